Background: an optimization exercise with open tools, aiming at small area, a short achievable clock period and few clock cycles. Do not read the settings as production practice. In this exercise RTL edits were held to simulation tests only and were not proved equivalent to the original. The runs stand in the order in which they began. Some may have run side by side, so a run need not build on the results above it, and the first need not be the original design. The series may have gaps, and a smaller design here may also do less where the tests do not look. Power figures rest on the tool's default switching activity, not on a simulated workload.

==> flow/design.v <==
module JAM (
input CLK,
input RST,
output reg [2:0] W,
output reg [2:0] J,
input [6:0] Cost,
output [3:0] MatchCount,
output [9:0] MinCost,
output reg Valid );
reg [6:0] k;       
reg [6:0] c;       
wire act = ~k[6];
wire [2:0] col = k[5:3];
wire [2:0] s = k[2:0];
always @(posedge CLK) begin
    c <= Cost;
    if (RST) begin
        {J, W} <= 6'd0;
        k <= 7'h7E;
        Valid <= 1'b0;
    end else begin
        {J, W} <= {J, W} + 6'd1;
        if (k != 7'd64) k <= k + 7'd1;
        if (k == 7'd63) Valid <= 1'b1;
    end
end
wire [7:0] en;
genvar g;
generate for (g = 0; g < 8; g = g + 1) begin : gen_en
    assign en[g] = act & (col == g);
end endgenerate
wire [7:0] fs;
generate for (g = 0; g < 8; g = g + 1) begin : gen_fs
    assign fs[g] = (s <= 7 - g);
end endgenerate
reg [9:0] v0;
reg [3:0] n0;
reg [9:0] v1;
reg [3:0] n1;
reg [9:0] v2;
reg [3:0] n2;
reg [9:0] v3;
reg [3:0] n3;
reg [9:0] v4;
reg [3:0] n4;
reg [9:0] v5;
reg [3:0] n5;
reg [9:0] v6;
reg [3:0] n6;
reg [9:0] v7;
reg [3:0] n7;
reg [9:0] v8;
reg [3:0] n8;
reg [9:0] v9;
reg [3:0] n9;
reg [9:0] v10;
reg [3:0] n10;
reg [9:0] v11;
reg [3:0] n11;
reg [9:0] v12;
reg [3:0] n12;
reg [9:0] v13;
reg [3:0] n13;
reg [9:0] v14;
reg [3:0] n14;
reg [8:0] v15;
reg [3:0] n15;
reg [9:0] v16;
reg [3:0] n16;
reg [9:0] v17;
reg [3:0] n17;
reg [9:0] v18;
reg [3:0] n18;
reg [9:0] v19;
reg [3:0] n19;
reg [9:0] v20;
reg [3:0] n20;
reg [9:0] v21;
reg [3:0] n21;
reg [9:0] v22;
reg [3:0] n22;
reg [8:0] v23;
reg [3:0] n23;
reg [9:0] v24;
reg [3:0] n24;
reg [9:0] v25;
reg [3:0] n25;
reg [9:0] v26;
reg [3:0] n26;
reg [8:0] v27;
reg [3:0] n27;
reg [9:0] v28;
reg [3:0] n28;
reg [8:0] v29;
reg [3:0] n29;
reg [8:0] v30;
reg [3:0] n30;
reg [9:0] v32;
reg [3:0] n32;
reg [9:0] v33;
reg [3:0] n33;
reg [9:0] v34;
reg [3:0] n34;
reg [9:0] v35;
reg [3:0] n35;
reg [9:0] v36;
reg [3:0] n36;
reg [9:0] v37;
reg [3:0] n37;
reg [9:0] v38;
reg [3:0] n38;
reg [8:0] v39;
reg [3:0] n39;
reg [9:0] v40;
reg [3:0] n40;
reg [9:0] v41;
reg [3:0] n41;
reg [9:0] v42;
reg [3:0] n42;
reg [8:0] v43;
reg [3:0] n43;
reg [9:0] v44;
reg [3:0] n44;
reg [8:0] v45;
reg [3:0] n45;
reg [8:0] v46;
reg [3:0] n46;
reg [9:0] v48;
reg [3:0] n48;
reg [9:0] v49;
reg [3:0] n49;
reg [9:0] v50;
reg [3:0] n50;
reg [8:0] v51;
reg [3:0] n51;
reg [9:0] v52;
reg [3:0] n52;
reg [8:0] v53;
reg [3:0] n53;
reg [8:0] v54;
reg [3:0] n54;
reg [9:0] v56;
reg [3:0] n56;
reg [8:0] v57;
reg [3:0] n57;
reg [8:0] v58;
reg [3:0] n58;
reg [8:0] v60;
reg [3:0] n60;
reg [9:0] v64;
reg [3:0] n64;
reg [9:0] v65;
reg [3:0] n65;
reg [9:0] v66;
reg [3:0] n66;
reg [9:0] v67;
reg [3:0] n67;
reg [9:0] v68;
reg [3:0] n68;
reg [9:0] v69;
reg [3:0] n69;
reg [9:0] v70;
reg [3:0] n70;
reg [8:0] v71;
reg [3:0] n71;
reg [9:0] v72;
reg [3:0] n72;
reg [9:0] v73;
reg [3:0] n73;
reg [9:0] v74;
reg [3:0] n74;
reg [8:0] v75;
reg [3:0] n75;
reg [9:0] v76;
reg [3:0] n76;
reg [8:0] v77;
reg [3:0] n77;
reg [8:0] v78;
reg [3:0] n78;
reg [9:0] v80;
reg [3:0] n80;
reg [9:0] v81;
reg [3:0] n81;
reg [9:0] v82;
reg [3:0] n82;
reg [8:0] v83;
reg [3:0] n83;
reg [9:0] v84;
reg [3:0] n84;
reg [8:0] v85;
reg [3:0] n85;
reg [8:0] v86;
reg [3:0] n86;
reg [9:0] v88;
reg [3:0] n88;
reg [8:0] v89;
reg [3:0] n89;
reg [8:0] v90;
reg [3:0] n90;
reg [8:0] v92;
reg [3:0] n92;
reg [9:0] v96;
reg [3:0] n96;
reg [9:0] v97;
reg [3:0] n97;
reg [9:0] v98;
reg [3:0] n98;
reg [8:0] v99;
reg [3:0] n99;
reg [9:0] v100;
reg [3:0] n100;
reg [8:0] v101;
reg [3:0] n101;
reg [8:0] v102;
reg [3:0] n102;
reg [9:0] v104;
reg [3:0] n104;
reg [8:0] v105;
reg [3:0] n105;
reg [8:0] v106;
reg [3:0] n106;
reg [8:0] v108;
reg [3:0] n108;
reg [9:0] v112;
reg [3:0] n112;
reg [8:0] v113;
reg [3:0] n113;
reg [8:0] v114;
reg [3:0] n114;
reg [8:0] v116;
reg [3:0] n116;
reg [8:0] v120;
reg [3:0] n120;
reg [9:0] v128;
reg [3:0] n128;
reg [9:0] v129;
reg [3:0] n129;
reg [9:0] v130;
reg [3:0] n130;
reg [9:0] v131;
reg [3:0] n131;
reg [9:0] v132;
reg [3:0] n132;
reg [9:0] v133;
reg [3:0] n133;
reg [9:0] v134;
reg [3:0] n134;
reg [8:0] v135;
reg [3:0] n135;
reg [9:0] v136;
reg [3:0] n136;
reg [9:0] v137;
reg [3:0] n137;
reg [9:0] v138;
reg [3:0] n138;
reg [8:0] v139;
reg [3:0] n139;
reg [9:0] v140;
reg [3:0] n140;
reg [8:0] v141;
reg [3:0] n141;
reg [8:0] v142;
reg [3:0] n142;
reg [9:0] v144;
reg [3:0] n144;
reg [9:0] v145;
reg [3:0] n145;
reg [9:0] v146;
reg [3:0] n146;
reg [8:0] v147;
reg [3:0] n147;
reg [9:0] v148;
reg [3:0] n148;
reg [8:0] v149;
reg [3:0] n149;
reg [8:0] v150;
reg [3:0] n150;
reg [9:0] v152;
reg [3:0] n152;
reg [8:0] v153;
reg [3:0] n153;
reg [8:0] v154;
reg [3:0] n154;
reg [8:0] v156;
reg [3:0] n156;
reg [9:0] v160;
reg [3:0] n160;
reg [9:0] v161;
reg [3:0] n161;
reg [9:0] v162;
reg [3:0] n162;
reg [8:0] v163;
reg [3:0] n163;
reg [9:0] v164;
reg [3:0] n164;
reg [8:0] v165;
reg [3:0] n165;
reg [8:0] v166;
reg [3:0] n166;
reg [9:0] v168;
reg [3:0] n168;
reg [8:0] v169;
reg [3:0] n169;
reg [8:0] v170;
reg [3:0] n170;
reg [8:0] v172;
reg [3:0] n172;
reg [9:0] v176;
reg [3:0] n176;
reg [8:0] v177;
reg [3:0] n177;
reg [8:0] v178;
reg [3:0] n178;
reg [8:0] v180;
reg [3:0] n180;
reg [8:0] v184;
reg [3:0] n184;
reg [9:0] v192;
reg [3:0] n192;
reg [9:0] v193;
reg [3:0] n193;
reg [9:0] v194;
reg [3:0] n194;
reg [8:0] v195;
reg [3:0] n195;
reg [9:0] v196;
reg [3:0] n196;
reg [8:0] v197;
reg [3:0] n197;
reg [8:0] v198;
reg [3:0] n198;
reg [9:0] v200;
reg [3:0] n200;
reg [8:0] v201;
reg [3:0] n201;
reg [8:0] v202;
reg [3:0] n202;
reg [8:0] v204;
reg [3:0] n204;
reg [9:0] v208;
reg [3:0] n208;
reg [8:0] v209;
reg [3:0] n209;
reg [8:0] v210;
reg [3:0] n210;
reg [8:0] v212;
reg [3:0] n212;
reg [8:0] v216;
reg [3:0] n216;
reg [9:0] v224;
reg [3:0] n224;
reg [8:0] v225;
reg [3:0] n225;
reg [8:0] v226;
reg [3:0] n226;
reg [8:0] v228;
reg [3:0] n228;
reg [8:0] v232;
reg [3:0] n232;
reg [8:0] v240;
reg [3:0] n240;
wire [9:0] sv0 = v1 + c;
wire take0 = fs[7] | (sv0 < v0);
wire eq0 = (sv0 == v0);
always @(posedge CLK) begin
    if (en[7] & take0) begin v0 <= sv0; n0 <= n1; end
    else if (en[7] & eq0) begin v0 <= v0; n0 <= n0 + n1; end
    else begin v0 <= v0; n0 <= n0; end
end
always @(posedge CLK) begin
    if (en[0]) begin v128 <= {3'd0, c}; n128 <= 4'd1; end
    else begin v128 <= v1; n128 <= n1; end
end
wire [9:0] sv2 = v3 + c;
wire take2 = fs[7] | (sv2 < v2);
wire eq2 = (sv2 == v2);
always @(posedge CLK) begin
    if (en[6] & take2) begin v1 <= sv2; n1 <= n3; end
    else if (en[6] & eq2) begin v1 <= v2; n1 <= n2 + n3; end
    else begin v1 <= v2; n1 <= n2; end
end
wire [9:0] sv3 = v2 + c;
wire take3 = fs[1] | (sv3 < v3);
wire eq3 = (sv3 == v3);
always @(posedge CLK) begin
    if (en[1] & take3) begin v129 <= sv3; n129 <= n2; end
    else if (en[1] & eq3) begin v129 <= v3; n129 <= n3 + n2; end
    else begin v129 <= v3; n129 <= n3; end
end
wire [9:0] sv4 = v5 + c;
wire take4 = fs[7] | (sv4 < v4);
wire eq4 = (sv4 == v4);
always @(posedge CLK) begin
    if (en[6] & take4) begin v2 <= sv4; n2 <= n5; end
    else if (en[6] & eq4) begin v2 <= v4; n2 <= n4 + n5; end
    else begin v2 <= v4; n2 <= n4; end
end
wire [9:0] sv5 = v4 + c;
wire take5 = fs[2] | (sv5 < v5);
wire eq5 = (sv5 == v5);
always @(posedge CLK) begin
    if (en[1] & take5) begin v130 <= sv5; n130 <= n4; end
    else if (en[1] & eq5) begin v130 <= v5; n130 <= n5 + n4; end
    else begin v130 <= v5; n130 <= n5; end
end
wire [9:0] sv6 = v7 + c;
wire take6 = fs[7] | (sv6 < v6);
wire eq6 = (sv6 == v6);
always @(posedge CLK) begin
    if (en[5] & take6) begin v3 <= sv6; n3 <= n7; end
    else if (en[5] & eq6) begin v3 <= v6; n3 <= n6 + n7; end
    else begin v3 <= v6; n3 <= n6; end
end
wire [9:0] sv7 = v6 + c;
wire take7 = fs[2] | (sv7 < v7);
wire eq7 = (sv7 == v7);
always @(posedge CLK) begin
    if (en[2] & take7) begin v131 <= sv7; n131 <= n6; end
    else if (en[2] & eq7) begin v131 <= v7; n131 <= n7 + n6; end
    else begin v131 <= v7; n131 <= n7; end
end
wire [9:0] sv8 = v9 + c;
wire take8 = fs[7] | (sv8 < v8);
wire eq8 = (sv8 == v8);
always @(posedge CLK) begin
    if (en[6] & take8) begin v4 <= sv8; n4 <= n9; end
    else if (en[6] & eq8) begin v4 <= v8; n4 <= n8 + n9; end
    else begin v4 <= v8; n4 <= n8; end
end
wire [9:0] sv9 = v8 + c;
wire take9 = fs[3] | (sv9 < v9);
wire eq9 = (sv9 == v9);
always @(posedge CLK) begin
    if (en[1] & take9) begin v132 <= sv9; n132 <= n8; end
    else if (en[1] & eq9) begin v132 <= v9; n132 <= n9 + n8; end
    else begin v132 <= v9; n132 <= n9; end
end
wire [9:0] sv10 = v11 + c;
wire take10 = fs[7] | (sv10 < v10);
wire eq10 = (sv10 == v10);
always @(posedge CLK) begin
    if (en[5] & take10) begin v5 <= sv10; n5 <= n11; end
    else if (en[5] & eq10) begin v5 <= v10; n5 <= n10 + n11; end
    else begin v5 <= v10; n5 <= n10; end
end
wire [9:0] sv11 = v10 + c;
wire take11 = fs[3] | (sv11 < v11);
wire eq11 = (sv11 == v11);
always @(posedge CLK) begin
    if (en[2] & take11) begin v133 <= sv11; n133 <= n10; end
    else if (en[2] & eq11) begin v133 <= v11; n133 <= n11 + n10; end
    else begin v133 <= v11; n133 <= n11; end
end
wire [9:0] sv12 = v13 + c;
wire take12 = fs[7] | (sv12 < v12);
wire eq12 = (sv12 == v12);
always @(posedge CLK) begin
    if (en[5] & take12) begin v6 <= sv12; n6 <= n13; end
    else if (en[5] & eq12) begin v6 <= v12; n6 <= n12 + n13; end
    else begin v6 <= v12; n6 <= n12; end
end
wire [9:0] sv13 = v12 + c;
wire take13 = fs[3] | (sv13 < v13);
wire eq13 = (sv13 == v13);
always @(posedge CLK) begin
    if (en[2] & take13) begin v134 <= sv13; n134 <= n12; end
    else if (en[2] & eq13) begin v134 <= v13; n134 <= n13 + n12; end
    else begin v134 <= v13; n134 <= n13; end
end
wire [9:0] sv14 = v240 + c;
wire take14 = fs[7] | (sv14 < v14);
wire eq14 = (sv14 == v14);
always @(posedge CLK) begin
    if (en[4] & take14) begin v7 <= sv14; n7 <= n240; end
    else if (en[4] & eq14) begin v7 <= v14; n7 <= n14 + n240; end
    else begin v7 <= v14; n7 <= n14; end
end
wire [8:0] sv15 = v14 + c;
wire take15 = fs[3] | (sv15 < v15);
wire eq15 = (sv15 == v15);
always @(posedge CLK) begin
    if (en[3] & take15) begin v135 <= sv15; n135 <= n14; end
    else if (en[3] & eq15) begin v135 <= v15; n135 <= n15 + n14; end
    else begin v135 <= v15; n135 <= n15; end
end
wire [9:0] sv16 = v17 + c;
wire take16 = fs[7] | (sv16 < v16);
wire eq16 = (sv16 == v16);
always @(posedge CLK) begin
    if (en[6] & take16) begin v8 <= sv16; n8 <= n17; end
    else if (en[6] & eq16) begin v8 <= v16; n8 <= n16 + n17; end
    else begin v8 <= v16; n8 <= n16; end
end
wire [9:0] sv17 = v16 + c;
wire take17 = fs[4] | (sv17 < v17);
wire eq17 = (sv17 == v17);
always @(posedge CLK) begin
    if (en[1] & take17) begin v136 <= sv17; n136 <= n16; end
    else if (en[1] & eq17) begin v136 <= v17; n136 <= n17 + n16; end
    else begin v136 <= v17; n136 <= n17; end
end
wire [9:0] sv18 = v19 + c;
wire take18 = fs[7] | (sv18 < v18);
wire eq18 = (sv18 == v18);
always @(posedge CLK) begin
    if (en[5] & take18) begin v9 <= sv18; n9 <= n19; end
    else if (en[5] & eq18) begin v9 <= v18; n9 <= n18 + n19; end
    else begin v9 <= v18; n9 <= n18; end
end
wire [9:0] sv19 = v18 + c;
wire take19 = fs[4] | (sv19 < v19);
wire eq19 = (sv19 == v19);
always @(posedge CLK) begin
    if (en[2] & take19) begin v137 <= sv19; n137 <= n18; end
    else if (en[2] & eq19) begin v137 <= v19; n137 <= n19 + n18; end
    else begin v137 <= v19; n137 <= n19; end
end
wire [9:0] sv20 = v21 + c;
wire take20 = fs[7] | (sv20 < v20);
wire eq20 = (sv20 == v20);
always @(posedge CLK) begin
    if (en[5] & take20) begin v10 <= sv20; n10 <= n21; end
    else if (en[5] & eq20) begin v10 <= v20; n10 <= n20 + n21; end
    else begin v10 <= v20; n10 <= n20; end
end
wire [9:0] sv21 = v20 + c;
wire take21 = fs[4] | (sv21 < v21);
wire eq21 = (sv21 == v21);
always @(posedge CLK) begin
    if (en[2] & take21) begin v138 <= sv21; n138 <= n20; end
    else if (en[2] & eq21) begin v138 <= v21; n138 <= n21 + n20; end
    else begin v138 <= v21; n138 <= n21; end
end
wire [9:0] sv22 = v232 + c;
wire take22 = fs[7] | (sv22 < v22);
wire eq22 = (sv22 == v22);
always @(posedge CLK) begin
    if (en[4] & take22) begin v11 <= sv22; n11 <= n232; end
    else if (en[4] & eq22) begin v11 <= v22; n11 <= n22 + n232; end
    else begin v11 <= v22; n11 <= n22; end
end
wire [8:0] sv23 = v22 + c;
wire take23 = fs[4] | (sv23 < v23);
wire eq23 = (sv23 == v23);
always @(posedge CLK) begin
    if (en[3] & take23) begin v139 <= sv23; n139 <= n22; end
    else if (en[3] & eq23) begin v139 <= v23; n139 <= n23 + n22; end
    else begin v139 <= v23; n139 <= n23; end
end
wire [9:0] sv24 = v25 + c;
wire take24 = fs[7] | (sv24 < v24);
wire eq24 = (sv24 == v24);
always @(posedge CLK) begin
    if (en[5] & take24) begin v12 <= sv24; n12 <= n25; end
    else if (en[5] & eq24) begin v12 <= v24; n12 <= n24 + n25; end
    else begin v12 <= v24; n12 <= n24; end
end
wire [9:0] sv25 = v24 + c;
wire take25 = fs[4] | (sv25 < v25);
wire eq25 = (sv25 == v25);
always @(posedge CLK) begin
    if (en[2] & take25) begin v140 <= sv25; n140 <= n24; end
    else if (en[2] & eq25) begin v140 <= v25; n140 <= n25 + n24; end
    else begin v140 <= v25; n140 <= n25; end
end
wire [9:0] sv26 = v228 + c;
wire take26 = fs[7] | (sv26 < v26);
wire eq26 = (sv26 == v26);
always @(posedge CLK) begin
    if (en[4] & take26) begin v13 <= sv26; n13 <= n228; end
    else if (en[4] & eq26) begin v13 <= v26; n13 <= n26 + n228; end
    else begin v13 <= v26; n13 <= n26; end
end
wire [8:0] sv27 = v26 + c;
wire take27 = fs[4] | (sv27 < v27);
wire eq27 = (sv27 == v27);
always @(posedge CLK) begin
    if (en[3] & take27) begin v141 <= sv27; n141 <= n26; end
    else if (en[3] & eq27) begin v141 <= v27; n141 <= n27 + n26; end
    else begin v141 <= v27; n141 <= n27; end
end
wire [9:0] sv28 = v226 + c;
wire take28 = fs[7] | (sv28 < v28);
wire eq28 = (sv28 == v28);
always @(posedge CLK) begin
    if (en[4] & take28) begin v14 <= sv28; n14 <= n226; end
    else if (en[4] & eq28) begin v14 <= v28; n14 <= n28 + n226; end
    else begin v14 <= v28; n14 <= n28; end
end
wire [8:0] sv29 = v28 + c;
wire take29 = fs[4] | (sv29 < v29);
wire eq29 = (sv29 == v29);
always @(posedge CLK) begin
    if (en[3] & take29) begin v142 <= sv29; n142 <= n28; end
    else if (en[3] & eq29) begin v142 <= v29; n142 <= n29 + n28; end
    else begin v142 <= v29; n142 <= n29; end
end
always @(posedge CLK) begin v15 <= v30; n15 <= n30; end
wire [9:0] sv32 = v33 + c;
wire take32 = fs[7] | (sv32 < v32);
wire eq32 = (sv32 == v32);
always @(posedge CLK) begin
    if (en[6] & take32) begin v16 <= sv32; n16 <= n33; end
    else if (en[6] & eq32) begin v16 <= v32; n16 <= n32 + n33; end
    else begin v16 <= v32; n16 <= n32; end
end
wire [9:0] sv33 = v32 + c;
wire take33 = fs[5] | (sv33 < v33);
wire eq33 = (sv33 == v33);
always @(posedge CLK) begin
    if (en[1] & take33) begin v144 <= sv33; n144 <= n32; end
    else if (en[1] & eq33) begin v144 <= v33; n144 <= n33 + n32; end
    else begin v144 <= v33; n144 <= n33; end
end
wire [9:0] sv34 = v35 + c;
wire take34 = fs[7] | (sv34 < v34);
wire eq34 = (sv34 == v34);
always @(posedge CLK) begin
    if (en[5] & take34) begin v17 <= sv34; n17 <= n35; end
    else if (en[5] & eq34) begin v17 <= v34; n17 <= n34 + n35; end
    else begin v17 <= v34; n17 <= n34; end
end
wire [9:0] sv35 = v34 + c;
wire take35 = fs[5] | (sv35 < v35);
wire eq35 = (sv35 == v35);
always @(posedge CLK) begin
    if (en[2] & take35) begin v145 <= sv35; n145 <= n34; end
    else if (en[2] & eq35) begin v145 <= v35; n145 <= n35 + n34; end
    else begin v145 <= v35; n145 <= n35; end
end
wire [9:0] sv36 = v37 + c;
wire take36 = fs[7] | (sv36 < v36);
wire eq36 = (sv36 == v36);
always @(posedge CLK) begin
    if (en[5] & take36) begin v18 <= sv36; n18 <= n37; end
    else if (en[5] & eq36) begin v18 <= v36; n18 <= n36 + n37; end
    else begin v18 <= v36; n18 <= n36; end
end
wire [9:0] sv37 = v36 + c;
wire take37 = fs[5] | (sv37 < v37);
wire eq37 = (sv37 == v37);
always @(posedge CLK) begin
    if (en[2] & take37) begin v146 <= sv37; n146 <= n36; end
    else if (en[2] & eq37) begin v146 <= v37; n146 <= n37 + n36; end
    else begin v146 <= v37; n146 <= n37; end
end
wire [9:0] sv38 = v216 + c;
wire take38 = fs[7] | (sv38 < v38);
wire eq38 = (sv38 == v38);
always @(posedge CLK) begin
    if (en[4] & take38) begin v19 <= sv38; n19 <= n216; end
    else if (en[4] & eq38) begin v19 <= v38; n19 <= n38 + n216; end
    else begin v19 <= v38; n19 <= n38; end
end
wire [8:0] sv39 = v38 + c;
wire take39 = fs[5] | (sv39 < v39);
wire eq39 = (sv39 == v39);
always @(posedge CLK) begin
    if (en[3] & take39) begin v147 <= sv39; n147 <= n38; end
    else if (en[3] & eq39) begin v147 <= v39; n147 <= n39 + n38; end
    else begin v147 <= v39; n147 <= n39; end
end
wire [9:0] sv40 = v41 + c;
wire take40 = fs[7] | (sv40 < v40);
wire eq40 = (sv40 == v40);
always @(posedge CLK) begin
    if (en[5] & take40) begin v20 <= sv40; n20 <= n41; end
    else if (en[5] & eq40) begin v20 <= v40; n20 <= n40 + n41; end
    else begin v20 <= v40; n20 <= n40; end
end
wire [9:0] sv41 = v40 + c;
wire take41 = fs[5] | (sv41 < v41);
wire eq41 = (sv41 == v41);
always @(posedge CLK) begin
    if (en[2] & take41) begin v148 <= sv41; n148 <= n40; end
    else if (en[2] & eq41) begin v148 <= v41; n148 <= n41 + n40; end
    else begin v148 <= v41; n148 <= n41; end
end
wire [9:0] sv42 = v212 + c;
wire take42 = fs[7] | (sv42 < v42);
wire eq42 = (sv42 == v42);
always @(posedge CLK) begin
    if (en[4] & take42) begin v21 <= sv42; n21 <= n212; end
    else if (en[4] & eq42) begin v21 <= v42; n21 <= n42 + n212; end
    else begin v21 <= v42; n21 <= n42; end
end
wire [8:0] sv43 = v42 + c;
wire take43 = fs[5] | (sv43 < v43);
wire eq43 = (sv43 == v43);
always @(posedge CLK) begin
    if (en[3] & take43) begin v149 <= sv43; n149 <= n42; end
    else if (en[3] & eq43) begin v149 <= v43; n149 <= n43 + n42; end
    else begin v149 <= v43; n149 <= n43; end
end
wire [9:0] sv44 = v210 + c;
wire take44 = fs[7] | (sv44 < v44);
wire eq44 = (sv44 == v44);
always @(posedge CLK) begin
    if (en[4] & take44) begin v22 <= sv44; n22 <= n210; end
    else if (en[4] & eq44) begin v22 <= v44; n22 <= n44 + n210; end
    else begin v22 <= v44; n22 <= n44; end
end
wire [8:0] sv45 = v44 + c;
wire take45 = fs[5] | (sv45 < v45);
wire eq45 = (sv45 == v45);
always @(posedge CLK) begin
    if (en[3] & take45) begin v150 <= sv45; n150 <= n44; end
    else if (en[3] & eq45) begin v150 <= v45; n150 <= n45 + n44; end
    else begin v150 <= v45; n150 <= n45; end
end
always @(posedge CLK) begin v23 <= v46; n23 <= n46; end
wire [9:0] sv48 = v49 + c;
wire take48 = fs[7] | (sv48 < v48);
wire eq48 = (sv48 == v48);
always @(posedge CLK) begin
    if (en[5] & take48) begin v24 <= sv48; n24 <= n49; end
    else if (en[5] & eq48) begin v24 <= v48; n24 <= n48 + n49; end
    else begin v24 <= v48; n24 <= n48; end
end
wire [9:0] sv49 = v48 + c;
wire take49 = fs[5] | (sv49 < v49);
wire eq49 = (sv49 == v49);
always @(posedge CLK) begin
    if (en[2] & take49) begin v152 <= sv49; n152 <= n48; end
    else if (en[2] & eq49) begin v152 <= v49; n152 <= n49 + n48; end
    else begin v152 <= v49; n152 <= n49; end
end
wire [9:0] sv50 = v204 + c;
wire take50 = fs[7] | (sv50 < v50);
wire eq50 = (sv50 == v50);
always @(posedge CLK) begin
    if (en[4] & take50) begin v25 <= sv50; n25 <= n204; end
    else if (en[4] & eq50) begin v25 <= v50; n25 <= n50 + n204; end
    else begin v25 <= v50; n25 <= n50; end
end
wire [8:0] sv51 = v50 + c;
wire take51 = fs[5] | (sv51 < v51);
wire eq51 = (sv51 == v51);
always @(posedge CLK) begin
    if (en[3] & take51) begin v153 <= sv51; n153 <= n50; end
    else if (en[3] & eq51) begin v153 <= v51; n153 <= n51 + n50; end
    else begin v153 <= v51; n153 <= n51; end
end
wire [9:0] sv52 = v202 + c;
wire take52 = fs[7] | (sv52 < v52);
wire eq52 = (sv52 == v52);
always @(posedge CLK) begin
    if (en[4] & take52) begin v26 <= sv52; n26 <= n202; end
    else if (en[4] & eq52) begin v26 <= v52; n26 <= n52 + n202; end
    else begin v26 <= v52; n26 <= n52; end
end
wire [8:0] sv53 = v52 + c;
wire take53 = fs[5] | (sv53 < v53);
wire eq53 = (sv53 == v53);
always @(posedge CLK) begin
    if (en[3] & take53) begin v154 <= sv53; n154 <= n52; end
    else if (en[3] & eq53) begin v154 <= v53; n154 <= n53 + n52; end
    else begin v154 <= v53; n154 <= n53; end
end
always @(posedge CLK) begin v27 <= v54; n27 <= n54; end
wire [9:0] sv56 = v198 + c;
wire take56 = fs[7] | (sv56 < v56);
wire eq56 = (sv56 == v56);
always @(posedge CLK) begin
    if (en[4] & take56) begin v28 <= sv56; n28 <= n198; end
    else if (en[4] & eq56) begin v28 <= v56; n28 <= n56 + n198; end
    else begin v28 <= v56; n28 <= n56; end
end
wire [8:0] sv57 = v56 + c;
wire take57 = fs[5] | (sv57 < v57);
wire eq57 = (sv57 == v57);
always @(posedge CLK) begin
    if (en[3] & take57) begin v156 <= sv57; n156 <= n56; end
    else if (en[3] & eq57) begin v156 <= v57; n156 <= n57 + n56; end
    else begin v156 <= v57; n156 <= n57; end
end
always @(posedge CLK) begin v29 <= v58; n29 <= n58; end
always @(posedge CLK) begin v30 <= v60; n30 <= n60; end
wire [9:0] sv64 = v65 + c;
wire take64 = fs[7] | (sv64 < v64);
wire eq64 = (sv64 == v64);
always @(posedge CLK) begin
    if (en[6] & take64) begin v32 <= sv64; n32 <= n65; end
    else if (en[6] & eq64) begin v32 <= v64; n32 <= n64 + n65; end
    else begin v32 <= v64; n32 <= n64; end
end
wire [9:0] sv65 = v64 + c;
wire take65 = fs[6] | (sv65 < v65);
wire eq65 = (sv65 == v65);
always @(posedge CLK) begin
    if (en[1] & take65) begin v160 <= sv65; n160 <= n64; end
    else if (en[1] & eq65) begin v160 <= v65; n160 <= n65 + n64; end
    else begin v160 <= v65; n160 <= n65; end
end
wire [9:0] sv66 = v67 + c;
wire take66 = fs[7] | (sv66 < v66);
wire eq66 = (sv66 == v66);
always @(posedge CLK) begin
    if (en[5] & take66) begin v33 <= sv66; n33 <= n67; end
    else if (en[5] & eq66) begin v33 <= v66; n33 <= n66 + n67; end
    else begin v33 <= v66; n33 <= n66; end
end
wire [9:0] sv67 = v66 + c;
wire take67 = fs[6] | (sv67 < v67);
wire eq67 = (sv67 == v67);
always @(posedge CLK) begin
    if (en[2] & take67) begin v161 <= sv67; n161 <= n66; end
    else if (en[2] & eq67) begin v161 <= v67; n161 <= n67 + n66; end
    else begin v161 <= v67; n161 <= n67; end
end
wire [9:0] sv68 = v69 + c;
wire take68 = fs[7] | (sv68 < v68);
wire eq68 = (sv68 == v68);
always @(posedge CLK) begin
    if (en[5] & take68) begin v34 <= sv68; n34 <= n69; end
    else if (en[5] & eq68) begin v34 <= v68; n34 <= n68 + n69; end
    else begin v34 <= v68; n34 <= n68; end
end
wire [9:0] sv69 = v68 + c;
wire take69 = fs[6] | (sv69 < v69);
wire eq69 = (sv69 == v69);
always @(posedge CLK) begin
    if (en[2] & take69) begin v162 <= sv69; n162 <= n68; end
    else if (en[2] & eq69) begin v162 <= v69; n162 <= n69 + n68; end
    else begin v162 <= v69; n162 <= n69; end
end
wire [9:0] sv70 = v184 + c;
wire take70 = fs[7] | (sv70 < v70);
wire eq70 = (sv70 == v70);
always @(posedge CLK) begin
    if (en[4] & take70) begin v35 <= sv70; n35 <= n184; end
    else if (en[4] & eq70) begin v35 <= v70; n35 <= n70 + n184; end
    else begin v35 <= v70; n35 <= n70; end
end
wire [8:0] sv71 = v70 + c;
wire take71 = fs[6] | (sv71 < v71);
wire eq71 = (sv71 == v71);
always @(posedge CLK) begin
    if (en[3] & take71) begin v163 <= sv71; n163 <= n70; end
    else if (en[3] & eq71) begin v163 <= v71; n163 <= n71 + n70; end
    else begin v163 <= v71; n163 <= n71; end
end
wire [9:0] sv72 = v73 + c;
wire take72 = fs[7] | (sv72 < v72);
wire eq72 = (sv72 == v72);
always @(posedge CLK) begin
    if (en[5] & take72) begin v36 <= sv72; n36 <= n73; end
    else if (en[5] & eq72) begin v36 <= v72; n36 <= n72 + n73; end
    else begin v36 <= v72; n36 <= n72; end
end
wire [9:0] sv73 = v72 + c;
wire take73 = fs[6] | (sv73 < v73);
wire eq73 = (sv73 == v73);
always @(posedge CLK) begin
    if (en[2] & take73) begin v164 <= sv73; n164 <= n72; end
    else if (en[2] & eq73) begin v164 <= v73; n164 <= n73 + n72; end
    else begin v164 <= v73; n164 <= n73; end
end
wire [9:0] sv74 = v180 + c;
wire take74 = fs[7] | (sv74 < v74);
wire eq74 = (sv74 == v74);
always @(posedge CLK) begin
    if (en[4] & take74) begin v37 <= sv74; n37 <= n180; end
    else if (en[4] & eq74) begin v37 <= v74; n37 <= n74 + n180; end
    else begin v37 <= v74; n37 <= n74; end
end
wire [8:0] sv75 = v74 + c;
wire take75 = fs[6] | (sv75 < v75);
wire eq75 = (sv75 == v75);
always @(posedge CLK) begin
    if (en[3] & take75) begin v165 <= sv75; n165 <= n74; end
    else if (en[3] & eq75) begin v165 <= v75; n165 <= n75 + n74; end
    else begin v165 <= v75; n165 <= n75; end
end
wire [9:0] sv76 = v178 + c;
wire take76 = fs[7] | (sv76 < v76);
wire eq76 = (sv76 == v76);
always @(posedge CLK) begin
    if (en[4] & take76) begin v38 <= sv76; n38 <= n178; end
    else if (en[4] & eq76) begin v38 <= v76; n38 <= n76 + n178; end
    else begin v38 <= v76; n38 <= n76; end
end
wire [8:0] sv77 = v76 + c;
wire take77 = fs[6] | (sv77 < v77);
wire eq77 = (sv77 == v77);
always @(posedge CLK) begin
    if (en[3] & take77) begin v166 <= sv77; n166 <= n76; end
    else if (en[3] & eq77) begin v166 <= v77; n166 <= n77 + n76; end
    else begin v166 <= v77; n166 <= n77; end
end
always @(posedge CLK) begin v39 <= v78; n39 <= n78; end
wire [9:0] sv80 = v81 + c;
wire take80 = fs[7] | (sv80 < v80);
wire eq80 = (sv80 == v80);
always @(posedge CLK) begin
    if (en[5] & take80) begin v40 <= sv80; n40 <= n81; end
    else if (en[5] & eq80) begin v40 <= v80; n40 <= n80 + n81; end
    else begin v40 <= v80; n40 <= n80; end
end
wire [9:0] sv81 = v80 + c;
wire take81 = fs[6] | (sv81 < v81);
wire eq81 = (sv81 == v81);
always @(posedge CLK) begin
    if (en[2] & take81) begin v168 <= sv81; n168 <= n80; end
    else if (en[2] & eq81) begin v168 <= v81; n168 <= n81 + n80; end
    else begin v168 <= v81; n168 <= n81; end
end
wire [9:0] sv82 = v172 + c;
wire take82 = fs[7] | (sv82 < v82);
wire eq82 = (sv82 == v82);
always @(posedge CLK) begin
    if (en[4] & take82) begin v41 <= sv82; n41 <= n172; end
    else if (en[4] & eq82) begin v41 <= v82; n41 <= n82 + n172; end
    else begin v41 <= v82; n41 <= n82; end
end
wire [8:0] sv83 = v82 + c;
wire take83 = fs[6] | (sv83 < v83);
wire eq83 = (sv83 == v83);
always @(posedge CLK) begin
    if (en[3] & take83) begin v169 <= sv83; n169 <= n82; end
    else if (en[3] & eq83) begin v169 <= v83; n169 <= n83 + n82; end
    else begin v169 <= v83; n169 <= n83; end
end
wire [9:0] sv84 = v170 + c;
wire take84 = fs[7] | (sv84 < v84);
wire eq84 = (sv84 == v84);
always @(posedge CLK) begin
    if (en[4] & take84) begin v42 <= sv84; n42 <= n170; end
    else if (en[4] & eq84) begin v42 <= v84; n42 <= n84 + n170; end
    else begin v42 <= v84; n42 <= n84; end
end
wire [8:0] sv85 = v84 + c;
wire take85 = fs[6] | (sv85 < v85);
wire eq85 = (sv85 == v85);
always @(posedge CLK) begin
    if (en[3] & take85) begin v170 <= sv85; n170 <= n84; end
    else if (en[3] & eq85) begin v170 <= v85; n170 <= n85 + n84; end
    else begin v170 <= v85; n170 <= n85; end
end
always @(posedge CLK) begin v43 <= v86; n43 <= n86; end
wire [9:0] sv88 = v166 + c;
wire take88 = fs[7] | (sv88 < v88);
wire eq88 = (sv88 == v88);
always @(posedge CLK) begin
    if (en[4] & take88) begin v44 <= sv88; n44 <= n166; end
    else if (en[4] & eq88) begin v44 <= v88; n44 <= n88 + n166; end
    else begin v44 <= v88; n44 <= n88; end
end
wire [8:0] sv89 = v88 + c;
wire take89 = fs[6] | (sv89 < v89);
wire eq89 = (sv89 == v89);
always @(posedge CLK) begin
    if (en[3] & take89) begin v172 <= sv89; n172 <= n88; end
    else if (en[3] & eq89) begin v172 <= v89; n172 <= n89 + n88; end
    else begin v172 <= v89; n172 <= n89; end
end
always @(posedge CLK) begin v45 <= v90; n45 <= n90; end
always @(posedge CLK) begin v46 <= v92; n46 <= n92; end
wire [9:0] sv96 = v97 + c;
wire take96 = fs[7] | (sv96 < v96);
wire eq96 = (sv96 == v96);
always @(posedge CLK) begin
    if (en[5] & take96) begin v48 <= sv96; n48 <= n97; end
    else if (en[5] & eq96) begin v48 <= v96; n48 <= n96 + n97; end
    else begin v48 <= v96; n48 <= n96; end
end
wire [9:0] sv97 = v96 + c;
wire take97 = fs[6] | (sv97 < v97);
wire eq97 = (sv97 == v97);
always @(posedge CLK) begin
    if (en[2] & take97) begin v176 <= sv97; n176 <= n96; end
    else if (en[2] & eq97) begin v176 <= v97; n176 <= n97 + n96; end
    else begin v176 <= v97; n176 <= n97; end
end
wire [9:0] sv98 = v156 + c;
wire take98 = fs[7] | (sv98 < v98);
wire eq98 = (sv98 == v98);
always @(posedge CLK) begin
    if (en[4] & take98) begin v49 <= sv98; n49 <= n156; end
    else if (en[4] & eq98) begin v49 <= v98; n49 <= n98 + n156; end
    else begin v49 <= v98; n49 <= n98; end
end
wire [8:0] sv99 = v98 + c;
wire take99 = fs[6] | (sv99 < v99);
wire eq99 = (sv99 == v99);
always @(posedge CLK) begin
    if (en[3] & take99) begin v177 <= sv99; n177 <= n98; end
    else if (en[3] & eq99) begin v177 <= v99; n177 <= n99 + n98; end
    else begin v177 <= v99; n177 <= n99; end
end
wire [9:0] sv100 = v154 + c;
wire take100 = fs[7] | (sv100 < v100);
wire eq100 = (sv100 == v100);
always @(posedge CLK) begin
    if (en[4] & take100) begin v50 <= sv100; n50 <= n154; end
    else if (en[4] & eq100) begin v50 <= v100; n50 <= n100 + n154; end
    else begin v50 <= v100; n50 <= n100; end
end
wire [8:0] sv101 = v100 + c;
wire take101 = fs[6] | (sv101 < v101);
wire eq101 = (sv101 == v101);
always @(posedge CLK) begin
    if (en[3] & take101) begin v178 <= sv101; n178 <= n100; end
    else if (en[3] & eq101) begin v178 <= v101; n178 <= n101 + n100; end
    else begin v178 <= v101; n178 <= n101; end
end
always @(posedge CLK) begin v51 <= v102; n51 <= n102; end
wire [9:0] sv104 = v150 + c;
wire take104 = fs[7] | (sv104 < v104);
wire eq104 = (sv104 == v104);
always @(posedge CLK) begin
    if (en[4] & take104) begin v52 <= sv104; n52 <= n150; end
    else if (en[4] & eq104) begin v52 <= v104; n52 <= n104 + n150; end
    else begin v52 <= v104; n52 <= n104; end
end
wire [8:0] sv105 = v104 + c;
wire take105 = fs[6] | (sv105 < v105);
wire eq105 = (sv105 == v105);
always @(posedge CLK) begin
    if (en[3] & take105) begin v180 <= sv105; n180 <= n104; end
    else if (en[3] & eq105) begin v180 <= v105; n180 <= n105 + n104; end
    else begin v180 <= v105; n180 <= n105; end
end
always @(posedge CLK) begin v53 <= v106; n53 <= n106; end
always @(posedge CLK) begin v54 <= v108; n54 <= n108; end
wire [9:0] sv112 = v142 + c;
wire take112 = fs[7] | (sv112 < v112);
wire eq112 = (sv112 == v112);
always @(posedge CLK) begin
    if (en[4] & take112) begin v56 <= sv112; n56 <= n142; end
    else if (en[4] & eq112) begin v56 <= v112; n56 <= n112 + n142; end
    else begin v56 <= v112; n56 <= n112; end
end
wire [8:0] sv113 = v112 + c;
wire take113 = fs[6] | (sv113 < v113);
wire eq113 = (sv113 == v113);
always @(posedge CLK) begin
    if (en[3] & take113) begin v184 <= sv113; n184 <= n112; end
    else if (en[3] & eq113) begin v184 <= v113; n184 <= n113 + n112; end
    else begin v184 <= v113; n184 <= n113; end
end
always @(posedge CLK) begin v57 <= v114; n57 <= n114; end
always @(posedge CLK) begin v58 <= v116; n58 <= n116; end
always @(posedge CLK) begin v60 <= v120; n60 <= n120; end
wire [9:0] sv128 = v129 + c;
wire take128 = fs[6] | (sv128 < v128);
wire eq128 = (sv128 == v128);
always @(posedge CLK) begin
    if (en[6] & take128) begin v64 <= sv128; n64 <= n129; end
    else if (en[6] & eq128) begin v64 <= v128; n64 <= n128 + n129; end
    else begin v64 <= v128; n64 <= n128; end
end
wire [9:0] sv129 = v128 + c;
wire take129 = fs[7] | (sv129 < v129);
wire eq129 = (sv129 == v129);
always @(posedge CLK) begin
    if (en[1] & take129) begin v192 <= sv129; n192 <= n128; end
    else if (en[1] & eq129) begin v192 <= v129; n192 <= n129 + n128; end
    else begin v192 <= v129; n192 <= n129; end
end
wire [9:0] sv130 = v131 + c;
wire take130 = fs[6] | (sv130 < v130);
wire eq130 = (sv130 == v130);
always @(posedge CLK) begin
    if (en[5] & take130) begin v65 <= sv130; n65 <= n131; end
    else if (en[5] & eq130) begin v65 <= v130; n65 <= n130 + n131; end
    else begin v65 <= v130; n65 <= n130; end
end
wire [9:0] sv131 = v130 + c;
wire take131 = fs[7] | (sv131 < v131);
wire eq131 = (sv131 == v131);
always @(posedge CLK) begin
    if (en[2] & take131) begin v193 <= sv131; n193 <= n130; end
    else if (en[2] & eq131) begin v193 <= v131; n193 <= n131 + n130; end
    else begin v193 <= v131; n193 <= n131; end
end
wire [9:0] sv132 = v133 + c;
wire take132 = fs[6] | (sv132 < v132);
wire eq132 = (sv132 == v132);
always @(posedge CLK) begin
    if (en[5] & take132) begin v66 <= sv132; n66 <= n133; end
    else if (en[5] & eq132) begin v66 <= v132; n66 <= n132 + n133; end
    else begin v66 <= v132; n66 <= n132; end
end
wire [9:0] sv133 = v132 + c;
wire take133 = fs[7] | (sv133 < v133);
wire eq133 = (sv133 == v133);
always @(posedge CLK) begin
    if (en[2] & take133) begin v194 <= sv133; n194 <= n132; end
    else if (en[2] & eq133) begin v194 <= v133; n194 <= n133 + n132; end
    else begin v194 <= v133; n194 <= n133; end
end
wire [9:0] sv134 = v120 + c;
wire take134 = fs[6] | (sv134 < v134);
wire eq134 = (sv134 == v134);
always @(posedge CLK) begin
    if (en[4] & take134) begin v67 <= sv134; n67 <= n120; end
    else if (en[4] & eq134) begin v67 <= v134; n67 <= n134 + n120; end
    else begin v67 <= v134; n67 <= n134; end
end
wire [8:0] sv135 = v134 + c;
wire take135 = fs[7] | (sv135 < v135);
wire eq135 = (sv135 == v135);
always @(posedge CLK) begin
    if (en[3] & take135) begin v195 <= sv135; n195 <= n134; end
    else if (en[3] & eq135) begin v195 <= v135; n195 <= n135 + n134; end
    else begin v195 <= v135; n195 <= n135; end
end
wire [9:0] sv136 = v137 + c;
wire take136 = fs[6] | (sv136 < v136);
wire eq136 = (sv136 == v136);
always @(posedge CLK) begin
    if (en[5] & take136) begin v68 <= sv136; n68 <= n137; end
    else if (en[5] & eq136) begin v68 <= v136; n68 <= n136 + n137; end
    else begin v68 <= v136; n68 <= n136; end
end
wire [9:0] sv137 = v136 + c;
wire take137 = fs[7] | (sv137 < v137);
wire eq137 = (sv137 == v137);
always @(posedge CLK) begin
    if (en[2] & take137) begin v196 <= sv137; n196 <= n136; end
    else if (en[2] & eq137) begin v196 <= v137; n196 <= n137 + n136; end
    else begin v196 <= v137; n196 <= n137; end
end
wire [9:0] sv138 = v116 + c;
wire take138 = fs[6] | (sv138 < v138);
wire eq138 = (sv138 == v138);
always @(posedge CLK) begin
    if (en[4] & take138) begin v69 <= sv138; n69 <= n116; end
    else if (en[4] & eq138) begin v69 <= v138; n69 <= n138 + n116; end
    else begin v69 <= v138; n69 <= n138; end
end
wire [8:0] sv139 = v138 + c;
wire take139 = fs[7] | (sv139 < v139);
wire eq139 = (sv139 == v139);
always @(posedge CLK) begin
    if (en[3] & take139) begin v197 <= sv139; n197 <= n138; end
    else if (en[3] & eq139) begin v197 <= v139; n197 <= n139 + n138; end
    else begin v197 <= v139; n197 <= n139; end
end
wire [9:0] sv140 = v114 + c;
wire take140 = fs[6] | (sv140 < v140);
wire eq140 = (sv140 == v140);
always @(posedge CLK) begin
    if (en[4] & take140) begin v70 <= sv140; n70 <= n114; end
    else if (en[4] & eq140) begin v70 <= v140; n70 <= n140 + n114; end
    else begin v70 <= v140; n70 <= n140; end
end
wire [8:0] sv141 = v140 + c;
wire take141 = fs[7] | (sv141 < v141);
wire eq141 = (sv141 == v141);
always @(posedge CLK) begin
    if (en[3] & take141) begin v198 <= sv141; n198 <= n140; end
    else if (en[3] & eq141) begin v198 <= v141; n198 <= n141 + n140; end
    else begin v198 <= v141; n198 <= n141; end
end
always @(posedge CLK) begin v71 <= v142; n71 <= n142; end
wire [9:0] sv144 = v145 + c;
wire take144 = fs[6] | (sv144 < v144);
wire eq144 = (sv144 == v144);
always @(posedge CLK) begin
    if (en[5] & take144) begin v72 <= sv144; n72 <= n145; end
    else if (en[5] & eq144) begin v72 <= v144; n72 <= n144 + n145; end
    else begin v72 <= v144; n72 <= n144; end
end
wire [9:0] sv145 = v144 + c;
wire take145 = fs[7] | (sv145 < v145);
wire eq145 = (sv145 == v145);
always @(posedge CLK) begin
    if (en[2] & take145) begin v200 <= sv145; n200 <= n144; end
    else if (en[2] & eq145) begin v200 <= v145; n200 <= n145 + n144; end
    else begin v200 <= v145; n200 <= n145; end
end
wire [9:0] sv146 = v108 + c;
wire take146 = fs[6] | (sv146 < v146);
wire eq146 = (sv146 == v146);
always @(posedge CLK) begin
    if (en[4] & take146) begin v73 <= sv146; n73 <= n108; end
    else if (en[4] & eq146) begin v73 <= v146; n73 <= n146 + n108; end
    else begin v73 <= v146; n73 <= n146; end
end
wire [8:0] sv147 = v146 + c;
wire take147 = fs[7] | (sv147 < v147);
wire eq147 = (sv147 == v147);
always @(posedge CLK) begin
    if (en[3] & take147) begin v201 <= sv147; n201 <= n146; end
    else if (en[3] & eq147) begin v201 <= v147; n201 <= n147 + n146; end
    else begin v201 <= v147; n201 <= n147; end
end
wire [9:0] sv148 = v106 + c;
wire take148 = fs[6] | (sv148 < v148);
wire eq148 = (sv148 == v148);
always @(posedge CLK) begin
    if (en[4] & take148) begin v74 <= sv148; n74 <= n106; end
    else if (en[4] & eq148) begin v74 <= v148; n74 <= n148 + n106; end
    else begin v74 <= v148; n74 <= n148; end
end
wire [8:0] sv149 = v148 + c;
wire take149 = fs[7] | (sv149 < v149);
wire eq149 = (sv149 == v149);
always @(posedge CLK) begin
    if (en[3] & take149) begin v202 <= sv149; n202 <= n148; end
    else if (en[3] & eq149) begin v202 <= v149; n202 <= n149 + n148; end
    else begin v202 <= v149; n202 <= n149; end
end
always @(posedge CLK) begin v75 <= v150; n75 <= n150; end
wire [9:0] sv152 = v102 + c;
wire take152 = fs[6] | (sv152 < v152);
wire eq152 = (sv152 == v152);
always @(posedge CLK) begin
    if (en[4] & take152) begin v76 <= sv152; n76 <= n102; end
    else if (en[4] & eq152) begin v76 <= v152; n76 <= n152 + n102; end
    else begin v76 <= v152; n76 <= n152; end
end
wire [8:0] sv153 = v152 + c;
wire take153 = fs[7] | (sv153 < v153);
wire eq153 = (sv153 == v153);
always @(posedge CLK) begin
    if (en[3] & take153) begin v204 <= sv153; n204 <= n152; end
    else if (en[3] & eq153) begin v204 <= v153; n204 <= n153 + n152; end
    else begin v204 <= v153; n204 <= n153; end
end
always @(posedge CLK) begin v77 <= v154; n77 <= n154; end
always @(posedge CLK) begin v78 <= v156; n78 <= n156; end
wire [9:0] sv160 = v161 + c;
wire take160 = fs[6] | (sv160 < v160);
wire eq160 = (sv160 == v160);
always @(posedge CLK) begin
    if (en[5] & take160) begin v80 <= sv160; n80 <= n161; end
    else if (en[5] & eq160) begin v80 <= v160; n80 <= n160 + n161; end
    else begin v80 <= v160; n80 <= n160; end
end
wire [9:0] sv161 = v160 + c;
wire take161 = fs[7] | (sv161 < v161);
wire eq161 = (sv161 == v161);
always @(posedge CLK) begin
    if (en[2] & take161) begin v208 <= sv161; n208 <= n160; end
    else if (en[2] & eq161) begin v208 <= v161; n208 <= n161 + n160; end
    else begin v208 <= v161; n208 <= n161; end
end
wire [9:0] sv162 = v92 + c;
wire take162 = fs[6] | (sv162 < v162);
wire eq162 = (sv162 == v162);
always @(posedge CLK) begin
    if (en[4] & take162) begin v81 <= sv162; n81 <= n92; end
    else if (en[4] & eq162) begin v81 <= v162; n81 <= n162 + n92; end
    else begin v81 <= v162; n81 <= n162; end
end
wire [8:0] sv163 = v162 + c;
wire take163 = fs[7] | (sv163 < v163);
wire eq163 = (sv163 == v163);
always @(posedge CLK) begin
    if (en[3] & take163) begin v209 <= sv163; n209 <= n162; end
    else if (en[3] & eq163) begin v209 <= v163; n209 <= n163 + n162; end
    else begin v209 <= v163; n209 <= n163; end
end
wire [9:0] sv164 = v90 + c;
wire take164 = fs[6] | (sv164 < v164);
wire eq164 = (sv164 == v164);
always @(posedge CLK) begin
    if (en[4] & take164) begin v82 <= sv164; n82 <= n90; end
    else if (en[4] & eq164) begin v82 <= v164; n82 <= n164 + n90; end
    else begin v82 <= v164; n82 <= n164; end
end
wire [8:0] sv165 = v164 + c;
wire take165 = fs[7] | (sv165 < v165);
wire eq165 = (sv165 == v165);
always @(posedge CLK) begin
    if (en[3] & take165) begin v210 <= sv165; n210 <= n164; end
    else if (en[3] & eq165) begin v210 <= v165; n210 <= n165 + n164; end
    else begin v210 <= v165; n210 <= n165; end
end
always @(posedge CLK) begin v83 <= v166; n83 <= n166; end
wire [9:0] sv168 = v86 + c;
wire take168 = fs[6] | (sv168 < v168);
wire eq168 = (sv168 == v168);
always @(posedge CLK) begin
    if (en[4] & take168) begin v84 <= sv168; n84 <= n86; end
    else if (en[4] & eq168) begin v84 <= v168; n84 <= n168 + n86; end
    else begin v84 <= v168; n84 <= n168; end
end
wire [8:0] sv169 = v168 + c;
wire take169 = fs[7] | (sv169 < v169);
wire eq169 = (sv169 == v169);
always @(posedge CLK) begin
    if (en[3] & take169) begin v212 <= sv169; n212 <= n168; end
    else if (en[3] & eq169) begin v212 <= v169; n212 <= n169 + n168; end
    else begin v212 <= v169; n212 <= n169; end
end
always @(posedge CLK) begin v85 <= v170; n85 <= n170; end
always @(posedge CLK) begin v86 <= v172; n86 <= n172; end
wire [9:0] sv176 = v78 + c;
wire take176 = fs[6] | (sv176 < v176);
wire eq176 = (sv176 == v176);
always @(posedge CLK) begin
    if (en[4] & take176) begin v88 <= sv176; n88 <= n78; end
    else if (en[4] & eq176) begin v88 <= v176; n88 <= n176 + n78; end
    else begin v88 <= v176; n88 <= n176; end
end
wire [8:0] sv177 = v176 + c;
wire take177 = fs[7] | (sv177 < v177);
wire eq177 = (sv177 == v177);
always @(posedge CLK) begin
    if (en[3] & take177) begin v216 <= sv177; n216 <= n176; end
    else if (en[3] & eq177) begin v216 <= v177; n216 <= n177 + n176; end
    else begin v216 <= v177; n216 <= n177; end
end
always @(posedge CLK) begin v89 <= v178; n89 <= n178; end
always @(posedge CLK) begin v90 <= v180; n90 <= n180; end
always @(posedge CLK) begin v92 <= v184; n92 <= n184; end
wire [9:0] sv192 = v193 + c;
wire take192 = fs[5] | (sv192 < v192);
wire eq192 = (sv192 == v192);
always @(posedge CLK) begin
    if (en[5] & take192) begin v96 <= sv192; n96 <= n193; end
    else if (en[5] & eq192) begin v96 <= v192; n96 <= n192 + n193; end
    else begin v96 <= v192; n96 <= n192; end
end
wire [9:0] sv193 = v192 + c;
wire take193 = fs[7] | (sv193 < v193);
wire eq193 = (sv193 == v193);
always @(posedge CLK) begin
    if (en[2] & take193) begin v224 <= sv193; n224 <= n192; end
    else if (en[2] & eq193) begin v224 <= v193; n224 <= n193 + n192; end
    else begin v224 <= v193; n224 <= n193; end
end
wire [9:0] sv194 = v60 + c;
wire take194 = fs[5] | (sv194 < v194);
wire eq194 = (sv194 == v194);
always @(posedge CLK) begin
    if (en[4] & take194) begin v97 <= sv194; n97 <= n60; end
    else if (en[4] & eq194) begin v97 <= v194; n97 <= n194 + n60; end
    else begin v97 <= v194; n97 <= n194; end
end
wire [8:0] sv195 = v194 + c;
wire take195 = fs[7] | (sv195 < v195);
wire eq195 = (sv195 == v195);
always @(posedge CLK) begin
    if (en[3] & take195) begin v225 <= sv195; n225 <= n194; end
    else if (en[3] & eq195) begin v225 <= v195; n225 <= n195 + n194; end
    else begin v225 <= v195; n225 <= n195; end
end
wire [9:0] sv196 = v58 + c;
wire take196 = fs[5] | (sv196 < v196);
wire eq196 = (sv196 == v196);
always @(posedge CLK) begin
    if (en[4] & take196) begin v98 <= sv196; n98 <= n58; end
    else if (en[4] & eq196) begin v98 <= v196; n98 <= n196 + n58; end
    else begin v98 <= v196; n98 <= n196; end
end
wire [8:0] sv197 = v196 + c;
wire take197 = fs[7] | (sv197 < v197);
wire eq197 = (sv197 == v197);
always @(posedge CLK) begin
    if (en[3] & take197) begin v226 <= sv197; n226 <= n196; end
    else if (en[3] & eq197) begin v226 <= v197; n226 <= n197 + n196; end
    else begin v226 <= v197; n226 <= n197; end
end
always @(posedge CLK) begin v99 <= v198; n99 <= n198; end
wire [9:0] sv200 = v54 + c;
wire take200 = fs[5] | (sv200 < v200);
wire eq200 = (sv200 == v200);
always @(posedge CLK) begin
    if (en[4] & take200) begin v100 <= sv200; n100 <= n54; end
    else if (en[4] & eq200) begin v100 <= v200; n100 <= n200 + n54; end
    else begin v100 <= v200; n100 <= n200; end
end
wire [8:0] sv201 = v200 + c;
wire take201 = fs[7] | (sv201 < v201);
wire eq201 = (sv201 == v201);
always @(posedge CLK) begin
    if (en[3] & take201) begin v228 <= sv201; n228 <= n200; end
    else if (en[3] & eq201) begin v228 <= v201; n228 <= n201 + n200; end
    else begin v228 <= v201; n228 <= n201; end
end
always @(posedge CLK) begin v101 <= v202; n101 <= n202; end
always @(posedge CLK) begin v102 <= v204; n102 <= n204; end
wire [9:0] sv208 = v46 + c;
wire take208 = fs[5] | (sv208 < v208);
wire eq208 = (sv208 == v208);
always @(posedge CLK) begin
    if (en[4] & take208) begin v104 <= sv208; n104 <= n46; end
    else if (en[4] & eq208) begin v104 <= v208; n104 <= n208 + n46; end
    else begin v104 <= v208; n104 <= n208; end
end
wire [8:0] sv209 = v208 + c;
wire take209 = fs[7] | (sv209 < v209);
wire eq209 = (sv209 == v209);
always @(posedge CLK) begin
    if (en[3] & take209) begin v232 <= sv209; n232 <= n208; end
    else if (en[3] & eq209) begin v232 <= v209; n232 <= n209 + n208; end
    else begin v232 <= v209; n232 <= n209; end
end
always @(posedge CLK) begin v105 <= v210; n105 <= n210; end
always @(posedge CLK) begin v106 <= v212; n106 <= n212; end
always @(posedge CLK) begin v108 <= v216; n108 <= n216; end
wire [9:0] sv224 = v30 + c;
wire take224 = fs[4] | (sv224 < v224);
wire eq224 = (sv224 == v224);
always @(posedge CLK) begin
    if (en[4] & take224) begin v112 <= sv224; n112 <= n30; end
    else if (en[4] & eq224) begin v112 <= v224; n112 <= n224 + n30; end
    else begin v112 <= v224; n112 <= n224; end
end
wire [8:0] sv225 = v224 + c;
wire take225 = fs[7] | (sv225 < v225);
wire eq225 = (sv225 == v225);
always @(posedge CLK) begin
    if (en[3] & take225) begin v240 <= sv225; n240 <= n224; end
    else if (en[3] & eq225) begin v240 <= v225; n240 <= n225 + n224; end
    else begin v240 <= v225; n240 <= n225; end
end
always @(posedge CLK) begin v113 <= v226; n113 <= n226; end
always @(posedge CLK) begin v114 <= v228; n114 <= n228; end
always @(posedge CLK) begin v116 <= v232; n116 <= n232; end
always @(posedge CLK) begin v120 <= v240; n120 <= n240; end
assign MinCost = v0;
assign MatchCount = n0;
endmodule
==> flow/run.sh <==
#!/bin/bash
# synth_recipe.tcl (not shown) runs the flow's synth.tcl, then flattens the netlist and writes it again
# the make line also repeats each setting of config.mk as NAME=value (left out here)
make -C /OpenROAD-flow-scripts/flow DESIGN_CONFIG=/design/flow/config.mk WORK_HOME=/design/flow/orfs CLKGATE_MAP_FILE= SYNTH_SCRIPT=/design/flow/synth_recipe.tcl finish
==> flow/config.mk <==
export PLATFORM = sky130hd
export DESIGN_NAME = JAM
export DESIGN_NICKNAME = JAM
export VERILOG_FILES = /design/flow/design.v
export SDC_FILE = /design/flow/constraint.sdc
export NUM_CORES = 4
export LEC_CHECK = 0
export CAP_MARGIN = 20
export CORE_MARGIN = 2
export CORE_UTILIZATION = 40
export SLEW_MARGIN = 20
==> flow/constraint.sdc <==
create_clock -name core_clock -period 6.0 [get_ports {CLK}]
set_input_delay 1.2000 -clock core_clock [delete_from_list [all_inputs] [get_ports {CLK}]]
set_output_delay 1.2000 -clock core_clock [all_outputs]
set_load 0.01 [all_outputs]
==> results of run 1 <==
power breakdown:
part / leakage [nW] / switching, mW / internal, mW
sequential: 18.3 / 4.11 / 17.5
combinational: 51.4 / 15.2 / 11.4
clock: 4.47 / 6.98 / 10.2
final timing paths:
| kind | cells after the start | endpoint | slack (ns) |
|---|---|---|---|
| setup reg to reg | 15 | n133[3] | 0.81 |
| hold / removal | 0 | v27[0] | 0.36 |
| setup / recovery | 15 | n133[3] | 0.81 |
| hold reg to reg | 0 | v27[0] | 0.36 |
area by class of cell:
class	instances	share of cell area, %
sequential	2233	26.3
clock inverter	123	0.933
tap	5038	3.69
multi-input combinational	12800	59.0
timing repair buffer	269	1.51
antenna	42	0.0616
clock buffer	347	4.43
inverter	1853	4.08
cells in the final DEF, fill, tap and decap left out, drive strengths merged, types with 226 or more instances in the layout:
cell	instances
fa	226
nor3	374
inv	1873
dfxtp	2219
a21o	266
nand4	289
nand3	455
o21ai	892
clkbuf	347
ha	2427
mux2i	259
o211ai	256
buf	240
nand2	912
nor2	1356
xnor2	705
mux2	897
a211oi	237
a21oi	1363
stage by stage:
step / setup TNS [ns] / area (µm²) / worst slack [ns] / hold WS, ns / power (mW)
after global placement: 0 / 161000 / 0.910 / 0.342 / 47.4
after detailed placement: 0 / 161000 / 0.873 / 0.344 / 47.7
final: 0 / 171000 / 0.806 / 0.356 / 65.3
after floorplan: -0.0553 / 153000 / -0.0553 / 0.334 / 38.9
after CTS: 0 / 171000 / 0.811 / 0.356 / 65.1
after global routing: 0 / 171000 / 0.308 / 0.364 / 69.6
cells by family after synthesis:
kind of cell / after synthesis
AO/OA/AOI/OAI: 3905
XOR/XNOR: 927
flip-flops: 2233
adder cells (fa/ha/maj): 2653
multiplexers: 1156
AND/OR/NAND/NOR: 4149
buffers and inverters: 2145
per-layer routing:
metal | global-route usage [%] | vias up | part of all wire, %
li1 | - | 61900 | -
met1 | 37.0 | 60700 | 44
met2 | 42.5 | 4245 | 43
met3 | 3.86 | 983 | 7.1
met4 | 14.3 | 16 | 5.9
met5 | 0 | - | 0.018
worst max-delay path, stage by stage (launching register included):
cell       delay (ns)
dfxtp_4          0.78
buf_12           0.33
ha_1             0.29
a21oi_1          0.18
o211ai_1         0.18
o41ai_1          0.60
nor3_1           0.12
xnor2_1          0.21
ha_1             0.28
nand4_1          0.16
a211oi_1         0.07
a2111oi_0        0.69
o21ai_1          0.35
buf_4            0.28
a22o_1           0.20
a221o_1          0.33
==> reports/results.ini, run 1 <==
[status]
status=complete, no violations

[clocking]
tritoncts=built
cts_hold_buf=0
cts_made_buffers=266
clk_pin_slew_ns=0.07
cts.sink_count=2233
insertion_delay_ns=0.93
post_cts_buffers=0
cts_max_level=5
cts_buffer_depth=4
clk_root_buffer_cell=clkbuf_16
cts-resized-gates=0

[critical_path]
crit_path_start=c[1]
required_ns=6.81
cp_max_fo=29
critPathArrivalTime_ns=6.00
rr_startpoint=c[1]
setup.worst_path.end_class=register
crit_path_start_kind=register
critPathKind=reg2reg

[floorplan]
ios=30
row_count=227
die_w_um=623
die_h_um=623
core_area_um2=382000
start_util_pct=40.1
dieArea_um2=388000

[global_routing]
grt.total_usage_pct=27.5
grt_max_degree=50
overflow=0
first_global_vias=120000
antenna_found_initial=45
grt_pass1_wl_um=795000

[power_and_ir_drop]
power.density_nw_per_um2=383
peakVddDrop_mv=0.347
power_leakage_nw=74.2

[synthesis]
postSynthAreaPerCell_um2=8.93
yosysWarnings=1
synth_top_area_cell=dfxtp_1
synth-async-reset-ratio_pct=0
synth-compound-area-share_pct=16.0
yosys-mux-area-fraction_pct=8.28
synth_edf_count=14
syn-num-nets=19800
ys_seq_area_share_pct=29.2
synth-xor-area-share_pct=5.30
synth.distinct_cells=79
yosysMostFrequentCell=ha_1
yosys-top-cells-area=dfxtp_1 (29%), ha_1 (20%), mux2_2 (6.6%)
synth_top_area_share_pct=29.0
ys_ff_latch=2233
synth_simple_gate_area_share_pct=13.1
synth_common_cells=ha_1 (2427), dfxtp_1 (2219), inv_1 (1852), a21oi_1 (1363), nor2_1 (1356)
synth_top_family_by_area=adder cells
syn_area_um2=153000
ys.flop_type=dfxtp_1
yosys.area_share.adder_pct=22.8
syn-instance-count=17200

[sta]
period_share_pct=86.6
layout_min_cycle_time_ns=5.19
drv_slew=0
hold_viol=0
skew_ns=0.0664
max_freq_mhz=193
max-slew-margin-rel_pct=19.9
rsz0062_at_grt=false
finalSetupViolCount=0
tightest_slew_ns=1.20

[hold_path]
hold_class=reg2reg
min_from=v54[0]

[route]
finalWirelength_um=551000
wl_per_cell_um=24.3
vias_per_cell=5.63
drt_iter0_drc=11000
drt-pass1-iter-count=6
remaining_drc_errors=0
ant_nets=0
vias=128000

[place]
gp_congestion=0.990
dp_hpwl_um=444000
placed_cells=22200
numPortBuffers=29

[layout]
instances_no_fill=22700
multiInputGateArea_um2=101000
syn_to_final_growth_pct=11.3
post-route-util_pct=44.7
num-fill-cells=36700
regArea_um2=44900
layout-drive-gt1-share_pct=9.84
finalNetCount=20100

[job]
maxCapViolations=0

Testbench counts, summed over its fixed seeds: cycles 1,206.
==> run 2: changes to the inputs <==
==> flow/design.v (replaced) <==
module JAM (
input CLK,
input RST,
output reg [2:0] W,
output reg [2:0] J,
input [6:0] Cost,
output [3:0] MatchCount,
output [9:0] MinCost,
output reg Valid );
reg [5:0] ta;      
reg [6:0] ka;      
reg [6:0] kb;      
reg [6:0] c;       
always @(posedge CLK) begin
    c <= Cost;
    if (RST) begin
        ta <= 6'd0; W <= 3'd0; J <= 3'd0;
        ka <= 7'h7E; kb <= 7'h7D;
        Valid <= 1'b0;
    end else begin
        ta <= ta + 6'd1;
        if (ta[2:0] == 3'd7) J <= J + 3'd1; else W <= W + 3'd1;
        if (ka != 7'd64) ka <= ka + 7'd1;
        if (kb != 7'd64) kb <= kb + 7'd1;
        if (kb == 7'd63) Valid <= 1'b1;
    end
end
wire loa = ~ka[5];            
wire lob = ~kb[5];            
reg [7:0] en;      
reg [7:0] sd;      
always @(posedge CLK) begin
    en <= ka[6] ? 8'd0 : (8'd1 << ka[5:3]);
    sd <= 8'd1 << ka[2:0];
end
reg [9:0] v0;
reg [3:0] n0;
reg [9:0] v1;
reg [3:0] n1;
reg [9:0] v2;
reg [3:0] n2;
reg [9:0] v3;
reg [3:0] n3;
reg [9:0] v4;
reg [3:0] n4;
reg [9:0] v5;
reg [3:0] n5;
reg [9:0] v6;
reg [3:0] n6;
reg [9:0] v7;
reg [3:0] n7;
reg [9:0] v8;
reg [3:0] n8;
reg [9:0] v9;
reg [3:0] n9;
reg [9:0] v10;
reg [3:0] n10;
reg [9:0] v11;
reg [3:0] n11;
reg [9:0] v12;
reg [3:0] n12;
reg [9:0] v13;
reg [3:0] n13;
reg [9:0] v14;
reg [3:0] n14;
reg [8:0] v15;
reg [3:0] n15;
reg [9:0] v16;
reg [3:0] n16;
reg [9:0] v17;
reg [3:0] n17;
reg [9:0] v18;
reg [3:0] n18;
reg [9:0] v19;
reg [3:0] n19;
reg [9:0] v20;
reg [3:0] n20;
reg [9:0] v21;
reg [3:0] n21;
reg [9:0] v22;
reg [3:0] n22;
reg [8:0] v23;
reg [3:0] n23;
reg [9:0] v24;
reg [3:0] n24;
reg [9:0] v25;
reg [3:0] n25;
reg [9:0] v26;
reg [3:0] n26;
reg [8:0] v27;
reg [3:0] n27;
reg [9:0] v28;
reg [3:0] n28;
reg [8:0] v29;
reg [3:0] n29;
reg [8:0] v30;
reg [3:0] n30;
reg [9:0] v32;
reg [3:0] n32;
reg [9:0] v33;
reg [3:0] n33;
reg [9:0] v34;
reg [3:0] n34;
reg [9:0] v35;
reg [3:0] n35;
reg [9:0] v36;
reg [3:0] n36;
reg [9:0] v37;
reg [3:0] n37;
reg [9:0] v38;
reg [3:0] n38;
reg [8:0] v39;
reg [3:0] n39;
reg [9:0] v40;
reg [3:0] n40;
reg [9:0] v41;
reg [3:0] n41;
reg [9:0] v42;
reg [3:0] n42;
reg [8:0] v43;
reg [3:0] n43;
reg [9:0] v44;
reg [3:0] n44;
reg [8:0] v45;
reg [3:0] n45;
reg [8:0] v46;
reg [3:0] n46;
reg [9:0] v48;
reg [3:0] n48;
reg [9:0] v49;
reg [3:0] n49;
reg [9:0] v50;
reg [3:0] n50;
reg [8:0] v51;
reg [3:0] n51;
reg [9:0] v52;
reg [3:0] n52;
reg [8:0] v53;
reg [3:0] n53;
reg [8:0] v54;
reg [3:0] n54;
reg [9:0] v56;
reg [3:0] n56;
reg [8:0] v57;
reg [3:0] n57;
reg [8:0] v58;
reg [3:0] n58;
reg [8:0] v60;
reg [3:0] n60;
reg [9:0] v64;
reg [3:0] n64;
reg [9:0] v65;
reg [3:0] n65;
reg [9:0] v66;
reg [3:0] n66;
reg [9:0] v67;
reg [3:0] n67;
reg [9:0] v68;
reg [3:0] n68;
reg [9:0] v69;
reg [3:0] n69;
reg [9:0] v70;
reg [3:0] n70;
reg [8:0] v71;
reg [3:0] n71;
reg [9:0] v72;
reg [3:0] n72;
reg [9:0] v73;
reg [3:0] n73;
reg [9:0] v74;
reg [3:0] n74;
reg [8:0] v75;
reg [3:0] n75;
reg [9:0] v76;
reg [3:0] n76;
reg [8:0] v77;
reg [3:0] n77;
reg [8:0] v78;
reg [3:0] n78;
reg [9:0] v80;
reg [3:0] n80;
reg [9:0] v81;
reg [3:0] n81;
reg [9:0] v82;
reg [3:0] n82;
reg [8:0] v83;
reg [3:0] n83;
reg [9:0] v84;
reg [3:0] n84;
reg [8:0] v85;
reg [3:0] n85;
reg [8:0] v86;
reg [3:0] n86;
reg [9:0] v88;
reg [3:0] n88;
reg [8:0] v89;
reg [3:0] n89;
reg [8:0] v90;
reg [3:0] n90;
reg [8:0] v92;
reg [3:0] n92;
reg [9:0] v96;
reg [3:0] n96;
reg [9:0] v97;
reg [3:0] n97;
reg [9:0] v98;
reg [3:0] n98;
reg [8:0] v99;
reg [3:0] n99;
reg [9:0] v100;
reg [3:0] n100;
reg [8:0] v101;
reg [3:0] n101;
reg [8:0] v102;
reg [3:0] n102;
reg [9:0] v104;
reg [3:0] n104;
reg [8:0] v105;
reg [3:0] n105;
reg [8:0] v106;
reg [3:0] n106;
reg [8:0] v108;
reg [3:0] n108;
reg [9:0] v112;
reg [3:0] n112;
reg [8:0] v113;
reg [3:0] n113;
reg [8:0] v114;
reg [3:0] n114;
reg [8:0] v116;
reg [3:0] n116;
reg [8:0] v120;
reg [3:0] n120;
reg [9:0] v128;
reg [3:0] n128;
reg [9:0] v129;
reg [3:0] n129;
reg [9:0] v130;
reg [3:0] n130;
reg [9:0] v131;
reg [3:0] n131;
reg [9:0] v132;
reg [3:0] n132;
reg [9:0] v133;
reg [3:0] n133;
reg [9:0] v134;
reg [3:0] n134;
reg [8:0] v135;
reg [3:0] n135;
reg [9:0] v136;
reg [3:0] n136;
reg [9:0] v137;
reg [3:0] n137;
reg [9:0] v138;
reg [3:0] n138;
reg [8:0] v139;
reg [3:0] n139;
reg [9:0] v140;
reg [3:0] n140;
reg [8:0] v141;
reg [3:0] n141;
reg [8:0] v142;
reg [3:0] n142;
reg [9:0] v144;
reg [3:0] n144;
reg [9:0] v145;
reg [3:0] n145;
reg [9:0] v146;
reg [3:0] n146;
reg [8:0] v147;
reg [3:0] n147;
reg [9:0] v148;
reg [3:0] n148;
reg [8:0] v149;
reg [3:0] n149;
reg [8:0] v150;
reg [3:0] n150;
reg [9:0] v152;
reg [3:0] n152;
reg [8:0] v153;
reg [3:0] n153;
reg [8:0] v154;
reg [3:0] n154;
reg [8:0] v156;
reg [3:0] n156;
reg [9:0] v160;
reg [3:0] n160;
reg [9:0] v161;
reg [3:0] n161;
reg [9:0] v162;
reg [3:0] n162;
reg [8:0] v163;
reg [3:0] n163;
reg [9:0] v164;
reg [3:0] n164;
reg [8:0] v165;
reg [3:0] n165;
reg [8:0] v166;
reg [3:0] n166;
reg [9:0] v168;
reg [3:0] n168;
reg [8:0] v169;
reg [3:0] n169;
reg [8:0] v170;
reg [3:0] n170;
reg [8:0] v172;
reg [3:0] n172;
reg [9:0] v176;
reg [3:0] n176;
reg [8:0] v177;
reg [3:0] n177;
reg [8:0] v178;
reg [3:0] n178;
reg [8:0] v180;
reg [3:0] n180;
reg [8:0] v184;
reg [3:0] n184;
reg [9:0] v192;
reg [3:0] n192;
reg [9:0] v193;
reg [3:0] n193;
reg [9:0] v194;
reg [3:0] n194;
reg [8:0] v195;
reg [3:0] n195;
reg [9:0] v196;
reg [3:0] n196;
reg [8:0] v197;
reg [3:0] n197;
reg [8:0] v198;
reg [3:0] n198;
reg [9:0] v200;
reg [3:0] n200;
reg [8:0] v201;
reg [3:0] n201;
reg [8:0] v202;
reg [3:0] n202;
reg [8:0] v204;
reg [3:0] n204;
reg [9:0] v208;
reg [3:0] n208;
reg [8:0] v209;
reg [3:0] n209;
reg [8:0] v210;
reg [3:0] n210;
reg [8:0] v212;
reg [3:0] n212;
reg [8:0] v216;
reg [3:0] n216;
reg [9:0] v224;
reg [3:0] n224;
reg [8:0] v225;
reg [3:0] n225;
reg [8:0] v226;
reg [3:0] n226;
reg [8:0] v228;
reg [3:0] n228;
reg [8:0] v232;
reg [3:0] n232;
reg [8:0] v240;
reg [3:0] n240;
reg [9:0] sv0;
always @(posedge CLK) sv0 <= v4 + c;
wire [3:0] ns0 = n2;
wire en0 = en[7];
wire tk0 = |(sd & 8'd1) | (sv0 < v0);
wire eq0 = (sv0 == v0);
always @(posedge CLK) begin
    if (en0 & tk0) begin v0 <= sv0; n0 <= ns0; end
    else if (en0 & eq0) begin v0 <= v0; n0 <= n0 + ns0; end
    else begin v0 <= v0; n0 <= n0; end
end
reg [9:0] sv1;
always @(posedge CLK) sv1 <= (loa ? 10'd0 : v10) + c;
wire [3:0] ns1 = (lob ? 4'd1 : n5);
wire en1 = (en[0] | en[6]);
wire tk1 = (lob ? |(sd & 8'd255) : |(sd & 8'd1)) | (sv1 < v1);
wire eq1 = (sv1 == v1);
always @(posedge CLK) begin
    if (en1 & tk1) begin v128 <= sv1; n128 <= ns1; end
    else if (en1 & eq1) begin v128 <= v1; n128 <= n1 + ns1; end
    else begin v128 <= v1; n128 <= n1; end
end
reg [9:0] sv2;
always @(posedge CLK) sv2 <= v12 + c;
wire [3:0] ns2 = n6;
wire en2 = en[6];
wire tk2 = |(sd & 8'd3) | (sv2 < v2);
wire eq2 = (sv2 == v2);
always @(posedge CLK) begin
    if (en2 & tk2) begin v1 <= sv2; n1 <= ns2; end
    else if (en2 & eq2) begin v1 <= v2; n1 <= n2 + ns2; end
    else begin v1 <= v2; n1 <= n2; end
end
reg [9:0] sv3;
always @(posedge CLK) sv3 <= v22 + c;
wire [3:0] ns3 = n11;
wire en3 = en[5];
wire tk3 = |(sd & 8'd1) | (sv3 < v3);
wire eq3 = (sv3 == v3);
always @(posedge CLK) begin
    if (en3 & tk3) begin v129 <= sv3; n129 <= ns3; end
    else if (en3 & eq3) begin v129 <= v3; n129 <= n3 + ns3; end
    else begin v129 <= v3; n129 <= n3; end
end
always @(posedge CLK) begin v2 <= v4; n2 <= n4; end
reg [9:0] sv5;
always @(posedge CLK) sv5 <= v26 + c;
wire [3:0] ns5 = n13;
wire en5 = en[5];
wire tk5 = |(sd & 8'd3) | (sv5 < v5);
wire eq5 = (sv5 == v5);
always @(posedge CLK) begin
    if (en5 & tk5) begin v130 <= sv5; n130 <= ns5; end
    else if (en5 & eq5) begin v130 <= v5; n130 <= n5 + ns5; end
    else begin v130 <= v5; n130 <= n5; end
end
reg [9:0] sv6;
always @(posedge CLK) sv6 <= v28 + c;
wire [3:0] ns6 = n14;
wire en6 = en[5];
wire tk6 = |(sd & 8'd7) | (sv6 < v6);
wire eq6 = (sv6 == v6);
always @(posedge CLK) begin
    if (en6 & tk6) begin v3 <= sv6; n3 <= ns6; end
    else if (en6 & eq6) begin v3 <= v6; n3 <= n6 + ns6; end
    else begin v3 <= v6; n3 <= n6; end
end
reg [9:0] sv7;
always @(posedge CLK) sv7 <= {1'd0, v209} + c;
wire [3:0] ns7 = n232;
wire en7 = en[4];
wire tk7 = |(sd & 8'd1) | (sv7 < v7);
wire eq7 = (sv7 == v7);
always @(posedge CLK) begin
    if (en7 & tk7) begin v131 <= sv7; n131 <= ns7; end
    else if (en7 & eq7) begin v131 <= v7; n131 <= n7 + ns7; end
    else begin v131 <= v7; n131 <= n7; end
end
reg [9:0] sv8;
always @(posedge CLK) sv8 <= v24 + c;
wire [3:0] ns8 = n12;
wire en8 = en[6];
wire tk8 = |(sd & 8'd1) | (sv8 < v8);
wire eq8 = (sv8 == v8);
always @(posedge CLK) begin
    if (en8 & tk8) begin v4 <= sv8; n4 <= ns8; end
    else if (en8 & eq8) begin v4 <= v8; n4 <= n8 + ns8; end
    else begin v4 <= v8; n4 <= n8; end
end
always @(posedge CLK) begin v132 <= v9; n132 <= n9; end
always @(posedge CLK) begin v5 <= v10; n5 <= n10; end
reg [9:0] sv11;
always @(posedge CLK) sv11 <= {1'd0, v201} + c;
wire [3:0] ns11 = n228;
wire en11 = en[4];
wire tk11 = |(sd & 8'd3) | (sv11 < v11);
wire eq11 = (sv11 == v11);
always @(posedge CLK) begin
    if (en11 & tk11) begin v133 <= sv11; n133 <= ns11; end
    else if (en11 & eq11) begin v133 <= v11; n133 <= n11 + ns11; end
    else begin v133 <= v11; n133 <= n11; end
end
always @(posedge CLK) begin v6 <= v12; n6 <= n12; end
reg [9:0] sv13;
always @(posedge CLK) sv13 <= {1'd0, v197} + c;
wire [3:0] ns13 = n226;
wire en13 = en[4];
wire tk13 = |(sd & 8'd7) | (sv13 < v13);
wire eq13 = (sv13 == v13);
always @(posedge CLK) begin
    if (en13 & tk13) begin v134 <= sv13; n134 <= ns13; end
    else if (en13 & eq13) begin v134 <= v13; n134 <= n13 + ns13; end
    else begin v134 <= v13; n134 <= n13; end
end
reg [9:0] sv14;
always @(posedge CLK) sv14 <= {1'd0, v195} + c;
wire [3:0] ns14 = n225;
wire en14 = en[4];
wire tk14 = |(sd & 8'd15) | (sv14 < v14);
wire eq14 = (sv14 == v14);
always @(posedge CLK) begin
    if (en14 & tk14) begin v7 <= sv14; n7 <= ns14; end
    else if (en14 & eq14) begin v7 <= v14; n7 <= n14 + ns14; end
    else begin v7 <= v14; n7 <= n14; end
end
always @(posedge CLK) begin v135 <= v15; n135 <= n15; end
reg [9:0] sv16;
always @(posedge CLK) sv16 <= v40 + c;
wire [3:0] ns16 = n20;
wire en16 = en[6];
wire tk16 = |(sd & 8'd1) | (sv16 < v16);
wire eq16 = (sv16 == v16);
always @(posedge CLK) begin
    if (en16 & tk16) begin v8 <= sv16; n8 <= ns16; end
    else if (en16 & eq16) begin v8 <= v16; n8 <= n16 + ns16; end
    else begin v8 <= v16; n8 <= n16; end
end
reg [9:0] sv17;
always @(posedge CLK) sv17 <= v50 + c;
wire [3:0] ns17 = n25;
wire en17 = en[5];
wire tk17 = |(sd & 8'd1) | (sv17 < v17);
wire eq17 = (sv17 == v17);
always @(posedge CLK) begin
    if (en17 & tk17) begin v136 <= sv17; n136 <= ns17; end
    else if (en17 & eq17) begin v136 <= v17; n136 <= n17 + ns17; end
    else begin v136 <= v17; n136 <= n17; end
end
reg [9:0] sv18;
always @(posedge CLK) sv18 <= v52 + c;
wire [3:0] ns18 = n26;
wire en18 = en[5];
wire tk18 = |(sd & 8'd1) | (sv18 < v18);
wire eq18 = (sv18 == v18);
always @(posedge CLK) begin
    if (en18 & tk18) begin v9 <= sv18; n9 <= ns18; end
    else if (en18 & eq18) begin v9 <= v18; n9 <= n18 + ns18; end
    else begin v9 <= v18; n9 <= n18; end
end
always @(posedge CLK) begin v137 <= v19; n137 <= n19; end
reg [9:0] sv20;
always @(posedge CLK) sv20 <= v56 + c;
wire [3:0] ns20 = n28;
wire en20 = en[5];
wire tk20 = |(sd & 8'd3) | (sv20 < v20);
wire eq20 = (sv20 == v20);
always @(posedge CLK) begin
    if (en20 & tk20) begin v10 <= sv20; n10 <= ns20; end
    else if (en20 & eq20) begin v10 <= v20; n10 <= n20 + ns20; end
    else begin v10 <= v20; n10 <= n20; end
end
always @(posedge CLK) begin v138 <= v21; n138 <= n21; end
always @(posedge CLK) begin v11 <= v22; n11 <= n22; end
always @(posedge CLK) begin v139 <= v23; n139 <= n23; end
always @(posedge CLK) begin v12 <= v24; n12 <= n24; end
always @(posedge CLK) begin v140 <= v25; n140 <= n25; end
always @(posedge CLK) begin v13 <= v26; n13 <= n26; end
always @(posedge CLK) begin v141 <= v27; n141 <= n27; end
always @(posedge CLK) begin v14 <= v28; n14 <= n28; end
always @(posedge CLK) begin v142 <= v29; n142 <= n29; end
always @(posedge CLK) begin v15 <= v30; n15 <= n30; end
reg [9:0] sv32;
always @(posedge CLK) sv32 <= v72 + c;
wire [3:0] ns32 = n36;
wire en32 = en[6];
wire tk32 = |(sd & 8'd1) | (sv32 < v32);
wire eq32 = (sv32 == v32);
always @(posedge CLK) begin
    if (en32 & tk32) begin v16 <= sv32; n16 <= ns32; end
    else if (en32 & eq32) begin v16 <= v32; n16 <= n32 + ns32; end
    else begin v16 <= v32; n16 <= n32; end
end
reg [9:0] sv33;
always @(posedge CLK) sv33 <= v82 + c;
wire [3:0] ns33 = n41;
wire en33 = en[5];
wire tk33 = |(sd & 8'd1) | (sv33 < v33);
wire eq33 = (sv33 == v33);
always @(posedge CLK) begin
    if (en33 & tk33) begin v144 <= sv33; n144 <= ns33; end
    else if (en33 & eq33) begin v144 <= v33; n144 <= n33 + ns33; end
    else begin v144 <= v33; n144 <= n33; end
end
reg [9:0] sv34;
always @(posedge CLK) sv34 <= v84 + c;
wire [3:0] ns34 = n42;
wire en34 = en[5];
wire tk34 = |(sd & 8'd1) | (sv34 < v34);
wire eq34 = (sv34 == v34);
always @(posedge CLK) begin
    if (en34 & tk34) begin v17 <= sv34; n17 <= ns34; end
    else if (en34 & eq34) begin v17 <= v34; n17 <= n34 + ns34; end
    else begin v17 <= v34; n17 <= n34; end
end
reg [9:0] sv35;
always @(posedge CLK) sv35 <= {1'd0, v153} + c;
wire [3:0] ns35 = n204;
wire en35 = en[4];
wire tk35 = |(sd & 8'd1) | (sv35 < v35);
wire eq35 = (sv35 == v35);
always @(posedge CLK) begin
    if (en35 & tk35) begin v145 <= sv35; n145 <= ns35; end
    else if (en35 & eq35) begin v145 <= v35; n145 <= n35 + ns35; end
    else begin v145 <= v35; n145 <= n35; end
end
reg [9:0] sv36;
always @(posedge CLK) sv36 <= v88 + c;
wire [3:0] ns36 = n44;
wire en36 = en[5];
wire tk36 = |(sd & 8'd3) | (sv36 < v36);
wire eq36 = (sv36 == v36);
always @(posedge CLK) begin
    if (en36 & tk36) begin v18 <= sv36; n18 <= ns36; end
    else if (en36 & eq36) begin v18 <= v36; n18 <= n36 + ns36; end
    else begin v18 <= v36; n18 <= n36; end
end
reg [9:0] sv37;
always @(posedge CLK) sv37 <= {1'd0, v149} + c;
wire [3:0] ns37 = n202;
wire en37 = en[4];
wire tk37 = |(sd & 8'd1) | (sv37 < v37);
wire eq37 = (sv37 == v37);
always @(posedge CLK) begin
    if (en37 & tk37) begin v146 <= sv37; n146 <= ns37; end
    else if (en37 & eq37) begin v146 <= v37; n146 <= n37 + ns37; end
    else begin v146 <= v37; n146 <= n37; end
end
reg [9:0] sv38;
always @(posedge CLK) sv38 <= {1'd0, v147} + c;
wire [3:0] ns38 = n201;
wire en38 = en[4];
wire tk38 = |(sd & 8'd1) | (sv38 < v38);
wire eq38 = (sv38 == v38);
always @(posedge CLK) begin
    if (en38 & tk38) begin v19 <= sv38; n19 <= ns38; end
    else if (en38 & eq38) begin v19 <= v38; n19 <= n38 + ns38; end
    else begin v19 <= v38; n19 <= n38; end
end
reg [8:0] sv39;
always @(posedge CLK) sv39 <= v14[8:0] + c;
wire [3:0] ns39 = n7;
wire en39 = en[3];
wire tk39 = |(sd & 8'd7) | (sv39 < v39);
wire eq39 = (sv39 == v39);
always @(posedge CLK) begin
    if (en39 & tk39) begin v147 <= sv39; n147 <= ns39; end
    else if (en39 & eq39) begin v147 <= v39; n147 <= n39 + ns39; end
    else begin v147 <= v39; n147 <= n39; end
end
always @(posedge CLK) begin v20 <= v40; n20 <= n40; end
reg [9:0] sv41;
always @(posedge CLK) sv41 <= {1'd0, v141} + c;
wire [3:0] ns41 = n198;
wire en41 = en[4];
wire tk41 = |(sd & 8'd3) | (sv41 < v41);
wire eq41 = (sv41 == v41);
always @(posedge CLK) begin
    if (en41 & tk41) begin v148 <= sv41; n148 <= ns41; end
    else if (en41 & eq41) begin v148 <= v41; n148 <= n41 + ns41; end
    else begin v148 <= v41; n148 <= n41; end
end
reg [9:0] sv42;
always @(posedge CLK) sv42 <= {1'd0, v139} + c;
wire [3:0] ns42 = n197;
wire en42 = en[4];
wire tk42 = |(sd & 8'd3) | (sv42 < v42);
wire eq42 = (sv42 == v42);
always @(posedge CLK) begin
    if (en42 & tk42) begin v21 <= sv42; n21 <= ns42; end
    else if (en42 & eq42) begin v21 <= v42; n21 <= n42 + ns42; end
    else begin v21 <= v42; n21 <= n42; end
end
reg [8:0] sv43;
always @(posedge CLK) sv43 <= v22[8:0] + c;
wire [3:0] ns43 = n11;
wire en43 = en[3];
wire tk43 = |(sd & 8'd3) | (sv43 < v43);
wire eq43 = (sv43 == v43);
always @(posedge CLK) begin
    if (en43 & tk43) begin v149 <= sv43; n149 <= ns43; end
    else if (en43 & eq43) begin v149 <= v43; n149 <= n43 + ns43; end
    else begin v149 <= v43; n149 <= n43; end
end
reg [9:0] sv44;
always @(posedge CLK) sv44 <= {1'd0, v135} + c;
wire [3:0] ns44 = n195;
wire en44 = en[4];
wire tk44 = |(sd & 8'd7) | (sv44 < v44);
wire eq44 = (sv44 == v44);
always @(posedge CLK) begin
    if (en44 & tk44) begin v22 <= sv44; n22 <= ns44; end
    else if (en44 & eq44) begin v22 <= v44; n22 <= n44 + ns44; end
    else begin v22 <= v44; n22 <= n44; end
end
reg [8:0] sv45;
always @(posedge CLK) sv45 <= v26[8:0] + c;
wire [3:0] ns45 = n13;
wire en45 = en[3];
wire tk45 = |(sd & 8'd3) | (sv45 < v45);
wire eq45 = (sv45 == v45);
always @(posedge CLK) begin
    if (en45 & tk45) begin v150 <= sv45; n150 <= ns45; end
    else if (en45 & eq45) begin v150 <= v45; n150 <= n45 + ns45; end
    else begin v150 <= v45; n150 <= n45; end
end
reg [8:0] sv46;
always @(posedge CLK) sv46 <= v28[8:0] + c;
wire [3:0] ns46 = n14;
wire en46 = en[3];
wire tk46 = |(sd & 8'd3) | (sv46 < v46);
wire eq46 = (sv46 == v46);
always @(posedge CLK) begin
    if (en46 & tk46) begin v23 <= sv46; n23 <= ns46; end
    else if (en46 & eq46) begin v23 <= v46; n23 <= n46 + ns46; end
    else begin v23 <= v46; n23 <= n46; end
end
reg [9:0] sv48;
always @(posedge CLK) sv48 <= v112 + c;
wire [3:0] ns48 = n56;
wire en48 = en[5];
wire tk48 = |(sd & 8'd1) | (sv48 < v48);
wire eq48 = (sv48 == v48);
always @(posedge CLK) begin
    if (en48 & tk48) begin v24 <= sv48; n24 <= ns48; end
    else if (en48 & eq48) begin v24 <= v48; n24 <= n48 + ns48; end
    else begin v24 <= v48; n24 <= n48; end
end
always @(posedge CLK) begin v152 <= v49; n152 <= n49; end
always @(posedge CLK) begin v25 <= v50; n25 <= n50; end
reg [8:0] sv51;
always @(posedge CLK) sv51 <= v38[8:0] + c;
wire [3:0] ns51 = n19;
wire en51 = en[3];
wire tk51 = |(sd & 8'd1) | (sv51 < v51);
wire eq51 = (sv51 == v51);
always @(posedge CLK) begin
    if (en51 & tk51) begin v153 <= sv51; n153 <= ns51; end
    else if (en51 & eq51) begin v153 <= v51; n153 <= n51 + ns51; end
    else begin v153 <= v51; n153 <= n51; end
end
always @(posedge CLK) begin v26 <= v52; n26 <= n52; end
reg [8:0] sv53;
always @(posedge CLK) sv53 <= v42[8:0] + c;
wire [3:0] ns53 = n21;
wire en53 = en[3];
wire tk53 = |(sd & 8'd1) | (sv53 < v53);
wire eq53 = (sv53 == v53);
always @(posedge CLK) begin
    if (en53 & tk53) begin v154 <= sv53; n154 <= ns53; end
    else if (en53 & eq53) begin v154 <= v53; n154 <= n53 + ns53; end
    else begin v154 <= v53; n154 <= n53; end
end
reg [8:0] sv54;
always @(posedge CLK) sv54 <= v44[8:0] + c;
wire [3:0] ns54 = n22;
wire en54 = en[3];
wire tk54 = |(sd & 8'd1) | (sv54 < v54);
wire eq54 = (sv54 == v54);
always @(posedge CLK) begin
    if (en54 & tk54) begin v27 <= sv54; n27 <= ns54; end
    else if (en54 & eq54) begin v27 <= v54; n27 <= n54 + ns54; end
    else begin v27 <= v54; n27 <= n54; end
end
always @(posedge CLK) begin v28 <= v56; n28 <= n56; end
reg [8:0] sv57;
always @(posedge CLK) sv57 <= v50[8:0] + c;
wire [3:0] ns57 = n25;
wire en57 = en[3];
wire tk57 = |(sd & 8'd1) | (sv57 < v57);
wire eq57 = (sv57 == v57);
always @(posedge CLK) begin
    if (en57 & tk57) begin v156 <= sv57; n156 <= ns57; end
    else if (en57 & eq57) begin v156 <= v57; n156 <= n57 + ns57; end
    else begin v156 <= v57; n156 <= n57; end
end
reg [8:0] sv58;
always @(posedge CLK) sv58 <= v52[8:0] + c;
wire [3:0] ns58 = n26;
wire en58 = en[3];
wire tk58 = |(sd & 8'd1) | (sv58 < v58);
wire eq58 = (sv58 == v58);
always @(posedge CLK) begin
    if (en58 & tk58) begin v29 <= sv58; n29 <= ns58; end
    else if (en58 & eq58) begin v29 <= v58; n29 <= n58 + ns58; end
    else begin v29 <= v58; n29 <= n58; end
end
reg [8:0] sv60;
always @(posedge CLK) sv60 <= v56[8:0] + c;
wire [3:0] ns60 = n28;
wire en60 = en[3];
wire tk60 = |(sd & 8'd1) | (sv60 < v60);
wire eq60 = (sv60 == v60);
always @(posedge CLK) begin
    if (en60 & tk60) begin v30 <= sv60; n30 <= ns60; end
    else if (en60 & eq60) begin v30 <= v60; n30 <= n60 + ns60; end
    else begin v30 <= v60; n30 <= n60; end
end
reg [9:0] sv64;
always @(posedge CLK) sv64 <= v136 + c;
wire [3:0] ns64 = n68;
wire en64 = en[6];
wire tk64 = |(sd & 8'd1) | (sv64 < v64);
wire eq64 = (sv64 == v64);
always @(posedge CLK) begin
    if (en64 & tk64) begin v32 <= sv64; n32 <= ns64; end
    else if (en64 & eq64) begin v32 <= v64; n32 <= n64 + ns64; end
    else begin v32 <= v64; n32 <= n64; end
end
reg [9:0] sv65;
always @(posedge CLK) sv65 <= v146 + c;
wire [3:0] ns65 = n73;
wire en65 = en[5];
wire tk65 = |(sd & 8'd1) | (sv65 < v65);
wire eq65 = (sv65 == v65);
always @(posedge CLK) begin
    if (en65 & tk65) begin v160 <= sv65; n160 <= ns65; end
    else if (en65 & eq65) begin v160 <= v65; n160 <= n65 + ns65; end
    else begin v160 <= v65; n160 <= n65; end
end
reg [9:0] sv66;
always @(posedge CLK) sv66 <= v148 + c;
wire [3:0] ns66 = n74;
wire en66 = en[5];
wire tk66 = |(sd & 8'd1) | (sv66 < v66);
wire eq66 = (sv66 == v66);
always @(posedge CLK) begin
    if (en66 & tk66) begin v33 <= sv66; n33 <= ns66; end
    else if (en66 & eq66) begin v33 <= v66; n33 <= n66 + ns66; end
    else begin v33 <= v66; n33 <= n66; end
end
reg [9:0] sv67;
always @(posedge CLK) sv67 <= (loa ? v6 : {1'd0, v89}) + c;
wire [3:0] ns67 = (lob ? n3 : n172);
wire en67 = (en[2] | en[4]);
wire tk67 = (lob ? |(sd & 8'd31) : |(sd & 8'd1)) | (sv67 < v67);
wire eq67 = (sv67 == v67);
always @(posedge CLK) begin
    if (en67 & tk67) begin v161 <= sv67; n161 <= ns67; end
    else if (en67 & eq67) begin v161 <= v67; n161 <= n67 + ns67; end
    else begin v161 <= v67; n161 <= n67; end
end
reg [9:0] sv68;
always @(posedge CLK) sv68 <= v152 + c;
wire [3:0] ns68 = n76;
wire en68 = en[5];
wire tk68 = |(sd & 8'd3) | (sv68 < v68);
wire eq68 = (sv68 == v68);
always @(posedge CLK) begin
    if (en68 & tk68) begin v34 <= sv68; n34 <= ns68; end
    else if (en68 & eq68) begin v34 <= v68; n34 <= n68 + ns68; end
    else begin v34 <= v68; n34 <= n68; end
end
reg [9:0] sv69;
always @(posedge CLK) sv69 <= (loa ? v10 : {1'd0, v85}) + c;
wire [3:0] ns69 = (lob ? n5 : n170);
wire en69 = (en[2] | en[4]);
wire tk69 = (lob ? |(sd & 8'd15) : |(sd & 8'd1)) | (sv69 < v69);
wire eq69 = (sv69 == v69);
always @(posedge CLK) begin
    if (en69 & tk69) begin v162 <= sv69; n162 <= ns69; end
    else if (en69 & eq69) begin v162 <= v69; n162 <= n69 + ns69; end
    else begin v162 <= v69; n162 <= n69; end
end
reg [9:0] sv70;
always @(posedge CLK) sv70 <= (loa ? v12 : {1'd0, v83}) + c;
wire [3:0] ns70 = (lob ? n6 : n169);
wire en70 = (en[2] | en[4]);
wire tk70 = (lob ? |(sd & 8'd15) : |(sd & 8'd1)) | (sv70 < v70);
wire eq70 = (sv70 == v70);
always @(posedge CLK) begin
    if (en70 & tk70) begin v35 <= sv70; n35 <= ns70; end
    else if (en70 & eq70) begin v35 <= v70; n35 <= n70 + ns70; end
    else begin v35 <= v70; n35 <= n70; end
end
always @(posedge CLK) begin v163 <= v71; n163 <= n71; end
always @(posedge CLK) begin v36 <= v72; n36 <= n72; end
reg [9:0] sv73;
always @(posedge CLK) sv73 <= (loa ? v18 : {1'd0, v77}) + c;
wire [3:0] ns73 = (lob ? n9 : n166);
wire en73 = (en[2] | en[4]);
wire tk73 = (lob ? |(sd & 8'd7) : |(sd & 8'd3)) | (sv73 < v73);
wire eq73 = (sv73 == v73);
always @(posedge CLK) begin
    if (en73 & tk73) begin v164 <= sv73; n164 <= ns73; end
    else if (en73 & eq73) begin v164 <= v73; n164 <= n73 + ns73; end
    else begin v164 <= v73; n164 <= n73; end
end
reg [9:0] sv74;
always @(posedge CLK) sv74 <= (loa ? v20 : {1'd0, v75}) + c;
wire [3:0] ns74 = (lob ? n10 : n165);
wire en74 = (en[2] | en[4]);
wire tk74 = (lob ? |(sd & 8'd7) : |(sd & 8'd3)) | (sv74 < v74);
wire eq74 = (sv74 == v74);
always @(posedge CLK) begin
    if (en74 & tk74) begin v37 <= sv74; n37 <= ns74; end
    else if (en74 & eq74) begin v37 <= v74; n37 <= n74 + ns74; end
    else begin v37 <= v74; n37 <= n74; end
end
always @(posedge CLK) begin v165 <= v75; n165 <= n75; end
reg [9:0] sv76;
always @(posedge CLK) sv76 <= (loa ? v24 : {1'd0, v71}) + c;
wire [3:0] ns76 = (lob ? n12 : n163);
wire en76 = (en[2] | en[4]);
wire tk76 = (lob ? |(sd & 8'd7) : |(sd & 8'd7)) | (sv76 < v76);
wire eq76 = (sv76 == v76);
always @(posedge CLK) begin
    if (en76 & tk76) begin v38 <= sv76; n38 <= ns76; end
    else if (en76 & eq76) begin v38 <= v76; n38 <= n76 + ns76; end
    else begin v38 <= v76; n38 <= n76; end
end
always @(posedge CLK) begin v166 <= v77; n166 <= n77; end
always @(posedge CLK) begin v39 <= v78; n39 <= n78; end
reg [9:0] sv80;
always @(posedge CLK) sv80 <= v176 + c;
wire [3:0] ns80 = n88;
wire en80 = en[5];
wire tk80 = |(sd & 8'd1) | (sv80 < v80);
wire eq80 = (sv80 == v80);
always @(posedge CLK) begin
    if (en80 & tk80) begin v40 <= sv80; n40 <= ns80; end
    else if (en80 & eq80) begin v40 <= v80; n40 <= n80 + ns80; end
    else begin v40 <= v80; n40 <= n80; end
end
reg [9:0] sv81;
always @(posedge CLK) sv81 <= v34 + c;
wire [3:0] ns81 = n17;
wire en81 = en[2];
wire tk81 = |(sd & 8'd3) | (sv81 < v81);
wire eq81 = (sv81 == v81);
always @(posedge CLK) begin
    if (en81 & tk81) begin v168 <= sv81; n168 <= ns81; end
    else if (en81 & eq81) begin v168 <= v81; n168 <= n81 + ns81; end
    else begin v168 <= v81; n168 <= n81; end
end
reg [9:0] sv82;
always @(posedge CLK) sv82 <= v36 + c;
wire [3:0] ns82 = n18;
wire en82 = en[2];
wire tk82 = |(sd & 8'd3) | (sv82 < v82);
wire eq82 = (sv82 == v82);
always @(posedge CLK) begin
    if (en82 & tk82) begin v41 <= sv82; n41 <= ns82; end
    else if (en82 & eq82) begin v41 <= v82; n41 <= n82 + ns82; end
    else begin v41 <= v82; n41 <= n82; end
end
always @(posedge CLK) begin v169 <= v83; n169 <= n83; end
reg [9:0] sv84;
always @(posedge CLK) sv84 <= v40 + c;
wire [3:0] ns84 = n20;
wire en84 = en[2];
wire tk84 = |(sd & 8'd3) | (sv84 < v84);
wire eq84 = (sv84 == v84);
always @(posedge CLK) begin
    if (en84 & tk84) begin v42 <= sv84; n42 <= ns84; end
    else if (en84 & eq84) begin v42 <= v84; n42 <= n84 + ns84; end
    else begin v42 <= v84; n42 <= n84; end
end
always @(posedge CLK) begin v170 <= v85; n170 <= n85; end
always @(posedge CLK) begin v43 <= v86; n43 <= n86; end
reg [9:0] sv88;
always @(posedge CLK) sv88 <= v48 + c;
wire [3:0] ns88 = n24;
wire en88 = en[2];
wire tk88 = |(sd & 8'd3) | (sv88 < v88);
wire eq88 = (sv88 == v88);
always @(posedge CLK) begin
    if (en88 & tk88) begin v44 <= sv88; n44 <= ns88; end
    else if (en88 & eq88) begin v44 <= v88; n44 <= n88 + ns88; end
    else begin v44 <= v88; n44 <= n88; end
end
always @(posedge CLK) begin v172 <= v89; n172 <= n89; end
always @(posedge CLK) begin v45 <= v90; n45 <= n90; end
always @(posedge CLK) begin v46 <= v92; n46 <= n92; end
reg [9:0] sv96;
always @(posedge CLK) sv96 <= v208 + c;
wire [3:0] ns96 = n104;
wire en96 = en[5];
wire tk96 = |(sd & 8'd1) | (sv96 < v96);
wire eq96 = (sv96 == v96);
always @(posedge CLK) begin
    if (en96 & tk96) begin v48 <= sv96; n48 <= ns96; end
    else if (en96 & eq96) begin v48 <= v96; n48 <= n96 + ns96; end
    else begin v48 <= v96; n48 <= n96; end
end
reg [9:0] sv97;
always @(posedge CLK) sv97 <= (loa ? v66 : {1'd0, v29}) + c;
wire [3:0] ns97 = (lob ? n33 : n142);
wire en97 = (en[2] | en[4]);
wire tk97 = (lob ? |(sd & 8'd1) : |(sd & 8'd1)) | (sv97 < v97);
wire eq97 = (sv97 == v97);
always @(posedge CLK) begin
    if (en97 & tk97) begin v176 <= sv97; n176 <= ns97; end
    else if (en97 & eq97) begin v176 <= v97; n176 <= n97 + ns97; end
    else begin v176 <= v97; n176 <= n97; end
end
reg [9:0] sv98;
always @(posedge CLK) sv98 <= (loa ? v68 : {1'd0, v27}) + c;
wire [3:0] ns98 = (lob ? n34 : n141);
wire en98 = (en[2] | en[4]);
wire tk98 = (lob ? |(sd & 8'd1) : |(sd & 8'd1)) | (sv98 < v98);
wire eq98 = (sv98 == v98);
always @(posedge CLK) begin
    if (en98 & tk98) begin v49 <= sv98; n49 <= ns98; end
    else if (en98 & eq98) begin v49 <= v98; n49 <= n98 + ns98; end
    else begin v49 <= v98; n49 <= n98; end
end
reg [8:0] sv99;
always @(posedge CLK) sv99 <= v134[8:0] + c;
wire [3:0] ns99 = n67;
wire en99 = en[3];
wire tk99 = |(sd & 8'd15) | (sv99 < v99);
wire eq99 = (sv99 == v99);
always @(posedge CLK) begin
    if (en99 & tk99) begin v177 <= sv99; n177 <= ns99; end
    else if (en99 & eq99) begin v177 <= v99; n177 <= n99 + ns99; end
    else begin v177 <= v99; n177 <= n99; end
end
reg [9:0] sv100;
always @(posedge CLK) sv100 <= (loa ? v72 : {1'd0, v23}) + c;
wire [3:0] ns100 = (lob ? n36 : n139);
wire en100 = (en[2] | en[4]);
wire tk100 = (lob ? |(sd & 8'd1) : |(sd & 8'd1)) | (sv100 < v100);
wire eq100 = (sv100 == v100);
always @(posedge CLK) begin
    if (en100 & tk100) begin v50 <= sv100; n50 <= ns100; end
    else if (en100 & eq100) begin v50 <= v100; n50 <= n100 + ns100; end
    else begin v50 <= v100; n50 <= n100; end
end
reg [8:0] sv101;
always @(posedge CLK) sv101 <= v138[8:0] + c;
wire [3:0] ns101 = n69;
wire en101 = en[3];
wire tk101 = |(sd & 8'd7) | (sv101 < v101);
wire eq101 = (sv101 == v101);
always @(posedge CLK) begin
    if (en101 & tk101) begin v178 <= sv101; n178 <= ns101; end
    else if (en101 & eq101) begin v178 <= v101; n178 <= n101 + ns101; end
    else begin v178 <= v101; n178 <= n101; end
end
reg [8:0] sv102;
always @(posedge CLK) sv102 <= v140[8:0] + c;
wire [3:0] ns102 = n70;
wire en102 = en[3];
wire tk102 = |(sd & 8'd7) | (sv102 < v102);
wire eq102 = (sv102 == v102);
always @(posedge CLK) begin
    if (en102 & tk102) begin v51 <= sv102; n51 <= ns102; end
    else if (en102 & eq102) begin v51 <= v102; n51 <= n102 + ns102; end
    else begin v51 <= v102; n51 <= n102; end
end
reg [9:0] sv104;
always @(posedge CLK) sv104 <= (loa ? v80 : {1'd0, v15}) + c;
wire [3:0] ns104 = (lob ? n40 : n135);
wire en104 = (en[2] | en[4]);
wire tk104 = (lob ? |(sd & 8'd1) : |(sd & 8'd3)) | (sv104 < v104);
wire eq104 = (sv104 == v104);
always @(posedge CLK) begin
    if (en104 & tk104) begin v52 <= sv104; n52 <= ns104; end
    else if (en104 & eq104) begin v52 <= v104; n52 <= n104 + ns104; end
    else begin v52 <= v104; n52 <= n104; end
end
reg [8:0] sv105;
always @(posedge CLK) sv105 <= v146[8:0] + c;
wire [3:0] ns105 = n73;
wire en105 = en[3];
wire tk105 = |(sd & 8'd3) | (sv105 < v105);
wire eq105 = (sv105 == v105);
always @(posedge CLK) begin
    if (en105 & tk105) begin v180 <= sv105; n180 <= ns105; end
    else if (en105 & eq105) begin v180 <= v105; n180 <= n105 + ns105; end
    else begin v180 <= v105; n180 <= n105; end
end
reg [8:0] sv106;
always @(posedge CLK) sv106 <= v148[8:0] + c;
wire [3:0] ns106 = n74;
wire en106 = en[3];
wire tk106 = |(sd & 8'd3) | (sv106 < v106);
wire eq106 = (sv106 == v106);
always @(posedge CLK) begin
    if (en106 & tk106) begin v53 <= sv106; n53 <= ns106; end
    else if (en106 & eq106) begin v53 <= v106; n53 <= n106 + ns106; end
    else begin v53 <= v106; n53 <= n106; end
end
reg [8:0] sv108;
always @(posedge CLK) sv108 <= v152[8:0] + c;
wire [3:0] ns108 = n76;
wire en108 = en[3];
wire tk108 = |(sd & 8'd3) | (sv108 < v108);
wire eq108 = (sv108 == v108);
always @(posedge CLK) begin
    if (en108 & tk108) begin v54 <= sv108; n54 <= ns108; end
    else if (en108 & eq108) begin v54 <= v108; n54 <= n108 + ns108; end
    else begin v54 <= v108; n54 <= n108; end
end
reg [9:0] sv112;
always @(posedge CLK) sv112 <= v96 + c;
wire [3:0] ns112 = n48;
wire en112 = en[2];
wire tk112 = |(sd & 8'd1) | (sv112 < v112);
wire eq112 = (sv112 == v112);
always @(posedge CLK) begin
    if (en112 & tk112) begin v56 <= sv112; n56 <= ns112; end
    else if (en112 & eq112) begin v56 <= v112; n56 <= n112 + ns112; end
    else begin v56 <= v112; n56 <= n112; end
end
reg [8:0] sv113;
always @(posedge CLK) sv113 <= v162[8:0] + c;
wire [3:0] ns113 = n81;
wire en113 = en[3];
wire tk113 = |(sd & 8'd1) | (sv113 < v113);
wire eq113 = (sv113 == v113);
always @(posedge CLK) begin
    if (en113 & tk113) begin v184 <= sv113; n184 <= ns113; end
    else if (en113 & eq113) begin v184 <= v113; n184 <= n113 + ns113; end
    else begin v184 <= v113; n184 <= n113; end
end
reg [8:0] sv114;
always @(posedge CLK) sv114 <= v164[8:0] + c;
wire [3:0] ns114 = n82;
wire en114 = en[3];
wire tk114 = |(sd & 8'd1) | (sv114 < v114);
wire eq114 = (sv114 == v114);
always @(posedge CLK) begin
    if (en114 & tk114) begin v57 <= sv114; n57 <= ns114; end
    else if (en114 & eq114) begin v57 <= v114; n57 <= n114 + ns114; end
    else begin v57 <= v114; n57 <= n114; end
end
reg [8:0] sv116;
always @(posedge CLK) sv116 <= v168[8:0] + c;
wire [3:0] ns116 = n84;
wire en116 = en[3];
wire tk116 = |(sd & 8'd1) | (sv116 < v116);
wire eq116 = (sv116 == v116);
always @(posedge CLK) begin
    if (en116 & tk116) begin v58 <= sv116; n58 <= ns116; end
    else if (en116 & eq116) begin v58 <= v116; n58 <= n116 + ns116; end
    else begin v58 <= v116; n58 <= n116; end
end
reg [8:0] sv120;
always @(posedge CLK) sv120 <= v176[8:0] + c;
wire [3:0] ns120 = n88;
wire en120 = en[3];
wire tk120 = |(sd & 8'd1) | (sv120 < v120);
wire eq120 = (sv120 == v120);
always @(posedge CLK) begin
    if (en120 & tk120) begin v60 <= sv120; n60 <= ns120; end
    else if (en120 & eq120) begin v60 <= v120; n60 <= n120 + ns120; end
    else begin v60 <= v120; n60 <= n120; end
end
reg [9:0] sv128;
always @(posedge CLK) sv128 <= v9 + c;
wire [3:0] ns128 = n132;
wire en128 = en[6];
wire tk128 = |(sd & 8'd1) | (sv128 < v128);
wire eq128 = (sv128 == v128);
always @(posedge CLK) begin
    if (en128 & tk128) begin v64 <= sv128; n64 <= ns128; end
    else if (en128 & eq128) begin v64 <= v128; n64 <= n128 + ns128; end
    else begin v64 <= v128; n64 <= n128; end
end
reg [9:0] sv129;
always @(posedge CLK) sv129 <= (loa ? v2 : v19) + c;
wire [3:0] ns129 = (lob ? n1 : n137);
wire en129 = (en[1] | en[5]);
wire tk129 = (lob ? |(sd & 8'd127) : |(sd & 8'd1)) | (sv129 < v129);
wire eq129 = (sv129 == v129);
always @(posedge CLK) begin
    if (en129 & tk129) begin v192 <= sv129; n192 <= ns129; end
    else if (en129 & eq129) begin v192 <= v129; n192 <= n129 + ns129; end
    else begin v192 <= v129; n192 <= n129; end
end
reg [9:0] sv130;
always @(posedge CLK) sv130 <= (loa ? v4 : v21) + c;
wire [3:0] ns130 = (lob ? n2 : n138);
wire en130 = (en[1] | en[5]);
wire tk130 = (lob ? |(sd & 8'd63) : |(sd & 8'd1)) | (sv130 < v130);
wire eq130 = (sv130 == v130);
always @(posedge CLK) begin
    if (en130 & tk130) begin v65 <= sv130; n65 <= ns130; end
    else if (en130 & eq130) begin v65 <= v130; n65 <= n130 + ns130; end
    else begin v65 <= v130; n65 <= n130; end
end
reg [9:0] sv131;
always @(posedge CLK) sv131 <= {1'd0, v216} + c;
wire [3:0] ns131 = n108;
wire en131 = en[4];
wire tk131 = |(sd & 8'd1) | (sv131 < v131);
wire eq131 = (sv131 == v131);
always @(posedge CLK) begin
    if (en131 & tk131) begin v193 <= sv131; n193 <= ns131; end
    else if (en131 & eq131) begin v193 <= v131; n193 <= n131 + ns131; end
    else begin v193 <= v131; n193 <= n131; end
end
reg [9:0] sv132;
always @(posedge CLK) sv132 <= (loa ? v8 : v25) + c;
wire [3:0] ns132 = (lob ? n4 : n140);
wire en132 = (en[1] | en[5]);
wire tk132 = (lob ? |(sd & 8'd31) : |(sd & 8'd3)) | (sv132 < v132);
wire eq132 = (sv132 == v132);
always @(posedge CLK) begin
    if (en132 & tk132) begin v66 <= sv132; n66 <= ns132; end
    else if (en132 & eq132) begin v66 <= v132; n66 <= n132 + ns132; end
    else begin v66 <= v132; n66 <= n132; end
end
reg [9:0] sv133;
always @(posedge CLK) sv133 <= {1'd0, v212} + c;
wire [3:0] ns133 = n106;
wire en133 = en[4];
wire tk133 = |(sd & 8'd1) | (sv133 < v133);
wire eq133 = (sv133 == v133);
always @(posedge CLK) begin
    if (en133 & tk133) begin v194 <= sv133; n194 <= ns133; end
    else if (en133 & eq133) begin v194 <= v133; n194 <= n133 + ns133; end
    else begin v194 <= v133; n194 <= n133; end
end
reg [9:0] sv134;
always @(posedge CLK) sv134 <= {1'd0, v210} + c;
wire [3:0] ns134 = n105;
wire en134 = en[4];
wire tk134 = |(sd & 8'd1) | (sv134 < v134);
wire eq134 = (sv134 == v134);
always @(posedge CLK) begin
    if (en134 & tk134) begin v67 <= sv134; n67 <= ns134; end
    else if (en134 & eq134) begin v67 <= v134; n67 <= n134 + ns134; end
    else begin v67 <= v134; n67 <= n134; end
end
always @(posedge CLK) begin v195 <= v135; n195 <= n135; end
reg [9:0] sv136;
always @(posedge CLK) sv136 <= v16 + c;
wire [3:0] ns136 = n8;
wire en136 = en[1];
wire tk136 = |(sd & 8'd15) | (sv136 < v136);
wire eq136 = (sv136 == v136);
always @(posedge CLK) begin
    if (en136 & tk136) begin v68 <= sv136; n68 <= ns136; end
    else if (en136 & eq136) begin v68 <= v136; n68 <= n136 + ns136; end
    else begin v68 <= v136; n68 <= n136; end
end
reg [9:0] sv137;
always @(posedge CLK) sv137 <= {1'd0, v204} + c;
wire [3:0] ns137 = n102;
wire en137 = en[4];
wire tk137 = |(sd & 8'd3) | (sv137 < v137);
wire eq137 = (sv137 == v137);
always @(posedge CLK) begin
    if (en137 & tk137) begin v196 <= sv137; n196 <= ns137; end
    else if (en137 & eq137) begin v196 <= v137; n196 <= n137 + ns137; end
    else begin v196 <= v137; n196 <= n137; end
end
reg [9:0] sv138;
always @(posedge CLK) sv138 <= {1'd0, v202} + c;
wire [3:0] ns138 = n101;
wire en138 = en[4];
wire tk138 = |(sd & 8'd3) | (sv138 < v138);
wire eq138 = (sv138 == v138);
always @(posedge CLK) begin
    if (en138 & tk138) begin v69 <= sv138; n69 <= ns138; end
    else if (en138 & eq138) begin v69 <= v138; n69 <= n138 + ns138; end
    else begin v69 <= v138; n69 <= n138; end
end
always @(posedge CLK) begin v197 <= v139; n197 <= n139; end
reg [9:0] sv140;
always @(posedge CLK) sv140 <= {1'd0, v198} + c;
wire [3:0] ns140 = n99;
wire en140 = en[4];
wire tk140 = |(sd & 8'd7) | (sv140 < v140);
wire eq140 = (sv140 == v140);
always @(posedge CLK) begin
    if (en140 & tk140) begin v70 <= sv140; n70 <= ns140; end
    else if (en140 & eq140) begin v70 <= v140; n70 <= n140 + ns140; end
    else begin v70 <= v140; n70 <= n140; end
end
always @(posedge CLK) begin v198 <= v141; n198 <= n141; end
always @(posedge CLK) begin v71 <= v142; n71 <= n142; end
reg [9:0] sv144;
always @(posedge CLK) sv144 <= (loa ? v32 : v49) + c;
wire [3:0] ns144 = (lob ? n16 : n152);
wire en144 = (en[1] | en[5]);
wire tk144 = (lob ? |(sd & 8'd7) : |(sd & 8'd1)) | (sv144 < v144);
wire eq144 = (sv144 == v144);
always @(posedge CLK) begin
    if (en144 & tk144) begin v72 <= sv144; n72 <= ns144; end
    else if (en144 & eq144) begin v72 <= v144; n72 <= n144 + ns144; end
    else begin v72 <= v144; n72 <= n144; end
end
always @(posedge CLK) begin v200 <= v145; n200 <= n145; end
always @(posedge CLK) begin v73 <= v146; n73 <= n146; end
always @(posedge CLK) begin v201 <= v147; n201 <= n147; end
always @(posedge CLK) begin v74 <= v148; n74 <= n148; end
always @(posedge CLK) begin v202 <= v149; n202 <= n149; end
always @(posedge CLK) begin v75 <= v150; n75 <= n150; end
always @(posedge CLK) begin v76 <= v152; n76 <= n152; end
always @(posedge CLK) begin v204 <= v153; n204 <= n153; end
always @(posedge CLK) begin v77 <= v154; n77 <= n154; end
always @(posedge CLK) begin v78 <= v156; n78 <= n156; end
reg [9:0] sv160;
always @(posedge CLK) sv160 <= (loa ? v64 : v81) + c;
wire [3:0] ns160 = (lob ? n32 : n168);
wire en160 = (en[1] | en[5]);
wire tk160 = (lob ? |(sd & 8'd3) : |(sd & 8'd1)) | (sv160 < v160);
wire eq160 = (sv160 == v160);
always @(posedge CLK) begin
    if (en160 & tk160) begin v80 <= sv160; n80 <= ns160; end
    else if (en160 & eq160) begin v80 <= v160; n80 <= n160 + ns160; end
    else begin v80 <= v160; n80 <= n160; end
end
reg [9:0] sv161;
always @(posedge CLK) sv161 <= {1'd0, v156} + c;
wire [3:0] ns161 = n78;
wire en161 = en[4];
wire tk161 = |(sd & 8'd1) | (sv161 < v161);
wire eq161 = (sv161 == v161);
always @(posedge CLK) begin
    if (en161 & tk161) begin v208 <= sv161; n208 <= ns161; end
    else if (en161 & eq161) begin v208 <= v161; n208 <= n161 + ns161; end
    else begin v208 <= v161; n208 <= n161; end
end
reg [9:0] sv162;
always @(posedge CLK) sv162 <= {1'd0, v154} + c;
wire [3:0] ns162 = n77;
wire en162 = en[4];
wire tk162 = |(sd & 8'd1) | (sv162 < v162);
wire eq162 = (sv162 == v162);
always @(posedge CLK) begin
    if (en162 & tk162) begin v81 <= sv162; n81 <= ns162; end
    else if (en162 & eq162) begin v81 <= v162; n81 <= n162 + ns162; end
    else begin v81 <= v162; n81 <= n162; end
end
reg [8:0] sv163;
always @(posedge CLK) sv163 <= v7[8:0] + c;
wire [3:0] ns163 = n131;
wire en163 = en[3];
wire tk163 = |(sd & 8'd15) | (sv163 < v163);
wire eq163 = (sv163 == v163);
always @(posedge CLK) begin
    if (en163 & tk163) begin v209 <= sv163; n209 <= ns163; end
    else if (en163 & eq163) begin v209 <= v163; n209 <= n163 + ns163; end
    else begin v209 <= v163; n209 <= n163; end
end
reg [9:0] sv164;
always @(posedge CLK) sv164 <= {1'd0, v150} + c;
wire [3:0] ns164 = n75;
wire en164 = en[4];
wire tk164 = |(sd & 8'd1) | (sv164 < v164);
wire eq164 = (sv164 == v164);
always @(posedge CLK) begin
    if (en164 & tk164) begin v82 <= sv164; n82 <= ns164; end
    else if (en164 & eq164) begin v82 <= v164; n82 <= n164 + ns164; end
    else begin v82 <= v164; n82 <= n164; end
end
reg [8:0] sv165;
always @(posedge CLK) sv165 <= v11[8:0] + c;
wire [3:0] ns165 = n133;
wire en165 = en[3];
wire tk165 = |(sd & 8'd7) | (sv165 < v165);
wire eq165 = (sv165 == v165);
always @(posedge CLK) begin
    if (en165 & tk165) begin v210 <= sv165; n210 <= ns165; end
    else if (en165 & eq165) begin v210 <= v165; n210 <= n165 + ns165; end
    else begin v210 <= v165; n210 <= n165; end
end
reg [8:0] sv166;
always @(posedge CLK) sv166 <= v13[8:0] + c;
wire [3:0] ns166 = n134;
wire en166 = en[3];
wire tk166 = |(sd & 8'd7) | (sv166 < v166);
wire eq166 = (sv166 == v166);
always @(posedge CLK) begin
    if (en166 & tk166) begin v83 <= sv166; n83 <= ns166; end
    else if (en166 & eq166) begin v83 <= v166; n83 <= n166 + ns166; end
    else begin v83 <= v166; n83 <= n166; end
end
reg [9:0] sv168;
always @(posedge CLK) sv168 <= {1'd0, v142} + c;
wire [3:0] ns168 = n71;
wire en168 = en[4];
wire tk168 = |(sd & 8'd3) | (sv168 < v168);
wire eq168 = (sv168 == v168);
always @(posedge CLK) begin
    if (en168 & tk168) begin v84 <= sv168; n84 <= ns168; end
    else if (en168 & eq168) begin v84 <= v168; n84 <= n168 + ns168; end
    else begin v84 <= v168; n84 <= n168; end
end
reg [8:0] sv169;
always @(posedge CLK) sv169 <= v19[8:0] + c;
wire [3:0] ns169 = n137;
wire en169 = en[3];
wire tk169 = |(sd & 8'd3) | (sv169 < v169);
wire eq169 = (sv169 == v169);
always @(posedge CLK) begin
    if (en169 & tk169) begin v212 <= sv169; n212 <= ns169; end
    else if (en169 & eq169) begin v212 <= v169; n212 <= n169 + ns169; end
    else begin v212 <= v169; n212 <= n169; end
end
reg [8:0] sv170;
always @(posedge CLK) sv170 <= v21[8:0] + c;
wire [3:0] ns170 = n138;
wire en170 = en[3];
wire tk170 = |(sd & 8'd3) | (sv170 < v170);
wire eq170 = (sv170 == v170);
always @(posedge CLK) begin
    if (en170 & tk170) begin v85 <= sv170; n85 <= ns170; end
    else if (en170 & eq170) begin v85 <= v170; n85 <= n170 + ns170; end
    else begin v85 <= v170; n85 <= n170; end
end
reg [8:0] sv172;
always @(posedge CLK) sv172 <= v25[8:0] + c;
wire [3:0] ns172 = n140;
wire en172 = en[3];
wire tk172 = |(sd & 8'd3) | (sv172 < v172);
wire eq172 = (sv172 == v172);
always @(posedge CLK) begin
    if (en172 & tk172) begin v86 <= sv172; n86 <= ns172; end
    else if (en172 & eq172) begin v86 <= v172; n86 <= n172 + ns172; end
    else begin v86 <= v172; n86 <= n172; end
end
always @(posedge CLK) begin v88 <= v176; n88 <= n176; end
reg [8:0] sv177;
always @(posedge CLK) sv177 <= v35[8:0] + c;
wire [3:0] ns177 = n145;
wire en177 = en[3];
wire tk177 = |(sd & 8'd1) | (sv177 < v177);
wire eq177 = (sv177 == v177);
always @(posedge CLK) begin
    if (en177 & tk177) begin v216 <= sv177; n216 <= ns177; end
    else if (en177 & eq177) begin v216 <= v177; n216 <= n177 + ns177; end
    else begin v216 <= v177; n216 <= n177; end
end
reg [8:0] sv178;
always @(posedge CLK) sv178 <= v37[8:0] + c;
wire [3:0] ns178 = n146;
wire en178 = en[3];
wire tk178 = |(sd & 8'd1) | (sv178 < v178);
wire eq178 = (sv178 == v178);
always @(posedge CLK) begin
    if (en178 & tk178) begin v89 <= sv178; n89 <= ns178; end
    else if (en178 & eq178) begin v89 <= v178; n89 <= n178 + ns178; end
    else begin v89 <= v178; n89 <= n178; end
end
reg [8:0] sv180;
always @(posedge CLK) sv180 <= v41[8:0] + c;
wire [3:0] ns180 = n148;
wire en180 = en[3];
wire tk180 = |(sd & 8'd1) | (sv180 < v180);
wire eq180 = (sv180 == v180);
always @(posedge CLK) begin
    if (en180 & tk180) begin v90 <= sv180; n90 <= ns180; end
    else if (en180 & eq180) begin v90 <= v180; n90 <= n180 + ns180; end
    else begin v90 <= v180; n90 <= n180; end
end
reg [8:0] sv184;
always @(posedge CLK) sv184 <= v49[8:0] + c;
wire [3:0] ns184 = n152;
wire en184 = en[3];
wire tk184 = |(sd & 8'd1) | (sv184 < v184);
wire eq184 = (sv184 == v184);
always @(posedge CLK) begin
    if (en184 & tk184) begin v92 <= sv184; n92 <= ns184; end
    else if (en184 & eq184) begin v92 <= v184; n92 <= n184 + ns184; end
    else begin v92 <= v184; n92 <= n184; end
end
reg [9:0] sv192;
always @(posedge CLK) sv192 <= (loa ? v128 : v145) + c;
wire [3:0] ns192 = (lob ? n64 : n200);
wire en192 = (en[1] | en[5]);
wire tk192 = (lob ? |(sd & 8'd1) : |(sd & 8'd1)) | (sv192 < v192);
wire eq192 = (sv192 == v192);
always @(posedge CLK) begin
    if (en192 & tk192) begin v96 <= sv192; n96 <= ns192; end
    else if (en192 & eq192) begin v96 <= v192; n96 <= n192 + ns192; end
    else begin v96 <= v192; n96 <= n192; end
end
reg [9:0] sv193;
always @(posedge CLK) sv193 <= (loa ? v3 : {1'd0, v92}) + c;
wire [3:0] ns193 = (lob ? n129 : n46);
wire en193 = (en[2] | en[4]);
wire tk193 = (lob ? |(sd & 8'd63) : |(sd & 8'd1)) | (sv193 < v193);
wire eq193 = (sv193 == v193);
always @(posedge CLK) begin
    if (en193 & tk193) begin v224 <= sv193; n224 <= ns193; end
    else if (en193 & eq193) begin v224 <= v193; n224 <= n193 + ns193; end
    else begin v224 <= v193; n224 <= n193; end
end
reg [9:0] sv194;
always @(posedge CLK) sv194 <= (loa ? v5 : {1'd0, v90}) + c;
wire [3:0] ns194 = (lob ? n130 : n45);
wire en194 = (en[2] | en[4]);
wire tk194 = (lob ? |(sd & 8'd31) : |(sd & 8'd1)) | (sv194 < v194);
wire eq194 = (sv194 == v194);
always @(posedge CLK) begin
    if (en194 & tk194) begin v97 <= sv194; n97 <= ns194; end
    else if (en194 & eq194) begin v97 <= v194; n97 <= n194 + ns194; end
    else begin v97 <= v194; n97 <= n194; end
end
always @(posedge CLK) begin v225 <= v195; n225 <= n195; end
reg [9:0] sv196;
always @(posedge CLK) sv196 <= (loa ? v9 : {1'd0, v86}) + c;
wire [3:0] ns196 = (lob ? n132 : n43);
wire en196 = (en[2] | en[4]);
wire tk196 = (lob ? |(sd & 8'd15) : |(sd & 8'd1)) | (sv196 < v196);
wire eq196 = (sv196 == v196);
always @(posedge CLK) begin
    if (en196 & tk196) begin v98 <= sv196; n98 <= ns196; end
    else if (en196 & eq196) begin v98 <= v196; n98 <= n196 + ns196; end
    else begin v98 <= v196; n98 <= n196; end
end
always @(posedge CLK) begin v226 <= v197; n226 <= n197; end
always @(posedge CLK) begin v99 <= v198; n99 <= n198; end
reg [9:0] sv200;
always @(posedge CLK) sv200 <= (loa ? v17 : {1'd0, v78}) + c;
wire [3:0] ns200 = (lob ? n136 : n39);
wire en200 = (en[2] | en[4]);
wire tk200 = (lob ? |(sd & 8'd7) : |(sd & 8'd3)) | (sv200 < v200);
wire eq200 = (sv200 == v200);
always @(posedge CLK) begin
    if (en200 & tk200) begin v100 <= sv200; n100 <= ns200; end
    else if (en200 & eq200) begin v100 <= v200; n100 <= n200 + ns200; end
    else begin v100 <= v200; n100 <= n200; end
end
always @(posedge CLK) begin v228 <= v201; n228 <= n201; end
always @(posedge CLK) begin v101 <= v202; n101 <= n202; end
always @(posedge CLK) begin v102 <= v204; n102 <= n204; end
reg [9:0] sv208;
always @(posedge CLK) sv208 <= v33 + c;
wire [3:0] ns208 = n144;
wire en208 = en[2];
wire tk208 = |(sd & 8'd3) | (sv208 < v208);
wire eq208 = (sv208 == v208);
always @(posedge CLK) begin
    if (en208 & tk208) begin v104 <= sv208; n104 <= ns208; end
    else if (en208 & eq208) begin v104 <= v208; n104 <= n208 + ns208; end
    else begin v104 <= v208; n104 <= n208; end
end
always @(posedge CLK) begin v232 <= v209; n232 <= n209; end
always @(posedge CLK) begin v105 <= v210; n105 <= n210; end
always @(posedge CLK) begin v106 <= v212; n106 <= n212; end
always @(posedge CLK) begin v108 <= v216; n108 <= n216; end
reg [9:0] sv224;
always @(posedge CLK) sv224 <= (loa ? v65 : {1'd0, v30}) + c;
wire [3:0] ns224 = (lob ? n160 : n15);
wire en224 = (en[2] | en[4]);
wire tk224 = (lob ? |(sd & 8'd1) : |(sd & 8'd1)) | (sv224 < v224);
wire eq224 = (sv224 == v224);
always @(posedge CLK) begin
    if (en224 & tk224) begin v112 <= sv224; n112 <= ns224; end
    else if (en224 & eq224) begin v112 <= v224; n112 <= n224 + ns224; end
    else begin v112 <= v224; n112 <= n224; end
end
reg [8:0] sv225;
always @(posedge CLK) sv225 <= v131[8:0] + c;
wire [3:0] ns225 = n193;
wire en225 = en[3];
wire tk225 = |(sd & 8'd31) | (sv225 < v225);
wire eq225 = (sv225 == v225);
always @(posedge CLK) begin
    if (en225 & tk225) begin v240 <= sv225; n240 <= ns225; end
    else if (en225 & eq225) begin v240 <= v225; n240 <= n225 + ns225; end
    else begin v240 <= v225; n240 <= n225; end
end
reg [8:0] sv226;
always @(posedge CLK) sv226 <= v133[8:0] + c;
wire [3:0] ns226 = n194;
wire en226 = en[3];
wire tk226 = |(sd & 8'd15) | (sv226 < v226);
wire eq226 = (sv226 == v226);
always @(posedge CLK) begin
    if (en226 & tk226) begin v113 <= sv226; n113 <= ns226; end
    else if (en226 & eq226) begin v113 <= v226; n113 <= n226 + ns226; end
    else begin v113 <= v226; n113 <= n226; end
end
reg [8:0] sv228;
always @(posedge CLK) sv228 <= v137[8:0] + c;
wire [3:0] ns228 = n196;
wire en228 = en[3];
wire tk228 = |(sd & 8'd7) | (sv228 < v228);
wire eq228 = (sv228 == v228);
always @(posedge CLK) begin
    if (en228 & tk228) begin v114 <= sv228; n114 <= ns228; end
    else if (en228 & eq228) begin v114 <= v228; n114 <= n228 + ns228; end
    else begin v114 <= v228; n114 <= n228; end
end
reg [8:0] sv232;
always @(posedge CLK) sv232 <= v145[8:0] + c;
wire [3:0] ns232 = n200;
wire en232 = en[3];
wire tk232 = |(sd & 8'd3) | (sv232 < v232);
wire eq232 = (sv232 == v232);
always @(posedge CLK) begin
    if (en232 & tk232) begin v116 <= sv232; n116 <= ns232; end
    else if (en232 & eq232) begin v116 <= v232; n116 <= n232 + ns232; end
    else begin v116 <= v232; n116 <= n232; end
end
reg [8:0] sv240;
always @(posedge CLK) sv240 <= v161[8:0] + c;
wire [3:0] ns240 = n208;
wire en240 = en[3];
wire tk240 = |(sd & 8'd1) | (sv240 < v240);
wire eq240 = (sv240 == v240);
always @(posedge CLK) begin
    if (en240 & tk240) begin v120 <= sv240; n120 <= ns240; end
    else if (en240 & eq240) begin v120 <= v240; n120 <= n240 + ns240; end
    else begin v120 <= v240; n120 <= n240; end
end
assign MinCost = v0;
assign MatchCount = n0;
endmodule
--- a/flow/config.mk
+++ b/flow/config.mk
@@ -8,4 +8,5 @@
 export CAP_MARGIN = 20
 export CORE_MARGIN = 2
 export CORE_UTILIZATION = 40
+export SETUP_SLACK_MARGIN = 3.5
 export SLEW_MARGIN = 20
==> run 2 against run 1 <==
Sequential share of layout area grew 6.6 points. Total power grew 41%. Still clean. First-iteration DRC count grew 33%.
==> reports/results.ini, run 2 <==
[status]
status=complete, no violations  ; unchanged

[layout]
layout_common_cells=dfxtp_1 (3046), ha_1 (1862), inv_1 (1523)  ; was ha_1 (2427), dfxtp_1 (2212), inv_1 (1852)
final_common_cell=dfxtp_1  ; was ha_1
layout-drive-gt1-share_pct=22.2  ; was 9.84%
finalNetCount=19500  ; was 20.1k
syn_to_final_growth_pct=25.2  ; was 11.3%

[power_and_ir_drop]
power.density_nw_per_um2=472  ; was 383 nW/µm²
p_seq_share_pct=40.2  ; was 33.0%
switching_share_pct=39.9  ; was 40.2%
p_comb_share_pct=34.4  ; was 40.7%
p_switching_mw=36.6  ; was 26.3 mW
peakVddDrop_mv=0.376  ; was 0.347 mV
clkPwrFrac_pct=25.4  ; was 26.3%
power_leakage_nw=87.0  ; was 74.2 nW
internal_power_mw=55.3  ; was 39.0 mW

[floorplan]
core_area_um2=388000  ; was 382000 µm²
die_h_um=628  ; was 623 µm
die_w_um=628  ; was 623 µm
start_util_pct=40.1  ; about the same
row_count=229  ; was 227
ios=30  ; unchanged
dieArea_um2=394000  ; was 388000 µm²

[critical_path]
reg2reg_slack_ns=3.09  ; was 0.81 ns
rr_startpoint=c[0]  ; was c[1]
crit_cells=18  ; was 15
critPathArrivalTime_ns=3.83  ; was 6.00 ns
setup.worst_path.end_class=register  ; unchanged
path_delay_family=buffers and inverters  ; was compound AO/OA/AOI/OAI gates
worstReg2RegEnd=sv134[4]  ; was n133[3]
critPathKind=reg2reg  ; unchanged
cp_max_fo=5  ; was 29
critPathSlowestCell=fa_2  ; was dfxtp_4
worst-path-buf-inv=13  ; was 2
path_common_cell=buf_6  ; was ha_1
crit_path_start_kind=register  ; unchanged
required_ns=6.91  ; was 6.81 ns
r2r_cells=18  ; was 15
cp_cell_sequence=buf_12 > buf_12 > buf_16 > buf_12 > ha_4 > fa_2 > a21o_1 > a21oi_2 > buf_4 > buf_6 > buf_6 > buf_6 > buf_6 > buf_6 > buf_6 > buf_6 > buf_6 > xnor2_2  ; was buf_12 > ha_1 > a21oi_1 > o211ai_1 > o41ai_1 > nor3_1 > xnor2_1 > ha_1 > nand4_1 > a211oi_1 > a2111oi_0 > o21ai_1 > buf_4 > a22o_1 > a221o_1
max_stage_delay_ns=0.38  ; was 0.78 ns

[job]
maxCapViolations=0  ; unchanged

[sta]
drv_slew=0  ; unchanged
max_freq_mhz=343  ; was 193 MHz
worst_slack_ns=3.09  ; was 0.806 ns
fin_tns_setup_ns=0  ; unchanged
max-slew-margin-rel_pct=22.4  ; was 19.9%
tightest_slew_ns=1.15  ; was 1.20 ns
layout_min_cycle_time_ns=2.91  ; was 5.19 ns
skew_ns=0.0559  ; was 0.0664 ns
period_share_pct=48.6  ; was 86.6%
hold_viol=0  ; unchanged
rsz0062_at_grt=true  ; was false
finalSetupViolCount=0  ; unchanged

[clocking]
cts_max_level=5  ; unchanged
insertion_delay_ns=1.01  ; was 0.93 ns
clk_pin_slew_ns=0.06  ; was 0.07 ns
cts_buffer_depth=4  ; unchanged
cts.sink_count=3184  ; was 2233
cts_made_buffers=355  ; was 266
clk_root_buffer_cell=clkbuf_16  ; unchanged
tritoncts=built  ; unchanged

[route]
wl_per_cell_um=30.0  ; was 24.3 µm
ant_nets=0  ; unchanged
drt_iter0_drc=14600  ; was 11.0k
drt-pass1-iter-count=6  ; unchanged
finalWirelength_um=690000  ; was 551000 µm
remaining_drc_errors=0  ; unchanged
vias_per_cell=5.65  ; was 5.63
vias=130000  ; was 128k

[global_routing]
grt.total_usage_pct=33.4  ; was 27.5%
first_global_vias=117000  ; was 120k
grt_pass1_wl_um=912000  ; was 795000 µm
grt_max_degree=44  ; was 50
antenna_found_initial=128  ; was 45
overflow=0  ; unchanged

[synthesis]
synth_common_cells=dfxtp_1 (3170), ha_1 (2018), inv_1 (1568), nand2_1 (1264), o21ai_0 (1083)  ; was ha_1 (2427), dfxtp_1 (2219), inv_1 (1852), a21oi_1 (1363), nor2_1 (1356)
postSynthAreaPerCell_um2=9.73  ; was 8.93 µm²
syn_area_um2=156000  ; was 153000 µm²
synth_edf_count=14  ; unchanged
synth-async-reset-ratio_pct=0  ; unchanged
ys.flop_type=dfxtp_1  ; unchanged
synth_top_area_share_pct=40.8  ; was 29.0%
synth_top_area_cell=dfxtp_1  ; unchanged
ys_seq_area_share_pct=41.1  ; was 29.2%
yosys-top-cells-area=dfxtp_1 (41%), ha_1 (16%), mux2_2 (5.6%)  ; was dfxtp_1 (29%), ha_1 (20%), mux2_2 (6.6%)
syn-instance-count=16000  ; was 17.2k
synth.distinct_cells=91  ; was 79
yosysWarnings=1  ; unchanged
ys_ff_latch=3184  ; was 2233
yosysMostFrequentCell=dfxtp_1  ; was ha_1
syn-num-nets=18200  ; was 19.8k

[hold_path]
min_from=n86[3]  ; was v54[0]
min_path_cells=0  ; unchanged
whs_endpoint=n43[3]  ; was v27[0]
hold_class=reg2reg  ; unchanged

[place]
gp_congestion=1.05  ; was 0.990
dp_hpwl_um=515000  ; was 444000 µm
numPortBuffers=29  ; unchanged
dp_slack_ns=2.11  ; was 0.873 ns

-- run 2: cell families after synthesis --
logic type	after synthesis	share of synthesized area, %
xor gates and xnor gates	709	3.99
buffers and inverters	1884	4.61
AOI/OAI and AO/OA	3257	13.2
DFF	3184	41.1
adders and majority gates	2219	18.8
and+or+nand+nor	3717	11.2
muxes	1019	7.18
-- run 2: per-stage QoR --
step	hold WS (ns)	instance area, µm²	power (mW)	std cells	util, %
2_1_floorplan	0.310	156000	49.0	16000	-
3_3_place_gp	0.310	163000	61.7	21100	42.0
3_5_place_dp	0.312	163000	62.0	21100	42.1
4_1_cts	0.287	187000	88.2	22400	48.2
5_1_grt	0.297	195000	95.5	22900	50.1
6_report	0.296	195000	91.9	23000	50.2
-- run 2: metal layers --
layer	vias up	track usage, %	part of all wire [%]
met3	1888	7.64	11
met5	-	0	0.021
met4	24	28.1	11
li1	58700	-	-
met1	62200	43.1	39
met2	6806	47.0	39
-- run 2: final cells by class --
class / instances / area [µm²]
repair buffers: 1276 / 13600
well taps: 5197 / 6500
diodes: 163 / 408
multi-input cells: 10900 / 91800
clock buffers: 481 / 10200
flip-flops and latches: 3184 / 64100
inverters: 1568 / 5930
fillers: 34900 / 193000
clock inverters: 171 / 2300
-- run 2: worst max path at each step --
| stage | start | endpoint |
|---|---|---|
| 2_1_floorplan | c[1] | sv100[6] |
| 3_3_place_gp | sd[0] | v100[0] |
| 3_5_place_dp | sd[0] | v162[0] |
| 4_1_cts | n0[3] | MatchCount[3] |
| 5_1_grt | c[0] | sv134[4] |
| 6_report | c[0] | sv134[4] |
-- run 2: timing repair --
item / 4_1_cts / 5_1_grt
hold buffers: 0 / 0
pin swaps: 467 / 702
endpoints found under the setup margin: 1912 / 1073
resized for setup: 1094 / 912
buffers inserted: 695 / 349
gates cloned: 36 / 17
hold endpoints to repair: 0 / 0
-- run 2: power by group through the flow --
stage	combinational (mW)	clock (mW)	sequential, mW
2_1_floorplan	18.5	0	30.6
3_3_place_gp	25.1	0	36.6
3_5_place_dp	25.5	0	36.5
4_1_cts	28.5	23.5	36.2
5_1_grt	34.5	24.3	36.7
6_report	31.6	23.4	37.0
Testbench counts for the RTL of run 2, summed over its fixed seeds: cycles 1,224.
==> run 3: changes to the inputs <==
==> flow/design.v (replaced) <==
module JAM (
input CLK,
input RST,
output reg [2:0] W,
output reg [2:0] J,
input [6:0] Cost,
output [3:0] MatchCount,
output [9:0] MinCost,
output reg Valid );
reg [5:0] ta;      
reg [6:0] ka;      
reg [6:0] kb;      
reg [6:0] kn;      
reg [6:0] c;       
always @(posedge CLK) begin
    c <= Cost;
    if (RST) begin
        ta <= 6'd0; W <= 3'd0; J <= 3'd0;
        kn <= 7'h7F; ka <= 7'h7E; kb <= 7'h7D;
        Valid <= 1'b0;
    end else begin
        ta <= ta + 6'd1;
        if (ta[2:0] == 3'd7) J <= J + 3'd1; else W <= W + 3'd1;
        if (kn != 7'd64) kn <= kn + 7'd1;
        if (ka != 7'd64) ka <= ka + 7'd1;
        if (kb != 7'd64) kb <= kb + 7'd1;
        if (kb == 7'd63) Valid <= 1'b1;
    end
end
wire lob = ~kb[5];            
reg [7:0] ca;
reg [7:0] en;
reg [7:0] sd;
always @(posedge CLK) begin
    ca <= kn[6] ? 8'd0 : (8'd1 << kn[5:3]);
    en <= ka[6] ? 8'd0 : (8'd1 << ka[5:3]);
    sd <= 8'd1 << ka[2:0];
end
reg [9:0] v0;
reg [3:0] n0;
reg [9:0] v1;
reg [3:0] n1;
reg [9:0] v2;
reg [3:0] n2;
reg [9:0] v3;
reg [3:0] n3;
reg [9:0] v4;
reg [3:0] n4;
reg [9:0] v5;
reg [3:0] n5;
reg [9:0] v6;
reg [3:0] n6;
reg [9:0] v7;
reg [3:0] n7;
reg [9:0] v8;
reg [3:0] n8;
reg [9:0] v9;
reg [3:0] n9;
reg [9:0] v10;
reg [3:0] n10;
reg [9:0] v11;
reg [3:0] n11;
reg [9:0] v12;
reg [3:0] n12;
reg [9:0] v13;
reg [3:0] n13;
reg [9:0] v14;
reg [3:0] n14;
reg [8:0] v15;
reg [3:0] n15;
reg [9:0] v16;
reg [3:0] n16;
reg [9:0] v17;
reg [3:0] n17;
reg [9:0] v18;
reg [3:0] n18;
reg [9:0] v19;
reg [3:0] n19;
reg [9:0] v20;
reg [3:0] n20;
reg [9:0] v21;
reg [3:0] n21;
reg [9:0] v22;
reg [3:0] n22;
reg [8:0] v23;
reg [3:0] n23;
reg [9:0] v24;
reg [3:0] n24;
reg [9:0] v25;
reg [3:0] n25;
reg [9:0] v26;
reg [3:0] n26;
reg [8:0] v27;
reg [3:0] n27;
reg [9:0] v28;
reg [3:0] n28;
reg [8:0] v29;
reg [3:0] n29;
reg [8:0] v30;
reg [3:0] n30;
reg [9:0] v32;
reg [3:0] n32;
reg [9:0] v33;
reg [3:0] n33;
reg [9:0] v34;
reg [3:0] n34;
reg [9:0] v35;
reg [3:0] n35;
reg [9:0] v36;
reg [3:0] n36;
reg [9:0] v37;
reg [3:0] n37;
reg [9:0] v38;
reg [3:0] n38;
reg [8:0] v39;
reg [3:0] n39;
reg [9:0] v40;
reg [3:0] n40;
reg [9:0] v41;
reg [3:0] n41;
reg [9:0] v42;
reg [3:0] n42;
reg [8:0] v43;
reg [3:0] n43;
reg [9:0] v44;
reg [3:0] n44;
reg [8:0] v45;
reg [3:0] n45;
reg [8:0] v46;
reg [3:0] n46;
reg [9:0] v48;
reg [3:0] n48;
reg [9:0] v49;
reg [3:0] n49;
reg [9:0] v50;
reg [3:0] n50;
reg [8:0] v51;
reg [3:0] n51;
reg [9:0] v52;
reg [3:0] n52;
reg [8:0] v53;
reg [3:0] n53;
reg [8:0] v54;
reg [3:0] n54;
reg [9:0] v56;
reg [3:0] n56;
reg [8:0] v57;
reg [3:0] n57;
reg [8:0] v58;
reg [3:0] n58;
reg [8:0] v60;
reg [3:0] n60;
reg [9:0] v64;
reg [3:0] n64;
reg [9:0] v65;
reg [3:0] n65;
reg [9:0] v66;
reg [3:0] n66;
reg [9:0] v67;
reg [3:0] n67;
reg [9:0] v68;
reg [3:0] n68;
reg [9:0] v69;
reg [3:0] n69;
reg [9:0] v70;
reg [3:0] n70;
reg [8:0] v71;
reg [3:0] n71;
reg [9:0] v72;
reg [3:0] n72;
reg [9:0] v73;
reg [3:0] n73;
reg [9:0] v74;
reg [3:0] n74;
reg [8:0] v75;
reg [3:0] n75;
reg [9:0] v76;
reg [3:0] n76;
reg [8:0] v77;
reg [3:0] n77;
reg [8:0] v78;
reg [3:0] n78;
reg [9:0] v80;
reg [3:0] n80;
reg [9:0] v81;
reg [3:0] n81;
reg [9:0] v82;
reg [3:0] n82;
reg [8:0] v83;
reg [3:0] n83;
reg [9:0] v84;
reg [3:0] n84;
reg [8:0] v85;
reg [3:0] n85;
reg [8:0] v86;
reg [3:0] n86;
reg [9:0] v88;
reg [3:0] n88;
reg [8:0] v89;
reg [3:0] n89;
reg [8:0] v90;
reg [3:0] n90;
reg [8:0] v92;
reg [3:0] n92;
reg [9:0] v96;
reg [3:0] n96;
reg [9:0] v97;
reg [3:0] n97;
reg [9:0] v98;
reg [3:0] n98;
reg [8:0] v99;
reg [3:0] n99;
reg [9:0] v100;
reg [3:0] n100;
reg [8:0] v101;
reg [3:0] n101;
reg [8:0] v102;
reg [3:0] n102;
reg [9:0] v104;
reg [3:0] n104;
reg [8:0] v105;
reg [3:0] n105;
reg [8:0] v106;
reg [3:0] n106;
reg [8:0] v108;
reg [3:0] n108;
reg [9:0] v112;
reg [3:0] n112;
reg [8:0] v113;
reg [3:0] n113;
reg [8:0] v114;
reg [3:0] n114;
reg [8:0] v116;
reg [3:0] n116;
reg [8:0] v120;
reg [3:0] n120;
reg [9:0] v128;
reg [3:0] n128;
reg [9:0] v129;
reg [3:0] n129;
reg [9:0] v130;
reg [3:0] n130;
reg [9:0] v131;
reg [3:0] n131;
reg [9:0] v132;
reg [3:0] n132;
reg [9:0] v133;
reg [3:0] n133;
reg [9:0] v134;
reg [3:0] n134;
reg [8:0] v135;
reg [3:0] n135;
reg [9:0] v136;
reg [3:0] n136;
reg [9:0] v137;
reg [3:0] n137;
reg [9:0] v138;
reg [3:0] n138;
reg [8:0] v139;
reg [3:0] n139;
reg [9:0] v140;
reg [3:0] n140;
reg [8:0] v141;
reg [3:0] n141;
reg [8:0] v142;
reg [3:0] n142;
reg [9:0] v144;
reg [3:0] n144;
reg [9:0] v145;
reg [3:0] n145;
reg [9:0] v146;
reg [3:0] n146;
reg [8:0] v147;
reg [3:0] n147;
reg [9:0] v148;
reg [3:0] n148;
reg [8:0] v149;
reg [3:0] n149;
reg [8:0] v150;
reg [3:0] n150;
reg [9:0] v152;
reg [3:0] n152;
reg [8:0] v153;
reg [3:0] n153;
reg [8:0] v154;
reg [3:0] n154;
reg [8:0] v156;
reg [3:0] n156;
reg [9:0] v160;
reg [3:0] n160;
reg [9:0] v161;
reg [3:0] n161;
reg [9:0] v162;
reg [3:0] n162;
reg [8:0] v163;
reg [3:0] n163;
reg [9:0] v164;
reg [3:0] n164;
reg [8:0] v165;
reg [3:0] n165;
reg [8:0] v166;
reg [3:0] n166;
reg [9:0] v168;
reg [3:0] n168;
reg [8:0] v169;
reg [3:0] n169;
reg [8:0] v170;
reg [3:0] n170;
reg [8:0] v172;
reg [3:0] n172;
reg [9:0] v176;
reg [3:0] n176;
reg [8:0] v177;
reg [3:0] n177;
reg [8:0] v178;
reg [3:0] n178;
reg [8:0] v180;
reg [3:0] n180;
reg [8:0] v184;
reg [3:0] n184;
reg [9:0] v192;
reg [3:0] n192;
reg [9:0] v193;
reg [3:0] n193;
reg [9:0] v194;
reg [3:0] n194;
reg [8:0] v195;
reg [3:0] n195;
reg [9:0] v196;
reg [3:0] n196;
reg [8:0] v197;
reg [3:0] n197;
reg [8:0] v198;
reg [3:0] n198;
reg [9:0] v200;
reg [3:0] n200;
reg [8:0] v201;
reg [3:0] n201;
reg [8:0] v202;
reg [3:0] n202;
reg [8:0] v204;
reg [3:0] n204;
reg [9:0] v208;
reg [3:0] n208;
reg [8:0] v209;
reg [3:0] n209;
reg [8:0] v210;
reg [3:0] n210;
reg [8:0] v212;
reg [3:0] n212;
reg [8:0] v216;
reg [3:0] n216;
reg [9:0] v224;
reg [3:0] n224;
reg [8:0] v225;
reg [3:0] n225;
reg [8:0] v226;
reg [3:0] n226;
reg [8:0] v228;
reg [3:0] n228;
reg [8:0] v232;
reg [3:0] n232;
reg [8:0] v240;
reg [3:0] n240;
reg [9:0] su0;
always @(posedge CLK) su0 <= (({10{ca[6]}} & v10) | ({10{ca[4]}} & {1'd0, v135}) | ({10{ca[3]}} & v164)) + c;
reg [9:0] su1;
always @(posedge CLK) su1 <= (({10{ca[2]}} & v6) | ({10{ca[4]}} & {1'd0, v89}) | ({10{ca[5]}} & v148) | ({10{ca[3]}} & v168)) + c;
reg [9:0] su2;
always @(posedge CLK) su2 <= (({10{ca[2]}} & v10) | ({10{ca[4]}} & {1'd0, v85}) | ({10{ca[5]}} & v152) | ({10{ca[3]}} & v176)) + c;
reg [9:0] su3;
always @(posedge CLK) su3 <= (({10{ca[2]}} & v12) | ({10{ca[4]}} & {1'd0, v83}) | ({10{ca[5]}} & v176) | ({10{ca[3]}} & v7)) + c;
reg [9:0] su4;
always @(posedge CLK) su4 <= (({10{ca[2]}} & v18) | ({10{ca[4]}} & {1'd0, v77}) | ({10{ca[5]}} & v208) | ({10{ca[3]}} & v11)) + c;
reg [9:0] su5;
always @(posedge CLK) su5 <= (({10{ca[2]}} & v20) | ({10{ca[4]}} & {1'd0, v75}) | ({10{ca[6]}} & v9) | ({10{ca[3]}} & v13)) + c;
reg [9:0] su6;
always @(posedge CLK) su6 <= (({10{ca[2]}} & v24) | ({10{ca[4]}} & {1'd0, v71}) | ({10{ca[1]}} & v16) | ({10{ca[3]}} & v19)) + c;
reg [9:0] su7;
always @(posedge CLK) su7 <= (({10{ca[2]}} & v66) | ({10{ca[4]}} & {1'd0, v29}) | ({10{ca[3]}} & v14)) + c;
reg [9:0] su8;
always @(posedge CLK) su8 <= (({10{ca[2]}} & v68) | ({10{ca[4]}} & {1'd0, v27}) | ({10{ca[3]}} & v22)) + c;
reg [9:0] su9;
always @(posedge CLK) su9 <= (({10{ca[2]}} & v72) | ({10{ca[4]}} & {1'd0, v23}) | ({10{ca[3]}} & v26)) + c;
reg [9:0] su10;
always @(posedge CLK) su10 <= (({10{ca[2]}} & v80) | ({10{ca[4]}} & {1'd0, v15}) | ({10{ca[3]}} & v28)) + c;
reg [9:0] su11;
always @(posedge CLK) su11 <= (({10{ca[1]}} & v2) | ({10{ca[5]}} & v19) | ({10{ca[2]}} & v34) | ({10{ca[4]}} & {1'd0, v198}) | ({10{ca[3]}} & v131)) + c;
reg [9:0] su12;
always @(posedge CLK) su12 <= (({10{ca[1]}} & v4) | ({10{ca[5]}} & v21) | ({10{ca[2]}} & v36) | ({10{ca[4]}} & {1'd0, v156}) | ({10{ca[3]}} & v133)) + c;
reg [9:0] su13;
always @(posedge CLK) su13 <= (({10{ca[1]}} & v8) | ({10{ca[5]}} & v25) | ({10{ca[2]}} & v40) | ({10{ca[4]}} & {1'd0, v154}) | ({10{ca[3]}} & v137)) + c;
reg [9:0] su14;
always @(posedge CLK) su14 <= (({10{ca[1]}} & v32) | ({10{ca[5]}} & v49) | ({10{ca[2]}} & v48) | ({10{ca[4]}} & {1'd0, v150}) | ({10{ca[3]}} & v145)) + c;
reg [9:0] su15;
always @(posedge CLK) su15 <= (({10{ca[1]}} & v64) | ({10{ca[5]}} & v81) | ({10{ca[2]}} & v96) | ({10{ca[4]}} & {1'd0, v142}) | ({10{ca[3]}} & v161)) + c;
reg [9:0] su16;
always @(posedge CLK) su16 <= (({10{ca[1]}} & v128) | ({10{ca[5]}} & v145) | ({10{ca[4]}} & {1'd0, v216}) | ({10{ca[3]}} & v21)) + c;
reg [9:0] su17;
always @(posedge CLK) su17 <= (({10{ca[2]}} & v3) | ({10{ca[4]}} & {1'd0, v92}) | ({10{ca[3]}} & v38)) + c;
reg [9:0] su18;
always @(posedge CLK) su18 <= (({10{ca[2]}} & v5) | ({10{ca[4]}} & {1'd0, v90}) | ({10{ca[3]}} & v42)) + c;
reg [9:0] su19;
always @(posedge CLK) su19 <= (({10{ca[2]}} & v9) | ({10{ca[4]}} & {1'd0, v86}) | ({10{ca[3]}} & v44)) + c;
reg [9:0] su20;
always @(posedge CLK) su20 <= (({10{ca[2]}} & v17) | ({10{ca[4]}} & {1'd0, v78}) | ({10{ca[3]}} & v50)) + c;
reg [9:0] su21;
always @(posedge CLK) su21 <= (({10{ca[2]}} & v65) | ({10{ca[4]}} & {1'd0, v30}) | ({10{ca[3]}} & v52)) + c;
reg [9:0] su22;
always @(posedge CLK) su22 <= (({10{ca[7]}} & v4) | ({10{ca[5]}} & v56) | ({10{ca[4]}} & {1'd0, v212}) | ({10{ca[3]}} & v25)) + c;
reg [9:0] su23;
always @(posedge CLK) su23 <= (({10{ca[6]}} & v12) | ({10{ca[5]}} & v82) | ({10{ca[4]}} & {1'd0, v210}) | ({10{ca[3]}} & v35)) + c;
reg [9:0] su24;
always @(posedge CLK) su24 <= (({10{ca[5]}} & v22) | ({10{ca[6]}} & v72) | ({10{ca[4]}} & {1'd0, v204}) | ({10{ca[3]}} & v37)) + c;
reg [9:0] su25;
always @(posedge CLK) su25 <= (({10{ca[5]}} & v26) | ({10{ca[4]}} & {1'd0, v153}) | ({10{ca[2]}} & v33) | ({10{ca[3]}} & v41)) + c;
reg [9:0] su26;
always @(posedge CLK) su26 <= (({10{ca[5]}} & v28) | ({10{ca[4]}} & {1'd0, v149}) | ({10{ca[3]}} & v56)) + c;
reg [9:0] su27;
always @(posedge CLK) su27 <= (({10{ca[4]}} & {1'd0, v209}) | ({10{ca[5]}} & v84) | ({10{ca[3]}} & v134)) + c;
reg [9:0] su28;
always @(posedge CLK) su28 <= (({10{ca[6]}} & v24) | ({10{ca[5]}} & v88) | ({10{ca[4]}} & {1'd0, v202}) | ({10{ca[3]}} & v49)) + c;
reg [9:0] su29;
always @(posedge CLK) su29 <= (({10{ca[4]}} & {1'd0, v201}) | ({10{ca[5]}} & v112) | ({10{ca[3]}} & v138)) + c;
reg [9:0] su30;
always @(posedge CLK) su30 <= (({10{ca[4]}} & {1'd0, v197}) | ({10{ca[6]}} & v136) | ({10{ca[3]}} & v140)) + c;
reg [9:0] su31;
always @(posedge CLK) su31 <= (({10{ca[4]}} & {1'd0, v195}) | ({10{ca[5]}} & v146) | ({10{ca[3]}} & v146)) + c;
reg [9:0] su32;
always @(posedge CLK) su32 <= (({10{ca[6]}} & v40) | ({10{ca[4]}} & {1'd0, v147}) | ({10{ca[3]}} & v148)) + c;
reg [9:0] su33;
always @(posedge CLK) su33 <= (({10{ca[5]}} & v50) | ({10{ca[4]}} & {1'd0, v141}) | ({10{ca[3]}} & v152)) + c;
reg [9:0] su34;
always @(posedge CLK) su34 <= (({10{ca[5]}} & v52) | ({10{ca[4]}} & {1'd0, v139}) | ({10{ca[3]}} & v162)) + c;
wire [3:0] ns0 = n2;
wire en0 = en[7];
wire lt0 = (su22 < v0);
wire eq0 = (su22 == v0);
wire tk0 = en0 & (|(sd & 8'd1) | lt0);
always @(posedge CLK) begin
    if (RST) begin v0 <= 10'd0; n0 <= 4'd0; end else
    if (tk0) begin v0 <= su22; n0 <= ns0; end
    else if (en0 & eq0) begin v0 <= v0; n0 <= n0 + ns0; end
    else begin v0 <= v0; n0 <= n0; end
end
wire [3:0] ns1 = (lob ? 4'd1 : n5);
wire en1 = (en[0] | en[6]);
wire lt1 = (su0 < v1);
wire eq1 = (su0 == v1);
wire tk1 = en1 & ((lob ? |(sd & 8'd255) : |(sd & 8'd1)) | lt1);
always @(posedge CLK) begin
    if (tk1) begin v128 <= su0; n128 <= ns1; end
    else if (en1 & eq1) begin v128 <= v1; n128 <= n1 + ns1; end
    else begin v128 <= v1; n128 <= n1; end
end
wire [3:0] ns2 = n6;
wire en2 = en[6];
wire lt2 = (su23 < v2);
wire eq2 = (su23 == v2);
wire tk2 = en2 & (|(sd & 8'd3) | lt2);
always @(posedge CLK) begin
    if (tk2) begin v1 <= su23; n1 <= ns2; end
    else if (en2 & eq2) begin v1 <= v2; n1 <= n2 + ns2; end
    else begin v1 <= v2; n1 <= n2; end
end
wire [3:0] ns3 = n11;
wire en3 = en[5];
wire lt3 = (su24 < v3);
wire eq3 = (su24 == v3);
wire tk3 = en3 & (|(sd & 8'd1) | lt3);
always @(posedge CLK) begin
    if (tk3) begin v129 <= su24; n129 <= ns3; end
    else if (en3 & eq3) begin v129 <= v3; n129 <= n3 + ns3; end
    else begin v129 <= v3; n129 <= n3; end
end
always @(posedge CLK) begin v2 <= v4; n2 <= n4; end
wire [3:0] ns5 = n13;
wire en5 = en[5];
wire lt5 = (su25 < v5);
wire eq5 = (su25 == v5);
wire tk5 = en5 & (|(sd & 8'd3) | lt5);
always @(posedge CLK) begin
    if (tk5) begin v130 <= su25; n130 <= ns5; end
    else if (en5 & eq5) begin v130 <= v5; n130 <= n5 + ns5; end
    else begin v130 <= v5; n130 <= n5; end
end
wire [3:0] ns6 = n14;
wire en6 = en[5];
wire lt6 = (su26 < v6);
wire eq6 = (su26 == v6);
wire tk6 = en6 & (|(sd & 8'd7) | lt6);
always @(posedge CLK) begin
    if (tk6) begin v3 <= su26; n3 <= ns6; end
    else if (en6 & eq6) begin v3 <= v6; n3 <= n6 + ns6; end
    else begin v3 <= v6; n3 <= n6; end
end
wire [3:0] ns7 = n232;
wire en7 = en[4];
wire lt7 = (su27 < v7);
wire eq7 = (su27 == v7);
wire tk7 = en7 & (|(sd & 8'd1) | lt7);
always @(posedge CLK) begin
    if (tk7) begin v131 <= su27; n131 <= ns7; end
    else if (en7 & eq7) begin v131 <= v7; n131 <= n7 + ns7; end
    else begin v131 <= v7; n131 <= n7; end
end
wire [3:0] ns8 = n12;
wire en8 = en[6];
wire lt8 = (su28 < v8);
wire eq8 = (su28 == v8);
wire tk8 = en8 & (|(sd & 8'd1) | lt8);
always @(posedge CLK) begin
    if (tk8) begin v4 <= su28; n4 <= ns8; end
    else if (en8 & eq8) begin v4 <= v8; n4 <= n8 + ns8; end
    else begin v4 <= v8; n4 <= n8; end
end
always @(posedge CLK) begin v132 <= v9; n132 <= n9; end
always @(posedge CLK) begin v5 <= v10; n5 <= n10; end
wire [3:0] ns11 = n228;
wire en11 = en[4];
wire lt11 = (su29 < v11);
wire eq11 = (su29 == v11);
wire tk11 = en11 & (|(sd & 8'd3) | lt11);
always @(posedge CLK) begin
    if (tk11) begin v133 <= su29; n133 <= ns11; end
    else if (en11 & eq11) begin v133 <= v11; n133 <= n11 + ns11; end
    else begin v133 <= v11; n133 <= n11; end
end
always @(posedge CLK) begin v6 <= v12; n6 <= n12; end
wire [3:0] ns13 = n226;
wire en13 = en[4];
wire lt13 = (su30 < v13);
wire eq13 = (su30 == v13);
wire tk13 = en13 & (|(sd & 8'd7) | lt13);
always @(posedge CLK) begin
    if (tk13) begin v134 <= su30; n134 <= ns13; end
    else if (en13 & eq13) begin v134 <= v13; n134 <= n13 + ns13; end
    else begin v134 <= v13; n134 <= n13; end
end
wire [3:0] ns14 = n225;
wire en14 = en[4];
wire lt14 = (su31 < v14);
wire eq14 = (su31 == v14);
wire tk14 = en14 & (|(sd & 8'd15) | lt14);
always @(posedge CLK) begin
    if (tk14) begin v7 <= su31; n7 <= ns14; end
    else if (en14 & eq14) begin v7 <= v14; n7 <= n14 + ns14; end
    else begin v7 <= v14; n7 <= n14; end
end
always @(posedge CLK) begin v135 <= v15; n135 <= n15; end
wire [3:0] ns16 = n20;
wire en16 = en[6];
wire lt16 = (su32 < v16);
wire eq16 = (su32 == v16);
wire tk16 = en16 & (|(sd & 8'd1) | lt16);
always @(posedge CLK) begin
    if (tk16) begin v8 <= su32; n8 <= ns16; end
    else if (en16 & eq16) begin v8 <= v16; n8 <= n16 + ns16; end
    else begin v8 <= v16; n8 <= n16; end
end
wire [3:0] ns17 = n25;
wire en17 = en[5];
wire lt17 = (su33 < v17);
wire eq17 = (su33 == v17);
wire tk17 = en17 & (|(sd & 8'd1) | lt17);
always @(posedge CLK) begin
    if (tk17) begin v136 <= su33; n136 <= ns17; end
    else if (en17 & eq17) begin v136 <= v17; n136 <= n17 + ns17; end
    else begin v136 <= v17; n136 <= n17; end
end
wire [3:0] ns18 = n26;
wire en18 = en[5];
wire lt18 = (su34 < v18);
wire eq18 = (su34 == v18);
wire tk18 = en18 & (|(sd & 8'd1) | lt18);
always @(posedge CLK) begin
    if (tk18) begin v9 <= su34; n9 <= ns18; end
    else if (en18 & eq18) begin v9 <= v18; n9 <= n18 + ns18; end
    else begin v9 <= v18; n9 <= n18; end
end
always @(posedge CLK) begin v137 <= v19; n137 <= n19; end
wire [3:0] ns20 = n28;
wire en20 = en[5];
wire lt20 = (su22 < v20);
wire eq20 = (su22 == v20);
wire tk20 = en20 & (|(sd & 8'd3) | lt20);
always @(posedge CLK) begin
    if (tk20) begin v10 <= su22; n10 <= ns20; end
    else if (en20 & eq20) begin v10 <= v20; n10 <= n20 + ns20; end
    else begin v10 <= v20; n10 <= n20; end
end
always @(posedge CLK) begin v138 <= v21; n138 <= n21; end
always @(posedge CLK) begin v11 <= v22; n11 <= n22; end
always @(posedge CLK) begin v139 <= v23; n139 <= n23; end
always @(posedge CLK) begin v12 <= v24; n12 <= n24; end
always @(posedge CLK) begin v140 <= v25; n140 <= n25; end
always @(posedge CLK) begin v13 <= v26; n13 <= n26; end
always @(posedge CLK) begin v141 <= v27; n141 <= n27; end
always @(posedge CLK) begin v14 <= v28; n14 <= n28; end
always @(posedge CLK) begin v142 <= v29; n142 <= n29; end
always @(posedge CLK) begin v15 <= v30; n15 <= n30; end
wire [3:0] ns32 = n36;
wire en32 = en[6];
wire lt32 = (su24 < v32);
wire eq32 = (su24 == v32);
wire tk32 = en32 & (|(sd & 8'd1) | lt32);
always @(posedge CLK) begin
    if (tk32) begin v16 <= su24; n16 <= ns32; end
    else if (en32 & eq32) begin v16 <= v32; n16 <= n32 + ns32; end
    else begin v16 <= v32; n16 <= n32; end
end
wire [3:0] ns33 = n41;
wire en33 = en[5];
wire lt33 = (su23 < v33);
wire eq33 = (su23 == v33);
wire tk33 = en33 & (|(sd & 8'd1) | lt33);
always @(posedge CLK) begin
    if (tk33) begin v144 <= su23; n144 <= ns33; end
    else if (en33 & eq33) begin v144 <= v33; n144 <= n33 + ns33; end
    else begin v144 <= v33; n144 <= n33; end
end
wire [3:0] ns34 = n42;
wire en34 = en[5];
wire lt34 = (su27 < v34);
wire eq34 = (su27 == v34);
wire tk34 = en34 & (|(sd & 8'd1) | lt34);
always @(posedge CLK) begin
    if (tk34) begin v17 <= su27; n17 <= ns34; end
    else if (en34 & eq34) begin v17 <= v34; n17 <= n34 + ns34; end
    else begin v17 <= v34; n17 <= n34; end
end
wire [3:0] ns35 = n204;
wire en35 = en[4];
wire lt35 = (su25 < v35);
wire eq35 = (su25 == v35);
wire tk35 = en35 & (|(sd & 8'd1) | lt35);
always @(posedge CLK) begin
    if (tk35) begin v145 <= su25; n145 <= ns35; end
    else if (en35 & eq35) begin v145 <= v35; n145 <= n35 + ns35; end
    else begin v145 <= v35; n145 <= n35; end
end
wire [3:0] ns36 = n44;
wire en36 = en[5];
wire lt36 = (su28 < v36);
wire eq36 = (su28 == v36);
wire tk36 = en36 & (|(sd & 8'd3) | lt36);
always @(posedge CLK) begin
    if (tk36) begin v18 <= su28; n18 <= ns36; end
    else if (en36 & eq36) begin v18 <= v36; n18 <= n36 + ns36; end
    else begin v18 <= v36; n18 <= n36; end
end
wire [3:0] ns37 = n202;
wire en37 = en[4];
wire lt37 = (su26 < v37);
wire eq37 = (su26 == v37);
wire tk37 = en37 & (|(sd & 8'd1) | lt37);
always @(posedge CLK) begin
    if (tk37) begin v146 <= su26; n146 <= ns37; end
    else if (en37 & eq37) begin v146 <= v37; n146 <= n37 + ns37; end
    else begin v146 <= v37; n146 <= n37; end
end
wire [3:0] ns38 = n201;
wire en38 = en[4];
wire lt38 = (su32 < v38);
wire eq38 = (su32 == v38);
wire tk38 = en38 & (|(sd & 8'd1) | lt38);
always @(posedge CLK) begin
    if (tk38) begin v19 <= su32; n19 <= ns38; end
    else if (en38 & eq38) begin v19 <= v38; n19 <= n38 + ns38; end
    else begin v19 <= v38; n19 <= n38; end
end
wire [3:0] ns39 = n7;
wire en39 = en[3];
wire lt39 = (su7[8:0] < v39);
wire eq39 = (su7[8:0] == v39);
wire tk39 = en39 & (|(sd & 8'd7) | lt39);
always @(posedge CLK) begin
    if (tk39) begin v147 <= su7[8:0]; n147 <= ns39; end
    else if (en39 & eq39) begin v147 <= v39; n147 <= n39 + ns39; end
    else begin v147 <= v39; n147 <= n39; end
end
always @(posedge CLK) begin v20 <= v40; n20 <= n40; end
wire [3:0] ns41 = n198;
wire en41 = en[4];
wire lt41 = (su33 < v41);
wire eq41 = (su33 == v41);
wire tk41 = en41 & (|(sd & 8'd3) | lt41);
always @(posedge CLK) begin
    if (tk41) begin v148 <= su33; n148 <= ns41; end
    else if (en41 & eq41) begin v148 <= v41; n148 <= n41 + ns41; end
    else begin v148 <= v41; n148 <= n41; end
end
wire [3:0] ns42 = n197;
wire en42 = en[4];
wire lt42 = (su34 < v42);
wire eq42 = (su34 == v42);
wire tk42 = en42 & (|(sd & 8'd3) | lt42);
always @(posedge CLK) begin
    if (tk42) begin v21 <= su34; n21 <= ns42; end
    else if (en42 & eq42) begin v21 <= v42; n21 <= n42 + ns42; end
    else begin v21 <= v42; n21 <= n42; end
end
wire [3:0] ns43 = n11;
wire en43 = en[3];
wire lt43 = (su8[8:0] < v43);
wire eq43 = (su8[8:0] == v43);
wire tk43 = en43 & (|(sd & 8'd3) | lt43);
always @(posedge CLK) begin
    if (tk43) begin v149 <= su8[8:0]; n149 <= ns43; end
    else if (en43 & eq43) begin v149 <= v43; n149 <= n43 + ns43; end
    else begin v149 <= v43; n149 <= n43; end
end
wire [3:0] ns44 = n195;
wire en44 = en[4];
wire lt44 = (su0 < v44);
wire eq44 = (su0 == v44);
wire tk44 = en44 & (|(sd & 8'd7) | lt44);
always @(posedge CLK) begin
    if (tk44) begin v22 <= su0; n22 <= ns44; end
    else if (en44 & eq44) begin v22 <= v44; n22 <= n44 + ns44; end
    else begin v22 <= v44; n22 <= n44; end
end
wire [3:0] ns45 = n13;
wire en45 = en[3];
wire lt45 = (su9[8:0] < v45);
wire eq45 = (su9[8:0] == v45);
wire tk45 = en45 & (|(sd & 8'd3) | lt45);
always @(posedge CLK) begin
    if (tk45) begin v150 <= su9[8:0]; n150 <= ns45; end
    else if (en45 & eq45) begin v150 <= v45; n150 <= n45 + ns45; end
    else begin v150 <= v45; n150 <= n45; end
end
wire [3:0] ns46 = n14;
wire en46 = en[3];
wire lt46 = (su10[8:0] < v46);
wire eq46 = (su10[8:0] == v46);
wire tk46 = en46 & (|(sd & 8'd3) | lt46);
always @(posedge CLK) begin
    if (tk46) begin v23 <= su10[8:0]; n23 <= ns46; end
    else if (en46 & eq46) begin v23 <= v46; n23 <= n46 + ns46; end
    else begin v23 <= v46; n23 <= n46; end
end
wire [3:0] ns48 = n56;
wire en48 = en[5];
wire lt48 = (su29 < v48);
wire eq48 = (su29 == v48);
wire tk48 = en48 & (|(sd & 8'd1) | lt48);
always @(posedge CLK) begin
    if (tk48) begin v24 <= su29; n24 <= ns48; end
    else if (en48 & eq48) begin v24 <= v48; n24 <= n48 + ns48; end
    else begin v24 <= v48; n24 <= n48; end
end
always @(posedge CLK) begin v152 <= v49; n152 <= n49; end
always @(posedge CLK) begin v25 <= v50; n25 <= n50; end
wire [3:0] ns51 = n19;
wire en51 = en[3];
wire lt51 = (su17[8:0] < v51);
wire eq51 = (su17[8:0] == v51);
wire tk51 = en51 & (|(sd & 8'd1) | lt51);
always @(posedge CLK) begin
    if (tk51) begin v153 <= su17[8:0]; n153 <= ns51; end
    else if (en51 & eq51) begin v153 <= v51; n153 <= n51 + ns51; end
    else begin v153 <= v51; n153 <= n51; end
end
always @(posedge CLK) begin v26 <= v52; n26 <= n52; end
wire [3:0] ns53 = n21;
wire en53 = en[3];
wire lt53 = (su18[8:0] < v53);
wire eq53 = (su18[8:0] == v53);
wire tk53 = en53 & (|(sd & 8'd1) | lt53);
always @(posedge CLK) begin
    if (tk53) begin v154 <= su18[8:0]; n154 <= ns53; end
    else if (en53 & eq53) begin v154 <= v53; n154 <= n53 + ns53; end
    else begin v154 <= v53; n154 <= n53; end
end
wire [3:0] ns54 = n22;
wire en54 = en[3];
wire lt54 = (su19[8:0] < v54);
wire eq54 = (su19[8:0] == v54);
wire tk54 = en54 & (|(sd & 8'd1) | lt54);
always @(posedge CLK) begin
    if (tk54) begin v27 <= su19[8:0]; n27 <= ns54; end
    else if (en54 & eq54) begin v27 <= v54; n27 <= n54 + ns54; end
    else begin v27 <= v54; n27 <= n54; end
end
always @(posedge CLK) begin v28 <= v56; n28 <= n56; end
wire [3:0] ns57 = n25;
wire en57 = en[3];
wire lt57 = (su20[8:0] < v57);
wire eq57 = (su20[8:0] == v57);
wire tk57 = en57 & (|(sd & 8'd1) | lt57);
always @(posedge CLK) begin
    if (tk57) begin v156 <= su20[8:0]; n156 <= ns57; end
    else if (en57 & eq57) begin v156 <= v57; n156 <= n57 + ns57; end
    else begin v156 <= v57; n156 <= n57; end
end
wire [3:0] ns58 = n26;
wire en58 = en[3];
wire lt58 = (su21[8:0] < v58);
wire eq58 = (su21[8:0] == v58);
wire tk58 = en58 & (|(sd & 8'd1) | lt58);
always @(posedge CLK) begin
    if (tk58) begin v29 <= su21[8:0]; n29 <= ns58; end
    else if (en58 & eq58) begin v29 <= v58; n29 <= n58 + ns58; end
    else begin v29 <= v58; n29 <= n58; end
end
wire [3:0] ns60 = n28;
wire en60 = en[3];
wire lt60 = (su26[8:0] < v60);
wire eq60 = (su26[8:0] == v60);
wire tk60 = en60 & (|(sd & 8'd1) | lt60);
always @(posedge CLK) begin
    if (tk60) begin v30 <= su26[8:0]; n30 <= ns60; end
    else if (en60 & eq60) begin v30 <= v60; n30 <= n60 + ns60; end
    else begin v30 <= v60; n30 <= n60; end
end
wire [3:0] ns64 = n68;
wire en64 = en[6];
wire lt64 = (su30 < v64);
wire eq64 = (su30 == v64);
wire tk64 = en64 & (|(sd & 8'd1) | lt64);
always @(posedge CLK) begin
    if (tk64) begin v32 <= su30; n32 <= ns64; end
    else if (en64 & eq64) begin v32 <= v64; n32 <= n64 + ns64; end
    else begin v32 <= v64; n32 <= n64; end
end
wire [3:0] ns65 = n73;
wire en65 = en[5];
wire lt65 = (su31 < v65);
wire eq65 = (su31 == v65);
wire tk65 = en65 & (|(sd & 8'd1) | lt65);
always @(posedge CLK) begin
    if (tk65) begin v160 <= su31; n160 <= ns65; end
    else if (en65 & eq65) begin v160 <= v65; n160 <= n65 + ns65; end
    else begin v160 <= v65; n160 <= n65; end
end
wire [3:0] ns66 = n74;
wire en66 = en[5];
wire lt66 = (su1 < v66);
wire eq66 = (su1 == v66);
wire tk66 = en66 & (|(sd & 8'd1) | lt66);
always @(posedge CLK) begin
    if (tk66) begin v33 <= su1; n33 <= ns66; end
    else if (en66 & eq66) begin v33 <= v66; n33 <= n66 + ns66; end
    else begin v33 <= v66; n33 <= n66; end
end
wire [3:0] ns67 = (lob ? n3 : n172);
wire en67 = (en[2] | en[4]);
wire lt67 = (su1 < v67);
wire eq67 = (su1 == v67);
wire tk67 = en67 & ((lob ? |(sd & 8'd31) : |(sd & 8'd1)) | lt67);
always @(posedge CLK) begin
    if (tk67) begin v161 <= su1; n161 <= ns67; end
    else if (en67 & eq67) begin v161 <= v67; n161 <= n67 + ns67; end
    else begin v161 <= v67; n161 <= n67; end
end
wire [3:0] ns68 = n76;
wire en68 = en[5];
wire lt68 = (su2 < v68);
wire eq68 = (su2 == v68);
wire tk68 = en68 & (|(sd & 8'd3) | lt68);
always @(posedge CLK) begin
    if (tk68) begin v34 <= su2; n34 <= ns68; end
    else if (en68 & eq68) begin v34 <= v68; n34 <= n68 + ns68; end
    else begin v34 <= v68; n34 <= n68; end
end
wire [3:0] ns69 = (lob ? n5 : n170);
wire en69 = (en[2] | en[4]);
wire lt69 = (su2 < v69);
wire eq69 = (su2 == v69);
wire tk69 = en69 & ((lob ? |(sd & 8'd15) : |(sd & 8'd1)) | lt69);
always @(posedge CLK) begin
    if (tk69) begin v162 <= su2; n162 <= ns69; end
    else if (en69 & eq69) begin v162 <= v69; n162 <= n69 + ns69; end
    else begin v162 <= v69; n162 <= n69; end
end
wire [3:0] ns70 = (lob ? n6 : n169);
wire en70 = (en[2] | en[4]);
wire lt70 = (su3 < v70);
wire eq70 = (su3 == v70);
wire tk70 = en70 & ((lob ? |(sd & 8'd15) : |(sd & 8'd1)) | lt70);
always @(posedge CLK) begin
    if (tk70) begin v35 <= su3; n35 <= ns70; end
    else if (en70 & eq70) begin v35 <= v70; n35 <= n70 + ns70; end
    else begin v35 <= v70; n35 <= n70; end
end
always @(posedge CLK) begin v163 <= v71; n163 <= n71; end
always @(posedge CLK) begin v36 <= v72; n36 <= n72; end
wire [3:0] ns73 = (lob ? n9 : n166);
wire en73 = (en[2] | en[4]);
wire lt73 = (su4 < v73);
wire eq73 = (su4 == v73);
wire tk73 = en73 & ((lob ? |(sd & 8'd7) : |(sd & 8'd3)) | lt73);
always @(posedge CLK) begin
    if (tk73) begin v164 <= su4; n164 <= ns73; end
    else if (en73 & eq73) begin v164 <= v73; n164 <= n73 + ns73; end
    else begin v164 <= v73; n164 <= n73; end
end
wire [3:0] ns74 = (lob ? n10 : n165);
wire en74 = (en[2] | en[4]);
wire lt74 = (su5 < v74);
wire eq74 = (su5 == v74);
wire tk74 = en74 & ((lob ? |(sd & 8'd7) : |(sd & 8'd3)) | lt74);
always @(posedge CLK) begin
    if (tk74) begin v37 <= su5; n37 <= ns74; end
    else if (en74 & eq74) begin v37 <= v74; n37 <= n74 + ns74; end
    else begin v37 <= v74; n37 <= n74; end
end
always @(posedge CLK) begin v165 <= v75; n165 <= n75; end
wire [3:0] ns76 = (lob ? n12 : n163);
wire en76 = (en[2] | en[4]);
wire lt76 = (su6 < v76);
wire eq76 = (su6 == v76);
wire tk76 = en76 & ((lob ? |(sd & 8'd7) : |(sd & 8'd7)) | lt76);
always @(posedge CLK) begin
    if (tk76) begin v38 <= su6; n38 <= ns76; end
    else if (en76 & eq76) begin v38 <= v76; n38 <= n76 + ns76; end
    else begin v38 <= v76; n38 <= n76; end
end
always @(posedge CLK) begin v166 <= v77; n166 <= n77; end
always @(posedge CLK) begin v39 <= v78; n39 <= n78; end
wire [3:0] ns80 = n88;
wire en80 = en[5];
wire lt80 = (su3 < v80);
wire eq80 = (su3 == v80);
wire tk80 = en80 & (|(sd & 8'd1) | lt80);
always @(posedge CLK) begin
    if (tk80) begin v40 <= su3; n40 <= ns80; end
    else if (en80 & eq80) begin v40 <= v80; n40 <= n80 + ns80; end
    else begin v40 <= v80; n40 <= n80; end
end
wire [3:0] ns81 = n17;
wire en81 = en[2];
wire lt81 = (su11 < v81);
wire eq81 = (su11 == v81);
wire tk81 = en81 & (|(sd & 8'd3) | lt81);
always @(posedge CLK) begin
    if (tk81) begin v168 <= su11; n168 <= ns81; end
    else if (en81 & eq81) begin v168 <= v81; n168 <= n81 + ns81; end
    else begin v168 <= v81; n168 <= n81; end
end
wire [3:0] ns82 = n18;
wire en82 = en[2];
wire lt82 = (su12 < v82);
wire eq82 = (su12 == v82);
wire tk82 = en82 & (|(sd & 8'd3) | lt82);
always @(posedge CLK) begin
    if (tk82) begin v41 <= su12; n41 <= ns82; end
    else if (en82 & eq82) begin v41 <= v82; n41 <= n82 + ns82; end
    else begin v41 <= v82; n41 <= n82; end
end
always @(posedge CLK) begin v169 <= v83; n169 <= n83; end
wire [3:0] ns84 = n20;
wire en84 = en[2];
wire lt84 = (su13 < v84);
wire eq84 = (su13 == v84);
wire tk84 = en84 & (|(sd & 8'd3) | lt84);
always @(posedge CLK) begin
    if (tk84) begin v42 <= su13; n42 <= ns84; end
    else if (en84 & eq84) begin v42 <= v84; n42 <= n84 + ns84; end
    else begin v42 <= v84; n42 <= n84; end
end
always @(posedge CLK) begin v170 <= v85; n170 <= n85; end
always @(posedge CLK) begin v43 <= v86; n43 <= n86; end
wire [3:0] ns88 = n24;
wire en88 = en[2];
wire lt88 = (su14 < v88);
wire eq88 = (su14 == v88);
wire tk88 = en88 & (|(sd & 8'd3) | lt88);
always @(posedge CLK) begin
    if (tk88) begin v44 <= su14; n44 <= ns88; end
    else if (en88 & eq88) begin v44 <= v88; n44 <= n88 + ns88; end
    else begin v44 <= v88; n44 <= n88; end
end
always @(posedge CLK) begin v172 <= v89; n172 <= n89; end
always @(posedge CLK) begin v45 <= v90; n45 <= n90; end
always @(posedge CLK) begin v46 <= v92; n46 <= n92; end
wire [3:0] ns96 = n104;
wire en96 = en[5];
wire lt96 = (su4 < v96);
wire eq96 = (su4 == v96);
wire tk96 = en96 & (|(sd & 8'd1) | lt96);
always @(posedge CLK) begin
    if (tk96) begin v48 <= su4; n48 <= ns96; end
    else if (en96 & eq96) begin v48 <= v96; n48 <= n96 + ns96; end
    else begin v48 <= v96; n48 <= n96; end
end
wire [3:0] ns97 = (lob ? n33 : n142);
wire en97 = (en[2] | en[4]);
wire lt97 = (su7 < v97);
wire eq97 = (su7 == v97);
wire tk97 = en97 & ((lob ? |(sd & 8'd1) : |(sd & 8'd1)) | lt97);
always @(posedge CLK) begin
    if (tk97) begin v176 <= su7; n176 <= ns97; end
    else if (en97 & eq97) begin v176 <= v97; n176 <= n97 + ns97; end
    else begin v176 <= v97; n176 <= n97; end
end
wire [3:0] ns98 = (lob ? n34 : n141);
wire en98 = (en[2] | en[4]);
wire lt98 = (su8 < v98);
wire eq98 = (su8 == v98);
wire tk98 = en98 & ((lob ? |(sd & 8'd1) : |(sd & 8'd1)) | lt98);
always @(posedge CLK) begin
    if (tk98) begin v49 <= su8; n49 <= ns98; end
    else if (en98 & eq98) begin v49 <= v98; n49 <= n98 + ns98; end
    else begin v49 <= v98; n49 <= n98; end
end
wire [3:0] ns99 = n67;
wire en99 = en[3];
wire lt99 = (su27[8:0] < v99);
wire eq99 = (su27[8:0] == v99);
wire tk99 = en99 & (|(sd & 8'd15) | lt99);
always @(posedge CLK) begin
    if (tk99) begin v177 <= su27[8:0]; n177 <= ns99; end
    else if (en99 & eq99) begin v177 <= v99; n177 <= n99 + ns99; end
    else begin v177 <= v99; n177 <= n99; end
end
wire [3:0] ns100 = (lob ? n36 : n139);
wire en100 = (en[2] | en[4]);
wire lt100 = (su9 < v100);
wire eq100 = (su9 == v100);
wire tk100 = en100 & ((lob ? |(sd & 8'd1) : |(sd & 8'd1)) | lt100);
always @(posedge CLK) begin
    if (tk100) begin v50 <= su9; n50 <= ns100; end
    else if (en100 & eq100) begin v50 <= v100; n50 <= n100 + ns100; end
    else begin v50 <= v100; n50 <= n100; end
end
wire [3:0] ns101 = n69;
wire en101 = en[3];
wire lt101 = (su29[8:0] < v101);
wire eq101 = (su29[8:0] == v101);
wire tk101 = en101 & (|(sd & 8'd7) | lt101);
always @(posedge CLK) begin
    if (tk101) begin v178 <= su29[8:0]; n178 <= ns101; end
    else if (en101 & eq101) begin v178 <= v101; n178 <= n101 + ns101; end
    else begin v178 <= v101; n178 <= n101; end
end
wire [3:0] ns102 = n70;
wire en102 = en[3];
wire lt102 = (su30[8:0] < v102);
wire eq102 = (su30[8:0] == v102);
wire tk102 = en102 & (|(sd & 8'd7) | lt102);
always @(posedge CLK) begin
    if (tk102) begin v51 <= su30[8:0]; n51 <= ns102; end
    else if (en102 & eq102) begin v51 <= v102; n51 <= n102 + ns102; end
    else begin v51 <= v102; n51 <= n102; end
end
wire [3:0] ns104 = (lob ? n40 : n135);
wire en104 = (en[2] | en[4]);
wire lt104 = (su10 < v104);
wire eq104 = (su10 == v104);
wire tk104 = en104 & ((lob ? |(sd & 8'd1) : |(sd & 8'd3)) | lt104);
always @(posedge CLK) begin
    if (tk104) begin v52 <= su10; n52 <= ns104; end
    else if (en104 & eq104) begin v52 <= v104; n52 <= n104 + ns104; end
    else begin v52 <= v104; n52 <= n104; end
end
wire [3:0] ns105 = n73;
wire en105 = en[3];
wire lt105 = (su31[8:0] < v105);
wire eq105 = (su31[8:0] == v105);
wire tk105 = en105 & (|(sd & 8'd3) | lt105);
always @(posedge CLK) begin
    if (tk105) begin v180 <= su31[8:0]; n180 <= ns105; end
    else if (en105 & eq105) begin v180 <= v105; n180 <= n105 + ns105; end
    else begin v180 <= v105; n180 <= n105; end
end
wire [3:0] ns106 = n74;
wire en106 = en[3];
wire lt106 = (su32[8:0] < v106);
wire eq106 = (su32[8:0] == v106);
wire tk106 = en106 & (|(sd & 8'd3) | lt106);
always @(posedge CLK) begin
    if (tk106) begin v53 <= su32[8:0]; n53 <= ns106; end
    else if (en106 & eq106) begin v53 <= v106; n53 <= n106 + ns106; end
    else begin v53 <= v106; n53 <= n106; end
end
wire [3:0] ns108 = n76;
wire en108 = en[3];
wire lt108 = (su33[8:0] < v108);
wire eq108 = (su33[8:0] == v108);
wire tk108 = en108 & (|(sd & 8'd3) | lt108);
always @(posedge CLK) begin
    if (tk108) begin v54 <= su33[8:0]; n54 <= ns108; end
    else if (en108 & eq108) begin v54 <= v108; n54 <= n108 + ns108; end
    else begin v54 <= v108; n54 <= n108; end
end
wire [3:0] ns112 = n48;
wire en112 = en[2];
wire lt112 = (su15 < v112);
wire eq112 = (su15 == v112);
wire tk112 = en112 & (|(sd & 8'd1) | lt112);
always @(posedge CLK) begin
    if (tk112) begin v56 <= su15; n56 <= ns112; end
    else if (en112 & eq112) begin v56 <= v112; n56 <= n112 + ns112; end
    else begin v56 <= v112; n56 <= n112; end
end
wire [3:0] ns113 = n81;
wire en113 = en[3];
wire lt113 = (su34[8:0] < v113);
wire eq113 = (su34[8:0] == v113);
wire tk113 = en113 & (|(sd & 8'd1) | lt113);
always @(posedge CLK) begin
    if (tk113) begin v184 <= su34[8:0]; n184 <= ns113; end
    else if (en113 & eq113) begin v184 <= v113; n184 <= n113 + ns113; end
    else begin v184 <= v113; n184 <= n113; end
end
wire [3:0] ns114 = n82;
wire en114 = en[3];
wire lt114 = (su0[8:0] < v114);
wire eq114 = (su0[8:0] == v114);
wire tk114 = en114 & (|(sd & 8'd1) | lt114);
always @(posedge CLK) begin
    if (tk114) begin v57 <= su0[8:0]; n57 <= ns114; end
    else if (en114 & eq114) begin v57 <= v114; n57 <= n114 + ns114; end
    else begin v57 <= v114; n57 <= n114; end
end
wire [3:0] ns116 = n84;
wire en116 = en[3];
wire lt116 = (su1[8:0] < v116);
wire eq116 = (su1[8:0] == v116);
wire tk116 = en116 & (|(sd & 8'd1) | lt116);
always @(posedge CLK) begin
    if (tk116) begin v58 <= su1[8:0]; n58 <= ns116; end
    else if (en116 & eq116) begin v58 <= v116; n58 <= n116 + ns116; end
    else begin v58 <= v116; n58 <= n116; end
end
wire [3:0] ns120 = n88;
wire en120 = en[3];
wire lt120 = (su2[8:0] < v120);
wire eq120 = (su2[8:0] == v120);
wire tk120 = en120 & (|(sd & 8'd1) | lt120);
always @(posedge CLK) begin
    if (tk120) begin v60 <= su2[8:0]; n60 <= ns120; end
    else if (en120 & eq120) begin v60 <= v120; n60 <= n120 + ns120; end
    else begin v60 <= v120; n60 <= n120; end
end
wire [3:0] ns128 = n132;
wire en128 = en[6];
wire lt128 = (su5 < v128);
wire eq128 = (su5 == v128);
wire tk128 = en128 & (|(sd & 8'd1) | lt128);
always @(posedge CLK) begin
    if (tk128) begin v64 <= su5; n64 <= ns128; end
    else if (en128 & eq128) begin v64 <= v128; n64 <= n128 + ns128; end
    else begin v64 <= v128; n64 <= n128; end
end
wire [3:0] ns129 = (lob ? n1 : n137);
wire en129 = (en[1] | en[5]);
wire lt129 = (su11 < v129);
wire eq129 = (su11 == v129);
wire tk129 = en129 & ((lob ? |(sd & 8'd127) : |(sd & 8'd1)) | lt129);
always @(posedge CLK) begin
    if (tk129) begin v192 <= su11; n192 <= ns129; end
    else if (en129 & eq129) begin v192 <= v129; n192 <= n129 + ns129; end
    else begin v192 <= v129; n192 <= n129; end
end
wire [3:0] ns130 = (lob ? n2 : n138);
wire en130 = (en[1] | en[5]);
wire lt130 = (su12 < v130);
wire eq130 = (su12 == v130);
wire tk130 = en130 & ((lob ? |(sd & 8'd63) : |(sd & 8'd1)) | lt130);
always @(posedge CLK) begin
    if (tk130) begin v65 <= su12; n65 <= ns130; end
    else if (en130 & eq130) begin v65 <= v130; n65 <= n130 + ns130; end
    else begin v65 <= v130; n65 <= n130; end
end
wire [3:0] ns131 = n108;
wire en131 = en[4];
wire lt131 = (su16 < v131);
wire eq131 = (su16 == v131);
wire tk131 = en131 & (|(sd & 8'd1) | lt131);
always @(posedge CLK) begin
    if (tk131) begin v193 <= su16; n193 <= ns131; end
    else if (en131 & eq131) begin v193 <= v131; n193 <= n131 + ns131; end
    else begin v193 <= v131; n193 <= n131; end
end
wire [3:0] ns132 = (lob ? n4 : n140);
wire en132 = (en[1] | en[5]);
wire lt132 = (su13 < v132);
wire eq132 = (su13 == v132);
wire tk132 = en132 & ((lob ? |(sd & 8'd31) : |(sd & 8'd3)) | lt132);
always @(posedge CLK) begin
    if (tk132) begin v66 <= su13; n66 <= ns132; end
    else if (en132 & eq132) begin v66 <= v132; n66 <= n132 + ns132; end
    else begin v66 <= v132; n66 <= n132; end
end
wire [3:0] ns133 = n106;
wire en133 = en[4];
wire lt133 = (su22 < v133);
wire eq133 = (su22 == v133);
wire tk133 = en133 & (|(sd & 8'd1) | lt133);
always @(posedge CLK) begin
    if (tk133) begin v194 <= su22; n194 <= ns133; end
    else if (en133 & eq133) begin v194 <= v133; n194 <= n133 + ns133; end
    else begin v194 <= v133; n194 <= n133; end
end
wire [3:0] ns134 = n105;
wire en134 = en[4];
wire lt134 = (su23 < v134);
wire eq134 = (su23 == v134);
wire tk134 = en134 & (|(sd & 8'd1) | lt134);
always @(posedge CLK) begin
    if (tk134) begin v67 <= su23; n67 <= ns134; end
    else if (en134 & eq134) begin v67 <= v134; n67 <= n134 + ns134; end
    else begin v67 <= v134; n67 <= n134; end
end
always @(posedge CLK) begin v195 <= v135; n195 <= n135; end
wire [3:0] ns136 = n8;
wire en136 = en[1];
wire lt136 = (su6 < v136);
wire eq136 = (su6 == v136);
wire tk136 = en136 & (|(sd & 8'd15) | lt136);
always @(posedge CLK) begin
    if (tk136) begin v68 <= su6; n68 <= ns136; end
    else if (en136 & eq136) begin v68 <= v136; n68 <= n136 + ns136; end
    else begin v68 <= v136; n68 <= n136; end
end
wire [3:0] ns137 = n102;
wire en137 = en[4];
wire lt137 = (su24 < v137);
wire eq137 = (su24 == v137);
wire tk137 = en137 & (|(sd & 8'd3) | lt137);
always @(posedge CLK) begin
    if (tk137) begin v196 <= su24; n196 <= ns137; end
    else if (en137 & eq137) begin v196 <= v137; n196 <= n137 + ns137; end
    else begin v196 <= v137; n196 <= n137; end
end
wire [3:0] ns138 = n101;
wire en138 = en[4];
wire lt138 = (su28 < v138);
wire eq138 = (su28 == v138);
wire tk138 = en138 & (|(sd & 8'd3) | lt138);
always @(posedge CLK) begin
    if (tk138) begin v69 <= su28; n69 <= ns138; end
    else if (en138 & eq138) begin v69 <= v138; n69 <= n138 + ns138; end
    else begin v69 <= v138; n69 <= n138; end
end
always @(posedge CLK) begin v197 <= v139; n197 <= n139; end
wire [3:0] ns140 = n99;
wire en140 = en[4];
wire lt140 = (su11 < v140);
wire eq140 = (su11 == v140);
wire tk140 = en140 & (|(sd & 8'd7) | lt140);
always @(posedge CLK) begin
    if (tk140) begin v70 <= su11; n70 <= ns140; end
    else if (en140 & eq140) begin v70 <= v140; n70 <= n140 + ns140; end
    else begin v70 <= v140; n70 <= n140; end
end
always @(posedge CLK) begin v198 <= v141; n198 <= n141; end
always @(posedge CLK) begin v71 <= v142; n71 <= n142; end
wire [3:0] ns144 = (lob ? n16 : n152);
wire en144 = (en[1] | en[5]);
wire lt144 = (su14 < v144);
wire eq144 = (su14 == v144);
wire tk144 = en144 & ((lob ? |(sd & 8'd7) : |(sd & 8'd1)) | lt144);
always @(posedge CLK) begin
    if (tk144) begin v72 <= su14; n72 <= ns144; end
    else if (en144 & eq144) begin v72 <= v144; n72 <= n144 + ns144; end
    else begin v72 <= v144; n72 <= n144; end
end
always @(posedge CLK) begin v200 <= v145; n200 <= n145; end
always @(posedge CLK) begin v73 <= v146; n73 <= n146; end
always @(posedge CLK) begin v201 <= v147; n201 <= n147; end
always @(posedge CLK) begin v74 <= v148; n74 <= n148; end
always @(posedge CLK) begin v202 <= v149; n202 <= n149; end
always @(posedge CLK) begin v75 <= v150; n75 <= n150; end
always @(posedge CLK) begin v76 <= v152; n76 <= n152; end
always @(posedge CLK) begin v204 <= v153; n204 <= n153; end
always @(posedge CLK) begin v77 <= v154; n77 <= n154; end
always @(posedge CLK) begin v78 <= v156; n78 <= n156; end
wire [3:0] ns160 = (lob ? n32 : n168);
wire en160 = (en[1] | en[5]);
wire lt160 = (su15 < v160);
wire eq160 = (su15 == v160);
wire tk160 = en160 & ((lob ? |(sd & 8'd3) : |(sd & 8'd1)) | lt160);
always @(posedge CLK) begin
    if (tk160) begin v80 <= su15; n80 <= ns160; end
    else if (en160 & eq160) begin v80 <= v160; n80 <= n160 + ns160; end
    else begin v80 <= v160; n80 <= n160; end
end
wire [3:0] ns161 = n78;
wire en161 = en[4];
wire lt161 = (su12 < v161);
wire eq161 = (su12 == v161);
wire tk161 = en161 & (|(sd & 8'd1) | lt161);
always @(posedge CLK) begin
    if (tk161) begin v208 <= su12; n208 <= ns161; end
    else if (en161 & eq161) begin v208 <= v161; n208 <= n161 + ns161; end
    else begin v208 <= v161; n208 <= n161; end
end
wire [3:0] ns162 = n77;
wire en162 = en[4];
wire lt162 = (su13 < v162);
wire eq162 = (su13 == v162);
wire tk162 = en162 & (|(sd & 8'd1) | lt162);
always @(posedge CLK) begin
    if (tk162) begin v81 <= su13; n81 <= ns162; end
    else if (en162 & eq162) begin v81 <= v162; n81 <= n162 + ns162; end
    else begin v81 <= v162; n81 <= n162; end
end
wire [3:0] ns163 = n131;
wire en163 = en[3];
wire lt163 = (su3[8:0] < v163);
wire eq163 = (su3[8:0] == v163);
wire tk163 = en163 & (|(sd & 8'd15) | lt163);
always @(posedge CLK) begin
    if (tk163) begin v209 <= su3[8:0]; n209 <= ns163; end
    else if (en163 & eq163) begin v209 <= v163; n209 <= n163 + ns163; end
    else begin v209 <= v163; n209 <= n163; end
end
wire [3:0] ns164 = n75;
wire en164 = en[4];
wire lt164 = (su14 < v164);
wire eq164 = (su14 == v164);
wire tk164 = en164 & (|(sd & 8'd1) | lt164);
always @(posedge CLK) begin
    if (tk164) begin v82 <= su14; n82 <= ns164; end
    else if (en164 & eq164) begin v82 <= v164; n82 <= n164 + ns164; end
    else begin v82 <= v164; n82 <= n164; end
end
wire [3:0] ns165 = n133;
wire en165 = en[3];
wire lt165 = (su4[8:0] < v165);
wire eq165 = (su4[8:0] == v165);
wire tk165 = en165 & (|(sd & 8'd7) | lt165);
always @(posedge CLK) begin
    if (tk165) begin v210 <= su4[8:0]; n210 <= ns165; end
    else if (en165 & eq165) begin v210 <= v165; n210 <= n165 + ns165; end
    else begin v210 <= v165; n210 <= n165; end
end
wire [3:0] ns166 = n134;
wire en166 = en[3];
wire lt166 = (su5[8:0] < v166);
wire eq166 = (su5[8:0] == v166);
wire tk166 = en166 & (|(sd & 8'd7) | lt166);
always @(posedge CLK) begin
    if (tk166) begin v83 <= su5[8:0]; n83 <= ns166; end
    else if (en166 & eq166) begin v83 <= v166; n83 <= n166 + ns166; end
    else begin v83 <= v166; n83 <= n166; end
end
wire [3:0] ns168 = n71;
wire en168 = en[4];
wire lt168 = (su15 < v168);
wire eq168 = (su15 == v168);
wire tk168 = en168 & (|(sd & 8'd3) | lt168);
always @(posedge CLK) begin
    if (tk168) begin v84 <= su15; n84 <= ns168; end
    else if (en168 & eq168) begin v84 <= v168; n84 <= n168 + ns168; end
    else begin v84 <= v168; n84 <= n168; end
end
wire [3:0] ns169 = n137;
wire en169 = en[3];
wire lt169 = (su6[8:0] < v169);
wire eq169 = (su6[8:0] == v169);
wire tk169 = en169 & (|(sd & 8'd3) | lt169);
always @(posedge CLK) begin
    if (tk169) begin v212 <= su6[8:0]; n212 <= ns169; end
    else if (en169 & eq169) begin v212 <= v169; n212 <= n169 + ns169; end
    else begin v212 <= v169; n212 <= n169; end
end
wire [3:0] ns170 = n138;
wire en170 = en[3];
wire lt170 = (su16[8:0] < v170);
wire eq170 = (su16[8:0] == v170);
wire tk170 = en170 & (|(sd & 8'd3) | lt170);
always @(posedge CLK) begin
    if (tk170) begin v85 <= su16[8:0]; n85 <= ns170; end
    else if (en170 & eq170) begin v85 <= v170; n85 <= n170 + ns170; end
    else begin v85 <= v170; n85 <= n170; end
end
wire [3:0] ns172 = n140;
wire en172 = en[3];
wire lt172 = (su22[8:0] < v172);
wire eq172 = (su22[8:0] == v172);
wire tk172 = en172 & (|(sd & 8'd3) | lt172);
always @(posedge CLK) begin
    if (tk172) begin v86 <= su22[8:0]; n86 <= ns172; end
    else if (en172 & eq172) begin v86 <= v172; n86 <= n172 + ns172; end
    else begin v86 <= v172; n86 <= n172; end
end
always @(posedge CLK) begin v88 <= v176; n88 <= n176; end
wire [3:0] ns177 = n145;
wire en177 = en[3];
wire lt177 = (su23[8:0] < v177);
wire eq177 = (su23[8:0] == v177);
wire tk177 = en177 & (|(sd & 8'd1) | lt177);
always @(posedge CLK) begin
    if (tk177) begin v216 <= su23[8:0]; n216 <= ns177; end
    else if (en177 & eq177) begin v216 <= v177; n216 <= n177 + ns177; end
    else begin v216 <= v177; n216 <= n177; end
end
wire [3:0] ns178 = n146;
wire en178 = en[3];
wire lt178 = (su24[8:0] < v178);
wire eq178 = (su24[8:0] == v178);
wire tk178 = en178 & (|(sd & 8'd1) | lt178);
always @(posedge CLK) begin
    if (tk178) begin v89 <= su24[8:0]; n89 <= ns178; end
    else if (en178 & eq178) begin v89 <= v178; n89 <= n178 + ns178; end
    else begin v89 <= v178; n89 <= n178; end
end
wire [3:0] ns180 = n148;
wire en180 = en[3];
wire lt180 = (su25[8:0] < v180);
wire eq180 = (su25[8:0] == v180);
wire tk180 = en180 & (|(sd & 8'd1) | lt180);
always @(posedge CLK) begin
    if (tk180) begin v90 <= su25[8:0]; n90 <= ns180; end
    else if (en180 & eq180) begin v90 <= v180; n90 <= n180 + ns180; end
    else begin v90 <= v180; n90 <= n180; end
end
wire [3:0] ns184 = n152;
wire en184 = en[3];
wire lt184 = (su28[8:0] < v184);
wire eq184 = (su28[8:0] == v184);
wire tk184 = en184 & (|(sd & 8'd1) | lt184);
always @(posedge CLK) begin
    if (tk184) begin v92 <= su28[8:0]; n92 <= ns184; end
    else if (en184 & eq184) begin v92 <= v184; n92 <= n184 + ns184; end
    else begin v92 <= v184; n92 <= n184; end
end
wire [3:0] ns192 = (lob ? n64 : n200);
wire en192 = (en[1] | en[5]);
wire lt192 = (su16 < v192);
wire eq192 = (su16 == v192);
wire tk192 = en192 & ((lob ? |(sd & 8'd1) : |(sd & 8'd1)) | lt192);
always @(posedge CLK) begin
    if (tk192) begin v96 <= su16; n96 <= ns192; end
    else if (en192 & eq192) begin v96 <= v192; n96 <= n192 + ns192; end
    else begin v96 <= v192; n96 <= n192; end
end
wire [3:0] ns193 = (lob ? n129 : n46);
wire en193 = (en[2] | en[4]);
wire lt193 = (su17 < v193);
wire eq193 = (su17 == v193);
wire tk193 = en193 & ((lob ? |(sd & 8'd63) : |(sd & 8'd1)) | lt193);
always @(posedge CLK) begin
    if (tk193) begin v224 <= su17; n224 <= ns193; end
    else if (en193 & eq193) begin v224 <= v193; n224 <= n193 + ns193; end
    else begin v224 <= v193; n224 <= n193; end
end
wire [3:0] ns194 = (lob ? n130 : n45);
wire en194 = (en[2] | en[4]);
wire lt194 = (su18 < v194);
wire eq194 = (su18 == v194);
wire tk194 = en194 & ((lob ? |(sd & 8'd31) : |(sd & 8'd1)) | lt194);
always @(posedge CLK) begin
    if (tk194) begin v97 <= su18; n97 <= ns194; end
    else if (en194 & eq194) begin v97 <= v194; n97 <= n194 + ns194; end
    else begin v97 <= v194; n97 <= n194; end
end
always @(posedge CLK) begin v225 <= v195; n225 <= n195; end
wire [3:0] ns196 = (lob ? n132 : n43);
wire en196 = (en[2] | en[4]);
wire lt196 = (su19 < v196);
wire eq196 = (su19 == v196);
wire tk196 = en196 & ((lob ? |(sd & 8'd15) : |(sd & 8'd1)) | lt196);
always @(posedge CLK) begin
    if (tk196) begin v98 <= su19; n98 <= ns196; end
    else if (en196 & eq196) begin v98 <= v196; n98 <= n196 + ns196; end
    else begin v98 <= v196; n98 <= n196; end
end
always @(posedge CLK) begin v226 <= v197; n226 <= n197; end
always @(posedge CLK) begin v99 <= v198; n99 <= n198; end
wire [3:0] ns200 = (lob ? n136 : n39);
wire en200 = (en[2] | en[4]);
wire lt200 = (su20 < v200);
wire eq200 = (su20 == v200);
wire tk200 = en200 & ((lob ? |(sd & 8'd7) : |(sd & 8'd3)) | lt200);
always @(posedge CLK) begin
    if (tk200) begin v100 <= su20; n100 <= ns200; end
    else if (en200 & eq200) begin v100 <= v200; n100 <= n200 + ns200; end
    else begin v100 <= v200; n100 <= n200; end
end
always @(posedge CLK) begin v228 <= v201; n228 <= n201; end
always @(posedge CLK) begin v101 <= v202; n101 <= n202; end
always @(posedge CLK) begin v102 <= v204; n102 <= n204; end
wire [3:0] ns208 = n144;
wire en208 = en[2];
wire lt208 = (su25 < v208);
wire eq208 = (su25 == v208);
wire tk208 = en208 & (|(sd & 8'd3) | lt208);
always @(posedge CLK) begin
    if (tk208) begin v104 <= su25; n104 <= ns208; end
    else if (en208 & eq208) begin v104 <= v208; n104 <= n208 + ns208; end
    else begin v104 <= v208; n104 <= n208; end
end
always @(posedge CLK) begin v232 <= v209; n232 <= n209; end
always @(posedge CLK) begin v105 <= v210; n105 <= n210; end
always @(posedge CLK) begin v106 <= v212; n106 <= n212; end
always @(posedge CLK) begin v108 <= v216; n108 <= n216; end
wire [3:0] ns224 = (lob ? n160 : n15);
wire en224 = (en[2] | en[4]);
wire lt224 = (su21 < v224);
wire eq224 = (su21 == v224);
wire tk224 = en224 & ((lob ? |(sd & 8'd1) : |(sd & 8'd1)) | lt224);
always @(posedge CLK) begin
    if (tk224) begin v112 <= su21; n112 <= ns224; end
    else if (en224 & eq224) begin v112 <= v224; n112 <= n224 + ns224; end
    else begin v112 <= v224; n112 <= n224; end
end
wire [3:0] ns225 = n193;
wire en225 = en[3];
wire lt225 = (su11[8:0] < v225);
wire eq225 = (su11[8:0] == v225);
wire tk225 = en225 & (|(sd & 8'd31) | lt225);
always @(posedge CLK) begin
    if (tk225) begin v240 <= su11[8:0]; n240 <= ns225; end
    else if (en225 & eq225) begin v240 <= v225; n240 <= n225 + ns225; end
    else begin v240 <= v225; n240 <= n225; end
end
wire [3:0] ns226 = n194;
wire en226 = en[3];
wire lt226 = (su12[8:0] < v226);
wire eq226 = (su12[8:0] == v226);
wire tk226 = en226 & (|(sd & 8'd15) | lt226);
always @(posedge CLK) begin
    if (tk226) begin v113 <= su12[8:0]; n113 <= ns226; end
    else if (en226 & eq226) begin v113 <= v226; n113 <= n226 + ns226; end
    else begin v113 <= v226; n113 <= n226; end
end
wire [3:0] ns228 = n196;
wire en228 = en[3];
wire lt228 = (su13[8:0] < v228);
wire eq228 = (su13[8:0] == v228);
wire tk228 = en228 & (|(sd & 8'd7) | lt228);
always @(posedge CLK) begin
    if (tk228) begin v114 <= su13[8:0]; n114 <= ns228; end
    else if (en228 & eq228) begin v114 <= v228; n114 <= n228 + ns228; end
    else begin v114 <= v228; n114 <= n228; end
end
wire [3:0] ns232 = n200;
wire en232 = en[3];
wire lt232 = (su14[8:0] < v232);
wire eq232 = (su14[8:0] == v232);
wire tk232 = en232 & (|(sd & 8'd3) | lt232);
always @(posedge CLK) begin
    if (tk232) begin v116 <= su14[8:0]; n116 <= ns232; end
    else if (en232 & eq232) begin v116 <= v232; n116 <= n232 + ns232; end
    else begin v116 <= v232; n116 <= n232; end
end
wire [3:0] ns240 = n208;
wire en240 = en[3];
wire lt240 = (su15[8:0] < v240);
wire eq240 = (su15[8:0] == v240);
wire tk240 = en240 & (|(sd & 8'd1) | lt240);
always @(posedge CLK) begin
    if (tk240) begin v120 <= su15[8:0]; n120 <= ns240; end
    else if (en240 & eq240) begin v120 <= v240; n120 <= n240 + ns240; end
    else begin v120 <= v240; n120 <= n240; end
end
assign MinCost = v0;
assign MatchCount = n0;
endmodule
--- a/flow/config.mk
+++ b/flow/config.mk
@@ -7,6 +7,8 @@
 export LEC_CHECK = 0
 export CAP_MARGIN = 20
 export CORE_MARGIN = 2
-export CORE_UTILIZATION = 40
+export CORE_UTILIZATION = 60
+export CTS_CLUSTER_DIAMETER = 80
+export CTS_CLUSTER_SIZE = 30
 export SETUP_SLACK_MARGIN = 3.5
 export SLEW_MARGIN = 20
==> run 3 against run 2 <==
The flow now stops in 5_1_grt. Synthesized cell count is 16% lower. Area after synthesis is 15% lower.
==> reports/results.ini, run 3 <==
[status]
status=did not finish  ; was complete, no violations
lastStage=5_1_grt
error=[ERROR GRT-0116] Global routing finished with congestion. Check the congestion regions in the DRC Viewer.

[synthesis]
synth_edf_count=0  ; was 14
postSynthAreaPerCell_um2=9.75  ; was 9.73 µm²
synth.distinct_cells=94  ; was 91
ys_ff_latch=2623  ; was 3184
synth_top_area_cell=dfxtp_1  ; unchanged
yosys-top-cells-area=dfxtp_1 (40%), ha_1 (15%), mux2_2 (8.3%)  ; was dfxtp_1 (41%), ha_1 (16%), mux2_2 (5.6%)
syn_area_um2=132000  ; was 156000 µm²
yosysMostFrequentCell=dfxtp_1  ; unchanged
synth_common_cells=dfxtp_1 (2623), inv_1 (1607), ha_1 (1600), mux2_2 (970), o21ai_0 (805)  ; was dfxtp_1 (3170), ha_1 (2018), inv_1 (1568), nand2_1 (1264), o21ai_0 (1083)
yosysWarnings=1  ; unchanged
ys.flop_type=dfxtp_1  ; unchanged
syn-num-nets=15300  ; was 18.2k
ys_seq_area_share_pct=39.8  ; was 41.1%
synth_top_area_share_pct=39.8  ; was 40.8%
syn-instance-count=13500  ; was 16.0k
synth-async-reset-ratio_pct=0  ; unchanged

[clocking]
cts_made_buffers=141  ; was 355
cts_buffer_depth=3  ; was 4
cts.sink_count=2623  ; was 3184
clk_root_buffer_cell=clkbuf_16  ; unchanged
cts_max_level=4  ; was 5

[floorplan]
die_w_um=473  ; was 628 µm
ios=30  ; unchanged
row_count=172  ; was 229
die_h_um=473  ; was 628 µm
start_util_pct=60.2  ; was 40.1%

[global_routing]
overflow=366
grt_pass1_wl_um=1190000
grt_max_degree=68
first_global_vias=132000
grt.total_usage_pct=75.7

[place]
numPortBuffers=29  ; unchanged
placed_cell_area_um2=137000  ; was 163000 µm²
dp_hpwl_um=595000  ; was 515000 µm
gp_congestion=1.28  ; was 1.05

run 3: cell types whose count changed after synthesis, sizes merged, moves of 94 or more:
cell	before	now
a211oi	175	81
nand3	176	295
a21oi	849	703
nand2	1264	803
mux2	779	975
a22oi	1	302
dfxtp	3170	2623
ha	2018	1600
nor3	250	67
xnor2	519	167
o21ai	1095	824
o211ai	148	42
a222oi	0	210
nor2	1022	468
run 3: timing repair:
action                                  in CTS
pin swaps                                  524
hold buffers                                 0
endpoints found under the setup margin    1772
resized for setup                         1614
setup buffers                              586
cloned                                      61
run 3: power groups by stage:
stage | sequential (mW) | clock [mW] | combinational, mW
2_1_floorplan | 22.3 | 0 | 7.78
3_3_place_gp | 26.2 | 0 | 11.5
3_5_place_dp | 26.2 | 0 | 12.2
4_1_cts | 25.9 | 12.3 | 14.2
run 3: per-stage QoR:
step / setup slack (ns) / util (%) / std cells / hold WS, ns
after floorplan: 3.11 / - / 13500 / 0.310
after global placement: 1.44 / 62.6 / 16200 / 0.310
after detailed placement: 1.37 / 62.6 / 16200 / 0.312
after CTS: 2.79 / 71.0 / 17100 / 0.325
run 3: kinds of logic after synthesis:
group                      synth area share, %
AOI/OAI and AO/OA                         16.0
DFF                                       39.8
and+or+nand+nor                           8.77
buffers and inverters                     6.04
adders and majority gates                 17.3
muxes                                     9.79
xor gates and xnor gates                  2.18
run 3: worst max-delay path by stage:
stage               start  cells after the start  slack, ns      end
floorplan            c[1]                      8       3.11  su31[8]
detailed placement  kb[5]                      5       1.37  n192[3]
global placement    kb[5]                      6       1.44   v97[7]
CTS                 ca[3]                      9       2.79  su12[9]
run 3: per-layer routing:
metal  overflow  GRT usage, %
met5          0          33.3
met4        168          68.5
met3          6          63.1
met2        189          88.5
met1          3          79.4
Testbench counts for the RTL of run 3, summed over its fixed seeds: cycles 1,224.
==> run 4: changes to the inputs <==
==> flow/design.v (replaced) <==
module JAM (
input CLK,
input RST,
output reg [2:0] W,
output reg [2:0] J,
input [6:0] Cost,
output [3:0] MatchCount,
output [9:0] MinCost,
output reg Valid );
reg [5:0] ta;      
reg [6:0] ka;      
reg [6:0] kb;      
reg [6:0] kn;      
always @(posedge CLK) begin
    if (RST) begin
        ta <= 6'd0; W <= 3'd0; J <= 3'd0;
        kn <= 7'h00; ka <= 7'h7F; kb <= 7'h7E;
        Valid <= 1'b0;
    end else begin
        ta <= ta + 6'd1;
        if (ta[2:0] == 3'd7) J <= J + 3'd1; else W <= W + 3'd1;
        if (kn != 7'd64) kn <= kn + 7'd1;
        if (ka != 7'd64) ka <= ka + 7'd1;
        if (kb != 7'd64) kb <= kb + 7'd1;
        if (kb == 7'd63) Valid <= 1'b1;
    end
end
wire lob = ~kb[5];            
reg [7:0] ca;
reg [7:0] en;
reg [7:0] sd;
always @(posedge CLK) begin
    ca <= kn[6] ? 8'd0 : (8'd1 << kn[5:3]);
    en <= ka[6] ? 8'd0 : (8'd1 << ka[5:3]);
    sd <= 8'd1 << ka[2:0];
end
reg [9:0] v0;
reg [3:0] n0;
reg [9:0] v1;
reg [3:0] n1;
reg [9:0] v2;
reg [3:0] n2;
reg [9:0] v3;
reg [3:0] n3;
reg [9:0] v4;
reg [3:0] n4;
reg [9:0] v5;
reg [3:0] n5;
reg [9:0] v6;
reg [3:0] n6;
reg [9:0] v7;
reg [3:0] n7;
reg [9:0] v8;
reg [3:0] n8;
reg [9:0] v9;
reg [3:0] n9;
reg [9:0] v10;
reg [3:0] n10;
reg [9:0] v11;
reg [3:0] n11;
reg [9:0] v12;
reg [3:0] n12;
reg [9:0] v13;
reg [3:0] n13;
reg [9:0] v14;
reg [3:0] n14;
reg [8:0] v15;
reg [3:0] n15;
reg [9:0] v16;
reg [3:0] n16;
reg [9:0] v17;
reg [3:0] n17;
reg [9:0] v18;
reg [3:0] n18;
reg [9:0] v19;
reg [3:0] n19;
reg [9:0] v20;
reg [3:0] n20;
reg [9:0] v21;
reg [3:0] n21;
reg [9:0] v22;
reg [3:0] n22;
reg [8:0] v23;
reg [3:0] n23;
reg [9:0] v24;
reg [3:0] n24;
reg [9:0] v25;
reg [3:0] n25;
reg [9:0] v26;
reg [3:0] n26;
reg [8:0] v27;
reg [3:0] n27;
reg [9:0] v28;
reg [3:0] n28;
reg [8:0] v29;
reg [3:0] n29;
reg [8:0] v30;
reg [3:0] n30;
reg [9:0] v32;
reg [3:0] n32;
reg [9:0] v33;
reg [3:0] n33;
reg [9:0] v34;
reg [3:0] n34;
reg [9:0] v35;
reg [3:0] n35;
reg [9:0] v36;
reg [3:0] n36;
reg [9:0] v37;
reg [3:0] n37;
reg [9:0] v38;
reg [3:0] n38;
reg [8:0] v39;
reg [3:0] n39;
reg [9:0] v40;
reg [3:0] n40;
reg [9:0] v41;
reg [3:0] n41;
reg [9:0] v42;
reg [3:0] n42;
reg [8:0] v43;
reg [3:0] n43;
reg [9:0] v44;
reg [3:0] n44;
reg [8:0] v45;
reg [3:0] n45;
reg [8:0] v46;
reg [3:0] n46;
reg [9:0] v48;
reg [3:0] n48;
reg [9:0] v49;
reg [3:0] n49;
reg [9:0] v50;
reg [3:0] n50;
reg [8:0] v51;
reg [3:0] n51;
reg [9:0] v52;
reg [3:0] n52;
reg [8:0] v53;
reg [3:0] n53;
reg [8:0] v54;
reg [3:0] n54;
reg [9:0] v56;
reg [3:0] n56;
reg [8:0] v57;
reg [3:0] n57;
reg [8:0] v58;
reg [3:0] n58;
reg [8:0] v60;
reg [3:0] n60;
reg [9:0] v64;
reg [3:0] n64;
reg [9:0] v65;
reg [3:0] n65;
reg [9:0] v66;
reg [3:0] n66;
reg [9:0] v67;
reg [3:0] n67;
reg [9:0] v68;
reg [3:0] n68;
reg [9:0] v69;
reg [3:0] n69;
reg [9:0] v70;
reg [3:0] n70;
reg [8:0] v71;
reg [3:0] n71;
reg [9:0] v72;
reg [3:0] n72;
reg [9:0] v73;
reg [3:0] n73;
reg [9:0] v74;
reg [3:0] n74;
reg [8:0] v75;
reg [3:0] n75;
reg [9:0] v76;
reg [3:0] n76;
reg [8:0] v77;
reg [3:0] n77;
reg [8:0] v78;
reg [3:0] n78;
reg [9:0] v80;
reg [3:0] n80;
reg [9:0] v81;
reg [3:0] n81;
reg [9:0] v82;
reg [3:0] n82;
reg [8:0] v83;
reg [3:0] n83;
reg [9:0] v84;
reg [3:0] n84;
reg [8:0] v85;
reg [3:0] n85;
reg [8:0] v86;
reg [3:0] n86;
reg [9:0] v88;
reg [3:0] n88;
reg [8:0] v89;
reg [3:0] n89;
reg [8:0] v90;
reg [3:0] n90;
reg [8:0] v92;
reg [3:0] n92;
reg [9:0] v96;
reg [3:0] n96;
reg [9:0] v97;
reg [3:0] n97;
reg [9:0] v98;
reg [3:0] n98;
reg [8:0] v99;
reg [3:0] n99;
reg [9:0] v100;
reg [3:0] n100;
reg [8:0] v101;
reg [3:0] n101;
reg [8:0] v102;
reg [3:0] n102;
reg [9:0] v104;
reg [3:0] n104;
reg [8:0] v105;
reg [3:0] n105;
reg [8:0] v106;
reg [3:0] n106;
reg [8:0] v108;
reg [3:0] n108;
reg [9:0] v112;
reg [3:0] n112;
reg [8:0] v113;
reg [3:0] n113;
reg [8:0] v114;
reg [3:0] n114;
reg [8:0] v116;
reg [3:0] n116;
reg [8:0] v120;
reg [3:0] n120;
reg [9:0] v128;
reg [3:0] n128;
reg [9:0] v129;
reg [3:0] n129;
reg [9:0] v130;
reg [3:0] n130;
reg [9:0] v131;
reg [3:0] n131;
reg [9:0] v132;
reg [3:0] n132;
reg [9:0] v133;
reg [3:0] n133;
reg [9:0] v134;
reg [3:0] n134;
reg [8:0] v135;
reg [3:0] n135;
reg [9:0] v136;
reg [3:0] n136;
reg [9:0] v137;
reg [3:0] n137;
reg [9:0] v138;
reg [3:0] n138;
reg [8:0] v139;
reg [3:0] n139;
reg [9:0] v140;
reg [3:0] n140;
reg [8:0] v141;
reg [3:0] n141;
reg [8:0] v142;
reg [3:0] n142;
reg [9:0] v144;
reg [3:0] n144;
reg [9:0] v145;
reg [3:0] n145;
reg [9:0] v146;
reg [3:0] n146;
reg [8:0] v147;
reg [3:0] n147;
reg [9:0] v148;
reg [3:0] n148;
reg [8:0] v149;
reg [3:0] n149;
reg [8:0] v150;
reg [3:0] n150;
reg [9:0] v152;
reg [3:0] n152;
reg [8:0] v153;
reg [3:0] n153;
reg [8:0] v154;
reg [3:0] n154;
reg [8:0] v156;
reg [3:0] n156;
reg [9:0] v160;
reg [3:0] n160;
reg [9:0] v161;
reg [3:0] n161;
reg [9:0] v162;
reg [3:0] n162;
reg [8:0] v163;
reg [3:0] n163;
reg [9:0] v164;
reg [3:0] n164;
reg [8:0] v165;
reg [3:0] n165;
reg [8:0] v166;
reg [3:0] n166;
reg [9:0] v168;
reg [3:0] n168;
reg [8:0] v169;
reg [3:0] n169;
reg [8:0] v170;
reg [3:0] n170;
reg [8:0] v172;
reg [3:0] n172;
reg [9:0] v176;
reg [3:0] n176;
reg [8:0] v177;
reg [3:0] n177;
reg [8:0] v178;
reg [3:0] n178;
reg [8:0] v180;
reg [3:0] n180;
reg [8:0] v184;
reg [3:0] n184;
reg [9:0] v192;
reg [3:0] n192;
reg [9:0] v193;
reg [3:0] n193;
reg [9:0] v194;
reg [3:0] n194;
reg [8:0] v195;
reg [3:0] n195;
reg [9:0] v196;
reg [3:0] n196;
reg [8:0] v197;
reg [3:0] n197;
reg [8:0] v198;
reg [3:0] n198;
reg [9:0] v200;
reg [3:0] n200;
reg [8:0] v201;
reg [3:0] n201;
reg [8:0] v202;
reg [3:0] n202;
reg [8:0] v204;
reg [3:0] n204;
reg [9:0] v208;
reg [3:0] n208;
reg [8:0] v209;
reg [3:0] n209;
reg [8:0] v210;
reg [3:0] n210;
reg [8:0] v212;
reg [3:0] n212;
reg [8:0] v216;
reg [3:0] n216;
reg [9:0] v224;
reg [3:0] n224;
reg [8:0] v225;
reg [3:0] n225;
reg [8:0] v226;
reg [3:0] n226;
reg [8:0] v228;
reg [3:0] n228;
reg [8:0] v232;
reg [3:0] n232;
reg [8:0] v240;
reg [3:0] n240;
reg [9:0] su0;
always @(posedge CLK) su0 <= (({10{ca[2]}} & v6) | ({10{ca[4]}} & {1'd0, v89}) | ({10{ca[3]}} & v134)) + Cost;
reg [9:0] su1;
always @(posedge CLK) su1 <= (({10{ca[2]}} & v10) | ({10{ca[4]}} & {1'd0, v85}) | ({10{ca[3]}} & v138)) + Cost;
reg [9:0] su2;
always @(posedge CLK) su2 <= (({10{ca[2]}} & v12) | ({10{ca[4]}} & {1'd0, v83}) | ({10{ca[3]}} & v140)) + Cost;
reg [9:0] su3;
always @(posedge CLK) su3 <= (({10{ca[2]}} & v18) | ({10{ca[4]}} & {1'd0, v77}) | ({10{ca[3]}} & v146) | ({10{ca[5]}} & v52)) + Cost;
reg [9:0] su4;
always @(posedge CLK) su4 <= (({10{ca[2]}} & v20) | ({10{ca[4]}} & {1'd0, v75}) | ({10{ca[3]}} & v148) | ({10{ca[5]}} & v56) | ({10{ca[6]}} & v40)) + Cost;
reg [9:0] su5;
always @(posedge CLK) su5 <= (({10{ca[2]}} & v24) | ({10{ca[4]}} & {1'd0, v71}) | ({10{ca[3]}} & v152) | ({10{ca[5]}} & v152) | ({10{ca[6]}} & v136) | ({10{ca[1]}} & v16)) + Cost;
reg [9:0] su6;
always @(posedge CLK) su6 <= (({10{ca[2]}} & v66) | ({10{ca[4]}} & {1'd0, v29}) | ({10{ca[3]}} & v35) | ({10{ca[5]}} & v148)) + Cost;
reg [9:0] su7;
always @(posedge CLK) su7 <= (({10{ca[2]}} & v68) | ({10{ca[4]}} & {1'd0, v27}) | ({10{ca[3]}} & v37)) + Cost;
reg [9:0] su8;
always @(posedge CLK) su8 <= (({10{ca[2]}} & v72) | ({10{ca[4]}} & {1'd0, v23}) | ({10{ca[3]}} & v41)) + Cost;
reg [9:0] su9;
always @(posedge CLK) su9 <= (({10{ca[2]}} & v80) | ({10{ca[4]}} & {1'd0, v15}) | ({10{ca[3]}} & v49) | ({10{ca[5]}} & v176)) + Cost;
reg [9:0] su10;
always @(posedge CLK) su10 <= (({10{ca[2]}} & v3) | ({10{ca[4]}} & {1'd0, v92}) | ({10{ca[3]}} & v131)) + Cost;
reg [9:0] su11;
always @(posedge CLK) su11 <= (({10{ca[2]}} & v5) | ({10{ca[4]}} & {1'd0, v90}) | ({10{ca[3]}} & v133)) + Cost;
reg [9:0] su12;
always @(posedge CLK) su12 <= (({10{ca[2]}} & v9) | ({10{ca[4]}} & {1'd0, v86}) | ({10{ca[3]}} & v137)) + Cost;
reg [9:0] su13;
always @(posedge CLK) su13 <= (({10{ca[2]}} & v17) | ({10{ca[4]}} & {1'd0, v78}) | ({10{ca[3]}} & v145) | ({10{ca[1]}} & v128) | ({10{ca[5]}} & v145) | ({10{ca[6]}} & v9)) + Cost;
reg [9:0] su14;
always @(posedge CLK) su14 <= (({10{ca[2]}} & v65) | ({10{ca[4]}} & {1'd0, v30}) | ({10{ca[3]}} & v161) | ({10{ca[5]}} & v146)) + Cost;
reg [9:0] su15;
always @(posedge CLK) su15 <= (({10{ca[4]}} & {1'd0, v209}) | ({10{ca[3]}} & v14) | ({10{ca[1]}} & v32) | ({10{ca[5]}} & v49) | ({10{ca[6]}} & v72)) + Cost;
reg [9:0] su16;
always @(posedge CLK) su16 <= (({10{ca[4]}} & {1'd0, v201}) | ({10{ca[3]}} & v22) | ({10{ca[5]}} & v22)) + Cost;
reg [9:0] su17;
always @(posedge CLK) su17 <= (({10{ca[4]}} & {1'd0, v197}) | ({10{ca[3]}} & v26) | ({10{ca[5]}} & v26) | ({10{ca[6]}} & v10)) + Cost;
reg [9:0] su18;
always @(posedge CLK) su18 <= (({10{ca[4]}} & {1'd0, v195}) | ({10{ca[3]}} & v28) | ({10{ca[5]}} & v28) | ({10{ca[6]}} & v12) | ({10{ca[7]}} & v4)) + Cost;
reg [9:0] su19;
always @(posedge CLK) su19 <= (({10{ca[4]}} & {1'd0, v153}) | ({10{ca[3]}} & v19) | ({10{ca[5]}} & v50)) + Cost;
reg [9:0] su20;
always @(posedge CLK) su20 <= (({10{ca[4]}} & {1'd0, v149}) | ({10{ca[3]}} & v21) | ({10{ca[5]}} & v112) | ({10{ca[2]}} & v96)) + Cost;
reg [9:0] su21;
always @(posedge CLK) su21 <= (({10{ca[4]}} & {1'd0, v147}) | ({10{ca[3]}} & v38) | ({10{ca[5]}} & v208) | ({10{ca[2]}} & v33)) + Cost;
reg [9:0] su22;
always @(posedge CLK) su22 <= (({10{ca[4]}} & {1'd0, v141}) | ({10{ca[3]}} & v25) | ({10{ca[5]}} & v82) | ({10{ca[2]}} & v36)) + Cost;
reg [9:0] su23;
always @(posedge CLK) su23 <= (({10{ca[4]}} & {1'd0, v139}) | ({10{ca[3]}} & v42) | ({10{ca[5]}} & v84) | ({10{ca[2]}} & v40)) + Cost;
reg [9:0] su24;
always @(posedge CLK) su24 <= (({10{ca[4]}} & {1'd0, v135}) | ({10{ca[3]}} & v44) | ({10{ca[5]}} & v88) | ({10{ca[2]}} & v48)) + Cost;
reg [9:0] su25;
always @(posedge CLK) su25 <= (({10{ca[3]}} & v50) | ({10{ca[4]}} & {1'd0, v204}) | ({10{ca[1]}} & v2) | ({10{ca[5]}} & v19)) + Cost;
reg [9:0] su26;
always @(posedge CLK) su26 <= (({10{ca[3]}} & v52) | ({10{ca[4]}} & {1'd0, v202}) | ({10{ca[1]}} & v4) | ({10{ca[5]}} & v21)) + Cost;
reg [9:0] su27;
always @(posedge CLK) su27 <= (({10{ca[3]}} & v56) | ({10{ca[4]}} & {1'd0, v198}) | ({10{ca[1]}} & v8) | ({10{ca[5]}} & v25) | ({10{ca[6]}} & v24)) + Cost;
reg [9:0] su28;
always @(posedge CLK) su28 <= (({10{ca[3]}} & v162) | ({10{ca[4]}} & {1'd0, v156})) + Cost;
reg [9:0] su29;
always @(posedge CLK) su29 <= (({10{ca[3]}} & v164) | ({10{ca[4]}} & {1'd0, v154})) + Cost;
reg [9:0] su30;
always @(posedge CLK) su30 <= (({10{ca[3]}} & v168) | ({10{ca[4]}} & {1'd0, v150})) + Cost;
reg [9:0] su31;
always @(posedge CLK) su31 <= (({10{ca[3]}} & v176) | ({10{ca[4]}} & {1'd0, v142}) | ({10{ca[1]}} & v64) | ({10{ca[5]}} & v81) | ({10{ca[2]}} & v34)) + Cost;
reg [9:0] su32;
always @(posedge CLK) su32 <= (({10{ca[4]}} & {1'd0, v216}) | ({10{ca[3]}} & v7)) + Cost;
reg [9:0] su33;
always @(posedge CLK) su33 <= (({10{ca[4]}} & {1'd0, v212}) | ({10{ca[3]}} & v11)) + Cost;
reg [9:0] su34;
always @(posedge CLK) su34 <= (({10{ca[4]}} & {1'd0, v210}) | ({10{ca[3]}} & v13)) + Cost;
wire [3:0] ns0 = n2;
wire en0 = en[7];
wire lt0 = (su18 < v0);
wire eq0 = (su18 == v0);
wire tk0 = en0 & (|(sd & 8'd1) | lt0);
always @(posedge CLK) begin
    if (RST) begin v0 <= 10'd0; n0 <= 4'd0; end else
    if (tk0) begin v0 <= su18; n0 <= ns0; end
    else if (en0 & eq0) begin v0 <= v0; n0 <= n0 + ns0; end
    else begin v0 <= v0; n0 <= n0; end
end
wire [3:0] ns1 = (lob ? 4'd1 : n5);
wire en1 = (en[0] | en[6]);
wire lt1 = (su17 < v1);
wire eq1 = (su17 == v1);
wire tk1 = en1 & ((lob ? |(sd & 8'd255) : |(sd & 8'd1)) | lt1);
always @(posedge CLK) begin
    if (tk1) begin v128 <= su17; n128 <= ns1; end
    else if (en1 & eq1) begin v128 <= v1; n128 <= n1 + ns1; end
    else begin v128 <= v1; n128 <= n1; end
end
wire [3:0] ns2 = n6;
wire en2 = en[6];
wire lt2 = (su18 < v2);
wire eq2 = (su18 == v2);
wire tk2 = en2 & (|(sd & 8'd3) | lt2);
always @(posedge CLK) begin
    if (tk2) begin v1 <= su18; n1 <= ns2; end
    else if (en2 & eq2) begin v1 <= v2; n1 <= n2 + ns2; end
    else begin v1 <= v2; n1 <= n2; end
end
wire [3:0] ns3 = n11;
wire en3 = en[5];
wire lt3 = (su16 < v3);
wire eq3 = (su16 == v3);
wire tk3 = en3 & (|(sd & 8'd1) | lt3);
always @(posedge CLK) begin
    if (tk3) begin v129 <= su16; n129 <= ns3; end
    else if (en3 & eq3) begin v129 <= v3; n129 <= n3 + ns3; end
    else begin v129 <= v3; n129 <= n3; end
end
always @(posedge CLK) begin v2 <= v4; n2 <= n4; end
wire [3:0] ns5 = n13;
wire en5 = en[5];
wire lt5 = (su17 < v5);
wire eq5 = (su17 == v5);
wire tk5 = en5 & (|(sd & 8'd3) | lt5);
always @(posedge CLK) begin
    if (tk5) begin v130 <= su17; n130 <= ns5; end
    else if (en5 & eq5) begin v130 <= v5; n130 <= n5 + ns5; end
    else begin v130 <= v5; n130 <= n5; end
end
wire [3:0] ns6 = n14;
wire en6 = en[5];
wire lt6 = (su18 < v6);
wire eq6 = (su18 == v6);
wire tk6 = en6 & (|(sd & 8'd7) | lt6);
always @(posedge CLK) begin
    if (tk6) begin v3 <= su18; n3 <= ns6; end
    else if (en6 & eq6) begin v3 <= v6; n3 <= n6 + ns6; end
    else begin v3 <= v6; n3 <= n6; end
end
wire [3:0] ns7 = n232;
wire en7 = en[4];
wire lt7 = (su15 < v7);
wire eq7 = (su15 == v7);
wire tk7 = en7 & (|(sd & 8'd1) | lt7);
always @(posedge CLK) begin
    if (tk7) begin v131 <= su15; n131 <= ns7; end
    else if (en7 & eq7) begin v131 <= v7; n131 <= n7 + ns7; end
    else begin v131 <= v7; n131 <= n7; end
end
wire [3:0] ns8 = n12;
wire en8 = en[6];
wire lt8 = (su27 < v8);
wire eq8 = (su27 == v8);
wire tk8 = en8 & (|(sd & 8'd1) | lt8);
always @(posedge CLK) begin
    if (tk8) begin v4 <= su27; n4 <= ns8; end
    else if (en8 & eq8) begin v4 <= v8; n4 <= n8 + ns8; end
    else begin v4 <= v8; n4 <= n8; end
end
always @(posedge CLK) begin v132 <= v9; n132 <= n9; end
always @(posedge CLK) begin v5 <= v10; n5 <= n10; end
wire [3:0] ns11 = n228;
wire en11 = en[4];
wire lt11 = (su16 < v11);
wire eq11 = (su16 == v11);
wire tk11 = en11 & (|(sd & 8'd3) | lt11);
always @(posedge CLK) begin
    if (tk11) begin v133 <= su16; n133 <= ns11; end
    else if (en11 & eq11) begin v133 <= v11; n133 <= n11 + ns11; end
    else begin v133 <= v11; n133 <= n11; end
end
always @(posedge CLK) begin v6 <= v12; n6 <= n12; end
wire [3:0] ns13 = n226;
wire en13 = en[4];
wire lt13 = (su17 < v13);
wire eq13 = (su17 == v13);
wire tk13 = en13 & (|(sd & 8'd7) | lt13);
always @(posedge CLK) begin
    if (tk13) begin v134 <= su17; n134 <= ns13; end
    else if (en13 & eq13) begin v134 <= v13; n134 <= n13 + ns13; end
    else begin v134 <= v13; n134 <= n13; end
end
wire [3:0] ns14 = n225;
wire en14 = en[4];
wire lt14 = (su18 < v14);
wire eq14 = (su18 == v14);
wire tk14 = en14 & (|(sd & 8'd15) | lt14);
always @(posedge CLK) begin
    if (tk14) begin v7 <= su18; n7 <= ns14; end
    else if (en14 & eq14) begin v7 <= v14; n7 <= n14 + ns14; end
    else begin v7 <= v14; n7 <= n14; end
end
always @(posedge CLK) begin v135 <= v15; n135 <= n15; end
wire [3:0] ns16 = n20;
wire en16 = en[6];
wire lt16 = (su4 < v16);
wire eq16 = (su4 == v16);
wire tk16 = en16 & (|(sd & 8'd1) | lt16);
always @(posedge CLK) begin
    if (tk16) begin v8 <= su4; n8 <= ns16; end
    else if (en16 & eq16) begin v8 <= v16; n8 <= n16 + ns16; end
    else begin v8 <= v16; n8 <= n16; end
end
wire [3:0] ns17 = n25;
wire en17 = en[5];
wire lt17 = (su19 < v17);
wire eq17 = (su19 == v17);
wire tk17 = en17 & (|(sd & 8'd1) | lt17);
always @(posedge CLK) begin
    if (tk17) begin v136 <= su19; n136 <= ns17; end
    else if (en17 & eq17) begin v136 <= v17; n136 <= n17 + ns17; end
    else begin v136 <= v17; n136 <= n17; end
end
wire [3:0] ns18 = n26;
wire en18 = en[5];
wire lt18 = (su3 < v18);
wire eq18 = (su3 == v18);
wire tk18 = en18 & (|(sd & 8'd1) | lt18);
always @(posedge CLK) begin
    if (tk18) begin v9 <= su3; n9 <= ns18; end
    else if (en18 & eq18) begin v9 <= v18; n9 <= n18 + ns18; end
    else begin v9 <= v18; n9 <= n18; end
end
always @(posedge CLK) begin v137 <= v19; n137 <= n19; end
wire [3:0] ns20 = n28;
wire en20 = en[5];
wire lt20 = (su4 < v20);
wire eq20 = (su4 == v20);
wire tk20 = en20 & (|(sd & 8'd3) | lt20);
always @(posedge CLK) begin
    if (tk20) begin v10 <= su4; n10 <= ns20; end
    else if (en20 & eq20) begin v10 <= v20; n10 <= n20 + ns20; end
    else begin v10 <= v20; n10 <= n20; end
end
always @(posedge CLK) begin v138 <= v21; n138 <= n21; end
always @(posedge CLK) begin v11 <= v22; n11 <= n22; end
always @(posedge CLK) begin v139 <= v23; n139 <= n23; end
always @(posedge CLK) begin v12 <= v24; n12 <= n24; end
always @(posedge CLK) begin v140 <= v25; n140 <= n25; end
always @(posedge CLK) begin v13 <= v26; n13 <= n26; end
always @(posedge CLK) begin v141 <= v27; n141 <= n27; end
always @(posedge CLK) begin v14 <= v28; n14 <= n28; end
always @(posedge CLK) begin v142 <= v29; n142 <= n29; end
always @(posedge CLK) begin v15 <= v30; n15 <= n30; end
wire [3:0] ns32 = n36;
wire en32 = en[6];
wire lt32 = (su15 < v32);
wire eq32 = (su15 == v32);
wire tk32 = en32 & (|(sd & 8'd1) | lt32);
always @(posedge CLK) begin
    if (tk32) begin v16 <= su15; n16 <= ns32; end
    else if (en32 & eq32) begin v16 <= v32; n16 <= n32 + ns32; end
    else begin v16 <= v32; n16 <= n32; end
end
wire [3:0] ns33 = n41;
wire en33 = en[5];
wire lt33 = (su22 < v33);
wire eq33 = (su22 == v33);
wire tk33 = en33 & (|(sd & 8'd1) | lt33);
always @(posedge CLK) begin
    if (tk33) begin v144 <= su22; n144 <= ns33; end
    else if (en33 & eq33) begin v144 <= v33; n144 <= n33 + ns33; end
    else begin v144 <= v33; n144 <= n33; end
end
wire [3:0] ns34 = n42;
wire en34 = en[5];
wire lt34 = (su23 < v34);
wire eq34 = (su23 == v34);
wire tk34 = en34 & (|(sd & 8'd1) | lt34);
always @(posedge CLK) begin
    if (tk34) begin v17 <= su23; n17 <= ns34; end
    else if (en34 & eq34) begin v17 <= v34; n17 <= n34 + ns34; end
    else begin v17 <= v34; n17 <= n34; end
end
wire [3:0] ns35 = n204;
wire en35 = en[4];
wire lt35 = (su19 < v35);
wire eq35 = (su19 == v35);
wire tk35 = en35 & (|(sd & 8'd1) | lt35);
always @(posedge CLK) begin
    if (tk35) begin v145 <= su19; n145 <= ns35; end
    else if (en35 & eq35) begin v145 <= v35; n145 <= n35 + ns35; end
    else begin v145 <= v35; n145 <= n35; end
end
wire [3:0] ns36 = n44;
wire en36 = en[5];
wire lt36 = (su24 < v36);
wire eq36 = (su24 == v36);
wire tk36 = en36 & (|(sd & 8'd3) | lt36);
always @(posedge CLK) begin
    if (tk36) begin v18 <= su24; n18 <= ns36; end
    else if (en36 & eq36) begin v18 <= v36; n18 <= n36 + ns36; end
    else begin v18 <= v36; n18 <= n36; end
end
wire [3:0] ns37 = n202;
wire en37 = en[4];
wire lt37 = (su20 < v37);
wire eq37 = (su20 == v37);
wire tk37 = en37 & (|(sd & 8'd1) | lt37);
always @(posedge CLK) begin
    if (tk37) begin v146 <= su20; n146 <= ns37; end
    else if (en37 & eq37) begin v146 <= v37; n146 <= n37 + ns37; end
    else begin v146 <= v37; n146 <= n37; end
end
wire [3:0] ns38 = n201;
wire en38 = en[4];
wire lt38 = (su21 < v38);
wire eq38 = (su21 == v38);
wire tk38 = en38 & (|(sd & 8'd1) | lt38);
always @(posedge CLK) begin
    if (tk38) begin v19 <= su21; n19 <= ns38; end
    else if (en38 & eq38) begin v19 <= v38; n19 <= n38 + ns38; end
    else begin v19 <= v38; n19 <= n38; end
end
wire [3:0] ns39 = n7;
wire en39 = en[3];
wire lt39 = (su15[8:0] < v39);
wire eq39 = (su15[8:0] == v39);
wire tk39 = en39 & (|(sd & 8'd7) | lt39);
always @(posedge CLK) begin
    if (tk39) begin v147 <= su15[8:0]; n147 <= ns39; end
    else if (en39 & eq39) begin v147 <= v39; n147 <= n39 + ns39; end
    else begin v147 <= v39; n147 <= n39; end
end
always @(posedge CLK) begin v20 <= v40; n20 <= n40; end
wire [3:0] ns41 = n198;
wire en41 = en[4];
wire lt41 = (su22 < v41);
wire eq41 = (su22 == v41);
wire tk41 = en41 & (|(sd & 8'd3) | lt41);
always @(posedge CLK) begin
    if (tk41) begin v148 <= su22; n148 <= ns41; end
    else if (en41 & eq41) begin v148 <= v41; n148 <= n41 + ns41; end
    else begin v148 <= v41; n148 <= n41; end
end
wire [3:0] ns42 = n197;
wire en42 = en[4];
wire lt42 = (su23 < v42);
wire eq42 = (su23 == v42);
wire tk42 = en42 & (|(sd & 8'd3) | lt42);
always @(posedge CLK) begin
    if (tk42) begin v21 <= su23; n21 <= ns42; end
    else if (en42 & eq42) begin v21 <= v42; n21 <= n42 + ns42; end
    else begin v21 <= v42; n21 <= n42; end
end
wire [3:0] ns43 = n11;
wire en43 = en[3];
wire lt43 = (su16[8:0] < v43);
wire eq43 = (su16[8:0] == v43);
wire tk43 = en43 & (|(sd & 8'd3) | lt43);
always @(posedge CLK) begin
    if (tk43) begin v149 <= su16[8:0]; n149 <= ns43; end
    else if (en43 & eq43) begin v149 <= v43; n149 <= n43 + ns43; end
    else begin v149 <= v43; n149 <= n43; end
end
wire [3:0] ns44 = n195;
wire en44 = en[4];
wire lt44 = (su24 < v44);
wire eq44 = (su24 == v44);
wire tk44 = en44 & (|(sd & 8'd7) | lt44);
always @(posedge CLK) begin
    if (tk44) begin v22 <= su24; n22 <= ns44; end
    else if (en44 & eq44) begin v22 <= v44; n22 <= n44 + ns44; end
    else begin v22 <= v44; n22 <= n44; end
end
wire [3:0] ns45 = n13;
wire en45 = en[3];
wire lt45 = (su17[8:0] < v45);
wire eq45 = (su17[8:0] == v45);
wire tk45 = en45 & (|(sd & 8'd3) | lt45);
always @(posedge CLK) begin
    if (tk45) begin v150 <= su17[8:0]; n150 <= ns45; end
    else if (en45 & eq45) begin v150 <= v45; n150 <= n45 + ns45; end
    else begin v150 <= v45; n150 <= n45; end
end
wire [3:0] ns46 = n14;
wire en46 = en[3];
wire lt46 = (su18[8:0] < v46);
wire eq46 = (su18[8:0] == v46);
wire tk46 = en46 & (|(sd & 8'd3) | lt46);
always @(posedge CLK) begin
    if (tk46) begin v23 <= su18[8:0]; n23 <= ns46; end
    else if (en46 & eq46) begin v23 <= v46; n23 <= n46 + ns46; end
    else begin v23 <= v46; n23 <= n46; end
end
wire [3:0] ns48 = n56;
wire en48 = en[5];
wire lt48 = (su20 < v48);
wire eq48 = (su20 == v48);
wire tk48 = en48 & (|(sd & 8'd1) | lt48);
always @(posedge CLK) begin
    if (tk48) begin v24 <= su20; n24 <= ns48; end
    else if (en48 & eq48) begin v24 <= v48; n24 <= n48 + ns48; end
    else begin v24 <= v48; n24 <= n48; end
end
always @(posedge CLK) begin v152 <= v49; n152 <= n49; end
always @(posedge CLK) begin v25 <= v50; n25 <= n50; end
wire [3:0] ns51 = n19;
wire en51 = en[3];
wire lt51 = (su21[8:0] < v51);
wire eq51 = (su21[8:0] == v51);
wire tk51 = en51 & (|(sd & 8'd1) | lt51);
always @(posedge CLK) begin
    if (tk51) begin v153 <= su21[8:0]; n153 <= ns51; end
    else if (en51 & eq51) begin v153 <= v51; n153 <= n51 + ns51; end
    else begin v153 <= v51; n153 <= n51; end
end
always @(posedge CLK) begin v26 <= v52; n26 <= n52; end
wire [3:0] ns53 = n21;
wire en53 = en[3];
wire lt53 = (su23[8:0] < v53);
wire eq53 = (su23[8:0] == v53);
wire tk53 = en53 & (|(sd & 8'd1) | lt53);
always @(posedge CLK) begin
    if (tk53) begin v154 <= su23[8:0]; n154 <= ns53; end
    else if (en53 & eq53) begin v154 <= v53; n154 <= n53 + ns53; end
    else begin v154 <= v53; n154 <= n53; end
end
wire [3:0] ns54 = n22;
wire en54 = en[3];
wire lt54 = (su24[8:0] < v54);
wire eq54 = (su24[8:0] == v54);
wire tk54 = en54 & (|(sd & 8'd1) | lt54);
always @(posedge CLK) begin
    if (tk54) begin v27 <= su24[8:0]; n27 <= ns54; end
    else if (en54 & eq54) begin v27 <= v54; n27 <= n54 + ns54; end
    else begin v27 <= v54; n27 <= n54; end
end
always @(posedge CLK) begin v28 <= v56; n28 <= n56; end
wire [3:0] ns57 = n25;
wire en57 = en[3];
wire lt57 = (su25[8:0] < v57);
wire eq57 = (su25[8:0] == v57);
wire tk57 = en57 & (|(sd & 8'd1) | lt57);
always @(posedge CLK) begin
    if (tk57) begin v156 <= su25[8:0]; n156 <= ns57; end
    else if (en57 & eq57) begin v156 <= v57; n156 <= n57 + ns57; end
    else begin v156 <= v57; n156 <= n57; end
end
wire [3:0] ns58 = n26;
wire en58 = en[3];
wire lt58 = (su26[8:0] < v58);
wire eq58 = (su26[8:0] == v58);
wire tk58 = en58 & (|(sd & 8'd1) | lt58);
always @(posedge CLK) begin
    if (tk58) begin v29 <= su26[8:0]; n29 <= ns58; end
    else if (en58 & eq58) begin v29 <= v58; n29 <= n58 + ns58; end
    else begin v29 <= v58; n29 <= n58; end
end
wire [3:0] ns60 = n28;
wire en60 = en[3];
wire lt60 = (su27[8:0] < v60);
wire eq60 = (su27[8:0] == v60);
wire tk60 = en60 & (|(sd & 8'd1) | lt60);
always @(posedge CLK) begin
    if (tk60) begin v30 <= su27[8:0]; n30 <= ns60; end
    else if (en60 & eq60) begin v30 <= v60; n30 <= n60 + ns60; end
    else begin v30 <= v60; n30 <= n60; end
end
wire [3:0] ns64 = n68;
wire en64 = en[6];
wire lt64 = (su5 < v64);
wire eq64 = (su5 == v64);
wire tk64 = en64 & (|(sd & 8'd1) | lt64);
always @(posedge CLK) begin
    if (tk64) begin v32 <= su5; n32 <= ns64; end
    else if (en64 & eq64) begin v32 <= v64; n32 <= n64 + ns64; end
    else begin v32 <= v64; n32 <= n64; end
end
wire [3:0] ns65 = n73;
wire en65 = en[5];
wire lt65 = (su14 < v65);
wire eq65 = (su14 == v65);
wire tk65 = en65 & (|(sd & 8'd1) | lt65);
always @(posedge CLK) begin
    if (tk65) begin v160 <= su14; n160 <= ns65; end
    else if (en65 & eq65) begin v160 <= v65; n160 <= n65 + ns65; end
    else begin v160 <= v65; n160 <= n65; end
end
wire [3:0] ns66 = n74;
wire en66 = en[5];
wire lt66 = (su6 < v66);
wire eq66 = (su6 == v66);
wire tk66 = en66 & (|(sd & 8'd1) | lt66);
always @(posedge CLK) begin
    if (tk66) begin v33 <= su6; n33 <= ns66; end
    else if (en66 & eq66) begin v33 <= v66; n33 <= n66 + ns66; end
    else begin v33 <= v66; n33 <= n66; end
end
wire [3:0] ns67 = (lob ? n3 : n172);
wire en67 = (en[2] | en[4]);
wire lt67 = (su0 < v67);
wire eq67 = (su0 == v67);
wire tk67 = en67 & ((lob ? |(sd & 8'd31) : |(sd & 8'd1)) | lt67);
always @(posedge CLK) begin
    if (tk67) begin v161 <= su0; n161 <= ns67; end
    else if (en67 & eq67) begin v161 <= v67; n161 <= n67 + ns67; end
    else begin v161 <= v67; n161 <= n67; end
end
wire [3:0] ns68 = n76;
wire en68 = en[5];
wire lt68 = (su5 < v68);
wire eq68 = (su5 == v68);
wire tk68 = en68 & (|(sd & 8'd3) | lt68);
always @(posedge CLK) begin
    if (tk68) begin v34 <= su5; n34 <= ns68; end
    else if (en68 & eq68) begin v34 <= v68; n34 <= n68 + ns68; end
    else begin v34 <= v68; n34 <= n68; end
end
wire [3:0] ns69 = (lob ? n5 : n170);
wire en69 = (en[2] | en[4]);
wire lt69 = (su1 < v69);
wire eq69 = (su1 == v69);
wire tk69 = en69 & ((lob ? |(sd & 8'd15) : |(sd & 8'd1)) | lt69);
always @(posedge CLK) begin
    if (tk69) begin v162 <= su1; n162 <= ns69; end
    else if (en69 & eq69) begin v162 <= v69; n162 <= n69 + ns69; end
    else begin v162 <= v69; n162 <= n69; end
end
wire [3:0] ns70 = (lob ? n6 : n169);
wire en70 = (en[2] | en[4]);
wire lt70 = (su2 < v70);
wire eq70 = (su2 == v70);
wire tk70 = en70 & ((lob ? |(sd & 8'd15) : |(sd & 8'd1)) | lt70);
always @(posedge CLK) begin
    if (tk70) begin v35 <= su2; n35 <= ns70; end
    else if (en70 & eq70) begin v35 <= v70; n35 <= n70 + ns70; end
    else begin v35 <= v70; n35 <= n70; end
end
always @(posedge CLK) begin v163 <= v71; n163 <= n71; end
always @(posedge CLK) begin v36 <= v72; n36 <= n72; end
wire [3:0] ns73 = (lob ? n9 : n166);
wire en73 = (en[2] | en[4]);
wire lt73 = (su3 < v73);
wire eq73 = (su3 == v73);
wire tk73 = en73 & ((lob ? |(sd & 8'd7) : |(sd & 8'd3)) | lt73);
always @(posedge CLK) begin
    if (tk73) begin v164 <= su3; n164 <= ns73; end
    else if (en73 & eq73) begin v164 <= v73; n164 <= n73 + ns73; end
    else begin v164 <= v73; n164 <= n73; end
end
wire [3:0] ns74 = (lob ? n10 : n165);
wire en74 = (en[2] | en[4]);
wire lt74 = (su4 < v74);
wire eq74 = (su4 == v74);
wire tk74 = en74 & ((lob ? |(sd & 8'd7) : |(sd & 8'd3)) | lt74);
always @(posedge CLK) begin
    if (tk74) begin v37 <= su4; n37 <= ns74; end
    else if (en74 & eq74) begin v37 <= v74; n37 <= n74 + ns74; end
    else begin v37 <= v74; n37 <= n74; end
end
always @(posedge CLK) begin v165 <= v75; n165 <= n75; end
wire [3:0] ns76 = (lob ? n12 : n163);
wire en76 = (en[2] | en[4]);
wire lt76 = (su5 < v76);
wire eq76 = (su5 == v76);
wire tk76 = en76 & ((lob ? |(sd & 8'd7) : |(sd & 8'd7)) | lt76);
always @(posedge CLK) begin
    if (tk76) begin v38 <= su5; n38 <= ns76; end
    else if (en76 & eq76) begin v38 <= v76; n38 <= n76 + ns76; end
    else begin v38 <= v76; n38 <= n76; end
end
always @(posedge CLK) begin v166 <= v77; n166 <= n77; end
always @(posedge CLK) begin v39 <= v78; n39 <= n78; end
wire [3:0] ns80 = n88;
wire en80 = en[5];
wire lt80 = (su9 < v80);
wire eq80 = (su9 == v80);
wire tk80 = en80 & (|(sd & 8'd1) | lt80);
always @(posedge CLK) begin
    if (tk80) begin v40 <= su9; n40 <= ns80; end
    else if (en80 & eq80) begin v40 <= v80; n40 <= n80 + ns80; end
    else begin v40 <= v80; n40 <= n80; end
end
wire [3:0] ns81 = n17;
wire en81 = en[2];
wire lt81 = (su31 < v81);
wire eq81 = (su31 == v81);
wire tk81 = en81 & (|(sd & 8'd3) | lt81);
always @(posedge CLK) begin
    if (tk81) begin v168 <= su31; n168 <= ns81; end
    else if (en81 & eq81) begin v168 <= v81; n168 <= n81 + ns81; end
    else begin v168 <= v81; n168 <= n81; end
end
wire [3:0] ns82 = n18;
wire en82 = en[2];
wire lt82 = (su22 < v82);
wire eq82 = (su22 == v82);
wire tk82 = en82 & (|(sd & 8'd3) | lt82);
always @(posedge CLK) begin
    if (tk82) begin v41 <= su22; n41 <= ns82; end
    else if (en82 & eq82) begin v41 <= v82; n41 <= n82 + ns82; end
    else begin v41 <= v82; n41 <= n82; end
end
always @(posedge CLK) begin v169 <= v83; n169 <= n83; end
wire [3:0] ns84 = n20;
wire en84 = en[2];
wire lt84 = (su23 < v84);
wire eq84 = (su23 == v84);
wire tk84 = en84 & (|(sd & 8'd3) | lt84);
always @(posedge CLK) begin
    if (tk84) begin v42 <= su23; n42 <= ns84; end
    else if (en84 & eq84) begin v42 <= v84; n42 <= n84 + ns84; end
    else begin v42 <= v84; n42 <= n84; end
end
always @(posedge CLK) begin v170 <= v85; n170 <= n85; end
always @(posedge CLK) begin v43 <= v86; n43 <= n86; end
wire [3:0] ns88 = n24;
wire en88 = en[2];
wire lt88 = (su24 < v88);
wire eq88 = (su24 == v88);
wire tk88 = en88 & (|(sd & 8'd3) | lt88);
always @(posedge CLK) begin
    if (tk88) begin v44 <= su24; n44 <= ns88; end
    else if (en88 & eq88) begin v44 <= v88; n44 <= n88 + ns88; end
    else begin v44 <= v88; n44 <= n88; end
end
always @(posedge CLK) begin v172 <= v89; n172 <= n89; end
always @(posedge CLK) begin v45 <= v90; n45 <= n90; end
always @(posedge CLK) begin v46 <= v92; n46 <= n92; end
wire [3:0] ns96 = n104;
wire en96 = en[5];
wire lt96 = (su21 < v96);
wire eq96 = (su21 == v96);
wire tk96 = en96 & (|(sd & 8'd1) | lt96);
always @(posedge CLK) begin
    if (tk96) begin v48 <= su21; n48 <= ns96; end
    else if (en96 & eq96) begin v48 <= v96; n48 <= n96 + ns96; end
    else begin v48 <= v96; n48 <= n96; end
end
wire [3:0] ns97 = (lob ? n33 : n142);
wire en97 = (en[2] | en[4]);
wire lt97 = (su6 < v97);
wire eq97 = (su6 == v97);
wire tk97 = en97 & ((lob ? |(sd & 8'd1) : |(sd & 8'd1)) | lt97);
always @(posedge CLK) begin
    if (tk97) begin v176 <= su6; n176 <= ns97; end
    else if (en97 & eq97) begin v176 <= v97; n176 <= n97 + ns97; end
    else begin v176 <= v97; n176 <= n97; end
end
wire [3:0] ns98 = (lob ? n34 : n141);
wire en98 = (en[2] | en[4]);
wire lt98 = (su7 < v98);
wire eq98 = (su7 == v98);
wire tk98 = en98 & ((lob ? |(sd & 8'd1) : |(sd & 8'd1)) | lt98);
always @(posedge CLK) begin
    if (tk98) begin v49 <= su7; n49 <= ns98; end
    else if (en98 & eq98) begin v49 <= v98; n49 <= n98 + ns98; end
    else begin v49 <= v98; n49 <= n98; end
end
wire [3:0] ns99 = n67;
wire en99 = en[3];
wire lt99 = (su0[8:0] < v99);
wire eq99 = (su0[8:0] == v99);
wire tk99 = en99 & (|(sd & 8'd15) | lt99);
always @(posedge CLK) begin
    if (tk99) begin v177 <= su0[8:0]; n177 <= ns99; end
    else if (en99 & eq99) begin v177 <= v99; n177 <= n99 + ns99; end
    else begin v177 <= v99; n177 <= n99; end
end
wire [3:0] ns100 = (lob ? n36 : n139);
wire en100 = (en[2] | en[4]);
wire lt100 = (su8 < v100);
wire eq100 = (su8 == v100);
wire tk100 = en100 & ((lob ? |(sd & 8'd1) : |(sd & 8'd1)) | lt100);
always @(posedge CLK) begin
    if (tk100) begin v50 <= su8; n50 <= ns100; end
    else if (en100 & eq100) begin v50 <= v100; n50 <= n100 + ns100; end
    else begin v50 <= v100; n50 <= n100; end
end
wire [3:0] ns101 = n69;
wire en101 = en[3];
wire lt101 = (su1[8:0] < v101);
wire eq101 = (su1[8:0] == v101);
wire tk101 = en101 & (|(sd & 8'd7) | lt101);
always @(posedge CLK) begin
    if (tk101) begin v178 <= su1[8:0]; n178 <= ns101; end
    else if (en101 & eq101) begin v178 <= v101; n178 <= n101 + ns101; end
    else begin v178 <= v101; n178 <= n101; end
end
wire [3:0] ns102 = n70;
wire en102 = en[3];
wire lt102 = (su2[8:0] < v102);
wire eq102 = (su2[8:0] == v102);
wire tk102 = en102 & (|(sd & 8'd7) | lt102);
always @(posedge CLK) begin
    if (tk102) begin v51 <= su2[8:0]; n51 <= ns102; end
    else if (en102 & eq102) begin v51 <= v102; n51 <= n102 + ns102; end
    else begin v51 <= v102; n51 <= n102; end
end
wire [3:0] ns104 = (lob ? n40 : n135);
wire en104 = (en[2] | en[4]);
wire lt104 = (su9 < v104);
wire eq104 = (su9 == v104);
wire tk104 = en104 & ((lob ? |(sd & 8'd1) : |(sd & 8'd3)) | lt104);
always @(posedge CLK) begin
    if (tk104) begin v52 <= su9; n52 <= ns104; end
    else if (en104 & eq104) begin v52 <= v104; n52 <= n104 + ns104; end
    else begin v52 <= v104; n52 <= n104; end
end
wire [3:0] ns105 = n73;
wire en105 = en[3];
wire lt105 = (su3[8:0] < v105);
wire eq105 = (su3[8:0] == v105);
wire tk105 = en105 & (|(sd & 8'd3) | lt105);
always @(posedge CLK) begin
    if (tk105) begin v180 <= su3[8:0]; n180 <= ns105; end
    else if (en105 & eq105) begin v180 <= v105; n180 <= n105 + ns105; end
    else begin v180 <= v105; n180 <= n105; end
end
wire [3:0] ns106 = n74;
wire en106 = en[3];
wire lt106 = (su4[8:0] < v106);
wire eq106 = (su4[8:0] == v106);
wire tk106 = en106 & (|(sd & 8'd3) | lt106);
always @(posedge CLK) begin
    if (tk106) begin v53 <= su4[8:0]; n53 <= ns106; end
    else if (en106 & eq106) begin v53 <= v106; n53 <= n106 + ns106; end
    else begin v53 <= v106; n53 <= n106; end
end
wire [3:0] ns108 = n76;
wire en108 = en[3];
wire lt108 = (su5[8:0] < v108);
wire eq108 = (su5[8:0] == v108);
wire tk108 = en108 & (|(sd & 8'd3) | lt108);
always @(posedge CLK) begin
    if (tk108) begin v54 <= su5[8:0]; n54 <= ns108; end
    else if (en108 & eq108) begin v54 <= v108; n54 <= n108 + ns108; end
    else begin v54 <= v108; n54 <= n108; end
end
wire [3:0] ns112 = n48;
wire en112 = en[2];
wire lt112 = (su20 < v112);
wire eq112 = (su20 == v112);
wire tk112 = en112 & (|(sd & 8'd1) | lt112);
always @(posedge CLK) begin
    if (tk112) begin v56 <= su20; n56 <= ns112; end
    else if (en112 & eq112) begin v56 <= v112; n56 <= n112 + ns112; end
    else begin v56 <= v112; n56 <= n112; end
end
wire [3:0] ns113 = n81;
wire en113 = en[3];
wire lt113 = (su28[8:0] < v113);
wire eq113 = (su28[8:0] == v113);
wire tk113 = en113 & (|(sd & 8'd1) | lt113);
always @(posedge CLK) begin
    if (tk113) begin v184 <= su28[8:0]; n184 <= ns113; end
    else if (en113 & eq113) begin v184 <= v113; n184 <= n113 + ns113; end
    else begin v184 <= v113; n184 <= n113; end
end
wire [3:0] ns114 = n82;
wire en114 = en[3];
wire lt114 = (su29[8:0] < v114);
wire eq114 = (su29[8:0] == v114);
wire tk114 = en114 & (|(sd & 8'd1) | lt114);
always @(posedge CLK) begin
    if (tk114) begin v57 <= su29[8:0]; n57 <= ns114; end
    else if (en114 & eq114) begin v57 <= v114; n57 <= n114 + ns114; end
    else begin v57 <= v114; n57 <= n114; end
end
wire [3:0] ns116 = n84;
wire en116 = en[3];
wire lt116 = (su30[8:0] < v116);
wire eq116 = (su30[8:0] == v116);
wire tk116 = en116 & (|(sd & 8'd1) | lt116);
always @(posedge CLK) begin
    if (tk116) begin v58 <= su30[8:0]; n58 <= ns116; end
    else if (en116 & eq116) begin v58 <= v116; n58 <= n116 + ns116; end
    else begin v58 <= v116; n58 <= n116; end
end
wire [3:0] ns120 = n88;
wire en120 = en[3];
wire lt120 = (su31[8:0] < v120);
wire eq120 = (su31[8:0] == v120);
wire tk120 = en120 & (|(sd & 8'd1) | lt120);
always @(posedge CLK) begin
    if (tk120) begin v60 <= su31[8:0]; n60 <= ns120; end
    else if (en120 & eq120) begin v60 <= v120; n60 <= n120 + ns120; end
    else begin v60 <= v120; n60 <= n120; end
end
wire [3:0] ns128 = n132;
wire en128 = en[6];
wire lt128 = (su13 < v128);
wire eq128 = (su13 == v128);
wire tk128 = en128 & (|(sd & 8'd1) | lt128);
always @(posedge CLK) begin
    if (tk128) begin v64 <= su13; n64 <= ns128; end
    else if (en128 & eq128) begin v64 <= v128; n64 <= n128 + ns128; end
    else begin v64 <= v128; n64 <= n128; end
end
wire [3:0] ns129 = (lob ? n1 : n137);
wire en129 = (en[1] | en[5]);
wire lt129 = (su25 < v129);
wire eq129 = (su25 == v129);
wire tk129 = en129 & ((lob ? |(sd & 8'd127) : |(sd & 8'd1)) | lt129);
always @(posedge CLK) begin
    if (tk129) begin v192 <= su25; n192 <= ns129; end
    else if (en129 & eq129) begin v192 <= v129; n192 <= n129 + ns129; end
    else begin v192 <= v129; n192 <= n129; end
end
wire [3:0] ns130 = (lob ? n2 : n138);
wire en130 = (en[1] | en[5]);
wire lt130 = (su26 < v130);
wire eq130 = (su26 == v130);
wire tk130 = en130 & ((lob ? |(sd & 8'd63) : |(sd & 8'd1)) | lt130);
always @(posedge CLK) begin
    if (tk130) begin v65 <= su26; n65 <= ns130; end
    else if (en130 & eq130) begin v65 <= v130; n65 <= n130 + ns130; end
    else begin v65 <= v130; n65 <= n130; end
end
wire [3:0] ns131 = n108;
wire en131 = en[4];
wire lt131 = (su32 < v131);
wire eq131 = (su32 == v131);
wire tk131 = en131 & (|(sd & 8'd1) | lt131);
always @(posedge CLK) begin
    if (tk131) begin v193 <= su32; n193 <= ns131; end
    else if (en131 & eq131) begin v193 <= v131; n193 <= n131 + ns131; end
    else begin v193 <= v131; n193 <= n131; end
end
wire [3:0] ns132 = (lob ? n4 : n140);
wire en132 = (en[1] | en[5]);
wire lt132 = (su27 < v132);
wire eq132 = (su27 == v132);
wire tk132 = en132 & ((lob ? |(sd & 8'd31) : |(sd & 8'd3)) | lt132);
always @(posedge CLK) begin
    if (tk132) begin v66 <= su27; n66 <= ns132; end
    else if (en132 & eq132) begin v66 <= v132; n66 <= n132 + ns132; end
    else begin v66 <= v132; n66 <= n132; end
end
wire [3:0] ns133 = n106;
wire en133 = en[4];
wire lt133 = (su33 < v133);
wire eq133 = (su33 == v133);
wire tk133 = en133 & (|(sd & 8'd1) | lt133);
always @(posedge CLK) begin
    if (tk133) begin v194 <= su33; n194 <= ns133; end
    else if (en133 & eq133) begin v194 <= v133; n194 <= n133 + ns133; end
    else begin v194 <= v133; n194 <= n133; end
end
wire [3:0] ns134 = n105;
wire en134 = en[4];
wire lt134 = (su34 < v134);
wire eq134 = (su34 == v134);
wire tk134 = en134 & (|(sd & 8'd1) | lt134);
always @(posedge CLK) begin
    if (tk134) begin v67 <= su34; n67 <= ns134; end
    else if (en134 & eq134) begin v67 <= v134; n67 <= n134 + ns134; end
    else begin v67 <= v134; n67 <= n134; end
end
always @(posedge CLK) begin v195 <= v135; n195 <= n135; end
wire [3:0] ns136 = n8;
wire en136 = en[1];
wire lt136 = (su5 < v136);
wire eq136 = (su5 == v136);
wire tk136 = en136 & (|(sd & 8'd15) | lt136);
always @(posedge CLK) begin
    if (tk136) begin v68 <= su5; n68 <= ns136; end
    else if (en136 & eq136) begin v68 <= v136; n68 <= n136 + ns136; end
    else begin v68 <= v136; n68 <= n136; end
end
wire [3:0] ns137 = n102;
wire en137 = en[4];
wire lt137 = (su25 < v137);
wire eq137 = (su25 == v137);
wire tk137 = en137 & (|(sd & 8'd3) | lt137);
always @(posedge CLK) begin
    if (tk137) begin v196 <= su25; n196 <= ns137; end
    else if (en137 & eq137) begin v196 <= v137; n196 <= n137 + ns137; end
    else begin v196 <= v137; n196 <= n137; end
end
wire [3:0] ns138 = n101;
wire en138 = en[4];
wire lt138 = (su26 < v138);
wire eq138 = (su26 == v138);
wire tk138 = en138 & (|(sd & 8'd3) | lt138);
always @(posedge CLK) begin
    if (tk138) begin v69 <= su26; n69 <= ns138; end
    else if (en138 & eq138) begin v69 <= v138; n69 <= n138 + ns138; end
    else begin v69 <= v138; n69 <= n138; end
end
always @(posedge CLK) begin v197 <= v139; n197 <= n139; end
wire [3:0] ns140 = n99;
wire en140 = en[4];
wire lt140 = (su27 < v140);
wire eq140 = (su27 == v140);
wire tk140 = en140 & (|(sd & 8'd7) | lt140);
always @(posedge CLK) begin
    if (tk140) begin v70 <= su27; n70 <= ns140; end
    else if (en140 & eq140) begin v70 <= v140; n70 <= n140 + ns140; end
    else begin v70 <= v140; n70 <= n140; end
end
always @(posedge CLK) begin v198 <= v141; n198 <= n141; end
always @(posedge CLK) begin v71 <= v142; n71 <= n142; end
wire [3:0] ns144 = (lob ? n16 : n152);
wire en144 = (en[1] | en[5]);
wire lt144 = (su15 < v144);
wire eq144 = (su15 == v144);
wire tk144 = en144 & ((lob ? |(sd & 8'd7) : |(sd & 8'd1)) | lt144);
always @(posedge CLK) begin
    if (tk144) begin v72 <= su15; n72 <= ns144; end
    else if (en144 & eq144) begin v72 <= v144; n72 <= n144 + ns144; end
    else begin v72 <= v144; n72 <= n144; end
end
always @(posedge CLK) begin v200 <= v145; n200 <= n145; end
always @(posedge CLK) begin v73 <= v146; n73 <= n146; end
always @(posedge CLK) begin v201 <= v147; n201 <= n147; end
always @(posedge CLK) begin v74 <= v148; n74 <= n148; end
always @(posedge CLK) begin v202 <= v149; n202 <= n149; end
always @(posedge CLK) begin v75 <= v150; n75 <= n150; end
always @(posedge CLK) begin v76 <= v152; n76 <= n152; end
always @(posedge CLK) begin v204 <= v153; n204 <= n153; end
always @(posedge CLK) begin v77 <= v154; n77 <= n154; end
always @(posedge CLK) begin v78 <= v156; n78 <= n156; end
wire [3:0] ns160 = (lob ? n32 : n168);
wire en160 = (en[1] | en[5]);
wire lt160 = (su31 < v160);
wire eq160 = (su31 == v160);
wire tk160 = en160 & ((lob ? |(sd & 8'd3) : |(sd & 8'd1)) | lt160);
always @(posedge CLK) begin
    if (tk160) begin v80 <= su31; n80 <= ns160; end
    else if (en160 & eq160) begin v80 <= v160; n80 <= n160 + ns160; end
    else begin v80 <= v160; n80 <= n160; end
end
wire [3:0] ns161 = n78;
wire en161 = en[4];
wire lt161 = (su28 < v161);
wire eq161 = (su28 == v161);
wire tk161 = en161 & (|(sd & 8'd1) | lt161);
always @(posedge CLK) begin
    if (tk161) begin v208 <= su28; n208 <= ns161; end
    else if (en161 & eq161) begin v208 <= v161; n208 <= n161 + ns161; end
    else begin v208 <= v161; n208 <= n161; end
end
wire [3:0] ns162 = n77;
wire en162 = en[4];
wire lt162 = (su29 < v162);
wire eq162 = (su29 == v162);
wire tk162 = en162 & (|(sd & 8'd1) | lt162);
always @(posedge CLK) begin
    if (tk162) begin v81 <= su29; n81 <= ns162; end
    else if (en162 & eq162) begin v81 <= v162; n81 <= n162 + ns162; end
    else begin v81 <= v162; n81 <= n162; end
end
wire [3:0] ns163 = n131;
wire en163 = en[3];
wire lt163 = (su32[8:0] < v163);
wire eq163 = (su32[8:0] == v163);
wire tk163 = en163 & (|(sd & 8'd15) | lt163);
always @(posedge CLK) begin
    if (tk163) begin v209 <= su32[8:0]; n209 <= ns163; end
    else if (en163 & eq163) begin v209 <= v163; n209 <= n163 + ns163; end
    else begin v209 <= v163; n209 <= n163; end
end
wire [3:0] ns164 = n75;
wire en164 = en[4];
wire lt164 = (su30 < v164);
wire eq164 = (su30 == v164);
wire tk164 = en164 & (|(sd & 8'd1) | lt164);
always @(posedge CLK) begin
    if (tk164) begin v82 <= su30; n82 <= ns164; end
    else if (en164 & eq164) begin v82 <= v164; n82 <= n164 + ns164; end
    else begin v82 <= v164; n82 <= n164; end
end
wire [3:0] ns165 = n133;
wire en165 = en[3];
wire lt165 = (su33[8:0] < v165);
wire eq165 = (su33[8:0] == v165);
wire tk165 = en165 & (|(sd & 8'd7) | lt165);
always @(posedge CLK) begin
    if (tk165) begin v210 <= su33[8:0]; n210 <= ns165; end
    else if (en165 & eq165) begin v210 <= v165; n210 <= n165 + ns165; end
    else begin v210 <= v165; n210 <= n165; end
end
wire [3:0] ns166 = n134;
wire en166 = en[3];
wire lt166 = (su34[8:0] < v166);
wire eq166 = (su34[8:0] == v166);
wire tk166 = en166 & (|(sd & 8'd7) | lt166);
always @(posedge CLK) begin
    if (tk166) begin v83 <= su34[8:0]; n83 <= ns166; end
    else if (en166 & eq166) begin v83 <= v166; n83 <= n166 + ns166; end
    else begin v83 <= v166; n83 <= n166; end
end
wire [3:0] ns168 = n71;
wire en168 = en[4];
wire lt168 = (su31 < v168);
wire eq168 = (su31 == v168);
wire tk168 = en168 & (|(sd & 8'd3) | lt168);
always @(posedge CLK) begin
    if (tk168) begin v84 <= su31; n84 <= ns168; end
    else if (en168 & eq168) begin v84 <= v168; n84 <= n168 + ns168; end
    else begin v84 <= v168; n84 <= n168; end
end
wire [3:0] ns169 = n137;
wire en169 = en[3];
wire lt169 = (su19[8:0] < v169);
wire eq169 = (su19[8:0] == v169);
wire tk169 = en169 & (|(sd & 8'd3) | lt169);
always @(posedge CLK) begin
    if (tk169) begin v212 <= su19[8:0]; n212 <= ns169; end
    else if (en169 & eq169) begin v212 <= v169; n212 <= n169 + ns169; end
    else begin v212 <= v169; n212 <= n169; end
end
wire [3:0] ns170 = n138;
wire en170 = en[3];
wire lt170 = (su20[8:0] < v170);
wire eq170 = (su20[8:0] == v170);
wire tk170 = en170 & (|(sd & 8'd3) | lt170);
always @(posedge CLK) begin
    if (tk170) begin v85 <= su20[8:0]; n85 <= ns170; end
    else if (en170 & eq170) begin v85 <= v170; n85 <= n170 + ns170; end
    else begin v85 <= v170; n85 <= n170; end
end
wire [3:0] ns172 = n140;
wire en172 = en[3];
wire lt172 = (su22[8:0] < v172);
wire eq172 = (su22[8:0] == v172);
wire tk172 = en172 & (|(sd & 8'd3) | lt172);
always @(posedge CLK) begin
    if (tk172) begin v86 <= su22[8:0]; n86 <= ns172; end
    else if (en172 & eq172) begin v86 <= v172; n86 <= n172 + ns172; end
    else begin v86 <= v172; n86 <= n172; end
end
always @(posedge CLK) begin v88 <= v176; n88 <= n176; end
wire [3:0] ns177 = n145;
wire en177 = en[3];
wire lt177 = (su6[8:0] < v177);
wire eq177 = (su6[8:0] == v177);
wire tk177 = en177 & (|(sd & 8'd1) | lt177);
always @(posedge CLK) begin
    if (tk177) begin v216 <= su6[8:0]; n216 <= ns177; end
    else if (en177 & eq177) begin v216 <= v177; n216 <= n177 + ns177; end
    else begin v216 <= v177; n216 <= n177; end
end
wire [3:0] ns178 = n146;
wire en178 = en[3];
wire lt178 = (su7[8:0] < v178);
wire eq178 = (su7[8:0] == v178);
wire tk178 = en178 & (|(sd & 8'd1) | lt178);
always @(posedge CLK) begin
    if (tk178) begin v89 <= su7[8:0]; n89 <= ns178; end
    else if (en178 & eq178) begin v89 <= v178; n89 <= n178 + ns178; end
    else begin v89 <= v178; n89 <= n178; end
end
wire [3:0] ns180 = n148;
wire en180 = en[3];
wire lt180 = (su8[8:0] < v180);
wire eq180 = (su8[8:0] == v180);
wire tk180 = en180 & (|(sd & 8'd1) | lt180);
always @(posedge CLK) begin
    if (tk180) begin v90 <= su8[8:0]; n90 <= ns180; end
    else if (en180 & eq180) begin v90 <= v180; n90 <= n180 + ns180; end
    else begin v90 <= v180; n90 <= n180; end
end
wire [3:0] ns184 = n152;
wire en184 = en[3];
wire lt184 = (su9[8:0] < v184);
wire eq184 = (su9[8:0] == v184);
wire tk184 = en184 & (|(sd & 8'd1) | lt184);
always @(posedge CLK) begin
    if (tk184) begin v92 <= su9[8:0]; n92 <= ns184; end
    else if (en184 & eq184) begin v92 <= v184; n92 <= n184 + ns184; end
    else begin v92 <= v184; n92 <= n184; end
end
wire [3:0] ns192 = (lob ? n64 : n200);
wire en192 = (en[1] | en[5]);
wire lt192 = (su13 < v192);
wire eq192 = (su13 == v192);
wire tk192 = en192 & ((lob ? |(sd & 8'd1) : |(sd & 8'd1)) | lt192);
always @(posedge CLK) begin
    if (tk192) begin v96 <= su13; n96 <= ns192; end
    else if (en192 & eq192) begin v96 <= v192; n96 <= n192 + ns192; end
    else begin v96 <= v192; n96 <= n192; end
end
wire [3:0] ns193 = (lob ? n129 : n46);
wire en193 = (en[2] | en[4]);
wire lt193 = (su10 < v193);
wire eq193 = (su10 == v193);
wire tk193 = en193 & ((lob ? |(sd & 8'd63) : |(sd & 8'd1)) | lt193);
always @(posedge CLK) begin
    if (tk193) begin v224 <= su10; n224 <= ns193; end
    else if (en193 & eq193) begin v224 <= v193; n224 <= n193 + ns193; end
    else begin v224 <= v193; n224 <= n193; end
end
wire [3:0] ns194 = (lob ? n130 : n45);
wire en194 = (en[2] | en[4]);
wire lt194 = (su11 < v194);
wire eq194 = (su11 == v194);
wire tk194 = en194 & ((lob ? |(sd & 8'd31) : |(sd & 8'd1)) | lt194);
always @(posedge CLK) begin
    if (tk194) begin v97 <= su11; n97 <= ns194; end
    else if (en194 & eq194) begin v97 <= v194; n97 <= n194 + ns194; end
    else begin v97 <= v194; n97 <= n194; end
end
always @(posedge CLK) begin v225 <= v195; n225 <= n195; end
wire [3:0] ns196 = (lob ? n132 : n43);
wire en196 = (en[2] | en[4]);
wire lt196 = (su12 < v196);
wire eq196 = (su12 == v196);
wire tk196 = en196 & ((lob ? |(sd & 8'd15) : |(sd & 8'd1)) | lt196);
always @(posedge CLK) begin
    if (tk196) begin v98 <= su12; n98 <= ns196; end
    else if (en196 & eq196) begin v98 <= v196; n98 <= n196 + ns196; end
    else begin v98 <= v196; n98 <= n196; end
end
always @(posedge CLK) begin v226 <= v197; n226 <= n197; end
always @(posedge CLK) begin v99 <= v198; n99 <= n198; end
wire [3:0] ns200 = (lob ? n136 : n39);
wire en200 = (en[2] | en[4]);
wire lt200 = (su13 < v200);
wire eq200 = (su13 == v200);
wire tk200 = en200 & ((lob ? |(sd & 8'd7) : |(sd & 8'd3)) | lt200);
always @(posedge CLK) begin
    if (tk200) begin v100 <= su13; n100 <= ns200; end
    else if (en200 & eq200) begin v100 <= v200; n100 <= n200 + ns200; end
    else begin v100 <= v200; n100 <= n200; end
end
always @(posedge CLK) begin v228 <= v201; n228 <= n201; end
always @(posedge CLK) begin v101 <= v202; n101 <= n202; end
always @(posedge CLK) begin v102 <= v204; n102 <= n204; end
wire [3:0] ns208 = n144;
wire en208 = en[2];
wire lt208 = (su21 < v208);
wire eq208 = (su21 == v208);
wire tk208 = en208 & (|(sd & 8'd3) | lt208);
always @(posedge CLK) begin
    if (tk208) begin v104 <= su21; n104 <= ns208; end
    else if (en208 & eq208) begin v104 <= v208; n104 <= n208 + ns208; end
    else begin v104 <= v208; n104 <= n208; end
end
always @(posedge CLK) begin v232 <= v209; n232 <= n209; end
always @(posedge CLK) begin v105 <= v210; n105 <= n210; end
always @(posedge CLK) begin v106 <= v212; n106 <= n212; end
always @(posedge CLK) begin v108 <= v216; n108 <= n216; end
wire [3:0] ns224 = (lob ? n160 : n15);
wire en224 = (en[2] | en[4]);
wire lt224 = (su14 < v224);
wire eq224 = (su14 == v224);
wire tk224 = en224 & ((lob ? |(sd & 8'd1) : |(sd & 8'd1)) | lt224);
always @(posedge CLK) begin
    if (tk224) begin v112 <= su14; n112 <= ns224; end
    else if (en224 & eq224) begin v112 <= v224; n112 <= n224 + ns224; end
    else begin v112 <= v224; n112 <= n224; end
end
wire [3:0] ns225 = n193;
wire en225 = en[3];
wire lt225 = (su10[8:0] < v225);
wire eq225 = (su10[8:0] == v225);
wire tk225 = en225 & (|(sd & 8'd31) | lt225);
always @(posedge CLK) begin
    if (tk225) begin v240 <= su10[8:0]; n240 <= ns225; end
    else if (en225 & eq225) begin v240 <= v225; n240 <= n225 + ns225; end
    else begin v240 <= v225; n240 <= n225; end
end
wire [3:0] ns226 = n194;
wire en226 = en[3];
wire lt226 = (su11[8:0] < v226);
wire eq226 = (su11[8:0] == v226);
wire tk226 = en226 & (|(sd & 8'd15) | lt226);
always @(posedge CLK) begin
    if (tk226) begin v113 <= su11[8:0]; n113 <= ns226; end
    else if (en226 & eq226) begin v113 <= v226; n113 <= n226 + ns226; end
    else begin v113 <= v226; n113 <= n226; end
end
wire [3:0] ns228 = n196;
wire en228 = en[3];
wire lt228 = (su12[8:0] < v228);
wire eq228 = (su12[8:0] == v228);
wire tk228 = en228 & (|(sd & 8'd7) | lt228);
always @(posedge CLK) begin
    if (tk228) begin v114 <= su12[8:0]; n114 <= ns228; end
    else if (en228 & eq228) begin v114 <= v228; n114 <= n228 + ns228; end
    else begin v114 <= v228; n114 <= n228; end
end
wire [3:0] ns232 = n200;
wire en232 = en[3];
wire lt232 = (su13[8:0] < v232);
wire eq232 = (su13[8:0] == v232);
wire tk232 = en232 & (|(sd & 8'd3) | lt232);
always @(posedge CLK) begin
    if (tk232) begin v116 <= su13[8:0]; n116 <= ns232; end
    else if (en232 & eq232) begin v116 <= v232; n116 <= n232 + ns232; end
    else begin v116 <= v232; n116 <= n232; end
end
wire [3:0] ns240 = n208;
wire en240 = en[3];
wire lt240 = (su14[8:0] < v240);
wire eq240 = (su14[8:0] == v240);
wire tk240 = en240 & (|(sd & 8'd1) | lt240);
always @(posedge CLK) begin
    if (tk240) begin v120 <= su14[8:0]; n120 <= ns240; end
    else if (en240 & eq240) begin v120 <= v240; n120 <= n240 + ns240; end
    else begin v120 <= v240; n120 <= n240; end
end
assign MinCost = v0;
assign MatchCount = n0;
endmodule
--- a/flow/config.mk
+++ b/flow/config.mk
@@ -7,7 +7,7 @@
 export LEC_CHECK = 0
 export CAP_MARGIN = 20
 export CORE_MARGIN = 2
-export CORE_UTILIZATION = 60
+export CORE_UTILIZATION = 45
 export CTS_CLUSTER_DIAMETER = 80
 export CTS_CLUSTER_SIZE = 30
 export SETUP_SLACK_MARGIN = 3.5
==> run 4 against run 3 <==
Synthesized cell count about the same. Now fails the layout checks on antenna rules. Area after synthesis shrank 2.1%.
==> reports/results.ini, run 4 <==
[synthesis]
syn_area_um2=129000  ; was 132000 µm²
yosysMostFrequentCell=dfxtp_1  ; unchanged
synth_common_cells=dfxtp_1 (2616), ha_1 (1600), inv_1 (1548), nand2_1 (1178), o21ai_0 (908)  ; was dfxtp_1 (2623), inv_1 (1607), ha_1 (1600), mux2_2 (970), o21ai_0 (805)
syn-num-nets=15300  ; about the same
synth_edf_count=0  ; unchanged
ys_ff_latch=2616  ; was 2623
synth_top_area_share_pct=40.6  ; was 39.8%
syn-instance-count=13500  ; about the same
synth_top_area_cell=dfxtp_1  ; unchanged
ys_seq_area_share_pct=40.6  ; was 39.8%
postSynthAreaPerCell_um2=9.55  ; was 9.75 µm²
yosysWarnings=1  ; unchanged
synth-async-reset-ratio_pct=0  ; unchanged
yosys-top-cells-area=dfxtp_1 (41%), ha_1 (16%), mux2_2 (6.8%)  ; was dfxtp_1 (40%), ha_1 (15%), mux2_2 (8.3%)
ys.flop_type=dfxtp_1  ; unchanged
synth.distinct_cells=85  ; was 94

[critical_path]
setup.worst_path.end_class=register
critPathSlowestCell=a222oi_1
worst-path-buf-inv=2
crit_path_start_kind=register
critPathKind=reg2reg
cp_cell_sequence=buf_12 > buf_6 > a222oi_1 > nand2_1 > ha_4 > fa_2 > a21o_1 > a21oi_2 > o21bai_1 > a21oi_2 > nor2b_1 > o21ai_1 > xnor2_1
critPathArrivalTime_ns=4.29
max_stage_delay_ns=0.85
path_delay_family=compound AO/OA/AOI/OAI gates
cp_max_fo=5
rr_startpoint=ca[3]
crit_path_start=ca[3]
required_ns=6.86
path_common_cell=a21oi_2

[route]
ant_nets=1
vias=120000
vias_per_cell=6.38
wl_per_cell_um=40.2
finalWirelength_um=756000
drt_iter0_drc=19200
drt-pass1-iter-count=12
remaining_drc_errors=0

[clocking]
cts_buffer_depth=4  ; was 3
tritoncts=built
cts.sink_count=2616  ; was 2623
insertion_delay_ns=0.95
clk_root_buffer_cell=clkbuf_16  ; unchanged
cts_made_buffers=151  ; was 141
cts_max_level=4  ; unchanged
clk_pin_slew_ns=0.11

[layout]
layout-drive-gt1-share_pct=28.9
final_common_cell=dfxtp_1
layout_common_cells=dfxtp_1 (2274), inv_1 (1481), ha_1 (1422)
syn_to_final_growth_pct=28.6
design_area_um2=166000
finalNetCount=16500

[hold_path]
hold_class=reg2reg
min_from=n52[0]

[sta]
period_share_pct=57.2
max_freq_mhz=292
drv_slew=0
fin_tns_setup_ns=0
skew_ns=0.0499
finalSetupViolCount=0
tightest_slew_ns=1.37
layout_min_cycle_time_ns=3.43
rsz0062_at_grt=true
hold_viol=0
max-slew-margin-rel_pct=8.81

[place]
numPortBuffers=29  ; unchanged
placed_cell_area_um2=136000  ; was 137000 µm²
dp_hpwl_um=554000  ; was 595000 µm
gp_congestion=1.14  ; was 1.28

[power_and_ir_drop]
p_seq_share_pct=50.5
p_comb_share_pct=27.2
power_leakage_nw=74.1
switching_share_pct=42.3
clkPwrFrac_pct=22.3
p_switching_mw=25.4
peakVddDrop_mv=0.263
internal_power_mw=34.5
power.density_nw_per_um2=361

[global_routing]
grt_pass1_wl_um=942000
overflow=0
antenna_found_initial=154
grt_max_degree=76
grt.total_usage_pct=48.5
first_global_vias=104000

[floorplan]
row_count=196  ; was 172
ios=30  ; unchanged
start_util_pct=45.2  ; was 60.2%
dieArea_um2=291000
die_h_um=539  ; was 473 µm
die_w_um=539  ; was 473 µm
core_area_um2=285000

[job]
maxCapViolations=0

[status]
status=complete, but fails checks  ; was did not finish
so_faults=antenna rules

[run 4: layer usage]
layer / wire [µm] / track usage (%) / part of all wire, % / vias up
li1: - / - / - / 49900
met1: 269000 / 58.5 / 36 / 57800
met2: 279000 / 63.7 / 37 / 9414
met3: 122000 / 22.9 / 16 / 2750
met4: 85100 / 42.4 / 11 / 48
met5: 823 / 0.279 / 0.11 / -
[run 4: through the flow]
step / instances / utilization [%] / setup WS, ns / total power, mW / hold WS, ns
after floorplan: 13500 / - / 2.91 / 32.6 / 0.310
after global placement: 17200 / 47.7 / 1.49 / 42.0 / 0.310
after detailed placement: 17200 / 47.7 / 1.84 / 42.0 / 0.312
after CTS: 18200 / 54.8 / 2.91 / 56.7 / 0.310
after global routing: 18700 / 58.1 / 2.73 / 60.8 / 0.319
final: 18800 / 58.2 / 2.57 / 59.9 / 0.302
[run 4: timing repair]
action,4_1_cts,5_1_grt
buffers inserted,680,369
endpoints found under the setup margin,1569,1046
gates resized for setup,1727,1353
cloned,82,37
pin swaps,544,721
hold buffers,0,0
[run 4: logic make-up after synthesis]
logic type      synth area share (%)
compound gates                  15.4
xor+xnor                        2.31
fa+ha+maj                       17.7
buf+inv                         5.80
flops                           40.6
mux                             8.44
simple gates                    9.73
[run 4: area by class of cell]
type	instances	area (µm²)
fill	24500	119000
multi-input combinational	8941	78900
sequential	2616	53100
timing repair buffer	1480	17200
inverter	1549	5900
tap	3762	4710
clock buffer	171	4150
clock inverter	101	1620
antenna	168	420
[run 4: path summary, 6_finish.rpt]
check                           slack [ns]  cells past startpoint      end
worst max-delay path                  2.57                     13  su31[8]
worst min-delay path                  0.30                      0   n26[0]
worst max register to register        2.57                     13  su31[8]
worst min register to register        0.30                      0   n26[0]
[run 4: power by group through the flow]
stage | Clock (mW) | Combinational [mW] | Sequential (mW)
2_1_floorplan | 0 | 8.67 | 23.9
3_3_place_gp | 0 | 12.6 | 29.3
3_5_place_dp | 0 | 12.8 | 29.2
4_1_cts | 13.3 | 14.4 | 29.0
5_1_grt | 13.9 | 17.4 | 29.5
6_report | 13.4 | 16.3 | 30.3
Testbench counts for the RTL of run 4, summed over its fixed seeds: cycles 1,206.
==> run 5: changes to the inputs <==
--- a/flow/design.v
+++ b/flow/design.v
@@ -361,17 +361,17 @@
 reg [8:0] v240;
 reg [3:0] n240;
 reg [9:0] su0;
-always @(posedge CLK) su0 <= (({10{ca[2]}} & v6) | ({10{ca[4]}} & {1'd0, v89}) | ({10{ca[3]}} & v134)) + Cost;
+always @(posedge CLK) su0 <= (({10{ca[2]}} & v6) | ({10{ca[4]}} & {1'd0, v89}) | ({10{ca[3]}} & v134) | ({10{ca[5]}} & v22)) + Cost;
 reg [9:0] su1;
-always @(posedge CLK) su1 <= (({10{ca[2]}} & v10) | ({10{ca[4]}} & {1'd0, v85}) | ({10{ca[3]}} & v138)) + Cost;
+always @(posedge CLK) su1 <= (({10{ca[2]}} & v10) | ({10{ca[4]}} & {1'd0, v85}) | ({10{ca[3]}} & v138) | ({10{ca[7]}} & v4)) + Cost;
 reg [9:0] su2;
 always @(posedge CLK) su2 <= (({10{ca[2]}} & v12) | ({10{ca[4]}} & {1'd0, v83}) | ({10{ca[3]}} & v140)) + Cost;
 reg [9:0] su3;
 always @(posedge CLK) su3 <= (({10{ca[2]}} & v18) | ({10{ca[4]}} & {1'd0, v77}) | ({10{ca[3]}} & v146) | ({10{ca[5]}} & v52)) + Cost;
 reg [9:0] su4;
-always @(posedge CLK) su4 <= (({10{ca[2]}} & v20) | ({10{ca[4]}} & {1'd0, v75}) | ({10{ca[3]}} & v148) | ({10{ca[5]}} & v56) | ({10{ca[6]}} & v40)) + Cost;
+always @(posedge CLK) su4 <= (({10{ca[2]}} & v20) | ({10{ca[4]}} & {1'd0, v75}) | ({10{ca[3]}} & v148) | ({10{ca[5]}} & v56)) + Cost;
 reg [9:0] su5;
-always @(posedge CLK) su5 <= (({10{ca[2]}} & v24) | ({10{ca[4]}} & {1'd0, v71}) | ({10{ca[3]}} & v152) | ({10{ca[5]}} & v152) | ({10{ca[6]}} & v136) | ({10{ca[1]}} & v16)) + Cost;
+always @(posedge CLK) su5 <= (({10{ca[2]}} & v24) | ({10{ca[4]}} & {1'd0, v71}) | ({10{ca[3]}} & v152) | ({10{ca[5]}} & v152)) + Cost;
 reg [9:0] su6;
 always @(posedge CLK) su6 <= (({10{ca[2]}} & v66) | ({10{ca[4]}} & {1'd0, v29}) | ({10{ca[3]}} & v35) | ({10{ca[5]}} & v148)) + Cost;
 reg [9:0] su7;
@@ -387,23 +387,23 @@
 reg [9:0] su12;
 always @(posedge CLK) su12 <= (({10{ca[2]}} & v9) | ({10{ca[4]}} & {1'd0, v86}) | ({10{ca[3]}} & v137)) + Cost;
 reg [9:0] su13;
-always @(posedge CLK) su13 <= (({10{ca[2]}} & v17) | ({10{ca[4]}} & {1'd0, v78}) | ({10{ca[3]}} & v145) | ({10{ca[1]}} & v128) | ({10{ca[5]}} & v145) | ({10{ca[6]}} & v9)) + Cost;
+always @(posedge CLK) su13 <= (({10{ca[2]}} & v17) | ({10{ca[4]}} & {1'd0, v78}) | ({10{ca[3]}} & v145) | ({10{ca[5]}} & v50)) + Cost;
 reg [9:0] su14;
 always @(posedge CLK) su14 <= (({10{ca[2]}} & v65) | ({10{ca[4]}} & {1'd0, v30}) | ({10{ca[3]}} & v161) | ({10{ca[5]}} & v146)) + Cost;
 reg [9:0] su15;
-always @(posedge CLK) su15 <= (({10{ca[4]}} & {1'd0, v209}) | ({10{ca[3]}} & v14) | ({10{ca[1]}} & v32) | ({10{ca[5]}} & v49) | ({10{ca[6]}} & v72)) + Cost;
+always @(posedge CLK) su15 <= (({10{ca[4]}} & {1'd0, v209}) | ({10{ca[3]}} & v14) | ({10{ca[1]}} & v32) | ({10{ca[5]}} & v49)) + Cost;
 reg [9:0] su16;
-always @(posedge CLK) su16 <= (({10{ca[4]}} & {1'd0, v201}) | ({10{ca[3]}} & v22) | ({10{ca[5]}} & v22)) + Cost;
+always @(posedge CLK) su16 <= (({10{ca[4]}} & {1'd0, v201}) | ({10{ca[3]}} & v22) | ({10{ca[1]}} & v128) | ({10{ca[5]}} & v145)) + Cost;
 reg [9:0] su17;
-always @(posedge CLK) su17 <= (({10{ca[4]}} & {1'd0, v197}) | ({10{ca[3]}} & v26) | ({10{ca[5]}} & v26) | ({10{ca[6]}} & v10)) + Cost;
+always @(posedge CLK) su17 <= (({10{ca[4]}} & {1'd0, v197}) | ({10{ca[3]}} & v26) | ({10{ca[5]}} & v26)) + Cost;
 reg [9:0] su18;
-always @(posedge CLK) su18 <= (({10{ca[4]}} & {1'd0, v195}) | ({10{ca[3]}} & v28) | ({10{ca[5]}} & v28) | ({10{ca[6]}} & v12) | ({10{ca[7]}} & v4)) + Cost;
+always @(posedge CLK) su18 <= (({10{ca[4]}} & {1'd0, v195}) | ({10{ca[3]}} & v28) | ({10{ca[5]}} & v28) | ({10{ca[6]}} & v12)) + Cost;
 reg [9:0] su19;
-always @(posedge CLK) su19 <= (({10{ca[4]}} & {1'd0, v153}) | ({10{ca[3]}} & v19) | ({10{ca[5]}} & v50)) + Cost;
+always @(posedge CLK) su19 <= (({10{ca[4]}} & {1'd0, v153}) | ({10{ca[3]}} & v19) | ({10{ca[5]}} & v112) | ({10{ca[2]}} & v96)) + Cost;
 reg [9:0] su20;
-always @(posedge CLK) su20 <= (({10{ca[4]}} & {1'd0, v149}) | ({10{ca[3]}} & v21) | ({10{ca[5]}} & v112) | ({10{ca[2]}} & v96)) + Cost;
+always @(posedge CLK) su20 <= (({10{ca[4]}} & {1'd0, v149}) | ({10{ca[3]}} & v21) | ({10{ca[5]}} & v208) | ({10{ca[2]}} & v33)) + Cost;
 reg [9:0] su21;
-always @(posedge CLK) su21 <= (({10{ca[4]}} & {1'd0, v147}) | ({10{ca[3]}} & v38) | ({10{ca[5]}} & v208) | ({10{ca[2]}} & v33)) + Cost;
+always @(posedge CLK) su21 <= (({10{ca[4]}} & {1'd0, v147}) | ({10{ca[3]}} & v38) | ({10{ca[6]}} & v10)) + Cost;
 reg [9:0] su22;
 always @(posedge CLK) su22 <= (({10{ca[4]}} & {1'd0, v141}) | ({10{ca[3]}} & v25) | ({10{ca[5]}} & v82) | ({10{ca[2]}} & v36)) + Cost;
 reg [9:0] su23;
@@ -415,39 +415,39 @@
 reg [9:0] su26;
 always @(posedge CLK) su26 <= (({10{ca[3]}} & v52) | ({10{ca[4]}} & {1'd0, v202}) | ({10{ca[1]}} & v4) | ({10{ca[5]}} & v21)) + Cost;
 reg [9:0] su27;
-always @(posedge CLK) su27 <= (({10{ca[3]}} & v56) | ({10{ca[4]}} & {1'd0, v198}) | ({10{ca[1]}} & v8) | ({10{ca[5]}} & v25) | ({10{ca[6]}} & v24)) + Cost;
+always @(posedge CLK) su27 <= (({10{ca[3]}} & v56) | ({10{ca[4]}} & {1'd0, v198}) | ({10{ca[1]}} & v8) | ({10{ca[5]}} & v25)) + Cost;
 reg [9:0] su28;
-always @(posedge CLK) su28 <= (({10{ca[3]}} & v162) | ({10{ca[4]}} & {1'd0, v156})) + Cost;
+always @(posedge CLK) su28 <= (({10{ca[3]}} & v162) | ({10{ca[4]}} & {1'd0, v156}) | ({10{ca[2]}} & v34)) + Cost;
 reg [9:0] su29;
-always @(posedge CLK) su29 <= (({10{ca[3]}} & v164) | ({10{ca[4]}} & {1'd0, v154})) + Cost;
+always @(posedge CLK) su29 <= (({10{ca[3]}} & v164) | ({10{ca[4]}} & {1'd0, v154}) | ({10{ca[6]}} & v24) | ({10{ca[1]}} & v16)) + Cost;
 reg [9:0] su30;
-always @(posedge CLK) su30 <= (({10{ca[3]}} & v168) | ({10{ca[4]}} & {1'd0, v150})) + Cost;
+always @(posedge CLK) su30 <= (({10{ca[3]}} & v168) | ({10{ca[4]}} & {1'd0, v150}) | ({10{ca[6]}} & v40)) + Cost;
 reg [9:0] su31;
-always @(posedge CLK) su31 <= (({10{ca[3]}} & v176) | ({10{ca[4]}} & {1'd0, v142}) | ({10{ca[1]}} & v64) | ({10{ca[5]}} & v81) | ({10{ca[2]}} & v34)) + Cost;
+always @(posedge CLK) su31 <= (({10{ca[3]}} & v176) | ({10{ca[4]}} & {1'd0, v142}) | ({10{ca[1]}} & v64) | ({10{ca[5]}} & v81)) + Cost;
 reg [9:0] su32;
-always @(posedge CLK) su32 <= (({10{ca[4]}} & {1'd0, v216}) | ({10{ca[3]}} & v7)) + Cost;
+always @(posedge CLK) su32 <= (({10{ca[4]}} & {1'd0, v216}) | ({10{ca[3]}} & v7) | ({10{ca[6]}} & v72)) + Cost;
 reg [9:0] su33;
-always @(posedge CLK) su33 <= (({10{ca[4]}} & {1'd0, v212}) | ({10{ca[3]}} & v11)) + Cost;
+always @(posedge CLK) su33 <= (({10{ca[4]}} & {1'd0, v212}) | ({10{ca[3]}} & v11) | ({10{ca[6]}} & v136)) + Cost;
 reg [9:0] su34;
-always @(posedge CLK) su34 <= (({10{ca[4]}} & {1'd0, v210}) | ({10{ca[3]}} & v13)) + Cost;
+always @(posedge CLK) su34 <= (({10{ca[4]}} & {1'd0, v210}) | ({10{ca[3]}} & v13) | ({10{ca[6]}} & v9)) + Cost;
 wire [3:0] ns0 = n2;
 wire en0 = en[7];
-wire lt0 = (su18 < v0);
-wire eq0 = (su18 == v0);
+wire lt0 = (su1 < v0);
+wire eq0 = (su1 == v0);
 wire tk0 = en0 & (|(sd & 8'd1) | lt0);
 always @(posedge CLK) begin
     if (RST) begin v0 <= 10'd0; n0 <= 4'd0; end else
-    if (tk0) begin v0 <= su18; n0 <= ns0; end
+    if (tk0) begin v0 <= su1; n0 <= ns0; end
     else if (en0 & eq0) begin v0 <= v0; n0 <= n0 + ns0; end
     else begin v0 <= v0; n0 <= n0; end
 end
 wire [3:0] ns1 = (lob ? 4'd1 : n5);
 wire en1 = (en[0] | en[6]);
-wire lt1 = (su17 < v1);
-wire eq1 = (su17 == v1);
+wire lt1 = (su21 < v1);
+wire eq1 = (su21 == v1);
 wire tk1 = en1 & ((lob ? |(sd & 8'd255) : |(sd & 8'd1)) | lt1);
 always @(posedge CLK) begin
-    if (tk1) begin v128 <= su17; n128 <= ns1; end
+    if (tk1) begin v128 <= su21; n128 <= ns1; end
     else if (en1 & eq1) begin v128 <= v1; n128 <= n1 + ns1; end
     else begin v128 <= v1; n128 <= n1; end
 end
@@ -463,11 +463,11 @@
 end
 wire [3:0] ns3 = n11;
 wire en3 = en[5];
-wire lt3 = (su16 < v3);
-wire eq3 = (su16 == v3);
+wire lt3 = (su0 < v3);
+wire eq3 = (su0 == v3);
 wire tk3 = en3 & (|(sd & 8'd1) | lt3);
 always @(posedge CLK) begin
-    if (tk3) begin v129 <= su16; n129 <= ns3; end
+    if (tk3) begin v129 <= su0; n129 <= ns3; end
     else if (en3 & eq3) begin v129 <= v3; n129 <= n3 + ns3; end
     else begin v129 <= v3; n129 <= n3; end
 end
@@ -504,11 +504,11 @@
 end
 wire [3:0] ns8 = n12;
 wire en8 = en[6];
-wire lt8 = (su27 < v8);
-wire eq8 = (su27 == v8);
+wire lt8 = (su29 < v8);
+wire eq8 = (su29 == v8);
 wire tk8 = en8 & (|(sd & 8'd1) | lt8);
 always @(posedge CLK) begin
-    if (tk8) begin v4 <= su27; n4 <= ns8; end
+    if (tk8) begin v4 <= su29; n4 <= ns8; end
     else if (en8 & eq8) begin v4 <= v8; n4 <= n8 + ns8; end
     else begin v4 <= v8; n4 <= n8; end
 end
@@ -548,21 +548,21 @@
 always @(posedge CLK) begin v135 <= v15; n135 <= n15; end
 wire [3:0] ns16 = n20;
 wire en16 = en[6];
-wire lt16 = (su4 < v16);
-wire eq16 = (su4 == v16);
+wire lt16 = (su30 < v16);
+wire eq16 = (su30 == v16);
 wire tk16 = en16 & (|(sd & 8'd1) | lt16);
 always @(posedge CLK) begin
-    if (tk16) begin v8 <= su4; n8 <= ns16; end
+    if (tk16) begin v8 <= su30; n8 <= ns16; end
     else if (en16 & eq16) begin v8 <= v16; n8 <= n16 + ns16; end
     else begin v8 <= v16; n8 <= n16; end
 end
 wire [3:0] ns17 = n25;
 wire en17 = en[5];
-wire lt17 = (su19 < v17);
-wire eq17 = (su19 == v17);
+wire lt17 = (su13 < v17);
+wire eq17 = (su13 == v17);
 wire tk17 = en17 & (|(sd & 8'd1) | lt17);
 always @(posedge CLK) begin
-    if (tk17) begin v136 <= su19; n136 <= ns17; end
+    if (tk17) begin v136 <= su13; n136 <= ns17; end
     else if (en17 & eq17) begin v136 <= v17; n136 <= n17 + ns17; end
     else begin v136 <= v17; n136 <= n17; end
 end
@@ -599,11 +599,11 @@
 always @(posedge CLK) begin v15 <= v30; n15 <= n30; end
 wire [3:0] ns32 = n36;
 wire en32 = en[6];
-wire lt32 = (su15 < v32);
-wire eq32 = (su15 == v32);
+wire lt32 = (su32 < v32);
+wire eq32 = (su32 == v32);
 wire tk32 = en32 & (|(sd & 8'd1) | lt32);
 always @(posedge CLK) begin
-    if (tk32) begin v16 <= su15; n16 <= ns32; end
+    if (tk32) begin v16 <= su32; n16 <= ns32; end
     else if (en32 & eq32) begin v16 <= v32; n16 <= n32 + ns32; end
     else begin v16 <= v32; n16 <= n32; end
 end
@@ -740,11 +740,11 @@
 end
 wire [3:0] ns48 = n56;
 wire en48 = en[5];
-wire lt48 = (su20 < v48);
-wire eq48 = (su20 == v48);
+wire lt48 = (su19 < v48);
+wire eq48 = (su19 == v48);
 wire tk48 = en48 & (|(sd & 8'd1) | lt48);
 always @(posedge CLK) begin
-    if (tk48) begin v24 <= su20; n24 <= ns48; end
+    if (tk48) begin v24 <= su19; n24 <= ns48; end
     else if (en48 & eq48) begin v24 <= v48; n24 <= n48 + ns48; end
     else begin v24 <= v48; n24 <= n48; end
 end
@@ -814,11 +814,11 @@
 end
 wire [3:0] ns64 = n68;
 wire en64 = en[6];
-wire lt64 = (su5 < v64);
-wire eq64 = (su5 == v64);
+wire lt64 = (su33 < v64);
+wire eq64 = (su33 == v64);
 wire tk64 = en64 & (|(sd & 8'd1) | lt64);
 always @(posedge CLK) begin
-    if (tk64) begin v32 <= su5; n32 <= ns64; end
+    if (tk64) begin v32 <= su33; n32 <= ns64; end
     else if (en64 & eq64) begin v32 <= v64; n32 <= n64 + ns64; end
     else begin v32 <= v64; n32 <= n64; end
 end
@@ -929,11 +929,11 @@
 end
 wire [3:0] ns81 = n17;
 wire en81 = en[2];
-wire lt81 = (su31 < v81);
-wire eq81 = (su31 == v81);
+wire lt81 = (su28 < v81);
+wire eq81 = (su28 == v81);
 wire tk81 = en81 & (|(sd & 8'd3) | lt81);
 always @(posedge CLK) begin
-    if (tk81) begin v168 <= su31; n168 <= ns81; end
+    if (tk81) begin v168 <= su28; n168 <= ns81; end
     else if (en81 & eq81) begin v168 <= v81; n168 <= n81 + ns81; end
     else begin v168 <= v81; n168 <= n81; end
 end
@@ -975,11 +975,11 @@
 always @(posedge CLK) begin v46 <= v92; n46 <= n92; end
 wire [3:0] ns96 = n104;
 wire en96 = en[5];
-wire lt96 = (su21 < v96);
-wire eq96 = (su21 == v96);
+wire lt96 = (su20 < v96);
+wire eq96 = (su20 == v96);
 wire tk96 = en96 & (|(sd & 8'd1) | lt96);
 always @(posedge CLK) begin
-    if (tk96) begin v48 <= su21; n48 <= ns96; end
+    if (tk96) begin v48 <= su20; n48 <= ns96; end
     else if (en96 & eq96) begin v48 <= v96; n48 <= n96 + ns96; end
     else begin v48 <= v96; n48 <= n96; end
 end
@@ -1085,11 +1085,11 @@
 end
 wire [3:0] ns112 = n48;
 wire en112 = en[2];
-wire lt112 = (su20 < v112);
-wire eq112 = (su20 == v112);
+wire lt112 = (su19 < v112);
+wire eq112 = (su19 == v112);
 wire tk112 = en112 & (|(sd & 8'd1) | lt112);
 always @(posedge CLK) begin
-    if (tk112) begin v56 <= su20; n56 <= ns112; end
+    if (tk112) begin v56 <= su19; n56 <= ns112; end
     else if (en112 & eq112) begin v56 <= v112; n56 <= n112 + ns112; end
     else begin v56 <= v112; n56 <= n112; end
 end
@@ -1135,11 +1135,11 @@
 end
 wire [3:0] ns128 = n132;
 wire en128 = en[6];
-wire lt128 = (su13 < v128);
-wire eq128 = (su13 == v128);
+wire lt128 = (su34 < v128);
+wire eq128 = (su34 == v128);
 wire tk128 = en128 & (|(sd & 8'd1) | lt128);
 always @(posedge CLK) begin
-    if (tk128) begin v64 <= su13; n64 <= ns128; end
+    if (tk128) begin v64 <= su34; n64 <= ns128; end
     else if (en128 & eq128) begin v64 <= v128; n64 <= n128 + ns128; end
     else begin v64 <= v128; n64 <= n128; end
 end
@@ -1206,11 +1206,11 @@
 always @(posedge CLK) begin v195 <= v135; n195 <= n135; end
 wire [3:0] ns136 = n8;
 wire en136 = en[1];
-wire lt136 = (su5 < v136);
-wire eq136 = (su5 == v136);
+wire lt136 = (su29 < v136);
+wire eq136 = (su29 == v136);
 wire tk136 = en136 & (|(sd & 8'd15) | lt136);
 always @(posedge CLK) begin
-    if (tk136) begin v68 <= su5; n68 <= ns136; end
+    if (tk136) begin v68 <= su29; n68 <= ns136; end
     else if (en136 & eq136) begin v68 <= v136; n68 <= n136 + ns136; end
     else begin v68 <= v136; n68 <= n136; end
 end
@@ -1420,11 +1420,11 @@
 end
 wire [3:0] ns192 = (lob ? n64 : n200);
 wire en192 = (en[1] | en[5]);
-wire lt192 = (su13 < v192);
-wire eq192 = (su13 == v192);
+wire lt192 = (su16 < v192);
+wire eq192 = (su16 == v192);
 wire tk192 = en192 & ((lob ? |(sd & 8'd1) : |(sd & 8'd1)) | lt192);
 always @(posedge CLK) begin
-    if (tk192) begin v96 <= su13; n96 <= ns192; end
+    if (tk192) begin v96 <= su16; n96 <= ns192; end
     else if (en192 & eq192) begin v96 <= v192; n96 <= n192 + ns192; end
     else begin v96 <= v192; n96 <= n192; end
 end
@@ -1476,11 +1476,11 @@
 always @(posedge CLK) begin v102 <= v204; n102 <= n204; end
 wire [3:0] ns208 = n144;
 wire en208 = en[2];
-wire lt208 = (su21 < v208);
-wire eq208 = (su21 == v208);
+wire lt208 = (su20 < v208);
+wire eq208 = (su20 == v208);
 wire tk208 = en208 & (|(sd & 8'd3) | lt208);
 always @(posedge CLK) begin
-    if (tk208) begin v104 <= su21; n104 <= ns208; end
+    if (tk208) begin v104 <= su20; n104 <= ns208; end
     else if (en208 & eq208) begin v104 <= v208; n104 <= n208 + ns208; end
     else begin v104 <= v208; n104 <= n208; end
 end
--- a/flow/config.mk
+++ b/flow/config.mk
@@ -10,5 +10,5 @@
 export CORE_UTILIZATION = 45
 export CTS_CLUSTER_DIAMETER = 80
 export CTS_CLUSTER_SIZE = 30
-export SETUP_SLACK_MARGIN = 3.5
+export SETUP_SLACK_MARGIN = 3.0
 export SLEW_MARGIN = 20
==> run 5 against run 4 <==
Flip-flop and latch count unchanged. Count of clock-buffer cells in the layout up 7. Worst hold slack better by 0.030 ns. Combinational power decreased by 2%. Die area up 1.4%. Total power increased by 2.9%. Non-clock buffer count down 865. Clock skew rose by 0.028 ns. Sequential share of layout area grew 3.3 points. Now clean on timing, DRC and antenna. Sequential power rose by 7.3%.
==> reports/results.ini, run 5 <==
[sta]
layout_min_cycle_time_ns=3.38  ; was 3.43 ns
skew_ns=0.0774  ; was 0.0499 ns
rsz0062_at_grt=true  ; unchanged
drv_slew=0  ; unchanged
fin_tns_setup_ns=0  ; unchanged
hold_slack_ns=0.332  ; was 0.302 ns
tightest_slew_ns=1.44  ; was 1.37 ns
period_share_pct=56.4  ; was 57.2%
max-slew-margin-rel_pct=3.72  ; was 8.81%
hold_viol=0  ; unchanged
max_freq_mhz=296  ; was 292 MHz
finalSetupViolCount=0  ; unchanged

[clocking]
cts_max_level=4  ; unchanged
cts_buffer_depth=4  ; unchanged
clk_pin_slew_ns=0.10  ; was 0.11 ns
cts_made_buffers=156  ; was 151
clk_root_buffer_cell=clkbuf_16  ; unchanged
cts.sink_count=2616  ; unchanged
cts_hold_buf=0  ; unchanged
insertion_delay_ns=0.96  ; was 0.95 ns
tritoncts=built  ; unchanged

[critical_path]
cp_max_fo=7  ; was 5
max_stage_delay_ns=0.98  ; was 0.85 ns
critPathKind=reg2reg  ; unchanged
worst-path-buf-inv=5  ; was 2
critPathArrivalTime_ns=4.14  ; was 4.29 ns
path_delay_family=compound AO/OA/AOI/OAI gates  ; unchanged
setup.worst_path.end_class=register  ; unchanged
crit_path_start_kind=register  ; unchanged
cp_cell_sequence=buf_12 > buf_16 > buf_12 > buf_16 > a222oi_1 > inv_1 > ha_4 > nor2b_4 > o31ai_4 > a2111oi_4 > xnor2_1  ; was buf_12 > buf_6 > a222oi_1 > nand2_1 > ha_4 > fa_2 > a21o_1 > a21oi_2 > o21bai_1 > a21oi_2 > nor2b_1 > o21ai_1 > xnor2_1
required_ns=6.76  ; was 6.86 ns
critPathSlowestCell=a222oi_1  ; unchanged

[global_routing]
grt_max_degree=71  ; was 76
first_global_vias=102000  ; was 104k
grt.total_usage_pct=51.5  ; was 48.5%
overflow=0  ; unchanged
antenna_found_initial=232  ; was 154
grt_pass1_wl_um=991000  ; was 942000 µm

[floorplan]
die_h_um=543  ; was 539 µm
ios=30  ; unchanged
dieArea_um2=295000  ; was 291000 µm²
core_area_um2=289000  ; was 285000 µm²
row_count=197  ; was 196
die_w_um=543  ; was 539 µm
start_util_pct=45.3  ; was 45.2%

[status]
status=complete, no violations  ; was complete, but fails checks

[synthesis]
yosysMostFrequentCell=dfxtp_1  ; unchanged
yosys-top-cells-area=dfxtp_1 (40%), ha_1 (15%), mux2_2 (7.4%)  ; was dfxtp_1 (41%), ha_1 (16%), mux2_2 (6.8%)
ys.flop_type=dfxtp_1  ; unchanged
ys_ff_latch=2616  ; unchanged
syn-instance-count=13500  ; about the same
syn_area_um2=131000  ; was 129000 µm²
synth_top_area_cell=dfxtp_1  ; unchanged
synth.distinct_cells=91  ; was 85
postSynthAreaPerCell_um2=9.67  ; was 9.55 µm²
synth_common_cells=dfxtp_1 (2616), ha_1 (1600), inv_1 (1567), nand2_1 (967), mux2_2 (856)  ; was dfxtp_1 (2616), ha_1 (1600), inv_1 (1548), nand2_1 (1178), o21ai_0 (908)
yosysWarnings=1  ; unchanged
syn-num-nets=15300  ; about the same
ys_seq_area_share_pct=40.0  ; was 40.6%
synth_edf_count=0  ; unchanged
synth-async-reset-ratio_pct=0  ; unchanged
synth_top_area_share_pct=40.0  ; was 40.6%

[hold_path]
hold_class=reg2reg  ; unchanged

[power_and_ir_drop]
power_leakage_nw=67.8  ; was 74.1 nW
internal_power_mw=34.0  ; was 34.5 mW
switching_share_pct=44.8  ; was 42.3%
peakVddDrop_mv=0.264  ; was 0.263 mV
p_comb_share_pct=25.8  ; was 27.2%
power.density_nw_per_um2=413  ; was 361 nW/µm²
p_switching_mw=27.6  ; was 25.4 mW
p_seq_share_pct=52.8  ; was 50.5%
clkPwrFrac_pct=21.4  ; was 22.3%

[job]
maxCapViolations=0  ; unchanged

[route]
remaining_drc_errors=0  ; unchanged
ant_nets=0  ; was 1
vias_per_cell=6.45  ; was 6.38
finalWirelength_um=785000  ; was 756000 µm
vias=117000  ; was 120k
drt_iter0_drc=19900  ; was 19.2k
wl_per_cell_um=43.2  ; was 40.2 µm
drt-pass1-iter-count=11  ; was 12

[place]
numPortBuffers=29  ; unchanged
dp_hpwl_um=629000  ; was 554000 µm
gp_congestion=1.11  ; was 1.14

[layout]
layout_common_cells=dfxtp_1 (2495), ha_1 (1570), inv_1 (1554)  ; was dfxtp_1 (2274), inv_1 (1481), ha_1 (1422)
syn_to_final_growth_pct=13.9  ; was 28.6%
finalNetCount=15600  ; was 16.5k
layout-drive-gt1-share_pct=16.7  ; was 28.9%
final_common_cell=dfxtp_1  ; unchanged

[run 5: power by group through the flow]
stage,clock (mW),combinational (mW),sequential (mW)
floorplan,0,9.55,24.5
global placement,0,14.8,31.7
detailed placement,0,14.8,31.5
CTS,13.1,15.1,31.2
global route,13.7,17.1,31.6
finish,13.2,15.9,32.5
[run 5: worst paths after layout]
path | start | to | slack, ns | cells past startpoint
max | ca[3] | su33[9] | 2.62 | 11
min | n50[2] | n25[2] | 0.33 | 0
max reg2reg | ca[3] | su33[9] | 2.62 | 11
min reg2reg | n50[2] | n25[2] | 0.33 | 0
[run 5: area by class of cell]
class / instances / area [µm²]
inverters: 1568 / 5920
well taps: 3880 / 4850
fillers: 26900 / 140000
diodes: 340 / 851
clock inverters: 100 / 1400
repair buffers: 615 / 6030
multi-input cells: 8884 / 73200
flip-flops and latches: 2616 / 52600
clock buffers: 178 / 4230
[run 5: kinds of logic after synthesis]
family          after synthesis  share of synthesized area [%]
compound gates             3320                           16.7
xor+xnor                    335                           2.24
fa+ha+maj                  1741                           17.5
buf+inv                    2027                           5.87
flops                      2616                           40.0
mux                        1072                           9.06
simple gates               2414                           8.67
[run 5: per-layer routing]
layer | track usage, % | share of wire [%] | wire length (µm) | vias up
li1 | - | - | - | 48800
met1 | 64.7 | 38 | 299000 | 57200
met2 | 68.0 | 38 | 297000 | 9036
met3 | 18.5 | 13 | 103000 | 2249
met4 | 46.6 | 11 | 85700 | 50
met5 | 0 | 0.11 | 899 | -
[run 5: timing repair]
| item | in CTS | in global routing |
|---|---|---|
| pin swaps | 72 | 188 |
| endpoints found under the setup margin | 1134 | 430 |
| resized for setup | 353 | 323 |
| gates cloned | 15 | 7 |
| setup buffers | 113 | 97 |
[run 5: through the flow]
stage	power [mW]	utilization [%]	instance area, µm²	std cells	worst slack (ns)
4_1_cts	59.4	50.5	146000	17700	2.85
2_1_floorplan	34.0	-	131000	13500	2.99
5_1_grt	62.5	51.4	148000	18000	2.64
3_5_place_dp	46.3	47.6	138000	17300	1.94
6_report	61.6	51.6	149000	18200	2.62
3_3_place_gp	46.4	47.6	137000	17300	1.50
Testbench counts for the RTL of run 5, summed over its fixed seeds: cycles 1,206.
==> run 6: changes to the inputs <==
--- a/flow/config.mk
+++ b/flow/config.mk
@@ -7,7 +7,7 @@
 export LEC_CHECK = 0
 export CAP_MARGIN = 20
 export CORE_MARGIN = 2
-export CORE_UTILIZATION = 45
+export CORE_UTILIZATION = 40
 export CTS_CLUSTER_DIAMETER = 80
 export CTS_CLUSTER_SIZE = 30
 export SETUP_SLACK_MARGIN = 3.0
==> run 6 against run 5 <==
Sequential power hardly changed. Final cell count is 2.3% higher. Combinational power is 3% lower. Maximum frequency is 0.40% higher. Routed wire length is 1.8% lower. Via count is 1.3% lower. Sequential share of layout area is 0.082 points lower. Critical path depth is 2 lower. Total power is 0.25% lower. Register-to-register slack hardly changed. Die area is 12% higher. Critical endpoint is now su7[9].
==> reports/results.ini, run 6 <==
[critical_path]
worst-path-buf-inv=3  ; was 5
cp_cell_sequence=buf_12 > buf_4 > a222oi_1 > inv_1 > ha_4 > o21a_1 > o31ai_2 > a2111oi_2 > xnor2_1  ; was buf_12 > buf_16 > buf_12 > buf_16 > a222oi_1 > inv_1 > ha_4 > nor2b_4 > o31ai_4 > a2111oi_4 > xnor2_1
cp_max_fo=8  ; was 7
critPathSlowestCell=a222oi_1  ; unchanged
required_ns=6.83  ; was 6.76 ns
max_stage_delay_ns=1.10  ; was 0.98 ns
critPathArrivalTime_ns=4.20  ; was 4.14 ns
crit_path_start_kind=register  ; unchanged
setup.worst_path.end_class=register  ; unchanged
path_delay_family=compound AO/OA/AOI/OAI gates  ; unchanged
critPathKind=reg2reg  ; unchanged

[sta]
period_share_pct=56.1  ; was 56.4%
finalSetupViolCount=0  ; unchanged
max-slew-margin-rel_pct=8.19  ; was 3.72%
max_freq_mhz=297  ; was 296 MHz
drv_slew=0  ; unchanged
rsz0062_at_grt=true  ; unchanged
tightest_slew_ns=1.38  ; was 1.44 ns
skew_ns=0.0763  ; was 0.0774 ns
layout_min_cycle_time_ns=3.37  ; was 3.38 ns
hold_viol=0  ; unchanged
fin_tns_setup_ns=0  ; unchanged

[synthesis]
yosys-top-cells-area=dfxtp_1 (40%), ha_1 (15%), mux2_2 (7.4%)  ; unchanged
postSynthAreaPerCell_um2=9.67  ; unchanged
syn_area_um2=131000  ; unchanged
synth_simple_gate_area_share_pct=8.67  ; unchanged
synth-compound-area-share_pct=16.7  ; unchanged
synth-xor-area-share_pct=2.24  ; unchanged
ys.flop_type=dfxtp_1  ; unchanged
synth_top_family_by_area=adder cells  ; unchanged
synth_top_area_share_pct=40.0  ; unchanged
yosysMostFrequentCell=dfxtp_1  ; unchanged
synth-async-reset-ratio_pct=0  ; unchanged
yosysWarnings=1  ; unchanged
yosys-mux-area-fraction_pct=9.06  ; unchanged
synth_common_cells=dfxtp_1 (2616), ha_1 (1600), inv_1 (1567), nand2_1 (967), mux2_2 (856)  ; unchanged
ys_ff_latch=2616  ; unchanged
yosys.area_share.adder_pct=17.5  ; unchanged
synth_edf_count=0  ; unchanged
synth_top_area_cell=dfxtp_1  ; unchanged
syn-instance-count=13500  ; unchanged
syn-num-nets=15300  ; unchanged
synth.distinct_cells=91  ; unchanged
ys_seq_area_share_pct=40.0  ; unchanged

[route]
vias_per_cell=6.23  ; was 6.45
drt-pass1-iter-count=11  ; unchanged
vias=116000  ; was 117k
finalWirelength_um=771000  ; was 785000 µm
ant_nets=0  ; unchanged
remaining_drc_errors=0  ; unchanged
wl_per_cell_um=41.4  ; was 43.2 µm
drt_iter0_drc=19300  ; was 19.9k

[status]
status=complete, no violations  ; unchanged

[global_routing]
antenna_found_initial=232  ; unchanged
use_met2_pct=59.3  ; was 68.0%
overflow=0  ; unchanged
grtUsageMet1_pct=56.7  ; was 64.7%
grt.total_usage_pct=44.4  ; was 51.5%
grt_pass1_wl_um=970000  ; was 991000 µm
grtUsageMet3_pct=13.7  ; was 18.5%
grt_max_degree=73  ; was 71
grt.busiest_layer=met2  ; unchanged
first_global_vias=101000  ; was 102k

[floorplan]
core_area_um2=325000  ; was 289000 µm²
dieArea_um2=332000  ; was 295000 µm²
start_util_pct=40.3  ; was 45.3%
die_h_um=576  ; was 543 µm
ios=30  ; unchanged
die_w_um=576  ; was 543 µm
row_count=209  ; was 197

[job]
maxCapViolations=0  ; unchanged

[power_and_ir_drop]
finalPower_mw=61.5  ; was 61.6 mW
power.density_nw_per_um2=412  ; was 413 nW/µm²
peakVddDrop_mv=0.278  ; was 0.264 mV
power_leakage_nw=67.7  ; was 67.8 nW

[place]
dp_hpwl_um=622000  ; was 629000 µm
gp_congestion=1.11  ; about the same
numPortBuffers=29  ; unchanged

[clocking]
cts_max_level=4  ; unchanged
cts_made_buffers=159  ; was 156
clk_pin_slew_ns=0.11  ; was 0.10 ns
tritoncts=built  ; unchanged
cts_buffer_depth=4  ; unchanged
clk_root_buffer_cell=clkbuf_16  ; unchanged
insertion_delay_ns=0.99  ; was 0.96 ns
cts.sink_count=2616  ; unchanged

[layout]
final_common_cell=dfxtp_1  ; unchanged
layout-drive-gt1-share_pct=16.1  ; was 16.7%
finalNetCount=15600  ; about the same
syn_to_final_growth_pct=14.2  ; was 13.9%
num-fill-cells=31400  ; was 26.9k
layout_common_cells=dfxtp_1 (2520), ha_1 (1578), inv_1 (1554)  ; was dfxtp_1 (2495), ha_1 (1570), inv_1 (1554)

[hold_path]
hold_class=reg2reg  ; unchanged

run 6: cell count changes in the layout (fill, tap and decap cells not counted), moves of 8 or more:
cell,delta
bufbuf_16,-11
ha_1,+8
diode_2,-15
ha_2,-9
o21ai_1,+8
a21oi_2,-12
dfxtp_1,+25
inv_6,+9
a21oi_1,+15
dfxtp_2,-28
buf_4,-12
run 6: timing repair:
item	in CTS	in global routing
setup endpoints to repair	1017	358
gates resized for setup	335	265
gates cloned	5	14
setup buffers	102	91
pin swaps	59	142
hold buffers	0	0
run 6: worst paths after layout:
kind           from      to  slack (ns)  cells past startpoint
min reg2reg  n50[3]  n25[3]        0.30                      0
max           ca[2]  su7[9]        2.63                      9
max reg2reg   ca[2]  su7[9]        2.63                      9
min          n50[3]  n25[3]        0.30                      0
run 6: cells by family (layout without fill, tap and decap cells):
group / count (synthesis) / after routing
muxes: 1072 / 1072
xor gates and xnor gates: 335 / 335
adders and majority gates: 1741 / 1741
DFF: 2616 / 2616
buffers and inverters: 2027 / 2456
and+or+nand+nor: 2414 / 2414
other: 0 / 325
AOI/OAI and AO/OA: 3320 / 3322
run 6: area by class of cell:
| type | count | area [µm²] | area share [%] |
|---|---|---|---|
| inverters | 1568 | 5920 | 3.96 |
| clock buffers | 169 | 4110 | 2.75 |
| well taps | 4325 | 5410 | 3.62 |
| diodes | 325 | 813 | 0.545 |
| clock inverters | 122 | 1740 | 1.16 |
| flip-flops and latches | 2616 | 52500 | 35.2 |
| multi-input cells | 8884 | 73000 | 48.9 |
| repair buffers | 597 | 5790 | 3.88 |
run 6: layer usage:
metal	wire length [µm]	up-vias
li1	-	48800
met1	295000	56500
met2	294000	8493
met3	100000	1986
met4	81400	28
met5	294	-
run 6: power breakdown:
part	leakage (nW)	internal (mW)	switching (mW)	total (mW)
Combinational	43.1	6.15	9.32	15.5
Sequential	21.7	22.1	10.4	32.5
Clock	2.81	5.73	7.81	13.5
Total	67.7	34.0	27.5	61.5
run 6: stage by stage:
stage                     hold WS, ns  utilization [%]  instance area, µm²  instances  setup WS, ns
final                           0.297             46.0              149000      18600          2.63
after global routing            0.316             45.8              149000      18400          2.77
after floorplan                 0.310                -              131000      13500          2.99
after detailed placement        0.312             42.5              138000      17800          1.89
after CTS                       0.315             45.0              146000      18200          2.86
after global placement          0.310             42.5              138000      17800          1.95
==> run 7: changes to the inputs <==
--- a/flow/config.mk
+++ b/flow/config.mk
@@ -7,8 +7,8 @@
 export LEC_CHECK = 0
 export CAP_MARGIN = 20
 export CORE_MARGIN = 2
-export CORE_UTILIZATION = 40
+export CORE_UTILIZATION = 45
 export CTS_CLUSTER_DIAMETER = 80
 export CTS_CLUSTER_SIZE = 30
 export SETUP_SLACK_MARGIN = 3.0
-export SLEW_MARGIN = 20
+export SLEW_MARGIN = 60
==> run 7 against run 6 <==
Total power grew 0.63%. Synthesized cell count is the same. Non-clock buffer count grew 100. Routed wire length grew 1.4%. Via count grew 0.99%. Largest cell class unchanged. Area after synthesis is the same. Cell area grew 0.67%.
==> reports/results.ini, run 7 <==
[status]
status=complete, no violations  ; unchanged

[place]
gp_congestion=1.11  ; about the same
dp_hpwl_um=634000  ; was 622000 µm
numPortBuffers=29  ; unchanged
dp_slack_ns=2.32  ; was 1.89 ns

[synthesis]
synth_top_area_share_pct=40.0  ; unchanged
ys_seq_area_share_pct=40.0  ; unchanged
syn-instance-count=13500  ; unchanged
yosysMostFrequentCell=dfxtp_1  ; unchanged
syn-num-nets=15300  ; unchanged
synth_top_area_cell=dfxtp_1  ; unchanged
postSynthAreaPerCell_um2=9.67  ; unchanged
ys_ff_latch=2616  ; unchanged
yosys-top-cells-area=dfxtp_1 (40%), ha_1 (15%), mux2_2 (7.4%)  ; unchanged
synth_edf_count=0  ; unchanged
ys.flop_type=dfxtp_1  ; unchanged
synth_common_cells=dfxtp_1 (2616), ha_1 (1600), inv_1 (1567), nand2_1 (967), mux2_2 (856)  ; unchanged
synth.distinct_cells=91  ; unchanged
yosysWarnings=1  ; unchanged
synth-async-reset-ratio_pct=0  ; unchanged
syn_area_um2=131000  ; unchanged

[global_routing]
grt.total_usage_pct=51.0  ; was 44.4%
grt_pass1_wl_um=986000  ; was 970000 µm
overflow=0  ; unchanged
first_global_vias=102000  ; was 101k
antenna_found_initial=241  ; was 232
grt_max_degree=74  ; was 73

[sta]
drv_slew=0  ; unchanged
worst_slack_ns=2.84  ; was 2.63 ns
max_freq_mhz=317  ; was 297 MHz
layout_min_cycle_time_ns=3.16  ; was 3.37 ns
tightest_slew_ns=0.739  ; was 1.38 ns
rsz0062_at_grt=true  ; unchanged
max-slew-margin-rel_pct=50.7  ; was 8.19%
skew_ns=0.0540  ; was 0.0763 ns
period_share_pct=52.7  ; was 56.1%
finalSetupViolCount=0  ; unchanged
fin_tns_setup_ns=0  ; unchanged
hold_viol=0  ; unchanged

[route]
remaining_drc_errors=0  ; unchanged
ant_nets=0  ; unchanged
vias_per_cell=6.42  ; was 6.23
finalWirelength_um=782000  ; was 771000 µm
wl_per_cell_um=42.9  ; was 41.4 µm
vias=117000  ; was 116k
drt_iter0_drc=19600  ; was 19.3k
drt-pass1-iter-count=7  ; was 11

[critical_path]
crit_path_start_kind=register  ; unchanged
required_ns=6.82  ; was 6.83 ns
setup.worst_path.end_class=register  ; unchanged
r2r_cells=12  ; was 9
rr_startpoint=ca[4]  ; was ca[2]
critPathArrivalTime_ns=3.98  ; was 4.20 ns
cp_max_fo=13  ; was 8
critPathKind=reg2reg  ; unchanged
reg2reg_slack_ns=2.84  ; was 2.63 ns
worstReg2RegEnd=su20[8]  ; was su7[9]

[hold_path]
min_path_cells=0  ; unchanged
min_from=n27[1]  ; was n50[3]
whs_endpoint=n141[1]  ; was n25[3]
hold_class=reg2reg  ; unchanged

[power_and_ir_drop]
power.density_nw_per_um2=411  ; was 412 nW/µm²
peakVddDrop_mv=0.382  ; was 0.278 mV
power_leakage_nw=68.3  ; was 67.7 nW
p_comb_share_pct=25.8  ; was 25.2%
p_switching_mw=27.6  ; was 27.5 mW
internal_power_mw=34.2  ; was 34.0 mW
switching_share_pct=44.6  ; was 44.7%
p_seq_share_pct=52.8  ; about the same
clkPwrFrac_pct=21.5  ; was 22.0%

[clocking]
cts_made_buffers=156  ; was 159
clk_root_buffer_cell=clkbuf_16  ; unchanged
cts_hold_buf=0  ; unchanged
clk_pin_slew_ns=0.10  ; was 0.11 ns
cts_max_level=4  ; unchanged
insertion_delay_ns=0.96  ; was 0.99 ns
cts_buffer_depth=4  ; unchanged
cts.sink_count=2616  ; unchanged
tritoncts=built  ; unchanged

[job]
maxCapViolations=0  ; unchanged

[layout]
syn_to_final_growth_pct=14.9  ; was 14.2%
layout_common_cells=dfxtp_1 (2301), ha_1 (1573), inv_1 (1540)  ; was dfxtp_1 (2520), ha_1 (1578), inv_1 (1554)
multiInputGateArea_um2=73400  ; was 73000 µm²
finalNetCount=15700  ; was 15.6k
regArea_um2=52800  ; was 52500 µm²
final_common_cell=dfxtp_1  ; unchanged
num-fill-cells=26800  ; was 31.4k
layout-drive-gt1-share_pct=18.5  ; was 16.1%

[floorplan]
dieArea_um2=295000  ; was 332000 µm²
die_h_um=543  ; was 576 µm
row_count=197  ; was 209
core_area_um2=289000  ; was 325000 µm²
start_util_pct=45.3  ; was 40.3%
ios=30  ; unchanged
die_w_um=543  ; was 576 µm

run 7: final cells by class:
| type | count | share of cell area (%) |
|---|---|---|
| well taps | 3880 | 3.23 |
| flip-flops and latches | 2616 | 35.1 |
| repair buffers | 697 | 4.61 |
| clock inverters | 97 | 0.897 |
| multi-input cells | 8883 | 48.8 |
| diodes | 293 | 0.488 |
| clock buffers | 184 | 2.88 |
| inverters | 1568 | 3.93 |
run 7: how the worst max path moves through the flow:
stage                       start      end  cells after the start
after floorplan             kb[5]  n192[3]                     13
after global placement      kb[5]   v35[1]                      6
after detailed placement  Cost[1]  su17[9]                     10
after CTS                   ca[3]  su33[9]                     12
after global routing        ca[4]  su20[8]                     12
final                       ca[4]  su20[8]                     12
run 7: power groups by stage:
stage	sequential (mW)	combinational (mW)	clock, mW
2_1_floorplan	24.5	9.55	0
3_3_place_gp	31.7	14.8	0
3_5_place_dp	31.7	15.0	0
4_1_cts	31.3	15.2	13.2
5_1_grt	31.8	17.2	13.8
6_report	32.6	15.9	13.3
run 7: routing by layer:
layer	vias up	part of all wire (%)	global-route usage [%]
met5	-	0.078	0
met1	57000	38	64.1
met2	8730	38	67.6
li1	48900	-	-
met3	2279	13	17.9
met4	52	11	46.8
run 7: kinds of logic after synthesis:
| group | count (synthesis) | synth area share, % |
|---|---|---|
| compound gates | 3320 | 16.7 |
| flops | 2616 | 40.0 |
| simple gates | 2414 | 8.67 |
| buf+inv | 2027 | 5.87 |
| fa+ha+maj | 1741 | 17.5 |
| mux | 1072 | 9.06 |
| xor+xnor | 335 | 2.24 |
run 7: worst max-delay path: stages (launching register included):
cell	delay [ns]
dfxtp_4	0.38
buf_12	0.18
buf_16	0.20
a22oi_2	0.45
buf_6	0.22
nand2_4	0.06
ha_4	0.18
fa_2	0.36
a21o_1	0.18
a21oi_2	0.17
o21bai_1	0.08
a21o_1	0.22
o311a_1	0.30
run 7: stage by stage:
stage	power [mW]	instance area, µm²	cells	utilization [%]	hold WS, ns
2_1_floorplan	34.0	131000	13500	-	0.310
3_3_place_gp	46.4	137000	17300	47.6	0.310
3_5_place_dp	46.6	140000	17500	48.4	0.312
4_1_cts	59.7	147000	17800	51.0	0.327
5_1_grt	62.7	150000	18000	51.9	0.328
6_report	61.8	150000	18200	52.1	0.329
run 7: timing repair:
item / CTS / global route
endpoints found under the setup margin: 445 / 236
gates resized for setup: 177 / 243
buffers inserted: 74 / 66
cloned: 19 / 13
pin swaps: 42 / 144
==> run 8: changes to the inputs <==
--- a/flow/config.mk
+++ b/flow/config.mk
@@ -7,7 +7,7 @@
 export LEC_CHECK = 0
 export CAP_MARGIN = 20
 export CORE_MARGIN = 2
-export CORE_UTILIZATION = 45
+export CORE_UTILIZATION = 40
 export CTS_CLUSTER_DIAMETER = 80
 export CTS_CLUSTER_SIZE = 30
 export SETUP_SLACK_MARGIN = 3.0
==> run 8 against run 7 <==
First-iteration DRC count shrank 2.5%. Routed wire length shrank 2.2%. Total power hardly changed. Largest cell class unchanged. Largest power group unchanged.
==> reports/results.ini, run 8 <==
[status]
status=complete, no violations  ; unchanged

[global_routing]
overflow=0  ; unchanged
grt.total_usage_pct=44.3  ; was 51.0%
first_global_vias=101000  ; was 102k
antenna_found_initial=228  ; was 241
grt_max_degree=52  ; was 74
grt_pass1_wl_um=968000  ; was 986000 µm

[layout]
finalNetCount=15700  ; about the same
post-route-util_pct=46.6  ; was 52.1%
syn_to_final_growth_pct=15.6  ; was 14.9%
layout-drive-gt1-share_pct=18.8  ; was 18.5%
layout_common_cells=dfxtp_1 (2309), ha_1 (1565), inv_1 (1543)  ; was dfxtp_1 (2301), ha_1 (1573), inv_1 (1540)
final_common_cell=dfxtp_1  ; unchanged
instances_no_fill=18700  ; was 18.2k

[clocking]
cts_max_level=4  ; unchanged
cts.sink_count=2616  ; unchanged
clk_pin_slew_ns=0.11  ; was 0.10 ns
cts_made_buffers=162  ; was 156
tritoncts=built  ; unchanged
cts_buffer_depth=4  ; unchanged
cts_hold_buf=0  ; unchanged
clk_root_buffer_cell=clkbuf_16  ; unchanged
insertion_delay_ns=0.98  ; was 0.96 ns

[synthesis]
synth_common_cells=dfxtp_1 (2616), ha_1 (1600), inv_1 (1567), nand2_1 (967), mux2_2 (856)  ; unchanged
syn-instance-count=13500  ; unchanged
postSynthAreaPerCell_um2=9.67  ; unchanged
ys_seq_area_share_pct=40.0  ; unchanged
syn_area_um2=131000  ; unchanged
yosysMostFrequentCell=dfxtp_1  ; unchanged
synth_top_area_share_pct=40.0  ; unchanged
synth_top_area_cell=dfxtp_1  ; unchanged
ys.flop_type=dfxtp_1  ; unchanged
ys_ff_latch=2616  ; unchanged
synth.distinct_cells=91  ; unchanged
yosysWarnings=1  ; unchanged
synth_edf_count=0  ; unchanged
yosys-top-cells-area=dfxtp_1 (40%), ha_1 (15%), mux2_2 (7.4%)  ; unchanged
synth-async-reset-ratio_pct=0  ; unchanged
syn-num-nets=15300  ; unchanged

[sta]
rsz0062_at_grt=true  ; unchanged
tightest_slew_ns=0.827  ; was 0.739 ns
hold_viol=0  ; unchanged
fin_tns_setup_ns=0  ; unchanged
period_share_pct=52.3  ; was 52.7%
worst_slack_ns=2.86  ; was 2.84 ns
max_freq_mhz=319  ; was 317 MHz
max-slew-margin-rel_pct=44.9  ; was 50.7%
layout_min_cycle_time_ns=3.14  ; was 3.16 ns
finalSetupViolCount=0  ; unchanged
drv_slew=0  ; unchanged
skew_ns=0.0783  ; was 0.0540 ns

[floorplan]
core_area_um2=325000  ; was 289000 µm²
die_w_um=576  ; was 543 µm
dieArea_um2=332000  ; was 295000 µm²
die_h_um=576  ; was 543 µm
start_util_pct=40.3  ; was 45.3%
ios=30  ; unchanged
row_count=209  ; was 197

[critical_path]
critPathArrivalTime_ns=3.93  ; was 3.98 ns
cp_max_fo=13  ; unchanged
required_ns=6.80  ; was 6.82 ns
setup.worst_path.end_class=register  ; unchanged
crit_path_start_kind=register  ; unchanged
crit_path_start=su19[7]  ; was ca[4]
critPathKind=reg2reg  ; unchanged
r2r_cells=6  ; was 12
rr_startpoint=su19[7]  ; was ca[4]

[hold_path]
min_from=n85[2]  ; was n27[1]
min_path_cells=0  ; unchanged
hold_class=reg2reg  ; unchanged

[route]
drt-pass1-iter-count=14  ; was 7
finalWirelength_um=765000  ; was 782000 µm
wl_per_cell_um=40.9  ; was 42.9 µm
vias=116000  ; was 117k
drt_iter0_drc=19100  ; was 19.6k
ant_nets=0  ; unchanged
remaining_drc_errors=0  ; unchanged
vias_per_cell=6.19  ; was 6.42

[job]
maxCapViolations=0  ; unchanged

[power_and_ir_drop]
power_leakage_nw=68.3  ; about the same
power.density_nw_per_um2=409  ; was 411 nW/µm²
peakVddDrop_mv=0.246  ; was 0.382 mV

[place]
dp_slack_ns=2.14  ; was 2.32 ns
placed_cells=17900  ; was 17.5k
numPortBuffers=29  ; unchanged
dp_hpwl_um=626000  ; was 634000 µm
gp_congestion=1.11  ; about the same

-- run 8: cell count changes in the layout (fill, tap and decap cells not counted), moves of 8 or more --
cell,delta
a21oi_1,-8
a21oi_2,+9
buf_4,+16
clkbuf_8,-9
clkinvlp_4,+9
dfxtp_1,+8
dfxtp_2,-10
ha_1,-8
inv_16,+16
mux2i_4,+8
o21ai_1,-9
o21ai_2,+12
-- run 8: kinds of logic after synthesis --
group | count (synthesis) | share of synthesized area (%)
buffers and inverters | 2027 | 5.87
AO/OA/AOI/OAI | 3320 | 16.7
XOR/XNOR | 335 | 2.24
multiplexers | 1072 | 9.06
flip-flops | 2616 | 40.0
AND/OR/NAND/NOR | 2414 | 8.67
adder cells (fa/ha/maj) | 1741 | 17.5
-- run 8: routing by layer --
metal  share of wire [%]  global-route usage (%)  wire [µm]
met1                  39                    56.6     296000
met2                  38                    59.2     290000
met3                  12                    13.6      94300
met4                  11                    39.8      83900
met5               0.067                       0        511
-- run 8: worst paths after layout --
kind | slack [ns] | end
min | 0.32 | n170[2]
max | 2.86 | n212[2]
min reg2reg | 0.32 | n170[2]
max reg2reg | 2.86 | n212[2]
-- run 8: report_power, final --
part,internal (mW),switching [mW]
combinational,6.28,9.36
clock,5.82,7.82
sequential,22.2,10.4
total,34.3,27.6
-- run 8: cell type report --
| type | instances | area [µm²] |
|---|---|---|
| clock buffers | 175 | 4240 |
| fillers | 31200 | 174000 |
| well taps | 4325 | 5410 |
| multi-input cells | 8882 | 73700 |
| repair buffers | 706 | 6750 |
| inverters | 1568 | 5900 |
| diodes | 297 | 743 |
| clock inverters | 118 | 1680 |
| flip-flops and latches | 2616 | 52800 |
-- run 8: worst max-delay path, cell delays in order (launching register included) --
cell and delay (ns):
dfxtp_1 0.74, buf_4 0.30, ha_1 0.26, o21a_1 0.19, o221ai_1 0.52, nand2_2 0.45
mux2_2 0.52
-- run 8: repair_timing --
item / 4_1_cts / 5_1_grt
setup endpoints to repair: 505 / 254
gates resized for setup: 233 / 241
pin swaps: 46 / 142
gates cloned: 15 / 8
buffers inserted: 54 / 83
-- run 8: metrics by stage --
stage | area, µm² | power (mW) | hold slack, ns
finish | 151000 | 61.9 | 0.324
global route | 151000 | 63.0 | 0.331
floorplan | 131000 | 34.0 | 0.310
global placement | 138000 | 46.1 | 0.310
CTS | 148000 | 60.0 | 0.323
detailed placement | 140000 | 46.4 | 0.312

==> separate check: timing with driven ports <==
In the flow no input, the clock included, has a driving cell. The finished layouts below were timed again as built, in two steps. Step 1 assumes that a clkbuf_16 drives the clock port and a buf_2 every other input. Step 2, shift: input delay + t, output delay - t, t = (earliest + latest rising clock arrival at the registers) / 2. This alone moves slack from input paths to output paths. Slacks: no drivers / after step 1 / after step 2; pairs: no drivers / after step 1.
| run | t, ns | setup slack, ns | hold slack, ns | latest minus earliest clock arrival (ns) | slew at the worst register clock pin (ns) |
|---|---|---|---|---|---|
| run 1 | 1.018 | 0.806 / 0.806 / 0.806 | 0.356 / 0.356 / 0.356 | 0.067 / 0.067 | 0.07 / 0.07 |
| run 2 | 1.105 | 3.085 / 2.969 / 3.085 | 0.296 / 0.296 / 0.296 | 0.069 / 0.069 | 0.07 / 0.07 |
| run 4 | 1.038 | 2.571 / 2.571 / 1.977 | 0.302 / 0.302 / 0.302 | 0.063 / 0.064 | 0.12 / 0.12 |
| run 5 | 1.039 | 2.619 / 2.619 / 2.046 | 0.332 / 0.332 / 0.332 | 0.078 / 0.078 | 0.12 / 0.12 |
| run 6 | 1.045 | 2.632 / 2.632 / 1.980 | 0.297 / 0.297 / 0.297 | 0.082 / 0.082 | 0.12 / 0.12 |
| run 7 | 1.031 | 2.841 / 2.841 / 2.260 | 0.329 / 0.329 / 0.329 | 0.056 / 0.056 | 0.12 / 0.12 |
| run 8 | 1.041 | 2.861 / 2.861 / 2.310 | 0.324 / 0.324 / 0.324 | 0.086 / 0.086 | 0.12 / 0.12 |
The setup slack of run 6, which loses most, moves by 0.000 ns with the drivers and by -0.652 ns with both steps.
